Background: an optimization exercise with open tools, aiming at small area. Do not read the settings as production practice. RTL that was checked went through simulation tests only; none was proved equivalent to the original. The runs stand in the order in which they began. Some may have run side by side, so a run need not build on the results above it, and the first need not be the original design. Some runs may be left out. An edit can pass the tests and still lose a function that they never use. Function not checked in runs 1 to 7, 16, 17, 24, 25, 28 and 29: the RTL went through the layout flow alone. Power is estimated from default activity; no workload was simulated.

--- design/flow/design.v ---
`timescale 1ns / 1ps
module pipelined_complex_mult (
    input clk,                    
    input rst,                    
    input signed [7:0] a,         
    input signed [7:0] b,         
    input signed [7:0] c,         
    input signed [7:0] d,         
    output reg signed [16:0] real_out,  
    output reg signed [16:0] imag_out   
);
reg signed [7:0] a_reg, b_reg, c_reg, d_reg;
reg signed [15:0] r1,r2,i1,i2; 
reg signed [16:0] re, im;  
always@(posedge clk, posedge rst)
begin
    if(rst) begin
        a_reg <= 0;
        b_reg <= 0;
        c_reg <= 0;
        d_reg <= 0;
    end
    else    begin
        a_reg <= a;
        b_reg <= b;
        c_reg <= c;
        d_reg <= d;
    end
end
always@(posedge clk, posedge rst)
begin
    if(rst) begin
        r1 <= 0;
        r2 <= 0;
        i1 <= 0;
        i2 <= 0;
    end
    else    begin
        r1 <= a_reg * c_reg;
        r2 <= b_reg * d_reg;
        i1 <= a_reg * d_reg;
        i2 <= b_reg * c_reg;
    end 
end
always@(posedge clk, posedge rst)
begin
    if(rst) begin
        re <= 0;
        im <= 0;
    end
    else    begin
        re <= r1 - r2;
        im <= i1 + i2;
    end 
end
always@(posedge clk, posedge rst)
begin
    if(rst) begin
        real_out <= 0;
        imag_out <= 0;
    end
    else    begin
        real_out <= re;
        imag_out <= im;
    end 
end
endmodule
--- design/flow/run.sh ---
#!/bin/bash
# synth_recipe.tcl (not shown) runs the flow's synth.tcl, then flattens the netlist and writes it again
# the make line also repeats each setting of config.mk as NAME=value (left out here)
make -C /OpenROAD-flow-scripts/flow DESIGN_CONFIG=/design/flow/config.mk WORK_HOME=/design/flow/orfs CLKGATE_MAP_FILE= SYNTH_SCRIPT=/design/flow/synth_recipe.tcl finish
--- design/flow/config.mk ---
export PLATFORM = sky130hd
export DESIGN_NAME = pipelined_complex_mult
export DESIGN_NICKNAME = pipelined_complex_mult
export VERILOG_FILES = /design/flow/design.v
export SDC_FILE = /design/flow/constraint.sdc
export NUM_CORES = 4
export LEC_CHECK = 0
export CAP_MARGIN = 20
export CORE_MARGIN = 2
export CORE_UTILIZATION = 40
export SLEW_MARGIN = 20
--- design/flow/constraint.sdc ---
create_clock -name core_clock -period 5.0 [get_ports {clk}]
set_input_delay 1.0000 -clock core_clock [delete_from_list [all_inputs] [get_ports {clk}]]
set_output_delay 1.0000 -clock core_clock [all_outputs]
set_load 0.01 [all_outputs]
==> flow_summary.ini, run 1 <==
[layout]
fillCellCount = 3727
nets = 2055
multiInputGateArea_mm2 = 0.0104
mostFrequentLayoutCells = inv_1, fa_1, and2_1
layout-drive-gt1-share_pct = 4.09
post-route-util_pct = 45.4
final_common_cell = inv_1
antenna_cells = 0
register_area_mm2 = 0.00411
synthToLayoutAreaGrowth_pct = 12.4

[global_routing]
use_met2_pct = 27.0
antenna_found_initial = 0
overflow = 0
busiest_layer = met2
grt_use_met1_pct = 25.3
grt_pass1_vias = 11365
track_usage_pct = 17.4
grt_max_degree = 91
use_met3_pct = 3.60
grt_pass1_wl_mm = 57.3

[critical_path]
crit_end = i2[15]
startpoint = c_reg[0]
r2r_slack_ps = 380
crit_required_ps = 5340
crit_fanout = 16
worstPathArrival_ps = 4950
cp-start-kind = flip-flop
end_kind = flip-flop
r2r_cells = 15
r2r_start = c_reg[0]
criticalPathCategory = reg2reg
r2r_end = i2[15]

[sta]
fin_crit_sh_pct = 92.4
whs_ps = 346
setup_tns_ps = 0
rsz0062_at_grt = no
finalHoldViolCount = 0
fmax_ghz = 0.217
setup_viol = 0
slew_viol_final = 0
fin_crit_ps = 4620
slew_headroom_pct = 52.0
clock_skew_ps = 13.0
worstMarginPinSlew_ps = 719

[power_and_ir_drop]
fin_total_pwr_mw = 10.4
internal_power_mw = 5.86
swShare_pct = 43.5
peakVddDrop_mv = 0.264
power_density_mw_per_mm2 = 577
p_seq_share_pct = 20.4
p_sw_mw = 4.51
leakage_nw = 8.78
clkPwrFrac_pct = 13.9
p_comb_share_pct = 65.7

[drt]
vias = 10636
via_per_inst = 4.86
drt_wl_total_mm = 32.6
drtIter0Drc = 630
detail-route-antenna-nets = 0
wl_per_cell_um = 14.9
drc = 0
first_pass_iters = 5

[clock_network]
numCtsBuffers = 17
clk_path_buf_depth = 2
insertion_delay_ps = 460
cts_tree = yes
cts_sinks = 164
clk_root_buffer_cell = clkbuf_16
post_cts_buffers = 0
clk_pin_slew_worst_paths_ps = 70
htreeDepth = 4

[place]
gp_congestion = 0.864
dpl.hpwl_mm = 25.7
io_buffers = 67

[synth]
avgSynthCellArea_um2 = 10.1
ys_warn_count = 1
syn_area_mm2 = 0.0160
yosysSeqAreaShare_pct = 25.7
synth.distinct_cells = 57
synth_edf_count = 0
syn_inst = 1586
ys_seq_elements = 164
synth_top_flop_cell = dfrtp_1
synthArstFlopShare_pct = 100

[flow_run]
maxCapViolCount = 0

[floorplanning]
start_util_pct = 40.4
die_area_mm2 = 0.0416
rows = 73
die_w_um = 204
io_pins = 68
die_h_um = 204
coreArea_mm2 = 0.0395

[worst_hold_path]
hp-class = reg2reg

[status]
status = finished clean
[cell type report]
type	instances	area share (%)
repair buffers	83	4.54
well taps	525	3.66
multi-input cells	1034	58.1
flip-flops and latches	164	22.9
clock inverters	14	1.09
clock buffers	18	2.44
inverters	351	7.35
[layer usage]
metal  wire (um)  vias to the layer above
met4         387                        0
met2       14400                      243
met1       16300                     5374
li1            -                     4994
met5           0                        -
met3        1560                       25
[power by group through the flow]
stage / Clock, mW / Sequential [mW] / Combinational (mW)
floorplan: 0 / 2.13 / 5.18
global placement: 0 / 2.14 / 6.69
detailed placement: 0 / 2.15 / 6.82
CTS: 1.49 / 2.13 / 6.87
global route: 1.53 / 2.17 / 7.80
finish: 1.44 / 2.12 / 6.81
[per-stage QoR]
stage / area (um^2) / setup WS [ps] / cells
after floorplan: 16000 / 649 / 1586
after global placement: 17300 / 399 / 2156
after detailed placement: 17300 / 321 / 2156
after CTS: 17900 / 286 / 2188
after global routing: 18000 / 109 / 2189
final: 18000 / 382 / 2189
[cells by family after synthesis]
logic type                 after synthesis  synth area share [%]
xor gates and xnor gates                83                  4.55
buffers and inverters                  388                  9.11
and+or+nand+nor                        409                  13.8
DFF                                    164                  25.7
AOI/OAI and AO/OA                      163                  6.89
adders and majority gates              370                  39.4
muxes                                    9                 0.610
[synthesized netlist by cell type, types with 2 or more instances]
cell | n | area [um^2]
or4_1 | 3 | 22.5
a31oi_1 | 5 | 31.3
and3_1 | 2 | 12.5
nor3_1 | 11 | 55.1
or3_1 | 2 | 12.5
a21o_1 | 23 | 173
o31ai_1 | 2 | 15.0
xor2_1 | 15 | 131
or3b_2 | 2 | 17.5
ha_1 | 148 | 1850
nor4_1 | 4 | 25.0
xnor2_1 | 68 | 596
inv_1 | 351 | 1320
nand2b_1 | 20 | 125
mux2i_1 | 3 | 30.0
fa_1 | 222 | 4440
nand2_1 | 83 | 312
o21a_1 | 10 | 75.1
and2_1 | 169 | 1060
o21bai_1 | 2 | 15.0
nand4_1 | 8 | 50.1
o21ai_0 | 29 | 145
a21boi_0 | 2 | 15.0
nor2_1 | 54 | 203
nor2b_1 | 30 | 188
o221ai_1 | 3 | 26.3
clkbuf_1 | 37 | 139
dfrtp_1 | 164 | 4100
nand3_1 | 14 | 70.1
or2_2 | 2 | 12.5
a31o_2 | 2 | 17.5
a32oi_1 | 2 | 17.5
a211o_1 | 3 | 26.3
o211ai_1 | 10 | 75.1
a311o_1 | 3 | 30.0
a21oi_1 | 46 | 230
a211oi_1 | 7 | 52.6
mux2_2 | 6 | 67.6
[repair_timing]
item,in CTS,in global routing
endpoints found under the setup margin,0,1
resized for setup,0,2
hold buffers,0,0
[worst min path at each step]
stage              endpoint  slack [ps]  startpoint  cells past startpoint
3_5_place_dp    imag_out[0]         330       im[0]                      0
4_1_cts        real_out[16]         350      re[16]                      0
3_3_place_gp    real_out[5]         330       re[5]                      0
5_1_grt        imag_out[16]         350      im[16]                      0
2_1_floorplan   imag_out[0]         330       im[0]                      0
6_report       imag_out[11]         350      im[11]                      0
[critical path: stages, from the launching register on]
cell and delay (ps):
dfrtp_1 610, and2_1 280, fa_1 490, inv_1 50, fa_1 490, inv_1 50
fa_1 520, inv_1 50, fa_1 470, inv_1 40, ha_1 320, a21o_1 170
a21oi_1 220, a21oi_1 160, o41ai_1 440, xnor2_1 130
==> run 2, diff against run 1 <==
==> design/flow/design.v (replaced) <==
`timescale 1ns / 1ps
module pipelined_complex_mult (
    input clk,
    input rst,
    input signed [7:0] a,
    input signed [7:0] b,
    input signed [7:0] c,
    input signed [7:0] d,
    output reg signed [16:0] real_out,
    output reg signed [16:0] imag_out
);
reg [7:0] a1, b1, c1, d1, a2, b2, c2, d2, a3, b3, c3, d3;
reg v1, v2, v3;
always @(posedge clk, posedge rst)
begin
    if (rst) begin
        v1 <= 1'b0; v2 <= 1'b0; v3 <= 1'b0;
    end else begin
        v1 <= 1'b1; v2 <= v1; v3 <= v2;
    end
end
always @(posedge clk)
begin
    a1 <= a; b1 <= b; c1 <= c; d1 <= d;
    a2 <= a1; b2 <= b1; c2 <= c1; d2 <= d1;
    a3 <= a2; b3 <= b2; c3 <= c2; d3 <= d2;
end
wire [7:0] ga = a3 & {8{v3}};
wire [7:0] gb = b3 & {8{v3}};
wire re_p1 = ~(ga[0] & c3[0]);
wire re_p2 = ~(ga[0] & c3[1]);
wire re_p3 = ~(ga[0] & c3[2]);
wire re_p4 = ~(ga[0] & c3[3]);
wire re_p5 = ~(ga[0] & c3[4]);
wire re_p6 = ~(ga[0] & c3[5]);
wire re_p7 = ~(ga[0] & c3[6]);
wire re_p8 = (ga[0] & c3[7]);
wire re_p9 = ~(ga[1] & c3[0]);
wire re_p10 = ~(ga[1] & c3[1]);
wire re_p11 = ~(ga[1] & c3[2]);
wire re_p12 = ~(ga[1] & c3[3]);
wire re_p13 = ~(ga[1] & c3[4]);
wire re_p14 = ~(ga[1] & c3[5]);
wire re_p15 = ~(ga[1] & c3[6]);
wire re_p16 = (ga[1] & c3[7]);
wire re_p17 = ~(ga[2] & c3[0]);
wire re_p18 = ~(ga[2] & c3[1]);
wire re_p19 = ~(ga[2] & c3[2]);
wire re_p20 = ~(ga[2] & c3[3]);
wire re_p21 = ~(ga[2] & c3[4]);
wire re_p22 = ~(ga[2] & c3[5]);
wire re_p23 = ~(ga[2] & c3[6]);
wire re_p24 = (ga[2] & c3[7]);
wire re_p25 = ~(ga[3] & c3[0]);
wire re_p26 = ~(ga[3] & c3[1]);
wire re_p27 = ~(ga[3] & c3[2]);
wire re_p28 = ~(ga[3] & c3[3]);
wire re_p29 = ~(ga[3] & c3[4]);
wire re_p30 = ~(ga[3] & c3[5]);
wire re_p31 = ~(ga[3] & c3[6]);
wire re_p32 = (ga[3] & c3[7]);
wire re_p33 = ~(ga[4] & c3[0]);
wire re_p34 = ~(ga[4] & c3[1]);
wire re_p35 = ~(ga[4] & c3[2]);
wire re_p36 = ~(ga[4] & c3[3]);
wire re_p37 = ~(ga[4] & c3[4]);
wire re_p38 = ~(ga[4] & c3[5]);
wire re_p39 = ~(ga[4] & c3[6]);
wire re_p40 = (ga[4] & c3[7]);
wire re_p41 = ~(ga[5] & c3[0]);
wire re_p42 = ~(ga[5] & c3[1]);
wire re_p43 = ~(ga[5] & c3[2]);
wire re_p44 = ~(ga[5] & c3[3]);
wire re_p45 = ~(ga[5] & c3[4]);
wire re_p46 = ~(ga[5] & c3[5]);
wire re_p47 = ~(ga[5] & c3[6]);
wire re_p48 = (ga[5] & c3[7]);
wire re_p49 = ~(ga[6] & c3[0]);
wire re_p50 = ~(ga[6] & c3[1]);
wire re_p51 = ~(ga[6] & c3[2]);
wire re_p52 = ~(ga[6] & c3[3]);
wire re_p53 = ~(ga[6] & c3[4]);
wire re_p54 = ~(ga[6] & c3[5]);
wire re_p55 = ~(ga[6] & c3[6]);
wire re_p56 = (ga[6] & c3[7]);
wire re_p57 = (ga[7] & c3[0]);
wire re_p58 = (ga[7] & c3[1]);
wire re_p59 = (ga[7] & c3[2]);
wire re_p60 = (ga[7] & c3[3]);
wire re_p61 = (ga[7] & c3[4]);
wire re_p62 = (ga[7] & c3[5]);
wire re_p63 = (ga[7] & c3[6]);
wire re_p64 = ~(ga[7] & c3[7]);
wire re_p65 = (gb[0] & d3[0]);
wire re_p66 = (gb[0] & d3[1]);
wire re_p67 = (gb[0] & d3[2]);
wire re_p68 = (gb[0] & d3[3]);
wire re_p69 = (gb[0] & d3[4]);
wire re_p70 = (gb[0] & d3[5]);
wire re_p71 = (gb[0] & d3[6]);
wire re_p72 = ~(gb[0] & d3[7]);
wire re_p73 = (gb[1] & d3[0]);
wire re_p74 = (gb[1] & d3[1]);
wire re_p75 = (gb[1] & d3[2]);
wire re_p76 = (gb[1] & d3[3]);
wire re_p77 = (gb[1] & d3[4]);
wire re_p78 = (gb[1] & d3[5]);
wire re_p79 = (gb[1] & d3[6]);
wire re_p80 = ~(gb[1] & d3[7]);
wire re_p81 = (gb[2] & d3[0]);
wire re_p82 = (gb[2] & d3[1]);
wire re_p83 = (gb[2] & d3[2]);
wire re_p84 = (gb[2] & d3[3]);
wire re_p85 = (gb[2] & d3[4]);
wire re_p86 = (gb[2] & d3[5]);
wire re_p87 = (gb[2] & d3[6]);
wire re_p88 = ~(gb[2] & d3[7]);
wire re_p89 = (gb[3] & d3[0]);
wire re_p90 = (gb[3] & d3[1]);
wire re_p91 = (gb[3] & d3[2]);
wire re_p92 = (gb[3] & d3[3]);
wire re_p93 = (gb[3] & d3[4]);
wire re_p94 = (gb[3] & d3[5]);
wire re_p95 = (gb[3] & d3[6]);
wire re_p96 = ~(gb[3] & d3[7]);
wire re_p97 = (gb[4] & d3[0]);
wire re_p98 = (gb[4] & d3[1]);
wire re_p99 = (gb[4] & d3[2]);
wire re_p100 = (gb[4] & d3[3]);
wire re_p101 = (gb[4] & d3[4]);
wire re_p102 = (gb[4] & d3[5]);
wire re_p103 = (gb[4] & d3[6]);
wire re_p104 = ~(gb[4] & d3[7]);
wire re_p105 = (gb[5] & d3[0]);
wire re_p106 = (gb[5] & d3[1]);
wire re_p107 = (gb[5] & d3[2]);
wire re_p108 = (gb[5] & d3[3]);
wire re_p109 = (gb[5] & d3[4]);
wire re_p110 = (gb[5] & d3[5]);
wire re_p111 = (gb[5] & d3[6]);
wire re_p112 = ~(gb[5] & d3[7]);
wire re_p113 = (gb[6] & d3[0]);
wire re_p114 = (gb[6] & d3[1]);
wire re_p115 = (gb[6] & d3[2]);
wire re_p116 = (gb[6] & d3[3]);
wire re_p117 = (gb[6] & d3[4]);
wire re_p118 = (gb[6] & d3[5]);
wire re_p119 = (gb[6] & d3[6]);
wire re_p120 = ~(gb[6] & d3[7]);
wire re_p121 = ~(gb[7] & d3[0]);
wire re_p122 = ~(gb[7] & d3[1]);
wire re_p123 = ~(gb[7] & d3[2]);
wire re_p124 = ~(gb[7] & d3[3]);
wire re_p125 = ~(gb[7] & d3[4]);
wire re_p126 = ~(gb[7] & d3[5]);
wire re_p127 = ~(gb[7] & d3[6]);
wire re_p128 = (gb[7] & d3[7]);
wire re_s129, re_c130;
cm_fa u_re_s129 (.x(re_p1), .y(re_p65), .z(1'b0), .s(re_s129), .c(re_c130));
wire re_s131, re_c132;
cm_fa u_re_s131 (.x(re_p2), .y(re_p9), .z(re_p66), .s(re_s131), .c(re_c132));
wire re_s133, re_c134;
cm_fa u_re_s133 (.x(re_p73), .y(1'b0), .z(re_c130), .s(re_s133), .c(re_c134));
wire re_s135, re_c136;
cm_fa u_re_s135 (.x(re_p3), .y(re_p10), .z(re_p17), .s(re_s135), .c(re_c136));
wire re_s137, re_c138;
cm_fa u_re_s137 (.x(re_p67), .y(re_p74), .z(re_p81), .s(re_s137), .c(re_c138));
wire re_s139, re_c140;
cm_fa u_re_s139 (.x(1'b0), .y(re_c132), .z(re_s135), .s(re_s139), .c(re_c140));
wire re_s141, re_c142;
cm_fa u_re_s141 (.x(re_s137), .y(re_c134), .z(re_s139), .s(re_s141), .c(re_c142));
wire re_s143, re_c144;
cm_fa u_re_s143 (.x(re_p4), .y(re_p11), .z(re_p18), .s(re_s143), .c(re_c144));
wire re_s145, re_c146;
cm_fa u_re_s145 (.x(re_p25), .y(re_p68), .z(re_p75), .s(re_s145), .c(re_c146));
wire re_s147, re_c148;
cm_fa u_re_s147 (.x(re_p82), .y(re_p89), .z(1'b0), .s(re_s147), .c(re_c148));
wire re_s149, re_c150;
cm_fa u_re_s149 (.x(re_c136), .y(re_c138), .z(re_s143), .s(re_s149), .c(re_c150));
wire re_s151, re_c152;
cm_fa u_re_s151 (.x(re_s145), .y(re_s147), .z(re_c140), .s(re_s151), .c(re_c152));
wire re_s153, re_c154;
cm_fa u_re_s153 (.x(re_s149), .y(re_c142), .z(re_s151), .s(re_s153), .c(re_c154));
wire re_s155, re_c156;
cm_fa u_re_s155 (.x(re_p5), .y(re_p12), .z(re_p19), .s(re_s155), .c(re_c156));
wire re_s157, re_c158;
cm_fa u_re_s157 (.x(re_p26), .y(re_p33), .z(re_p69), .s(re_s157), .c(re_c158));
wire re_s159, re_c160;
cm_fa u_re_s159 (.x(re_p76), .y(re_p83), .z(re_p90), .s(re_s159), .c(re_c160));
wire re_s161, re_c162;
cm_fa u_re_s161 (.x(re_p97), .y(1'b0), .z(re_c144), .s(re_s161), .c(re_c162));
wire re_s163, re_c164;
cm_fa u_re_s163 (.x(re_c146), .y(re_c148), .z(re_s155), .s(re_s163), .c(re_c164));
wire re_s165, re_c166;
cm_fa u_re_s165 (.x(re_s157), .y(re_s159), .z(re_c150), .s(re_s165), .c(re_c166));
wire re_s167, re_c168;
cm_fa u_re_s167 (.x(re_s161), .y(re_s163), .z(re_c152), .s(re_s167), .c(re_c168));
wire re_s169, re_c170;
cm_fa u_re_s169 (.x(re_s165), .y(re_c154), .z(re_s167), .s(re_s169), .c(re_c170));
wire re_s171, re_c172;
cm_fa u_re_s171 (.x(re_p6), .y(re_p13), .z(re_p20), .s(re_s171), .c(re_c172));
wire re_s173, re_c174;
cm_fa u_re_s173 (.x(re_p27), .y(re_p34), .z(re_p41), .s(re_s173), .c(re_c174));
wire re_s175, re_c176;
cm_fa u_re_s175 (.x(re_p70), .y(re_p77), .z(re_p84), .s(re_s175), .c(re_c176));
wire re_s177, re_c178;
cm_fa u_re_s177 (.x(re_p91), .y(re_p98), .z(re_p105), .s(re_s177), .c(re_c178));
wire re_s179, re_c180;
cm_fa u_re_s179 (.x(1'b0), .y(re_c156), .z(re_c158), .s(re_s179), .c(re_c180));
wire re_s181, re_c182;
cm_fa u_re_s181 (.x(re_c160), .y(re_s171), .z(re_s173), .s(re_s181), .c(re_c182));
wire re_s183, re_c184;
cm_fa u_re_s183 (.x(re_s175), .y(re_s177), .z(re_c162), .s(re_s183), .c(re_c184));
wire re_s185, re_c186;
cm_fa u_re_s185 (.x(re_c164), .y(re_s179), .z(re_s181), .s(re_s185), .c(re_c186));
wire re_s187, re_c188;
cm_fa u_re_s187 (.x(re_c166), .y(re_s183), .z(re_s185), .s(re_s187), .c(re_c188));
wire re_s189, re_c190;
cm_fa u_re_s189 (.x(re_c168), .y(re_s187), .z(re_c170), .s(re_s189), .c(re_c190));
wire re_s191, re_c192;
cm_fa u_re_s191 (.x(re_p7), .y(re_p14), .z(re_p21), .s(re_s191), .c(re_c192));
wire re_s193, re_c194;
cm_fa u_re_s193 (.x(re_p28), .y(re_p35), .z(re_p42), .s(re_s193), .c(re_c194));
wire re_s195, re_c196;
cm_fa u_re_s195 (.x(re_p49), .y(re_p71), .z(re_p78), .s(re_s195), .c(re_c196));
wire re_s197, re_c198;
cm_fa u_re_s197 (.x(re_p85), .y(re_p92), .z(re_p99), .s(re_s197), .c(re_c198));
wire re_s199, re_c200;
cm_fa u_re_s199 (.x(re_p106), .y(re_p113), .z(1'b0), .s(re_s199), .c(re_c200));
wire re_s201, re_c202;
cm_fa u_re_s201 (.x(re_c172), .y(re_c174), .z(re_c176), .s(re_s201), .c(re_c202));
wire re_s203, re_c204;
cm_fa u_re_s203 (.x(re_c178), .y(re_s191), .z(re_s193), .s(re_s203), .c(re_c204));
wire re_s205, re_c206;
cm_fa u_re_s205 (.x(re_s195), .y(re_s197), .z(re_s199), .s(re_s205), .c(re_c206));
wire re_s207, re_c208;
cm_fa u_re_s207 (.x(re_c180), .y(re_c182), .z(re_s201), .s(re_s207), .c(re_c208));
wire re_s209, re_c210;
cm_fa u_re_s209 (.x(re_s203), .y(re_s205), .z(re_c184), .s(re_s209), .c(re_c210));
wire re_s211, re_c212;
cm_fa u_re_s211 (.x(re_c186), .y(re_s207), .z(re_s209), .s(re_s211), .c(re_c212));
wire re_s213, re_c214;
cm_fa u_re_s213 (.x(re_c188), .y(re_s211), .z(re_c190), .s(re_s213), .c(re_c214));
wire re_s215, re_c216;
cm_fa u_re_s215 (.x(re_p8), .y(re_p15), .z(re_p22), .s(re_s215), .c(re_c216));
wire re_s217, re_c218;
cm_fa u_re_s217 (.x(re_p29), .y(re_p36), .z(re_p43), .s(re_s217), .c(re_c218));
wire re_s219, re_c220;
cm_fa u_re_s219 (.x(re_p50), .y(re_p57), .z(re_p72), .s(re_s219), .c(re_c220));
wire re_s221, re_c222;
cm_fa u_re_s221 (.x(re_p79), .y(re_p86), .z(re_p93), .s(re_s221), .c(re_c222));
wire re_s223, re_c224;
cm_fa u_re_s223 (.x(re_p100), .y(re_p107), .z(re_p114), .s(re_s223), .c(re_c224));
wire re_s225, re_c226;
cm_fa u_re_s225 (.x(re_p121), .y(1'b0), .z(re_c192), .s(re_s225), .c(re_c226));
wire re_s227, re_c228;
cm_fa u_re_s227 (.x(re_c194), .y(re_c196), .z(re_c198), .s(re_s227), .c(re_c228));
wire re_s229, re_c230;
cm_fa u_re_s229 (.x(re_c200), .y(re_s215), .z(re_s217), .s(re_s229), .c(re_c230));
wire re_s231, re_c232;
cm_fa u_re_s231 (.x(re_s219), .y(re_s221), .z(re_s223), .s(re_s231), .c(re_c232));
wire re_s233, re_c234;
cm_fa u_re_s233 (.x(re_c202), .y(re_c204), .z(re_c206), .s(re_s233), .c(re_c234));
wire re_s235, re_c236;
cm_fa u_re_s235 (.x(re_s225), .y(re_s227), .z(re_s229), .s(re_s235), .c(re_c236));
wire re_s237, re_c238;
cm_fa u_re_s237 (.x(re_s231), .y(re_c208), .z(re_s233), .s(re_s237), .c(re_c238));
wire re_s239, re_c240;
cm_fa u_re_s239 (.x(re_s235), .y(re_c210), .z(re_s237), .s(re_s239), .c(re_c240));
wire re_s241, re_c242;
cm_fa u_re_s241 (.x(re_c212), .y(re_s239), .z(re_c214), .s(re_s241), .c(re_c242));
wire re_s243, re_c244;
cm_fa u_re_s243 (.x(re_p16), .y(re_p23), .z(re_p30), .s(re_s243), .c(re_c244));
wire re_s245, re_c246;
cm_fa u_re_s245 (.x(re_p37), .y(re_p44), .z(re_p51), .s(re_s245), .c(re_c246));
wire re_s247, re_c248;
cm_fa u_re_s247 (.x(re_p58), .y(re_p80), .z(re_p87), .s(re_s247), .c(re_c248));
wire re_s249, re_c250;
cm_fa u_re_s249 (.x(re_p94), .y(re_p101), .z(re_p108), .s(re_s249), .c(re_c250));
wire re_s251, re_c252;
cm_fa u_re_s251 (.x(re_p115), .y(re_p122), .z(1'b0), .s(re_s251), .c(re_c252));
wire re_s253, re_c254;
cm_fa u_re_s253 (.x(re_c216), .y(re_c218), .z(re_c220), .s(re_s253), .c(re_c254));
wire re_s255, re_c256;
cm_fa u_re_s255 (.x(re_c222), .y(re_c224), .z(re_s243), .s(re_s255), .c(re_c256));
wire re_s257, re_c258;
cm_fa u_re_s257 (.x(re_s245), .y(re_s247), .z(re_s249), .s(re_s257), .c(re_c258));
wire re_s259, re_c260;
cm_fa u_re_s259 (.x(re_s251), .y(re_c226), .z(re_c228), .s(re_s259), .c(re_c260));
wire re_s261, re_c262;
cm_fa u_re_s261 (.x(re_c230), .y(re_c232), .z(re_s253), .s(re_s261), .c(re_c262));
wire re_s263, re_c264;
cm_fa u_re_s263 (.x(re_s255), .y(re_s257), .z(re_c234), .s(re_s263), .c(re_c264));
wire re_s265, re_c266;
cm_fa u_re_s265 (.x(re_s259), .y(re_c236), .z(re_s261), .s(re_s265), .c(re_c266));
wire re_s267, re_c268;
cm_fa u_re_s267 (.x(re_c238), .y(re_s263), .z(re_s265), .s(re_s267), .c(re_c268));
wire re_s269, re_c270;
cm_fa u_re_s269 (.x(re_c240), .y(re_s267), .z(re_c242), .s(re_s269), .c(re_c270));
wire re_s271, re_c272;
cm_fa u_re_s271 (.x(re_p24), .y(re_p31), .z(re_p38), .s(re_s271), .c(re_c272));
wire re_s273, re_c274;
cm_fa u_re_s273 (.x(re_p45), .y(re_p52), .z(re_p59), .s(re_s273), .c(re_c274));
wire re_s275, re_c276;
cm_fa u_re_s275 (.x(re_p88), .y(re_p95), .z(re_p102), .s(re_s275), .c(re_c276));
wire re_s277, re_c278;
cm_fa u_re_s277 (.x(re_p109), .y(re_p116), .z(re_p123), .s(re_s277), .c(re_c278));
wire re_s279, re_c280;
cm_fa u_re_s279 (.x(re_c244), .y(re_c246), .z(re_c248), .s(re_s279), .c(re_c280));
wire re_s281, re_c282;
cm_fa u_re_s281 (.x(re_c250), .y(re_c252), .z(re_s271), .s(re_s281), .c(re_c282));
wire re_s283, re_c284;
cm_fa u_re_s283 (.x(re_s273), .y(re_s275), .z(re_s277), .s(re_s283), .c(re_c284));
wire re_s285, re_c286;
cm_fa u_re_s285 (.x(re_c254), .y(re_c256), .z(re_c258), .s(re_s285), .c(re_c286));
wire re_s287, re_c288;
cm_fa u_re_s287 (.x(re_s279), .y(re_s281), .z(re_s283), .s(re_s287), .c(re_c288));
wire re_s289, re_c290;
cm_fa u_re_s289 (.x(re_c260), .y(re_c262), .z(re_s285), .s(re_s289), .c(re_c290));
wire re_s291, re_c292;
cm_fa u_re_s291 (.x(re_s287), .y(re_c264), .z(re_c266), .s(re_s291), .c(re_c292));
wire re_s293, re_c294;
cm_fa u_re_s293 (.x(re_s289), .y(re_c268), .z(re_s291), .s(re_s293), .c(re_c294));
wire re_s295, re_c296;
cm_fa u_re_s295 (.x(re_p32), .y(re_p39), .z(re_p46), .s(re_s295), .c(re_c296));
wire re_s297, re_c298;
cm_fa u_re_s297 (.x(re_p53), .y(re_p60), .z(re_p96), .s(re_s297), .c(re_c298));
wire re_s299, re_c300;
cm_fa u_re_s299 (.x(re_p103), .y(re_p110), .z(re_p117), .s(re_s299), .c(re_c300));
wire re_s301, re_c302;
cm_fa u_re_s301 (.x(re_p124), .y(re_c272), .z(re_c274), .s(re_s301), .c(re_c302));
wire re_s303, re_c304;
cm_fa u_re_s303 (.x(re_c276), .y(re_c278), .z(re_s295), .s(re_s303), .c(re_c304));
wire re_s305, re_c306;
cm_fa u_re_s305 (.x(re_s297), .y(re_s299), .z(re_c280), .s(re_s305), .c(re_c306));
wire re_s307, re_c308;
cm_fa u_re_s307 (.x(re_c282), .y(re_c284), .z(re_s301), .s(re_s307), .c(re_c308));
wire re_s309, re_c310;
cm_fa u_re_s309 (.x(re_s303), .y(re_c286), .z(re_s305), .s(re_s309), .c(re_c310));
wire re_s311, re_c312;
cm_fa u_re_s311 (.x(re_c288), .y(re_s307), .z(re_c290), .s(re_s311), .c(re_c312));
wire re_s313, re_c314;
cm_fa u_re_s313 (.x(re_s309), .y(re_c292), .z(re_s311), .s(re_s313), .c(re_c314));
wire re_s315, re_c316;
cm_fa u_re_s315 (.x(re_p40), .y(re_p47), .z(re_p54), .s(re_s315), .c(re_c316));
wire re_s317, re_c318;
cm_fa u_re_s317 (.x(re_p61), .y(re_p104), .z(re_p111), .s(re_s317), .c(re_c318));
wire re_s319, re_c320;
cm_fa u_re_s319 (.x(re_p118), .y(re_p125), .z(re_c296), .s(re_s319), .c(re_c320));
wire re_s321, re_c322;
cm_fa u_re_s321 (.x(re_c298), .y(re_c300), .z(re_s315), .s(re_s321), .c(re_c322));
wire re_s323, re_c324;
cm_fa u_re_s323 (.x(re_s317), .y(re_c302), .z(re_c304), .s(re_s323), .c(re_c324));
wire re_s325, re_c326;
cm_fa u_re_s325 (.x(re_s319), .y(re_s321), .z(re_c306), .s(re_s325), .c(re_c326));
wire re_s327, re_c328;
cm_fa u_re_s327 (.x(re_c308), .y(re_s323), .z(re_s325), .s(re_s327), .c(re_c328));
wire re_s329, re_c330;
cm_fa u_re_s329 (.x(re_c310), .y(re_s327), .z(re_c312), .s(re_s329), .c(re_c330));
wire re_s331, re_c332;
cm_fa u_re_s331 (.x(re_p48), .y(re_p55), .z(re_p62), .s(re_s331), .c(re_c332));
wire re_s333, re_c334;
cm_fa u_re_s333 (.x(re_p112), .y(re_p119), .z(re_p126), .s(re_s333), .c(re_c334));
wire re_s335, re_c336;
cm_fa u_re_s335 (.x(re_c316), .y(re_c318), .z(re_s331), .s(re_s335), .c(re_c336));
wire re_s337, re_c338;
cm_fa u_re_s337 (.x(re_s333), .y(re_c320), .z(re_c322), .s(re_s337), .c(re_c338));
wire re_s339, re_c340;
cm_fa u_re_s339 (.x(re_s335), .y(re_c324), .z(re_s337), .s(re_s339), .c(re_c340));
wire re_s341, re_c342;
cm_fa u_re_s341 (.x(re_c326), .y(re_s339), .z(re_c328), .s(re_s341), .c(re_c342));
wire re_s343, re_c344;
cm_fa u_re_s343 (.x(re_p56), .y(re_p63), .z(re_p120), .s(re_s343), .c(re_c344));
wire re_s345, re_c346;
cm_fa u_re_s345 (.x(re_p127), .y(re_c332), .z(re_c334), .s(re_s345), .c(re_c346));
wire re_s347, re_c348;
cm_fa u_re_s347 (.x(re_s343), .y(re_c336), .z(re_s345), .s(re_s347), .c(re_c348));
wire re_s349, re_c350;
cm_fa u_re_s349 (.x(re_c338), .y(re_s347), .z(re_c340), .s(re_s349), .c(re_c350));
wire re_s351, re_c352;
cm_fa u_re_s351 (.x(re_p64), .y(re_p128), .z(re_c344), .s(re_s351), .c(re_c352));
wire re_s353, re_c354;
cm_fa u_re_s353 (.x(re_c346), .y(re_s351), .z(re_c348), .s(re_s353), .c(re_c354));
wire [16:0] re_ra = {1'b0, re_c352, re_c350, re_c342, re_c330, re_c314, re_c294, re_c270, re_s269, re_s241, re_s213, re_s189, re_s169, re_s153, re_s141, re_s131, re_s129};
wire [16:0] re_rb = {1'b1, re_c354, re_s353, re_s349, re_s341, re_s329, re_s313, re_s293, 1'b1, 1'b1, 1'b1, 1'b1, 1'b1, 1'b1, 1'b1, re_s133, 1'b1};
wire [16:0] re_sum;
assign re_sum = ~(re_ra + re_rb + 17'd1);
wire im_p355 = ~(ga[0] & d3[0]);
wire im_p356 = ~(ga[0] & d3[1]);
wire im_p357 = ~(ga[0] & d3[2]);
wire im_p358 = ~(ga[0] & d3[3]);
wire im_p359 = ~(ga[0] & d3[4]);
wire im_p360 = ~(ga[0] & d3[5]);
wire im_p361 = ~(ga[0] & d3[6]);
wire im_p362 = (ga[0] & d3[7]);
wire im_p363 = ~(ga[1] & d3[0]);
wire im_p364 = ~(ga[1] & d3[1]);
wire im_p365 = ~(ga[1] & d3[2]);
wire im_p366 = ~(ga[1] & d3[3]);
wire im_p367 = ~(ga[1] & d3[4]);
wire im_p368 = ~(ga[1] & d3[5]);
wire im_p369 = ~(ga[1] & d3[6]);
wire im_p370 = (ga[1] & d3[7]);
wire im_p371 = ~(ga[2] & d3[0]);
wire im_p372 = ~(ga[2] & d3[1]);
wire im_p373 = ~(ga[2] & d3[2]);
wire im_p374 = ~(ga[2] & d3[3]);
wire im_p375 = ~(ga[2] & d3[4]);
wire im_p376 = ~(ga[2] & d3[5]);
wire im_p377 = ~(ga[2] & d3[6]);
wire im_p378 = (ga[2] & d3[7]);
wire im_p379 = ~(ga[3] & d3[0]);
wire im_p380 = ~(ga[3] & d3[1]);
wire im_p381 = ~(ga[3] & d3[2]);
wire im_p382 = ~(ga[3] & d3[3]);
wire im_p383 = ~(ga[3] & d3[4]);
wire im_p384 = ~(ga[3] & d3[5]);
wire im_p385 = ~(ga[3] & d3[6]);
wire im_p386 = (ga[3] & d3[7]);
wire im_p387 = ~(ga[4] & d3[0]);
wire im_p388 = ~(ga[4] & d3[1]);
wire im_p389 = ~(ga[4] & d3[2]);
wire im_p390 = ~(ga[4] & d3[3]);
wire im_p391 = ~(ga[4] & d3[4]);
wire im_p392 = ~(ga[4] & d3[5]);
wire im_p393 = ~(ga[4] & d3[6]);
wire im_p394 = (ga[4] & d3[7]);
wire im_p395 = ~(ga[5] & d3[0]);
wire im_p396 = ~(ga[5] & d3[1]);
wire im_p397 = ~(ga[5] & d3[2]);
wire im_p398 = ~(ga[5] & d3[3]);
wire im_p399 = ~(ga[5] & d3[4]);
wire im_p400 = ~(ga[5] & d3[5]);
wire im_p401 = ~(ga[5] & d3[6]);
wire im_p402 = (ga[5] & d3[7]);
wire im_p403 = ~(ga[6] & d3[0]);
wire im_p404 = ~(ga[6] & d3[1]);
wire im_p405 = ~(ga[6] & d3[2]);
wire im_p406 = ~(ga[6] & d3[3]);
wire im_p407 = ~(ga[6] & d3[4]);
wire im_p408 = ~(ga[6] & d3[5]);
wire im_p409 = ~(ga[6] & d3[6]);
wire im_p410 = (ga[6] & d3[7]);
wire im_p411 = (ga[7] & d3[0]);
wire im_p412 = (ga[7] & d3[1]);
wire im_p413 = (ga[7] & d3[2]);
wire im_p414 = (ga[7] & d3[3]);
wire im_p415 = (ga[7] & d3[4]);
wire im_p416 = (ga[7] & d3[5]);
wire im_p417 = (ga[7] & d3[6]);
wire im_p418 = ~(ga[7] & d3[7]);
wire im_p419 = ~(gb[0] & c3[0]);
wire im_p420 = ~(gb[0] & c3[1]);
wire im_p421 = ~(gb[0] & c3[2]);
wire im_p422 = ~(gb[0] & c3[3]);
wire im_p423 = ~(gb[0] & c3[4]);
wire im_p424 = ~(gb[0] & c3[5]);
wire im_p425 = ~(gb[0] & c3[6]);
wire im_p426 = (gb[0] & c3[7]);
wire im_p427 = ~(gb[1] & c3[0]);
wire im_p428 = ~(gb[1] & c3[1]);
wire im_p429 = ~(gb[1] & c3[2]);
wire im_p430 = ~(gb[1] & c3[3]);
wire im_p431 = ~(gb[1] & c3[4]);
wire im_p432 = ~(gb[1] & c3[5]);
wire im_p433 = ~(gb[1] & c3[6]);
wire im_p434 = (gb[1] & c3[7]);
wire im_p435 = ~(gb[2] & c3[0]);
wire im_p436 = ~(gb[2] & c3[1]);
wire im_p437 = ~(gb[2] & c3[2]);
wire im_p438 = ~(gb[2] & c3[3]);
wire im_p439 = ~(gb[2] & c3[4]);
wire im_p440 = ~(gb[2] & c3[5]);
wire im_p441 = ~(gb[2] & c3[6]);
wire im_p442 = (gb[2] & c3[7]);
wire im_p443 = ~(gb[3] & c3[0]);
wire im_p444 = ~(gb[3] & c3[1]);
wire im_p445 = ~(gb[3] & c3[2]);
wire im_p446 = ~(gb[3] & c3[3]);
wire im_p447 = ~(gb[3] & c3[4]);
wire im_p448 = ~(gb[3] & c3[5]);
wire im_p449 = ~(gb[3] & c3[6]);
wire im_p450 = (gb[3] & c3[7]);
wire im_p451 = ~(gb[4] & c3[0]);
wire im_p452 = ~(gb[4] & c3[1]);
wire im_p453 = ~(gb[4] & c3[2]);
wire im_p454 = ~(gb[4] & c3[3]);
wire im_p455 = ~(gb[4] & c3[4]);
wire im_p456 = ~(gb[4] & c3[5]);
wire im_p457 = ~(gb[4] & c3[6]);
wire im_p458 = (gb[4] & c3[7]);
wire im_p459 = ~(gb[5] & c3[0]);
wire im_p460 = ~(gb[5] & c3[1]);
wire im_p461 = ~(gb[5] & c3[2]);
wire im_p462 = ~(gb[5] & c3[3]);
wire im_p463 = ~(gb[5] & c3[4]);
wire im_p464 = ~(gb[5] & c3[5]);
wire im_p465 = ~(gb[5] & c3[6]);
wire im_p466 = (gb[5] & c3[7]);
wire im_p467 = ~(gb[6] & c3[0]);
wire im_p468 = ~(gb[6] & c3[1]);
wire im_p469 = ~(gb[6] & c3[2]);
wire im_p470 = ~(gb[6] & c3[3]);
wire im_p471 = ~(gb[6] & c3[4]);
wire im_p472 = ~(gb[6] & c3[5]);
wire im_p473 = ~(gb[6] & c3[6]);
wire im_p474 = (gb[6] & c3[7]);
wire im_p475 = (gb[7] & c3[0]);
wire im_p476 = (gb[7] & c3[1]);
wire im_p477 = (gb[7] & c3[2]);
wire im_p478 = (gb[7] & c3[3]);
wire im_p479 = (gb[7] & c3[4]);
wire im_p480 = (gb[7] & c3[5]);
wire im_p481 = (gb[7] & c3[6]);
wire im_p482 = ~(gb[7] & c3[7]);
wire im_s483, im_c484;
cm_fa u_im_s483 (.x(im_p356), .y(im_p363), .z(im_p420), .s(im_s483), .c(im_c484));
wire im_s485, im_c486;
cm_fa u_im_s485 (.x(im_p357), .y(im_p364), .z(im_p371), .s(im_s485), .c(im_c486));
wire im_s487, im_c488;
cm_fa u_im_s487 (.x(im_p421), .y(im_p428), .z(im_p435), .s(im_s487), .c(im_c488));
wire im_s489, im_c490;
cm_fa u_im_s489 (.x(im_c484), .y(im_s485), .z(im_s487), .s(im_s489), .c(im_c490));
wire im_s491, im_c492;
cm_fa u_im_s491 (.x(im_p358), .y(im_p365), .z(im_p372), .s(im_s491), .c(im_c492));
wire im_s493, im_c494;
cm_fa u_im_s493 (.x(im_p379), .y(im_p422), .z(im_p429), .s(im_s493), .c(im_c494));
wire im_s495, im_c496;
cm_fa u_im_s495 (.x(im_p436), .y(im_p443), .z(im_c486), .s(im_s495), .c(im_c496));
wire im_s497, im_c498;
cm_fa u_im_s497 (.x(im_c488), .y(im_s491), .z(im_s493), .s(im_s497), .c(im_c498));
wire im_s499, im_c500;
cm_fa u_im_s499 (.x(im_c490), .y(im_s495), .z(im_s497), .s(im_s499), .c(im_c500));
wire im_s501, im_c502;
cm_fa u_im_s501 (.x(im_p359), .y(im_p366), .z(im_p373), .s(im_s501), .c(im_c502));
wire im_s503, im_c504;
cm_fa u_im_s503 (.x(im_p380), .y(im_p387), .z(im_p423), .s(im_s503), .c(im_c504));
wire im_s505, im_c506;
cm_fa u_im_s505 (.x(im_p430), .y(im_p437), .z(im_p444), .s(im_s505), .c(im_c506));
wire im_s507, im_c508;
cm_fa u_im_s507 (.x(im_p451), .y(im_c492), .z(im_c494), .s(im_s507), .c(im_c508));
wire im_s509, im_c510;
cm_fa u_im_s509 (.x(im_s501), .y(im_s503), .z(im_s505), .s(im_s509), .c(im_c510));
wire im_s511, im_c512;
cm_fa u_im_s511 (.x(im_c496), .y(im_c498), .z(im_s507), .s(im_s511), .c(im_c512));
wire im_s513, im_c514;
cm_fa u_im_s513 (.x(im_s509), .y(im_c500), .z(im_s511), .s(im_s513), .c(im_c514));
wire im_s515, im_c516;
cm_fa u_im_s515 (.x(im_p360), .y(im_p367), .z(im_p374), .s(im_s515), .c(im_c516));
wire im_s517, im_c518;
cm_fa u_im_s517 (.x(im_p381), .y(im_p388), .z(im_p395), .s(im_s517), .c(im_c518));
wire im_s519, im_c520;
cm_fa u_im_s519 (.x(im_p424), .y(im_p431), .z(im_p438), .s(im_s519), .c(im_c520));
wire im_s521, im_c522;
cm_fa u_im_s521 (.x(im_p445), .y(im_p452), .z(im_p459), .s(im_s521), .c(im_c522));
wire im_s523, im_c524;
cm_fa u_im_s523 (.x(im_c502), .y(im_c504), .z(im_c506), .s(im_s523), .c(im_c524));
wire im_s525, im_c526;
cm_fa u_im_s525 (.x(im_s515), .y(im_s517), .z(im_s519), .s(im_s525), .c(im_c526));
wire im_s527, im_c528;
cm_fa u_im_s527 (.x(im_s521), .y(im_c508), .z(im_c510), .s(im_s527), .c(im_c528));
wire im_s529, im_c530;
cm_fa u_im_s529 (.x(im_s523), .y(im_s525), .z(im_c512), .s(im_s529), .c(im_c530));
wire im_s531, im_c532;
cm_fa u_im_s531 (.x(im_s527), .y(im_c514), .z(im_s529), .s(im_s531), .c(im_c532));
wire im_s533, im_c534;
cm_fa u_im_s533 (.x(im_p361), .y(im_p368), .z(im_p375), .s(im_s533), .c(im_c534));
wire im_s535, im_c536;
cm_fa u_im_s535 (.x(im_p382), .y(im_p389), .z(im_p396), .s(im_s535), .c(im_c536));
wire im_s537, im_c538;
cm_fa u_im_s537 (.x(im_p403), .y(im_p425), .z(im_p432), .s(im_s537), .c(im_c538));
wire im_s539, im_c540;
cm_fa u_im_s539 (.x(im_p439), .y(im_p446), .z(im_p453), .s(im_s539), .c(im_c540));
wire im_s541, im_c542;
cm_fa u_im_s541 (.x(im_p460), .y(im_p467), .z(im_c516), .s(im_s541), .c(im_c542));
wire im_s543, im_c544;
cm_fa u_im_s543 (.x(im_c518), .y(im_c520), .z(im_c522), .s(im_s543), .c(im_c544));
wire im_s545, im_c546;
cm_fa u_im_s545 (.x(im_s533), .y(im_s535), .z(im_s537), .s(im_s545), .c(im_c546));
wire im_s547, im_c548;
cm_fa u_im_s547 (.x(im_s539), .y(im_c524), .z(im_c526), .s(im_s547), .c(im_c548));
wire im_s549, im_c550;
cm_fa u_im_s549 (.x(im_s541), .y(im_s543), .z(im_s545), .s(im_s549), .c(im_c550));
wire im_s551, im_c552;
cm_fa u_im_s551 (.x(im_c528), .y(im_s547), .z(im_s549), .s(im_s551), .c(im_c552));
wire im_s553, im_c554;
cm_fa u_im_s553 (.x(im_c530), .y(im_s551), .z(im_c532), .s(im_s553), .c(im_c554));
wire im_s555, im_c556;
cm_fa u_im_s555 (.x(im_p362), .y(im_p369), .z(im_p376), .s(im_s555), .c(im_c556));
wire im_s557, im_c558;
cm_fa u_im_s557 (.x(im_p383), .y(im_p390), .z(im_p397), .s(im_s557), .c(im_c558));
wire im_s559, im_c560;
cm_fa u_im_s559 (.x(im_p404), .y(im_p411), .z(im_p426), .s(im_s559), .c(im_c560));
wire im_s561, im_c562;
cm_fa u_im_s561 (.x(im_p433), .y(im_p440), .z(im_p447), .s(im_s561), .c(im_c562));
wire im_s563, im_c564;
cm_fa u_im_s563 (.x(im_p454), .y(im_p461), .z(im_p468), .s(im_s563), .c(im_c564));
wire im_s565, im_c566;
cm_fa u_im_s565 (.x(im_p475), .y(im_c534), .z(im_c536), .s(im_s565), .c(im_c566));
wire im_s567, im_c568;
cm_fa u_im_s567 (.x(im_c538), .y(im_c540), .z(im_s555), .s(im_s567), .c(im_c568));
wire im_s569, im_c570;
cm_fa u_im_s569 (.x(im_s557), .y(im_s559), .z(im_s561), .s(im_s569), .c(im_c570));
wire im_s571, im_c572;
cm_fa u_im_s571 (.x(im_s563), .y(im_c542), .z(im_c544), .s(im_s571), .c(im_c572));
wire im_s573, im_c574;
cm_fa u_im_s573 (.x(im_c546), .y(im_s565), .z(im_s567), .s(im_s573), .c(im_c574));
wire im_s575, im_c576;
cm_fa u_im_s575 (.x(im_s569), .y(im_c548), .z(im_s571), .s(im_s575), .c(im_c576));
wire im_s577, im_c578;
cm_fa u_im_s577 (.x(im_c550), .y(im_s573), .z(im_s575), .s(im_s577), .c(im_c578));
wire im_s579, im_c580;
cm_fa u_im_s579 (.x(im_c552), .y(im_s577), .z(im_c554), .s(im_s579), .c(im_c580));
wire im_s581, im_c582;
cm_fa u_im_s581 (.x(im_p370), .y(im_p377), .z(im_p384), .s(im_s581), .c(im_c582));
wire im_s583, im_c584;
cm_fa u_im_s583 (.x(im_p391), .y(im_p398), .z(im_p405), .s(im_s583), .c(im_c584));
wire im_s585, im_c586;
cm_fa u_im_s585 (.x(im_p412), .y(im_p434), .z(im_p441), .s(im_s585), .c(im_c586));
wire im_s587, im_c588;
cm_fa u_im_s587 (.x(im_p448), .y(im_p455), .z(im_p462), .s(im_s587), .c(im_c588));
wire im_s589, im_c590;
cm_fa u_im_s589 (.x(im_p469), .y(im_p476), .z(im_c556), .s(im_s589), .c(im_c590));
wire im_s591, im_c592;
cm_fa u_im_s591 (.x(im_c558), .y(im_c560), .z(im_c562), .s(im_s591), .c(im_c592));
wire im_s593, im_c594;
cm_fa u_im_s593 (.x(im_c564), .y(im_s581), .z(im_s583), .s(im_s593), .c(im_c594));
wire im_s595, im_c596;
cm_fa u_im_s595 (.x(im_s585), .y(im_s587), .z(im_c566), .s(im_s595), .c(im_c596));
wire im_s597, im_c598;
cm_fa u_im_s597 (.x(im_c568), .y(im_c570), .z(im_s589), .s(im_s597), .c(im_c598));
wire im_s599, im_c600;
cm_fa u_im_s599 (.x(im_s591), .y(im_s593), .z(im_c572), .s(im_s599), .c(im_c600));
wire im_s601, im_c602;
cm_fa u_im_s601 (.x(im_s595), .y(im_c574), .z(im_s597), .s(im_s601), .c(im_c602));
wire im_s603, im_c604;
cm_fa u_im_s603 (.x(im_s599), .y(im_c576), .z(im_s601), .s(im_s603), .c(im_c604));
wire im_s605, im_c606;
cm_fa u_im_s605 (.x(im_c578), .y(im_s603), .z(im_c580), .s(im_s605), .c(im_c606));
wire im_s607, im_c608;
cm_fa u_im_s607 (.x(im_p378), .y(im_p385), .z(im_p392), .s(im_s607), .c(im_c608));
wire im_s609, im_c610;
cm_fa u_im_s609 (.x(im_p399), .y(im_p406), .z(im_p413), .s(im_s609), .c(im_c610));
wire im_s611, im_c612;
cm_fa u_im_s611 (.x(im_p442), .y(im_p449), .z(im_p456), .s(im_s611), .c(im_c612));
wire im_s613, im_c614;
cm_fa u_im_s613 (.x(im_p463), .y(im_p470), .z(im_p477), .s(im_s613), .c(im_c614));
wire im_s615, im_c616;
cm_fa u_im_s615 (.x(1'b0), .y(im_c582), .z(im_c584), .s(im_s615), .c(im_c616));
wire im_s617, im_c618;
cm_fa u_im_s617 (.x(im_c586), .y(im_c588), .z(im_s607), .s(im_s617), .c(im_c618));
wire im_s619, im_c620;
cm_fa u_im_s619 (.x(im_s609), .y(im_s611), .z(im_s613), .s(im_s619), .c(im_c620));
wire im_s621, im_c622;
cm_fa u_im_s621 (.x(im_c590), .y(im_c592), .z(im_c594), .s(im_s621), .c(im_c622));
wire im_s623, im_c624;
cm_fa u_im_s623 (.x(im_s615), .y(im_s617), .z(im_s619), .s(im_s623), .c(im_c624));
wire im_s625, im_c626;
cm_fa u_im_s625 (.x(im_c596), .y(im_c598), .z(im_s621), .s(im_s625), .c(im_c626));
wire im_s627, im_c628;
cm_fa u_im_s627 (.x(im_s623), .y(im_c600), .z(im_c602), .s(im_s627), .c(im_c628));
wire im_s629, im_c630;
cm_fa u_im_s629 (.x(im_s625), .y(im_c604), .z(im_s627), .s(im_s629), .c(im_c630));
wire im_s631, im_c632;
cm_fa u_im_s631 (.x(im_p386), .y(im_p393), .z(im_p400), .s(im_s631), .c(im_c632));
wire im_s633, im_c634;
cm_fa u_im_s633 (.x(im_p407), .y(im_p414), .z(im_p450), .s(im_s633), .c(im_c634));
wire im_s635, im_c636;
cm_fa u_im_s635 (.x(im_p457), .y(im_p464), .z(im_p471), .s(im_s635), .c(im_c636));
wire im_s637, im_c638;
cm_fa u_im_s637 (.x(im_p478), .y(im_c608), .z(im_c610), .s(im_s637), .c(im_c638));
wire im_s639, im_c640;
cm_fa u_im_s639 (.x(im_c612), .y(im_c614), .z(im_s631), .s(im_s639), .c(im_c640));
wire im_s641, im_c642;
cm_fa u_im_s641 (.x(im_s633), .y(im_s635), .z(im_c616), .s(im_s641), .c(im_c642));
wire im_s643, im_c644;
cm_fa u_im_s643 (.x(im_c618), .y(im_c620), .z(im_s637), .s(im_s643), .c(im_c644));
wire im_s645, im_c646;
cm_fa u_im_s645 (.x(im_s639), .y(im_c622), .z(im_s641), .s(im_s645), .c(im_c646));
wire im_s647, im_c648;
cm_fa u_im_s647 (.x(im_c624), .y(im_s643), .z(im_c626), .s(im_s647), .c(im_c648));
wire im_s649, im_c650;
cm_fa u_im_s649 (.x(im_s645), .y(im_c628), .z(im_s647), .s(im_s649), .c(im_c650));
wire im_s651, im_c652;
cm_fa u_im_s651 (.x(im_p394), .y(im_p401), .z(im_p408), .s(im_s651), .c(im_c652));
wire im_s653, im_c654;
cm_fa u_im_s653 (.x(im_p415), .y(im_p458), .z(im_p465), .s(im_s653), .c(im_c654));
wire im_s655, im_c656;
cm_fa u_im_s655 (.x(im_p472), .y(im_p479), .z(im_c632), .s(im_s655), .c(im_c656));
wire im_s657, im_c658;
cm_fa u_im_s657 (.x(im_c634), .y(im_c636), .z(im_s651), .s(im_s657), .c(im_c658));
wire im_s659, im_c660;
cm_fa u_im_s659 (.x(im_s653), .y(im_c638), .z(im_c640), .s(im_s659), .c(im_c660));
wire im_s661, im_c662;
cm_fa u_im_s661 (.x(im_s655), .y(im_s657), .z(im_c642), .s(im_s661), .c(im_c662));
wire im_s663, im_c664;
cm_fa u_im_s663 (.x(im_c644), .y(im_s659), .z(im_s661), .s(im_s663), .c(im_c664));
wire im_s665, im_c666;
cm_fa u_im_s665 (.x(im_c646), .y(im_s663), .z(im_c648), .s(im_s665), .c(im_c666));
wire im_s667, im_c668;
cm_fa u_im_s667 (.x(im_p402), .y(im_p409), .z(im_p416), .s(im_s667), .c(im_c668));
wire im_s669, im_c670;
cm_fa u_im_s669 (.x(im_p466), .y(im_p473), .z(im_p480), .s(im_s669), .c(im_c670));
wire im_s671, im_c672;
cm_fa u_im_s671 (.x(im_c652), .y(im_c654), .z(im_s667), .s(im_s671), .c(im_c672));
wire im_s673, im_c674;
cm_fa u_im_s673 (.x(im_s669), .y(im_c656), .z(im_c658), .s(im_s673), .c(im_c674));
wire im_s675, im_c676;
cm_fa u_im_s675 (.x(im_s671), .y(im_c660), .z(im_s673), .s(im_s675), .c(im_c676));
wire im_s677, im_c678;
cm_fa u_im_s677 (.x(im_c662), .y(im_s675), .z(im_c664), .s(im_s677), .c(im_c678));
wire im_s679, im_c680;
cm_fa u_im_s679 (.x(im_p410), .y(im_p417), .z(im_p474), .s(im_s679), .c(im_c680));
wire im_s681, im_c682;
cm_fa u_im_s681 (.x(im_p481), .y(im_c668), .z(im_c670), .s(im_s681), .c(im_c682));
wire im_s683, im_c684;
cm_fa u_im_s683 (.x(im_s679), .y(im_c672), .z(im_s681), .s(im_s683), .c(im_c684));
wire im_s685, im_c686;
cm_fa u_im_s685 (.x(im_c674), .y(im_s683), .z(im_c676), .s(im_s685), .c(im_c686));
wire im_s687, im_c688;
cm_fa u_im_s687 (.x(im_p418), .y(im_p482), .z(im_c680), .s(im_s687), .c(im_c688));
wire im_s689, im_c690;
cm_fa u_im_s689 (.x(im_c682), .y(im_s687), .z(im_c684), .s(im_s689), .c(im_c690));
wire [16:0] im_ra = {1'b0, im_c688, im_c686, im_c678, im_c666, im_c650, im_c630, im_c606, im_s605, im_s579, im_s553, im_s531, im_s513, im_s499, im_s489, im_p427, im_p355};
wire [16:0] im_rb = {1'b1, im_c690, im_s689, im_s685, im_s677, im_s665, im_s649, im_s629, 1'b1, 1'b1, 1'b1, 1'b1, 1'b1, 1'b1, 1'b1, im_s483, im_p419};
wire [16:0] im_sum;
assign im_sum = ~(im_ra + im_rb + 17'd1);
always @(posedge clk, posedge rst)
begin
    if (rst) begin
        real_out <= 17'd0;
        imag_out <= 17'd0;
    end else begin
        real_out <= re_sum;
        imag_out <= im_sum;
    end
end
endmodule
module cm_fa (input x, input y, input z, output s, output c);
assign s = x ^ y ^ z;
assign c = (x & y) | (x & z) | (y & z);
endmodule
--- a/design/flow/config.mk
+++ b/design/flow/config.mk
@@ -11 +11,2 @@
 export SLEW_MARGIN = 20
+export SYNTH_HIERARCHICAL = 1
==> flow_summary.ini, run 2 <==
[status]
status = complete, but fails checks
violations = setup timing

[synth]
synth.distinct_cells = 36
synth_edf_count = 0
syn_area_mm2 = 0.00967
syn_inst = 807
synth_top_cell_area_share_pct = 45.1
ys_seq_elements = 133
synth_area_leader_cell = fa_1
synth_top_flop_cell = dfxtp_1
synth_most_common_cell = fa_1
ys_warn_count = 7
synthArstFlopShare_pct = 27.8
yosys-top-cells-count = fa_1, nand2_1, dfxtp_1
yosysSeqAreaShare_pct = 29.4
avgSynthCellArea_um2 = 12.0
synth_area_leaders = fa_1, dfxtp_1, dfrtp_1, nand2_1, and3_1

[clock_network]
clk_path_buf_depth = 2
insertion_delay_ps = 430
holdBufCountCts = 0
numCtsBuffers = 17
clk_root_buffer_cell = clkbuf_16
htreeDepth = 4
cts_tree = yes
cts_sinks = 133
clk_pin_slew_worst_paths_ps = 70

[drt]
detail-route-antenna-nets = 0
drt_wl_total_mm = 23.8
wl_per_cell_um = 18.1
vias = 6732
first_pass_iters = 5
via_per_inst = 5.11
drtIter0Drc = 454
drc = 0

[layout]
final_common_cell = fa_1
nets = 1257
fillCellCount = 2063
antenna_cells = 0
largestRegisters = imag_out x17, real_out x17
layout-drive-gt1-share_pct = 23.5
mostFrequentLayoutCells = fa_1, nand2_1, buf_4
synthToLayoutAreaGrowth_pct = 30.7

[critical_path]
crit_chain = and2_4 > nand2_2 > fa_1 > fa_2 > fa_2 > fa_2 > fa_2 > fa_2 > fa_2 > fa_2 > fa_2 > nor3_4 > nand4_1 > a31oi_2 > buf_4 > xor2_1
startpoint = v3
path_delay_family = adder cells
cp_slowest_stage_delay_ps = 560
r2r_start = v3
r2r_end = real_out[12]
critical_path_buf_inv_count = 1
worstPathArrival_ps = 5800
criticalPathCategory = reg2reg
cp-start-kind = flip-flop
crit_required_ps = 5340
r2r_cells = 16
r2r_slack_ps = -460
end_kind = flip-flop
cp.depth = 16
slowest_stage = fa_1
crit_path_frequent_cell = fa_2
crit_end = real_out[12]
crit_fanout = 7

[global_routing]
use_met2_pct = 33.0
busiest_layer = met2
grt_max_degree = 38
overflow = 0
antenna_found_initial = 0
grt_use_met1_pct = 27.0
use_met3_pct = 3.20
grt_pass1_wl_mm = 39.3
grt_pass1_vias = 7377
track_usage_pct = 20.1

[place]
dpl.hpwl_mm = 18.2
io_buffers = 67
gp_congestion = 0.912
post-place-ws_ps = -537

[worst_hold_path]
whs_path_depth = 0
hp-class = reg2reg

[sta]
setup_viol = 15
slew_viol_final = 0
fin_crit_ps = 5460
finalHoldViolCount = 0
whs_ps = 319
fin_ws_ps = -456
worstMarginPinSlew_ps = 535
fin_crit_sh_pct = 109
rsz0062_at_grt = yes
fmax_ghz = 0.183
clock_skew_ps = 15.3
slew_headroom_pct = 64.4

[power_and_ir_drop]
leakage_nw = 5.21
peakVddDrop_mv = 0.611
fin_total_pwr_mw = 9.74
power_density_mw_per_mm2 = 770

[flow_run]
maxCapViolCount = 0

[floorplanning]
die_w_um = 159
rows = 56
start_util_pct = 41.0
coreArea_mm2 = 0.0236
die_h_um = 159
die_area_mm2 = 0.0254
io_pins = 68
[run 2: cell count changes after synthesis, moves of 26 or more]
cell,before,now
ha_1,148,19
a21oi_1,46,9
nand2_1,83,166
and3_1,2,95
and2_1,169,15
nor2_1,54,11
xnor2_1,68,15
dfrtp_1,164,37
inv_1,351,10
o21ai_0,29,3
nor2b_1,30,3
dfxtp_1,0,96
[run 2: how the worst min path moves through the flow]
stage          start  endpoint  slack (ps)
2_1_floorplan  a1[0]     a2[0]         310
3_3_place_gp   c1[2]     c2[2]         310
3_5_place_dp   a1[1]     a2[1]         310
4_1_cts        b1[5]     b2[5]         320
5_1_grt        b1[5]     b2[5]         320
6_report       b1[5]     b2[5]         320
[run 2: final cells by class]
cell class / count / area, um^2 / share of cell area [%]
clock buffers: 20 / 447 / 3.53
clock inverters: 12 / 144 / 1.14
inverters: 10 / 37.5 / 0.297
multi-input cells: 627 / 6960 / 55.0
flip-flops and latches: 133 / 2850 / 22.5
well taps: 319 / 399 / 3.16
repair buffers: 197 / 1810 / 14.3
[run 2: metrics by stage]
step	area [um^2]	util, %	setup TNS [ps]	instances
floorplan	9880	-	-1220	816
global placement	11700	49.6	-4580	1274
detailed placement	11700	49.6	-5930	1274
CTS	12600	53.4	-3780	1317
global route	12600	53.5	-6680	1318
finish	12600	53.5	-3870	1318
[run 2: worst reg2reg max path, stage by stage (launching register included)]
cell and delay [ps]:
dfrtp_2 460, and2_4 220, nand2_2 70, fa_1 560, fa_2 450, fa_2 370, fa_2 410, fa_2 390
fa_2 340, fa_2 340, fa_2 350, fa_2 450, nor3_4 180, nand4_1 170, a31oi_2 280, buf_4 150
xor2_1 140
[run 2: power breakdown]
part | switching (mW) | internal, mW | leakage, nW | total, mW
sequential | 0.0633 | 1.32 | 1.24 | 1.39
clock | 0.529 | 0.759 | 0.281 | 1.29
combinational | 3.30 | 3.76 | 3.69 | 7.06
[run 2: per-module statistics from Yosys (local to each module, per instance)]
| module | cells inside | area [um^2] | copies in the design |
|---|---|---|---|
| pipelined_complex_mult | 590 | 5330 | 1 |
| cm_fa | 1 | 20.0 | 217 |
[run 2: logic make-up after synthesis]
| kind of cell | count (synthesis) | share of synthesized area, % |
|---|---|---|
| other | 2 | 0.0776 |
| DFF | 133 | 29.4 |
| and+or+nand+nor | 319 | 16.0 |
| xor gates and xnor gates | 27 | 2.45 |
| adders and majority gates | 237 | 47.6 |
| AOI/OAI and AO/OA | 33 | 2.25 |
| buffers and inverters | 56 | 2.17 |
[run 2: metal layers]
layer	up-vias	wire length, um
li1	2935	-
met1	3473	9830
met2	273	11800
met3	49	1450
met4	2	646
met5	-	52
[run 2: repair_timing]
action,in CTS,in global routing
gates resized for setup,60,11
endpoints found under the setup margin,16,17
setup buffers,13,4
pin swaps,44,18
==> run 3, diff against run 2 <==
==> design/flow/design.v (replaced) <==
`timescale 1ns / 1ps
module pipelined_complex_mult (
    input clk,                    
    input rst,                    
    input signed [7:0] a,         
    input signed [7:0] b,         
    input signed [7:0] c,         
    input signed [7:0] d,         
    output signed [16:0] real_out,  
    output signed [16:0] imag_out   
);
reg [7:0] a1, b1, c1, d1, a2, b2, c2, d2, a3, b3, c3, d3, c4, d4;
reg [7:0] a4, b4;
reg v1, v2, v3;
always @(posedge clk, posedge rst)
begin
    if (rst) begin
        v1 <= 1'b0;
        v2 <= 1'b0;
        v3 <= 1'b0;
        a4 <= 8'd0;
        b4 <= 8'd0;
    end else begin
        v1 <= 1'b1;
        v2 <= v1;
        v3 <= v2;
        a4 <= a3 & {8{v3}};
        b4 <= b3 & {8{v3}};
    end
end
always @(posedge clk)
begin
    a1 <= a; b1 <= b; c1 <= c; d1 <= d;
    a2 <= a1; b2 <= b1; c2 <= c1; d2 <= d1;
    a3 <= a2; b3 <= b2; c3 <= c2; d3 <= d2;
    c4 <= c3; d4 <= d3;
end
wire re_p1 = ~(a4[0] & c4[0]);
wire re_p2 = ~(a4[0] & c4[1]);
wire re_p3 = ~(a4[0] & c4[2]);
wire re_p4 = ~(a4[0] & c4[3]);
wire re_p5 = ~(a4[0] & c4[4]);
wire re_p6 = ~(a4[0] & c4[5]);
wire re_p7 = ~(a4[0] & c4[6]);
wire re_p8 = (a4[0] & c4[7]);
wire re_p9 = ~(a4[1] & c4[0]);
wire re_p10 = ~(a4[1] & c4[1]);
wire re_p11 = ~(a4[1] & c4[2]);
wire re_p12 = ~(a4[1] & c4[3]);
wire re_p13 = ~(a4[1] & c4[4]);
wire re_p14 = ~(a4[1] & c4[5]);
wire re_p15 = ~(a4[1] & c4[6]);
wire re_p16 = (a4[1] & c4[7]);
wire re_p17 = ~(a4[2] & c4[0]);
wire re_p18 = ~(a4[2] & c4[1]);
wire re_p19 = ~(a4[2] & c4[2]);
wire re_p20 = ~(a4[2] & c4[3]);
wire re_p21 = ~(a4[2] & c4[4]);
wire re_p22 = ~(a4[2] & c4[5]);
wire re_p23 = ~(a4[2] & c4[6]);
wire re_p24 = (a4[2] & c4[7]);
wire re_p25 = ~(a4[3] & c4[0]);
wire re_p26 = ~(a4[3] & c4[1]);
wire re_p27 = ~(a4[3] & c4[2]);
wire re_p28 = ~(a4[3] & c4[3]);
wire re_p29 = ~(a4[3] & c4[4]);
wire re_p30 = ~(a4[3] & c4[5]);
wire re_p31 = ~(a4[3] & c4[6]);
wire re_p32 = (a4[3] & c4[7]);
wire re_p33 = ~(a4[4] & c4[0]);
wire re_p34 = ~(a4[4] & c4[1]);
wire re_p35 = ~(a4[4] & c4[2]);
wire re_p36 = ~(a4[4] & c4[3]);
wire re_p37 = ~(a4[4] & c4[4]);
wire re_p38 = ~(a4[4] & c4[5]);
wire re_p39 = ~(a4[4] & c4[6]);
wire re_p40 = (a4[4] & c4[7]);
wire re_p41 = ~(a4[5] & c4[0]);
wire re_p42 = ~(a4[5] & c4[1]);
wire re_p43 = ~(a4[5] & c4[2]);
wire re_p44 = ~(a4[5] & c4[3]);
wire re_p45 = ~(a4[5] & c4[4]);
wire re_p46 = ~(a4[5] & c4[5]);
wire re_p47 = ~(a4[5] & c4[6]);
wire re_p48 = (a4[5] & c4[7]);
wire re_p49 = ~(a4[6] & c4[0]);
wire re_p50 = ~(a4[6] & c4[1]);
wire re_p51 = ~(a4[6] & c4[2]);
wire re_p52 = ~(a4[6] & c4[3]);
wire re_p53 = ~(a4[6] & c4[4]);
wire re_p54 = ~(a4[6] & c4[5]);
wire re_p55 = ~(a4[6] & c4[6]);
wire re_p56 = (a4[6] & c4[7]);
wire re_p57 = (a4[7] & c4[0]);
wire re_p58 = (a4[7] & c4[1]);
wire re_p59 = (a4[7] & c4[2]);
wire re_p60 = (a4[7] & c4[3]);
wire re_p61 = (a4[7] & c4[4]);
wire re_p62 = (a4[7] & c4[5]);
wire re_p63 = (a4[7] & c4[6]);
wire re_p64 = ~(a4[7] & c4[7]);
wire re_p65 = (b4[0] & d4[0]);
wire re_p66 = (b4[0] & d4[1]);
wire re_p67 = (b4[0] & d4[2]);
wire re_p68 = (b4[0] & d4[3]);
wire re_p69 = (b4[0] & d4[4]);
wire re_p70 = (b4[0] & d4[5]);
wire re_p71 = (b4[0] & d4[6]);
wire re_p72 = ~(b4[0] & d4[7]);
wire re_p73 = (b4[1] & d4[0]);
wire re_p74 = (b4[1] & d4[1]);
wire re_p75 = (b4[1] & d4[2]);
wire re_p76 = (b4[1] & d4[3]);
wire re_p77 = (b4[1] & d4[4]);
wire re_p78 = (b4[1] & d4[5]);
wire re_p79 = (b4[1] & d4[6]);
wire re_p80 = ~(b4[1] & d4[7]);
wire re_p81 = (b4[2] & d4[0]);
wire re_p82 = (b4[2] & d4[1]);
wire re_p83 = (b4[2] & d4[2]);
wire re_p84 = (b4[2] & d4[3]);
wire re_p85 = (b4[2] & d4[4]);
wire re_p86 = (b4[2] & d4[5]);
wire re_p87 = (b4[2] & d4[6]);
wire re_p88 = ~(b4[2] & d4[7]);
wire re_p89 = (b4[3] & d4[0]);
wire re_p90 = (b4[3] & d4[1]);
wire re_p91 = (b4[3] & d4[2]);
wire re_p92 = (b4[3] & d4[3]);
wire re_p93 = (b4[3] & d4[4]);
wire re_p94 = (b4[3] & d4[5]);
wire re_p95 = (b4[3] & d4[6]);
wire re_p96 = ~(b4[3] & d4[7]);
wire re_p97 = (b4[4] & d4[0]);
wire re_p98 = (b4[4] & d4[1]);
wire re_p99 = (b4[4] & d4[2]);
wire re_p100 = (b4[4] & d4[3]);
wire re_p101 = (b4[4] & d4[4]);
wire re_p102 = (b4[4] & d4[5]);
wire re_p103 = (b4[4] & d4[6]);
wire re_p104 = ~(b4[4] & d4[7]);
wire re_p105 = (b4[5] & d4[0]);
wire re_p106 = (b4[5] & d4[1]);
wire re_p107 = (b4[5] & d4[2]);
wire re_p108 = (b4[5] & d4[3]);
wire re_p109 = (b4[5] & d4[4]);
wire re_p110 = (b4[5] & d4[5]);
wire re_p111 = (b4[5] & d4[6]);
wire re_p112 = ~(b4[5] & d4[7]);
wire re_p113 = (b4[6] & d4[0]);
wire re_p114 = (b4[6] & d4[1]);
wire re_p115 = (b4[6] & d4[2]);
wire re_p116 = (b4[6] & d4[3]);
wire re_p117 = (b4[6] & d4[4]);
wire re_p118 = (b4[6] & d4[5]);
wire re_p119 = (b4[6] & d4[6]);
wire re_p120 = ~(b4[6] & d4[7]);
wire re_p121 = ~(b4[7] & d4[0]);
wire re_p122 = ~(b4[7] & d4[1]);
wire re_p123 = ~(b4[7] & d4[2]);
wire re_p124 = ~(b4[7] & d4[3]);
wire re_p125 = ~(b4[7] & d4[4]);
wire re_p126 = ~(b4[7] & d4[5]);
wire re_p127 = ~(b4[7] & d4[6]);
wire re_p128 = (b4[7] & d4[7]);
wire re_s129, re_c130;
cm_ha u_re_s129 (.x(re_p7), .y(re_p14), .s(re_s129), .c(re_c130));
wire re_s131, re_c132;
cm_ha u_re_s131 (.x(re_p8), .y(re_p15), .s(re_s131), .c(re_c132));
wire re_s133, re_c134;
cm_fa u_re_s133 (.x(re_p22), .y(re_p29), .z(re_p36), .s(re_s133), .c(re_c134));
wire re_s135, re_c136;
cm_han u_re_s135 (.x(re_p43), .y(re_p50), .s(re_s135), .c(re_c136));
wire re_s137, re_c138;
cm_ha u_re_s137 (.x(re_p16), .y(re_p23), .s(re_s137), .c(re_c138));
wire re_s139, re_c140;
cm_fa u_re_s139 (.x(re_p30), .y(re_p37), .z(re_p44), .s(re_s139), .c(re_c140));
wire re_s141, re_c142;
cm_han u_re_s141 (.x(re_p51), .y(re_p58), .s(re_s141), .c(re_c142));
wire re_s143, re_c144;
cm_fa u_re_s143 (.x(re_p24), .y(re_p31), .z(re_p38), .s(re_s143), .c(re_c144));
wire re_s145, re_c146;
cm_ha u_re_s145 (.x(re_p5), .y(re_p12), .s(re_s145), .c(re_c146));
wire re_s147, re_c148;
cm_ha u_re_s147 (.x(re_p6), .y(re_p13), .s(re_s147), .c(re_c148));
wire re_s149, re_c150;
cm_fa u_re_s149 (.x(re_p20), .y(re_p27), .z(re_p34), .s(re_s149), .c(re_c150));
wire re_s151, re_c152;
cm_han u_re_s151 (.x(re_p41), .y(re_p70), .s(re_s151), .c(re_c152));
wire re_s153, re_c154;
cm_fa u_re_s153 (.x(re_p21), .y(re_p28), .z(re_p35), .s(re_s153), .c(re_c154));
wire re_s155, re_c156;
cm_fa u_re_s155 (.x(re_p42), .y(re_p49), .z(re_p71), .s(re_s155), .c(re_c156));
wire re_s157, re_c158;
cm_fa u_re_s157 (.x(re_p78), .y(re_p85), .z(re_p92), .s(re_s157), .c(re_c158));
wire re_s159, re_c160;
cm_han u_re_s159 (.x(re_p99), .y(re_p106), .s(re_s159), .c(re_c160));
wire re_s161, re_c162;
cm_fa u_re_s161 (.x(re_p57), .y(re_p72), .z(re_p79), .s(re_s161), .c(re_c162));
wire re_s163, re_c164;
cm_fa u_re_s163 (.x(re_p86), .y(re_p93), .z(re_p100), .s(re_s163), .c(re_c164));
wire re_s165, re_c166;
cm_fa u_re_s165 (.x(re_p107), .y(re_p114), .z(re_p121), .s(re_s165), .c(re_c166));
wire re_s167, re_c168;
cm_fa u_re_s167 (.x(re_c130), .y(re_s131), .z(re_s135), .s(re_s167), .c(re_c168));
wire re_s169, re_c170;
cm_fa u_re_s169 (.x(re_p80), .y(re_p87), .z(re_p94), .s(re_s169), .c(re_c170));
wire re_s171, re_c172;
cm_fa u_re_s171 (.x(re_p101), .y(re_p108), .z(re_p115), .s(re_s171), .c(re_c172));
wire re_s173, re_c174;
cm_fa u_re_s173 (.x(re_p122), .y(re_c132), .z(re_c136), .s(re_s173), .c(re_c174));
wire re_s175, re_c176;
cm_fa u_re_s175 (.x(re_s137), .y(re_s141), .z(re_c134), .s(re_s175), .c(re_c176));
wire re_s177, re_c178;
cm_fa u_re_s177 (.x(re_p45), .y(re_p52), .z(re_p59), .s(re_s177), .c(re_c178));
wire re_s179, re_c180;
cm_fa u_re_s179 (.x(re_p88), .y(re_p95), .z(re_p102), .s(re_s179), .c(re_c180));
wire re_s181, re_c182;
cm_fa u_re_s181 (.x(re_p109), .y(re_p116), .z(re_p123), .s(re_s181), .c(re_c182));
wire re_s183, re_c184;
cm_fa u_re_s183 (.x(re_c138), .y(re_c142), .z(re_c140), .s(re_s183), .c(re_c184));
wire re_s185, re_c186;
cm_fa u_re_s185 (.x(re_p32), .y(re_p39), .z(re_p46), .s(re_s185), .c(re_c186));
wire re_s187, re_c188;
cm_fa u_re_s187 (.x(re_p53), .y(re_p60), .z(re_p96), .s(re_s187), .c(re_c188));
wire re_s189, re_c190;
cm_fa u_re_s189 (.x(re_p103), .y(re_p110), .z(re_p117), .s(re_s189), .c(re_c190));
wire re_s191, re_c192;
cm_fa u_re_s191 (.x(re_p40), .y(re_p47), .z(re_p54), .s(re_s191), .c(re_c192));
wire re_s193 = ~re_p3;
wire re_s194, re_c195;
cm_ha u_re_s194 (.x(re_p4), .y(re_p11), .s(re_s194), .c(re_c195));
wire re_s196, re_c197;
cm_fa u_re_s196 (.x(re_p18), .y(re_p25), .z(re_p68), .s(re_s196), .c(re_c197));
wire re_s198, re_c199;
cm_fa u_re_s198 (.x(re_p19), .y(re_p26), .z(re_p33), .s(re_s198), .c(re_c199));
wire re_s200, re_c201;
cm_fa u_re_s200 (.x(re_p69), .y(re_p76), .z(re_p83), .s(re_s200), .c(re_c201));
wire re_s202, re_c203;
cm_han u_re_s202 (.x(re_p90), .y(re_p97), .s(re_s202), .c(re_c203));
wire re_s204, re_c205;
cm_fa u_re_s204 (.x(re_p77), .y(re_p84), .z(re_p91), .s(re_s204), .c(re_c205));
wire re_s206, re_c207;
cm_fa u_re_s206 (.x(re_p98), .y(re_p105), .z(re_c146), .s(re_s206), .c(re_c207));
wire re_s208, re_c209;
cm_fa u_re_s208 (.x(re_s147), .y(re_s151), .z(re_s149), .s(re_s208), .c(re_c209));
wire re_s210, re_c211;
cm_fa u_re_s210 (.x(re_p113), .y(re_c148), .z(re_c152), .s(re_s210), .c(re_c211));
wire re_s212, re_c213;
cm_fa u_re_s212 (.x(re_s159), .y(re_s129), .z(re_c150), .s(re_s212), .c(re_c213));
wire re_s214, re_c215;
cm_fa u_re_s214 (.x(re_s153), .y(re_s155), .z(re_s157), .s(re_s214), .c(re_c215));
wire re_s216, re_c217;
cm_fa u_re_s216 (.x(re_c160), .y(re_c154), .z(re_c156), .s(re_s216), .c(re_c217));
wire re_s218, re_c219;
cm_fa u_re_s218 (.x(re_c158), .y(re_s161), .z(re_s163), .s(re_s218), .c(re_c219));
wire re_s220, re_c221;
cm_fa u_re_s220 (.x(re_s165), .y(re_s133), .z(re_s167), .s(re_s220), .c(re_c221));
wire re_s222, re_c223;
cm_fa u_re_s222 (.x(re_c162), .y(re_c164), .z(re_c166), .s(re_s222), .c(re_c223));
wire re_s224, re_c225;
cm_fa u_re_s224 (.x(re_s169), .y(re_s171), .z(re_s139), .s(re_s224), .c(re_c225));
wire re_s226, re_c227;
cm_fa u_re_s226 (.x(re_c168), .y(re_s173), .z(re_s175), .s(re_s226), .c(re_c227));
wire re_s228, re_c229;
cm_fa u_re_s228 (.x(re_c170), .y(re_c172), .z(re_s177), .s(re_s228), .c(re_c229));
wire re_s230, re_c231;
cm_fa u_re_s230 (.x(re_s179), .y(re_s181), .z(re_s143), .s(re_s230), .c(re_c231));
wire re_s232, re_c233;
cm_fa u_re_s232 (.x(re_c174), .y(re_c176), .z(re_s183), .s(re_s232), .c(re_c233));
wire re_s234, re_c235;
cm_fa u_re_s234 (.x(re_p124), .y(re_c178), .z(re_c180), .s(re_s234), .c(re_c235));
wire re_s236, re_c237;
cm_fa u_re_s236 (.x(re_c182), .y(re_c144), .z(re_s185), .s(re_s236), .c(re_c237));
wire re_s238, re_c239;
cm_fa u_re_s238 (.x(re_s187), .y(re_s189), .z(re_c184), .s(re_s238), .c(re_c239));
wire re_s240, re_c241;
cm_fa u_re_s240 (.x(re_p61), .y(re_p104), .z(re_p111), .s(re_s240), .c(re_c241));
wire re_s242, re_c243;
cm_fa u_re_s242 (.x(re_p118), .y(re_p125), .z(re_c186), .s(re_s242), .c(re_c243));
wire re_s244, re_c245;
cm_fa u_re_s244 (.x(re_c188), .y(re_c190), .z(re_s191), .s(re_s244), .c(re_c245));
wire re_s246, re_c247;
cm_fa u_re_s246 (.x(re_p48), .y(re_p55), .z(re_p62), .s(re_s246), .c(re_c247));
wire re_s248, re_c249;
cm_fa u_re_s248 (.x(re_p112), .y(re_p119), .z(re_p126), .s(re_s248), .c(re_c249));
wire re_s250 = ~re_p2;
wire re_s251, re_c252;
cm_fa u_re_s251 (.x(re_p10), .y(re_p17), .z(re_p67), .s(re_s251), .c(re_c252));
wire re_s253, re_c254;
cm_han u_re_s253 (.x(re_p74), .y(re_p81), .s(re_s253), .c(re_c254));
wire re_s255, re_c256;
cm_fa u_re_s255 (.x(re_p3), .y(re_p75), .z(re_p82), .s(re_s255), .c(re_c256));
wire re_s257, re_c258;
cm_fa u_re_s257 (.x(re_p89), .y(re_s194), .z(re_s196), .s(re_s257), .c(re_c258));
wire re_s259, re_c260;
cm_fa u_re_s259 (.x(re_c195), .y(re_s202), .z(re_s145), .s(re_s259), .c(re_c260));
wire re_s261, re_c262;
cm_fa u_re_s261 (.x(re_c197), .y(re_s198), .z(re_s200), .s(re_s261), .c(re_c262));
wire re_s263, re_c264;
cm_fa u_re_s263 (.x(re_c203), .y(re_c199), .z(re_c201), .s(re_s263), .c(re_c264));
wire re_s265, re_c266;
cm_fa u_re_s265 (.x(re_s204), .y(re_s206), .z(re_s208), .s(re_s265), .c(re_c266));
wire re_s267, re_c268;
cm_fa u_re_s267 (.x(re_c205), .y(re_c207), .z(re_s210), .s(re_s267), .c(re_c268));
wire re_s269, re_c270;
cm_fa u_re_s269 (.x(re_c209), .y(re_s212), .z(re_s214), .s(re_s269), .c(re_c270));
wire re_s271, re_c272;
cm_fa u_re_s271 (.x(re_c211), .y(re_c213), .z(re_c215), .s(re_s271), .c(re_c272));
wire re_s273, re_c274;
cm_fa u_re_s273 (.x(re_s216), .y(re_s218), .z(re_s220), .s(re_s273), .c(re_c274));
wire re_s275, re_c276;
cm_fa u_re_s275 (.x(re_c217), .y(re_c219), .z(re_s222), .s(re_s275), .c(re_c276));
wire re_s277, re_c278;
cm_fa u_re_s277 (.x(re_s224), .y(re_c221), .z(re_s226), .s(re_s277), .c(re_c278));
wire re_s279, re_c280;
cm_fa u_re_s279 (.x(re_c223), .y(re_c225), .z(re_s228), .s(re_s279), .c(re_c280));
wire re_s281, re_c282;
cm_fa u_re_s281 (.x(re_s230), .y(re_c227), .z(re_s232), .s(re_s281), .c(re_c282));
wire re_s283, re_c284;
cm_fa u_re_s283 (.x(re_c229), .y(re_c231), .z(re_s234), .s(re_s283), .c(re_c284));
wire re_s285, re_c286;
cm_fa u_re_s285 (.x(re_s236), .y(re_c233), .z(re_s238), .s(re_s285), .c(re_c286));
wire re_s287, re_c288;
cm_fa u_re_s287 (.x(re_s240), .y(re_c235), .z(re_c237), .s(re_s287), .c(re_c288));
wire re_s289, re_c290;
cm_fa u_re_s289 (.x(re_s242), .y(re_s244), .z(re_c239), .s(re_s289), .c(re_c290));
wire re_s291, re_c292;
cm_fa u_re_s291 (.x(re_c241), .y(re_c192), .z(re_s246), .s(re_s291), .c(re_c292));
wire re_s293, re_c294;
cm_fa u_re_s293 (.x(re_s248), .y(re_c243), .z(re_c245), .s(re_s293), .c(re_c294));
wire re_s295, re_c296;
cm_fa u_re_s295 (.x(re_p56), .y(re_p63), .z(re_p120), .s(re_s295), .c(re_c296));
wire re_s297, re_c298;
cm_fa u_re_s297 (.x(re_p127), .y(re_c247), .z(re_c249), .s(re_s297), .c(re_c298));
wire re_s299, re_c300;
cm_han u_re_s299 (.x(re_p9), .y(re_p66), .s(re_s299), .c(re_c300));
wire re_s301, re_c302;
cm_fa u_re_s301 (.x(re_p2), .y(re_s193), .z(re_s253), .s(re_s301), .c(re_c302));
wire re_s303, re_c304;
cm_fa u_re_s303 (.x(re_c254), .y(re_c252), .z(re_s255), .s(re_s303), .c(re_c304));
wire re_s305, re_c306;
cm_fa u_re_s305 (.x(re_c256), .y(re_s259), .z(re_c258), .s(re_s305), .c(re_c306));
wire re_s307, re_c308;
cm_fa u_re_s307 (.x(re_c260), .y(re_c262), .z(re_s263), .s(re_s307), .c(re_c308));
wire re_s309, re_c310;
cm_fa u_re_s309 (.x(re_c264), .y(re_s267), .z(re_c266), .s(re_s309), .c(re_c310));
wire re_s311, re_c312;
cm_fa u_re_s311 (.x(re_c268), .y(re_c270), .z(re_s271), .s(re_s311), .c(re_c312));
wire re_s313, re_c314;
cm_fa u_re_s313 (.x(re_c272), .y(re_s275), .z(re_c274), .s(re_s313), .c(re_c314));
wire re_s315, re_c316;
cm_fa u_re_s315 (.x(re_c276), .y(re_s279), .z(re_c278), .s(re_s315), .c(re_c316));
wire re_s317, re_c318;
cm_fa u_re_s317 (.x(re_c280), .y(re_s283), .z(re_s285), .s(re_s317), .c(re_c318));
wire re_s319, re_c320;
cm_fa u_re_s319 (.x(re_c284), .y(re_s287), .z(re_c286), .s(re_s319), .c(re_c320));
wire re_s321, re_c322;
cm_fa u_re_s321 (.x(re_s291), .y(re_c288), .z(re_s293), .s(re_s321), .c(re_c322));
wire re_s323, re_c324;
cm_fa u_re_s323 (.x(re_s295), .y(re_c292), .z(re_s297), .s(re_s323), .c(re_c324));
wire re_s325, re_c326;
cm_fa u_re_s325 (.x(re_p64), .y(re_p128), .z(re_c296), .s(re_s325), .c(re_c326));
wire re_s327 = ~re_p1;
wire re_s328, re_c329;
cm_fa u_re_s328 (.x(re_p73), .y(re_s250), .z(re_s299), .s(re_s328), .c(re_c329));
wire re_s330, re_c331;
cm_fa u_re_s330 (.x(re_c300), .y(re_s251), .z(re_s301), .s(re_s330), .c(re_c331));
wire re_s332, re_c333;
cm_fa u_re_s332 (.x(re_c302), .y(re_s303), .z(re_s257), .s(re_s332), .c(re_c333));
wire re_s334, re_c335;
cm_fa u_re_s334 (.x(re_c304), .y(re_s261), .z(re_s305), .s(re_s334), .c(re_c335));
wire re_s336, re_c337;
cm_fa u_re_s336 (.x(re_c306), .y(re_s307), .z(re_s265), .s(re_s336), .c(re_c337));
wire re_s338, re_c339;
cm_fa u_re_s338 (.x(re_c308), .y(re_s269), .z(re_s309), .s(re_s338), .c(re_c339));
wire re_s340, re_c341;
cm_fa u_re_s340 (.x(re_c310), .y(re_s273), .z(re_s311), .s(re_s340), .c(re_c341));
wire re_s342, re_c343;
cm_fa u_re_s342 (.x(re_c312), .y(re_s277), .z(re_s313), .s(re_s342), .c(re_c343));
wire re_s344, re_c345;
cm_fa u_re_s344 (.x(re_s281), .y(re_c314), .z(re_s315), .s(re_s344), .c(re_c345));
wire re_s346, re_c347;
cm_fa u_re_s346 (.x(re_c282), .y(re_c316), .z(re_s317), .s(re_s346), .c(re_c347));
wire re_s348, re_c349;
cm_fa u_re_s348 (.x(re_s289), .y(re_c318), .z(re_s319), .s(re_s348), .c(re_c349));
wire re_s350, re_c351;
cm_fa u_re_s350 (.x(re_c290), .y(re_s321), .z(re_c320), .s(re_s350), .c(re_c351));
wire re_s352, re_c353;
cm_fa u_re_s352 (.x(re_c294), .y(re_s323), .z(re_c322), .s(re_s352), .c(re_c353));
wire re_s354, re_c355;
cm_fa u_re_s354 (.x(re_c298), .y(re_s325), .z(re_c324), .s(re_s354), .c(re_c355));
wire [16:0] re_ra = {1'b0, re_c355, re_c353, re_c351, re_c349, re_c347, re_c345, re_c343, re_c341, re_c339, re_c337, re_c335, re_c333, re_c331, re_c329, re_p1, re_s327};
wire [16:0] re_rb = {1'b1, re_c326, re_s354, re_s352, re_s350, re_s348, re_s346, re_s344, re_s342, re_s340, re_s338, re_s336, re_s334, re_s332, re_s330, re_s328, re_p65};
wire [16:0] re_sum;
assign re_sum = ~(re_ra + re_rb + 17'd1);
wire im_p356 = ~(a4[0] & d4[0]);
wire im_p357 = ~(a4[0] & d4[1]);
wire im_p358 = ~(a4[0] & d4[2]);
wire im_p359 = ~(a4[0] & d4[3]);
wire im_p360 = ~(a4[0] & d4[4]);
wire im_p361 = ~(a4[0] & d4[5]);
wire im_p362 = ~(a4[0] & d4[6]);
wire im_p363 = (a4[0] & d4[7]);
wire im_p364 = ~(a4[1] & d4[0]);
wire im_p365 = ~(a4[1] & d4[1]);
wire im_p366 = ~(a4[1] & d4[2]);
wire im_p367 = ~(a4[1] & d4[3]);
wire im_p368 = ~(a4[1] & d4[4]);
wire im_p369 = ~(a4[1] & d4[5]);
wire im_p370 = ~(a4[1] & d4[6]);
wire im_p371 = (a4[1] & d4[7]);
wire im_p372 = ~(a4[2] & d4[0]);
wire im_p373 = ~(a4[2] & d4[1]);
wire im_p374 = ~(a4[2] & d4[2]);
wire im_p375 = ~(a4[2] & d4[3]);
wire im_p376 = ~(a4[2] & d4[4]);
wire im_p377 = ~(a4[2] & d4[5]);
wire im_p378 = ~(a4[2] & d4[6]);
wire im_p379 = (a4[2] & d4[7]);
wire im_p380 = ~(a4[3] & d4[0]);
wire im_p381 = ~(a4[3] & d4[1]);
wire im_p382 = ~(a4[3] & d4[2]);
wire im_p383 = ~(a4[3] & d4[3]);
wire im_p384 = ~(a4[3] & d4[4]);
wire im_p385 = ~(a4[3] & d4[5]);
wire im_p386 = ~(a4[3] & d4[6]);
wire im_p387 = (a4[3] & d4[7]);
wire im_p388 = ~(a4[4] & d4[0]);
wire im_p389 = ~(a4[4] & d4[1]);
wire im_p390 = ~(a4[4] & d4[2]);
wire im_p391 = ~(a4[4] & d4[3]);
wire im_p392 = ~(a4[4] & d4[4]);
wire im_p393 = ~(a4[4] & d4[5]);
wire im_p394 = ~(a4[4] & d4[6]);
wire im_p395 = (a4[4] & d4[7]);
wire im_p396 = ~(a4[5] & d4[0]);
wire im_p397 = ~(a4[5] & d4[1]);
wire im_p398 = ~(a4[5] & d4[2]);
wire im_p399 = ~(a4[5] & d4[3]);
wire im_p400 = ~(a4[5] & d4[4]);
wire im_p401 = ~(a4[5] & d4[5]);
wire im_p402 = ~(a4[5] & d4[6]);
wire im_p403 = (a4[5] & d4[7]);
wire im_p404 = ~(a4[6] & d4[0]);
wire im_p405 = ~(a4[6] & d4[1]);
wire im_p406 = ~(a4[6] & d4[2]);
wire im_p407 = ~(a4[6] & d4[3]);
wire im_p408 = ~(a4[6] & d4[4]);
wire im_p409 = ~(a4[6] & d4[5]);
wire im_p410 = ~(a4[6] & d4[6]);
wire im_p411 = (a4[6] & d4[7]);
wire im_p412 = (a4[7] & d4[0]);
wire im_p413 = (a4[7] & d4[1]);
wire im_p414 = (a4[7] & d4[2]);
wire im_p415 = (a4[7] & d4[3]);
wire im_p416 = (a4[7] & d4[4]);
wire im_p417 = (a4[7] & d4[5]);
wire im_p418 = (a4[7] & d4[6]);
wire im_p419 = ~(a4[7] & d4[7]);
wire im_p420 = ~(b4[0] & c4[0]);
wire im_p421 = ~(b4[0] & c4[1]);
wire im_p422 = ~(b4[0] & c4[2]);
wire im_p423 = ~(b4[0] & c4[3]);
wire im_p424 = ~(b4[0] & c4[4]);
wire im_p425 = ~(b4[0] & c4[5]);
wire im_p426 = ~(b4[0] & c4[6]);
wire im_p427 = (b4[0] & c4[7]);
wire im_p428 = ~(b4[1] & c4[0]);
wire im_p429 = ~(b4[1] & c4[1]);
wire im_p430 = ~(b4[1] & c4[2]);
wire im_p431 = ~(b4[1] & c4[3]);
wire im_p432 = ~(b4[1] & c4[4]);
wire im_p433 = ~(b4[1] & c4[5]);
wire im_p434 = ~(b4[1] & c4[6]);
wire im_p435 = (b4[1] & c4[7]);
wire im_p436 = ~(b4[2] & c4[0]);
wire im_p437 = ~(b4[2] & c4[1]);
wire im_p438 = ~(b4[2] & c4[2]);
wire im_p439 = ~(b4[2] & c4[3]);
wire im_p440 = ~(b4[2] & c4[4]);
wire im_p441 = ~(b4[2] & c4[5]);
wire im_p442 = ~(b4[2] & c4[6]);
wire im_p443 = (b4[2] & c4[7]);
wire im_p444 = ~(b4[3] & c4[0]);
wire im_p445 = ~(b4[3] & c4[1]);
wire im_p446 = ~(b4[3] & c4[2]);
wire im_p447 = ~(b4[3] & c4[3]);
wire im_p448 = ~(b4[3] & c4[4]);
wire im_p449 = ~(b4[3] & c4[5]);
wire im_p450 = ~(b4[3] & c4[6]);
wire im_p451 = (b4[3] & c4[7]);
wire im_p452 = ~(b4[4] & c4[0]);
wire im_p453 = ~(b4[4] & c4[1]);
wire im_p454 = ~(b4[4] & c4[2]);
wire im_p455 = ~(b4[4] & c4[3]);
wire im_p456 = ~(b4[4] & c4[4]);
wire im_p457 = ~(b4[4] & c4[5]);
wire im_p458 = ~(b4[4] & c4[6]);
wire im_p459 = (b4[4] & c4[7]);
wire im_p460 = ~(b4[5] & c4[0]);
wire im_p461 = ~(b4[5] & c4[1]);
wire im_p462 = ~(b4[5] & c4[2]);
wire im_p463 = ~(b4[5] & c4[3]);
wire im_p464 = ~(b4[5] & c4[4]);
wire im_p465 = ~(b4[5] & c4[5]);
wire im_p466 = ~(b4[5] & c4[6]);
wire im_p467 = (b4[5] & c4[7]);
wire im_p468 = ~(b4[6] & c4[0]);
wire im_p469 = ~(b4[6] & c4[1]);
wire im_p470 = ~(b4[6] & c4[2]);
wire im_p471 = ~(b4[6] & c4[3]);
wire im_p472 = ~(b4[6] & c4[4]);
wire im_p473 = ~(b4[6] & c4[5]);
wire im_p474 = ~(b4[6] & c4[6]);
wire im_p475 = (b4[6] & c4[7]);
wire im_p476 = (b4[7] & c4[0]);
wire im_p477 = (b4[7] & c4[1]);
wire im_p478 = (b4[7] & c4[2]);
wire im_p479 = (b4[7] & c4[3]);
wire im_p480 = (b4[7] & c4[4]);
wire im_p481 = (b4[7] & c4[5]);
wire im_p482 = (b4[7] & c4[6]);
wire im_p483 = ~(b4[7] & c4[7]);
wire im_s484, im_c485;
cm_han u_im_s484 (.x(im_p362), .y(im_p369), .s(im_s484), .c(im_c485));
wire im_s486, im_c487;
cm_fa u_im_s486 (.x(im_p363), .y(im_p370), .z(im_p377), .s(im_s486), .c(im_c487));
wire im_s488, im_c489;
cm_fa u_im_s488 (.x(im_p384), .y(im_p391), .z(im_p398), .s(im_s488), .c(im_c489));
wire im_s490, im_c491;
cm_fa u_im_s490 (.x(im_p371), .y(im_p378), .z(im_p385), .s(im_s490), .c(im_c491));
wire im_s492, im_c493;
cm_han u_im_s492 (.x(im_p392), .y(im_p399), .s(im_s492), .c(im_c493));
wire im_s494, im_c495;
cm_ha u_im_s494 (.x(im_p379), .y(im_p386), .s(im_s494), .c(im_c495));
wire im_s496, im_c497;
cm_han u_im_s496 (.x(im_p360), .y(im_p367), .s(im_s496), .c(im_c497));
wire im_s498, im_c499;
cm_fa u_im_s498 (.x(im_p361), .y(im_p368), .z(im_p375), .s(im_s498), .c(im_c499));
wire im_s500, im_c501;
cm_fa u_im_s500 (.x(im_p382), .y(im_p389), .z(im_p396), .s(im_s500), .c(im_c501));
wire im_s502, im_c503;
cm_fa u_im_s502 (.x(im_p376), .y(im_p383), .z(im_p390), .s(im_s502), .c(im_c503));
wire im_s504, im_c505;
cm_fa u_im_s504 (.x(im_p397), .y(im_p404), .z(im_p426), .s(im_s504), .c(im_c505));
wire im_s506, im_c507;
cm_fa u_im_s506 (.x(im_p433), .y(im_p440), .z(im_p447), .s(im_s506), .c(im_c507));
wire im_s508, im_c509;
cm_fa u_im_s508 (.x(im_p405), .y(im_p412), .z(im_p427), .s(im_s508), .c(im_c509));
wire im_s510, im_c511;
cm_fa u_im_s510 (.x(im_p434), .y(im_p441), .z(im_p448), .s(im_s510), .c(im_c511));
wire im_s512, im_c513;
cm_fa u_im_s512 (.x(im_p455), .y(im_p462), .z(im_p469), .s(im_s512), .c(im_c513));
wire im_s514, im_c515;
cm_han u_im_s514 (.x(im_p476), .y(im_c485), .s(im_s514), .c(im_c515));
wire im_s516, im_c517;
cm_fa u_im_s516 (.x(im_p406), .y(im_p413), .z(im_p435), .s(im_s516), .c(im_c517));
wire im_s518, im_c519;
cm_fa u_im_s518 (.x(im_p442), .y(im_p449), .z(im_p456), .s(im_s518), .c(im_c519));
wire im_s520, im_c521;
cm_fa u_im_s520 (.x(im_p463), .y(im_p470), .z(im_p477), .s(im_s520), .c(im_c521));
wire im_s522, im_c523;
cm_fa u_im_s522 (.x(im_s492), .y(im_c487), .z(im_c489), .s(im_s522), .c(im_c523));
wire im_s524, im_c525;
cm_fa u_im_s524 (.x(im_p393), .y(im_p400), .z(im_p407), .s(im_s524), .c(im_c525));
wire im_s526, im_c527;
cm_fa u_im_s526 (.x(im_p414), .y(im_p443), .z(im_p450), .s(im_s526), .c(im_c527));
wire im_s528, im_c529;
cm_fa u_im_s528 (.x(im_p457), .y(im_p464), .z(im_p471), .s(im_s528), .c(im_c529));
wire im_s530, im_c531;
cm_fa u_im_s530 (.x(im_p478), .y(im_c493), .z(im_s494), .s(im_s530), .c(im_c531));
wire im_s532, im_c533;
cm_fa u_im_s532 (.x(im_p387), .y(im_p394), .z(im_p401), .s(im_s532), .c(im_c533));
wire im_s534, im_c535;
cm_fa u_im_s534 (.x(im_p408), .y(im_p415), .z(im_p451), .s(im_s534), .c(im_c535));
wire im_s536, im_c537;
cm_fa u_im_s536 (.x(im_p458), .y(im_p465), .z(im_p472), .s(im_s536), .c(im_c537));
wire im_s538, im_c539;
cm_fa u_im_s538 (.x(im_p395), .y(im_p402), .z(im_p409), .s(im_s538), .c(im_c539));
wire im_s540, im_c541;
cm_fa u_im_s540 (.x(im_p359), .y(im_p366), .z(im_p373), .s(im_s540), .c(im_c541));
wire im_s542, im_c543;
cm_fa u_im_s542 (.x(im_p374), .y(im_p381), .z(im_p388), .s(im_s542), .c(im_c543));
wire im_s544, im_c545;
cm_fa u_im_s544 (.x(im_p424), .y(im_p431), .z(im_p438), .s(im_s544), .c(im_c545));
wire im_s546, im_c547;
cm_fa u_im_s546 (.x(im_p425), .y(im_p432), .z(im_p439), .s(im_s546), .c(im_c547));
wire im_s548, im_c549;
cm_fa u_im_s548 (.x(im_p446), .y(im_p453), .z(im_p460), .s(im_s548), .c(im_c549));
wire im_s550, im_c551;
cm_han u_im_s550 (.x(im_c497), .y(im_s498), .s(im_s550), .c(im_c551));
wire im_s552, im_c553;
cm_fa u_im_s552 (.x(im_p454), .y(im_p461), .z(im_p468), .s(im_s552), .c(im_c553));
wire im_s554, im_c555;
cm_fa u_im_s554 (.x(im_s484), .y(im_c499), .z(im_c501), .s(im_s554), .c(im_c555));
wire im_s556, im_c557;
cm_fa u_im_s556 (.x(im_s502), .y(im_s504), .z(im_s506), .s(im_s556), .c(im_c557));
wire im_s558, im_c559;
cm_fa u_im_s558 (.x(im_c503), .y(im_c505), .z(im_c507), .s(im_s558), .c(im_c559));
wire im_s560, im_c561;
cm_fa u_im_s560 (.x(im_s508), .y(im_s510), .z(im_s512), .s(im_s560), .c(im_c561));
wire im_s562, im_c563;
cm_fa u_im_s562 (.x(im_s486), .y(im_s488), .z(im_s514), .s(im_s562), .c(im_c563));
wire im_s564, im_c565;
cm_fa u_im_s564 (.x(im_c509), .y(im_c511), .z(im_c513), .s(im_s564), .c(im_c565));
wire im_s566, im_c567;
cm_fa u_im_s566 (.x(im_s516), .y(im_s518), .z(im_s520), .s(im_s566), .c(im_c567));
wire im_s568, im_c569;
cm_fa u_im_s568 (.x(im_s490), .y(im_c515), .z(im_s522), .s(im_s568), .c(im_c569));
wire im_s570, im_c571;
cm_fa u_im_s570 (.x(im_c517), .y(im_c519), .z(im_c521), .s(im_s570), .c(im_c571));
wire im_s572, im_c573;
cm_fa u_im_s572 (.x(im_c491), .y(im_s524), .z(im_s526), .s(im_s572), .c(im_c573));
wire im_s574, im_c575;
cm_fa u_im_s574 (.x(im_s528), .y(im_c523), .z(im_s530), .s(im_s574), .c(im_c575));
wire im_s576, im_c577;
cm_fa u_im_s576 (.x(im_p479), .y(im_c495), .z(im_c525), .s(im_s576), .c(im_c577));
wire im_s578, im_c579;
cm_fa u_im_s578 (.x(im_c527), .y(im_c529), .z(im_s532), .s(im_s578), .c(im_c579));
wire im_s580, im_c581;
cm_fa u_im_s580 (.x(im_s534), .y(im_s536), .z(im_c531), .s(im_s580), .c(im_c581));
wire im_s582, im_c583;
cm_fa u_im_s582 (.x(im_p416), .y(im_p459), .z(im_p466), .s(im_s582), .c(im_c583));
wire im_s584, im_c585;
cm_fa u_im_s584 (.x(im_p473), .y(im_p480), .z(im_c533), .s(im_s584), .c(im_c585));
wire im_s586, im_c587;
cm_fa u_im_s586 (.x(im_c535), .y(im_c537), .z(im_s538), .s(im_s586), .c(im_c587));
wire im_s588, im_c589;
cm_fa u_im_s588 (.x(im_p403), .y(im_p410), .z(im_p417), .s(im_s588), .c(im_c589));
wire im_s590, im_c591;
cm_fa u_im_s590 (.x(im_p467), .y(im_p474), .z(im_p481), .s(im_s590), .c(im_c591));
wire im_s592, im_c593;
cm_fa u_im_s592 (.x(im_p358), .y(im_p365), .z(im_p372), .s(im_s592), .c(im_c593));
wire im_s594, im_c595;
cm_fa u_im_s594 (.x(im_p380), .y(im_p423), .z(im_p430), .s(im_s594), .c(im_c595));
wire im_s596, im_c597;
cm_han u_im_s596 (.x(im_p437), .y(im_p444), .s(im_s596), .c(im_c597));
wire im_s598, im_c599;
cm_fa u_im_s598 (.x(im_p445), .y(im_p452), .z(im_s496), .s(im_s598), .c(im_c599));
wire im_s600, im_c601;
cm_fa u_im_s600 (.x(im_c541), .y(im_s542), .z(im_s544), .s(im_s600), .c(im_c601));
wire im_s602, im_c603;
cm_fa u_im_s602 (.x(im_c543), .y(im_c545), .z(im_s546), .s(im_s602), .c(im_c603));
wire im_s604, im_c605;
cm_fa u_im_s604 (.x(im_s548), .y(im_s500), .z(im_s550), .s(im_s604), .c(im_c605));
wire im_s606, im_c607;
cm_fa u_im_s606 (.x(im_c547), .y(im_c549), .z(im_s552), .s(im_s606), .c(im_c607));
wire im_s608, im_c609;
cm_fa u_im_s608 (.x(im_c551), .y(im_s554), .z(im_s556), .s(im_s608), .c(im_c609));
wire im_s610, im_c611;
cm_fa u_im_s610 (.x(im_c553), .y(im_c555), .z(im_c557), .s(im_s610), .c(im_c611));
wire im_s612, im_c613;
cm_fa u_im_s612 (.x(im_s558), .y(im_s560), .z(im_s562), .s(im_s612), .c(im_c613));
wire im_s614, im_c615;
cm_fa u_im_s614 (.x(im_c559), .y(im_c561), .z(im_s564), .s(im_s614), .c(im_c615));
wire im_s616, im_c617;
cm_fa u_im_s616 (.x(im_s566), .y(im_c563), .z(im_s568), .s(im_s616), .c(im_c617));
wire im_s618, im_c619;
cm_fa u_im_s618 (.x(im_c565), .y(im_c567), .z(im_s570), .s(im_s618), .c(im_c619));
wire im_s620, im_c621;
cm_fa u_im_s620 (.x(im_s572), .y(im_c569), .z(im_s574), .s(im_s620), .c(im_c621));
wire im_s622, im_c623;
cm_fa u_im_s622 (.x(im_c571), .y(im_c573), .z(im_s576), .s(im_s622), .c(im_c623));
wire im_s624, im_c625;
cm_fa u_im_s624 (.x(im_s578), .y(im_c575), .z(im_s580), .s(im_s624), .c(im_c625));
wire im_s626, im_c627;
cm_fa u_im_s626 (.x(im_s582), .y(im_c577), .z(im_c579), .s(im_s626), .c(im_c627));
wire im_s628, im_c629;
cm_fa u_im_s628 (.x(im_s584), .y(im_s586), .z(im_c581), .s(im_s628), .c(im_c629));
wire im_s630, im_c631;
cm_fa u_im_s630 (.x(im_c583), .y(im_c539), .z(im_s588), .s(im_s630), .c(im_c631));
wire im_s632, im_c633;
cm_fa u_im_s632 (.x(im_s590), .y(im_c585), .z(im_c587), .s(im_s632), .c(im_c633));
wire im_s634, im_c635;
cm_fa u_im_s634 (.x(im_p411), .y(im_p418), .z(im_p475), .s(im_s634), .c(im_c635));
wire im_s636, im_c637;
cm_fa u_im_s636 (.x(im_p482), .y(im_c589), .z(im_c591), .s(im_s636), .c(im_c637));
wire im_s638, im_c639;
cm_han u_im_s638 (.x(im_p357), .y(im_p364), .s(im_s638), .c(im_c639));
wire im_s640, im_c641;
cm_fa u_im_s640 (.x(im_p422), .y(im_p429), .z(im_p436), .s(im_s640), .c(im_c641));
wire im_s642, im_c643;
cm_fa u_im_s642 (.x(im_s596), .y(im_c593), .z(im_s594), .s(im_s642), .c(im_c643));
wire im_s644, im_c645;
cm_fa u_im_s644 (.x(im_c597), .y(im_c595), .z(im_s598), .s(im_s644), .c(im_c645));
wire im_s646, im_c647;
cm_fa u_im_s646 (.x(im_c599), .y(im_c601), .z(im_s602), .s(im_s646), .c(im_c647));
wire im_s648, im_c649;
cm_fa u_im_s648 (.x(im_c603), .y(im_s606), .z(im_c605), .s(im_s648), .c(im_c649));
wire im_s650, im_c651;
cm_fa u_im_s650 (.x(im_c607), .y(im_c609), .z(im_s610), .s(im_s650), .c(im_c651));
wire im_s652, im_c653;
cm_fa u_im_s652 (.x(im_c611), .y(im_s614), .z(im_c613), .s(im_s652), .c(im_c653));
wire im_s654, im_c655;
cm_fa u_im_s654 (.x(im_c615), .y(im_s618), .z(im_c617), .s(im_s654), .c(im_c655));
wire im_s656, im_c657;
cm_fa u_im_s656 (.x(im_c619), .y(im_s622), .z(im_s624), .s(im_s656), .c(im_c657));
wire im_s658, im_c659;
cm_fa u_im_s658 (.x(im_c623), .y(im_s626), .z(im_c625), .s(im_s658), .c(im_c659));
wire im_s660, im_c661;
cm_fa u_im_s660 (.x(im_s630), .y(im_c627), .z(im_s632), .s(im_s660), .c(im_c661));
wire im_s662, im_c663;
cm_fa u_im_s662 (.x(im_s634), .y(im_c631), .z(im_s636), .s(im_s662), .c(im_c663));
wire im_s664, im_c665;
cm_fa u_im_s664 (.x(im_p419), .y(im_p483), .z(im_c635), .s(im_s664), .c(im_c665));
wire im_s666, im_c667;
cm_han u_im_s666 (.x(im_p421), .y(im_p428), .s(im_s666), .c(im_c667));
wire im_s668, im_c669;
cm_fa u_im_s668 (.x(im_c639), .y(im_s640), .z(im_s592), .s(im_s668), .c(im_c669));
wire im_s670, im_c671;
cm_fa u_im_s670 (.x(im_c641), .y(im_s540), .z(im_s642), .s(im_s670), .c(im_c671));
wire im_s672, im_c673;
cm_fa u_im_s672 (.x(im_c643), .y(im_s600), .z(im_s644), .s(im_s672), .c(im_c673));
wire im_s674, im_c675;
cm_fa u_im_s674 (.x(im_c645), .y(im_s604), .z(im_s646), .s(im_s674), .c(im_c675));
wire im_s676, im_c677;
cm_fa u_im_s676 (.x(im_c647), .y(im_s608), .z(im_s648), .s(im_s676), .c(im_c677));
wire im_s678, im_c679;
cm_fa u_im_s678 (.x(im_s612), .y(im_c649), .z(im_s650), .s(im_s678), .c(im_c679));
wire im_s680, im_c681;
cm_fa u_im_s680 (.x(im_c651), .y(im_s616), .z(im_s652), .s(im_s680), .c(im_c681));
wire im_s682, im_c683;
cm_fa u_im_s682 (.x(im_s620), .y(im_c653), .z(im_s654), .s(im_s682), .c(im_c683));
wire im_s684, im_c685;
cm_fa u_im_s684 (.x(im_c621), .y(im_c655), .z(im_s656), .s(im_s684), .c(im_c685));
wire im_s686, im_c687;
cm_fa u_im_s686 (.x(im_s628), .y(im_s658), .z(im_c657), .s(im_s686), .c(im_c687));
wire im_s688, im_c689;
cm_fa u_im_s688 (.x(im_c629), .y(im_s660), .z(im_c659), .s(im_s688), .c(im_c689));
wire im_s690, im_c691;
cm_fa u_im_s690 (.x(im_c633), .y(im_s662), .z(im_c661), .s(im_s690), .c(im_c691));
wire im_s692, im_c693;
cm_fa u_im_s692 (.x(im_c637), .y(im_s664), .z(im_c663), .s(im_s692), .c(im_c693));
wire [16:0] im_ra = {1'b0, im_c693, im_c691, im_c689, im_c687, im_c685, im_c683, im_c681, im_c679, im_c677, im_c675, im_c673, im_c671, im_c669, im_c667, im_s666, im_p356};
wire [16:0] im_rb = {1'b1, im_c665, im_s692, im_s690, im_s688, im_s686, im_s684, im_s682, im_s680, im_s678, im_s676, im_s674, im_s672, im_s670, im_s668, im_s638, im_p420};
wire [16:0] im_sum;
assign im_sum = ~(im_ra + im_rb + 17'd1);
assign real_out = re_sum;
assign imag_out = im_sum;
endmodule
module cm_fa (input x, input y, input z, output s, output c);
assign s = x ^ y ^ z;
assign c = (x & y) | (x & z) | (y & z);
endmodule
module cm_ha (input x, input y, output s, output c);
assign s = x ^ y;
assign c = x & y;
endmodule
module cm_han (input x, input y, output s, output c);
assign s = ~(x ^ y);
assign c = x | y;
endmodule
==> flow_summary.ini, run 3 <==
[synth]
ys_warn_count = 7
synth_area_leader_cell = fa_1
synth_area_leaders = fa_1, dfxtp_1, ha_1, and2_1, nand2_1
syn_inst = 906
synth_most_common_cell = fa_1
ys_seq_elements = 131
synth.distinct_cells = 47
synth_top_flop_cell = dfxtp_1
synth_edf_count = 0
yosys-top-cells-count = fa_1, nand2_1, dfxtp_1
synth_top_cell_area_share_pct = 39.3
avgSynthCellArea_um2 = 11.1
syn_area_mm2 = 0.0100
synthArstFlopShare_pct = 14.5
yosysSeqAreaShare_pct = 27.0

[status]
status = complete, but fails checks
violations = setup timing

[sta]
clock_skew_ps = 6.41
slew_headroom_pct = 52.9
slew_viol_final = 0
fin_ws_ps = -1300
fin_crit_sh_pct = 126
rsz0062_at_grt = yes
fmax_ghz = 0.159
worstMarginPinSlew_ps = 706
setup_viol = 25
finalHoldViolCount = 0
setup_tns_ps = -21260
fin_crit_ps = 6300

[flow_run]
maxCapViolCount = 0

[global_routing]
busiest_layer = met2
use_met2_pct = 33.6
grt_pass1_vias = 7828
track_usage_pct = 18.5
use_met3_pct = 2.19
overflow = 0
antenna_found_initial = 0
grt_use_met1_pct = 22.8
grt_pass1_wl_mm = 37.9
grt_max_degree = 20

[clock_network]
insertion_delay_ps = 410
clk_pin_slew_worst_paths_ps = 60
htreeDepth = 4
clk_root_buffer_cell = clkbuf_16
numCtsBuffers = 17
cts_tree = yes
clk_path_buf_depth = 2
cts_sinks = 131

[critical_path]
worstPathArrival_ps = 5300
criticalPathCategory = reg2out
cp-start-kind = flip-flop
crit_required_ps = 4000
r2r_end = b4[2]
r2r_start = v3
r2r_cells = 1
end_kind = output port
crit_fanout = 6
r2r_slack_ps = 4190

[place]
io_buffers = 67
gp_congestion = 0.855
dpl.hpwl_mm = 17.9

[layout]
layout-drive-gt1-share_pct = 34.7
mostFrequentLayoutCells = fa_1, nand2_1, buf_4
synthToLayoutAreaGrowth_pct = 38.4
post-route-util_pct = 55.9
final_common_cell = fa_1
nets = 1434
antenna_cells = 0

[drt]
via_per_inst = 4.70
detail-route-antenna-nets = 0
drtIter0Drc = 275
first_pass_iters = 4
drt_wl_total_mm = 22.8
wl_per_cell_um = 15.3
vias = 7001
drc = 0

[worst_hold_path]
whs_path_depth = 0
hp-start = d2[2]
hp-class = reg2reg
worst_hold_path.endpoint = d3[2]

[floorplanning]
rows = 58
die_area_mm2 = 0.0264
start_util_pct = 40.4
coreArea_mm2 = 0.0249
die_h_um = 162
die_w_um = 162
io_pins = 68

[power_and_ir_drop]
power_density_mw_per_mm2 = 838
peakVddDrop_mv = 0.727
fin_total_pwr_mw = 11.7
leakage_nw = 5.91
-- run 3: cell type report --
class	count	area (um^2)
Fill cell	2128	11000
Multi-Input combinational cell	666	7630
Sequential cell	131	2760
Timing Repair Buffer	257	2220
Clock buffer	18	450
Tap cell	330	413
Inverter	74	278
Clock inverter	14	158
-- run 3: report_power, final --
part	internal (mW)	switching, mW
registers	1.10	0.0416
logic	5.06	4.21
clock network	0.739	0.502
total	6.90	4.76
-- run 3: repair_timing --
| item | CTS | global route |
|---|---|---|
| endpoints found under the setup margin | 27 | 29 |
| gates resized for setup | 221 | 42 |
| pin swaps | 87 | 60 |
| setup buffers | 30 | 4 |
| hold buffers | 0 | 0 |
-- run 3: critical path, stage by stage, from the launching register on --
cell and delay, ps:
dfrtp_1 370, buf_12 120, buf_12 110, nand2_2 50, fa_2 340, fa_2 550
fa_1 450, fa_2 350, fa_1 450, fa_1 530, ha_4 210, a21o_1 150
a21o_1 180, a221o_1 380, a221o_1 340, a21o_1 160, buf_2 130
-- run 3: how the worst max path moves through the flow --
stage          slack [ps]  depth (start not counted)           end  startpoint
2_1_floorplan        -670                         16  real_out[16]       a4[7]
4_1_cts             -1370                         17  imag_out[14]       a4[3]
3_3_place_gp        -1320                         14  real_out[16]       d4[6]
6_report            -1300                         16  real_out[16]       a4[3]
3_5_place_dp        -1320                         15  imag_out[14]       d4[6]
5_1_grt             -1440                         16  real_out[16]       a4[2]
-- run 3: routing by layer --
metal  part of all wire, %  vias up
met1                    42     3536
met3                   2.8       34
met5                     0        -
met4                   2.2        0
met2                    53      123
li1                      -     3308
-- run 3: kinds of logic after synthesis --
| logic type | synth area share (%) |
|---|---|
| AND/OR/NAND/NOR | 15.3 |
| adder cells (fa/ha/maj) | 46.2 |
| flip-flops | 27.0 |
| buffers and inverters | 4.12 |
| AO/OA/AOI/OAI | 5.12 |
| XOR/XNOR | 2.18 |
| other | 0.0373 |
-- run 3: per-module statistics from Yosys, one instance, submodules excluded --
module                  flops+latches  cells inside  cell area, um^2  copies in the design
pipelined_complex_mult            131           629             5640                     1
cm_fa                               0             1             20.0                   195
cm_han                              0             5             27.5                    15
cm_ha                               0             1             12.5                     7
-- run 3: metrics by stage --
step | setup WS, ps | cells | hold WS [ps] | cell area [um^2]
after floorplan | -667 | 906 | 310 | 10400
after global placement | -1320 | 1425 | 311 | 12500
after detailed placement | -1320 | 1425 | 312 | 12500
after CTS | -1370 | 1487 | 320 | 13700
after global routing | -1440 | 1490 | 325 | 13900
final | -1300 | 1490 | 322 | 13900
==> run 4, diff against run 3 <==
--- a/design/flow/design.v
+++ b/design/flow/design.v
@@ -8,8 +8,8 @@
     input signed [7:0] d,         
-    output signed [16:0] real_out,  
-    output signed [16:0] imag_out   
+    output reg signed [16:0] real_out,  
+    output reg signed [16:0] imag_out   
 );
-reg [7:0] a1, b1, c1, d1, a2, b2, c2, d2, a3, b3, c3, d3, c4, d4;
-reg [7:0] a4, b4;
-reg v1, v2, v3;
+reg [7:0] a1, b1, c1, d1, a2, b2, c2, d2, c3, d3;
+reg [7:0] a3, b3;
+reg v1, v2;
 always @(posedge clk, posedge rst)
@@ -19,5 +19,4 @@
         v2 <= 1'b0;
-        v3 <= 1'b0;
-        a4 <= 8'd0;
-        b4 <= 8'd0;
+        a3 <= 8'd0;
+        b3 <= 8'd0;
     end else begin
@@ -25,5 +24,4 @@
         v2 <= v1;
-        v3 <= v2;
-        a4 <= a3 & {8{v3}};
-        b4 <= b3 & {8{v3}};
+        a3 <= a2 & {8{v2}};
+        b3 <= b2 & {8{v2}};
     end
@@ -34,133 +32,132 @@
     a2 <= a1; b2 <= b1; c2 <= c1; d2 <= d1;
-    a3 <= a2; b3 <= b2; c3 <= c2; d3 <= d2;
-    c4 <= c3; d4 <= d3;
+    c3 <= c2; d3 <= d2;
 end
-wire re_p1 = ~(a4[0] & c4[0]);
-wire re_p2 = ~(a4[0] & c4[1]);
-wire re_p3 = ~(a4[0] & c4[2]);
-wire re_p4 = ~(a4[0] & c4[3]);
-wire re_p5 = ~(a4[0] & c4[4]);
-wire re_p6 = ~(a4[0] & c4[5]);
-wire re_p7 = ~(a4[0] & c4[6]);
-wire re_p8 = (a4[0] & c4[7]);
-wire re_p9 = ~(a4[1] & c4[0]);
-wire re_p10 = ~(a4[1] & c4[1]);
-wire re_p11 = ~(a4[1] & c4[2]);
-wire re_p12 = ~(a4[1] & c4[3]);
-wire re_p13 = ~(a4[1] & c4[4]);
-wire re_p14 = ~(a4[1] & c4[5]);
-wire re_p15 = ~(a4[1] & c4[6]);
-wire re_p16 = (a4[1] & c4[7]);
-wire re_p17 = ~(a4[2] & c4[0]);
-wire re_p18 = ~(a4[2] & c4[1]);
-wire re_p19 = ~(a4[2] & c4[2]);
-wire re_p20 = ~(a4[2] & c4[3]);
-wire re_p21 = ~(a4[2] & c4[4]);
-wire re_p22 = ~(a4[2] & c4[5]);
-wire re_p23 = ~(a4[2] & c4[6]);
-wire re_p24 = (a4[2] & c4[7]);
-wire re_p25 = ~(a4[3] & c4[0]);
-wire re_p26 = ~(a4[3] & c4[1]);
-wire re_p27 = ~(a4[3] & c4[2]);
-wire re_p28 = ~(a4[3] & c4[3]);
-wire re_p29 = ~(a4[3] & c4[4]);
-wire re_p30 = ~(a4[3] & c4[5]);
-wire re_p31 = ~(a4[3] & c4[6]);
-wire re_p32 = (a4[3] & c4[7]);
-wire re_p33 = ~(a4[4] & c4[0]);
-wire re_p34 = ~(a4[4] & c4[1]);
-wire re_p35 = ~(a4[4] & c4[2]);
-wire re_p36 = ~(a4[4] & c4[3]);
-wire re_p37 = ~(a4[4] & c4[4]);
-wire re_p38 = ~(a4[4] & c4[5]);
-wire re_p39 = ~(a4[4] & c4[6]);
-wire re_p40 = (a4[4] & c4[7]);
-wire re_p41 = ~(a4[5] & c4[0]);
-wire re_p42 = ~(a4[5] & c4[1]);
-wire re_p43 = ~(a4[5] & c4[2]);
-wire re_p44 = ~(a4[5] & c4[3]);
-wire re_p45 = ~(a4[5] & c4[4]);
-wire re_p46 = ~(a4[5] & c4[5]);
-wire re_p47 = ~(a4[5] & c4[6]);
-wire re_p48 = (a4[5] & c4[7]);
-wire re_p49 = ~(a4[6] & c4[0]);
-wire re_p50 = ~(a4[6] & c4[1]);
-wire re_p51 = ~(a4[6] & c4[2]);
-wire re_p52 = ~(a4[6] & c4[3]);
-wire re_p53 = ~(a4[6] & c4[4]);
-wire re_p54 = ~(a4[6] & c4[5]);
-wire re_p55 = ~(a4[6] & c4[6]);
-wire re_p56 = (a4[6] & c4[7]);
-wire re_p57 = (a4[7] & c4[0]);
-wire re_p58 = (a4[7] & c4[1]);
-wire re_p59 = (a4[7] & c4[2]);
-wire re_p60 = (a4[7] & c4[3]);
-wire re_p61 = (a4[7] & c4[4]);
-wire re_p62 = (a4[7] & c4[5]);
-wire re_p63 = (a4[7] & c4[6]);
-wire re_p64 = ~(a4[7] & c4[7]);
-wire re_p65 = (b4[0] & d4[0]);
-wire re_p66 = (b4[0] & d4[1]);
-wire re_p67 = (b4[0] & d4[2]);
-wire re_p68 = (b4[0] & d4[3]);
-wire re_p69 = (b4[0] & d4[4]);
-wire re_p70 = (b4[0] & d4[5]);
-wire re_p71 = (b4[0] & d4[6]);
-wire re_p72 = ~(b4[0] & d4[7]);
-wire re_p73 = (b4[1] & d4[0]);
-wire re_p74 = (b4[1] & d4[1]);
-wire re_p75 = (b4[1] & d4[2]);
-wire re_p76 = (b4[1] & d4[3]);
-wire re_p77 = (b4[1] & d4[4]);
-wire re_p78 = (b4[1] & d4[5]);
-wire re_p79 = (b4[1] & d4[6]);
-wire re_p80 = ~(b4[1] & d4[7]);
-wire re_p81 = (b4[2] & d4[0]);
-wire re_p82 = (b4[2] & d4[1]);
-wire re_p83 = (b4[2] & d4[2]);
-wire re_p84 = (b4[2] & d4[3]);
-wire re_p85 = (b4[2] & d4[4]);
-wire re_p86 = (b4[2] & d4[5]);
-wire re_p87 = (b4[2] & d4[6]);
-wire re_p88 = ~(b4[2] & d4[7]);
-wire re_p89 = (b4[3] & d4[0]);
-wire re_p90 = (b4[3] & d4[1]);
-wire re_p91 = (b4[3] & d4[2]);
-wire re_p92 = (b4[3] & d4[3]);
-wire re_p93 = (b4[3] & d4[4]);
-wire re_p94 = (b4[3] & d4[5]);
-wire re_p95 = (b4[3] & d4[6]);
-wire re_p96 = ~(b4[3] & d4[7]);
-wire re_p97 = (b4[4] & d4[0]);
-wire re_p98 = (b4[4] & d4[1]);
-wire re_p99 = (b4[4] & d4[2]);
-wire re_p100 = (b4[4] & d4[3]);
-wire re_p101 = (b4[4] & d4[4]);
-wire re_p102 = (b4[4] & d4[5]);
-wire re_p103 = (b4[4] & d4[6]);
-wire re_p104 = ~(b4[4] & d4[7]);
-wire re_p105 = (b4[5] & d4[0]);
-wire re_p106 = (b4[5] & d4[1]);
-wire re_p107 = (b4[5] & d4[2]);
-wire re_p108 = (b4[5] & d4[3]);
-wire re_p109 = (b4[5] & d4[4]);
-wire re_p110 = (b4[5] & d4[5]);
-wire re_p111 = (b4[5] & d4[6]);
-wire re_p112 = ~(b4[5] & d4[7]);
-wire re_p113 = (b4[6] & d4[0]);
-wire re_p114 = (b4[6] & d4[1]);
-wire re_p115 = (b4[6] & d4[2]);
-wire re_p116 = (b4[6] & d4[3]);
-wire re_p117 = (b4[6] & d4[4]);
-wire re_p118 = (b4[6] & d4[5]);
-wire re_p119 = (b4[6] & d4[6]);
-wire re_p120 = ~(b4[6] & d4[7]);
-wire re_p121 = ~(b4[7] & d4[0]);
-wire re_p122 = ~(b4[7] & d4[1]);
-wire re_p123 = ~(b4[7] & d4[2]);
-wire re_p124 = ~(b4[7] & d4[3]);
-wire re_p125 = ~(b4[7] & d4[4]);
-wire re_p126 = ~(b4[7] & d4[5]);
-wire re_p127 = ~(b4[7] & d4[6]);
-wire re_p128 = (b4[7] & d4[7]);
+wire re_p1 = ~(a3[0] & c3[0]);
+wire re_p2 = ~(a3[0] & c3[1]);
+wire re_p3 = ~(a3[0] & c3[2]);
+wire re_p4 = ~(a3[0] & c3[3]);
+wire re_p5 = ~(a3[0] & c3[4]);
+wire re_p6 = ~(a3[0] & c3[5]);
+wire re_p7 = ~(a3[0] & c3[6]);
+wire re_p8 = (a3[0] & c3[7]);
+wire re_p9 = ~(a3[1] & c3[0]);
+wire re_p10 = ~(a3[1] & c3[1]);
+wire re_p11 = ~(a3[1] & c3[2]);
+wire re_p12 = ~(a3[1] & c3[3]);
+wire re_p13 = ~(a3[1] & c3[4]);
+wire re_p14 = ~(a3[1] & c3[5]);
+wire re_p15 = ~(a3[1] & c3[6]);
+wire re_p16 = (a3[1] & c3[7]);
+wire re_p17 = ~(a3[2] & c3[0]);
+wire re_p18 = ~(a3[2] & c3[1]);
+wire re_p19 = ~(a3[2] & c3[2]);
+wire re_p20 = ~(a3[2] & c3[3]);
+wire re_p21 = ~(a3[2] & c3[4]);
+wire re_p22 = ~(a3[2] & c3[5]);
+wire re_p23 = ~(a3[2] & c3[6]);
+wire re_p24 = (a3[2] & c3[7]);
+wire re_p25 = ~(a3[3] & c3[0]);
+wire re_p26 = ~(a3[3] & c3[1]);
+wire re_p27 = ~(a3[3] & c3[2]);
+wire re_p28 = ~(a3[3] & c3[3]);
+wire re_p29 = ~(a3[3] & c3[4]);
+wire re_p30 = ~(a3[3] & c3[5]);
+wire re_p31 = ~(a3[3] & c3[6]);
+wire re_p32 = (a3[3] & c3[7]);
+wire re_p33 = ~(a3[4] & c3[0]);
+wire re_p34 = ~(a3[4] & c3[1]);
+wire re_p35 = ~(a3[4] & c3[2]);
+wire re_p36 = ~(a3[4] & c3[3]);
+wire re_p37 = ~(a3[4] & c3[4]);
+wire re_p38 = ~(a3[4] & c3[5]);
+wire re_p39 = ~(a3[4] & c3[6]);
+wire re_p40 = (a3[4] & c3[7]);
+wire re_p41 = ~(a3[5] & c3[0]);
+wire re_p42 = ~(a3[5] & c3[1]);
+wire re_p43 = ~(a3[5] & c3[2]);
+wire re_p44 = ~(a3[5] & c3[3]);
+wire re_p45 = ~(a3[5] & c3[4]);
+wire re_p46 = ~(a3[5] & c3[5]);
+wire re_p47 = ~(a3[5] & c3[6]);
+wire re_p48 = (a3[5] & c3[7]);
+wire re_p49 = ~(a3[6] & c3[0]);
+wire re_p50 = ~(a3[6] & c3[1]);
+wire re_p51 = ~(a3[6] & c3[2]);
+wire re_p52 = ~(a3[6] & c3[3]);
+wire re_p53 = ~(a3[6] & c3[4]);
+wire re_p54 = ~(a3[6] & c3[5]);
+wire re_p55 = ~(a3[6] & c3[6]);
+wire re_p56 = (a3[6] & c3[7]);
+wire re_p57 = (a3[7] & c3[0]);
+wire re_p58 = (a3[7] & c3[1]);
+wire re_p59 = (a3[7] & c3[2]);
+wire re_p60 = (a3[7] & c3[3]);
+wire re_p61 = (a3[7] & c3[4]);
+wire re_p62 = (a3[7] & c3[5]);
+wire re_p63 = (a3[7] & c3[6]);
+wire re_p64 = ~(a3[7] & c3[7]);
+wire re_p65 = (b3[0] & d3[0]);
+wire re_p66 = (b3[0] & d3[1]);
+wire re_p67 = (b3[0] & d3[2]);
+wire re_p68 = (b3[0] & d3[3]);
+wire re_p69 = (b3[0] & d3[4]);
+wire re_p70 = (b3[0] & d3[5]);
+wire re_p71 = (b3[0] & d3[6]);
+wire re_p72 = ~(b3[0] & d3[7]);
+wire re_p73 = (b3[1] & d3[0]);
+wire re_p74 = (b3[1] & d3[1]);
+wire re_p75 = (b3[1] & d3[2]);
+wire re_p76 = (b3[1] & d3[3]);
+wire re_p77 = (b3[1] & d3[4]);
+wire re_p78 = (b3[1] & d3[5]);
+wire re_p79 = (b3[1] & d3[6]);
+wire re_p80 = ~(b3[1] & d3[7]);
+wire re_p81 = (b3[2] & d3[0]);
+wire re_p82 = (b3[2] & d3[1]);
+wire re_p83 = (b3[2] & d3[2]);
+wire re_p84 = (b3[2] & d3[3]);
+wire re_p85 = (b3[2] & d3[4]);
+wire re_p86 = (b3[2] & d3[5]);
+wire re_p87 = (b3[2] & d3[6]);
+wire re_p88 = ~(b3[2] & d3[7]);
+wire re_p89 = (b3[3] & d3[0]);
+wire re_p90 = (b3[3] & d3[1]);
+wire re_p91 = (b3[3] & d3[2]);
+wire re_p92 = (b3[3] & d3[3]);
+wire re_p93 = (b3[3] & d3[4]);
+wire re_p94 = (b3[3] & d3[5]);
+wire re_p95 = (b3[3] & d3[6]);
+wire re_p96 = ~(b3[3] & d3[7]);
+wire re_p97 = (b3[4] & d3[0]);
+wire re_p98 = (b3[4] & d3[1]);
+wire re_p99 = (b3[4] & d3[2]);
+wire re_p100 = (b3[4] & d3[3]);
+wire re_p101 = (b3[4] & d3[4]);
+wire re_p102 = (b3[4] & d3[5]);
+wire re_p103 = (b3[4] & d3[6]);
+wire re_p104 = ~(b3[4] & d3[7]);
+wire re_p105 = (b3[5] & d3[0]);
+wire re_p106 = (b3[5] & d3[1]);
+wire re_p107 = (b3[5] & d3[2]);
+wire re_p108 = (b3[5] & d3[3]);
+wire re_p109 = (b3[5] & d3[4]);
+wire re_p110 = (b3[5] & d3[5]);
+wire re_p111 = (b3[5] & d3[6]);
+wire re_p112 = ~(b3[5] & d3[7]);
+wire re_p113 = (b3[6] & d3[0]);
+wire re_p114 = (b3[6] & d3[1]);
+wire re_p115 = (b3[6] & d3[2]);
+wire re_p116 = (b3[6] & d3[3]);
+wire re_p117 = (b3[6] & d3[4]);
+wire re_p118 = (b3[6] & d3[5]);
+wire re_p119 = (b3[6] & d3[6]);
+wire re_p120 = ~(b3[6] & d3[7]);
+wire re_p121 = ~(b3[7] & d3[0]);
+wire re_p122 = ~(b3[7] & d3[1]);
+wire re_p123 = ~(b3[7] & d3[2]);
+wire re_p124 = ~(b3[7] & d3[3]);
+wire re_p125 = ~(b3[7] & d3[4]);
+wire re_p126 = ~(b3[7] & d3[5]);
+wire re_p127 = ~(b3[7] & d3[6]);
+wire re_p128 = (b3[7] & d3[7]);
 wire re_s129, re_c130;
@@ -396,130 +393,130 @@
 assign re_sum = ~(re_ra + re_rb + 17'd1);
-wire im_p356 = ~(a4[0] & d4[0]);
-wire im_p357 = ~(a4[0] & d4[1]);
-wire im_p358 = ~(a4[0] & d4[2]);
-wire im_p359 = ~(a4[0] & d4[3]);
-wire im_p360 = ~(a4[0] & d4[4]);
-wire im_p361 = ~(a4[0] & d4[5]);
-wire im_p362 = ~(a4[0] & d4[6]);
-wire im_p363 = (a4[0] & d4[7]);
-wire im_p364 = ~(a4[1] & d4[0]);
-wire im_p365 = ~(a4[1] & d4[1]);
-wire im_p366 = ~(a4[1] & d4[2]);
-wire im_p367 = ~(a4[1] & d4[3]);
-wire im_p368 = ~(a4[1] & d4[4]);
-wire im_p369 = ~(a4[1] & d4[5]);
-wire im_p370 = ~(a4[1] & d4[6]);
-wire im_p371 = (a4[1] & d4[7]);
-wire im_p372 = ~(a4[2] & d4[0]);
-wire im_p373 = ~(a4[2] & d4[1]);
-wire im_p374 = ~(a4[2] & d4[2]);
-wire im_p375 = ~(a4[2] & d4[3]);
-wire im_p376 = ~(a4[2] & d4[4]);
-wire im_p377 = ~(a4[2] & d4[5]);
-wire im_p378 = ~(a4[2] & d4[6]);
-wire im_p379 = (a4[2] & d4[7]);
-wire im_p380 = ~(a4[3] & d4[0]);
-wire im_p381 = ~(a4[3] & d4[1]);
-wire im_p382 = ~(a4[3] & d4[2]);
-wire im_p383 = ~(a4[3] & d4[3]);
-wire im_p384 = ~(a4[3] & d4[4]);
-wire im_p385 = ~(a4[3] & d4[5]);
-wire im_p386 = ~(a4[3] & d4[6]);
-wire im_p387 = (a4[3] & d4[7]);
-wire im_p388 = ~(a4[4] & d4[0]);
-wire im_p389 = ~(a4[4] & d4[1]);
-wire im_p390 = ~(a4[4] & d4[2]);
-wire im_p391 = ~(a4[4] & d4[3]);
-wire im_p392 = ~(a4[4] & d4[4]);
-wire im_p393 = ~(a4[4] & d4[5]);
-wire im_p394 = ~(a4[4] & d4[6]);
-wire im_p395 = (a4[4] & d4[7]);
-wire im_p396 = ~(a4[5] & d4[0]);
-wire im_p397 = ~(a4[5] & d4[1]);
-wire im_p398 = ~(a4[5] & d4[2]);
-wire im_p399 = ~(a4[5] & d4[3]);
-wire im_p400 = ~(a4[5] & d4[4]);
-wire im_p401 = ~(a4[5] & d4[5]);
-wire im_p402 = ~(a4[5] & d4[6]);
-wire im_p403 = (a4[5] & d4[7]);
-wire im_p404 = ~(a4[6] & d4[0]);
-wire im_p405 = ~(a4[6] & d4[1]);
-wire im_p406 = ~(a4[6] & d4[2]);
-wire im_p407 = ~(a4[6] & d4[3]);
-wire im_p408 = ~(a4[6] & d4[4]);
-wire im_p409 = ~(a4[6] & d4[5]);
-wire im_p410 = ~(a4[6] & d4[6]);
-wire im_p411 = (a4[6] & d4[7]);
-wire im_p412 = (a4[7] & d4[0]);
-wire im_p413 = (a4[7] & d4[1]);
-wire im_p414 = (a4[7] & d4[2]);
-wire im_p415 = (a4[7] & d4[3]);
-wire im_p416 = (a4[7] & d4[4]);
-wire im_p417 = (a4[7] & d4[5]);
-wire im_p418 = (a4[7] & d4[6]);
-wire im_p419 = ~(a4[7] & d4[7]);
-wire im_p420 = ~(b4[0] & c4[0]);
-wire im_p421 = ~(b4[0] & c4[1]);
-wire im_p422 = ~(b4[0] & c4[2]);
-wire im_p423 = ~(b4[0] & c4[3]);
-wire im_p424 = ~(b4[0] & c4[4]);
-wire im_p425 = ~(b4[0] & c4[5]);
-wire im_p426 = ~(b4[0] & c4[6]);
-wire im_p427 = (b4[0] & c4[7]);
-wire im_p428 = ~(b4[1] & c4[0]);
-wire im_p429 = ~(b4[1] & c4[1]);
-wire im_p430 = ~(b4[1] & c4[2]);
-wire im_p431 = ~(b4[1] & c4[3]);
-wire im_p432 = ~(b4[1] & c4[4]);
-wire im_p433 = ~(b4[1] & c4[5]);
-wire im_p434 = ~(b4[1] & c4[6]);
-wire im_p435 = (b4[1] & c4[7]);
-wire im_p436 = ~(b4[2] & c4[0]);
-wire im_p437 = ~(b4[2] & c4[1]);
-wire im_p438 = ~(b4[2] & c4[2]);
-wire im_p439 = ~(b4[2] & c4[3]);
-wire im_p440 = ~(b4[2] & c4[4]);
-wire im_p441 = ~(b4[2] & c4[5]);
-wire im_p442 = ~(b4[2] & c4[6]);
-wire im_p443 = (b4[2] & c4[7]);
-wire im_p444 = ~(b4[3] & c4[0]);
-wire im_p445 = ~(b4[3] & c4[1]);
-wire im_p446 = ~(b4[3] & c4[2]);
-wire im_p447 = ~(b4[3] & c4[3]);
-wire im_p448 = ~(b4[3] & c4[4]);
-wire im_p449 = ~(b4[3] & c4[5]);
-wire im_p450 = ~(b4[3] & c4[6]);
-wire im_p451 = (b4[3] & c4[7]);
-wire im_p452 = ~(b4[4] & c4[0]);
-wire im_p453 = ~(b4[4] & c4[1]);
-wire im_p454 = ~(b4[4] & c4[2]);
-wire im_p455 = ~(b4[4] & c4[3]);
-wire im_p456 = ~(b4[4] & c4[4]);
-wire im_p457 = ~(b4[4] & c4[5]);
-wire im_p458 = ~(b4[4] & c4[6]);
-wire im_p459 = (b4[4] & c4[7]);
-wire im_p460 = ~(b4[5] & c4[0]);
-wire im_p461 = ~(b4[5] & c4[1]);
-wire im_p462 = ~(b4[5] & c4[2]);
-wire im_p463 = ~(b4[5] & c4[3]);
-wire im_p464 = ~(b4[5] & c4[4]);
-wire im_p465 = ~(b4[5] & c4[5]);
-wire im_p466 = ~(b4[5] & c4[6]);
-wire im_p467 = (b4[5] & c4[7]);
-wire im_p468 = ~(b4[6] & c4[0]);
-wire im_p469 = ~(b4[6] & c4[1]);
-wire im_p470 = ~(b4[6] & c4[2]);
-wire im_p471 = ~(b4[6] & c4[3]);
-wire im_p472 = ~(b4[6] & c4[4]);
-wire im_p473 = ~(b4[6] & c4[5]);
-wire im_p474 = ~(b4[6] & c4[6]);
-wire im_p475 = (b4[6] & c4[7]);
-wire im_p476 = (b4[7] & c4[0]);
-wire im_p477 = (b4[7] & c4[1]);
-wire im_p478 = (b4[7] & c4[2]);
-wire im_p479 = (b4[7] & c4[3]);
-wire im_p480 = (b4[7] & c4[4]);
-wire im_p481 = (b4[7] & c4[5]);
-wire im_p482 = (b4[7] & c4[6]);
-wire im_p483 = ~(b4[7] & c4[7]);
+wire im_p356 = ~(a3[0] & d3[0]);
+wire im_p357 = ~(a3[0] & d3[1]);
+wire im_p358 = ~(a3[0] & d3[2]);
+wire im_p359 = ~(a3[0] & d3[3]);
+wire im_p360 = ~(a3[0] & d3[4]);
+wire im_p361 = ~(a3[0] & d3[5]);
+wire im_p362 = ~(a3[0] & d3[6]);
+wire im_p363 = (a3[0] & d3[7]);
+wire im_p364 = ~(a3[1] & d3[0]);
+wire im_p365 = ~(a3[1] & d3[1]);
+wire im_p366 = ~(a3[1] & d3[2]);
+wire im_p367 = ~(a3[1] & d3[3]);
+wire im_p368 = ~(a3[1] & d3[4]);
+wire im_p369 = ~(a3[1] & d3[5]);
+wire im_p370 = ~(a3[1] & d3[6]);
+wire im_p371 = (a3[1] & d3[7]);
+wire im_p372 = ~(a3[2] & d3[0]);
+wire im_p373 = ~(a3[2] & d3[1]);
+wire im_p374 = ~(a3[2] & d3[2]);
+wire im_p375 = ~(a3[2] & d3[3]);
+wire im_p376 = ~(a3[2] & d3[4]);
+wire im_p377 = ~(a3[2] & d3[5]);
+wire im_p378 = ~(a3[2] & d3[6]);
+wire im_p379 = (a3[2] & d3[7]);
+wire im_p380 = ~(a3[3] & d3[0]);
+wire im_p381 = ~(a3[3] & d3[1]);
+wire im_p382 = ~(a3[3] & d3[2]);
+wire im_p383 = ~(a3[3] & d3[3]);
+wire im_p384 = ~(a3[3] & d3[4]);
+wire im_p385 = ~(a3[3] & d3[5]);
+wire im_p386 = ~(a3[3] & d3[6]);
+wire im_p387 = (a3[3] & d3[7]);
+wire im_p388 = ~(a3[4] & d3[0]);
+wire im_p389 = ~(a3[4] & d3[1]);
+wire im_p390 = ~(a3[4] & d3[2]);
+wire im_p391 = ~(a3[4] & d3[3]);
+wire im_p392 = ~(a3[4] & d3[4]);
+wire im_p393 = ~(a3[4] & d3[5]);
+wire im_p394 = ~(a3[4] & d3[6]);
+wire im_p395 = (a3[4] & d3[7]);
+wire im_p396 = ~(a3[5] & d3[0]);
+wire im_p397 = ~(a3[5] & d3[1]);
+wire im_p398 = ~(a3[5] & d3[2]);
+wire im_p399 = ~(a3[5] & d3[3]);
+wire im_p400 = ~(a3[5] & d3[4]);
+wire im_p401 = ~(a3[5] & d3[5]);
+wire im_p402 = ~(a3[5] & d3[6]);
+wire im_p403 = (a3[5] & d3[7]);
+wire im_p404 = ~(a3[6] & d3[0]);
+wire im_p405 = ~(a3[6] & d3[1]);
+wire im_p406 = ~(a3[6] & d3[2]);
+wire im_p407 = ~(a3[6] & d3[3]);
+wire im_p408 = ~(a3[6] & d3[4]);
+wire im_p409 = ~(a3[6] & d3[5]);
+wire im_p410 = ~(a3[6] & d3[6]);
+wire im_p411 = (a3[6] & d3[7]);
+wire im_p412 = (a3[7] & d3[0]);
+wire im_p413 = (a3[7] & d3[1]);
+wire im_p414 = (a3[7] & d3[2]);
+wire im_p415 = (a3[7] & d3[3]);
+wire im_p416 = (a3[7] & d3[4]);
+wire im_p417 = (a3[7] & d3[5]);
+wire im_p418 = (a3[7] & d3[6]);
+wire im_p419 = ~(a3[7] & d3[7]);
+wire im_p420 = ~(b3[0] & c3[0]);
+wire im_p421 = ~(b3[0] & c3[1]);
+wire im_p422 = ~(b3[0] & c3[2]);
+wire im_p423 = ~(b3[0] & c3[3]);
+wire im_p424 = ~(b3[0] & c3[4]);
+wire im_p425 = ~(b3[0] & c3[5]);
+wire im_p426 = ~(b3[0] & c3[6]);
+wire im_p427 = (b3[0] & c3[7]);
+wire im_p428 = ~(b3[1] & c3[0]);
+wire im_p429 = ~(b3[1] & c3[1]);
+wire im_p430 = ~(b3[1] & c3[2]);
+wire im_p431 = ~(b3[1] & c3[3]);
+wire im_p432 = ~(b3[1] & c3[4]);
+wire im_p433 = ~(b3[1] & c3[5]);
+wire im_p434 = ~(b3[1] & c3[6]);
+wire im_p435 = (b3[1] & c3[7]);
+wire im_p436 = ~(b3[2] & c3[0]);
+wire im_p437 = ~(b3[2] & c3[1]);
+wire im_p438 = ~(b3[2] & c3[2]);
+wire im_p439 = ~(b3[2] & c3[3]);
+wire im_p440 = ~(b3[2] & c3[4]);
+wire im_p441 = ~(b3[2] & c3[5]);
+wire im_p442 = ~(b3[2] & c3[6]);
+wire im_p443 = (b3[2] & c3[7]);
+wire im_p444 = ~(b3[3] & c3[0]);
+wire im_p445 = ~(b3[3] & c3[1]);
+wire im_p446 = ~(b3[3] & c3[2]);
+wire im_p447 = ~(b3[3] & c3[3]);
+wire im_p448 = ~(b3[3] & c3[4]);
+wire im_p449 = ~(b3[3] & c3[5]);
+wire im_p450 = ~(b3[3] & c3[6]);
+wire im_p451 = (b3[3] & c3[7]);
+wire im_p452 = ~(b3[4] & c3[0]);
+wire im_p453 = ~(b3[4] & c3[1]);
+wire im_p454 = ~(b3[4] & c3[2]);
+wire im_p455 = ~(b3[4] & c3[3]);
+wire im_p456 = ~(b3[4] & c3[4]);
+wire im_p457 = ~(b3[4] & c3[5]);
+wire im_p458 = ~(b3[4] & c3[6]);
+wire im_p459 = (b3[4] & c3[7]);
+wire im_p460 = ~(b3[5] & c3[0]);
+wire im_p461 = ~(b3[5] & c3[1]);
+wire im_p462 = ~(b3[5] & c3[2]);
+wire im_p463 = ~(b3[5] & c3[3]);
+wire im_p464 = ~(b3[5] & c3[4]);
+wire im_p465 = ~(b3[5] & c3[5]);
+wire im_p466 = ~(b3[5] & c3[6]);
+wire im_p467 = (b3[5] & c3[7]);
+wire im_p468 = ~(b3[6] & c3[0]);
+wire im_p469 = ~(b3[6] & c3[1]);
+wire im_p470 = ~(b3[6] & c3[2]);
+wire im_p471 = ~(b3[6] & c3[3]);
+wire im_p472 = ~(b3[6] & c3[4]);
+wire im_p473 = ~(b3[6] & c3[5]);
+wire im_p474 = ~(b3[6] & c3[6]);
+wire im_p475 = (b3[6] & c3[7]);
+wire im_p476 = (b3[7] & c3[0]);
+wire im_p477 = (b3[7] & c3[1]);
+wire im_p478 = (b3[7] & c3[2]);
+wire im_p479 = (b3[7] & c3[3]);
+wire im_p480 = (b3[7] & c3[4]);
+wire im_p481 = (b3[7] & c3[5]);
+wire im_p482 = (b3[7] & c3[6]);
+wire im_p483 = ~(b3[7] & c3[7]);
 wire im_s484, im_c485;
@@ -738,4 +735,12 @@
 assign im_sum = ~(im_ra + im_rb + 17'd1);
-assign real_out = re_sum;
-assign imag_out = im_sum;
+always @(posedge clk, posedge rst)
+begin
+    if (rst) begin
+        real_out <= 17'd0;
+        imag_out <= 17'd0;
+    end else begin
+        real_out <= re_sum;
+        imag_out <= im_sum;
+    end
+end
 endmodule
==> flow_summary.ini, run 4 <==
[floorplanning]
io_pins = 68
die_w_um = 164
die_area_mm2 = 0.0269
start_util_pct = 40.6
coreArea_mm2 = 0.0252
rows = 58
die_h_um = 164

[synth]
ys_seq_elements = 132
yosys-top-cells-count = fa_1, nand2_1, and2_1
synthArstFlopShare_pct = 39.4
syn_area_mm2 = 0.0102
synth_edf_count = 0
ys_warn_count = 7
synth_top_flop_cell = dfxtp_1
yosysSeqAreaShare_pct = 28.4
synth.distinct_cells = 47
syn_inst = 907
synth_top_cell_area_share_pct = 38.5
synth_area_leaders = fa_1, dfxtp_1, dfrtp_1, ha_1, and2_1
synth_area_leader_cell = fa_1
avgSynthCellArea_um2 = 11.3
synth_most_common_cell = fa_1

[critical_path]
end_kind = flip-flop
crit_path_frequent_cell = fa_1
criticalPathCategory = reg2reg
cp_slowest_stage_delay_ps = 570
worstPathArrival_ps = 5190
crit_required_ps = 5310
crit_fanout = 4
path_delay_family = adder cells
slowest_stage = fa_1
r2r_slack_ps = 120
critical_path_buf_inv_count = 3
crit_chain = buf_4 > nand2_1 > inv_1 > ha_1 > inv_1 > fa_1 > fa_1 > fa_1 > fa_1 > fa_2 > ha_1 > a21o_1 > a21o_1 > a221o_1 > a221o_1 > a21o_1
cp-start-kind = flip-flop

[clock_network]
cts_tree = yes
numCtsBuffers = 17
clk_pin_slew_worst_paths_ps = 70
insertion_delay_ps = 420
clk_path_buf_depth = 2
htreeDepth = 4
clk_root_buffer_cell = clkbuf_16
cts_sinks = 132

[sta]
finalHoldViolCount = 0
setup_viol = 0
slew_viol_final = 0
worstMarginPinSlew_ps = 769
slew_headroom_pct = 48.7
fin_ws_ps = 120
fin_crit_sh_pct = 97.6
clock_skew_ps = 14.8
fmax_ghz = 0.205
fin_crit_ps = 4880

[layout]
post-route-util_pct = 50.2
largestRegisters = imag_out x17, real_out x17
stdcell_count = 1390
nets = 1334
layout-drive-gt1-share_pct = 16.3
mostFrequentLayoutCells = fa_1, nand2_1, and2_1
antenna_cells = 0
final_common_cell = fa_1
synthToLayoutAreaGrowth_pct = 23.6
design_area_mm2 = 0.0126

[worst_hold_path]
hp-class = reg2reg

[place]
gp_congestion = 0.892
io_buffers = 67
post_dp_cell_area_mm2 = 0.0119
dp_cells = 1355
post-place-ws_ps = -157
dpl.hpwl_mm = 17.7

[drt]
vias = 6692
first_pass_iters = 5
via_per_inst = 4.81
drc = 0
drtIter0Drc = 322
drt_wl_total_mm = 22.6
wl_per_cell_um = 16.3
detail-route-antenna-nets = 0

[global_routing]
track_usage_pct = 18.3
grt_pass1_vias = 7130
overflow = 0
antenna_found_initial = 0
grt_pass1_wl_mm = 37.3
grt_max_degree = 35

[status]
status = finished clean

[power_and_ir_drop]
leakage_nw = 5.30
p_sw_mw = 3.43
p_seq_share_pct = 16.3
swShare_pct = 40.5
peakVddDrop_mv = 0.437
clkPwrFrac_pct = 14.3
power_density_mw_per_mm2 = 669
internal_power_mw = 5.04
p_comb_share_pct = 69.4
fin_total_pwr_mw = 8.47

[flow_run]
maxCapViolCount = 0
## run 4: cell types whose count changed in the layout (fill, tap and decap cells not counted), sizes merged, moves of 2 or more
cell,change
buf,-127
dfrtp,+33
dfxtp,-32
clkdlybuf4s50,+29
inv,-6
clkbuf,+2
clkinv,+2
clkinvlp,+2
dlygate4sd2,-2
## run 4: layout make-up
class | instances | area (um^2)
fill | 2276 | 12500
multi-input combinational | 666 | 7070
sequential | 132 | 2920
timing repair buffer | 156 | 1420
clock buffer | 20 | 447
tap | 330 | 413
inverter | 74 | 278
clock inverter | 12 | 106
## run 4: cell families after synthesis
family / count (synthesis) / share of synthesized area (%)
flops: 132 / 28.4
other cells: 1 / 0.0366
compound gates: 69 / 5.03
fa+ha+maj: 253 / 45.4
xor+xnor: 25 / 2.14
simple gates: 318 / 15.0
buf+inv: 109 / 4.05
## run 4: worst register-to-register path, delay by kind of cell (launching register included)
kind | cells | cell delay [ps]
adder cells (fa/ha/maj) | 7 | 2900
AO/OA/AOI/OAI | 5 | 1210
flip-flops | 1 | 360
buffers and inverters | 3 | 250
AND/OR/NAND/NOR | 1 | 50
## run 4: what timing repair did
| action | 4_1_cts | 5_1_grt |
|---|---|---|
| resized for setup | 5 | 49 |
| hold buffers | 0 | 0 |
| buffers inserted | 0 | 3 |
| setup endpoints to repair | 4 | 11 |
| pin swaps | 2 | 24 |
## run 4: layer usage
metal	GRT usage, %	wire length (um)
met1	24.4	9890
met2	30.7	11400
met3	3.13	1010
met4	5.86	369
met5	0	0
## run 4: metrics by stage
stage	hold slack, ps	TNS [ps]
3_3_place_gp	311	-211
6_report	320	0
2_1_floorplan	310	-9.48
3_5_place_dp	312	-500
4_1_cts	316	-3.66
5_1_grt	325	-12.0
## run 4: power groups by stage
stage / clock, mW / combinational (mW) / sequential (mW)
floorplan: 0 / 3.65 / 1.45
global placement: 0 / 5.41 / 1.40
detailed placement: 0 / 5.47 / 1.40
CTS: 1.24 / 5.49 / 1.38
global route: 1.28 / 6.59 / 1.40
finish: 1.21 / 5.88 / 1.38
## run 4: worst paths after layout
check / from / to / depth (start not counted)
setup / recovery: c3[1] / real_out[16] / 16
hold / removal: d1[0] / d2[0] / 0
setup reg to reg: c3[1] / real_out[16] / 16
hold reg to reg: d1[0] / d2[0] / 0
max in group asynchronous: rst / b3[5] / 3
min in group asynchronous: rst / imag_out[1] / 2
## run 4: modules after synthesis, one instance, submodules excluded
module,copies in the design,flops+latches,cells inside
cm_han,15,0,5
pipelined_complex_mult,1,132,630
cm_ha,7,0,1
cm_fa,195,0,1
==> run 5: too many edits to list; what changed since run 4 <==
design/flow/design.v: 758 -> 964 lines; modules unchanged: 2
  pipelined_complex_mult: edited, 745 -> 940 lines, shown in part
  cm_xor: new, 3 lines
  cm_xnor: new, 3 lines
  cm_or: new, 3 lines
  cm_ao: new, 3 lines
  cm_and: new, 3 lines
  removed: cm_han
==> module pipelined_complex_mult, changes in run 5, first 27 of 916 lines <==
@@ -168,3 +168,4 @@
 wire re_s135, re_c136;
-cm_han u_re_s135 (.x(re_p43), .y(re_p50), .s(re_s135), .c(re_c136));
+cm_xnor u_re_s135 (.x(re_p43), .y(re_p50), .s(re_s135));
+cm_or u_re_c136 (.x(re_p43), .y(re_p50), .c(re_c136));
 wire re_s137, re_c138;
@@ -174,3 +175,4 @@
 wire re_s141, re_c142;
-cm_han u_re_s141 (.x(re_p51), .y(re_p58), .s(re_s141), .c(re_c142));
+cm_xnor u_re_s141 (.x(re_p51), .y(re_p58), .s(re_s141));
+cm_or u_re_c142 (.x(re_p51), .y(re_p58), .c(re_c142));
 wire re_s143, re_c144;
@@ -184,3 +186,4 @@
 wire re_s151, re_c152;
-cm_han u_re_s151 (.x(re_p41), .y(re_p70), .s(re_s151), .c(re_c152));
+cm_xnor u_re_s151 (.x(re_p41), .y(re_p70), .s(re_s151));
+cm_or u_re_c152 (.x(re_p41), .y(re_p70), .c(re_c152));
 wire re_s153, re_c154;
@@ -192,3 +195,4 @@
 wire re_s159, re_c160;
-cm_han u_re_s159 (.x(re_p99), .y(re_p106), .s(re_s159), .c(re_c160));
+cm_xnor u_re_s159 (.x(re_p99), .y(re_p106), .s(re_s159));
+cm_or u_re_c160 (.x(re_p99), .y(re_p106), .c(re_c160));
 wire re_s161, re_c162;
@@ -200,3 +204,3 @@
 wire re_s167, re_c168;
-cm_fa u_re_s167 (.x(re_c130), .y(re_s131), .z(re_s135), .s(re_s167), .c(re_c168));
==> module cm_xor as of run 5 <==
module cm_xor (input x, input y, output s);
assign s = x ^ y;
endmodule
==> module cm_xnor as of run 5 <==
module cm_xnor (input x, input y, output s);
assign s = ~(x ^ y);
endmodule
==> module cm_or as of run 5 <==
module cm_or (input x, input y, output c);
assign c = x | y;
endmodule
==> module cm_ao as of run 5 <==
module cm_ao (input a, input b, input c, output y);
assign y = c | (a & b);
endmodule
==> module cm_and as of run 5 <==
module cm_and (input a, input b, output y);
assign y = a & b;
endmodule
--- a/design/flow/config.mk
+++ b/design/flow/config.mk
@@ -10,2 +10,4 @@
 export CORE_UTILIZATION = 40
+export CTS_BUF_LIST = sky130_fd_sc_hd__clkbuf_8
+export GPL_TIMING_DRIVEN = 0
 export SLEW_MARGIN = 20
==> flow_summary.ini, run 5 <==
[status]
status = finished clean

[critical_path]
r2r_end = real_out[16]
cp-start-kind = flip-flop
r2r_start = b3[0]
crit_required_ps = 5340
crit_fanout = 7
worstPathArrival_ps = 5290
criticalPathCategory = reg2reg
r2r_slack_ps = 50
end_kind = flip-flop
r2r_cells = 14

[sta]
fmax_ghz = 0.202
setup_tns_ps = 0
worstMarginPinSlew_ps = 675
setup_viol = 0
finalHoldViolCount = 0
fin_crit_ps = 4950
rsz0062_at_grt = yes
slew_viol_final = 0
slew_headroom_pct = 55.0
fin_crit_sh_pct = 98.9
clock_skew_ps = 31.7

[floorplanning]
io_pins = 68
start_util_pct = 40.4
coreArea_mm2 = 0.0241
die_h_um = 160
rows = 57
die_w_um = 160
die_area_mm2 = 0.0256

[synth]
synthAdderAreaFrac_pct = 45.9
synth_top_cell_area_share_pct = 43.0
synth_compound_area_share_pct = 2.00
synth.distinct_cells = 13
yosysSeqAreaShare_pct = 29.8
synth_edf_count = 0
synthArstFlopShare_pct = 39.4
ys_seq_elements = 132
synth_area_leaders = fa_1, dfxtp_1, dfrtp_1, and2_1, nand2_1
synth_area_leader_cell = fa_1
synthMuxAreaShare_pct = 0
ys_warn_count = 7
synth_xor_area_share_pct = 2.97
avgSynthCellArea_um2 = 12.5
yosys-top-cells-count = fa_1, nand2_1, and2_1
synth_top_family_by_area = adder cells
syn_inst = 777
synth_most_common_cell = fa_1
yosys.area_share.simple_pct = 15.2
synth_top_flop_cell = dfxtp_1
syn_area_mm2 = 0.00974

[drt]
drtIter0Drc = 404
wl_per_cell_um = 17.3
first_pass_iters = 5
vias = 5856
detail-route-antenna-nets = 0
drt_wl_total_mm = 21.2
via_per_inst = 4.78
drc = 0

[global_routing]
antenna_found_initial = 0
grt_pass1_wl_mm = 34.6
grt_max_degree = 53
grt_pass1_vias = 6564
overflow = 0
track_usage_pct = 17.8

[layout]
antenna_cells = 0
stdcell_count = 1226
synthToLayoutAreaGrowth_pct = 19.5
fillCellCount = 2234
final_common_cell = fa_1
mostFrequentLayoutCells = fa_1, nand2_1, and2_1
layout-drive-gt1-share_pct = 15.4
largestRegisters = imag_out x17, real_out x17
nets = 1155

[worst_hold_path]
worst_hold_path.endpoint = c3[4]
hp-class = reg2reg
hp-start = c2[4]
whs_path_depth = 0

[power_and_ir_drop]
peakVddDrop_mv = 0.360
fin_total_pwr_mw = 6.12
leakage_nw = 4.57
power_density_mw_per_mm2 = 525

[clock_network]
clk_pin_slew_worst_paths_ps = 110
holdBufCountCts = 0
htreeDepth = 4
cts_tree = yes
clk_root_buffer_cell = clkbuf_8
numCtsBuffers = 17
cts_sinks = 132
clk_path_buf_depth = 2
insertion_delay_ps = 470

[place]
gp_congestion = 0.857
dpl.hpwl_mm = 15.4
io_buffers = 67
dp_cells = 1168

[flow_run]
maxCapViolCount = 0
-- run 5: report_power, final --
part           internal [mW]  leakage (nW)  switching [mW]
Combinational           2.05          3.06            1.68
Sequential              1.30          1.30          0.0716
Clock                  0.524         0.217           0.492
Total                   3.87          4.57            2.24
-- run 5: critical path, cell delays in order, from the launching register on --
cell and delay [ps]:
dfrtp_2 490, buf_6 160, and2_4 130, fa_1 450, fa_2 370, fa_1 500, fa_1 450, fa_2 410
fa_2 350, fa_2 350, fa_2 340, a21o_1 220, a21o_4 230, a21o_1 210, a21o_1 160
-- run 5: what timing repair did --
item                       in CTS  in global routing
gates resized for setup        45                 14
buffers inserted               20                  6
hold endpoints to repair        0                  0
pin swaps                      23                  8
setup endpoints to repair      15                 11
-- run 5: routing by layer --
layer	routed length (um)	part of all wire [%]	GRT usage, %
met4	306	1.4	4.79
met3	1260	6.0	3.56
met1	8640	41	23.3
met2	10900	52	30.4
met5	0	0	0
-- run 5: per-module statistics from Yosys (local to each module, per instance) --
module | cell area, um^2 | flops+latches | cells inside
cm_fa | 20.0 | 0 | 1
pipelined_complex_mult | 4610 | 132 | 459
cm_or | 6.26 | 0 | 1
cm_and | 6.26 | 0 | 1
cm_xnor | 8.76 | 0 | 1
cm_ao | 7.51 | 0 | 1
cm_ha | 12.5 | 0 | 1
-- run 5: cells by family after synthesis --
| group | Yosys count |
|---|---|
| adders and majority gates | 232 |
| DFF | 132 |
| xor gates and xnor gates | 33 |
| other | 1 |
| and+or+nand+nor | 302 |
| AOI/OAI and AO/OA | 26 |
| buffers and inverters | 51 |
-- run 5: worst max-delay path by stage --
stage / from / end / slack, ps / depth (start not counted)
detailed placement: b3[0] / imag_out[16] / -470 / 14
global placement: b3[0] / imag_out[16] / -450 / 14
CTS: b3[2] / real_out[16] / -10 / 15
floorplan: b3[2] / real_out[16] / -4 / 15
global route: b3[0] / real_out[16] / -80 / 14
finish: b3[0] / real_out[16] / 50 / 14
-- run 5: layout make-up --
type | instances | area, um^2 | share of cell area (%)
Buffer | 34 | 372 | 3.19
Clock buffer | 18 | 248 | 2.13
Clock inverter | 14 | 191 | 1.64
Inverter | 17 | 66.3 | 0.570
Multi-Input combinational cell | 594 | 6540 | 56.2
Sequential cell | 132 | 2960 | 25.4
Tap cell | 324 | 405 | 3.48
Timing Repair Buffer | 93 | 866 | 7.44
-- run 5: per-stage QoR --
stage / util (%) / hold slack, ps / cell area [um^2] / setup slack (ps)
floorplan: - / 310 / 9760 / -4.28
global placement: 44.9 / 312 / 10800 / -446
detailed placement: 45.0 / 312 / 10800 / -473
CTS: 47.9 / 300 / 11500 / -13.3
global route: 48.3 / 312 / 11600 / -84.1
finish: 48.3 / 293 / 11600 / 54.4
## Run 6: large edit since run 5, in outline
design/flow/design.v: 964 -> 1255 lines; modules unchanged: 7
  pipelined_complex_mult: edited, 940 -> 1222 lines, shown in part
  cm_ao22: new, 3 lines
  cm_bpp0: new, 3 lines
  cm_bpp0n: new, 3 lines
==> module pipelined_complex_mult as of run 6, first 53 of 1222 lines <==
module pipelined_complex_mult (
    input clk,                    
    input rst,                    
    input signed [7:0] a,         
    input signed [7:0] b,         
    input signed [7:0] c,         
    input signed [7:0] d,         
    output reg signed [16:0] real_out,  
    output reg signed [16:0] imag_out   
);
reg [7:0] a1, b1, c1, d1, a2, b2, c2, d2, c3, d3;
reg [7:0] a3, b3;
reg v1, v2;
always @(posedge clk, posedge rst)
begin
    if (rst) begin
        v1 <= 1'b0;
        v2 <= 1'b0;
        a3 <= 8'd0;
        b3 <= 8'd0;
    end else begin
        v1 <= 1'b1;
        v2 <= v1;
        a3 <= a2 & {8{v2}};
        b3 <= b2 & {8{v2}};
    end
end
always @(posedge clk)
begin
    a1 <= a; b1 <= b; c1 <= c; d1 <= d;
    a2 <= a1; b2 <= b1; c2 <= c1; d2 <= d1;
    c3 <= c2; d3 <= d2;
end
wire c3_one0 = c3[0] ^ 1'b0;
wire c3_two0 = (c3[1] ^ c3[0]) & ~c3_one0;
wire c3_one1 = c3[2] ^ c3[1];
wire c3_two1 = (c3[3] ^ c3[2]) & ~c3_one1;
wire c3_one2 = c3[4] ^ c3[3];
wire c3_two2 = (c3[5] ^ c3[4]) & ~c3_one2;
wire c3_one3 = c3[6] ^ c3[5];
wire c3_two3 = (c3[7] ^ c3[6]) & ~c3_one3;
wire d3_one0 = d3[0] ^ 1'b0;
wire d3_two0 = (d3[1] ^ d3[0]) & ~d3_one0;
wire d3_one1 = d3[2] ^ d3[1];
wire d3_two1 = (d3[3] ^ d3[2]) & ~d3_one1;
wire d3_one2 = d3[4] ^ d3[3];
wire d3_two2 = (d3[5] ^ d3[4]) & ~d3_one2;
wire d3_one3 = d3[6] ^ d3[5];
wire d3_two3 = (d3[7] ^ d3[6]) & ~d3_one3;
wire re_p1;
cm_bpp0n u_re_p1 (.x(a3[0]), .one(c3_one0), .n(c3[1]), .y(re_p1));
wire re_p2;
wire re_p2_t;
==> module cm_ao22 as of run 6 <==
module cm_ao22 (input a, input b, input c, input d, output y);
assign y = (a & b) | (c & d);
endmodule
==> module cm_bpp0 as of run 6 <==
module cm_bpp0 (input x, input one, input n, output y);
assign y = (x & one) ^ n;
endmodule
==> module cm_bpp0n as of run 6 <==
module cm_bpp0n (input x, input one, input n, output y);
assign y = ~((x & one) ^ n);
endmodule
==> flow_summary.ini, run 6 <==
[global_routing]
grt_max_degree = 53
track_usage_pct = 18.0
antenna_found_initial = 0
grt_pass1_vias = 6281
grt_pass1_wl_mm = 34.2
overflow = 0

[place]
dpl.hpwl_mm = 13.7
post-place-ws_ps = -723
gp_congestion = 0.790
dp_cells = 1180
io_buffers = 67

[sta]
slew_headroom_pct = 41.2
rsz0062_at_grt = no
fin_ws_ps = 257
clock_skew_ps = 18.9
setup_viol = 0
slew_viol_final = 0
setup_tns_ps = 0
fmax_ghz = 0.211
worstMarginPinSlew_ps = 882
fin_crit_ps = 4740
finalHoldViolCount = 0
fin_crit_sh_pct = 94.9

[power_and_ir_drop]
leakage_nw = 4.88
swShare_pct = 40.9
p_seq_share_pct = 18.1
clkPwrFrac_pct = 12.2
internal_power_mw = 4.77
peakVddDrop_mv = 0.559
p_sw_mw = 3.31
p_comb_share_pct = 69.7
power_density_mw_per_mm2 = 694

[synth]
syn_inst = 785
synth_edf_count = 0
avgSynthCellArea_um2 = 12.0
synth_top_flop_cell = dfxtp_1
syn_area_mm2 = 0.00941
synth_area_leader_cell = fa_1
synthArstFlopShare_pct = 39.4
yosys-top-cells-count = xnor2_1, a22o_1, fa_1
synth.distinct_cells = 18
synth_most_common_cell = xnor2_1
yosysSeqAreaShare_pct = 30.8
ys_warn_count = 7
synth_top_cell_area_share_pct = 20.8
synth_area_leaders = fa_1, dfxtp_1, dfrtp_1, xnor2_1, a22o_1
ys_seq_elements = 132

[clock_network]
clk_path_buf_depth = 2
cts_tree = yes
cts_sinks = 132
clk_root_buffer_cell = clkbuf_8
numCtsBuffers = 17
insertion_delay_ps = 460
htreeDepth = 4
clk_pin_slew_worst_paths_ps = 90

[critical_path]
worstPathArrival_ps = 5090
path_delay_family = adder cells
crit_required_ps = 5350
cp_slowest_stage_delay_ps = 930
cp-start-kind = flip-flop
critical_path_buf_inv_count = 0
r2r_cells = 12
criticalPathCategory = reg2reg
crit_fanout = 24
slowest_stage = dfrtp_1
crit_chain = a22o_1 > xor2_1 > fa_1 > fa_1 > fa_1 > fa_1 > ha_1 > a21o_1 > a21o_1 > a21o_1 > a21o_1 > a21o_1
end_kind = flip-flop
cp.depth = 12
crit_path_frequent_cell = a21o_1

[worst_hold_path]
hp-class = reg2reg
whs_path_depth = 0

[layout]
final_common_cell = xnor2_1
largestRegisters = imag_out x17, real_out x17
antenna_cells = 0
layout-drive-gt1-share_pct = 12.5
nets = 1090
mostFrequentLayoutCells = xnor2_1, a22o_1, fa_1
post-route-util_pct = 50.0
fillCellCount = 2166
synthToLayoutAreaGrowth_pct = 23.6
stdcell_count = 1252

[floorplanning]
io_pins = 68
die_area_mm2 = 0.0248
coreArea_mm2 = 0.0233
die_w_um = 157
rows = 56
die_h_um = 157
start_util_pct = 40.5

[drt]
vias = 6267
wl_per_cell_um = 17.6
drt_wl_total_mm = 22.1
detail-route-antenna-nets = 0
drtIter0Drc = 267
drc = 0
first_pass_iters = 5
via_per_inst = 5.01

[flow_run]
maxCapViolCount = 0

[status]
status = finished clean
-- run 6: logic make-up (layout without fill, tap and decap cells) --
kind of cell,count (synthesis),in the layout,share of synthesized area [%]
buffers and inverters,12,158,0.558
adders and majority gates,136,136,25.9
DFF,132,132,30.8
xor gates and xnor gates,202,202,18.8
AOI/OAI and AO/OA,200,200,17.6
and+or+nand+nor,102,102,6.30
other,1,3,0.0398
-- run 6: final cells by class --
class	count	area, um^2	share of cell area (%)
tap	319	399	3.43
sequential	132	2940	25.2
inverter	11	43.8	0.376
clock inverter	15	213	1.83
timing repair buffer	114	1160	10.0
multi-input combinational	643	6640	57.0
clock buffer	17	234	2.01
buffer	1	11.3	0.0968
-- run 6: repair_timing --
item	4_1_cts	5_1_grt
gates cloned	0	0
pin swaps	3	6
setup endpoints to repair	20	17
resized for setup	17	5
buffers inserted	7	33
hold buffers	0	0
-- run 6: modules after synthesis (local to each module, per instance) --
module,cells,flip-flops and latches,times used
cm_ao,1,0,66
cm_fa,1,0,98
cm_xor,1,0,40
pipelined_complex_mult,187,132,1
cm_and,1,0,34
cm_bpp0n,2,0,12
cm_ao22,1,0,128
cm_ha,1,0,38
cm_or,1,0,22
cm_bpp0,2,0,4
cm_xnor,1,0,140
-- run 6: power by group through the flow --
stage	Clock [mW]	Combinational, mW	Sequential [mW]
after floorplan	0	4.29	1.54
after CTS	1.03	5.64	1.48
after global placement	0	5.50	1.50
final	0.987	5.63	1.46
after global routing	1.06	6.35	1.49
after detailed placement	0	5.55	1.50
-- run 6: metrics by stage --
stage	power (mW)	hold WS (ps)	cell area, um^2
floorplan	5.83	310	9450
global placement	7.01	312	10500
detailed placement	7.05	312	10700
CTS	8.14	317	11300
global route	8.90	322	11600
finish	8.08	323	11600
-- run 6: worst paths after layout --
path                            start      endpoint  slack, ps
max in group asynchronous         rst  imag_out[11]       3540
worst min-delay path            d2[3]         d3[3]        320
worst max register to register  b3[7]  real_out[16]        260
worst max-delay path            b3[7]  real_out[16]        260
min in group asynchronous         rst         b3[1]       1000
worst min register to register  d2[3]         d3[3]        320
-- run 6: per-layer routing --
layer | track usage (%) | share of wire [%]
met5 | 0 | 0
met3 | 2.81 | 4.1
met2 | 30.5 | 50
met1 | 23.6 | 45
met4 | 5.71 | 1.7
-- run 6: worst register-to-register path, cell delays in order, from the launching register on --
cell and delay [ps]:
dfrtp_1 930, a22o_1 280, xor2_1 200, fa_1 470, fa_1 430, fa_1 600
fa_1 440, ha_1 350, a21o_1 220, a21o_1 220, a21o_1 180, a21o_1 170
a21o_1 150
## Run 7: large edit since run 6, in outline
design/flow/design.v: 1255 -> 1181 lines; modules unchanged: 10
  pipelined_complex_mult: edited, 1222 -> 1148 lines, shown in part
==> module pipelined_complex_mult, changes in run 7, first 36 of 1277 lines <==
@@ -467,746 +467,672 @@
 cm_fa u_re_s206 (.x(re_p79), .y(n177), .z(re_c176), .s(re_s206), .c(re_c207));
-wire re_hp208, re_hg209;
-cm_ha u_re_hp208 (.x(re_s178), .y(re_p41), .s(re_hp208), .c(re_hg209));
-wire re_hp210, re_hg211;
-cm_ha u_re_hp210 (.x(re_c179), .y(re_s180), .s(re_hp210), .c(re_hg211));
-wire re_hp212, re_hg213;
-cm_ha u_re_hp212 (.x(re_c181), .y(re_s182), .s(re_hp212), .c(re_hg213));
-wire re_hp214, re_hg215;
-cm_ha u_re_hp214 (.x(re_c183), .y(re_s184), .s(re_hp214), .c(re_hg215));
-wire re_hp216, re_hg217;
-cm_ha u_re_hp216 (.x(re_c185), .y(re_s186), .s(re_hp216), .c(re_hg217));
-wire re_hp218, re_hg219;
-cm_ha u_re_hp218 (.x(re_c187), .y(re_s188), .s(re_hp218), .c(re_hg219));
+wire re_s208, re_c209;
+cm_xnor u_re_s208 (.x(re_s178), .y(re_p41), .s(re_s208));
+cm_or u_re_c209 (.x(re_s178), .y(re_p41), .c(re_c209));
+wire n210 = ~re_s208;
+wire re_s211, re_c212;
+cm_fa u_re_s211 (.x(re_c179), .y(re_s180), .z(re_c209), .s(re_s211), .c(re_c212));
+wire n213 = ~re_s211;
+wire re_s214, re_c215;
+cm_fa u_re_s214 (.x(re_c181), .y(re_s182), .z(re_c212), .s(re_s214), .c(re_c215));
+wire n216 = ~re_s214;
+wire re_s217, re_c218;
+cm_fa u_re_s217 (.x(re_c183), .y(re_s184), .z(re_c215), .s(re_s217), .c(re_c218));
+wire n219 = ~re_s217;
 wire re_hp220, re_hg221;
-cm_ha u_re_hp220 (.x(re_c189), .y(re_s190), .s(re_hp220), .c(re_hg221));
+cm_ha u_re_hp220 (.x(re_c185), .y(re_s186), .s(re_hp220), .c(re_hg221));
 wire re_hp222, re_hg223;
-cm_ha u_re_hp222 (.x(re_c191), .y(re_s192), .s(re_hp222), .c(re_hg223));
+cm_ha u_re_hp222 (.x(re_c187), .y(re_s188), .s(re_hp222), .c(re_hg223));
 wire re_hp224, re_hg225;
-cm_ha u_re_hp224 (.x(re_c193), .y(re_s194), .s(re_hp224), .c(re_hg225));
+cm_ha u_re_hp224 (.x(re_c189), .y(re_s190), .s(re_hp224), .c(re_hg225));
==> flow_summary.ini, run 7 <==
[layout]
antenna_cells = 0
mostFrequentLayoutCells = xnor2_1, a22o_1, fa_1
nets = 1065
synthToLayoutAreaGrowth_pct = 25.1
stdcell_count = 1195
multiInputGateArea_mm2 = 0.00641
largestRegisters = imag_out x17, real_out x17
layout-drive-gt1-share_pct = 14.1
register_area_mm2 = 0.00294
final_common_cell = xnor2_1
fillCellCount = 2046

[synth]
synth_area_leaders = fa_1, dfxtp_1, dfrtp_1, xnor2_1, a22o_1
synth_area_leader_cell = fa_1
ys_warn_count = 7
ys_seq_elements = 132
yosys-top-cells-count = xnor2_1, a22o_1, fa_1
synthArstFlopShare_pct = 39.4
syn_inst = 753
synth_most_common_cell = xnor2_1
synth_top_flop_cell = dfxtp_1
avgSynthCellArea_um2 = 12.2
synth_edf_count = 0
synth.distinct_cells = 18
syn_area_mm2 = 0.00919
yosysSeqAreaShare_pct = 31.6
synth_top_cell_area_share_pct = 22.7

[global_routing]
grt_pass1_wl_mm = 34.0
use_met2_pct = 29.8
antenna_found_initial = 0
use_met3_pct = 3.44
grt_pass1_vias = 6336
track_usage_pct = 18.2
grt_use_met1_pct = 24.6
busiest_layer = met2
grt_max_degree = 34
overflow = 0

[sta]
setup_tns_ps = 0
setup_viol = 0
fin_crit_sh_pct = 96.1
worstMarginPinSlew_ps = 856
fmax_ghz = 0.208
slew_headroom_pct = 42.9
clock_skew_ps = 22.5
finalHoldViolCount = 0
fin_crit_ps = 4810
whs_ps = 324
slew_viol_final = 0

[drt]
drt_wl_total_mm = 21.5
vias = 6330
via_per_inst = 5.30
drtIter0Drc = 379
detail-route-antenna-nets = 0
wl_per_cell_um = 18.0
drc = 0
first_pass_iters = 5

[critical_path]
r2r_start = c3[3]
crit_chain = buf_12 > nand2b_1 > o22ai_4 > a22o_1 > xnor2_1 > fa_1 > fa_1 > fa_1 > fa_1 > ha_1 > a21o_1 > a21o_1 > a21o_1 > a21o_1 > xnor2_1
cp-start-kind = flip-flop
crit_required_ps = 5360
worstPathArrival_ps = 5170
r2r_slack_ps = 190
crit_fanout = 8
r2r_cells = 15
r2r_end = real_out[14]
cp_slowest_stage_delay_ps = 580
end_kind = flip-flop
startpoint = c3[3]
slowest_stage = fa_1
criticalPathCategory = reg2reg

[power_and_ir_drop]
leakage_nw = 4.74
peakVddDrop_mv = 0.366
power_density_mw_per_mm2 = 648

[flow_run]
maxCapViolCount = 0

[worst_hold_path]
hp-start = a1[1]
worst_hold_path.endpoint = a2[1]
hp-class = reg2reg
whs_path_depth = 0

[clock_network]
cts_tree = yes
htreeDepth = 4
cts_sinks = 132
insertion_delay_ps = 470
clk_pin_slew_worst_paths_ps = 90
clk_path_buf_depth = 2
numCtsBuffers = 17
clk_root_buffer_cell = clkbuf_8

[place]
dp_cells = 1112
io_buffers = 67
gp_congestion = 0.766
dpl.hpwl_mm = 13.4

[floorplanning]
start_util_pct = 40.7
coreArea_mm2 = 0.0226
die_area_mm2 = 0.0242
io_pins = 68
rows = 55
die_w_um = 156
die_h_um = 156

[status]
status = finished clean
run 7: cell count changes after synthesis, sizes merged, moves of 4 or more:
cell / delta
a21o: -22
and2: -14
ha: -8
inv: +8
fa: +6
xnor2: -4
run 7: final cells by class:
class,instances,share of cell area [%]
Multi-Input combinational cell,601,55.8
Sequential cell,132,25.6
Timing Repair Buffer,125,11.3
Tap cell,285,3.10
Clock buffer,17,2.04
Clock inverter,15,1.46
Inverter,19,0.642
Buffer,1,0.0980
run 7: what timing repair did:
action	CTS	global route
setup endpoints to repair	20	12
endpoints found under the hold margin	0	0
buffers inserted	5	46
pin swaps	1	7
gates resized for setup	21	7
hold buffers	0	0
run 7: critical path: cells and delay by family (launching register included):
family	cells	cell delay (ps)
AO/OA/AOI/OAI	6	1350
adder cells (fa/ha/maj)	5	2300
buffers and inverters	1	150
flip-flops	1	450
XOR/XNOR	2	360
AND/OR/NAND/NOR	1	100
run 7: cells by family after synthesis:
logic type               Yosys count  share of synthesized area, %
XOR/XNOR                         198                          18.9
flip-flops                       132                          31.6
other                              1                        0.0408
buffers and inverters             20                         0.899
AND/OR/NAND/NOR                   90                          5.64
adder cells (fa/ha/maj)          134                          26.7
AO/OA/AOI/OAI                    178                          16.2
run 7: stage by stage:
| step | worst slack, ps | power (mW) | cell area [um^2] | util (%) |
|---|---|---|---|---|
| 6_report | 193 | 7.45 | 11500 | 50.9 |
| 4_1_cts | 1.43 | 7.54 | 11000 | 48.7 |
| 3_5_place_dp | -828 | 6.52 | 10400 | 46.1 |
| 2_1_floorplan | 2.58 | 5.43 | 9220 | - |
| 5_1_grt | -6.63 | 8.21 | 11500 | 50.9 |
| 3_3_place_gp | -1140 | 6.46 | 10200 | 45.4 |
run 7: worst max-delay path by stage:
stage	endpoint	cells past startpoint
floorplan	imag_out[14]	14
global placement	real_out[14]	14
detailed placement	real_out[14]	14
CTS	real_out[14]	15
global route	real_out[14]	15
finish	real_out[14]	15
run 7: power breakdown:
group | total (mW) | internal (mW) | switching [mW]
logic | 5.03 | 2.68 | 2.35
registers | 1.46 | 1.35 | 0.115
clock network | 0.953 | 0.457 | 0.496
total | 7.45 | 4.49 | 2.96
run 7: per-module statistics from Yosys (local to each module, per instance), excerpt:
module	flip-flops and latches	area, um^2	times used
cm_ao22	0	8.76	128
cm_ha	0	12.5	30
cm_xor	0	8.76	40
cm_bpp0n	0	12.5	12
cm_xnor	0	8.76	136
cm_fa	0	20.0	104
pipelined_complex_mult	132	3260	1
cm_and	0	6.26	20
cm_bpp0	0	12.5	4
cm_or	0	6.26	24
run 7: layer usage:
layer | wire length (um) | vias to the layer above | share of wire [%]
met5 | 0 | - | 0
met4 | 381 | 0 | 1.8
met3 | 1130 | 26 | 5.2
met2 | 10500 | 192 | 49
met1 | 9420 | 3216 | 44
li1 | - | 2896 | -
## Run 8: large edit since run 7, in outline
design/flow/design.v: 1181 -> 1028 lines; modules unchanged: 7
  pipelined_complex_mult: edited, 1148 -> 1004 lines, shown in part
  removed: cm_ao22, cm_bpp0, cm_bpp0n
==> module pipelined_complex_mult as of run 8, first 64 of 1004 lines <==
module pipelined_complex_mult (
    input clk,                    
    input rst,                    
    input signed [7:0] a,         
    input signed [7:0] b,         
    input signed [7:0] c,         
    input signed [7:0] d,         
    output reg signed [16:0] real_out,  
    output reg signed [16:0] imag_out   
);
reg [7:0] a1, b1, c1, d1, a2, b2, c2, d2, c3, d3;
reg [7:0] a3, b3;
reg v1, v2;
always @(posedge clk, posedge rst)
begin
    if (rst) begin
        v1 <= 1'b0;
        v2 <= 1'b0;
        a3 <= 8'd0;
        b3 <= 8'd0;
    end else begin
        v1 <= 1'b1;
        v2 <= v1;
        a3 <= a2 & {8{v2}};
        b3 <= b2 & {8{v2}};
    end
end
always @(posedge clk)
begin
    a1 <= a; b1 <= b; c1 <= c; d1 <= d;
    a2 <= a1; b2 <= b1; c2 <= c1; d2 <= d1;
    c3 <= c2; d3 <= d2;
end
wire re_p1 = ~(a3[0] & c3[0]);
wire re_p2 = ~(a3[0] & c3[1]);
wire re_p3 = ~(a3[0] & c3[2]);
wire re_p4 = ~(a3[0] & c3[3]);
wire re_p5 = ~(a3[0] & c3[4]);
wire re_p6 = ~(a3[0] & c3[5]);
wire re_p7 = ~(a3[0] & c3[6]);
wire re_p8 = (a3[0] & c3[7]);
wire re_p9 = ~(a3[1] & c3[0]);
wire re_p10 = ~(a3[1] & c3[1]);
wire re_p11 = ~(a3[1] & c3[2]);
wire re_p12 = ~(a3[1] & c3[3]);
wire re_p13 = ~(a3[1] & c3[4]);
wire re_p14 = ~(a3[1] & c3[5]);
wire re_p15 = ~(a3[1] & c3[6]);
wire re_p16 = (a3[1] & c3[7]);
wire re_p17 = ~(a3[2] & c3[0]);
wire re_p18 = ~(a3[2] & c3[1]);
wire re_p19 = ~(a3[2] & c3[2]);
wire re_p20 = ~(a3[2] & c3[3]);
wire re_p21 = ~(a3[2] & c3[4]);
wire re_p22 = ~(a3[2] & c3[5]);
wire re_p23 = ~(a3[2] & c3[6]);
wire re_p24 = (a3[2] & c3[7]);
wire re_p25 = ~(a3[3] & c3[0]);
wire re_p26 = ~(a3[3] & c3[1]);
wire re_p27 = ~(a3[3] & c3[2]);
wire re_p28 = ~(a3[3] & c3[3]);
wire re_p29 = ~(a3[3] & c3[4]);
wire re_p30 = ~(a3[3] & c3[5]);
wire re_p31 = ~(a3[3] & c3[6]);
==> flow_summary.ini, run 8 <==
[global_routing]
grt_pass1_wl_mm = 34.8
track_usage_pct = 17.5
antenna_found_initial = 0
grt_pass1_vias = 6539
overflow = 0
grt_max_degree = 53

[critical_path]
worstPathArrival_ps = 5210
cp-start-kind = flip-flop
crit_fanout = 10
crit_required_ps = 5370
end_kind = flip-flop
criticalPathCategory = reg2reg

[synth]
ys_seq_elements = 132
syn_inst = 805
yosys-top-cells-count = fa_1, nand2_1, and2_1
syn_area_mm2 = 0.00992
avgSynthCellArea_um2 = 12.3
synth_most_common_cell = fa_1
synth_top_cell_area_share_pct = 40.6
ys_warn_count = 7
synthArstFlopShare_pct = 39.4
synth_area_leader_cell = fa_1
synth_area_leaders = fa_1, dfxtp_1, dfrtp_1, and2_1, nand2_1
yosysSeqAreaShare_pct = 29.3
synth.distinct_cells = 13
synth_edf_count = 0
synth_top_flop_cell = dfxtp_1

[clock_network]
cts_sinks = 132
clk_root_buffer_cell = clkbuf_8
numCtsBuffers = 17
clk_pin_slew_worst_paths_ps = 100
htreeDepth = 4
clk_path_buf_depth = 2
insertion_delay_ps = 460
cts_tree = yes

[flow_run]
maxCapViolCount = 0

[floorplanning]
die_h_um = 161
start_util_pct = 40.8
die_w_um = 161
rows = 57
io_pins = 68
die_area_mm2 = 0.0261
coreArea_mm2 = 0.0243

[worst_hold_path]
hp-class = reg2reg

[layout]
layout-drive-gt1-share_pct = 11.0
stdcell_count = 1234
largestRegisters = imag_out x17, real_out x17
antenna_cells = 0
synthToLayoutAreaGrowth_pct = 16.7
nets = 1163
design_area_mm2 = 0.0116
final_common_cell = fa_1
mostFrequentLayoutCells = fa_1, nand2_1, and2_1

[drt]
drtIter0Drc = 341
first_pass_iters = 5
vias = 5876
detail-route-antenna-nets = 0
via_per_inst = 4.76
wl_per_cell_um = 17.1
drc = 0
drt_wl_total_mm = 21.1

[sta]
slew_viol_final = 0
fmax_ghz = 0.207
whs_ps = 311
fin_crit_sh_pct = 96.8
fin_crit_ps = 4840
finalHoldViolCount = 0
rsz0062_at_grt = no
slew_headroom_pct = 54.0
worstMarginPinSlew_ps = 691
setup_viol = 0
clock_skew_ps = 22.6
setup_tns_ps = 0

[power_and_ir_drop]
fin_total_pwr_mw = 6.52
leakage_nw = 4.59
peakVddDrop_mv = 0.356
power_density_mw_per_mm2 = 564

[place]
dpl.hpwl_mm = 15.4
io_buffers = 67
dp_cells = 1196
post_dp_cell_area_mm2 = 0.0110
gp_congestion = 0.836

[status]
status = finished clean
-- run 8: cell count changes in the layout (fill, tap and decap cells not counted), sizes merged, moves of 58 or more --
cell   previous run  this run
a22o            128         0
nand2            22       164
fa              104       201
and2             36       131
xnor2           140        41
xor2             58         0
-- run 8: path summary, 6_finish.rpt --
check                      slack [ps]  start  cells past startpoint      endpoint
max                               160  a3[3]                     14  real_out[14]
min                               310  c2[2]                      0         c3[2]
max reg2reg                       160  a3[3]                     14  real_out[14]
min reg2reg                       310  c2[2]                      0         c3[2]
max in group asynchronous        3480    rst                      2         a3[5]
min in group asynchronous        1000    rst                      2   real_out[1]
-- run 8: what timing repair did --
| action | 4_1_cts | 5_1_grt |
|---|---|---|
| setup endpoints to repair | 11 | 9 |
| setup buffers | 3 | 3 |
| hold buffers | 0 | 0 |
| pin swaps | 1 | 3 |
| resized for setup | 17 | 23 |
| hold endpoints to repair | 0 | 0 |
-- run 8: cell type report --
class,instances,area (um^2)
plain buffers,34,364
flip-flops and latches,132,2940
clock inverters,15,160
well taps,324,405
multi-input cells,630,6720
repair buffers,73,716
clock buffers,17,234
fillers,2236,12800
inverters,9,36.3
-- run 8: per-layer routing --
layer | GRT usage, % | wire length, um | vias to the layer above
li1 | - | - | 2655
met1 | 23.7 | 9120 | 3050
met2 | 29.2 | 10600 | 148
met3 | 2.70 | 916 | 23
met4 | 5.48 | 375 | 0
met5 | 0 | 0 | -
-- run 8: through the flow --
step	worst slack [ps]	utilization (%)
after floorplan	310	-
after global placement	-122	45.2
after detailed placement	-176	45.2
after CTS	12.5	47.0
after global routing	9.44	47.6
final	162	47.6
-- run 8: cell families (layout without fill, tap and decap cells) --
family          Yosys count  after routing  synth area share (%)
compound gates           44             44                  3.33
xor+xnor                 41             41                  3.62
fa+ha+maj               232            232                  44.5
buf+inv                  43            148                  3.71
flops                   132            132                  29.3
other cells               1              1                0.0378
simple gates            312            312                  15.5
-- run 8: power breakdown --
part	switching, mW	total (mW)	internal [mW]
Clock	0.511	0.929	0.418
Sequential	0.0704	1.38	1.31
Combinational	1.93	4.22	2.29
-- run 8: worst max-delay path: stages, from the launching register on --
cell and delay (ps):
dfrtp_2 450, buf_6 170, nand2_1 90, fa_1 450, fa_1 530, fa_1 480, fa_2 390, fa_1 480
fa_1 570, ha_4 230, and2_1 150, and2_1 150, a21o_2 260, a21o_1 180, xnor2_1 160
-- run 8: per-module statistics from Yosys (local to each module, per instance) --
module	cell area (um^2)	times used	cells
cm_fa	20.0	201	1
cm_or	6.26	17	1
cm_ha	12.5	31	1
cm_xnor	8.76	41	1
cm_and	6.26	20	1
cm_ao	7.51	44	1
pipelined_complex_mult	4580	1	451
==> run 9, diff against run 8 <==
==> design/flow/flow/run.sh (new file) <==
#!/bin/bash
set -e
cd "$(dirname "$0")/.."
export BUFFER_PORTS_ARGS="-buffer_cell sky130_fd_sc_hd__buf_1"
export RECOVER_POWER=100
cp standard.sh run_standard_copy.log
bash standard.sh > run.log 2>&1
==> design/flow/standard.sh (new file) <==
#!/bin/bash
# synth_recipe.tcl (not shown) runs the flow's synth.tcl, then flattens the netlist and writes it again
# the make line also repeats each setting of config.mk as NAME=value (left out here)
make -C /OpenROAD-flow-scripts/flow DESIGN_CONFIG=/design/flow/config.mk WORK_HOME=/design/flow/orfs CLKGATE_MAP_FILE= SYNTH_SCRIPT=/design/flow/synth_recipe.tcl "${@:-finish}"
removed: design/flow/run.sh
==> flow_summary.ini, run 9 <==
[drt]
via_per_inst = 4.72
vias = 5816
drtIter0Drc = 390
detail-route-antenna-nets = 0
wl_per_cell_um = 16.8
drt_wl_total_mm = 20.7
drc = 0
first_pass_iters = 5

[synth]
synth_most_common_cell = fa_1
syn_inst = 805
synth_xor_area_share_pct = 3.62
yosys-top-cells-count = fa_1, nand2_1, and2_1
ys_warn_count = 7
syn_area_mm2 = 0.00992
synthArstFlopShare_pct = 39.4
synthMuxAreaShare_pct = 0
synth_top_flop_cell = dfxtp_1
synth_top_family_by_area = adder cells
yosys.area_share.simple_pct = 15.5
synth_area_leader_cell = fa_1
synth_top_cell_area_share_pct = 40.6
synth_area_leaders = fa_1, dfxtp_1, dfrtp_1, and2_1, nand2_1
yosysSeqAreaShare_pct = 29.3
ys_seq_elements = 132
avgSynthCellArea_um2 = 12.3
synth_edf_count = 0
synth.distinct_cells = 13
synthAdderAreaFrac_pct = 44.5
synth_compound_area_share_pct = 3.33

[global_routing]
antenna_found_initial = 0
grt_max_degree = 53
overflow = 0
track_usage_pct = 17.2
grt_pass1_wl_mm = 34.2
grt_pass1_vias = 6569

[status]
status = complete, but fails checks
violations = capacitance limit, slew limit

[sta]
setup_tns_ps = 0
fmax_ghz = 0.207
setup_viol = 0
fin_ws_ps = 175
fin_crit_ps = 4830
whs_ps = 303
worstMarginPinSlew_ps = 2370
slew_viol_final = 53
clock_skew_ps = 22.7
fin_crit_sh_pct = 96.5
slew_headroom_pct = -59.1
finalHoldViolCount = 0

[place]
gp_congestion = 0.830
io_buffers = 67
post-place-ws_ps = -154
dpl.hpwl_mm = 15.5

[critical_path]
cp_slowest_stage_delay_ps = 620
criticalPathCategory = reg2reg
crit_required_ps = 5350
crit_chain = buf_6 > nand2_1 > fa_1 > fa_1 > fa_1 > fa_1 > fa_1 > fa_1 > ha_4 > and2_1 > and2_1 > a21o_4 > a21o_1 > xnor2_1
cp-start-kind = flip-flop
crit_fanout = 10
slowest_stage = fa_1
critical_path_buf_inv_count = 1
end_kind = flip-flop
path_delay_family = adder cells
crit_path_frequent_cell = fa_1
worstPathArrival_ps = 5180

[clock_network]
holdBufCountCts = 0
cts_tree = yes
clk_pin_slew_worst_paths_ps = 110
clk_path_buf_depth = 2
clk_root_buffer_cell = clkbuf_8
htreeDepth = 4
insertion_delay_ps = 470
cts_sinks = 132
numCtsBuffers = 17

[power_and_ir_drop]
power_density_mw_per_mm2 = 566
fin_total_pwr_mw = 6.30
internal_power_mw = 3.81
peakVddDrop_mv = 0.413
p_seq_share_pct = 21.9
p_sw_mw = 2.48
clkPwrFrac_pct = 15.2
p_comb_share_pct = 62.9
swShare_pct = 39.4
leakage_nw = 4.39

[floorplanning]
start_util_pct = 40.8
rows = 57
die_area_mm2 = 0.0261
die_w_um = 161
coreArea_mm2 = 0.0243
die_h_um = 161
io_pins = 68

[layout]
mostFrequentLayoutCells = fa_1, nand2_1, and2_1
nets = 1162
largestRegisters = imag_out x17, real_out x17
layout-drive-gt1-share_pct = 10.8
synthToLayoutAreaGrowth_pct = 12.2
antenna_cells = 0
final_common_cell = fa_1
post-route-util_pct = 45.8

[worst_hold_path]
hp-class = reg2reg

[flow_run]
maxCapViolCount = 1
[run 9: what timing repair did]
item,CTS,global route
pin swaps,0,5
gates resized for setup,13,23
endpoints found under the setup margin,12,10
cloned,0,0
buffers inserted,3,2
[run 9: logic make-up after synthesis]
| family | Yosys count |
|---|---|
| flip-flops | 132 |
| AO/OA/AOI/OAI | 44 |
| AND/OR/NAND/NOR | 312 |
| other | 1 |
| buffers and inverters | 43 |
| XOR/XNOR | 41 |
| adder cells (fa/ha/maj) | 232 |
[run 9: Yosys stat by module, one instance, submodules excluded]
module	cell area (um^2)	flip-flops and latches	cells	copies in the design
cm_xnor	8.76	0	1	41
cm_ha	12.5	0	1	31
cm_ao	7.51	0	1	44
cm_fa	20.0	0	1	201
cm_and	6.26	0	1	20
pipelined_complex_mult	4580	132	451	1
cm_or	6.26	0	1	17
[run 9: power groups by stage]
stage	sequential, mW	clock, mW	combinational [mW]
2_1_floorplan	1.45	0	3.07
3_3_place_gp	1.41	0	3.78
3_5_place_dp	1.41	0	3.83
4_1_cts	1.38	1.00	3.86
5_1_grt	1.40	1.04	4.60
6_report	1.38	0.959	3.96
[run 9: metrics by stage]
stage,instances,instance area [um^2]
global placement,1196,10600
floorplan,805,9920
CTS,1231,11000
global route,1233,11100
finish,1233,11100
detailed placement,1196,10600
[run 9: area by class of cell]
class / count / area (um^2)
multi-input cells: 630 / 6710
clock buffers: 17 / 234
well taps: 324 / 405
inverters: 9 / 35.0
clock inverters: 15 / 175
flip-flops and latches: 132 / 2940
repair buffers: 72 / 289
fillers: 2292 / 13200
plain buffers: 34 / 345
[run 9: routing by layer]
layer	share of wire, %	vias up	track usage, %
met5	0.25	-	1.52
met4	1.1	2	4.87
met3	5.3	18	3.65
met2	50	153	28.7
met1	43	2990	22.7
li1	-	2653	-
[run 9: final timing paths]
path                       slack, ps      endpoint  cells after the start  start
min in group asynchronous       1130   imag_out[5]                      2    rst
hold reg to reg                  300         a2[7]                      0  a1[7]
max in group asynchronous       2630         a3[5]                      2    rst
setup / recovery                 170  real_out[15]                     14  a3[3]
hold / removal                   300         a2[7]                      0  a1[7]
setup reg to reg                 170  real_out[15]                     14  a3[3]
==> run 10, diff against run 9 <==
==> design/flow/flow/run.sh (replaced) <==
#!/bin/bash
# The standard layout (standard.sh) with one change: the buffers that
# buffer_ports puts on every input and output port are the smallest buffer,
# sky130_fd_sc_hd__buf_1, instead of the cell it picks by default.
# Each tool's full output is in the logs standard.sh writes under orfs/logs;
# this script's own output goes to run.log.
set -e
cd "$(dirname "$0")/.."
export BUFFER_PORTS_ARGS="-buffer_cell sky130_fd_sc_hd__buf_1"
bash standard.sh > run.log 2>&1
==> flow_summary.ini, run 10 <==
[status]
status = finished clean

[layout]
antenna_cells = 0
largestRegisters = imag_out x17, real_out x17
layout-drive-gt1-share_pct = 10.9
mostFrequentLayoutCells = fa_1, nand2_1, and2_1
final_common_cell = fa_1
synthToLayoutAreaGrowth_pct = 12.3
fillCellCount = 2289
design_area_mm2 = 0.0111
nets = 1162

[global_routing]
use_met2_pct = 28.7
grt_max_degree = 53
antenna_found_initial = 0
track_usage_pct = 17.2
grt_use_met1_pct = 22.7
overflow = 0
use_met3_pct = 3.65
busiest_layer = met2
grt_pass1_wl_mm = 34.2
grt_pass1_vias = 6569

[synth]
ys_warn_count = 7
synth_area_leader_cell = fa_1
ys_seq_elements = 132
yosys-top-cells-count = fa_1, nand2_1, and2_1
avgSynthCellArea_um2 = 12.3
synth_top_flop_cell = dfxtp_1
synth_top_cell_area_share_pct = 40.6
syn_inst = 805
synthArstFlopShare_pct = 39.4
synth_most_common_cell = fa_1
synth_area_leaders = fa_1, dfxtp_1, dfrtp_1, and2_1, nand2_1
synth.distinct_cells = 13
yosysSeqAreaShare_pct = 29.3
synth_edf_count = 0
syn_area_mm2 = 0.00992

[drt]
first_pass_iters = 4
drt_wl_total_mm = 20.7
drc = 0
drtIter0Drc = 352
via_per_inst = 4.70
detail-route-antenna-nets = 0
wl_per_cell_um = 16.8
vias = 5801

[worst_hold_path]
hp-start = a1[7]
hp-class = reg2reg

[sta]
worstMarginPinSlew_ps = 674
clock_skew_ps = 25.0
fin_crit_ps = 4830
fmax_ghz = 0.207
fin_crit_sh_pct = 96.6
whs_ps = 301
slew_viol_final = 0
finalHoldViolCount = 0
setup_viol = 0
slew_headroom_pct = 55.1

[floorplanning]
io_pins = 68
die_h_um = 161
rows = 57
die_area_mm2 = 0.0261
start_util_pct = 40.8
die_w_um = 161
coreArea_mm2 = 0.0243

[place]
io_buffers = 67
post_dp_cell_area_mm2 = 0.0106
gp_congestion = 0.830
dpl.hpwl_mm = 15.5

[critical_path]
r2r_start = a3[3]
crit_fanout = 10
cp-start-kind = flip-flop
worstPathArrival_ps = 5190
criticalPathCategory = reg2reg
startpoint = a3[3]
end_kind = flip-flop
crit_required_ps = 5360

[power_and_ir_drop]
power_density_mw_per_mm2 = 566
leakage_nw = 4.41
peakVddDrop_mv = 0.413

[clock_network]
clk_pin_slew_worst_paths_ps = 110
clk_root_buffer_cell = clkbuf_8
insertion_delay_ps = 480
cts_sinks = 132
htreeDepth = 4
numCtsBuffers = 17
clk_path_buf_depth = 2
cts_tree = yes

[flow_run]
maxCapViolCount = 0
run 10: cell counts after synthesis:
Identical to the previous run, type by type.
run 10: per-module statistics from Yosys (local to each module, per instance):
module                  copies in the design  area, um^2  cells inside
cm_or                                     17        6.26             1
cm_fa                                    201        20.0             1
cm_ao                                     44        7.51             1
pipelined_complex_mult                     1        4580           451
cm_ha                                     31        12.5             1
cm_xnor                                   41        8.76             1
cm_and                                    20        6.26             1
run 10: where the power goes:
part,switching [mW],internal (mW),total (mW)
Sequential,0.0701,1.31,1.38
Combinational,1.88,2.08,3.96
Clock,0.534,0.427,0.961
Total,2.49,3.81,6.30
run 10: what timing repair did:
| action | 4_1_cts | 5_1_grt |
|---|---|---|
| gates cloned | 0 | 0 |
| buffers inserted | 3 | 2 |
| endpoints found under the setup margin | 12 | 10 |
| pin swaps | 0 | 5 |
| resized for setup | 13 | 23 |
| hold buffers | 0 | 0 |
run 10: layout make-up:
class                   instances  area, um^2  area share [%]
flip-flops and latches        132        2940            26.4
inverters                       9        36.3           0.326
clock inverters                15         175            1.57
well taps                     324         405            3.64
repair buffers                 72         289            2.60
multi-input cells             630        6710            60.3
clock buffers                  17         234            2.10
plain buffers                  34         349            3.14
run 10: critical path: stages (launching register included):
cell     delay, ps
dfrtp_2        450
buf_6          170
nand2_1         80
fa_1           440
fa_1           530
fa_1           460
fa_1           440
fa_1           440
fa_1           620
ha_4           230
and2_1         160
and2_1         160
a21o_4         240
a21o_1         160
xnor2_1        120
run 10: final timing paths:
check,depth (start not counted),to,slack (ps)
max,14,real_out[15],170
min,0,a2[7],300
max reg2reg,14,real_out[15],170
min reg2reg,0,a2[7],300
max in group asynchronous,2,a3[5],3880
min in group asynchronous,2,imag_out[5],600
run 10: through the flow:
step                TNS [ps]  util (%)  cells  setup slack, ps  total power, mW
finish                     0      45.8   1233              171             6.30
global route           -5.97      45.8   1233            -5.97             7.04
CTS                        0      45.3   1231             15.5             6.24
detailed placement     -1090      43.5   1196             -154             5.24
global placement        -820      43.5   1196             -120             5.18
floorplan                  0         -    805              310             4.53
run 10: cells by family after synthesis:
logic type      synth area share (%)
compound gates                  3.33
xor+xnor                        3.62
fa+ha+maj                       44.5
buf+inv                         3.71
flops                           29.3
other cells                   0.0378
simple gates                    15.5
run 10: metal layers:
layer,vias to the layer above,wire length (um)
li1,2652,-
met1,2987,8640
met2,144,10600
met3,16,1220
met4,2,246
met5,-,51
==> run 11, diff against run 10 <==
==> design/flow/flow/run.sh (replaced) <==
#!/bin/bash
# The standard layout (standard.sh) with these changes:
#  - buffer_ports puts the smallest buffer, sky130_fd_sc_hd__buf_1, on every
#    input and output port instead of the cell it picks by default;
#  - clock tree synthesis arguments as set below (CTS_ARGS), if any.
# Each tool's full output is in the logs standard.sh writes under orfs/logs;
# this script's own output goes to run.log.
set -e
cd "$(dirname "$0")/.."
export BUFFER_PORTS_ARGS="-buffer_cell sky130_fd_sc_hd__buf_1"
export CTS_ARGS="-sink_clustering_enable -repair_clock_nets -dont_use_dummy_load -buf_list sky130_fd_sc_hd__clkbuf_8"
bash standard.sh > run.log 2>&1
==> design/flow/flow/ff.json (new file) <==
{"SYNTH_HIERARCHICAL": 1, "GPL_TIMING_DRIVEN": 0, "CTS_BUF_LIST": ["sky130_fd_sc_hd__clkbuf_8"]}
--- a/design/flow/config.mk
+++ b/design/flow/config.mk
@@ -10,5 +10,2 @@
 export CORE_UTILIZATION = 40
-export CTS_BUF_LIST = sky130_fd_sc_hd__clkbuf_8
-export GPL_TIMING_DRIVEN = 0
 export SLEW_MARGIN = 20
-export SYNTH_HIERARCHICAL = 1
==> flow_summary.ini, run 11 <==
[status]
status = finished clean

[layout]
mostFrequentLayoutCells = fa_1, inv_1, and2_1
multiInputGateArea_mm2 = 0.00682
synthToLayoutAreaGrowth_pct = 14.1
final_common_cell = fa_1
largestRegisters = imag_out x17, real_out x17
stdcell_count = 1423
antenna_cells = 0
post-route-util_pct = 46.2
register_area_mm2 = 0.00292
layout-drive-gt1-share_pct = 11.5
nets = 1380
fillCellCount = 2512

[sta]
clock_skew_ps = 39.1
fin_crit_ps = 4890
finalHoldViolCount = 0
whs_ps = 303
slew_viol_final = 0
slew_headroom_pct = 54.0
rsz0062_at_grt = yes
fin_ws_ps = 111
worstMarginPinSlew_ps = 690
fin_crit_sh_pct = 97.8
setup_viol = 0
fmax_ghz = 0.205
setup_tns_ps = 0

[floorplanning]
coreArea_mm2 = 0.0259
start_util_pct = 40.5
die_h_um = 166
rows = 59
io_pins = 68
die_area_mm2 = 0.0276
die_w_um = 166

[drt]
drc = 0
drt_wl_total_mm = 21.3
vias = 6544
via_per_inst = 4.60
wl_per_cell_um = 15.0
detail-route-antenna-nets = 0
drtIter0Drc = 256
first_pass_iters = 4

[power_and_ir_drop]
internal_power_mw = 3.78
peakVddDrop_mv = 0.464
power_density_mw_per_mm2 = 542
p_seq_share_pct = 21.2
clkPwrFrac_pct = 10.4
swShare_pct = 41.8
p_comb_share_pct = 68.4
leakage_nw = 5.64
p_sw_mw = 2.71

[clock_network]
cts_tree = yes
clk_root_buffer_cell = clkbuf_8
insertion_delay_ps = 450
cts_sinks = 132
clk_path_buf_depth = 2
numCtsBuffers = 17
htreeDepth = 4
clk_pin_slew_worst_paths_ps = 90

[synth]
yosys-top-cells-count = fa_1, inv_1, and2_1
synth_edf_count = 0
ys_seq_elements = 132
synth_area_leaders = fa_1, dfxtp_1, dfrtp_1, and2_1, inv_1
ys_warn_count = 1
synthAdderAreaFrac_pct = 45.4
synth_top_family_by_area = adder cells
synth_area_leader_cell = fa_1
syn_area_mm2 = 0.0105
yosys.area_share.simple_pct = 14.6
synth_most_common_cell = fa_1
syn_inst = 969
synth_xor_area_share_pct = 1.25
synthArstFlopShare_pct = 39.4
yosysSeqAreaShare_pct = 27.7
synth_top_flop_cell = dfxtp_1
synthMuxAreaShare_pct = 0
synth_top_cell_area_share_pct = 39.7
synth.distinct_cells = 34
synth_compound_area_share_pct = 2.80
avgSynthCellArea_um2 = 10.8

[global_routing]
grt_max_degree = 53
grt_pass1_wl_mm = 36.9
overflow = 0
antenna_found_initial = 0
track_usage_pct = 16.9
grt_pass1_vias = 7366

[place]
gp_congestion = 0.848
dp_cells = 1399
io_buffers = 67
dpl.hpwl_mm = 16.8
post-place-ws_ps = -114

[critical_path]
end_kind = flip-flop
criticalPathCategory = reg2reg
cp-start-kind = flip-flop
crit_fanout = 6
worstPathArrival_ps = 5220
crit_required_ps = 5330

[worst_hold_path]
hp-class = reg2reg

[flow_run]
maxCapViolCount = 0
## run 11: cell count changes after synthesis, moves of 9 or more
cell / change
nor2_1: +9
xor2_1: +10
buf_4: -13
ha_1: +17
or2_1: -17
nand2_1: -43
xnor2_1: -36
a21o_1: -36
buf_6: -21
clkbuf_1: +35
and2_1: +22
inv_1: +188
## run 11: cell type report
| class | instances | area share (%) |
|---|---|---|
| Tap cell | 335 | 3.50 |
| Clock buffer | 17 | 1.95 |
| Inverter | 197 | 6.18 |
| Sequential cell | 132 | 24.4 |
| Multi-Input combinational cell | 605 | 57.0 |
| Timing Repair Buffer | 137 | 7.04 |
## run 11: worst paths after layout
check / slack [ps] / start / depth (start not counted) / to
max in group asynchronous: 3770 / rst / 3 / a3[3]
worst min-delay path: 300 / d1[4] / 0 / d2[4]
worst max-delay path: 110 / a3[2] / 16 / imag_out[13]
min in group asynchronous: 710 / rst / 3 / imag_out[11]
worst max register to register: 110 / a3[2] / 16 / imag_out[13]
worst min register to register: 300 / d1[4] / 0 / d2[4]
## run 11: cells by family after synthesis
logic type | count (synthesis)
adders and majority gates | 256
AOI/OAI and AO/OA | 37
buffers and inverters | 232
and+or+nand+nor | 296
other | 1
DFF | 132
xor gates and xnor gates | 15
## run 11: timing repair
item | 4_1_cts | 5_1_grt
buffers inserted | 2 | 5
hold buffers | 0 | 0
pin swaps | 0 | 12
setup endpoints to repair | 6 | 12
resized for setup | 4 | 28
## run 11: per-stage QoR
step | area (um^2) | total power, mW
floorplan | 10500 | 4.40
global placement | 11600 | 5.55
detailed placement | 11600 | 5.62
CTS | 11800 | 6.36
global route | 12000 | 7.28
finish | 12000 | 6.48
## run 11: critical path: stages (launching register included)
cell	delay, ps
dfrtp_1	410
buf_4	140
buf_4	150
and2_1	170
fa_1	480
ha_1	340
fa_1	470
fa_1	540
inv_1	50
fa_1	470
ha_1	350
o21a_1	200
o31ai_2	80
a21oi_2	140
buf_4	160
and3_1	150
or4_1	490
## run 11: per-layer routing
metal | global-route usage (%) | vias to the layer above | part of all wire [%] | routed length, um
met5 | 0 | - | 0 | 0
met4 | 4.05 | 0 | 1.6 | 344
met3 | 2.91 | 23 | 4.3 | 907
met2 | 29.6 | 129 | 51 | 10900
met1 | 22.0 | 3347 | 43 | 9130
li1 | - | 3045 | - | -
## run 11: power by group through the flow
stage	Clock [mW]	Combinational (mW)	Sequential, mW
5_1_grt	0.744	5.14	1.39
3_5_place_dp	0	4.22	1.40
6_report	0.674	4.44	1.37
2_1_floorplan	0	2.95	1.45
3_3_place_gp	0	4.15	1.40
4_1_cts	0.706	4.27	1.38
==> run 12, diff against run 11 <==
--- a/design/flow/flow/run.sh
+++ b/design/flow/flow/run.sh
@@ -10,3 +10,3 @@
 export BUFFER_PORTS_ARGS="-buffer_cell sky130_fd_sc_hd__buf_1"
-export CTS_ARGS="-sink_clustering_enable -repair_clock_nets -dont_use_dummy_load -buf_list sky130_fd_sc_hd__clkbuf_8"
+export CTS_ARGS="-sink_clustering_enable -repair_clock_nets -dont_use_dummy_load -buf_list sky130_fd_sc_hd__clkbuf_8 -sink_clustering_size 30 -sink_clustering_max_diameter 150"
 bash standard.sh > run.log 2>&1
==> flow_summary.ini, run 12 <==
[status]
status = finished clean

[layout]
post-route-util_pct = 46.2
nets = 1380
design_area_mm2 = 0.0120
antenna_cells = 0
stdcell_count = 1423
layout-drive-gt1-share_pct = 11.5
largestRegisters = imag_out x17, real_out x17
mostFrequentLayoutCells = fa_1, inv_1, and2_1
synthToLayoutAreaGrowth_pct = 14.1
final_common_cell = fa_1

[drt]
drc = 0
drtIter0Drc = 256
via_per_inst = 4.60
wl_per_cell_um = 15.0
vias = 6544
drt_wl_total_mm = 21.3
first_pass_iters = 4
detail-route-antenna-nets = 0

[synth]
yosys.area_share.simple_pct = 14.6
synth_area_leader_cell = fa_1
synth.distinct_cells = 34
synthMuxAreaShare_pct = 0
yosysSeqAreaShare_pct = 27.7
syn_inst = 969
avgSynthCellArea_um2 = 10.8
synth_compound_area_share_pct = 2.80
yosys-top-cells-count = fa_1, inv_1, and2_1
synth_top_cell_area_share_pct = 39.7
synth_most_common_cell = fa_1
synthAdderAreaFrac_pct = 45.4
ys_warn_count = 1
ys_seq_elements = 132
syn_area_mm2 = 0.0105
synth_area_leaders = fa_1, dfxtp_1, dfrtp_1, and2_1, inv_1
synth_top_family_by_area = adder cells
synth_edf_count = 0
synth_xor_area_share_pct = 1.25
synth_top_flop_cell = dfxtp_1
synthArstFlopShare_pct = 39.4

[critical_path]
crit_fanout = 6
criticalPathCategory = reg2reg
crit_required_ps = 5330
worstPathArrival_ps = 5220
cp-start-kind = flip-flop
end_kind = flip-flop

[power_and_ir_drop]
power_density_mw_per_mm2 = 542
fin_total_pwr_mw = 6.48
leakage_nw = 5.64
peakVddDrop_mv = 0.464

[clock_network]
insertion_delay_ps = 450
clk_path_buf_depth = 2
clk_pin_slew_worst_paths_ps = 90
clk_root_buffer_cell = clkbuf_8
numCtsBuffers = 17
cts_tree = yes
cts_sinks = 132
htreeDepth = 4

[worst_hold_path]
hp-class = reg2reg

[place]
post_dp_cell_area_mm2 = 0.0116
io_buffers = 67
gp_congestion = 0.848
dp_cells = 1399
post-place-ws_ps = -114
dpl.hpwl_mm = 16.8

[floorplanning]
coreArea_mm2 = 0.0259
die_area_mm2 = 0.0276
die_w_um = 166
io_pins = 68
start_util_pct = 40.5
rows = 59
die_h_um = 166

[sta]
finalHoldViolCount = 0
clock_skew_ps = 39.1
fmax_ghz = 0.205
slew_viol_final = 0
fin_crit_sh_pct = 97.8
setup_viol = 0
worstMarginPinSlew_ps = 690
rsz0062_at_grt = yes
fin_ws_ps = 111
setup_tns_ps = 0
whs_ps = 303
fin_crit_ps = 4890
slew_headroom_pct = 54.0

[global_routing]
grt_max_degree = 53
overflow = 0
antenna_found_initial = 0
track_usage_pct = 16.9
grt_pass1_vias = 7366
grt_pass1_wl_mm = 36.9

[flow_run]
maxCapViolCount = 0
run 12: cell counts in the layout (fill, tap and decap cells not counted):
Identical to the previous run, type by type.
run 12: kinds of logic (layout without fill, tap and decap cells):
| family | Yosys count | count (layout) |
|---|---|---|
| flip-flops | 132 | 132 |
| AO/OA/AOI/OAI | 37 | 37 |
| adder cells (fa/ha/maj) | 256 | 256 |
| AND/OR/NAND/NOR | 296 | 296 |
| buffers and inverters | 232 | 351 |
| XOR/XNOR | 15 | 15 |
| other | 1 | 1 |
run 12: report_power, final:
part	switching (mW)	internal (mW)	leakage (nW)	total, mW
Sequential	0.0662	1.31	1.30	1.37
Combinational	2.27	2.17	4.22	4.44
Clock	0.375	0.299	0.122	0.674
Total	2.71	3.78	5.64	6.48
run 12: area by class of cell:
class,instances,area [um^2]
inverters,197,739
repair buffers,137,843
fillers,2512,13900
flip-flops and latches,132,2920
multi-input cells,605,6820
clock buffers,17,234
well taps,335,419
run 12: layer usage:
metal  GRT usage (%)  vias to the layer above  wire length [um]
met4            4.05                        0               344
li1                -                     3045                 -
met2            29.6                      129             10900
met3            2.91                       23               907
met1            22.0                     3347              9130
met5               0                        -                 0
run 12: worst paths after layout:
path	from	to	slack [ps]	depth (start not counted)
worst max-delay path	a3[2]	imag_out[13]	110	16
worst min-delay path	d1[4]	d2[4]	300	0
worst max register to register	a3[2]	imag_out[13]	110	16
worst min register to register	d1[4]	d2[4]	300	0
max in group asynchronous	rst	a3[3]	3770	3
min in group asynchronous	rst	imag_out[11]	710	3
run 12: critical path: stages (launching register included):
cell     delay [ps]
dfrtp_1         410
buf_4           140
buf_4           150
and2_1          170
fa_1            480
ha_1            340
fa_1            470
fa_1            540
inv_1            50
fa_1            470
ha_1            350
o21a_1          200
o31ai_2          80
a21oi_2         140
buf_4           160
and3_1          150
or4_1           490
run 12: what timing repair did:
action                     in CTS  in global routing
hold buffers                    0                  0
setup endpoints to repair       6                 12
buffers inserted                2                  5
gates cloned                    0                  0
resized for setup               4                 28
pin swaps                       0                 12
==> run 13, diff against run 12 <==
--- a/design/flow/flow/run.sh
+++ b/design/flow/flow/run.sh
@@ -10,3 +10,3 @@
 export BUFFER_PORTS_ARGS="-buffer_cell sky130_fd_sc_hd__buf_1"
-export CTS_ARGS="-sink_clustering_enable -repair_clock_nets -dont_use_dummy_load -buf_list sky130_fd_sc_hd__clkbuf_8 -sink_clustering_size 30 -sink_clustering_max_diameter 150"
+export CTS_ARGS="-sink_clustering_enable -repair_clock_nets -dont_use_dummy_load -buf_list sky130_fd_sc_hd__clkbuf_8"
 bash standard.sh > run.log 2>&1
--- a/design/flow/config.mk
+++ b/design/flow/config.mk
@@ -10,2 +10,5 @@
 export CORE_UTILIZATION = 40
+export CTS_BUF_LIST = sky130_fd_sc_hd__clkbuf_8
+export GPL_TIMING_DRIVEN = 0
 export SLEW_MARGIN = 20
+export SYNTH_HIERARCHICAL = 1
removed: design/flow/flow/ff.json
==> flow_summary.ini, run 13 <==
[critical_path]
end_kind = flip-flop
crit_chain = buf_6 > nand2_1 > fa_1 > fa_1 > fa_1 > fa_1 > fa_1 > fa_1 > ha_1 > and2_1 > and2_1 > a21o_4 > a21o_1 > xnor2_1
crit_path_frequent_cell = fa_1
crit_fanout = 10
cp-start-kind = flip-flop
worstPathArrival_ps = 5190
cp_slowest_stage_delay_ps = 540
critical_path_buf_inv_count = 1
r2r_cells = 14
cp.depth = 14
crit_required_ps = 5340
criticalPathCategory = reg2reg
path_delay_family = adder cells
slowest_stage = fa_1

[clock_network]
cts_tree = yes
htreeDepth = 4
holdBufCountCts = 0
numCtsBuffers = 17
clk_root_buffer_cell = clkbuf_8
insertion_delay_ps = 470
clk_pin_slew_worst_paths_ps = 90
clk_path_buf_depth = 2
cts_sinks = 132

[layout]
final_common_cell = fa_1
post-route-util_pct = 45.1
largestRegisters = imag_out x17, real_out x17
mostFrequentLayoutCells = fa_1, nand2_1, and2_1
fillCellCount = 2297
synthToLayoutAreaGrowth_pct = 10.5
design_area_mm2 = 0.0110
nets = 1164
layout-drive-gt1-share_pct = 9.49
antenna_cells = 0

[floorplanning]
coreArea_mm2 = 0.0243
die_w_um = 161
rows = 57
die_h_um = 161
die_area_mm2 = 0.0261
io_pins = 68
start_util_pct = 40.8

[synth]
synth_most_common_cell = fa_1
avgSynthCellArea_um2 = 12.3
ys_seq_elements = 132
synth_edf_count = 0
synth_top_cell_area_share_pct = 40.6
synthArstFlopShare_pct = 39.4
synth_area_leaders = fa_1, dfxtp_1, dfrtp_1, and2_1, nand2_1
synth_top_flop_cell = dfxtp_1
synth_area_leader_cell = fa_1
synth.distinct_cells = 13
syn_inst = 805
yosys-top-cells-count = fa_1, nand2_1, and2_1
syn_area_mm2 = 0.00992
ys_warn_count = 7
yosysSeqAreaShare_pct = 29.3

[drt]
detail-route-antenna-nets = 0
wl_per_cell_um = 16.8
vias = 5805
via_per_inst = 4.76
first_pass_iters = 5
drc = 0
drt_wl_total_mm = 20.5
drtIter0Drc = 372

[global_routing]
grt_pass1_vias = 6499
grt_max_degree = 53
grt_pass1_wl_mm = 33.9
antenna_found_initial = 0
overflow = 0
track_usage_pct = 17.1

[sta]
setup_viol = 0
fmax_ghz = 0.206
fin_crit_sh_pct = 97.0
worstMarginPinSlew_ps = 681
finalHoldViolCount = 0
whs_ps = 298
setup_tns_ps = 0
clock_skew_ps = 34.0
slew_viol_final = 0
fin_crit_ps = 4850
slew_headroom_pct = 54.6

[flow_run]
maxCapViolCount = 0

[place]
post_dp_cell_area_mm2 = 0.0106
io_buffers = 67
gp_congestion = 0.830
dpl.hpwl_mm = 15.5

[status]
status = finished clean

[power_and_ir_drop]
fin_total_pwr_mw = 5.96
peakVddDrop_mv = 0.414
power_density_mw_per_mm2 = 544
leakage_nw = 4.33

[worst_hold_path]
hp-class = reg2reg
whs_path_depth = 0
-- run 13: cells by family (layout without fill, tap and decap cells) --
group / Yosys count / after routing / share of synthesized area, %
flip-flops: 132 / 132 / 29.3
XOR/XNOR: 41 / 41 / 3.62
other: 1 / 1 / 0.0378
AO/OA/AOI/OAI: 44 / 44 / 3.33
adder cells (fa/ha/maj): 232 / 232 / 44.5
buffers and inverters: 43 / 134 / 3.71
AND/OR/NAND/NOR: 312 / 312 / 15.5
-- run 13: final timing paths --
| check | startpoint | endpoint | slack [ps] |
|---|---|---|---|
| max in group asynchronous | rst | a3[2] | 3850 |
| setup reg to reg | a3[3] | real_out[15] | 150 |
| setup / recovery | a3[3] | real_out[15] | 150 |
| min in group asynchronous | rst | imag_out[5] | 640 |
| hold / removal | b1[1] | b2[1] | 300 |
| hold reg to reg | b1[1] | b2[1] | 300 |
-- run 13: per-module statistics from Yosys (local to each module, per instance) --
module	cells	area, um^2
cm_ao	1	7.51
cm_xnor	1	8.76
pipelined_complex_mult	451	4580
cm_ha	1	12.5
cm_and	1	6.26
cm_or	1	6.26
cm_fa	1	20.0
-- run 13: metal layers --
layer  vias to the layer above  GRT usage, %  wire length [um]
met2                       160          28.4             10300
met3                        21          3.85              1080
li1                       2637             -                 -
met4                         0          4.71               282
met5                         -             0                 0
met1                      2987          22.6              8810
-- run 13: power breakdown --
part           leakage, nW  switching, mW  internal (mW)  total, mW
clock network        0.122          0.371          0.299      0.670
registers             1.30         0.0694           1.31       1.38
logic                 2.91           1.87           2.04       3.91
-- run 13: area by class of cell --
| cell class | count | area, um^2 | share of cell area (%) |
|---|---|---|---|
| sequential | 132 | 2940 | 26.8 |
| tap | 324 | 405 | 3.70 |
| buffer | 34 | 353 | 3.22 |
| timing repair buffer | 74 | 304 | 2.77 |
| inverter | 9 | 36.3 | 0.331 |
| multi-input combinational | 630 | 6700 | 61.1 |
| clock buffer | 17 | 234 | 2.13 |
-- run 13: timing repair --
action / in CTS / in global routing
endpoints found under the setup margin: 10 / 12
resized for setup: 10 / 26
pin swaps: 0 / 4
buffers inserted: 3 / 4
-- run 13: per-stage QoR --
step                setup WS, ps  std cells
floorplan                    310        805
global placement            -120       1196
detailed placement          -154       1196
CTS                         1.89       1216
global route               -8.87       1220
finish                       151       1220
==> run 14, diff against run 13 <==
--- a/design/flow/flow/run.sh
+++ b/design/flow/flow/run.sh
@@ -11,2 +11,3 @@
 export CTS_ARGS="-sink_clustering_enable -repair_clock_nets -dont_use_dummy_load -buf_list sky130_fd_sc_hd__clkbuf_8"
+export REMOVE_ABC_BUFFERS=1
 bash standard.sh > run.log 2>&1
==> flow_summary.ini, run 14 <==
[place]
dpl.hpwl_mm = 13.5
io_buffers = 67
dp_cells = 1162
gp_congestion = 0.776

[drt]
via_per_inst = 4.82
wl_per_cell_um = 16.7
detail-route-antenna-nets = 0
first_pass_iters = 7
drtIter0Drc = 345
vias = 5803
drt_wl_total_mm = 20.2
drc = 0

[clock_network]
cts_sinks = 132
insertion_delay_ps = 470
clk_path_buf_depth = 2
clk_root_buffer_cell = clkbuf_8
holdBufCountCts = 0
cts_tree = yes
clk_pin_slew_worst_paths_ps = 90
numCtsBuffers = 17
htreeDepth = 4

[sta]
fin_crit_ps = 4850
worstMarginPinSlew_ps = 684
fmax_ghz = 0.206
setup_viol = 0
slew_headroom_pct = 54.4
clock_skew_ps = 36.1
slew_viol_final = 0
finalHoldViolCount = 0
fin_crit_sh_pct = 97.0

[power_and_ir_drop]
power_density_mw_per_mm2 = 549
leakage_nw = 4.22
peakVddDrop_mv = 0.352

[layout]
largestRegisters = imag_out x17, real_out x17
final_common_cell = fa_1
antenna_cells = 0
synthToLayoutAreaGrowth_pct = 8.81
mostFrequentLayoutCells = fa_1, nand2_1, and2_1
layout-drive-gt1-share_pct = 8.97
stdcell_count = 1205
nets = 1149
post-route-util_pct = 44.4

[critical_path]
crit_chain = and2_1 > fa_1 > fa_1 > fa_1 > fa_1 > fa_1 > fa_1 > ha_4 > and2_1 > and2_1 > a21o_2 > a21o_1 > xnor2_1
startpoint = a3[0]
r2r_end = imag_out[15]
cp_slowest_stage_delay_ps = 630
crit_path_frequent_cell = fa_1
path_delay_family = adder cells
critical_path_buf_inv_count = 0
slowest_stage = fa_1
cp-start-kind = flip-flop
r2r_start = a3[0]
crit_fanout = 6
crit_required_ps = 5340
r2r_slack_ps = 150
criticalPathCategory = reg2reg
r2r_cells = 13
worstPathArrival_ps = 5190
end_kind = flip-flop

[synth]
synthMuxAreaShare_pct = 0
synth.distinct_cells = 13
synth_most_common_cell = fa_1
ys_warn_count = 7
avgSynthCellArea_um2 = 12.3
synthArstFlopShare_pct = 39.4
syn_inst = 805
synthAdderAreaFrac_pct = 44.5
ys_seq_elements = 132
yosys-top-cells-count = fa_1, nand2_1, and2_1
synth_top_family_by_area = adder cells
synth_top_flop_cell = dfxtp_1
yosys.area_share.simple_pct = 15.5
synth_edf_count = 0
synth_area_leader_cell = fa_1
synth_top_cell_area_share_pct = 40.6
synth_compound_area_share_pct = 3.33
synth_xor_area_share_pct = 3.62
syn_area_mm2 = 0.00992
yosysSeqAreaShare_pct = 29.3
synth_area_leaders = fa_1, dfxtp_1, dfrtp_1, and2_1, nand2_1

[global_routing]
track_usage_pct = 16.8
grt_pass1_wl_mm = 33.5
antenna_found_initial = 0
overflow = 0
grt_pass1_vias = 6472
grt_max_degree = 53

[worst_hold_path]
worst_hold_path.endpoint = d3[7]
hp-start = d2[7]
hp-class = reg2reg
whs_path_depth = 0

[floorplanning]
coreArea_mm2 = 0.0243
die_w_um = 161
die_h_um = 161
rows = 57
die_area_mm2 = 0.0261
io_pins = 68
start_util_pct = 40.8

[flow_run]
maxCapViolCount = 0

[status]
status = finished clean
## run 14: kinds of logic after synthesis
group                    count (synthesis)
XOR/XNOR                                41
other                                    1
AO/OA/AOI/OAI                           44
adder cells (fa/ha/maj)                232
flip-flops                             132
AND/OR/NAND/NOR                        312
buffers and inverters                   43
## run 14: worst max path at each step
stage / end / slack, ps / depth (start not counted)
floorplan: imag_out[14] / 260 / 13
global placement: real_out[14] / -280 / 13
detailed placement: real_out[12] / -330 / 13
CTS: imag_out[15] / 5 / 13
global route: imag_out[15] / -6 / 13
finish: imag_out[15] / 150 / 13
## run 14: what timing repair did
item | 4_1_cts | 5_1_grt
buffers inserted | 2 | 24
gates resized for setup | 26 | 27
setup endpoints to repair | 12 | 10
## run 14: layer usage
| metal | routed length, um | up-vias | track usage [%] | part of all wire, % |
|---|---|---|---|---|
| met4 | 316 | 0 | 5.48 | 1.6 |
| li1 | - | 2608 | - | - |
| met1 | 8430 | 3002 | 21.4 | 42 |
| met3 | 975 | 27 | 3.70 | 4.8 |
| met5 | 0 | - | 0 | 0 |
| met2 | 10500 | 166 | 28.6 | 52 |
## run 14: worst register-to-register path: stages, from the launching register on
cell and delay (ps):
dfrtp_4 490, and2_1 170, fa_1 400, fa_1 610
fa_1 460, fa_1 430, fa_1 440, fa_1 630
ha_4 230, and2_1 160, and2_1 150, a21o_2 270
a21o_1 190, xnor2_1 120
## run 14: final cells by class
type	count	area [um^2]
fill	2255	13500
tap	324	405
clock buffer	17	234
timing repair buffer	93	454
inverter	9	36.3
multi-input combinational	630	6670
sequential	132	2990
## run 14: report_power, final
group / switching [mW] / internal (mW) / leakage (nW) / total [mW]
clock network: 0.375 / 0.299 / 0.122 / 0.674
registers: 0.102 / 1.31 / 1.29 / 1.41
logic: 1.85 / 2.00 / 2.81 / 3.84
total: 2.32 / 3.61 / 4.22 / 5.93
## run 14: stage by stage
stage	TNS, ps	power, mW	cell area (um^2)	setup WS [ps]	hold slack (ps)
2_1_floorplan	0	4.50	9580	257	310
3_3_place_gp	-2710	5.16	10200	-285	310
3_5_place_dp	-3130	5.20	10200	-331	312
4_1_cts	0	5.93	10500	5.40	316
5_1_grt	-5.67	6.60	10800	-5.67	320
6_report	0	5.93	10800	149	316
## run 14: modules after synthesis, one instance, submodules excluded
| module | flip-flops and latches | cells inside | area (um^2) | copies in the design |
|---|---|---|---|---|
| pipelined_complex_mult | 132 | 451 | 4580 | 1 |
| cm_fa | 0 | 1 | 20.0 | 201 |
| cm_ha | 0 | 1 | 12.5 | 31 |
| cm_xnor | 0 | 1 | 8.76 | 41 |
| cm_ao | 0 | 1 | 7.51 | 44 |
| cm_and | 0 | 1 | 6.26 | 20 |
| cm_or | 0 | 1 | 6.26 | 17 |
--- run 15: outline of the changes from run 14 ---
design/flow/design.v: 1028 -> 1153 lines; modules unchanged: 7
  pipelined_complex_mult: edited, 1004 -> 1120 lines, not shown
  cm_ao22: new, 3 lines
  cm_bpp0: new, 3 lines
  cm_bpp0n: new, 3 lines
==> module cm_ao22 as of run 15 <==
module cm_ao22 (input a, input b, input c, input d, output y);
assign y = (a & b) | (c & d);
endmodule
==> module cm_bpp0 as of run 15 <==
module cm_bpp0 (input x, input one, input n, output y);
assign y = (x & one) ^ n;
endmodule
==> module cm_bpp0n as of run 15 <==
module cm_bpp0n (input x, input one, input n, output y);
assign y = ~((x & one) ^ n);
endmodule
==> design/flow/flow/run.sh (replaced) <==
#!/bin/bash
# The standard layout (standard.sh) with one change: the buffers that
# buffer_ports puts on every input and output port are the smallest buffer,
# sky130_fd_sc_hd__buf_1, instead of the cell it picks by default.
# Each tool's full output is in the logs standard.sh writes under orfs/logs;
# this script's own output goes to run.log.
set -e
cd "$(dirname "$0")/.."
export BUFFER_PORTS_ARGS="-buffer_cell sky130_fd_sc_hd__buf_1"
bash standard.sh > run.log 2>&1
==> flow_summary.ini, run 15 <==
[status]
status = finished clean

[synth]
ys_seq_elements = 140
synth_compound_area_share_pct = 15.3
synthArstFlopShare_pct = 37.1
yosysSeqAreaShare_pct = 33.1
synth_edf_count = 0
ys_warn_count = 7
yosys-top-cells-count = xnor2_1, a22o_1, fa_1
syn_area_mm2 = 0.00925
yosys.area_share.simple_pct = 5.27
synth.distinct_cells = 18
synth_most_common_cell = xnor2_1
synth_top_cell_area_share_pct = 23.4
synthAdderAreaFrac_pct = 26.9
syn_inst = 745
synth_area_leaders = fa_1, dfxtp_1, dfrtp_1, xnor2_1, a22o_1
synth_top_flop_cell = dfxtp_1
synth_area_leader_cell = fa_1
avgSynthCellArea_um2 = 12.4
synth_xor_area_share_pct = 18.4
synthMuxAreaShare_pct = 0
synth_top_family_by_area = adder cells

[global_routing]
grt_use_met1_pct = 23.5
grt_pass1_vias = 6107
use_met2_pct = 29.8
overflow = 0
use_met3_pct = 3.08
grt_max_degree = 53
busiest_layer = met2
grt_pass1_wl_mm = 33.5
antenna_found_initial = 0
track_usage_pct = 17.9

[layout]
mostFrequentLayoutCells = xnor2_1, a22o_1, fa_1
layout-drive-gt1-share_pct = 10.5
synthToLayoutAreaGrowth_pct = 13.2
multiInputGateArea_mm2 = 0.00612
design_area_mm2 = 0.0105
stdcell_count = 1141
antenna_cells = 0
largestRegisters = imag_out x17, real_out x17
final_common_cell = xnor2_1
register_area_mm2 = 0.00311
post-route-util_pct = 46.3
nets = 1011
fillCellCount = 2121

[floorplanning]
io_pins = 68
die_h_um = 156
coreArea_mm2 = 0.0226
rows = 55
die_area_mm2 = 0.0244
start_util_pct = 40.9
die_w_um = 156

[drt]
first_pass_iters = 5
drt_wl_total_mm = 20.7
drc = 0
vias = 5844
drtIter0Drc = 251
detail-route-antenna-nets = 0
wl_per_cell_um = 18.1
via_per_inst = 5.12

[power_and_ir_drop]
fin_total_pwr_mw = 7.22
peakVddDrop_mv = 0.582
power_density_mw_per_mm2 = 690
leakage_nw = 4.24

[place]
dpl.hpwl_mm = 13.1
io_buffers = 67
post_dp_cell_area_mm2 = 0.00987
gp_congestion = 0.799
post-place-ws_ps = -500
dp_cells = 1097

[sta]
slew_viol_final = 0
clock_skew_ps = 13.1
finalHoldViolCount = 0
fin_crit_sh_pct = 96.3
slew_headroom_pct = 40.5
worstMarginPinSlew_ps = 891
rsz0062_at_grt = no
setup_viol = 0
fmax_ghz = 0.208
fin_ws_ps = 184
fin_crit_ps = 4820

[critical_path]
worstPathArrival_ps = 5160
end_kind = flip-flop
criticalPathCategory = reg2reg
r2r_slack_ps = 180
cp-start-kind = flip-flop
crit_fanout = 7
crit_required_ps = 5340

[clock_network]
insertion_delay_ps = 450
clk_pin_slew_worst_paths_ps = 90
numCtsBuffers = 17
holdBufCountCts = 0
clk_root_buffer_cell = clkbuf_8
clk_path_buf_depth = 2
cts_tree = yes
cts_sinks = 140
htreeDepth = 4

[flow_run]
maxCapViolCount = 0

[worst_hold_path]
hp-class = reg2reg
## run 15: changes by cell type after synthesis, sizes merged, moves of 6 or more
cell / before / now
fa: 201 / 108
inv: 9 / 23
o22ai: 0 / 6
nand2: 164 / 22
a22o: 0 / 128
xnor2: 41 / 136
nand2b: 0 / 6
and2: 131 / 30
or2: 17 / 24
a21o: 44 / 34
dfxtp: 80 / 88
buf: 34 / 1
xor2: 0 / 58
## run 15: path summary, 6_finish.rpt
check                      depth (start not counted)            to   from
max                                               14  imag_out[14]  a3[1]
min                                                0         d2[7]  d1[7]
max reg2reg                                       14  imag_out[14]  a3[1]
min reg2reg                                        0         d2[7]  d1[7]
max in group asynchronous                          2         a3[0]    rst
min in group asynchronous                          2   real_out[4]    rst
## run 15: layer usage
metal | vias up | wire length (um)
li1 | 2758 | -
met1 | 2927 | 9360
met2 | 141 | 10100
met3 | 18 | 899
met4 | 0 | 348
met5 | - | 0
## run 15: layout make-up
class,instances,area share [%]
well taps,285,3.41
multi-input cells,581,58.5
clock buffers,18,2.37
clock inverters,14,1.79
flip-flops and latches,140,29.7
inverters,23,0.848
repair buffers,79,3.26
plain buffers,1,0.108
## run 15: cell families after synthesis
kind of cell	after synthesis
xor gates and xnor gates	194
other	1
DFF	140
adders and majority gates	134
buffers and inverters	24
AOI/OAI and AO/OA	168
and+or+nand+nor	84
## run 15: Yosys stat by module (local to each module, per instance), a selection
module / flops+latches / area [um^2]
cm_xnor: 0 / 8.76
cm_bpp0: 0 / 12.5
cm_ha: 0 / 12.5
cm_ao: 0 / 7.51
cm_fa: 0 / 20.0
cm_ao22: 0 / 8.76
cm_bpp0n: 0 / 12.5
cm_xor: 0 / 8.76
## run 15: worst max-delay path, cell delays in order (launching register included)
cell     delay (ps)
dfrtp_4         540
buf_4           170
a22o_1          220
xnor2_2         140
fa_1            540
fa_1            450
fa_1            460
fa_1            430
fa_2            390
fa_2            380
a21o_1          200
a21o_1          240
a21o_1          240
a21o_1          180
xnor2_1         120
## run 15: metrics by stage
step / setup TNS [ps] / hold slack, ps
detailed placement: -4760 / 312
global route: 0 / 336
finish: 0 / 328
global placement: -4480 / 312
CTS: 0 / 332
floorplan: 0 / 310
## run 15: power by group
group          total (mW)  internal (mW)  leakage [nW]  switching [mW]
sequential           1.60           1.42          1.36           0.181
clock                1.00          0.488         0.223           0.517
combinational        4.62           2.37          2.66            2.24
## run 15: timing repair
action | 4_1_cts | 5_1_grt
setup buffers | 2 | 10
gates resized for setup | 14 | 20
gates cloned | 0 | 0
setup endpoints to repair | 17 | 6
hold endpoints to repair | 0 | 0
pin swaps | 0 | 2
## Run 16: large edit since run 15, in outline
design/flow/design.v: 1153 -> 1125 lines; modules unchanged: 10
  pipelined_complex_mult: edited, 1120 -> 1092 lines, shown in part
==> module pipelined_complex_mult, changes in run 16, first 28 of 978 lines <==
@@ -494,96 +494,106 @@
 wire n225 = ~re_s223;
-wire re_hp226, re_hg227;
-cm_ha u_re_hp226 (.x(re_c189), .y(re_s190), .s(re_hp226), .c(re_hg227));
-wire re_hp228, re_hg229;
-cm_ha u_re_hp228 (.x(re_c191), .y(re_s192), .s(re_hp228), .c(re_hg229));
-wire re_hp230, re_hg231;
-cm_ha u_re_hp230 (.x(re_c193), .y(re_s194), .s(re_hp230), .c(re_hg231));
+wire re_s226, re_c227;
+cm_fa u_re_s226 (.x(re_c189), .y(re_s190), .z(re_c224), .s(re_s226), .c(re_c227));
+wire n228 = ~re_s226;
+wire re_s229, re_c230;
+cm_fa u_re_s229 (.x(re_c191), .y(re_s192), .z(re_c227), .s(re_s229), .c(re_c230));
+wire n231 = ~re_s229;
 wire re_hp232, re_hg233;
-cm_ha u_re_hp232 (.x(re_c195), .y(re_s196), .s(re_hp232), .c(re_hg233));
+cm_ha u_re_hp232 (.x(re_c193), .y(re_s194), .s(re_hp232), .c(re_hg233));
 wire re_hp234, re_hg235;
-cm_ha u_re_hp234 (.x(re_c197), .y(re_s198), .s(re_hp234), .c(re_hg235));
+cm_ha u_re_hp234 (.x(re_c195), .y(re_s196), .s(re_hp234), .c(re_hg235));
 wire re_hp236, re_hg237;
-cm_ha u_re_hp236 (.x(re_c199), .y(re_s200), .s(re_hp236), .c(re_hg237));
+cm_ha u_re_hp236 (.x(re_c197), .y(re_s198), .s(re_hp236), .c(re_hg237));
 wire re_hp238, re_hg239;
-cm_ha u_re_hp238 (.x(re_c201), .y(re_s202), .s(re_hp238), .c(re_hg239));
+cm_ha u_re_hp238 (.x(re_c199), .y(re_s200), .s(re_hp238), .c(re_hg239));
 wire re_hp240, re_hg241;
-cm_ha u_re_hp240 (.x(re_c203), .y(re_s204), .s(re_hp240), .c(re_hg241));
==> design/flow/flow/run.sh (replaced) <==
#!/bin/bash
# The standard layout (standard.sh) with these changes:
#  - buffer_ports puts the smallest buffer, sky130_fd_sc_hd__buf_1, on every
#    input and output port instead of the cell it picks by default;
#  - clock tree synthesis arguments as set below (CTS_ARGS), if any.
# Each tool's full output is in the logs standard.sh writes under orfs/logs;
# this script's own output goes to run.log.
set -e
cd "$(dirname "$0")/.."
export BUFFER_PORTS_ARGS="-buffer_cell sky130_fd_sc_hd__buf_1"
export CTS_ARGS="-sink_clustering_enable -repair_clock_nets -dont_use_dummy_load -buf_list sky130_fd_sc_hd__clkbuf_8"
export REMOVE_ABC_BUFFERS=1
bash standard.sh > run.log 2>&1
==> flow_summary.ini, run 16 <==
[sta]
rsz0062_at_grt = yes
finalHoldViolCount = 0
worstMarginPinSlew_ps = 891
fin_ws_ps = -5.05
clock_skew_ps = 31.2
whs_ps = 303
slew_viol_final = 0
fin_crit_ps = 5010
slew_headroom_pct = 40.6
fmax_ghz = 0.200
setup_viol = 1
fin_crit_sh_pct = 100

[layout]
mostFrequentLayoutCells = a22o_1, xnor2_1, fa_1
final_common_cell = a22o_1
layout-drive-gt1-share_pct = 12.9
design_area_mm2 = 0.0104
largestRegisters = imag_out x17, real_out x17
antenna_cells = 0
stdcell_count = 1122
register_area_mm2 = 0.00312
synthToLayoutAreaGrowth_pct = 13.3
multiInputGateArea_mm2 = 0.00614
fillCellCount = 2139
nets = 1007

[critical_path]
critical_path_buf_inv_count = 0
cp_slowest_stage_delay_ps = 550
startpoint = a3[2]
crit_path_frequent_cell = fa_2
crit_chain = a22o_1 > xnor2_2 > fa_1 > fa_1 > fa_2 > fa_2 > fa_2 > fa_2 > fa_2 > fa_2 > a21o_1 > a21o_4 > a21o_1 > a21o_1
r2r_end = imag_out[16]
crit_required_ps = 5340
criticalPathCategory = reg2reg
cp-start-kind = flip-flop
cp.depth = 14
end_kind = flip-flop
worstPathArrival_ps = 5340
crit_end = imag_out[16]
crit_fanout = 6
r2r_cells = 14
r2r_start = a3[2]
path_delay_family = adder cells
slowest_stage = dfrtp_4
r2r_slack_ps = -5

[power_and_ir_drop]
peakVddDrop_mv = 0.441
leakage_nw = 4.16
power_density_mw_per_mm2 = 645
fin_total_pwr_mw = 6.71

[global_routing]
grt_pass1_vias = 6102
grt_pass1_wl_mm = 31.6
track_usage_pct = 17.0
grt_max_degree = 53
antenna_found_initial = 0
overflow = 0

[clock_network]
clk_path_buf_depth = 2
insertion_delay_ps = 440
cts_sinks = 140
numCtsBuffers = 17
cts_tree = yes
htreeDepth = 4
clk_pin_slew_worst_paths_ps = 80
clk_root_buffer_cell = clkbuf_8

[place]
gp_congestion = 0.768
io_buffers = 67
post-place-ws_ps = -1120
dpl.hpwl_mm = 12.7
dp_cells = 1084
post_dp_cell_area_mm2 = 0.00978

[synth]
syn_area_mm2 = 0.00918
synth_compound_area_share_pct = 14.8
synth_top_flop_cell = dfxtp_1
synth_edf_count = 0
ys_seq_elements = 140
synthAdderAreaFrac_pct = 27.4
yosys.area_share.simple_pct = 5.04
synthMuxAreaShare_pct = 0
synth.distinct_cells = 18
yosysSeqAreaShare_pct = 33.4
synth_xor_area_share_pct = 18.1
synthArstFlopShare_pct = 37.1
yosys-top-cells-count = xnor2_1, a22o_1, fa_1
synth_most_common_cell = xnor2_1
avgSynthCellArea_um2 = 12.5
syn_inst = 733
synth_top_family_by_area = adder cells
synth_top_cell_area_share_pct = 24.4
ys_warn_count = 7
synth_area_leaders = fa_1, dfxtp_1, dfrtp_1, xnor2_1, a22o_1
synth_area_leader_cell = fa_1

[drt]
vias = 5907
wl_met3_um = 924
detail-route-antenna-nets = 0
wl_met1_mm = 8.72
routed-wl-met2_mm = 9.61
drc = 0
highest_layer = met4
wl_per_cell_um = 17.4
drt_wl_total_mm = 19.6
via_per_inst = 5.26
drtIter0Drc = 469
first_pass_iters = 5

[flow_run]
maxCapViolCount = 0

[floorplanning]
io_pins = 68
start_util_pct = 40.7
coreArea_mm2 = 0.0226
die_h_um = 155
die_area_mm2 = 0.0242
rows = 55
die_w_um = 155

[worst_hold_path]
hp-class = reg2reg
hp-start = d1[4]

[status]
violations = setup timing
status = complete, but fails checks
==> run 16: changes by cell type in the layout (fill, tap and decap cells not counted), moves of 4 or more <==
cell	change
xnor2_1	-13
fa_2	+11
xnor2_2	+9
a21o_1	-8
fa_1	-7
inv_8	-6
and2_1	-4
ha_1	-4
inv_1	+4
inv_6	-4
==> run 16: report_power, final <==
part           total (mW)  switching [mW]  internal, mW  leakage, nW
registers            1.59           0.176          1.42         1.36
logic                4.45            2.07          2.38         2.68
clock network       0.666           0.367         0.300        0.122
total                6.71            2.61          4.09         4.16
==> run 16: modules after synthesis (local to each module, per instance) <==
module / cells inside / flops+latches / copies in the design
pipelined_complex_mult: 211 / 140 / 1
cm_fa: 1 / 0 / 112
cm_bpp0: 2 / 0 / 4
cm_bpp0n: 2 / 0 / 12
cm_ha: 1 / 0 / 22
cm_ao22: 1 / 0 / 128
cm_xnor: 1 / 0 / 128
cm_xor: 1 / 0 / 40
cm_ao: 1 / 0 / 26
cm_and: 1 / 0 / 10
cm_or: 1 / 0 / 24
==> run 16: through the flow <==
step,setup TNS [ps],utilization [%]
CTS,-185,45.7
finish,-5.05,46.1
floorplan,-7180,-
global route,-1150,46.1
detailed placement,-16820,43.3
global placement,-16410,43.3
==> run 16: worst min-delay path by stage <==
stage	endpoint	slack (ps)	depth (start not counted)
finish	d2[4]	300	0
global route	d2[4]	310	0
CTS	d2[4]	300	0
detailed placement	b2[4]	310	0
global placement	c2[6]	310	0
floorplan	a2[0]	310	0
==> run 16: logic make-up (layout without fill, tap and decap cells) <==
logic type / count (synthesis) / count (layout)
adder cells (fa/ha/maj): 134 / 134
AND/OR/NAND/NOR: 80 / 80
buffers and inverters: 28 / 132
XOR/XNOR: 190 / 190
flip-flops: 140 / 140
AO/OA/AOI/OAI: 160 / 160
other: 1 / 1
==> run 16: what timing repair did <==
action / in CTS / in global routing
gates cloned: 0 / 0
hold buffers: 0 / 0
setup buffers: 17 / 4
resized for setup: 55 / 11
pin swaps: 37 / 25
setup endpoints to repair: 20 / 11
==> run 16: layer usage <==
metal  up-vias  GRT usage (%)
met2       176           29.0
met1      3011           22.5
met5         -              0
li1       2700              -
met4         0           4.76
met3        20           2.87
==> run 16: layout make-up <==
class / count / area share (%)
multi-input combinational: 565 / 59.0
sequential: 140 / 30.0
timing repair buffer: 88 / 4.27
tap: 285 / 3.43
clock buffer: 17 / 2.25
inverter: 27 / 0.998
## Run 17: large edit since run 16, in outline
design/flow/design.v: 1125 -> 1097 lines; modules unchanged: 10
  pipelined_complex_mult: edited, 1092 -> 1064 lines, shown in part
==> module pipelined_complex_mult, changes in run 17, first 36 of 924 lines <==
@@ -500,76 +500,86 @@
 wire n231 = ~re_s229;
-wire re_hp232, re_hg233;
-cm_ha u_re_hp232 (.x(re_c193), .y(re_s194), .s(re_hp232), .c(re_hg233));
-wire re_hp234, re_hg235;
-cm_ha u_re_hp234 (.x(re_c195), .y(re_s196), .s(re_hp234), .c(re_hg235));
-wire re_hp236, re_hg237;
-cm_ha u_re_hp236 (.x(re_c197), .y(re_s198), .s(re_hp236), .c(re_hg237));
+wire re_s232, re_c233;
+cm_fa u_re_s232 (.x(re_c193), .y(re_s194), .z(re_c230), .s(re_s232), .c(re_c233));
+wire n234 = ~re_s232;
+wire re_s235, re_c236;
+cm_fa u_re_s235 (.x(re_c195), .y(re_s196), .z(re_c233), .s(re_s235), .c(re_c236));
+wire n237 = ~re_s235;
 wire re_hp238, re_hg239;
-cm_ha u_re_hp238 (.x(re_c199), .y(re_s200), .s(re_hp238), .c(re_hg239));
+cm_ha u_re_hp238 (.x(re_c197), .y(re_s198), .s(re_hp238), .c(re_hg239));
 wire re_hp240, re_hg241;
-cm_ha u_re_hp240 (.x(re_c201), .y(re_s202), .s(re_hp240), .c(re_hg241));
+cm_ha u_re_hp240 (.x(re_c199), .y(re_s200), .s(re_hp240), .c(re_hg241));
 wire re_hp242, re_hg243;
-cm_ha u_re_hp242 (.x(re_c203), .y(re_s204), .s(re_hp242), .c(re_hg243));
+cm_ha u_re_hp242 (.x(re_c201), .y(re_s202), .s(re_hp242), .c(re_hg243));
 wire re_hp244, re_hg245;
-cm_ha u_re_hp244 (.x(re_c205), .y(re_s206), .s(re_hp244), .c(re_hg245));
+cm_ha u_re_hp244 (.x(re_c203), .y(re_s204), .s(re_hp244), .c(re_hg245));
 wire re_hp246, re_hg247;
-cm_ha u_re_hp246 (.x(re_c207), .y(re_p39), .s(re_hp246), .c(re_hg247));
-wire re_g248;
-cm_ao u_re_g248 (.a(re_hp232), .b(re_c230), .c(re_hg233), .y(re_g248));
-wire re_g249;
-cm_ao u_re_g249 (.a(re_hp236), .b(re_hg235), .c(re_hg237), .y(re_g249));
-wire re_pp250;
-cm_and u_re_pp250 (.a(re_hp236), .b(re_hp234), .y(re_pp250));
+cm_ha u_re_hp246 (.x(re_c205), .y(re_s206), .s(re_hp246), .c(re_hg247));
+wire re_hp248, re_hg249;
==> flow_summary.ini, run 17 <==
[critical_path]
slowest_stage = dfrtp_4
cp_slowest_stage_delay_ps = 560
cp.depth = 16
crit_chain = a22o_1 > xnor2_2 > fa_1 > fa_1 > fa_2 > fa_2 > fa_2 > fa_2 > fa_2 > fa_2 > fa_2 > fa_2 > a21o_1 > a21o_1 > a21o_1 > xnor2_2
r2r_cells = 16
startpoint = a3[2]
cp-start-kind = flip-flop
worstPathArrival_ps = 5990
r2r_start = a3[2]
crit_fanout = 6
end_kind = flip-flop
crit_required_ps = 5340
crit_path_frequent_cell = fa_2
criticalPathCategory = reg2reg
path_delay_family = adder cells
critical_path_buf_inv_count = 0

[sta]
rsz0062_at_grt = yes
slew_viol_final = 0
clock_skew_ps = 37.0
finalHoldViolCount = 0
fin_crit_ps = 5650
fmax_ghz = 0.177
whs_ps = 306
fin_crit_sh_pct = 113
setup_viol = 16
worstMarginPinSlew_ps = 879
slew_headroom_pct = 41.4
fin_ws_ps = -654

[floorplanning]
coreArea_mm2 = 0.0225
die_w_um = 155
die_h_um = 155
die_area_mm2 = 0.0240
rows = 55
io_pins = 68
start_util_pct = 40.5

[synth]
synth_edf_count = 0
synth.distinct_cells = 18
synth_top_cell_area_share_pct = 25.5
ys_warn_count = 7
syn_area_mm2 = 0.00910
synth_top_flop_cell = dfxtp_1
syn_inst = 721
synth_area_leader_cell = fa_1
ys_seq_elements = 140
avgSynthCellArea_um2 = 12.6
yosys-top-cells-count = a22o_1, xnor2_1, fa_1
yosysSeqAreaShare_pct = 33.6
synthArstFlopShare_pct = 37.1
synth_area_leaders = fa_1, dfxtp_1, dfrtp_1, a22o_1, xnor2_1

[power_and_ir_drop]
power_density_mw_per_mm2 = 657
p_comb_share_pct = 66.6
leakage_nw = 4.13
internal_power_mw = 4.19
clkPwrFrac_pct = 10.1
p_seq_share_pct = 23.3
swShare_pct = 38.5
peakVddDrop_mv = 0.543
fin_total_pwr_mw = 6.82
p_sw_mw = 2.62

[place]
dpl.hpwl_mm = 12.3
io_buffers = 67
post-place-ws_ps = -1930
gp_congestion = 0.771
post_dp_cell_area_mm2 = 0.00971

[drt]
highest_layer = met4
drt_wl_total_mm = 19.6
drtIter0Drc = 380
wl_per_cell_um = 17.5
wl_met3_um = 976
vias = 5803
routed-wl-met2_mm = 9.72
wl_met1_mm = 8.53
first_pass_iters = 5
via_per_inst = 5.19
drc = 0
detail-route-antenna-nets = 0

[clock_network]
cts_tree = yes
htreeDepth = 4
clk_path_buf_depth = 2
insertion_delay_ps = 460
numCtsBuffers = 17
clk_root_buffer_cell = clkbuf_8
clk_pin_slew_worst_paths_ps = 100
cts_sinks = 140

[global_routing]
grt_max_degree = 53
antenna_found_initial = 0
overflow = 0
grt_pass1_vias = 5909
track_usage_pct = 17.3
grt_pass1_wl_mm = 31.8

[worst_hold_path]
hp-start = a1[4]
hp-class = reg2reg
whs_path_depth = 0

[layout]
final_common_cell = a22o_1
largestRegisters = imag_out x17, real_out x17
mostFrequentLayoutCells = a22o_1, xnor2_1, fa_1
nets = 1002
layout-drive-gt1-share_pct = 14.3
design_area_mm2 = 0.0104
synthToLayoutAreaGrowth_pct = 14.0
fillCellCount = 2096

[flow_run]
maxCapViolCount = 0

[status]
violations = setup timing
status = complete, but fails checks
## run 17: cell types whose count changed after synthesis, sizes merged
cell   before  now
a21o       26   18
and2       26   22
fa        112  116
ha         22   18
inv        27   31
xnor2     132  128
## run 17: stage by stage
step | util [%] | TNS, ps | cells
finish | 46.1 | -6970 | 1118
global route | 46.1 | -9480 | 1117
CTS | 45.6 | -6540 | 1107
detailed placement | 43.1 | -28690 | 1072
global placement | 43.1 | -27770 | 1072
floorplan | - | -18620 | 720
## run 17: per-module statistics from Yosys (local to each module, per instance), a selection
module | area, um^2 | copies in the design | flip-flops and latches
cm_and | 6.26 | 6 | 0
cm_ha | 12.5 | 18 | 0
cm_fa | 20.0 | 116 | 0
cm_bpp0n | 12.5 | 12 | 0
cm_bpp0 | 12.5 | 4 | 0
pipelined_complex_mult | 3470 | 1 | 140
cm_xor | 8.76 | 40 | 0
cm_ao | 7.51 | 18 | 0
cm_ao22 | 8.76 | 128 | 0
cm_or | 6.26 | 24 | 0
## run 17: layout make-up
cell class	instances	area, um^2	area share (%)
antenna	1	2.50	0.0241
clock buffer	17	234	2.26
inverter	31	119	1.15
multi-input combinational	549	6050	58.3
sequential	140	3120	30.1
tap	285	357	3.44
timing repair buffer	95	492	4.74
## run 17: power by group through the flow
stage	Sequential [mW]	Clock (mW)	Combinational, mW
after floorplan	1.63	0	2.82
after global placement	1.62	0	3.59
after detailed placement	1.62	0	3.59
after CTS	1.59	0.728	4.28
after global routing	1.61	0.773	5.15
final	1.59	0.690	4.54
## run 17: metal layers
metal	global-route usage, %	vias up
li1	-	2660
met1	22.5	2969
met2	29.0	151
met3	3.84	23
met4	5.03	0
met5	0	-
## run 17: worst paths after layout
| path | slack, ps | to |
|---|---|---|
| max | -650 | imag_out[14] |
| min | 310 | a2[4] |
| max reg2reg | -650 | imag_out[14] |
| min reg2reg | 310 | a2[4] |
| max in group asynchronous | 3850 | b3[1] |
| min in group asynchronous | 640 | a3[2] |
## run 17: logic make-up (layout without fill, tap and decap cells)
kind of cell / Yosys count / in the layout / synth area share (%)
fa+ha+maj: 134 / 134 / 28.0
xor+xnor: 186 / 186 / 17.9
flops: 140 / 140 / 33.6
other cells: 1 / 2 / 0.0412
buf+inv: 32 / 143 / 1.40
simple gates: 76 / 76 / 4.81
compound gates: 152 / 152 / 14.2
## run 17: what timing repair did
| action | in CTS | in global routing |
|---|---|---|
| pin swaps | 36 | 10 |
| endpoints found under the setup margin | 20 | 16 |
| resized for setup | 65 | 9 |
| buffers inserted | 18 | 11 |
| endpoints found under the hold margin | 0 | 0 |
| hold buffers | 0 | 0 |
==> run 18, diff against run 17 <==
==> design/flow/design.v: back to that of run 15 <==
==> flow_summary.ini, run 18 <==
[synth]
synth.distinct_cells = 18
synth_xor_area_share_pct = 18.4
yosysSeqAreaShare_pct = 33.1
synth_top_cell_area_share_pct = 23.4
synth_compound_area_share_pct = 15.3
syn_inst = 745
ys_seq_elements = 140
synthAdderAreaFrac_pct = 26.9
yosys-top-cells-count = xnor2_1, a22o_1, fa_1
synth_top_family_by_area = adder cells
synthMuxAreaShare_pct = 0
synth_area_leader_cell = fa_1
synthArstFlopShare_pct = 37.1
ys_warn_count = 7
syn_area_mm2 = 0.00925
synth_edf_count = 0
yosys.area_share.simple_pct = 5.27
avgSynthCellArea_um2 = 12.4
synth_most_common_cell = xnor2_1
synth_area_leaders = fa_1, dfxtp_1, dfrtp_1, xnor2_1, a22o_1
synth_top_flop_cell = dfxtp_1

[global_routing]
grt_max_degree = 53
track_usage_pct = 17.3
antenna_found_initial = 0
grt_pass1_vias = 5924
overflow = 0
grt_pass1_wl_mm = 32.3

[layout]
largestRegisters = imag_out x17, real_out x17
final_common_cell = xnor2_1
antenna_cells = 0
fillCellCount = 2117
post-route-util_pct = 45.4
synthToLayoutAreaGrowth_pct = 11.1
mostFrequentLayoutCells = xnor2_1, a22o_1, fa_1
stdcell_count = 1126
layout-drive-gt1-share_pct = 9.16
nets = 1011

[drt]
vias = 5780
drc = 0
first_pass_iters = 6
detail-route-antenna-nets = 0
wl_per_cell_um = 17.8
wl_met3_um = 889
highest_layer = met4
drtIter0Drc = 283
drt_wl_total_mm = 20.1
routed-wl-met2_mm = 9.89
wl_met1_mm = 8.90
via_per_inst = 5.13

[clock_network]
numCtsBuffers = 17
clk_pin_slew_worst_paths_ps = 70
insertion_delay_ps = 450
cts_sinks = 140
htreeDepth = 4
cts_tree = yes
clk_root_buffer_cell = clkbuf_8
holdBufCountCts = 0
clk_path_buf_depth = 2

[critical_path]
r2r_cells = 12
r2r_end = real_out[14]
crit_fanout = 16
crit_chain = a22o_1 > xor2_1 > fa_1 > fa_1 > fa_1 > fa_2 > fa_1 > a21o_1 > a21o_2 > a21o_4 > a21o_1 > xnor2_1
critical_path_buf_inv_count = 0
crit_required_ps = 5310
r2r_start = b3[4]
worstPathArrival_ps = 5110
path_delay_family = adder cells
r2r_slack_ps = 190
cp_slowest_stage_delay_ps = 830
cp-start-kind = flip-flop
criticalPathCategory = reg2reg
end_kind = flip-flop
crit_path_frequent_cell = fa_1
slowest_stage = dfrtp_1

[status]
status = finished clean

[sta]
fin_crit_sh_pct = 96.1
rsz0062_at_grt = no
setup_tns_ps = 0
slew_headroom_pct = 41.1
fin_crit_ps = 4810
slew_viol_final = 0
worstMarginPinSlew_ps = 883
finalHoldViolCount = 0
fmax_ghz = 0.208
setup_viol = 0
clock_skew_ps = 38.5
whs_ps = 310

[floorplanning]
start_util_pct = 40.9
coreArea_mm2 = 0.0226
rows = 55
io_pins = 68
die_area_mm2 = 0.0244
die_h_um = 156
die_w_um = 156

[worst_hold_path]
whs_path_depth = 0
hp-class = reg2reg
hp-start = b1[6]
worst_hold_path.endpoint = b2[6]

[place]
gp_congestion = 0.805
io_buffers = 67
dp_cells = 1096
dpl.hpwl_mm = 13.0

[power_and_ir_drop]
power_density_mw_per_mm2 = 673
peakVddDrop_mv = 0.532
leakage_nw = 4.14

[flow_run]
maxCapViolCount = 0
-- run 18: cell types whose count changed after synthesis --
cell and change:
inv_1 -8, xnor2_1 +8, and2_1 +8, fa_1 -8, a21o_1 +16, ha_1 +8
-- run 18: repair_timing --
action | 4_1_cts | 5_1_grt
setup endpoints to repair | 17 | 7
gates resized for setup | 16 | 22
pin swaps | 0 | 1
buffers inserted | 3 | 10
-- run 18: where the power goes --
group / internal, mW / switching [mW] / leakage, nW
combinational: 2.40 / 2.25 / 2.66
clock: 0.300 / 0.369 / 0.122
sequential: 1.42 / 0.177 / 1.36
total: 4.12 / 2.79 / 4.14
-- run 18: Yosys stat by module (local to each module, per instance), excerpt --
module / flops+latches / copies in the design
pipelined_complex_mult: 140 / 1
cm_and: 0 / 14
cm_bpp0n: 0 / 12
cm_ao22: 0 / 128
cm_xor: 0 / 40
cm_xnor: 0 / 132
cm_ha: 0 / 26
-- run 18: how the worst max path moves through the flow --
stage,startpoint,cells after the start,endpoint,slack [ps]
floorplan,c3_neg[0],13,imag_out[15],100
global placement,c3_neg[0],13,real_out[14],-460
detailed placement,c3_neg[0],13,real_out[15],-520
CTS,a3[1],13,real_out[15],10
global route,a3[2],13,real_out[15],3
finish,b3[4],12,real_out[14],190
-- run 18: layer usage --
layer	track usage, %	up-vias
met4	5.94	0
li1	-	2737
met5	0	-
met3	2.89	21
met1	22.5	2871
met2	29.1	151
-- run 18: cell families (layout without fill, tap and decap cells) --
family,count (synthesis),after routing
compound gates,168,168
simple gates,84,84
other cells,1,1
flops,140,140
xor+xnor,194,194
fa+ha+maj,134,134
buf+inv,24,120
-- run 18: final cells by class --
cell class / count / area (um^2) / area share [%]
clock buffers: 17 / 234 / 2.28
inverters: 23 / 88.8 / 0.864
multi-input cells: 581 / 6130 / 59.7
flip-flops and latches: 140 / 3120 / 30.3
well taps: 285 / 357 / 3.47
repair buffers: 80 / 349 / 3.40
-- run 18: metrics by stage --
stage	cell area [um^2]	power, mW	setup WS, ps
5_1_grt	10300	7.68	3.16
6_report	10300	6.91	193
3_5_place_dp	9860	6.14	-515
3_3_place_gp	9850	6.11	-463
4_1_cts	10100	6.88	9.81
2_1_floorplan	9240	5.20	101
==> run 19, diff against run 18 <==
--- a/design/flow/config.mk
+++ b/design/flow/config.mk
@@ -9,5 +9,6 @@
 export CORE_MARGIN = 2
-export CORE_UTILIZATION = 40
+export CORE_UTILIZATION = 65
 export CTS_BUF_LIST = sky130_fd_sc_hd__clkbuf_8
 export GPL_TIMING_DRIVEN = 0
+export PLACE_DENSITY = 0.75
 export SLEW_MARGIN = 20
==> flow_summary.ini, run 19 <==
[global_routing]
overflow = 0
use_met2_pct = 47.7
grt_use_met1_pct = 36.1
grt_pass1_wl_mm = 31.7
use_met3_pct = 5.03
busiest_layer = met2
antenna_found_initial = 0
track_usage_pct = 28.0
grt_pass1_vias = 6194
grt_max_degree = 31

[sta]
fmax_ghz = 0.207
fin_crit_sh_pct = 96.5
setup_tns_ps = 0
clock_skew_ps = 21.9
setup_viol = 0
fin_crit_ps = 4830
finalHoldViolCount = 0
slew_headroom_pct = 40.1
slew_viol_final = 0
worstMarginPinSlew_ps = 898

[drt]
drtIter0Drc = 360
drc = 0
drt_wl_total_mm = 20.1
via_per_inst = 5.95
first_pass_iters = 5
wl_per_cell_um = 19.6
detail-route-antenna-nets = 0
vias = 6093

[critical_path]
crit_required_ps = 5350
worstPathArrival_ps = 5180
crit_fanout = 6
criticalPathCategory = reg2reg
cp-start-kind = flip-flop
end_kind = flip-flop

[synth]
yosysSeqAreaShare_pct = 33.1
avgSynthCellArea_um2 = 12.4
synth_top_flop_cell = dfxtp_1
synth_edf_count = 0
synth_area_leaders = fa_1, dfxtp_1, dfrtp_1, xnor2_1, a22o_1
synth.distinct_cells = 18
synth_most_common_cell = xnor2_1
syn_inst = 745
synth_area_leader_cell = fa_1
syn_area_mm2 = 0.00925
yosys-top-cells-count = xnor2_1, a22o_1, fa_1
synth_top_cell_area_share_pct = 23.4
ys_seq_elements = 140
synthArstFlopShare_pct = 37.1
ys_warn_count = 7

[status]
status = finished clean

[layout]
fillCellCount = 999
antenna_cells = 0
post-route-util_pct = 73.2
register_area_mm2 = 0.00311
final_common_cell = xnor2_1
multiInputGateArea_mm2 = 0.00612
mostFrequentLayoutCells = xnor2_1, a22o_1, fa_1
design_area_mm2 = 0.0102
layout-drive-gt1-share_pct = 8.89
largestRegisters = imag_out x17, real_out x17
nets = 1014
synthToLayoutAreaGrowth_pct = 9.79

[place]
dpl.hpwl_mm = 13.3
post_dp_cell_area_mm2 = 0.00974
io_buffers = 67
gp_congestion = 0.829

[worst_hold_path]
hp-class = reg2reg

[clock_network]
clk_pin_slew_worst_paths_ps = 70
numCtsBuffers = 17
cts_tree = yes
clk_path_buf_depth = 2
insertion_delay_ps = 440
clk_root_buffer_cell = clkbuf_8
htreeDepth = 4
cts_sinks = 140

[flow_run]
maxCapViolCount = 0

[floorplanning]
die_area_mm2 = 0.0152
die_w_um = 123
io_pins = 68
start_util_pct = 66.7
coreArea_mm2 = 0.0139
die_h_um = 123
rows = 43

[power_and_ir_drop]
peakVddDrop_mv = 0.621
fin_total_pwr_mw = 6.86
power_density_mw_per_mm2 = 675
leakage_nw = 4.17
[run 19: worst max-delay path, stage by stage (launching register included)]
cell     delay [ps]
dfrtp_4         520
a22o_1          280
xnor2_2         150
fa_1            540
fa_1            450
fa_1            460
fa_1            420
fa_1            440
fa_2            400
a21o_1          220
a21o_2          260
a21o_1          240
a21o_1          190
xnor2_1         160
[run 19: metal layers]
metal | routed length, um | vias to the layer above
met5 | 0 | -
met4 | 272 | 0
met3 | 1110 | 25
met2 | 10200 | 214
met1 | 8460 | 3107
li1 | - | 2747
[run 19: repair_timing]
item | in CTS | in global routing
endpoints found under the hold margin | 0 | 0
gates resized for setup | 13 | 18
hold buffers | 0 | 0
buffers inserted | 0 | 15
pin swaps | 0 | 0
endpoints found under the setup margin | 16 | 5
[run 19: modules after synthesis, one instance, submodules excluded, excerpt]
module | area, um^2 | copies in the design
cm_xnor | 8.76 | 132
cm_ha | 12.5 | 26
cm_xor | 8.76 | 40
cm_fa | 20.0 | 108
cm_and | 6.26 | 14
cm_ao | 7.51 | 34
cm_bpp0n | 12.5 | 12
cm_or | 6.26 | 24
cm_ao22 | 8.76 | 128
cm_bpp0 | 12.5 | 4
[run 19: area by class of cell]
cell class / count / share of cell area (%)
clock buffers: 17 / 2.30
inverters: 23 / 0.850
multi-input cells: 581 / 60.2
flip-flops and latches: 140 / 30.6
well taps: 180 / 2.22
repair buffers: 83 / 3.78
[run 19: kinds of logic (layout without fill, tap and decap cells)]
| group | count (synthesis) | after routing | share of synthesized area [%] |
|---|---|---|---|
| AOI/OAI and AO/OA | 168 | 168 | 15.3 |
| xor gates and xnor gates | 194 | 194 | 18.4 |
| adders and majority gates | 134 | 134 | 26.9 |
| buffers and inverters | 24 | 123 | 1.05 |
| DFF | 140 | 140 | 33.1 |
| other | 1 | 1 | 0.0405 |
| and+or+nand+nor | 84 | 84 | 5.27 |
[run 19: metrics by stage]
step | setup WS, ps | hold slack [ps] | std cells
floorplan | 101 | 310 | 744
global placement | -397 | 310 | 991
detailed placement | -455 | 312 | 992
CTS | 44.4 | 316 | 1009
global route | -21.5 | 315 | 1024
finish | 174 | 314 | 1024
[run 19: worst paths after layout]
check / depth (start not counted) / from / to / slack [ps]
max in group asynchronous: 3 / rst / imag_out[6] / 3870
worst max-delay path: 13 / a3[2] / real_out[15] / 170
worst min-delay path: 0 / d1[4] / d2[4] / 310
worst max register to register: 13 / a3[2] / real_out[15] / 170
min in group asynchronous: 2 / rst / v2 / 550
worst min register to register: 0 / d1[4] / d2[4] / 310
[run 19: report_power, final]
part	total [mW]	leakage, nW	switching [mW]	internal, mW
clock	0.648	0.122	0.349	0.298
sequential	1.60	1.36	0.180	1.42
combinational	4.61	2.68	2.30	2.31
==> run 20, diff against run 19 <==
--- a/design/flow/design.v
+++ b/design/flow/design.v
@@ -342,3 +342,3 @@
 wire re_s83, re_c84;
-cm_fa u_re_s83 (.x(re_p30), .y(re_p70), .z(re_p5), .s(re_s83), .c(re_c84));
+cm_fa u_re_s83 (.x(re_p5), .y(re_p30), .z(re_p70), .s(re_s83), .c(re_c84));
 wire re_s85, re_c86;
@@ -347,3 +347,3 @@
 wire re_s87, re_c88;
-cm_fa u_re_s87 (.x(re_s81), .y(re_p7), .z(re_p15), .s(re_s87), .c(re_c88));
+cm_fa u_re_s87 (.x(re_p7), .y(re_p15), .z(re_s81), .s(re_s87), .c(re_c88));
 wire re_s89, re_c90;
@@ -351,3 +351,3 @@
 wire re_s91, re_c92;
-cm_fa u_re_s91 (.x(re_c82), .y(re_p8), .z(re_p16), .s(re_s91), .c(re_c92));
+cm_fa u_re_s91 (.x(re_p8), .y(re_p16), .z(re_c82), .s(re_s91), .c(re_c92));
 wire re_s93, re_c94;
@@ -374,3 +374,3 @@
 wire re_s111, re_c112;
-cm_fa u_re_s111 (.x(re_p20), .y(re_p60), .z(re_p3), .s(re_s111), .c(re_c112));
+cm_fa u_re_s111 (.x(re_p3), .y(re_p20), .z(re_p60), .s(re_s111), .c(re_c112));
 wire re_s113, re_c114;
@@ -386,3 +386,3 @@
 wire re_s121, re_c122;
-cm_fa u_re_s121 (.x(re_p62), .y(re_s85), .z(re_c84), .s(re_s121), .c(re_c122));
+cm_fa u_re_s121 (.x(re_c84), .y(re_s85), .z(re_p62), .s(re_s121), .c(re_c122));
 wire re_s123, re_c124;
@@ -390,19 +390,19 @@
 wire re_s125, re_c126;
-cm_fa u_re_s125 (.x(re_c86), .y(re_s87), .z(re_s89), .s(re_s125), .c(re_c126));
+cm_fa u_re_s125 (.x(re_s87), .y(re_s89), .z(re_c86), .s(re_s125), .c(re_c126));
 wire re_s127, re_c128;
-cm_fa u_re_s127 (.x(re_p72), .y(re_s95), .z(re_c88), .s(re_s127), .c(re_c128));
+cm_fa u_re_s127 (.x(re_c88), .y(re_s95), .z(re_p72), .s(re_s127), .c(re_c128));
 wire re_s129, re_c130;
-cm_fa u_re_s129 (.x(re_c90), .y(re_s91), .z(re_s93), .s(re_s129), .c(re_c130));
+cm_fa u_re_s129 (.x(re_s91), .y(re_s93), .z(re_c90), .s(re_s129), .c(re_c130));
 wire re_s131, re_c132;
-cm_fa u_re_s131 (.x(re_s101), .y(re_c96), .z(re_c92), .s(re_s131), .c(re_c132));
+cm_fa u_re_s131 (.x(re_c92), .y(re_c96), .z(re_s101), .s(re_s131), .c(re_c132));
 wire re_s133, re_c134;
-cm_fa u_re_s133 (.x(re_c94), .y(re_s97), .z(re_s99), .s(re_s133), .c(re_c134));
+cm_fa u_re_s133 (.x(re_s97), .y(re_s99), .z(re_c94), .s(re_s133), .c(re_c134));
 wire re_s135, re_c136;
-cm_fa u_re_s135 (.x(re_p74), .y(re_c102), .z(re_s103), .s(re_s135), .c(re_c136));
+cm_fa u_re_s135 (.x(re_s103), .y(re_c102), .z(re_p74), .s(re_s135), .c(re_c136));
 wire re_s137, re_c138;
-cm_fa u_re_s137 (.x(re_c98), .y(re_c100), .z(re_s105), .s(re_s137), .c(re_c138));
+cm_fa u_re_s137 (.x(re_s105), .y(re_c98), .z(re_c100), .s(re_s137), .c(re_c138));
 wire re_s139, re_c140;
-cm_fa u_re_s139 (.x(re_p67), .y(re_p75), .z(re_s109), .s(re_s139), .c(re_c140));
+cm_fa u_re_s139 (.x(re_s109), .y(re_p67), .z(re_p75), .s(re_s139), .c(re_c140));
 wire re_s141, re_c142;
-cm_fa u_re_s141 (.x(re_c104), .y(re_s107), .z(re_c106), .s(re_s141), .c(re_c142));
+cm_fa u_re_s141 (.x(re_c106), .y(re_s107), .z(re_c104), .s(re_s141), .c(re_c142));
 wire re_s143, re_c144;
@@ -410,3 +410,3 @@
 wire re_s145, re_c146;
-cm_fa u_re_s145 (.x(re_p76), .y(re_c108), .z(re_c110), .s(re_s145), .c(re_c146));
+cm_fa u_re_s145 (.x(re_c108), .y(re_c110), .z(re_p76), .s(re_s145), .c(re_c146));
 wire re_s147, re_c148;
@@ -423,23 +423,23 @@
 wire re_s155, re_c156;
-cm_fa u_re_s155 (.x(re_p44), .y(re_p52), .z(re_s113), .s(re_s155), .c(re_c156));
+cm_fa u_re_s155 (.x(re_s113), .y(re_p44), .z(re_p52), .s(re_s155), .c(re_c156));
 wire re_s157, re_c158;
-cm_fa u_re_s157 (.x(re_s117), .y(re_c114), .z(re_s115), .s(re_s157), .c(re_c158));
+cm_fa u_re_s157 (.x(re_s115), .y(re_c114), .z(re_s117), .s(re_s157), .c(re_c158));
 wire re_s159, re_c160;
-cm_fa u_re_s159 (.x(re_c118), .y(re_c116), .z(re_s119), .s(re_s159), .c(re_c160));
+cm_fa u_re_s159 (.x(re_s119), .y(re_c116), .z(re_c118), .s(re_s159), .c(re_c160));
 wire re_s161, re_c162;
-cm_fa u_re_s161 (.x(re_c120), .y(re_s123), .z(re_c122), .s(re_s161), .c(re_c162));
+cm_fa u_re_s161 (.x(re_c122), .y(re_s123), .z(re_c120), .s(re_s161), .c(re_c162));
 wire re_s163, re_c164;
-cm_fa u_re_s163 (.x(re_c124), .y(re_c126), .z(re_s127), .s(re_s163), .c(re_c164));
+cm_fa u_re_s163 (.x(re_c126), .y(re_s127), .z(re_c124), .s(re_s163), .c(re_c164));
 wire re_s165, re_c166;
-cm_fa u_re_s165 (.x(re_c128), .y(re_c130), .z(re_s131), .s(re_s165), .c(re_c166));
+cm_fa u_re_s165 (.x(re_c130), .y(re_s131), .z(re_c128), .s(re_s165), .c(re_c166));
 wire re_s167, re_c168;
-cm_fa u_re_s167 (.x(re_c132), .y(re_s135), .z(re_c134), .s(re_s167), .c(re_c168));
+cm_fa u_re_s167 (.x(re_c134), .y(re_c132), .z(re_s135), .s(re_s167), .c(re_c168));
 wire re_s169, re_c170;
-cm_fa u_re_s169 (.x(re_c136), .y(re_s139), .z(re_c138), .s(re_s169), .c(re_c170));
+cm_fa u_re_s169 (.x(re_c138), .y(re_s139), .z(re_c136), .s(re_s169), .c(re_c170));
 wire re_s171, re_c172;
-cm_fa u_re_s171 (.x(re_s143), .y(re_c140), .z(re_s145), .s(re_s171), .c(re_c172));
+cm_fa u_re_s171 (.x(re_s145), .y(re_c140), .z(re_s143), .s(re_s171), .c(re_c172));
 wire re_s173, re_c174;
-cm_fa u_re_s173 (.x(re_s149), .y(re_s147), .z(re_c144), .s(re_s173), .c(re_c174));
+cm_fa u_re_s173 (.x(re_c144), .y(re_s147), .z(re_s149), .s(re_s173), .c(re_c174));
 wire re_s175, re_c176;
-cm_fa u_re_s175 (.x(re_p38), .y(re_p78), .z(re_c148), .s(re_s175), .c(re_c176));
+cm_fa u_re_s175 (.x(re_c148), .y(re_p38), .z(re_p78), .s(re_s175), .c(re_c176));
 wire n177 = ~re_p39;
@@ -449,29 +449,29 @@
 wire re_s180, re_c181;
-cm_fa u_re_s180 (.x(re_c152), .y(re_p2), .z(re_p42), .s(re_s180), .c(re_c181));
+cm_fa u_re_s180 (.x(re_p2), .y(re_p42), .z(re_c152), .s(re_s180), .c(re_c181));
 wire re_s182, re_c183;
-cm_fa u_re_s182 (.x(re_p51), .y(re_s153), .z(re_s111), .s(re_s182), .c(re_c183));
+cm_fa u_re_s182 (.x(re_s111), .y(re_s153), .z(re_p51), .s(re_s182), .c(re_c183));
 wire re_s184, re_c185;
-cm_fa u_re_s184 (.x(re_c154), .y(re_c112), .z(re_s155), .s(re_s184), .c(re_c185));
+cm_fa u_re_s184 (.x(re_s155), .y(re_c112), .z(re_c154), .s(re_s184), .c(re_c185));
 wire re_s186, re_c187;
-cm_fa u_re_s186 (.x(re_s83), .y(re_c156), .z(re_s157), .s(re_s186), .c(re_c187));
+cm_fa u_re_s186 (.x(re_s157), .y(re_c156), .z(re_s83), .s(re_s186), .c(re_c187));
 wire re_s188, re_c189;
-cm_fa u_re_s188 (.x(re_c158), .y(re_s121), .z(re_s159), .s(re_s188), .c(re_c189));
+cm_fa u_re_s188 (.x(re_s159), .y(re_c158), .z(re_s121), .s(re_s188), .c(re_c189));
 wire re_s190, re_c191;
-cm_fa u_re_s190 (.x(re_c160), .y(re_s125), .z(re_s161), .s(re_s190), .c(re_c191));
+cm_fa u_re_s190 (.x(re_s161), .y(re_s125), .z(re_c160), .s(re_s190), .c(re_c191));
 wire re_s192, re_c193;
-cm_fa u_re_s192 (.x(re_s129), .y(re_c162), .z(re_s163), .s(re_s192), .c(re_c193));
+cm_fa u_re_s192 (.x(re_s163), .y(re_c162), .z(re_s129), .s(re_s192), .c(re_c193));
 wire re_s194, re_c195;
-cm_fa u_re_s194 (.x(re_s133), .y(re_c164), .z(re_s165), .s(re_s194), .c(re_c195));
+cm_fa u_re_s194 (.x(re_s165), .y(re_c164), .z(re_s133), .s(re_s194), .c(re_c195));
 wire re_s196, re_c197;
-cm_fa u_re_s196 (.x(re_s137), .y(re_c166), .z(re_s167), .s(re_s196), .c(re_c197));
+cm_fa u_re_s196 (.x(re_s167), .y(re_c166), .z(re_s137), .s(re_s196), .c(re_c197));
 wire re_s198, re_c199;
-cm_fa u_re_s198 (.x(re_s141), .y(re_c168), .z(re_s169), .s(re_s198), .c(re_c199));
+cm_fa u_re_s198 (.x(re_s169), .y(re_c168), .z(re_s141), .s(re_s198), .c(re_c199));
 wire re_s200, re_c201;
-cm_fa u_re_s200 (.x(re_c142), .y(re_s171), .z(re_c170), .s(re_s200), .c(re_c201));
+cm_fa u_re_s200 (.x(re_c170), .y(re_s171), .z(re_c142), .s(re_s200), .c(re_c201));
 wire re_s202, re_c203;
-cm_fa u_re_s202 (.x(re_c146), .y(re_s173), .z(re_c172), .s(re_s202), .c(re_c203));
+cm_fa u_re_s202 (.x(re_c172), .y(re_s173), .z(re_c146), .s(re_s202), .c(re_c203));
 wire re_s204, re_c205;
-cm_fa u_re_s204 (.x(re_c150), .y(re_s175), .z(re_c174), .s(re_s204), .c(re_c205));
+cm_fa u_re_s204 (.x(re_c174), .y(re_s175), .z(re_c150), .s(re_s204), .c(re_c205));
 wire re_s206, re_c207;
-cm_fa u_re_s206 (.x(re_p79), .y(n177), .z(re_c176), .s(re_s206), .c(re_c207));
+cm_fa u_re_s206 (.x(re_c176), .y(n177), .z(re_p79), .s(re_s206), .c(re_c207));
 wire re_s208, re_c209;
@@ -481,15 +481,15 @@
 wire re_s211, re_c212;
-cm_fa u_re_s211 (.x(re_c179), .y(re_s180), .z(re_c209), .s(re_s211), .c(re_c212));
+cm_fa u_re_s211 (.x(re_s180), .y(re_c209), .z(re_c179), .s(re_s211), .c(re_c212));
 wire n213 = ~re_s211;
 wire re_s214, re_c215;
-cm_fa u_re_s214 (.x(re_c181), .y(re_s182), .z(re_c212), .s(re_s214), .c(re_c215));
+cm_fa u_re_s214 (.x(re_s182), .y(re_c212), .z(re_c181), .s(re_s214), .c(re_c215));
 wire n216 = ~re_s214;
 wire re_s217, re_c218;
-cm_fa u_re_s217 (.x(re_c183), .y(re_s184), .z(re_c215), .s(re_s217), .c(re_c218));
+cm_fa u_re_s217 (.x(re_c215), .y(re_s184), .z(re_c183), .s(re_s217), .c(re_c218));
 wire n219 = ~re_s217;
 wire re_s220, re_c221;
-cm_fa u_re_s220 (.x(re_c185), .y(re_s186), .z(re_c218), .s(re_s220), .c(re_c221));
+cm_fa u_re_s220 (.x(re_c218), .y(re_s186), .z(re_c185), .s(re_s220), .c(re_c221));
 wire n222 = ~re_s220;
 wire re_s223, re_c224;
-cm_fa u_re_s223 (.x(re_c187), .y(re_s188), .z(re_c221), .s(re_s223), .c(re_c224));
+cm_fa u_re_s223 (.x(re_c221), .y(re_s188), .z(re_c187), .s(re_s223), .c(re_c224));
 wire n225 = ~re_s223;
@@ -868,3 +868,3 @@
 wire im_s362, im_c363;
-cm_fa u_im_s362 (.x(im_p309), .y(im_p349), .z(im_p284), .s(im_s362), .c(im_c363));
+cm_fa u_im_s362 (.x(im_p284), .y(im_p309), .z(im_p349), .s(im_s362), .c(im_c363));
 wire im_s364, im_c365;
@@ -873,3 +873,3 @@
 wire im_s366, im_c367;
-cm_fa u_im_s366 (.x(im_s360), .y(im_p286), .z(im_p294), .s(im_s366), .c(im_c367));
+cm_fa u_im_s366 (.x(im_p286), .y(im_p294), .z(im_s360), .s(im_s366), .c(im_c367));
 wire im_s368, im_c369;
@@ -877,3 +877,3 @@
 wire im_s370, im_c371;
-cm_fa u_im_s370 (.x(im_c361), .y(im_p287), .z(im_p295), .s(im_s370), .c(im_c371));
+cm_fa u_im_s370 (.x(im_p287), .y(im_p295), .z(im_c361), .s(im_s370), .c(im_c371));
 wire im_s372, im_c373;
@@ -900,3 +900,3 @@
 wire im_s390, im_c391;
-cm_fa u_im_s390 (.x(im_p299), .y(im_p339), .z(im_p282), .s(im_s390), .c(im_c391));
+cm_fa u_im_s390 (.x(im_p282), .y(im_p299), .z(im_p339), .s(im_s390), .c(im_c391));
 wire im_s392, im_c393;
@@ -912,3 +912,3 @@
 wire im_s400, im_c401;
-cm_fa u_im_s400 (.x(im_p341), .y(im_s364), .z(im_c363), .s(im_s400), .c(im_c401));
+cm_fa u_im_s400 (.x(im_c363), .y(im_s364), .z(im_p341), .s(im_s400), .c(im_c401));
 wire im_s402, im_c403;
@@ -916,19 +916,19 @@
 wire im_s404, im_c405;
-cm_fa u_im_s404 (.x(im_c365), .y(im_s366), .z(im_s368), .s(im_s404), .c(im_c405));
+cm_fa u_im_s404 (.x(im_s366), .y(im_s368), .z(im_c365), .s(im_s404), .c(im_c405));
 wire im_s406, im_c407;
-cm_fa u_im_s406 (.x(im_p351), .y(im_s374), .z(im_c367), .s(im_s406), .c(im_c407));
+cm_fa u_im_s406 (.x(im_c367), .y(im_s374), .z(im_p351), .s(im_s406), .c(im_c407));
 wire im_s408, im_c409;
-cm_fa u_im_s408 (.x(im_c369), .y(im_s370), .z(im_s372), .s(im_s408), .c(im_c409));
+cm_fa u_im_s408 (.x(im_s370), .y(im_s372), .z(im_c369), .s(im_s408), .c(im_c409));
 wire im_s410, im_c411;
-cm_fa u_im_s410 (.x(im_s380), .y(im_c375), .z(im_c371), .s(im_s410), .c(im_c411));
+cm_fa u_im_s410 (.x(im_c371), .y(im_c375), .z(im_s380), .s(im_s410), .c(im_c411));
 wire im_s412, im_c413;
-cm_fa u_im_s412 (.x(im_c373), .y(im_s376), .z(im_s378), .s(im_s412), .c(im_c413));
+cm_fa u_im_s412 (.x(im_s376), .y(im_s378), .z(im_c373), .s(im_s412), .c(im_c413));
 wire im_s414, im_c415;
-cm_fa u_im_s414 (.x(im_p353), .y(im_c381), .z(im_s382), .s(im_s414), .c(im_c415));
+cm_fa u_im_s414 (.x(im_s382), .y(im_c381), .z(im_p353), .s(im_s414), .c(im_c415));
 wire im_s416, im_c417;
-cm_fa u_im_s416 (.x(im_c377), .y(im_c379), .z(im_s384), .s(im_s416), .c(im_c417));
+cm_fa u_im_s416 (.x(im_s384), .y(im_c377), .z(im_c379), .s(im_s416), .c(im_c417));
 wire im_s418, im_c419;
-cm_fa u_im_s418 (.x(im_p346), .y(im_p354), .z(im_s388), .s(im_s418), .c(im_c419));
+cm_fa u_im_s418 (.x(im_s388), .y(im_p346), .z(im_p354), .s(im_s418), .c(im_c419));
 wire im_s420, im_c421;
-cm_fa u_im_s420 (.x(im_c383), .y(im_s386), .z(im_c385), .s(im_s420), .c(im_c421));
+cm_fa u_im_s420 (.x(im_c385), .y(im_s386), .z(im_c383), .s(im_s420), .c(im_c421));
 wire im_s422, im_c423;
@@ -936,3 +936,3 @@
 wire im_s424, im_c425;
-cm_fa u_im_s424 (.x(im_p355), .y(im_c387), .z(im_c389), .s(im_s424), .c(im_c425));
+cm_fa u_im_s424 (.x(im_c387), .y(im_c389), .z(im_p355), .s(im_s424), .c(im_c425));
 wire im_s426, im_c427;
@@ -949,23 +949,23 @@
 wire im_s434, im_c435;
-cm_fa u_im_s434 (.x(im_p323), .y(im_p331), .z(im_s392), .s(im_s434), .c(im_c435));
+cm_fa u_im_s434 (.x(im_s392), .y(im_p323), .z(im_p331), .s(im_s434), .c(im_c435));
 wire im_s436, im_c437;
-cm_fa u_im_s436 (.x(im_s396), .y(im_c393), .z(im_s394), .s(im_s436), .c(im_c437));
+cm_fa u_im_s436 (.x(im_s394), .y(im_c393), .z(im_s396), .s(im_s436), .c(im_c437));
 wire im_s438, im_c439;
-cm_fa u_im_s438 (.x(im_c397), .y(im_c395), .z(im_s398), .s(im_s438), .c(im_c439));
+cm_fa u_im_s438 (.x(im_s398), .y(im_c395), .z(im_c397), .s(im_s438), .c(im_c439));
 wire im_s440, im_c441;
-cm_fa u_im_s440 (.x(im_c399), .y(im_s402), .z(im_c401), .s(im_s440), .c(im_c441));
+cm_fa u_im_s440 (.x(im_c401), .y(im_s402), .z(im_c399), .s(im_s440), .c(im_c441));
 wire im_s442, im_c443;
-cm_fa u_im_s442 (.x(im_c403), .y(im_c405), .z(im_s406), .s(im_s442), .c(im_c443));
+cm_fa u_im_s442 (.x(im_c405), .y(im_s406), .z(im_c403), .s(im_s442), .c(im_c443));
 wire im_s444, im_c445;
-cm_fa u_im_s444 (.x(im_c407), .y(im_c409), .z(im_s410), .s(im_s444), .c(im_c445));
+cm_fa u_im_s444 (.x(im_c409), .y(im_s410), .z(im_c407), .s(im_s444), .c(im_c445));
 wire im_s446, im_c447;
-cm_fa u_im_s446 (.x(im_c411), .y(im_s414), .z(im_c413), .s(im_s446), .c(im_c447));
+cm_fa u_im_s446 (.x(im_c413), .y(im_c411), .z(im_s414), .s(im_s446), .c(im_c447));
 wire im_s448, im_c449;
-cm_fa u_im_s448 (.x(im_c415), .y(im_s418), .z(im_c417), .s(im_s448), .c(im_c449));
+cm_fa u_im_s448 (.x(im_c417), .y(im_s418), .z(im_c415), .s(im_s448), .c(im_c449));
 wire im_s450, im_c451;
-cm_fa u_im_s450 (.x(im_s422), .y(im_c419), .z(im_s424), .s(im_s450), .c(im_c451));
+cm_fa u_im_s450 (.x(im_s424), .y(im_c419), .z(im_s422), .s(im_s450), .c(im_c451));
 wire im_s452, im_c453;
-cm_fa u_im_s452 (.x(im_s428), .y(im_s426), .z(im_c423), .s(im_s452), .c(im_c453));
+cm_fa u_im_s452 (.x(im_c423), .y(im_s426), .z(im_s428), .s(im_s452), .c(im_c453));
 wire im_s454, im_c455;
-cm_fa u_im_s454 (.x(im_p317), .y(im_p357), .z(im_c427), .s(im_s454), .c(im_c455));
+cm_fa u_im_s454 (.x(im_c427), .y(im_p317), .z(im_p357), .s(im_s454), .c(im_c455));
 wire n456 = ~im_p318;
@@ -975,29 +975,29 @@
 wire im_s459, im_c460;
-cm_fa u_im_s459 (.x(im_c431), .y(im_p281), .z(im_p321), .s(im_s459), .c(im_c460));
+cm_fa u_im_s459 (.x(im_p281), .y(im_p321), .z(im_c431), .s(im_s459), .c(im_c460));
 wire im_s461, im_c462;
-cm_fa u_im_s461 (.x(im_p330), .y(im_s432), .z(im_s390), .s(im_s461), .c(im_c462));
+cm_fa u_im_s461 (.x(im_s390), .y(im_s432), .z(im_p330), .s(im_s461), .c(im_c462));
 wire im_s463, im_c464;
-cm_fa u_im_s463 (.x(im_c433), .y(im_c391), .z(im_s434), .s(im_s463), .c(im_c464));
+cm_fa u_im_s463 (.x(im_s434), .y(im_c391), .z(im_c433), .s(im_s463), .c(im_c464));
 wire im_s465, im_c466;
-cm_fa u_im_s465 (.x(im_s362), .y(im_c435), .z(im_s436), .s(im_s465), .c(im_c466));
+cm_fa u_im_s465 (.x(im_s436), .y(im_c435), .z(im_s362), .s(im_s465), .c(im_c466));
 wire im_s467, im_c468;
-cm_fa u_im_s467 (.x(im_c437), .y(im_s400), .z(im_s438), .s(im_s467), .c(im_c468));
+cm_fa u_im_s467 (.x(im_s438), .y(im_c437), .z(im_s400), .s(im_s467), .c(im_c468));
 wire im_s469, im_c470;
-cm_fa u_im_s469 (.x(im_c439), .y(im_s404), .z(im_s440), .s(im_s469), .c(im_c470));
+cm_fa u_im_s469 (.x(im_s440), .y(im_s404), .z(im_c439), .s(im_s469), .c(im_c470));
 wire im_s471, im_c472;
-cm_fa u_im_s471 (.x(im_s408), .y(im_c441), .z(im_s442), .s(im_s471), .c(im_c472));
+cm_fa u_im_s471 (.x(im_s442), .y(im_c441), .z(im_s408), .s(im_s471), .c(im_c472));
 wire im_s473, im_c474;
-cm_fa u_im_s473 (.x(im_s412), .y(im_c443), .z(im_s444), .s(im_s473), .c(im_c474));
+cm_fa u_im_s473 (.x(im_s444), .y(im_c443), .z(im_s412), .s(im_s473), .c(im_c474));
 wire im_s475, im_c476;
-cm_fa u_im_s475 (.x(im_s416), .y(im_c445), .z(im_s446), .s(im_s475), .c(im_c476));
+cm_fa u_im_s475 (.x(im_s446), .y(im_c445), .z(im_s416), .s(im_s475), .c(im_c476));
 wire im_s477, im_c478;
-cm_fa u_im_s477 (.x(im_s420), .y(im_c447), .z(im_s448), .s(im_s477), .c(im_c478));
+cm_fa u_im_s477 (.x(im_s448), .y(im_c447), .z(im_s420), .s(im_s477), .c(im_c478));
 wire im_s479, im_c480;
-cm_fa u_im_s479 (.x(im_c421), .y(im_s450), .z(im_c449), .s(im_s479), .c(im_c480));
+cm_fa u_im_s479 (.x(im_c449), .y(im_s450), .z(im_c421), .s(im_s479), .c(im_c480));
 wire im_s481, im_c482;
-cm_fa u_im_s481 (.x(im_c425), .y(im_s452), .z(im_c451), .s(im_s481), .c(im_c482));
+cm_fa u_im_s481 (.x(im_c451), .y(im_s452), .z(im_c425), .s(im_s481), .c(im_c482));
 wire im_s483, im_c484;
-cm_fa u_im_s483 (.x(im_c429), .y(im_s454), .z(im_c453), .s(im_s483), .c(im_c484));
+cm_fa u_im_s483 (.x(im_c453), .y(im_s454), .z(im_c429), .s(im_s483), .c(im_c484));
 wire im_s485, im_c486;
-cm_fa u_im_s485 (.x(im_p358), .y(n456), .z(im_c455), .s(im_s485), .c(im_c486));
+cm_fa u_im_s485 (.x(im_c455), .y(n456), .z(im_p358), .s(im_s485), .c(im_c486));
 wire im_s487, im_c488;
@@ -1007,15 +1007,15 @@
 wire im_s490, im_c491;
-cm_fa u_im_s490 (.x(im_c458), .y(im_s459), .z(im_c488), .s(im_s490), .c(im_c491));
+cm_fa u_im_s490 (.x(im_s459), .y(im_c488), .z(im_c458), .s(im_s490), .c(im_c491));
 wire n492 = ~im_s490;
 wire im_s493, im_c494;
-cm_fa u_im_s493 (.x(im_c460), .y(im_s461), .z(im_c491), .s(im_s493), .c(im_c494));
+cm_fa u_im_s493 (.x(im_s461), .y(im_c491), .z(im_c460), .s(im_s493), .c(im_c494));
 wire n495 = ~im_s493;
 wire im_s496, im_c497;
-cm_fa u_im_s496 (.x(im_c462), .y(im_s463), .z(im_c494), .s(im_s496), .c(im_c497));
+cm_fa u_im_s496 (.x(im_c494), .y(im_s463), .z(im_c462), .s(im_s496), .c(im_c497));
 wire n498 = ~im_s496;
 wire im_s499, im_c500;
-cm_fa u_im_s499 (.x(im_c464), .y(im_s465), .z(im_c497), .s(im_s499), .c(im_c500));
+cm_fa u_im_s499 (.x(im_c497), .y(im_s465), .z(im_c464), .s(im_s499), .c(im_c500));
 wire n501 = ~im_s499;
 wire im_s502, im_c503;
-cm_fa u_im_s502 (.x(im_c466), .y(im_s467), .z(im_c500), .s(im_s502), .c(im_c503));
+cm_fa u_im_s502 (.x(im_c500), .y(im_s467), .z(im_c466), .s(im_s502), .c(im_c503));
 wire n504 = ~im_s502;
--- a/design/flow/config.mk
+++ b/design/flow/config.mk
@@ -9,6 +9,5 @@
 export CORE_MARGIN = 2
-export CORE_UTILIZATION = 65
+export CORE_UTILIZATION = 40
 export CTS_BUF_LIST = sky130_fd_sc_hd__clkbuf_8
 export GPL_TIMING_DRIVEN = 0
-export PLACE_DENSITY = 0.75
 export SLEW_MARGIN = 20
==> flow_summary.ini, run 20 <==
[status]
status = finished clean

[critical_path]
criticalPathCategory = reg2reg
crit_chain = a22o_1 > xor2_1 > fa_1 > fa_1 > fa_1 > fa_1 > fa_1 > a21o_1 > a21o_1 > a21o_1 > a21o_1 > xnor2_1
end_kind = flip-flop
r2r_cells = 12
cp-start-kind = flip-flop
slowest_stage = dfrtp_1
r2r_end = real_out[14]
critical_path_buf_inv_count = 0
worstPathArrival_ps = 5140
startpoint = b3[4]
path_delay_family = adder cells
crit_path_frequent_cell = fa_1
r2r_start = b3[4]
r2r_slack_ps = 180
cp_slowest_stage_delay_ps = 820
crit_required_ps = 5320
crit_fanout = 16

[clock_network]
clk_path_buf_depth = 2
clk_root_buffer_cell = clkbuf_8
holdBufCountCts = 0
cts_tree = yes
clk_pin_slew_worst_paths_ps = 80
insertion_delay_ps = 460
numCtsBuffers = 17
cts_sinks = 140
htreeDepth = 4

[layout]
final_common_cell = xnor2_1
multiInputGateArea_mm2 = 0.00609
register_area_mm2 = 0.00309
stdcell_count = 1115
layout-drive-gt1-share_pct = 6.39
design_area_mm2 = 0.0101
antenna_cells = 0
mostFrequentLayoutCells = xnor2_1, a22o_1, fa_1
synthToLayoutAreaGrowth_pct = 9.48
fillCellCount = 2124
nets = 1000
largestRegisters = imag_out x17, real_out x17

[power_and_ir_drop]
leakage_nw = 4.08
power_density_mw_per_mm2 = 663
peakVddDrop_mv = 0.544

[global_routing]
antenna_found_initial = 0
track_usage_pct = 17.5
overflow = 0
grt_pass1_wl_mm = 32.7
grt_pass1_vias = 6030
grt_max_degree = 53

[drt]
vias = 5710
via_per_inst = 5.12
drc = 0
drt_wl_total_mm = 19.9
detail-route-antenna-nets = 0
wl_per_cell_um = 17.9
drtIter0Drc = 251
first_pass_iters = 4

[floorplanning]
rows = 55
coreArea_mm2 = 0.0226
start_util_pct = 40.9
io_pins = 68
die_w_um = 156
die_h_um = 156
die_area_mm2 = 0.0244

[sta]
fmax_ghz = 0.207
finalHoldViolCount = 0
slew_viol_final = 0
fin_crit_sh_pct = 96.5
slew_headroom_pct = 42.8
rsz0062_at_grt = no
setup_viol = 0
clock_skew_ps = 42.3
worstMarginPinSlew_ps = 858
fin_crit_ps = 4820

[worst_hold_path]
whs_path_depth = 0
hp-class = reg2reg
worst_hold_path.endpoint = a2[5]
hp-start = a1[5]

[synth]
synth.distinct_cells = 18
synth_area_leader_cell = fa_1
yosysSeqAreaShare_pct = 33.1
syn_area_mm2 = 0.00925
ys_warn_count = 7
avgSynthCellArea_um2 = 12.4
synth_top_cell_area_share_pct = 23.4
synth_edf_count = 0
synth_area_leaders = fa_1, dfxtp_1, dfrtp_1, xnor2_1, a22o_1
synth_top_flop_cell = dfxtp_1
ys_seq_elements = 140
syn_inst = 745
synth_most_common_cell = xnor2_1
yosys-top-cells-count = xnor2_1, a22o_1, fa_1
synthArstFlopShare_pct = 37.1

[flow_run]
maxCapViolCount = 0

[place]
io_buffers = 67
post_dp_cell_area_mm2 = 0.00986
dpl.hpwl_mm = 13.0
dp_cells = 1096
gp_congestion = 0.815
run 20: cell types whose count changed in the layout (fill, tap and decap cells not counted), sizes merged:
| cell | before | now |
|---|---|---|
| buf | 83 | 69 |
run 20: worst reg2reg max path, stage by stage, from the launching register on:
cell     delay (ps)
dfrtp_1         820
a22o_1          280
xor2_1          220
fa_1            490
fa_1            520
fa_1            450
fa_1            450
fa_1            410
a21o_1          230
a21o_1          260
a21o_1          270
a21o_1          190
xnor2_1         120
run 20: logic make-up (layout without fill, tap and decap cells):
logic type	Yosys count	in the layout	synth area share, %
DFF	140	140	33.1
and+or+nand+nor	84	84	5.27
xor gates and xnor gates	194	194	18.4
AOI/OAI and AO/OA	168	168	15.3
other	1	1	0.0405
buffers and inverters	24	109	1.05
adders and majority gates	134	134	26.9
run 20: timing repair:
action / CTS / global route
setup buffers: 0 / 2
setup endpoints to repair: 15 / 6
gates resized for setup: 4 / 13
run 20: worst max path at each step:
stage	to	slack [ps]	cells past startpoint
3_3_place_gp	real_out[14]	-420	13
2_1_floorplan	imag_out[15]	230	13
6_report	real_out[14]	180	12
4_1_cts	real_out[14]	5	13
5_1_grt	real_out[14]	5	12
3_5_place_dp	real_out[14]	-440	13
run 20: power breakdown:
part           leakage, nW  switching (mW)  total [mW]  internal, mW
clock network        0.122           0.365       0.664         0.299
registers             1.36           0.184        1.60          1.42
logic                 2.60            2.19        4.45          2.26
total                 4.08            2.74        6.72          3.98
run 20: metrics by stage:
stage / setup slack (ps) / hold slack [ps] / util (%) / power, mW / TNS [ps]
after global routing: 5.13 / 319 / 44.7 / 7.41 / 0
after CTS: 4.77 / 307 / 44.6 / 6.84 / 0
final: 176 / 308 / 44.7 / 6.72 / 0
after detailed placement: -437 / 312 / 43.5 / 6.10 / -3500
after global placement: -415 / 311 / 43.5 / 6.07 / -3150
after floorplan: 228 / 310 / - / 5.17 / 0
run 20: per-layer routing:
layer  track usage (%)  wire length (um)  part of all wire (%)  vias up
li1                  -                 -                     -     2720
met1              22.9              8750                    44     2821
met2              28.8              9730                    49      145
met3              3.08              1030                   5.1       24
met4              7.03               426                   2.1        0
met5                 0                 0                     0        -
run 20: Yosys stat by module (local to each module, per instance):
module,times used,flops+latches
cm_and,14,0
cm_ao,34,0
cm_ao22,128,0
cm_bpp0,4,0
cm_bpp0n,12,0
cm_fa,108,0
cm_ha,26,0
cm_or,24,0
cm_xnor,132,0
cm_xor,40,0
pipelined_complex_mult,1,140
run 20: cell type report:
| class | count | share of cell area [%] |
|---|---|---|
| clock buffers | 17 | 2.31 |
| inverters | 23 | 0.877 |
| multi-input cells | 581 | 60.1 |
| flip-flops and latches | 140 | 30.5 |
| well taps | 285 | 3.52 |
| repair buffers | 69 | 2.63 |
==> run 21, diff against run 20 <==
--- a/design/flow/flow/run.sh
+++ b/design/flow/flow/run.sh
@@ -10,3 +10,3 @@
 export BUFFER_PORTS_ARGS="-buffer_cell sky130_fd_sc_hd__buf_1"
-export CTS_ARGS="-sink_clustering_enable -repair_clock_nets -dont_use_dummy_load -buf_list sky130_fd_sc_hd__clkbuf_8"
+export CTS_ARGS="-sink_clustering_enable -repair_clock_nets -dont_use_dummy_load -buf_list sky130_fd_sc_hd__clkbuf_8 -sink_clustering_size 16 -sink_clustering_max_diameter 120"
 export REMOVE_ABC_BUFFERS=1
==> flow_summary.ini, run 21 <==
[drt]
drc = 0
routed-wl-met2_mm = 9.73
wl_per_cell_um = 17.9
first_pass_iters = 4
wl_met3_mm = 1.03
via_per_inst = 5.12
highest_layer = met4
drt_wl_total_mm = 19.9
detail-route-antenna-nets = 0
drtIter0Drc = 251
vias = 5710
wl_met1_mm = 8.75

[layout]
largestRegisters = imag_out x17, real_out x17
design_area_mm2 = 0.0101
final_common_cell = xnor2_1
nets = 1000
stdcell_count = 1115
synthToLayoutAreaGrowth_pct = 9.48
layout-drive-gt1-share_pct = 6.39
mostFrequentLayoutCells = xnor2_1, a22o_1, fa_1
antenna_cells = 0

[worst_hold_path]
hp-start = a1[5]
hp-class = reg2reg

[synth]
synth_compound_area_share_pct = 15.3
ys_seq_elements = 140
synthAdderAreaFrac_pct = 26.9
syn_area_mm2 = 0.00925
synth_edf_count = 0
ys_warn_count = 7
synth_top_family_by_area = adder cells
synth_area_leader_cell = fa_1
synth_area_leaders = fa_1, dfxtp_1, dfrtp_1, xnor2_1, a22o_1
syn_inst = 745
avgSynthCellArea_um2 = 12.4
synth_most_common_cell = xnor2_1
yosys-top-cells-count = xnor2_1, a22o_1, fa_1
synthMuxAreaShare_pct = 0
synth_top_flop_cell = dfxtp_1
yosys.area_share.simple_pct = 5.27
synthArstFlopShare_pct = 37.1
synth.distinct_cells = 18
yosysSeqAreaShare_pct = 33.1
synth_xor_area_share_pct = 18.4
synth_top_cell_area_share_pct = 23.4

[critical_path]
r2r_start = b3[4]
slowest_stage = dfrtp_1
crit_required_ps = 5320
r2r_slack_ps = 180
criticalPathCategory = reg2reg
end_kind = flip-flop
crit_path_frequent_cell = fa_1
crit_end = real_out[14]
r2r_end = real_out[14]
r2r_cells = 12
cp-start-kind = flip-flop
worstPathArrival_ps = 5140
crit_chain = a22o_1 > xor2_1 > fa_1 > fa_1 > fa_1 > fa_1 > fa_1 > a21o_1 > a21o_1 > a21o_1 > a21o_1 > xnor2_1
startpoint = b3[4]
crit_fanout = 16
cp_slowest_stage_delay_ps = 820

[clock_network]
clk_path_buf_depth = 2
clk_root_buffer_cell = clkbuf_8
clk_pin_slew_worst_paths_ps = 80
htreeDepth = 4
cts_sinks = 140
numCtsBuffers = 17
insertion_delay_ps = 460
cts_tree = yes
holdBufCountCts = 0

[power_and_ir_drop]
swShare_pct = 40.8
power_density_mw_per_mm2 = 663
p_sw_mw = 2.74
internal_power_mw = 3.98
peakVddDrop_mv = 0.544
leakage_nw = 4.08
p_seq_share_pct = 23.8
p_comb_share_pct = 66.3
clkPwrFrac_pct = 9.9

[sta]
fmax_ghz = 0.207
rsz0062_at_grt = no
clock_skew_ps = 42.3
slew_viol_final = 0
fin_crit_sh_pct = 96.5
setup_viol = 0
fin_crit_ps = 4820
whs_ps = 308
finalHoldViolCount = 0
worstMarginPinSlew_ps = 858
slew_headroom_pct = 42.8
fin_ws_ps = 176

[place]
dpl.hpwl_mm = 13.0
post-place-ws_ps = -437
post_dp_cell_area_mm2 = 0.00986
gp_congestion = 0.815
dp_cells = 1096
io_buffers = 67

[global_routing]
track_usage_pct = 17.5
antenna_found_initial = 0
grt_max_degree = 53
grt_pass1_wl_mm = 32.7
grt_pass1_vias = 6030
overflow = 0

[floorplanning]
die_area_mm2 = 0.0244
die_h_um = 156
io_pins = 68
die_w_um = 156
rows = 55
start_util_pct = 40.9
coreArea_mm2 = 0.0226

[status]
status = finished clean

[flow_run]
maxCapViolCount = 0
==> run 21: cell families after synthesis <==
logic type | after synthesis
AOI/OAI and AO/OA | 168
xor gates and xnor gates | 194
adders and majority gates | 134
buffers and inverters | 24
DFF | 140
other | 1
and+or+nand+nor | 84
==> run 21: metal layers <==
metal	vias to the layer above	global-route usage, %
met1	2821	22.9
li1	2720	-
met4	0	7.03
met5	-	0
met3	24	3.08
met2	145	28.8
==> run 21: area by class of cell <==
cell class	count	area, um^2
fill	2124	12500
tap	285	357
inverter	23	88.8
multi-input combinational	581	6090
sequential	140	3090
clock buffer	17	234
timing repair buffer	69	267
==> run 21: how the worst min path moves through the flow <==
stage	end	cells past startpoint
6_report	a2[5]	0
5_1_grt	a2[5]	0
4_1_cts	b2[5]	0
3_5_place_dp	a2[6]	0
3_3_place_gp	c2[5]	0
2_1_floorplan	a2[0]	0
==> run 21: what timing repair did <==
| item | 4_1_cts | 5_1_grt |
|---|---|---|
| gates cloned | 0 | 0 |
| resized for setup | 4 | 13 |
| endpoints found under the setup margin | 15 | 6 |
| buffers inserted | 0 | 2 |
==> run 21: modules after synthesis, one instance, submodules excluded <==
module                  times used  cells
cm_and                          14      1
cm_ao                           34      1
cm_ao22                        128      1
cm_bpp0                          4      2
cm_bpp0n                        12      2
cm_fa                          108      1
cm_ha                           26      1
cm_or                           24      1
cm_xnor                        132      1
cm_xor                          40      1
pipelined_complex_mult           1    207
==> run 21: power groups by stage <==
stage / clock [mW] / sequential, mW / combinational [mW]
2_1_floorplan: 0 / 1.64 / 3.53
3_3_place_gp: 0 / 1.63 / 4.44
3_5_place_dp: 0 / 1.62 / 4.47
4_1_cts: 0.700 / 1.60 / 4.53
5_1_grt: 0.745 / 1.63 / 5.04
6_report: 0.664 / 1.60 / 4.45
==> run 21: per-stage QoR <==
| stage | power (mW) | util, % | setup TNS, ps |
|---|---|---|---|
| finish | 6.72 | 44.7 | 0 |
| global route | 7.41 | 44.7 | 0 |
| CTS | 6.84 | 44.6 | 0 |
| detailed placement | 6.10 | 43.5 | -3500 |
| global placement | 6.07 | 43.5 | -3150 |
| floorplan | 5.17 | - | 0 |
==> run 21: critical path, delay by kind of cell, from the launching register on <==
family	cells	cell delay [ps]
flops	1	820
xor+xnor	2	340
fa+ha+maj	5	2320
compound gates	5	1220
==> run 22, diff against run 21 <==
--- a/design/flow/flow/run.sh
+++ b/design/flow/flow/run.sh
@@ -10,3 +10,3 @@
 export BUFFER_PORTS_ARGS="-buffer_cell sky130_fd_sc_hd__buf_1"
-export CTS_ARGS="-sink_clustering_enable -repair_clock_nets -dont_use_dummy_load -buf_list sky130_fd_sc_hd__clkbuf_8 -sink_clustering_size 16 -sink_clustering_max_diameter 120"
+export CTS_ARGS="-sink_clustering_enable -repair_clock_nets -dont_use_dummy_load -buf_list sky130_fd_sc_hd__clkbuf_8 -sink_clustering_size 24 -sink_clustering_max_diameter 120"
 export REMOVE_ABC_BUFFERS=1
==> flow_summary.ini, run 22 <==
[status]
status = finished clean

[clock_network]
numCtsBuffers = 17
clk_root_buffer_cell = clkbuf_8
cts_sinks = 140
holdBufCountCts = 0
cts_tree = yes
clk_pin_slew_worst_paths_ps = 80
clk_path_buf_depth = 2
htreeDepth = 4
insertion_delay_ps = 460

[floorplanning]
rows = 55
start_util_pct = 40.9
die_area_mm2 = 0.0244
die_h_um = 156
coreArea_mm2 = 0.0226
die_w_um = 156
io_pins = 68

[synth]
synth_top_flop_cell = dfxtp_1
syn_inst = 745
ys_warn_count = 7
synth_most_common_cell = xnor2_1
yosysSeqAreaShare_pct = 33.1
ys_seq_elements = 140
yosys-top-cells-count = xnor2_1, a22o_1, fa_1
avgSynthCellArea_um2 = 12.4
synthArstFlopShare_pct = 37.1
synth_top_cell_area_share_pct = 23.4
synth.distinct_cells = 18
synth_area_leaders = fa_1, dfxtp_1, dfrtp_1, xnor2_1, a22o_1
synth_edf_count = 0
synth_area_leader_cell = fa_1
syn_area_mm2 = 0.00925

[layout]
post-route-util_pct = 44.7
design_area_mm2 = 0.0101
synthToLayoutAreaGrowth_pct = 9.48
nets = 1000
final_common_cell = xnor2_1
mostFrequentLayoutCells = xnor2_1, a22o_1, fa_1
largestRegisters = imag_out x17, real_out x17
stdcell_count = 1115
layout-drive-gt1-share_pct = 6.39
fillCellCount = 2124
antenna_cells = 0

[critical_path]
cp-start-kind = flip-flop
crit_path_frequent_cell = fa_1
cp_slowest_stage_delay_ps = 820
r2r_slack_ps = 180
crit_fanout = 16
crit_chain = a22o_1 > xor2_1 > fa_1 > fa_1 > fa_1 > fa_1 > fa_1 > a21o_1 > a21o_1 > a21o_1 > a21o_1 > xnor2_1
end_kind = flip-flop
slowest_stage = dfrtp_1
crit_required_ps = 5320
r2r_end = real_out[14]
worstPathArrival_ps = 5140
r2r_start = b3[4]
r2r_cells = 12
criticalPathCategory = reg2reg

[sta]
clock_skew_ps = 42.3
fin_crit_sh_pct = 96.5
slew_viol_final = 0
fin_ws_ps = 176
worstMarginPinSlew_ps = 858
whs_ps = 308
setup_tns_ps = 0
fmax_ghz = 0.207
rsz0062_at_grt = no
setup_viol = 0
finalHoldViolCount = 0
slew_headroom_pct = 42.8
fin_crit_ps = 4820

[drt]
via_per_inst = 5.12
drtIter0Drc = 251
first_pass_iters = 4
vias = 5710
wl_per_cell_um = 17.9
detail-route-antenna-nets = 0
drt_wl_total_mm = 19.9
drc = 0

[worst_hold_path]
hp-class = reg2reg
whs_path_depth = 0
hp-start = a1[5]
worst_hold_path.endpoint = a2[5]

[global_routing]
antenna_found_initial = 0
grt_max_degree = 53
grt_pass1_wl_mm = 32.7
grt_pass1_vias = 6030
track_usage_pct = 17.5
overflow = 0

[power_and_ir_drop]
peakVddDrop_mv = 0.544
leakage_nw = 4.08
fin_total_pwr_mw = 6.72
power_density_mw_per_mm2 = 663

[place]
io_buffers = 67
post-place-ws_ps = -437
dp_cells = 1096
post_dp_cell_area_mm2 = 0.00986
gp_congestion = 0.815
dpl.hpwl_mm = 13.0

[flow_run]
maxCapViolCount = 0
-- run 22: metal layers --
layer	share of wire [%]	global-route usage (%)	vias up
li1	-	-	2720
met1	44	22.9	2821
met2	49	28.8	145
met3	5.1	3.08	24
met4	2.1	7.03	0
met5	0	0	-
-- run 22: timing repair --
item,in CTS,in global routing
setup buffers,0,2
gates resized for setup,4,13
endpoints found under the setup margin,15,6
cloned,0,0
-- run 22: how the worst max path moves through the flow --
stage	start	end
global route	c3_neg[1]	real_out[14]
detailed placement	c3_neg[0]	real_out[14]
global placement	c3_neg[0]	real_out[14]
CTS	b3[1]	real_out[14]
floorplan	c3_neg[0]	imag_out[15]
finish	b3[4]	real_out[14]
-- run 22: cell type report --
type / instances / area, um^2 / share of cell area (%)
clock buffer: 17 / 234 / 2.31
inverter: 23 / 88.8 / 0.877
multi-input combinational: 581 / 6090 / 60.1
sequential: 140 / 3090 / 30.5
tap: 285 / 357 / 3.52
timing repair buffer: 69 / 267 / 2.63
-- run 22: kinds of logic after synthesis --
logic type | count (synthesis) | synth area share (%)
fa+ha+maj | 134 | 26.9
simple gates | 84 | 5.27
other cells | 1 | 0.0405
xor+xnor | 194 | 18.4
compound gates | 168 | 15.3
flops | 140 | 33.1
buf+inv | 24 | 1.05
-- run 22: critical path, delay by kind of cell (launching register included) --
kind	cells	cell delay [ps]
adders and majority gates	5	2320
AOI/OAI and AO/OA	5	1220
xor gates and xnor gates	2	340
DFF	1	820
-- run 22: modules after synthesis, one instance, submodules excluded, excerpt --
module	area, um^2	cells inside
pipelined_complex_mult	3440	207
cm_fa	20.0	1
cm_bpp0n	12.5	2
cm_ha	12.5	1
cm_xnor	8.76	1
cm_ao22	8.76	1
cm_ao	7.51	1
-- run 22: power breakdown --
part / leakage [nW] / internal, mW / total (mW) / switching, mW
clock: 0.122 / 0.299 / 0.664 / 0.365
sequential: 1.36 / 1.42 / 1.60 / 0.184
combinational: 2.60 / 2.26 / 4.45 / 2.19
total: 4.08 / 3.98 / 6.72 / 2.74
==> run 23, diff against run 22 <==
==> design/flow/flow/run.sh (replaced) <==
#!/bin/bash
# The standard layout (standard.sh), with these ORFS settings changed:
#  - BUFFER_PORTS_ARGS: buffer_ports puts the smallest buffer,
#    sky130_fd_sc_hd__buf_1, on every input and output port instead of the
#    cell it picks by default (every port still gets its buffer);
#  - CTS_ARGS: the standard clock tree synthesis arguments plus
#    -dont_use_dummy_load (no dummy clock loads for balancing);
#  - REMOVE_ABC_BUFFERS: the floorplan step removes the buffers that ABC put
#    into the synthesized netlist and leaves buffering to the resizer.
# Each tool's full output is in the logs standard.sh writes under orfs/logs;
# this script's own output goes to run.log.
set -e
cd "$(dirname "$0")/.."
export BUFFER_PORTS_ARGS="-buffer_cell sky130_fd_sc_hd__buf_1"
export CTS_ARGS="-sink_clustering_enable -repair_clock_nets -dont_use_dummy_load -buf_list sky130_fd_sc_hd__clkbuf_8"
export REMOVE_ABC_BUFFERS=1
bash standard.sh > run.log 2>&1
==> flow_summary.ini, run 23 <==
[status]
status = finished clean

[power_and_ir_drop]
clkPwrFrac_pct = 9.9
leakage_nw = 4.08
internal_power_mw = 3.98
p_comb_share_pct = 66.3
peakVddDrop_mv = 0.544
power_density_mw_per_mm2 = 663
p_seq_share_pct = 23.8
p_sw_mw = 2.74
swShare_pct = 40.8

[floorplanning]
io_pins = 68
start_util_pct = 40.9
coreArea_mm2 = 0.0226
rows = 55
die_area_mm2 = 0.0244
die_h_um = 156
die_w_um = 156

[flow_run]
maxCapViolCount = 0

[drt]
drtIter0Drc = 251
wl_per_cell_um = 17.9
drt_wl_total_mm = 19.9
first_pass_iters = 4
detail-route-antenna-nets = 0
vias = 5710
via_per_inst = 5.12
drc = 0

[synth]
syn_area_mm2 = 0.00925
syn_inst = 745
ys_seq_elements = 140
yosysSeqAreaShare_pct = 33.1
avgSynthCellArea_um2 = 12.4
ys_warn_count = 7
yosys-top-cells-count = xnor2_1, a22o_1, fa_1
synthArstFlopShare_pct = 37.1
synth.distinct_cells = 18
synth_edf_count = 0
synth_top_flop_cell = dfxtp_1
synth_area_leader_cell = fa_1
synth_top_cell_area_share_pct = 23.4
synth_most_common_cell = xnor2_1
synth_area_leaders = fa_1, dfxtp_1, dfrtp_1, xnor2_1, a22o_1

[clock_network]
holdBufCountCts = 0
cts_sinks = 140
insertion_delay_ps = 460
cts_tree = yes
clk_path_buf_depth = 2
clk_root_buffer_cell = clkbuf_8
clk_pin_slew_worst_paths_ps = 80
htreeDepth = 4
numCtsBuffers = 17

[critical_path]
cp-start-kind = flip-flop
crit_chain = a22o_1 > xor2_1 > fa_1 > fa_1 > fa_1 > fa_1 > fa_1 > a21o_1 > a21o_1 > a21o_1 > a21o_1 > xnor2_1
criticalPathCategory = reg2reg
crit_fanout = 16
r2r_cells = 12
slowest_stage = dfrtp_1
end_kind = flip-flop
worstPathArrival_ps = 5140
cp_slowest_stage_delay_ps = 820
crit_required_ps = 5320
crit_path_frequent_cell = fa_1

[layout]
multiInputGateArea_mm2 = 0.00609
final_common_cell = xnor2_1
mostFrequentLayoutCells = xnor2_1, a22o_1, fa_1
design_area_mm2 = 0.0101
layout-drive-gt1-share_pct = 6.39
largestRegisters = imag_out x17, real_out x17
nets = 1000
antenna_cells = 0
fillCellCount = 2124
register_area_mm2 = 0.00309
synthToLayoutAreaGrowth_pct = 9.48

[sta]
setup_viol = 0
fin_crit_sh_pct = 96.5
rsz0062_at_grt = no
fin_crit_ps = 4820
whs_ps = 308
clock_skew_ps = 42.3
setup_tns_ps = 0
worstMarginPinSlew_ps = 858
finalHoldViolCount = 0
slew_viol_final = 0
slew_headroom_pct = 42.8
fmax_ghz = 0.207

[place]
io_buffers = 67
dpl.hpwl_mm = 13.0
post_dp_cell_area_mm2 = 0.00986
gp_congestion = 0.815

[global_routing]
grt_pass1_wl_mm = 32.7
overflow = 0
track_usage_pct = 17.5
antenna_found_initial = 0
grt_max_degree = 53
grt_pass1_vias = 6030

[worst_hold_path]
whs_path_depth = 0
hp-class = reg2reg
[run 23: cell counts after synthesis]
No cell type changed its count.
[run 23: Yosys stat by module, one instance, submodules excluded, a selection]
module / times used / cell area, um^2 / flip-flops and latches / cells
cm_ao: 34 / 7.51 / 0 / 1
cm_or: 24 / 6.26 / 0 / 1
cm_ha: 26 / 12.5 / 0 / 1
cm_ao22: 128 / 8.76 / 0 / 1
pipelined_complex_mult: 1 / 3440 / 140 / 207
cm_xnor: 132 / 8.76 / 0 / 1
cm_and: 14 / 6.26 / 0 / 1
cm_bpp0n: 12 / 12.5 / 0 / 2
cm_xor: 40 / 8.76 / 0 / 1
cm_bpp0: 4 / 12.5 / 0 / 2
[run 23: per-stage QoR]
| stage | power [mW] | instances | setup slack, ps | utilization [%] |
|---|---|---|---|---|
| final | 6.72 | 1115 | 176 | 44.7 |
| after global routing | 7.41 | 1115 | 5.13 | 44.7 |
| after CTS | 6.84 | 1113 | 4.77 | 44.6 |
| after detailed placement | 6.10 | 1096 | -437 | 43.5 |
| after global placement | 6.07 | 1096 | -415 | 43.5 |
| after floorplan | 5.17 | 744 | 228 | - |
[run 23: worst paths after layout]
check	from	to	slack [ps]
max	b3[4]	real_out[14]	180
min	a1[5]	a2[5]	310
max reg2reg	b3[4]	real_out[14]	180
min reg2reg	a1[5]	a2[5]	310
max in group asynchronous	rst	b3[1]	3870
min in group asynchronous	rst	v1	630
[run 23: cell type report]
class	instances	share of cell area, %
clock buffer	17	2.31
inverter	23	0.877
multi-input combinational	581	60.1
sequential	140	30.5
tap	285	3.52
timing repair buffer	69	2.63
[run 23: logic make-up after synthesis]
logic type / count (synthesis) / synth area share [%]
AND/OR/NAND/NOR: 84 / 5.27
flip-flops: 140 / 33.1
AO/OA/AOI/OAI: 168 / 15.3
other: 1 / 0.0405
buffers and inverters: 24 / 1.05
adder cells (fa/ha/maj): 134 / 26.9
XOR/XNOR: 194 / 18.4
[run 23: routing by layer]
metal | wire length (um) | global-route usage (%)
met2 | 9730 | 28.8
met5 | 0 | 0
met1 | 8750 | 22.9
met3 | 1030 | 3.08
met4 | 426 | 7.03
[run 23: power groups by stage]
stage / sequential, mW / clock (mW) / combinational, mW
finish: 1.60 / 0.664 / 4.45
global route: 1.63 / 0.745 / 5.04
detailed placement: 1.62 / 0 / 4.47
global placement: 1.63 / 0 / 4.44
CTS: 1.60 / 0.700 / 4.53
floorplan: 1.64 / 0 / 3.53
[run 23: critical path: cells and delay by family, from the launching register on]
kind                       cells  cell delay, ps
DFF                            1             820
AOI/OAI and AO/OA              5            1220
adders and majority gates      5            2320
xor gates and xnor gates       2             340
[run 23: what timing repair did]
item / in CTS / in global routing
cloned: 0 / 0
setup buffers: 0 / 2
gates resized for setup: 4 / 13
setup endpoints to repair: 15 / 6
==> run 24: too many edits to list; what changed since run 23 <==
design/flow/design.v: 1153 -> 1139 lines; modules unchanged: 10
  pipelined_complex_mult: edited, 1120 -> 1106 lines, shown in part
==> module pipelined_complex_mult, changes in run 24, first 38 of 1023 lines <==
@@ -494,96 +494,101 @@
 wire n225 = ~re_s223;
-wire re_hp226, re_hg227;
-cm_ha u_re_hp226 (.x(re_c189), .y(re_s190), .s(re_hp226), .c(re_hg227));
-wire re_hp228, re_hg229;
-cm_ha u_re_hp228 (.x(re_c191), .y(re_s192), .s(re_hp228), .c(re_hg229));
-wire re_hp230, re_hg231;
-cm_ha u_re_hp230 (.x(re_c193), .y(re_s194), .s(re_hp230), .c(re_hg231));
-wire re_hp232, re_hg233;
-cm_ha u_re_hp232 (.x(re_c195), .y(re_s196), .s(re_hp232), .c(re_hg233));
-wire re_hp234, re_hg235;
-cm_ha u_re_hp234 (.x(re_c197), .y(re_s198), .s(re_hp234), .c(re_hg235));
-wire re_hp236, re_hg237;
-cm_ha u_re_hp236 (.x(re_c199), .y(re_s200), .s(re_hp236), .c(re_hg237));
-wire re_hp238, re_hg239;
-cm_ha u_re_hp238 (.x(re_c201), .y(re_s202), .s(re_hp238), .c(re_hg239));
-wire re_hp240, re_hg241;
-cm_ha u_re_hp240 (.x(re_c203), .y(re_s204), .s(re_hp240), .c(re_hg241));
-wire re_hp242, re_hg243;
-cm_ha u_re_hp242 (.x(re_c205), .y(re_s206), .s(re_hp242), .c(re_hg243));
-wire re_hp244, re_hg245;
-cm_ha u_re_hp244 (.x(re_c207), .y(re_p39), .s(re_hp244), .c(re_hg245));
-wire re_g246;
-cm_ao u_re_g246 (.a(re_hp226), .b(re_c224), .c(re_hg227), .y(re_g246));
+wire re_s226, re_c227;
+cm_fa u_re_s226 (.x(re_c224), .y(re_s190), .z(re_c189), .s(re_s226), .c(re_c227));
+wire n228 = ~re_s226;
+wire re_hp229, re_hg230;
+cm_ha u_re_hp229 (.x(re_c191), .y(re_s192), .s(re_hp229), .c(re_hg230));
+wire re_hp231, re_hg232;
+cm_ha u_re_hp231 (.x(re_c193), .y(re_s194), .s(re_hp231), .c(re_hg232));
+wire re_hp233, re_hg234;
+cm_ha u_re_hp233 (.x(re_c195), .y(re_s196), .s(re_hp233), .c(re_hg234));
+wire re_hp235, re_hg236;
+cm_ha u_re_hp235 (.x(re_c197), .y(re_s198), .s(re_hp235), .c(re_hg236));
+wire re_hp237, re_hg238;
+cm_ha u_re_hp237 (.x(re_c199), .y(re_s200), .s(re_hp237), .c(re_hg238));
+wire re_hp239, re_hg240;
==> flow_summary.ini, run 24 <==
[status]
status = finished clean

[synth]
ys_seq_elements = 140
avgSynthCellArea_um2 = 12.5
synth_xor_area_share_pct = 18.2
synth_most_common_cell = xnor2_1
synth_area_leaders = fa_1, dfxtp_1, dfrtp_1, xnor2_1, a22o_1
synth_edf_count = 0
syn_inst = 739
synth_compound_area_share_pct = 15.0
yosys-top-cells-count = xnor2_1, a22o_1, fa_1
ys_warn_count = 7
yosysSeqAreaShare_pct = 33.2
synth_top_family_by_area = adder cells
synthMuxAreaShare_pct = 0
synth.distinct_cells = 18
synthArstFlopShare_pct = 37.1
synth_top_flop_cell = dfxtp_1
synthAdderAreaFrac_pct = 27.2
syn_area_mm2 = 0.00922
yosys.area_share.simple_pct = 5.16
synth_area_leader_cell = fa_1
synth_top_cell_area_share_pct = 23.9

[clock_network]
cts_sinks = 140
clk_root_buffer_cell = clkbuf_8
clk_path_buf_depth = 2
cts_tree = yes
insertion_delay_ps = 450
numCtsBuffers = 17
htreeDepth = 4
holdBufCountCts = 0
clk_pin_slew_worst_paths_ps = 100

[sta]
fin_ws_ps = 183
worstMarginPinSlew_ps = 896
whs_ps = 295
setup_tns_ps = 0
fmax_ghz = 0.208
finalHoldViolCount = 0
slew_viol_final = 0
slew_headroom_pct = 40.3
fin_crit_ps = 4820
fin_crit_sh_pct = 96.3
setup_viol = 0
clock_skew_ps = 32.1

[drt]
drt_wl_total_mm = 20.5
drc = 0
via_per_inst = 5.22
wl_per_cell_um = 18.3
detail-route-antenna-nets = 0
vias = 5846
drtIter0Drc = 280
first_pass_iters = 5

[floorplanning]
die_area_mm2 = 0.0243
die_w_um = 156
io_pins = 68
die_h_um = 156
start_util_pct = 40.7
rows = 55
coreArea_mm2 = 0.0226

[power_and_ir_drop]
leakage_nw = 4.12
power_density_mw_per_mm2 = 663
peakVddDrop_mv = 0.429
fin_total_pwr_mw = 6.81

[global_routing]
grt_pass1_vias = 6129
overflow = 0
antenna_found_initial = 0
grt_max_degree = 53
track_usage_pct = 17.8
grt_pass1_wl_mm = 33.3

[place]
dpl.hpwl_mm = 13.1
io_buffers = 67
gp_congestion = 0.796
post-place-ws_ps = -692

[critical_path]
cp-start-kind = flip-flop
worstPathArrival_ps = 5130
crit_fanout = 16
r2r_slack_ps = 180
criticalPathCategory = reg2reg
crit_required_ps = 5310
end_kind = flip-flop

[worst_hold_path]
hp-class = reg2reg

[layout]
fillCellCount = 2113
layout-drive-gt1-share_pct = 10.4
largestRegisters = imag_out x17, real_out x17
multiInputGateArea_mm2 = 0.00611
nets = 1005
synthToLayoutAreaGrowth_pct = 11.5
final_common_cell = xnor2_1
antenna_cells = 0
register_area_mm2 = 0.00312
mostFrequentLayoutCells = xnor2_1, a22o_1, fa_1

[flow_run]
maxCapViolCount = 0
run 24: metrics by stage:
stage	instance area [um^2]	cells	util (%)
floorplan	9200	738	-
global placement	9810	1090	43.3
detailed placement	9820	1090	43.4
CTS	10200	1117	45.0
global route	10300	1120	45.4
finish	10300	1120	45.4
run 24: area by class of cell:
cell class / instances / share of cell area, %
flip-flops and latches: 140 / 30.4
repair buffers: 80 / 3.40
well taps: 285 / 3.47
inverters: 25 / 0.938
multi-input cells: 573 / 59.5
clock buffers: 17 / 2.28
run 24: worst max-delay path, cell delays in order, from the launching register on:
cell and delay, ps:
dfrtp_2 550, a22o_1 260, xnor2_1 180, fa_1 470
fa_2 390, fa_1 440, fa_2 350, fa_2 340
fa_1 380, fa_2 370, a21o_1 230, a21o_1 200
a21o_1 230, a21o_1 180, xnor2_1 120
run 24: worst paths after layout:
kind	start	endpoint	depth (start not counted)
worst max-delay path	a3[0]	real_out[15]	14
worst min-delay path	b1[3]	b2[3]	0
worst max register to register	a3[0]	real_out[15]	14
worst min register to register	b1[3]	b2[3]	0
max in group asynchronous	rst	a3[2]	2
min in group asynchronous	rst	v2	2
run 24: report_power, final:
part | internal [mW] | switching [mW] | total [mW] | leakage, nW
combinational | 2.33 | 2.21 | 4.55 | 2.64
sequential | 1.42 | 0.178 | 1.60 | 1.36
clock | 0.299 | 0.371 | 0.671 | 0.122
total | 4.05 | 2.76 | 6.81 | 4.12
run 24: timing repair:
| action | CTS | global route |
|---|---|---|
| pin swaps | 2 | 8 |
| buffers inserted | 10 | 3 |
| setup endpoints to repair | 18 | 13 |
| resized for setup | 33 | 15 |
run 24: kinds of logic (layout without fill, tap and decap cells):
logic type,after synthesis,after routing
XOR/XNOR,192,192
AO/OA/AOI/OAI,164,164
flip-flops,140,140
adder cells (fa/ha/maj),134,134
AND/OR/NAND/NOR,82,82
buffers and inverters,26,122
other,1,1
run 24: per-module statistics from Yosys, one instance, submodules excluded:
module                  flip-flops and latches  times used
cm_and                                       0          12
cm_or                                        0          24
cm_bpp0                                      0           4
cm_xor                                       0          40
cm_xnor                                      0         130
cm_ha                                        0          24
pipelined_complex_mult                     140           1
cm_ao22                                      0         128
cm_bpp0n                                     0          12
cm_fa                                        0         110
cm_ao                                        0          30
run 24: metal layers:
metal | up-vias | track usage [%] | share of wire, %
met4 | 0 | 6.25 | 1.4
met1 | 2955 | 23.5 | 45
met5 | - | 0 | 0
met3 | 20 | 3.53 | 5.7
li1 | 2707 | - | -
met2 | 164 | 29.3 | 48
--- run 25: outline of the changes from run 24 ---
design/flow/design.v: 1139 -> 1147 lines; modules unchanged: 10
  pipelined_complex_mult: edited, 1106 -> 1114 lines, shown in part
==> module pipelined_complex_mult, changes in run 25, first 38 of 977 lines <==
@@ -494,89 +494,94 @@
 wire n225 = ~re_s223;
-wire re_s226, re_c227;
-cm_fa u_re_s226 (.x(re_c224), .y(re_s190), .z(re_c189), .s(re_s226), .c(re_c227));
-wire n228 = ~re_s226;
-wire re_hp229, re_hg230;
-cm_ha u_re_hp229 (.x(re_c191), .y(re_s192), .s(re_hp229), .c(re_hg230));
-wire re_hp231, re_hg232;
-cm_ha u_re_hp231 (.x(re_c193), .y(re_s194), .s(re_hp231), .c(re_hg232));
-wire re_hp233, re_hg234;
-cm_ha u_re_hp233 (.x(re_c195), .y(re_s196), .s(re_hp233), .c(re_hg234));
-wire re_hp235, re_hg236;
-cm_ha u_re_hp235 (.x(re_c197), .y(re_s198), .s(re_hp235), .c(re_hg236));
-wire re_hp237, re_hg238;
-cm_ha u_re_hp237 (.x(re_c199), .y(re_s200), .s(re_hp237), .c(re_hg238));
-wire re_hp239, re_hg240;
-cm_ha u_re_hp239 (.x(re_c201), .y(re_s202), .s(re_hp239), .c(re_hg240));
-wire re_hp241, re_hg242;
-cm_ha u_re_hp241 (.x(re_c203), .y(re_s204), .s(re_hp241), .c(re_hg242));
-wire re_hp243, re_hg244;
-cm_ha u_re_hp243 (.x(re_c205), .y(re_s206), .s(re_hp243), .c(re_hg244));
-wire re_hp245, re_hg246;
-cm_ha u_re_hp245 (.x(re_c207), .y(re_p39), .s(re_hp245), .c(re_hg246));
-wire re_g247;
-cm_ao u_re_g247 (.a(re_hp229), .b(re_c227), .c(re_hg230), .y(re_g247));
+wire re_hp226, re_hg227;
+cm_ha u_re_hp226 (.x(re_c189), .y(re_s190), .s(re_hp226), .c(re_hg227));
+wire re_hp228, re_hg229;
+cm_ha u_re_hp228 (.x(re_c191), .y(re_s192), .s(re_hp228), .c(re_hg229));
+wire re_hp230, re_hg231;
+cm_ha u_re_hp230 (.x(re_c193), .y(re_s194), .s(re_hp230), .c(re_hg231));
+wire re_hp232, re_hg233;
+cm_ha u_re_hp232 (.x(re_c195), .y(re_s196), .s(re_hp232), .c(re_hg233));
+wire re_hp234, re_hg235;
+cm_ha u_re_hp234 (.x(re_c197), .y(re_s198), .s(re_hp234), .c(re_hg235));
+wire re_hp236, re_hg237;
+cm_ha u_re_hp236 (.x(re_c199), .y(re_s200), .s(re_hp236), .c(re_hg237));
+wire re_hp238, re_hg239;
==> flow_summary.ini, run 25 <==
[synth]
yosysSeqAreaShare_pct = 33.0
synth_most_common_cell = xnor2_1
synth.distinct_cells = 19
synth_area_leader_cell = fa_1
syn_inst = 742
yosys-top-cells-count = xnor2_1, a22o_1, fa_1
ys_warn_count = 7
syn_area_mm2 = 0.00921
synth_area_leaders = fa_1, dfxtp_1, dfrtp_1, xnor2_1, a22o_1
ys_seq_elements = 139
synth_top_cell_area_share_pct = 23.5
synth_edf_count = 0
synth_top_flop_cell = dfxtp_1
synthArstFlopShare_pct = 36.7
avgSynthCellArea_um2 = 12.4

[clock_network]
numCtsBuffers = 17
post_cts_buffers = 0
clk_pin_slew_worst_paths_ps = 70
cts_tree = yes
clk_path_buf_depth = 2
cts_sinks = 139
clk_root_buffer_cell = clkbuf_8
insertion_delay_ps = 440
holdBufCountCts = 0
htreeDepth = 4

[global_routing]
grt_pass1_vias = 5790
grt_max_degree = 52
track_usage_pct = 16.1
grt_pass1_wl_mm = 30.4
antenna_found_initial = 0
overflow = 0

[critical_path]
crit_required_ps = 5320
cp-start-kind = flip-flop
end_kind = flip-flop
crit_fanout = 16
criticalPathCategory = reg2reg
worstPathArrival_ps = 5090

[drt]
drc = 0
via_per_inst = 5.17
drtIter0Drc = 315
drt_wl_total_mm = 18.5
first_pass_iters = 7
wl_per_cell_um = 16.7
detail-route-antenna-nets = 0
vias = 5728

[layout]
largestRegisters = imag_out x17, real_out x16
max_flop_register = imag_out
layout-drive-gt1-share_pct = 5.46
antenna_cells = 0
nets = 993
final_common_cell = xnor2_1
largest_reg_flops = 17
synthToLayoutAreaGrowth_pct = 9.17
mostFrequentLayoutCells = xnor2_1, a22o_1, fa_1

[floorplanning]
die_area_mm2 = 0.0243
coreArea_mm2 = 0.0226
rows = 55
die_w_um = 156
io_pins = 68
start_util_pct = 40.7
die_h_um = 156

[power_and_ir_drop]
p_seq_share_pct = 24.5
leakage_nw = 4.04
p_comb_share_pct = 65.5
power_density_mw_per_mm2 = 645
fin_total_pwr_mw = 6.48
swShare_pct = 39.6
p_sw_mw = 2.56
internal_power_mw = 3.92
peakVddDrop_mv = 0.362
clkPwrFrac_pct = 10.1

[sta]
fin_crit_sh_pct = 95.3
slew_headroom_pct = 26.4
worstMarginPinSlew_ps = 1100
setup_tns_ps = 0
finalHoldViolCount = 0
slew_viol_final = 0
setup_viol = 0
whs_ps = 301
clock_skew_ps = 39.8
fmax_ghz = 0.210
fin_crit_ps = 4760
rsz0062_at_grt = no

[place]
dpl.hpwl_mm = 12.6
gp_congestion = 0.776
io_buffers = 67

[status]
status = finished clean

[flow_run]
maxCapViolCount = 0

[worst_hold_path]
hp-class = reg2reg
==> run 25: final timing paths <==
kind                       startpoint            to  slack [ps]  cells past startpoint
max in group asynchronous         rst         a3[2]        3870                      2
min reg2reg                     b1[1]         b2[1]         300                      0
max reg2reg                     a3[1]  imag_out[14]         240                     13
max                             a3[1]  imag_out[14]         240                     13
min                             b1[1]         b2[1]         300                      0
min in group asynchronous         rst  imag_out[16]         650                      2
==> run 25: what timing repair did <==
| item | in CTS | in global routing |
|---|---|---|
| endpoints found under the setup margin | 10 | 4 |
| pin swaps | 0 | 0 |
| gates resized for setup | 2 | 8 |
==> run 25: cell type report <==
type / instances / area [um^2]
fillers: 2093 / 12600
flip-flops and latches: 139 / 3060
clock buffers: 17 / 234
well taps: 285 / 357
inverters: 23 / 88.8
repair buffers: 67 / 251
multi-input cells: 578 / 6070
==> run 25: kinds of logic (layout without fill, tap and decap cells) <==
| logic type | after synthesis | in the layout | share of synthesized area [%] |
|---|---|---|---|
| and+or+nand+nor | 83 | 83 | 5.23 |
| other | 1 | 1 | 0.0407 |
| DFF | 139 | 139 | 33.0 |
| AOI/OAI and AO/OA | 166 | 166 | 15.2 |
| buffers and inverters | 25 | 107 | 1.14 |
| xor gates and xnor gates | 195 | 195 | 18.5 |
| adders and majority gates | 133 | 133 | 26.9 |
==> run 25: per-layer routing <==
| layer | up-vias | wire, um | global-route usage (%) |
|---|---|---|---|
| met5 | - | 0 | 0 |
| met4 | 0 | 261 | 4.46 |
| met3 | 15 | 927 | 2.78 |
| met2 | 167 | 9070 | 26.8 |
| met1 | 2855 | 8250 | 21.9 |
| li1 | 2691 | - | - |
==> run 25: Yosys stat by module, one instance, submodules excluded <==
module	cells	cell area (um^2)	times used	flip-flops and latches
cm_bpp0n	2	12.5	12	0
cm_ha	1	12.5	25	0
cm_fa	1	20.0	108	0
cm_or	1	6.26	24	0
cm_ao22	1	8.76	128	0
cm_bpp0	2	12.5	4	0
cm_xor	1	8.76	41	0
pipelined_complex_mult	207	3430	1	139
cm_xnor	1	8.76	132	0
cm_and	1	6.26	13	0
cm_ao	1	7.51	32	0
==> run 25: critical path, cell delays in order, from the launching register on <==
cell	delay, ps
dfrtp_1	790
a22o_1	270
xnor2_1	140
fa_1	450
fa_1	410
fa_1	440
fa_1	390
fa_1	390
fa_1	410
a21o_1	210
a21o_1	240
a21o_1	240
a21o_1	180
xnor2_1	110
==> run 25: metrics by stage <==
stage / setup WS, ps / instances / area [um^2] / util, %
after floorplan: 228 / 740 / 9190 / -
after global placement: -232 / 1092 / 9800 / 43.3
after detailed placement: -227 / 1092 / 9810 / 43.3
after CTS: 15.9 / 1109 / 10000 / 44.4
after global routing: 5.46 / 1109 / 10100 / 44.4
final: 237 / 1109 / 10100 / 44.4
==> run 25: power by group through the flow <==
| stage | registers, mW | logic [mW] | clock network (mW) |
|---|---|---|---|
| floorplan | 1.63 | 3.51 | 0 |
| global route | 1.61 | 4.91 | 0.728 |
| finish | 1.59 | 4.24 | 0.652 |
| CTS | 1.58 | 4.36 | 0.685 |
| detailed placement | 1.61 | 4.33 | 0 |
| global placement | 1.61 | 4.27 | 0 |
## Run 26: large edit since run 25, in outline
design/flow/design.v: 1147 -> 1113 lines; modules unchanged: 10
  pipelined_complex_mult: edited, 1114 -> 1080 lines, not shown
==> flow_summary.ini, run 26 <==
[drt]
drc = 0
drt_wl_total_mm = 18.5
via_per_inst = 5.26
detail-route-antenna-nets = 0
drtIter0Drc = 322
wl_per_cell_um = 17.1
first_pass_iters = 5
vias = 5705

[place]
dp_cells = 1067
post-place-ws_ps = 110
io_buffers = 67
dpl.hpwl_mm = 12.3
gp_congestion = 0.761
post_dp_cell_area_mm2 = 0.00961

[layout]
design_area_mm2 = 0.00985
post-route-util_pct = 44.7
mostFrequentLayoutCells = a22o_1, xnor2_1, fa_1
fillCellCount = 2114
nets = 973
largest_reg_flops = 17
multiInputGateArea_mm2 = 0.00591
register_area_mm2 = 0.00304
synthToLayoutAreaGrowth_pct = 9.02
largestRegisters = imag_out x17, real_out x16
layout-drive-gt1-share_pct = 4.73
final_common_cell = a22o_1
max_flop_register = imag_out
antenna_cells = 0
stdcell_count = 1084

[power_and_ir_drop]
swShare_pct = 39.5
p_sw_mw = 2.50
internal_power_mw = 3.84
leakage_nw = 3.97
p_seq_share_pct = 24.9
power_density_mw_per_mm2 = 643
peakVddDrop_mv = 0.531
p_comb_share_pct = 64.7
clkPwrFrac_pct = 10.5

[sta]
setup_tns_ps = 0
fin_crit_ps = 4800
worstMarginPinSlew_ps = 1090
rsz0062_at_grt = no
finalHoldViolCount = 0
fmax_ghz = 0.208
slew_headroom_pct = 27.5
setup_viol = 0
fin_ws_ps = 201
fin_crit_sh_pct = 96.0
clock_skew_ps = 33.6
slew_viol_final = 0

[synth]
syn_inst = 724
synth_most_common_cell = a22o_1
avgSynthCellArea_um2 = 12.5
synth_edf_count = 0
synth_top_flop_cell = dfxtp_1
synth_top_cell_area_share_pct = 23.9
synth_area_leaders = fa_1, dfxtp_1, dfrtp_1, a22o_1, xnor2_1
synth_area_leader_cell = fa_1
yosys-top-cells-count = a22o_1, xnor2_1, fa_1
synthArstFlopShare_pct = 36.7
syn_area_mm2 = 0.00903
ys_seq_elements = 139
synth.distinct_cells = 20
yosysSeqAreaShare_pct = 33.6
ys_warn_count = 7

[floorplanning]
start_util_pct = 41.0
die_h_um = 154
coreArea_mm2 = 0.0220
die_area_mm2 = 0.0238
die_w_um = 154
rows = 54
io_pins = 68

[status]
status = finished clean

[critical_path]
crit_chain = a22o_1 > xnor2_1 > fa_1 > fa_1 > fa_1 > fa_1 > fa_1 > fa_1 > a21o_1 > a21o_1 > a21o_1 > a21o_1 > xnor2_1
r2r_start = a3[2]
cp_slowest_stage_delay_ps = 820
r2r_slack_ps = 200
r2r_cells = 13
slowest_stage = dfrtp_1
r2r_end = imag_out[15]
crit_path_frequent_cell = fa_1
path_delay_family = adder cells
criticalPathCategory = reg2reg
crit_required_ps = 5370
cp-start-kind = flip-flop
crit_fanout = 16
worstPathArrival_ps = 5170
critical_path_buf_inv_count = 0
end_kind = flip-flop

[clock_network]
cts_sinks = 139
numCtsBuffers = 17
clk_root_buffer_cell = clkbuf_8
post_cts_buffers = 0
cts_tree = yes
clk_pin_slew_worst_paths_ps = 90
clk_path_buf_depth = 2
insertion_delay_ps = 450
htreeDepth = 4
holdBufCountCts = 0

[global_routing]
overflow = 0
track_usage_pct = 16.4
grt_max_degree = 52
grt_pass1_vias = 5766
antenna_found_initial = 0
grt_pass1_wl_mm = 30.4

[worst_hold_path]
hp-start = c1[1]
whs_path_depth = 0
worst_hold_path.endpoint = c2[1]
hp-class = reg2reg

[flow_run]
maxCapViolCount = 0
-- run 26: final cells by class --
class,count,share of cell area (%)
clock buffers,17,2.38
inverters,15,0.597
multi-input cells,566,60.0
flip-flops and latches,139,30.9
well taps,280,3.56
repair buffers,67,2.55
-- run 26: modules after synthesis (local to each module, per instance) --
module / copies in the design / cell area (um^2)
cm_and: 13 / 6.26
pipelined_complex_mult: 1 / 3540
cm_ao22: 128 / 8.76
cm_ao: 32 / 7.51
cm_fa: 108 / 20.0
cm_or: 18 / 6.26
cm_xor: 41 / 8.76
cm_xnor: 126 / 8.76
cm_ha: 25 / 12.5
-- run 26: through the flow --
step	power, mW	hold slack, ps
after global placement	5.72	310
final	6.34	312
after floorplan	5.00	310
after global routing	7.07	318
after detailed placement	5.77	312
after CTS	6.47	317
-- run 26: power groups by stage --
stage	combinational [mW]	clock, mW	sequential, mW
after floorplan	3.39	0	1.61
after global placement	4.12	0	1.59
after detailed placement	4.17	0	1.60
after CTS	4.20	0.704	1.57
after global routing	4.72	0.747	1.60
final	4.10	0.664	1.58
-- run 26: cells by family (layout without fill, tap and decap cells) --
logic type	Yosys count	after routing	share of synthesized area, %
other	1	1	0.0415
AOI/OAI and AO/OA	166	166	15.5
DFF	139	139	33.6
and+or+nand+nor	93	93	5.72
buffers and inverters	19	99	0.942
adders and majority gates	133	133	27.4
xor gates and xnor gates	173	173	16.8
-- run 26: per-layer routing --
layer | wire length, um | GRT usage [%] | up-vias | share of wire, %
met5 | 0 | 0 | - | 0
met4 | 313 | 4.98 | 0 | 1.7
met3 | 791 | 2.89 | 15 | 4.3
met2 | 9120 | 27.6 | 153 | 49
met1 | 8310 | 21.9 | 2894 | 45
li1 | - | - | 2643 | -
-- run 26: worst max-delay path by stage --
stage	start	to	slack (ps)	depth (start not counted)
floorplan	d3_neg[0]	imag_out[15]	580	12
global placement	d3_neg[0]	imag_out[15]	120	12
detailed placement	d3_neg[0]	imag_out[15]	110	12
CTS	d3_neg[0]	imag_out[15]	120	12
global route	c3_neg[0]	real_out[15]	7	12
finish	a3[2]	imag_out[15]	200	13
-- run 26: timing repair --
item	in CTS	in global routing
setup endpoints to repair	0	2
resized for setup	0	2
hold endpoints to repair	0	0
==> run 27, diff against run 26 <==
--- a/design/flow/flow/run.sh
+++ b/design/flow/flow/run.sh
@@ -14,3 +14,3 @@
 export BUFFER_PORTS_ARGS="-buffer_cell sky130_fd_sc_hd__buf_1"
-export CTS_ARGS="-sink_clustering_enable -repair_clock_nets -dont_use_dummy_load -buf_list sky130_fd_sc_hd__clkbuf_8"
+export CTS_ARGS="-sink_clustering_enable -repair_clock_nets -dont_use_dummy_load -buf_list sky130_fd_sc_hd__clkbuf_8 -sink_clustering_levels 1"
 export REMOVE_ABC_BUFFERS=1
==> flow_summary.ini, run 27 <==
[sta]
fin_crit_sh_pct = 96.0
slew_headroom_pct = 27.5
fin_crit_ps = 4800
worstMarginPinSlew_ps = 1090
fin_ws_ps = 201
clock_skew_ps = 33.6
rsz0062_at_grt = no
setup_viol = 0
setup_tns_ps = 0
finalHoldViolCount = 0
slew_viol_final = 0
fmax_ghz = 0.208

[critical_path]
criticalPathCategory = reg2reg
cp_slowest_stage_delay_ps = 820
end_kind = flip-flop
crit_fanout = 16
r2r_start = a3[2]
crit_required_ps = 5370
crit_chain = a22o_1 > xnor2_1 > fa_1 > fa_1 > fa_1 > fa_1 > fa_1 > fa_1 > a21o_1 > a21o_1 > a21o_1 > a21o_1 > xnor2_1
slowest_stage = dfrtp_1
crit_path_frequent_cell = fa_1
r2r_slack_ps = 200
r2r_end = imag_out[15]
worstPathArrival_ps = 5170
cp-start-kind = flip-flop
r2r_cells = 13

[worst_hold_path]
hp-class = reg2reg
worst_hold_path.endpoint = c2[1]
whs_path_depth = 0
hp-start = c1[1]

[clock_network]
holdBufCountCts = 0
clk_path_buf_depth = 2
cts_sinks = 139
htreeDepth = 4
clk_pin_slew_worst_paths_ps = 90
post_cts_buffers = 0
insertion_delay_ps = 450
clk_root_buffer_cell = clkbuf_8
numCtsBuffers = 17
cts_tree = yes

[synth]
synth_top_flop_cell = dfxtp_1
syn_area_mm2 = 0.00903
synth_top_cell_area_share_pct = 23.9
synth.distinct_cells = 20
synthArstFlopShare_pct = 36.7
ys_seq_elements = 139
synth_area_leader_cell = fa_1
synth_edf_count = 0
synth_most_common_cell = a22o_1
avgSynthCellArea_um2 = 12.5
syn_inst = 724
yosysSeqAreaShare_pct = 33.6
synth_area_leaders = fa_1, dfxtp_1, dfrtp_1, a22o_1, xnor2_1
yosys-top-cells-count = a22o_1, xnor2_1, fa_1
ys_warn_count = 7

[place]
dpl.hpwl_mm = 12.3
post-place-ws_ps = 110
gp_congestion = 0.761
io_buffers = 67

[layout]
fillCellCount = 2114
layout-drive-gt1-share_pct = 4.73
final_common_cell = a22o_1
nets = 973
largestRegisters = imag_out x17, real_out x16
synthToLayoutAreaGrowth_pct = 9.02
mostFrequentLayoutCells = a22o_1, xnor2_1, fa_1
post-route-util_pct = 44.7
antenna_cells = 0
max_flop_register = imag_out
largest_reg_flops = 17

[drt]
drtIter0Drc = 322
detail-route-antenna-nets = 0
drt_wl_total_mm = 18.5
first_pass_iters = 5
vias = 5705
drc = 0
via_per_inst = 5.26
wl_per_cell_um = 17.1

[global_routing]
grt_pass1_vias = 5766
grt_pass1_wl_mm = 30.4
track_usage_pct = 16.4
overflow = 0
grt_max_degree = 52
antenna_found_initial = 0

[power_and_ir_drop]
power_density_mw_per_mm2 = 643
peakVddDrop_mv = 0.531
leakage_nw = 3.97

[floorplanning]
io_pins = 68
die_w_um = 154
start_util_pct = 41.0
rows = 54
die_h_um = 154
die_area_mm2 = 0.0238
coreArea_mm2 = 0.0220

[status]
status = finished clean

[flow_run]
maxCapViolCount = 0
==> run 27: cell counts after synthesis <==
No cell type changed its count.
==> run 27: worst max path at each step <==
stage / startpoint / cells past startpoint / end / slack, ps
after global placement: d3_neg[0] / 12 / imag_out[15] / 120
after detailed placement: d3_neg[0] / 12 / imag_out[15] / 110
after floorplan: d3_neg[0] / 12 / imag_out[15] / 580
after CTS: d3_neg[0] / 12 / imag_out[15] / 120
after global routing: c3_neg[0] / 12 / real_out[15] / 7
final: a3[2] / 13 / imag_out[15] / 200
==> run 27: timing repair <==
action | CTS | global route
gates resized for setup | 0 | 2
hold endpoints to repair | 0 | 0
endpoints found under the setup margin | 0 | 2
==> run 27: kinds of logic (layout without fill, tap and decap cells) <==
logic type,count (synthesis),count (layout),share of synthesized area (%)
AOI/OAI and AO/OA,166,166,15.5
xor gates and xnor gates,173,173,16.8
adders and majority gates,133,133,27.4
buffers and inverters,19,99,0.942
DFF,139,139,33.6
other,1,1,0.0415
and+or+nand+nor,93,93,5.72
==> run 27: modules after synthesis (local to each module, per instance) <==
module / flip-flops and latches / cells inside
cm_fa: 0 / 1
cm_and: 0 / 1
cm_xor: 0 / 1
cm_or: 0 / 1
cm_ao: 0 / 1
cm_ha: 0 / 1
cm_ao22: 0 / 1
cm_xnor: 0 / 1
pipelined_complex_mult: 139 / 233
==> run 27: worst max-delay path: cells and delay by family, from the launching register on <==
| family | cells | cell delay, ps |
|---|---|---|
| fa+ha+maj | 6 | 2460 |
| compound gates | 5 | 1140 |
| flops | 1 | 820 |
| xor+xnor | 2 | 300 |
==> run 27: final cells by class <==
| type | count | area, um^2 | area share [%] |
|---|---|---|---|
| clock buffers | 17 | 234 | 2.38 |
| inverters | 15 | 58.8 | 0.597 |
| multi-input cells | 566 | 5910 | 60.0 |
| flip-flops and latches | 139 | 3040 | 30.9 |
| well taps | 280 | 350 | 3.56 |
| repair buffers | 67 | 251 | 2.55 |
==> run 27: report_power, final <==
group / switching [mW] / internal, mW / total (mW)
clock network: 0.365 / 0.299 / 0.664
logic: 1.95 / 2.14 / 4.10
registers: 0.181 / 1.39 / 1.58
total: 2.50 / 3.84 / 6.34
==> run 27: through the flow <==
step / instances / hold slack (ps) / instance area [um^2] / total power, mW
4_1_cts: 1084 / 317 / 9840 / 6.47
5_1_grt: 1084 / 318 / 9850 / 7.07
6_report: 1084 / 312 / 9850 / 6.34
2_1_floorplan: 720 / 310 / 9000 / 5.00
3_5_place_dp: 1067 / 312 / 9610 / 5.77
3_3_place_gp: 1067 / 310 / 9610 / 5.72
==> run 27: metal layers <==
metal / GRT usage (%) / up-vias / part of all wire, %
li1: - / 2643 / -
met1: 21.9 / 2894 / 45
met2: 27.6 / 153 / 49
met3: 2.89 / 15 / 4.3
met4: 4.98 / 0 / 1.7
met5: 0 / - / 0
==> run 28: too many edits to list; what changed since run 27 <==
design/flow/design.v: 1113 -> 1102 lines; modules unchanged: 10
  pipelined_complex_mult: edited, 1080 -> 1066 lines, not shown
  cm_oai22: new, 3 lines
==> module cm_oai22 as of run 28 <==
module cm_oai22 (input a, input b, input c, input d, output y);
assign y = ~((a | b) & (c | d));
endmodule
--- a/design/flow/flow/run.sh
+++ b/design/flow/flow/run.sh
@@ -14,3 +14,3 @@
 export BUFFER_PORTS_ARGS="-buffer_cell sky130_fd_sc_hd__buf_1"
-export CTS_ARGS="-sink_clustering_enable -repair_clock_nets -dont_use_dummy_load -buf_list sky130_fd_sc_hd__clkbuf_8 -sink_clustering_levels 1"
+export CTS_ARGS="-sink_clustering_enable -repair_clock_nets -dont_use_dummy_load -buf_list sky130_fd_sc_hd__clkbuf_8"
 export REMOVE_ABC_BUFFERS=1
==> flow_summary.ini, run 28 <==
[critical_path]
worstPathArrival_ps = 5110
end_kind = flip-flop
crit_required_ps = 5300
cp-start-kind = flip-flop
startpoint = a3n[2]
criticalPathCategory = reg2reg
r2r_start = a3n[2]
crit_fanout = 5

[synth]
syn_area_mm2 = 0.00868
avgSynthCellArea_um2 = 12.1
yosysSeqAreaShare_pct = 35.2
synth_most_common_cell = xnor2_1
yosys-top-cells-count = xnor2_1, o22ai_1, fa_1
synth_top_flop_cell = dfxtp_1
synth_top_cell_area_share_pct = 25.4
synth_area_leader_cell = fa_1
synth_area_leaders = fa_1, dfxtp_1, xnor2_1, dfrtp_1, o22ai_1
syn_inst = 719
synthArstFlopShare_pct = 36.7
synth.distinct_cells = 21
ys_warn_count = 7
synth_edf_count = 0
ys_seq_elements = 139

[sta]
whs_ps = 317
setup_viol = 0
fin_crit_sh_pct = 96.1
finalHoldViolCount = 0
fin_crit_ps = 4810
slew_headroom_pct = 29.6
rsz0062_at_grt = no
slew_viol_final = 0
worstMarginPinSlew_ps = 1050
fmax_ghz = 0.208
clock_skew_ps = 27.6

[layout]
max_flop_register = imag_out
design_area_mm2 = 0.00959
largestRegisters = imag_out x17, real_out x16
mostFrequentLayoutCells = xnor2_1, o22ai_1, fa_1
antenna_cells = 0
final_common_cell = xnor2_1
largest_reg_flops = 17
synthToLayoutAreaGrowth_pct = 10.5
nets = 974
layout-drive-gt1-share_pct = 7.45
fillCellCount = 2022

[power_and_ir_drop]
power_density_mw_per_mm2 = 662
fin_total_pwr_mw = 6.35
leakage_nw = 3.64
clkPwrFrac_pct = 10.4
p_seq_share_pct = 24.7
p_comb_share_pct = 64.8
swShare_pct = 39.2
p_sw_mw = 2.49
internal_power_mw = 3.86
peakVddDrop_mv = 0.488

[drt]
drt_wl_total_mm = 18.2
detail-route-antenna-nets = 0
vias = 5690
first_pass_iters = 4
drtIter0Drc = 303
via_per_inst = 5.27
drc = 0
wl_per_cell_um = 16.9

[floorplanning]
coreArea_mm2 = 0.0212
rows = 53
io_pins = 68
start_util_pct = 41.0
die_h_um = 151
die_w_um = 151
die_area_mm2 = 0.0229

[global_routing]
track_usage_pct = 16.8
overflow = 0
grt_max_degree = 52
grt_pass1_wl_mm = 29.2
antenna_found_initial = 0
grt_pass1_vias = 5749

[clock_network]
clk_pin_slew_worst_paths_ps = 60
cts_sinks = 139
cts_tree = yes
htreeDepth = 4
clk_path_buf_depth = 2
clk_root_buffer_cell = clkbuf_8
numCtsBuffers = 17
insertion_delay_ps = 430
holdBufCountCts = 0

[place]
dpl.hpwl_mm = 12.2
post_dp_cell_area_mm2 = 0.00926
gp_congestion = 0.776
io_buffers = 67

[worst_hold_path]
hp-start = a1[0]
hp-class = reg2reg

[flow_run]
maxCapViolCount = 0

[status]
status = finished clean
==> run 28: cell types whose count changed after synthesis, sizes merged, moves of 16 or more <==
cell	previous run	this run
dfrtp	51	35
or2	18	34
a22o	128	0
and2	29	11
o22ai	6	128
dfstp	0	16
==> run 28: cell families (layout without fill, tap and decap cells) <==
group                    count (synthesis)  in the layout  synth area share (%)
AO/OA/AOI/OAI                          162            162                  12.0
XOR/XNOR                               171            171                  17.3
adder cells (fa/ha/maj)                133            133                  28.7
buffers and inverters                   22            108                  1.05
flip-flops                             139            139                  35.2
other                                    1              1                0.0432
AND/OR/NAND/NOR                         91             91                  5.72
==> run 28: layer usage <==
| metal | routed length (um) | track usage [%] | vias up |
|---|---|---|---|
| met5 | 0 | 0 | - |
| met4 | 218 | 5.28 | 0 |
| met3 | 877 | 2.89 | 16 |
| met2 | 9030 | 28.3 | 163 |
| met1 | 8100 | 22.0 | 2861 |
| li1 | - | - | 2650 |
==> run 28: power groups by stage <==
stage / clock network [mW] / logic (mW) / registers [mW]
2_1_floorplan: 0 / 3.21 / 1.61
3_3_place_gp: 0 / 3.96 / 1.59
3_5_place_dp: 0 / 4.02 / 1.60
4_1_cts: 0.691 / 4.04 / 1.57
5_1_grt: 0.741 / 4.72 / 1.60
6_report: 0.663 / 4.12 / 1.57
==> run 28: path summary, 6_finish.rpt <==
kind,cells after the start,endpoint,slack [ps]
hold / removal,0,a2[0],320
setup / recovery,14,real_out[15],190
max in group asynchronous,2,real_out[11],3890
min in group asynchronous,2,imag_out[4],660
hold reg to reg,0,a2[0],320
setup reg to reg,14,real_out[15],190
==> run 28: critical path, cell delays in order (launching register included) <==
cell,delay [ps]
dfstp_4,670
o22ai_1,100
xnor2_1,230
fa_1,470
fa_1,460
fa_1,390
fa_2,350
fa_1,380
fa_2,350
fa_2,350
a21o_1,220
a21o_4,230
a21o_1,180
a21o_1,180
xnor2_2,130
==> run 28: final cells by class <==
| class | instances | area [um^2] | share of cell area, % |
|---|---|---|---|
| Sequential cell | 139 | 3080 | 32.1 |
| Multi-Input combinational cell | 558 | 5570 | 58.1 |
| Timing Repair Buffer | 72 | 289 | 3.01 |
| Tap cell | 275 | 344 | 3.59 |
| Clock buffer | 17 | 234 | 2.44 |
| Inverter | 19 | 73.8 | 0.770 |
==> run 28: what timing repair did <==
item / in CTS / in global routing
buffers inserted: 4 / 1
endpoints found under the setup margin: 9 / 5
gates resized for setup: 10 / 11
gates cloned: 0 / 0
pin swaps: 0 / 7
==> run 28: Yosys stat by module (local to each module, per instance) <==
module                  cells  flip-flops and latches  times used
cm_fa                       1                       0         110
cm_and                      1                       0          11
cm_ao                       1                       0          28
cm_ha                       1                       0          23
cm_xnor                     1                       0         124
cm_oai22                    1                       0         128
cm_or                       1                       0          18
pipelined_complex_mult    236                     139           1
cm_xor                      1                       0          41
==> run 28: metrics by stage <==
| step | util (%) | TNS [ps] | std cells | setup WS, ps |
|---|---|---|---|---|
| finish | 45.3 | 0 | 1080 | 194 |
| global route | 45.3 | 0 | 1080 | 17.2 |
| CTS | 45.1 | 0 | 1079 | 34.2 |
| detailed placement | 43.8 | -976 | 1058 | -276 |
| global placement | 43.7 | -721 | 1058 | -232 |
| floorplan | - | 0 | 716 | 218 |
==> run 29: too many edits to list; what changed since run 28 <==
design/flow/design.v: 1102 -> 1092 lines; modules unchanged: 11
  pipelined_complex_mult: edited, 1066 -> 1056 lines, shown in part
==> module pipelined_complex_mult, changes in run 29, first 38 of 940 lines <==
@@ -480,80 +480,81 @@
 wire n222 = ~re_s220;
-wire re_hp223, re_hg224;
-cm_ha u_re_hp223 (.x(re_c185), .y(re_s186), .s(re_hp223), .c(re_hg224));
-wire re_hp225, re_hg226;
-cm_ha u_re_hp225 (.x(re_c187), .y(re_s188), .s(re_hp225), .c(re_hg226));
-wire re_hp227, re_hg228;
-cm_ha u_re_hp227 (.x(re_c189), .y(re_s190), .s(re_hp227), .c(re_hg228));
-wire re_hp229, re_hg230;
-cm_ha u_re_hp229 (.x(re_c191), .y(re_s192), .s(re_hp229), .c(re_hg230));
-wire re_hp231, re_hg232;
-cm_ha u_re_hp231 (.x(re_c193), .y(re_s194), .s(re_hp231), .c(re_hg232));
-wire re_hp233, re_hg234;
-cm_ha u_re_hp233 (.x(re_c195), .y(re_s196), .s(re_hp233), .c(re_hg234));
-wire re_hp235, re_hg236;
-cm_ha u_re_hp235 (.x(re_c197), .y(re_s198), .s(re_hp235), .c(re_hg236));
-wire re_hp237, re_hg238;
-cm_ha u_re_hp237 (.x(re_c199), .y(re_s200), .s(re_hp237), .c(re_hg238));
-wire re_x239;
-cm_xor u_re_x239 (.x(re_p40), .y(re_c201), .s(re_x239));
-wire re_g240;
-cm_ao u_re_g240 (.a(re_hp223), .b(re_c221), .c(re_hg224), .y(re_g240));
+wire re_s223, re_c224;
+cm_fa u_re_s223 (.x(re_c221), .y(re_s186), .z(re_c185), .s(re_s223), .c(re_c224));
+wire n225 = ~re_s223;
+wire re_hp226, re_hg227;
+cm_ha u_re_hp226 (.x(re_c187), .y(re_s188), .s(re_hp226), .c(re_hg227));
+wire re_hp228, re_hg229;
+cm_ha u_re_hp228 (.x(re_c189), .y(re_s190), .s(re_hp228), .c(re_hg229));
+wire re_hp230, re_hg231;
+cm_ha u_re_hp230 (.x(re_c191), .y(re_s192), .s(re_hp230), .c(re_hg231));
+wire re_hp232, re_hg233;
+cm_ha u_re_hp232 (.x(re_c193), .y(re_s194), .s(re_hp232), .c(re_hg233));
+wire re_hp234, re_hg235;
+cm_ha u_re_hp234 (.x(re_c195), .y(re_s196), .s(re_hp234), .c(re_hg235));
+wire re_hp236, re_hg237;
+cm_ha u_re_hp236 (.x(re_c197), .y(re_s198), .s(re_hp236), .c(re_hg237));
+wire re_hp238, re_hg239;
==> flow_summary.ini, run 29 <==
[status]
status = finished clean

[floorplanning]
rows = 53
die_area_mm2 = 0.0228
coreArea_mm2 = 0.0212
io_pins = 68
die_w_um = 151
start_util_pct = 40.9
die_h_um = 151

[clock_network]
clk_pin_slew_worst_paths_ps = 80
cts_sinks = 139
holdBufCountCts = 0
insertion_delay_ps = 450
numCtsBuffers = 17
clk_root_buffer_cell = clkbuf_8
cts_tree = yes
htreeDepth = 4
clk_path_buf_depth = 2

[critical_path]
r2r_slack_ps = 110
crit_required_ps = 5350
criticalPathCategory = reg2reg
r2r_start = a3n[2]
startpoint = a3n[2]
r2r_cells = 14
cp-start-kind = flip-flop
end_kind = flip-flop
worstPathArrival_ps = 5230
crit_fanout = 5

[synth]
ys_seq_elements = 139
synthArstFlopShare_pct = 36.7
synth.distinct_cells = 21
syn_area_mm2 = 0.00865
ys_warn_count = 7
synth_top_cell_area_share_pct = 25.9
synth_edf_count = 0
syn_inst = 715
synth_area_leaders = fa_1, dfxtp_1, xnor2_1, dfrtp_1, o22ai_1
yosysSeqAreaShare_pct = 35.3
synth_area_leader_cell = fa_1
yosys-top-cells-count = o22ai_1, xnor2_1, fa_1
avgSynthCellArea_um2 = 12.1
synth_top_flop_cell = dfxtp_1

[power_and_ir_drop]
p_seq_share_pct = 25.2
p_comb_share_pct = 64.3
clkPwrFrac_pct = 10.5
p_sw_mw = 2.41
internal_power_mw = 3.83
power_density_mw_per_mm2 = 647
peakVddDrop_mv = 0.481
swShare_pct = 38.6
leakage_nw = 3.66

[layout]
fillCellCount = 2043
nets = 977
largestRegisters = imag_out x17, real_out x16
max_flop_register = imag_out
stdcell_count = 1083
synthToLayoutAreaGrowth_pct = 11.4
antenna_cells = 0
mostFrequentLayoutCells = xnor2_1, o22ai_1, fa_1
post-route-util_pct = 45.6
layout-drive-gt1-share_pct = 9.28
largest_reg_flops = 17

[drt]
drc = 0
drtIter0Drc = 418
drt_wl_total_mm = 18.5
via_per_inst = 5.27
vias = 5702
detail-route-antenna-nets = 0
first_pass_iters = 4
wl_per_cell_um = 17.0

[global_routing]
grt_max_degree = 28
overflow = 0
antenna_found_initial = 0
track_usage_pct = 17.2
grt_pass1_wl_mm = 29.9
grt_pass1_vias = 5850

[worst_hold_path]
hp-start = a1[6]
hp-class = reg2reg
whs_path_depth = 0

[sta]
clock_skew_ps = 42.2
fin_crit_ps = 4890
finalHoldViolCount = 0
fin_crit_sh_pct = 97.7
setup_tns_ps = 0
worstMarginPinSlew_ps = 1120
slew_viol_final = 0
fmax_ghz = 0.205
slew_headroom_pct = 25.4
setup_viol = 0
rsz0062_at_grt = yes

[flow_run]
maxCapViolCount = 0

[place]
gp_congestion = 0.759
dpl.hpwl_mm = 12.2
dp_cells = 1055
io_buffers = 67
-- run 29: through the flow --
| stage | hold WS [ps] | power (mW) | instance area [um^2] | setup slack [ps] |
|---|---|---|---|---|
| floorplan | 310 | 4.65 | 8630 | -18.2 |
| global placement | 310 | 5.32 | 9230 | -471 |
| detailed placement | 312 | 5.39 | 9250 | -511 |
| CTS | 298 | 6.23 | 9590 | 1.74 |
| global route | 303 | 6.90 | 9640 | -15.5 |
| finish | 298 | 6.24 | 9640 | 114 |
-- run 29: repair_timing --
item | 4_1_cts | 5_1_grt
endpoints found under the setup margin | 15 | 11
pin swaps | 5 | 12
resized for setup | 21 | 9
buffers inserted | 8 | 3
-- run 29: final timing paths --
kind / end
worst max-delay path: imag_out[16]
worst min-delay path: a2[6]
worst max register to register: imag_out[16]
worst min register to register: a2[6]
max in group asynchronous: b3n[0]
min in group asynchronous: imag_out[15]
-- run 29: final cells by class --
type                    instances  area (um^2)  area share (%)
multi-input cells             552         5550            57.5
clock buffers                  17          234            2.43
repair buffers                 79          354            3.67
inverters                      21         78.8           0.817
flip-flops and latches        139         3080            32.0
well taps                     275          344            3.57
-- run 29: power groups by stage --
stage	Combinational, mW	Sequential, mW	Clock, mW
final	4.01	1.57	0.654
after global routing	4.57	1.60	0.727
after CTS	3.97	1.57	0.688
after detailed placement	3.79	1.60	0
after global placement	3.73	1.59	0
after floorplan	3.04	1.61	0
-- run 29: cell families (layout without fill, tap and decap cells) --
| logic type | count (synthesis) | count (layout) | synth area share, % |
|---|---|---|---|
| xor gates and xnor gates | 169 | 169 | 17.1 |
| AOI/OAI and AO/OA | 159 | 159 | 11.8 |
| DFF | 139 | 139 | 35.3 |
| adders and majority gates | 133 | 133 | 28.9 |
| and+or+nand+nor | 90 | 90 | 5.67 |
| buffers and inverters | 24 | 117 | 1.14 |
| other | 1 | 1 | 0.0433 |
-- run 29: routing by layer --
layer | part of all wire [%] | up-vias | global-route usage (%)
li1 | - | 2647 | -
met1 | 43 | 2870 | 22.1
met2 | 51 | 169 | 29.8
met3 | 4.5 | 16 | 2.98
met4 | 1.5 | 0 | 5.37
met5 | 0 | - | 0
-- run 29: critical path, cell delays in order, from the launching register on --
cell and delay (ps):
dfstp_4 670, o22ai_4 80, xnor2_2 160, fa_1 540, fa_1 430, fa_2 350
fa_2 340, fa_2 340, fa_2 350, fa_2 350, fa_2 370, a21o_1 220
a21o_1 220, a21o_1 220, a21o_1 150
-- run 29: Yosys stat by module (local to each module, per instance), a selection --
module                  copies in the design  cells
pipelined_complex_mult                     1    238
cm_ha                                     21      1
cm_xor                                    41      1
cm_and                                    10      1
cm_or                                     18      1
cm_fa                                    112      1
cm_oai22                                 128      1
## Run 30: large edit since run 29, in outline
design/flow/design.v: 1092 -> 1116 lines; modules unchanged: 11
  pipelined_complex_mult: edited, 1056 -> 1080 lines, shown in part
==> module pipelined_complex_mult, changes in run 30, first 36 of 940 lines <==
@@ -477,54 +477,56 @@
 wire n219 = ~re_s217;
-wire re_s220, re_c221;
-cm_fa u_re_s220 (.x(re_c218), .y(re_s184), .z(re_c183), .s(re_s220), .c(re_c221));
-wire n222 = ~re_s220;
-wire re_s223, re_c224;
-cm_fa u_re_s223 (.x(re_c221), .y(re_s186), .z(re_c185), .s(re_s223), .c(re_c224));
-wire n225 = ~re_s223;
+wire re_hp220, re_hg221;
+cm_ha u_re_hp220 (.x(re_c183), .y(re_s184), .s(re_hp220), .c(re_hg221));
+wire re_hp222, re_hg223;
+cm_ha u_re_hp222 (.x(re_c185), .y(re_s186), .s(re_hp222), .c(re_hg223));
+wire re_hp224, re_hg225;
+cm_ha u_re_hp224 (.x(re_c187), .y(re_s188), .s(re_hp224), .c(re_hg225));
 wire re_hp226, re_hg227;
-cm_ha u_re_hp226 (.x(re_c187), .y(re_s188), .s(re_hp226), .c(re_hg227));
+cm_ha u_re_hp226 (.x(re_c189), .y(re_s190), .s(re_hp226), .c(re_hg227));
 wire re_hp228, re_hg229;
-cm_ha u_re_hp228 (.x(re_c189), .y(re_s190), .s(re_hp228), .c(re_hg229));
+cm_ha u_re_hp228 (.x(re_c191), .y(re_s192), .s(re_hp228), .c(re_hg229));
 wire re_hp230, re_hg231;
-cm_ha u_re_hp230 (.x(re_c191), .y(re_s192), .s(re_hp230), .c(re_hg231));
+cm_ha u_re_hp230 (.x(re_c193), .y(re_s194), .s(re_hp230), .c(re_hg231));
 wire re_hp232, re_hg233;
-cm_ha u_re_hp232 (.x(re_c193), .y(re_s194), .s(re_hp232), .c(re_hg233));
+cm_ha u_re_hp232 (.x(re_c195), .y(re_s196), .s(re_hp232), .c(re_hg233));
 wire re_hp234, re_hg235;
-cm_ha u_re_hp234 (.x(re_c195), .y(re_s196), .s(re_hp234), .c(re_hg235));
+cm_ha u_re_hp234 (.x(re_c197), .y(re_s198), .s(re_hp234), .c(re_hg235));
 wire re_hp236, re_hg237;
-cm_ha u_re_hp236 (.x(re_c197), .y(re_s198), .s(re_hp236), .c(re_hg237));
-wire re_hp238, re_hg239;
-cm_ha u_re_hp238 (.x(re_c199), .y(re_s200), .s(re_hp238), .c(re_hg239));
-wire re_x240;
-cm_xor u_re_x240 (.x(re_p40), .y(re_c201), .s(re_x240));
-wire re_g241;
==> flow_summary.ini, run 30 <==
[critical_path]
path_delay_family = adder cells
crit_chain = o22ai_1 > xnor2_1 > fa_1 > fa_1 > fa_1 > fa_1 > fa_1 > fa_1 > a21o_1 > a21o_1 > a21o_1 > a21o_1 > xnor2_1
criticalPathCategory = reg2reg
crit_fanout = 16
cp-start-kind = flip-flop
crit_path_frequent_cell = fa_1
slowest_stage = dfstp_2
worstPathArrival_ps = 5070
crit_required_ps = 5360
critical_path_buf_inv_count = 0
cp_slowest_stage_delay_ps = 760
end_kind = flip-flop

[power_and_ir_drop]
clkPwrFrac_pct = 10.4
p_seq_share_pct = 25.1
power_density_mw_per_mm2 = 657
p_sw_mw = 2.47
p_comb_share_pct = 64.5
internal_power_mw = 3.82
leakage_nw = 3.66
peakVddDrop_mv = 0.464
swShare_pct = 39.2

[layout]
nets = 976
synthToLayoutAreaGrowth_pct = 9.68
max_flop_register = imag_out
antenna_cells = 0
layout-drive-gt1-share_pct = 5.33
largest_reg_flops = 17
mostFrequentLayoutCells = xnor2_1, o22ai_1, fa_1
largestRegisters = imag_out x17, real_out x16
final_common_cell = xnor2_1
stdcell_count = 1087

[clock_network]
clk_root_buffer_cell = clkbuf_8
post_cts_buffers = 0
htreeDepth = 4
numCtsBuffers = 17
clk_pin_slew_worst_paths_ps = 90
ctsResizeCount = 0
cts_sinks = 139
holdBufCountCts = 0
cts_tree = yes
insertion_delay_ps = 450
clk_path_buf_depth = 2

[drt]
first_pass_iters = 6
drt_wl_total_mm = 18.2
via_per_inst = 5.31
drc = 0
drtIter0Drc = 351
wl_per_cell_um = 16.7
vias = 5767
detail-route-antenna-nets = 0

[synth]
synth_most_common_cell = xnor2_1
syn_area_mm2 = 0.00872
yosys-top-cells-count = xnor2_1, o22ai_1, fa_1
yosysSeqAreaShare_pct = 35.1
synthArstFlopShare_pct = 36.7
synth_top_flop_cell = dfxtp_1
synth_area_leader_cell = fa_1
synth_area_leaders = fa_1, dfxtp_1, xnor2_1, dfrtp_1, o22ai_1
synth_edf_count = 0
synth_top_cell_area_share_pct = 24.8
ys_seq_elements = 139
ys_warn_count = 7
syn_inst = 725
avgSynthCellArea_um2 = 12.0
synth.distinct_cells = 21

[status]
status = finished clean

[floorplanning]
coreArea_mm2 = 0.0216
start_util_pct = 40.3
die_area_mm2 = 0.0230
die_h_um = 152
die_w_um = 152
rows = 54
io_pins = 68

[worst_hold_path]
hp-class = reg2reg

[global_routing]
grt_pass1_wl_mm = 30.0
grt_pass1_vias = 5917
track_usage_pct = 17.0
grt_max_degree = 30
overflow = 0
antenna_found_initial = 0

[sta]
slew_viol_final = 0
fin_crit_sh_pct = 94.2
setup_viol = 0
fin_crit_ps = 4710
finalHoldViolCount = 0
worstMarginPinSlew_ps = 1120
slew_headroom_pct = 25.1
clock_skew_ps = 43.9
fmax_ghz = 0.212
rsz0062_at_grt = no
setup_tns_ps = 0

[place]
dpl.hpwl_mm = 12.2
gp_congestion = 0.759
io_buffers = 67
dp_cells = 1070

[flow_run]
maxCapViolCount = 0
run 30: path summary, 6_finish.rpt:
path                            startpoint            to  slack, ps  depth (start not counted)
worst max-delay path                a3n[2]  real_out[15]        290                         13
worst min-delay path                 d1[7]         d2[7]        300                          0
worst max register to register      a3n[2]  real_out[15]        290                         13
worst min register to register       d1[7]         d2[7]        300                          0
max in group asynchronous              rst        b3n[2]       3800                          3
min in group asynchronous              rst  imag_out[16]        560                          2
run 30: through the flow:
step | hold slack, ps | instance area, um^2 | utilization (%) | worst slack [ps] | total power, mW
3_5_place_dp | 312 | 9320 | 43.1 | 116 | 5.73
6_report | 296 | 9560 | 44.2 | 288 | 6.28
4_1_cts | 297 | 9550 | 44.2 | 122 | 6.43
2_1_floorplan | 310 | 8700 | - | 585 | 4.99
3_3_place_gp | 311 | 9300 | 43.0 | 142 | 5.69
5_1_grt | 295 | 9560 | 44.2 | 32.2 | 7.04
run 30: per-module statistics from Yosys (local to each module, per instance):
module                  area (um^2)  copies in the design
pipelined_complex_mult         3540                     1
cm_fa                          20.0                   108
cm_ha                          12.5                    25
cm_xnor                        8.76                   126
cm_xor                         8.76                    41
cm_ao                          7.51                    32
cm_and                         6.26                    13
cm_oai22                       6.26                   128
cm_or                          6.26                    18
run 30: cell type report:
cell class              instances  area (um^2)
flip-flops and latches        139         3070
well taps                     280          350
repair buffers                 68          272
inverters                      17         63.8
multi-input cells             566         5570
clock buffers                  17          234
fillers                      2045        12100
run 30: power groups by stage:
| stage | Sequential (mW) | Combinational (mW) | Clock [mW] |
|---|---|---|---|
| global route | 1.61 | 4.70 | 0.729 |
| CTS | 1.58 | 4.17 | 0.689 |
| floorplan | 1.61 | 3.37 | 0 |
| finish | 1.58 | 4.05 | 0.656 |
| global placement | 1.60 | 4.10 | 0 |
| detailed placement | 1.60 | 4.13 | 0 |
run 30: kinds of logic (layout without fill, tap and decap cells):
logic type               after synthesis  after routing  synth area share, %
XOR/XNOR                             173            173                 17.4
AO/OA/AOI/OAI                        166            166                 12.3
flip-flops                           139            139                 35.1
adder cells (fa/ha/maj)              133            133                 28.4
AND/OR/NAND/NOR                       93             93                 5.84
buffers and inverters                 20            102                0.962
other                                  1              1               0.0430
run 30: routing by layer:
layer	wire [um]	up-vias	part of all wire (%)	track usage [%]
met5	0	-	0	0
met4	346	0	1.9	6.44
met3	920	27	5.1	3.14
met2	9000	182	50	28.4
met1	7900	2894	43	22.1
li1	-	2664	-	-
==> run 31, diff against run 30 <==
--- a/design/flow/flow/run.sh
+++ b/design/flow/flow/run.sh
@@ -14,3 +14,3 @@
 export BUFFER_PORTS_ARGS="-buffer_cell sky130_fd_sc_hd__buf_1"
-export CTS_ARGS="-sink_clustering_enable -repair_clock_nets -dont_use_dummy_load -buf_list sky130_fd_sc_hd__clkbuf_8"
+export CTS_ARGS="-repair_clock_nets -dont_use_dummy_load -buf_list sky130_fd_sc_hd__clkbuf_8"
 export REMOVE_ABC_BUFFERS=1
==> flow_summary.ini, run 31 <==
[synth]
ys_warn_count = 7
yosysSeqAreaShare_pct = 35.1
synth_top_flop_cell = dfxtp_1
avgSynthCellArea_um2 = 12.0
synth_edf_count = 0
synthArstFlopShare_pct = 36.7
synth.distinct_cells = 21
syn_area_mm2 = 0.00872
synth_top_cell_area_share_pct = 24.8
yosys-top-cells-count = xnor2_1, o22ai_1, fa_1
ys_seq_elements = 139
synth_most_common_cell = xnor2_1
synth_area_leader_cell = fa_1
synth_area_leaders = fa_1, dfxtp_1, xnor2_1, dfrtp_1, o22ai_1
syn_inst = 725

[sta]
slew_viol_final = 0
finalHoldViolCount = 0
setup_viol = 0
slew_headroom_pct = 25.1
clock_skew_ps = 43.9
fin_ws_ps = 288
fmax_ghz = 0.212
worstMarginPinSlew_ps = 1120
rsz0062_at_grt = no
fin_crit_ps = 4710
fin_crit_sh_pct = 94.2
setup_tns_ps = 0

[place]
post-place-ws_ps = 116
io_buffers = 67
dpl.hpwl_mm = 12.2
gp_congestion = 0.759

[floorplanning]
die_area_mm2 = 0.0230
io_pins = 68
coreArea_mm2 = 0.0216
start_util_pct = 40.3
die_w_um = 152
rows = 54
die_h_um = 152

[critical_path]
crit_chain = o22ai_1 > xnor2_1 > fa_1 > fa_1 > fa_1 > fa_1 > fa_1 > fa_1 > a21o_1 > a21o_1 > a21o_1 > a21o_1 > xnor2_1
r2r_slack_ps = 290
end_kind = flip-flop
cp-start-kind = flip-flop
r2r_cells = 13
critical_path_buf_inv_count = 0
criticalPathCategory = reg2reg
cp_slowest_stage_delay_ps = 760
slowest_stage = dfstp_2
r2r_end = real_out[15]
worstPathArrival_ps = 5070
crit_required_ps = 5360
path_delay_family = adder cells
r2r_start = a3n[2]
crit_fanout = 16
crit_path_frequent_cell = fa_1

[clock_network]
insertion_delay_ps = 450
htreeDepth = 4
clk_pin_slew_worst_paths_ps = 90
cts_sinks = 139
clk_root_buffer_cell = clkbuf_8
cts_tree = yes
clk_path_buf_depth = 2
post_cts_buffers = 0
numCtsBuffers = 17

[drt]
wl_per_cell_um = 16.7
drc = 0
via_per_inst = 5.31
first_pass_iters = 6
drt_wl_total_mm = 18.2
routed-wl-met2_mm = 9.00
detail-route-antenna-nets = 0
vias = 5767
wl_met1_mm = 7.90
wl_met3_um = 920
drtIter0Drc = 351
highest_layer = met4

[layout]
largestRegisters = imag_out x17, real_out x16
fillCellCount = 2045
synthToLayoutAreaGrowth_pct = 9.68
layout-drive-gt1-share_pct = 5.33
antenna_cells = 0
mostFrequentLayoutCells = xnor2_1, o22ai_1, fa_1
max_flop_register = imag_out
nets = 976
final_common_cell = xnor2_1
largest_reg_flops = 17

[power_and_ir_drop]
peakVddDrop_mv = 0.464
power_density_mw_per_mm2 = 657
leakage_nw = 3.66

[status]
status = finished clean

[global_routing]
grt_max_degree = 30
antenna_found_initial = 0
overflow = 0
grt_pass1_wl_mm = 30.0
grt_pass1_vias = 5917
track_usage_pct = 17.0

[worst_hold_path]
hp-start = d1[7]
worst_hold_path.endpoint = d2[7]
hp-class = reg2reg
whs_path_depth = 0

[flow_run]
maxCapViolCount = 0
==> run 31: cell counts in the layout (fill, tap and decap cells not counted) <==
Identical to the previous run, type by type.
==> run 31: metrics by stage <==
| step | power [mW] | area (um^2) | hold slack [ps] | util, % | std cells |
|---|---|---|---|---|---|
| after floorplan | 4.99 | 8700 | 310 | - | 722 |
| after global placement | 5.69 | 9300 | 311 | 43.0 | 1069 |
| after detailed placement | 5.73 | 9320 | 312 | 43.1 | 1070 |
| after CTS | 6.43 | 9550 | 297 | 44.2 | 1087 |
| after global routing | 7.04 | 9560 | 295 | 44.2 | 1087 |
| final | 6.28 | 9560 | 296 | 44.2 | 1087 |
==> run 31: power by group <==
part	switching (mW)	internal [mW]
sequential	0.175	1.40
combinational	1.93	2.12
clock	0.357	0.299
==> run 31: repair_timing <==
item                                    CTS  global route
gates resized for setup                   0             5
endpoints found under the setup margin    0             4
hold buffers                              0             0
==> run 31: kinds of logic after synthesis <==
| kind of cell | synth area share [%] |
|---|---|
| buffers and inverters | 0.962 |
| DFF | 35.1 |
| AOI/OAI and AO/OA | 12.3 |
| xor gates and xnor gates | 17.4 |
| adders and majority gates | 28.4 |
| other | 0.0430 |
| and+or+nand+nor | 5.84 |
==> run 31: final cells by class <==
class | instances | area [um^2] | area share, %
Clock buffer | 17 | 234 | 2.45
Inverter | 17 | 63.8 | 0.668
Multi-Input combinational cell | 566 | 5570 | 58.3
Sequential cell | 139 | 3070 | 32.1
Tap cell | 280 | 350 | 3.66
Timing Repair Buffer | 68 | 272 | 2.84
==> run 31: worst max-delay path by stage <==
stage	from	to	slack, ps	cells after the start
finish	a3n[2]	real_out[15]	290	13
global route	c3_twon[0]	real_out[15]	30	13
CTS	d3_neg[0]	imag_out[14]	120	12
detailed placement	d3_neg[0]	imag_out[15]	120	12
global placement	d3_neg[0]	imag_out[15]	140	12
floorplan	d3_neg[0]	imag_out[15]	580	12
==> run 31: per-module statistics from Yosys, one instance, submodules excluded <==
module	cells inside	flip-flops and latches	cell area, um^2	copies in the design
pipelined_complex_mult	234	139	3540	1
cm_fa	1	0	20.0	108
cm_ha	1	0	12.5	25
cm_xnor	1	0	8.76	126
cm_xor	1	0	8.76	41
cm_ao	1	0	7.51	32
cm_and	1	0	6.26	13
cm_oai22	1	0	6.26	128
cm_or	1	0	6.26	18
==> run 31: metal layers <==
layer / global-route usage, % / vias up
met3: 3.14 / 27
met2: 28.4 / 182
met5: 0 / -
li1: - / 2664
met4: 6.44 / 0
met1: 22.1 / 2894
==> run 32, diff against run 31 <==
--- a/design/flow/flow/run.sh
+++ b/design/flow/flow/run.sh
@@ -14,3 +14,3 @@
 export BUFFER_PORTS_ARGS="-buffer_cell sky130_fd_sc_hd__buf_1"
-export CTS_ARGS="-repair_clock_nets -dont_use_dummy_load -buf_list sky130_fd_sc_hd__clkbuf_8"
+export CTS_ARGS="-sink_clustering_enable -repair_clock_nets -dont_use_dummy_load -buf_list sky130_fd_sc_hd__clkbuf_8 -distance_between_buffers 200 -branching_point_buffers_distance 200"
 export REMOVE_ABC_BUFFERS=1
==> flow_summary.ini, run 32 <==
[global_routing]
track_usage_pct = 17.2
grt_pass1_wl_mm = 30.0
antenna_found_initial = 0
grt_pass1_vias = 5890
grt_max_degree = 30
overflow = 0

[layout]
max_flop_register = imag_out
mostFrequentLayoutCells = xnor2_1, o22ai_1, fa_1
stdcell_count = 1087
largestRegisters = imag_out x17, real_out x16
synthToLayoutAreaGrowth_pct = 9.68
fillCellCount = 2052
antenna_cells = 0
nets = 976
layout-drive-gt1-share_pct = 5.33
largest_reg_flops = 17
final_common_cell = xnor2_1

[drt]
drt_wl_total_mm = 18.1
drc = 0
via_per_inst = 5.32
wl_per_cell_um = 16.6
first_pass_iters = 5
drtIter0Drc = 418
detail-route-antenna-nets = 0
vias = 5779

[synth]
ys_seq_elements = 139
synth_area_leaders = fa_1, dfxtp_1, xnor2_1, dfrtp_1, o22ai_1
avgSynthCellArea_um2 = 12.0
syn_area_mm2 = 0.00872
syn_inst = 725
synth_top_cell_area_share_pct = 24.8
synth_top_flop_cell = dfxtp_1
synth_area_leader_cell = fa_1
yosys-top-cells-count = xnor2_1, o22ai_1, fa_1
ys_warn_count = 7
synthArstFlopShare_pct = 36.7
synth_most_common_cell = xnor2_1
synth.distinct_cells = 21
synth_edf_count = 0
yosysSeqAreaShare_pct = 35.1

[floorplanning]
die_w_um = 152
coreArea_mm2 = 0.0216
die_area_mm2 = 0.0230
rows = 54
start_util_pct = 40.3
die_h_um = 152
io_pins = 68

[clock_network]
ctsResizeCount = 0
clk_pin_slew_worst_paths_ps = 90
htreeDepth = 4
insertion_delay_ps = 470
post_cts_buffers = 0
clk_root_buffer_cell = clkbuf_8
cts_sinks = 139
holdBufCountCts = 0
numCtsBuffers = 17
clk_path_buf_depth = 2
cts_tree = yes

[sta]
fin_crit_sh_pct = 93.9
fmax_ghz = 0.213
fin_crit_ps = 4700
finalHoldViolCount = 0
setup_viol = 0
slew_viol_final = 0
setup_tns_ps = 0
slew_headroom_pct = 24.5
clock_skew_ps = 41.9
rsz0062_at_grt = no
worstMarginPinSlew_ps = 1130

[place]
dp_cells = 1070
io_buffers = 67
gp_congestion = 0.759
dpl.hpwl_mm = 12.2

[status]
status = finished clean

[critical_path]
crit_path_frequent_cell = fa_1
cp-start-kind = flip-flop
criticalPathCategory = reg2reg
r2r_slack_ps = 300
end_kind = flip-flop
slowest_stage = dfstp_2
crit_chain = o22ai_1 > xnor2_1 > fa_1 > fa_1 > fa_1 > fa_1 > fa_1 > fa_1 > a21o_1 > a21o_1 > a21o_1 > a21o_1 > xnor2_1
worstPathArrival_ps = 5080
crit_fanout = 16
crit_required_ps = 5380
cp_slowest_stage_delay_ps = 760

[flow_run]
maxCapViolCount = 0

[power_and_ir_drop]
fin_total_pwr_mw = 6.28
leakage_nw = 3.66
peakVddDrop_mv = 0.481
power_density_mw_per_mm2 = 657

[worst_hold_path]
hp-class = reg2reg
==> run 32: cell counts in the layout (fill, tap and decap cells not counted) <==
No cell type changed its count.
==> run 32: final cells by class <==
| type | instances | area (um^2) | share of cell area (%) |
|---|---|---|---|
| multi-input cells | 566 | 5570 | 58.3 |
| flip-flops and latches | 139 | 3070 | 32.1 |
| clock buffers | 17 | 234 | 2.45 |
| inverters | 17 | 63.8 | 0.668 |
| repair buffers | 68 | 272 | 2.84 |
| well taps | 280 | 350 | 3.66 |
==> run 32: stage by stage <==
stage                     utilization, %  cell area (um^2)  setup WS (ps)  hold WS (ps)
final                               44.2              9560            304           299
after global routing                44.2              9560           41.8           292
after CTS                           44.2              9550            124           296
after detailed placement            43.1              9320            116           312
after global placement              43.0              9300            142           311
after floorplan                        -              8700            585           310
==> run 32: path summary, 6_finish.rpt <==
| kind | startpoint | end | cells past startpoint |
|---|---|---|---|
| setup / recovery | a3n[2] | real_out[15] | 13 |
| hold / removal | d1[7] | d2[7] | 0 |
| setup reg to reg | a3n[2] | real_out[15] | 13 |
| hold reg to reg | d1[7] | d2[7] | 0 |
| max in group asynchronous | rst | b3n[2] | 3 |
| min in group asynchronous | rst | imag_out[16] | 2 |
==> run 32: cells by family after synthesis <==
| kind of cell | share of synthesized area, % |
|---|---|
| compound gates | 12.3 |
| xor+xnor | 17.4 |
| fa+ha+maj | 28.4 |
| buf+inv | 0.962 |
| flops | 35.1 |
| other cells | 0.0430 |
| simple gates | 5.84 |
==> run 32: per-layer routing <==
layer | routed length [um] | track usage (%)
met3 | 941 | 3.62
met5 | 0 | 0
met4 | 389 | 7.50
met2 | 8810 | 28.2
met1 | 7920 | 21.9
==> run 32: critical path, delay by kind of cell, from the launching register on <==
kind | cells | cell delay [ps]
adders and majority gates | 6 | 2490
AOI/OAI and AO/OA | 5 | 960
DFF | 1 | 760
xor gates and xnor gates | 2 | 380
==> run 32: power breakdown <==
part           switching (mW)  total [mW]  internal, mW
clock                   0.361       0.659         0.298
sequential              0.175        1.58          1.40
combinational            1.93        4.04          2.12
==> run 32: per-module statistics from Yosys, one instance, submodules excluded <==
module	flip-flops and latches	cell area [um^2]	cells inside
pipelined_complex_mult	139	3540	234
cm_oai22	0	6.26	1
cm_and	0	6.26	1
cm_fa	0	20.0	1
cm_ao	0	7.51	1
cm_or	0	6.26	1
cm_xnor	0	8.76	1
cm_xor	0	8.76	1
cm_ha	0	12.5	1
==> run 33, diff against run 32 <==
--- a/design/flow/flow/run.sh
+++ b/design/flow/flow/run.sh
@@ -14,3 +14,3 @@
 export BUFFER_PORTS_ARGS="-buffer_cell sky130_fd_sc_hd__buf_1"
-export CTS_ARGS="-sink_clustering_enable -repair_clock_nets -dont_use_dummy_load -buf_list sky130_fd_sc_hd__clkbuf_8 -distance_between_buffers 200 -branching_point_buffers_distance 200"
+export CTS_ARGS="-sink_clustering_enable -repair_clock_nets -dont_use_dummy_load -buf_list sky130_fd_sc_hd__clkbuf_8 -sink_buffer_max_cap_derate 1.0 -sink_clustering_size 30 -sink_clustering_max_diameter 200"
 export REMOVE_ABC_BUFFERS=1
==> flow_summary.ini, run 33 <==
[status]
status = finished clean

[critical_path]
crit_chain = o22ai_1 > xnor2_1 > fa_1 > fa_1 > fa_1 > fa_1 > fa_1 > fa_1 > a21o_1 > a21o_1 > a21o_1 > a21o_1 > xnor2_1
crit_fanout = 16
crit_path_frequent_cell = fa_1
crit_required_ps = 5360
cp-start-kind = flip-flop
critical_path_buf_inv_count = 0
slowest_stage = dfstp_2
end_kind = flip-flop
criticalPathCategory = reg2reg
cp_slowest_stage_delay_ps = 760
worstPathArrival_ps = 5070
path_delay_family = adder cells

[power_and_ir_drop]
clkPwrFrac_pct = 10.4
leakage_nw = 3.66
swShare_pct = 39.2
power_density_mw_per_mm2 = 657
internal_power_mw = 3.82
p_seq_share_pct = 25.1
p_sw_mw = 2.47
fin_total_pwr_mw = 6.28
peakVddDrop_mv = 0.464
p_comb_share_pct = 64.5

[clock_network]
insertion_delay_ps = 450
cts_tree = yes
holdBufCountCts = 0
clk_pin_slew_worst_paths_ps = 90
clk_root_buffer_cell = clkbuf_8
clk_path_buf_depth = 2
htreeDepth = 4
cts_sinks = 139
numCtsBuffers = 17

[synth]
ys_seq_elements = 139
yosysSeqAreaShare_pct = 35.1
synthArstFlopShare_pct = 36.7
syn_inst = 725
avgSynthCellArea_um2 = 12.0
ys_warn_count = 7
synth_area_leader_cell = fa_1
synth_top_cell_area_share_pct = 24.8
synth_most_common_cell = xnor2_1
synth_area_leaders = fa_1, dfxtp_1, xnor2_1, dfrtp_1, o22ai_1
synth.distinct_cells = 21
yosys-top-cells-count = xnor2_1, o22ai_1, fa_1
synth_top_flop_cell = dfxtp_1
syn_area_mm2 = 0.00872
synth_edf_count = 0

[layout]
synthToLayoutAreaGrowth_pct = 9.68
mostFrequentLayoutCells = xnor2_1, o22ai_1, fa_1
nets = 976
antenna_cells = 0
largestRegisters = imag_out x17, real_out x16
layout-drive-gt1-share_pct = 5.33
largest_reg_flops = 17
max_flop_register = imag_out
post-route-util_pct = 44.2
final_common_cell = xnor2_1

[sta]
finalHoldViolCount = 0
fin_ws_ps = 288
fmax_ghz = 0.212
rsz0062_at_grt = no
setup_viol = 0
worstMarginPinSlew_ps = 1120
slew_headroom_pct = 25.1
setup_tns_ps = 0
fin_crit_ps = 4710
fin_crit_sh_pct = 94.2
slew_viol_final = 0
clock_skew_ps = 43.9

[floorplanning]
die_h_um = 152
die_w_um = 152
io_pins = 68
coreArea_mm2 = 0.0216
rows = 54
die_area_mm2 = 0.0230
start_util_pct = 40.3

[place]
post-place-ws_ps = 116
gp_congestion = 0.759
dpl.hpwl_mm = 12.2
io_buffers = 67

[global_routing]
grt_pass1_wl_mm = 30.0
grt_pass1_vias = 5917
overflow = 0
antenna_found_initial = 0
grt_max_degree = 30
track_usage_pct = 17.0

[drt]
drc = 0
wl_per_cell_um = 16.7
drtIter0Drc = 351
via_per_inst = 5.31
vias = 5767
first_pass_iters = 6
detail-route-antenna-nets = 0
drt_wl_total_mm = 18.2

[worst_hold_path]
hp-class = reg2reg

[flow_run]
maxCapViolCount = 0
-- run 33: cell counts after synthesis --
No cell type changed its count.
-- run 33: Yosys stat by module (local to each module, per instance), excerpt --
module	times used	flops+latches	cells	cell area (um^2)
cm_xor	41	0	1	8.76
cm_xnor	126	0	1	8.76
cm_and	13	0	1	6.26
cm_or	18	0	1	6.26
pipelined_complex_mult	1	139	234	3540
cm_fa	108	0	1	20.0
cm_ha	25	0	1	12.5
-- run 33: metrics by stage --
stage | instances | hold slack, ps | area, um^2
after floorplan | 722 | 310 | 8700
after global placement | 1069 | 311 | 9300
after detailed placement | 1070 | 312 | 9320
after CTS | 1087 | 297 | 9550
after global routing | 1087 | 295 | 9560
final | 1087 | 296 | 9560
-- run 33: kinds of logic (layout without fill, tap and decap cells) --
logic type      after synthesis  after routing  share of synthesized area (%)
fa+ha+maj                   133            133                           28.4
flops                       139            139                           35.1
compound gates              166            166                           12.3
simple gates                 93             93                           5.84
buf+inv                      20            102                          0.962
xor+xnor                    173            173                           17.4
other cells                   1              1                         0.0430
-- run 33: power by group through the flow --
stage	Sequential (mW)	Clock (mW)	Combinational, mW
2_1_floorplan	1.61	0	3.37
3_3_place_gp	1.60	0	4.10
3_5_place_dp	1.60	0	4.13
4_1_cts	1.58	0.689	4.17
5_1_grt	1.61	0.729	4.70
6_report	1.58	0.656	4.05
-- run 33: what timing repair did --
action                                 4_1_cts  5_1_grt
buffers inserted                             0        0
endpoints found under the hold margin        0        0
setup endpoints to repair                    0        4
gates resized for setup                      0        5
-- run 33: worst register-to-register path: stages (launching register included) --
cell	delay [ps]
dfstp_2	760
o22ai_1	150
xnor2_1	220
fa_1	460
fa_1	460
fa_1	390
fa_1	390
fa_1	380
fa_1	420
a21o_1	220
a21o_1	240
a21o_1	210
a21o_1	170
xnor2_1	160
-- run 33: per-layer routing --
| metal | share of wire [%] | GRT usage (%) |
|---|---|---|
| met5 | 0 | 0 |
| met4 | 1.9 | 6.44 |
| met3 | 5.1 | 3.14 |
| met2 | 50 | 28.4 |
| met1 | 43 | 22.1 |
-- run 33: final cells by class --
class	count	area (um^2)
fill	2045	12100
multi-input combinational	566	5570
sequential	139	3070
tap	280	350
timing repair buffer	68	272
clock buffer	17	234
inverter	17	63.8
-- run 33: path summary, 6_finish.rpt --
path / start / to / slack [ps] / cells past startpoint
max in group asynchronous: rst / b3n[2] / 3800 / 3
worst min register to register: d1[7] / d2[7] / 300 / 0
worst min-delay path: d1[7] / d2[7] / 300 / 0
worst max register to register: a3n[2] / real_out[15] / 290 / 13
worst max-delay path: a3n[2] / real_out[15] / 290 / 13
min in group asynchronous: rst / imag_out[16] / 560 / 2
==> run 34, diff against run 33 <==
--- a/design/flow/flow/run.sh
+++ b/design/flow/flow/run.sh
@@ -14,3 +14,3 @@
 export BUFFER_PORTS_ARGS="-buffer_cell sky130_fd_sc_hd__buf_1"
-export CTS_ARGS="-sink_clustering_enable -repair_clock_nets -dont_use_dummy_load -buf_list sky130_fd_sc_hd__clkbuf_8 -sink_buffer_max_cap_derate 1.0 -sink_clustering_size 30 -sink_clustering_max_diameter 200"
+export CTS_ARGS="-sink_clustering_enable -repair_clock_nets -dont_use_dummy_load -buf_list \"sky130_fd_sc_hd__clkbuf_4 sky130_fd_sc_hd__clkbuf_8\""
 export REMOVE_ABC_BUFFERS=1
==> flow_summary.ini, run 34 <==
[status]
status = finished clean

[drt]
drt_wl_total_mm = 18.2
highest_layer = met4
wl_met1_mm = 7.90
routed-wl-met2_mm = 9.00
first_pass_iters = 6
wl_per_cell_um = 16.7
wl_met3_um = 920
via_per_inst = 5.31
vias = 5767
drtIter0Drc = 351
drc = 0
detail-route-antenna-nets = 0

[synth]
avgSynthCellArea_um2 = 12.0
synth_area_leaders = fa_1, dfxtp_1, xnor2_1, dfrtp_1, o22ai_1
synth_top_cell_area_share_pct = 24.8
synth.distinct_cells = 21
synth_edf_count = 0
syn_area_mm2 = 0.00872
syn_inst = 725
synth_most_common_cell = xnor2_1
yosysSeqAreaShare_pct = 35.1
yosys-top-cells-count = xnor2_1, o22ai_1, fa_1
ys_warn_count = 7
ys_seq_elements = 139
synthArstFlopShare_pct = 36.7
synth_area_leader_cell = fa_1
synth_top_flop_cell = dfxtp_1

[floorplanning]
coreArea_mm2 = 0.0216
die_h_um = 152
io_pins = 68
die_area_mm2 = 0.0230
die_w_um = 152
rows = 54
start_util_pct = 40.3

[layout]
largestRegisters = imag_out x17, real_out x16
max_flop_register = imag_out
largest_reg_flops = 17
design_area_mm2 = 0.00956
stdcell_count = 1087
nets = 976
mostFrequentLayoutCells = xnor2_1, o22ai_1, fa_1
antenna_cells = 0
final_common_cell = xnor2_1
layout-drive-gt1-share_pct = 5.33
synthToLayoutAreaGrowth_pct = 9.68

[sta]
setup_tns_ps = 0
clock_skew_ps = 43.9
finalHoldViolCount = 0
fin_crit_sh_pct = 94.2
worstMarginPinSlew_ps = 1120
rsz0062_at_grt = no
slew_viol_final = 0
fin_crit_ps = 4710
slew_headroom_pct = 25.1
setup_viol = 0
fmax_ghz = 0.212
whs_ps = 296

[global_routing]
antenna_found_initial = 0
track_usage_pct = 17.0
overflow = 0
grt_pass1_vias = 5917
grt_pass1_wl_mm = 30.0
grt_max_degree = 30

[critical_path]
r2r_cells = 13
crit_required_ps = 5360
crit_fanout = 16
end_kind = flip-flop
worstPathArrival_ps = 5070
r2r_end = real_out[15]
startpoint = a3n[2]
criticalPathCategory = reg2reg
r2r_slack_ps = 290
r2r_start = a3n[2]
crit_chain = o22ai_1 > xnor2_1 > fa_1 > fa_1 > fa_1 > fa_1 > fa_1 > fa_1 > a21o_1 > a21o_1 > a21o_1 > a21o_1 > xnor2_1
cp_slowest_stage_delay_ps = 760
cp-start-kind = flip-flop
crit_path_frequent_cell = fa_1
slowest_stage = dfstp_2

[worst_hold_path]
hp-start = d1[7]
hp-class = reg2reg
worst_hold_path.endpoint = d2[7]
whs_path_depth = 0

[clock_network]
htreeDepth = 4
clk_path_buf_depth = 2
cts_sinks = 139
clk_root_buffer_cell = clkbuf_8
cts_tree = yes
insertion_delay_ps = 450
clk_pin_slew_worst_paths_ps = 90
numCtsBuffers = 17

[place]
gp_congestion = 0.759
io_buffers = 67
dp_cells = 1070
post_dp_cell_area_mm2 = 0.00932
dpl.hpwl_mm = 12.2

[power_and_ir_drop]
power_density_mw_per_mm2 = 657
leakage_nw = 3.66
peakVddDrop_mv = 0.464
fin_total_pwr_mw = 6.28

[flow_run]
maxCapViolCount = 0
[run 34: modules after synthesis, one instance, submodules excluded, excerpt]
module	area (um^2)	times used
cm_oai22	6.26	128
pipelined_complex_mult	3540	1
cm_xnor	8.76	126
cm_ha	12.5	25
cm_or	6.26	18
cm_and	6.26	13
cm_xor	8.76	41
[run 34: metrics by stage]
| stage | util [%] | setup slack, ps |
|---|---|---|
| 6_report | 44.2 | 288 |
| 3_5_place_dp | 43.1 | 116 |
| 3_3_place_gp | 43.0 | 142 |
| 4_1_cts | 44.2 | 122 |
| 2_1_floorplan | - | 585 |
| 5_1_grt | 44.2 | 32.2 |
[run 34: kinds of logic (layout without fill, tap and decap cells)]
logic type,after synthesis,count (layout),synth area share (%)
xor gates and xnor gates,173,173,17.4
AOI/OAI and AO/OA,166,166,12.3
DFF,139,139,35.1
adders and majority gates,133,133,28.4
and+or+nand+nor,93,93,5.84
buffers and inverters,20,102,0.962
other,1,1,0.0430
[run 34: worst max-delay path, delay by kind of cell, from the launching register on]
kind / cells / cell delay, ps
xor gates and xnor gates: 2 / 380
DFF: 1 / 760
AOI/OAI and AO/OA: 5 / 980
adders and majority gates: 6 / 2500
[run 34: report_power, final]
group          switching (mW)  internal (mW)  total (mW)  leakage [nW]
clock network           0.357          0.299       0.656         0.122
registers               0.175           1.40        1.58          1.32
logic                    1.93           2.12        4.05          2.22
total                    2.47           3.82        6.28          3.66
[run 34: cell type report]
type | instances | area (um^2)
Sequential cell | 139 | 3070
Multi-Input combinational cell | 566 | 5570
Timing Repair Buffer | 68 | 272
Tap cell | 280 | 350
Inverter | 17 | 63.8
Fill cell | 2045 | 12100
Clock buffer | 17 | 234
[run 34: worst max path at each step]
stage | end | cells after the start | slack, ps
4_1_cts | imag_out[14] | 12 | 120
3_3_place_gp | imag_out[15] | 12 | 140
2_1_floorplan | imag_out[15] | 12 | 580
5_1_grt | real_out[15] | 13 | 30
6_report | real_out[15] | 13 | 290
3_5_place_dp | imag_out[15] | 12 | 120
[run 34: what timing repair did]
action                                  CTS  global route
endpoints found under the setup margin    0             4
buffers inserted                          0             0
hold buffers                              0             0
resized for setup                         0             5
[run 34: layer usage]
| layer | vias to the layer above | track usage, % |
|---|---|---|
| met5 | - | 0 |
| met4 | 0 | 6.44 |
| met3 | 27 | 3.14 |
| met2 | 182 | 28.4 |
| met1 | 2894 | 22.1 |
| li1 | 2664 | - |
==> run 35, diff against run 34 <==
--- a/design/flow/design.v
+++ b/design/flow/design.v
@@ -35,24 +35,24 @@
     c3_twon[0] <= ~((c2[1] ^ c2[0]) & ~(c2[0] ^ 1'b0));
-    c3_neg[0] <= c2[1];
+    c3_neg[0] <= c2[1] & v2;
     c3_onen[1] <= ~(c2[2] ^ c2[1]);
     c3_twon[1] <= ~((c2[3] ^ c2[2]) & ~(c2[2] ^ c2[1]));
-    c3_neg[1] <= c2[3];
+    c3_neg[1] <= c2[3] & v2;
     c3_onen[2] <= ~(c2[4] ^ c2[3]);
     c3_twon[2] <= ~((c2[5] ^ c2[4]) & ~(c2[4] ^ c2[3]));
-    c3_neg[2] <= c2[5];
+    c3_neg[2] <= c2[5] & v2;
     c3_onen[3] <= ~(c2[6] ^ c2[5]);
     c3_twon[3] <= ~((c2[7] ^ c2[6]) & ~(c2[6] ^ c2[5]));
-    c3_neg[3] <= c2[7];
+    c3_neg[3] <= c2[7] & v2;
     d3_onen[0] <= ~(d2[0] ^ 1'b0);
     d3_twon[0] <= ~((d2[1] ^ d2[0]) & ~(d2[0] ^ 1'b0));
-    d3_neg[0] <= d2[1];
+    d3_neg[0] <= d2[1] & v2;
     d3_onen[1] <= ~(d2[2] ^ d2[1]);
     d3_twon[1] <= ~((d2[3] ^ d2[2]) & ~(d2[2] ^ d2[1]));
-    d3_neg[1] <= d2[3];
+    d3_neg[1] <= d2[3] & v2;
     d3_onen[2] <= ~(d2[4] ^ d2[3]);
     d3_twon[2] <= ~((d2[5] ^ d2[4]) & ~(d2[4] ^ d2[3]));
-    d3_neg[2] <= d2[5];
+    d3_neg[2] <= d2[5] & v2;
     d3_onen[3] <= ~(d2[6] ^ d2[5]);
     d3_twon[3] <= ~((d2[7] ^ d2[6]) & ~(d2[6] ^ d2[5]));
-    d3_neg[3] <= d2[7];
+    d3_neg[3] <= d2[7] & v2;
 end
--- a/design/flow/flow/run.sh
+++ b/design/flow/flow/run.sh
@@ -14,3 +14,3 @@
 export BUFFER_PORTS_ARGS="-buffer_cell sky130_fd_sc_hd__buf_1"
-export CTS_ARGS="-sink_clustering_enable -repair_clock_nets -dont_use_dummy_load -buf_list \"sky130_fd_sc_hd__clkbuf_4 sky130_fd_sc_hd__clkbuf_8\""
+export CTS_ARGS="-sink_clustering_enable -repair_clock_nets -dont_use_dummy_load -buf_list sky130_fd_sc_hd__clkbuf_8"
 export REMOVE_ABC_BUFFERS=1
==> flow_summary.ini, run 35 <==
[clock_network]
cts_sinks = 139
post_cts_buffers = 0
clk_pin_slew_worst_paths_ps = 70
cts_tree = yes
holdBufCountCts = 0
insertion_delay_ps = 450
htreeDepth = 4
clk_root_buffer_cell = clkbuf_8
numCtsBuffers = 17
ctsResizeCount = 0
clk_path_buf_depth = 2

[synth]
synth_most_common_cell = xnor2_1
synth_top_cell_area_share_pct = 24.7
synth.distinct_cells = 23
avgSynthCellArea_um2 = 12.0
syn_area_mm2 = 0.00877
synthArstFlopShare_pct = 36.7
synth_top_flop_cell = dfxtp_1
synth_area_leader_cell = fa_1
synth_area_leaders = fa_1, dfxtp_1, xnor2_1, dfrtp_1, o22ai_1
yosys-top-cells-count = xnor2_1, o22ai_1, fa_1
synth_edf_count = 0
syn_inst = 733
ys_seq_elements = 139
ys_warn_count = 7
yosysSeqAreaShare_pct = 34.9

[sta]
fin_ws_ps = 173
rsz0062_at_grt = no
slew_viol_final = 0
finalHoldViolCount = 0
fin_crit_ps = 4830
whs_ps = 316
clock_skew_ps = 34.3
fin_crit_sh_pct = 96.5
setup_viol = 0
fmax_ghz = 0.207
setup_tns_ps = 0
worstMarginPinSlew_ps = 1120
slew_headroom_pct = 25.3

[drt]
drtIter0Drc = 372
wl_per_cell_um = 16.8
via_per_inst = 5.25
detail-route-antenna-nets = 0
first_pass_iters = 5
drc = 0
drt_wl_total_mm = 18.4
vias = 5751

[layout]
stdcell_count = 1096
max_flop_register = imag_out
largest_reg_flops = 17
synthToLayoutAreaGrowth_pct = 9.90
design_area_mm2 = 0.00964
mostFrequentLayoutCells = xnor2_1, o22ai_1, fa_1
antenna_cells = 0
largestRegisters = imag_out x17, real_out x16
post-route-util_pct = 44.4
layout-drive-gt1-share_pct = 6.37
nets = 985
final_common_cell = xnor2_1

[place]
gp_congestion = 0.775
dp_cells = 1078
dpl.hpwl_mm = 12.4
post-place-ws_ps = 82.3
io_buffers = 67
post_dp_cell_area_mm2 = 0.00937

[floorplanning]
coreArea_mm2 = 0.0217
die_area_mm2 = 0.0231
die_w_um = 152
io_pins = 68
start_util_pct = 40.4
die_h_um = 152
rows = 54

[global_routing]
grt_max_degree = 28
track_usage_pct = 16.4
antenna_found_initial = 0
grt_pass1_wl_mm = 30.1
overflow = 0
grt_pass1_vias = 5899

[critical_path]
r2r_start = d3_twon[0]
r2r_slack_ps = 170
cp-start-kind = flip-flop
crit_required_ps = 5330
cp_slowest_stage_delay_ps = 790
end_kind = flip-flop
critical_path_buf_inv_count = 0
slowest_stage = dfxtp_1
crit_path_frequent_cell = fa_1
r2r_end = imag_out[14]
path_delay_family = adder cells
crit_chain = o22ai_1 > xnor2_1 > fa_1 > fa_1 > fa_1 > fa_1 > fa_1 > fa_1 > a21o_1 > a21o_1 > a21o_1 > a21o_1 > xnor2_1
worstPathArrival_ps = 5150
crit_fanout = 16
r2r_cells = 13
criticalPathCategory = reg2reg

[worst_hold_path]
whs_path_depth = 0
hp-class = reg2reg
hp-start = c1[7]
worst_hold_path.endpoint = c2[7]

[power_and_ir_drop]
leakage_nw = 3.65
fin_total_pwr_mw = 6.23
power_density_mw_per_mm2 = 646
peakVddDrop_mv = 0.385

[flow_run]
maxCapViolCount = 0

[status]
status = finished clean
run 35: worst max path at each step:
| stage | start | endpoint | cells past startpoint |
|---|---|---|---|
| 2_1_floorplan | d3_neg[0] | imag_out[15] | 12 |
| 3_3_place_gp | d3_neg[0] | imag_out[15] | 12 |
| 3_5_place_dp | d3_neg[0] | imag_out[14] | 12 |
| 4_1_cts | d3_neg[0] | imag_out[14] | 12 |
| 5_1_grt | d3_twon[0] | imag_out[14] | 13 |
| 6_report | d3_twon[0] | imag_out[14] | 13 |
run 35: cell families (layout without fill, tap and decap cells):
kind of cell               Yosys count  in the layout  synth area share [%]
and+or+nand+nor                    101            101                  6.41
xor gates and xnor gates           173            173                  17.3
AOI/OAI and AO/OA                  166            166                  12.2
adders and majority gates          133            133                  28.2
DFF                                139            139                  34.9
buffers and inverters               20            103                 0.956
other                                1              1                0.0428
run 35: cell type report:
type | instances | area (um^2)
inverter | 17 | 63.8
multi-input combinational | 574 | 5630
tap | 280 | 350
timing repair buffer | 69 | 299
fill | 2091 | 12100
clock buffer | 17 | 234
sequential | 139 | 3060
run 35: report_power, final:
part	switching [mW]	internal [mW]	leakage, nW
sequential	0.176	1.40	1.32
clock	0.358	0.299	0.122
combinational	1.92	2.08	2.21
run 35: metal layers:
metal | part of all wire [%] | GRT usage (%) | vias up
li1 | - | - | 2690
met1 | 44 | 21.0 | 2847
met2 | 49 | 27.5 | 187
met3 | 5.5 | 3.62 | 27
met4 | 1.7 | 6.01 | 0
met5 | 0 | 0 | -
run 35: modules after synthesis, one instance, submodules excluded:
| module | copies in the design | cells inside |
|---|---|---|
| cm_and | 13 | 1 |
| cm_ao | 32 | 1 |
| cm_fa | 108 | 1 |
| cm_ha | 25 | 1 |
| cm_oai22 | 128 | 1 |
| cm_or | 18 | 1 |
| cm_xnor | 126 | 1 |
| cm_xor | 41 | 1 |
| pipelined_complex_mult | 1 | 242 |
==> run 36, diff against run 35 <==
--- a/design/flow/flow/run.sh
+++ b/design/flow/flow/run.sh
@@ -14,3 +14,3 @@
 export BUFFER_PORTS_ARGS="-buffer_cell sky130_fd_sc_hd__buf_1"
-export CTS_ARGS="-sink_clustering_enable -repair_clock_nets -dont_use_dummy_load -buf_list sky130_fd_sc_hd__clkbuf_8"
+export CTS_ARGS="-sink_clustering_enable -repair_clock_nets -dont_use_dummy_load -buf_list sky130_fd_sc_hd__clkbuf_8 -sink_clustering_size 20 -sink_clustering_max_diameter 60 -sink_clustering_levels 1 -balance_levels -num_static_layers 1"
 export REMOVE_ABC_BUFFERS=1
==> flow_summary.ini, run 36 <==
[status]
status = finished clean

[sta]
worstMarginPinSlew_ps = 1090
rsz0062_at_grt = no
fmax_ghz = 0.208
slew_viol_final = 0
setup_viol = 0
setup_tns_ps = 0
fin_crit_ps = 4810
finalHoldViolCount = 0
slew_headroom_pct = 27.4
fin_ws_ps = 185
clock_skew_ps = 33.3
whs_ps = 315
fin_crit_sh_pct = 96.3

[floorplanning]
start_util_pct = 40.4
coreArea_mm2 = 0.0217
io_pins = 68
die_h_um = 152
rows = 54
die_area_mm2 = 0.0231
die_w_um = 152

[drt]
via_per_inst = 5.25
drtIter0Drc = 367
vias = 5753
drc = 0
detail-route-antenna-nets = 0
wl_per_cell_um = 16.8
drt_wl_total_mm = 18.5
first_pass_iters = 7

[worst_hold_path]
hp-class = reg2reg
worst_hold_path.endpoint = c2[7]
hp-start = c1[7]
whs_path_depth = 0

[critical_path]
crit_chain = o22ai_1 > xnor2_1 > fa_1 > fa_1 > fa_1 > fa_1 > fa_1 > fa_1 > a21o_1 > a21o_1 > a21o_1 > a21o_1 > xnor2_1
crit_required_ps = 5330
crit_path_frequent_cell = fa_1
criticalPathCategory = reg2reg
crit_fanout = 16
r2r_start = d3_twon[0]
r2r_slack_ps = 190
cp_slowest_stage_delay_ps = 780
slowest_stage = dfxtp_1
worstPathArrival_ps = 5140
cp-start-kind = flip-flop
r2r_cells = 13
end_kind = flip-flop
r2r_end = imag_out[14]

[layout]
layout-drive-gt1-share_pct = 6.37
max_flop_register = imag_out
register_area_mm2 = 0.00306
antenna_cells = 0
mostFrequentLayoutCells = xnor2_1, o22ai_1, fa_1
synthToLayoutAreaGrowth_pct = 9.90
largestRegisters = imag_out x17, real_out x16
multiInputGateArea_mm2 = 0.00563
nets = 985
largest_reg_flops = 17
final_common_cell = xnor2_1
fillCellCount = 2095

[clock_network]
clk_path_buf_depth = 2
numCtsBuffers = 17
htreeDepth = 4
post_cts_buffers = 0
cts_sinks = 139
clk_root_buffer_cell = clkbuf_8
insertion_delay_ps = 450
clk_pin_slew_worst_paths_ps = 70
cts_tree = yes

[flow_run]
maxCapViolCount = 0

[synth]
synth_area_leaders = fa_1, dfxtp_1, xnor2_1, dfrtp_1, o22ai_1
syn_inst = 733
syn_area_mm2 = 0.00877
synth_area_leader_cell = fa_1
synth_top_cell_area_share_pct = 24.7
synth.distinct_cells = 23
synth_edf_count = 0
avgSynthCellArea_um2 = 12.0
synth_most_common_cell = xnor2_1
ys_seq_elements = 139
yosys-top-cells-count = xnor2_1, o22ai_1, fa_1
synth_top_flop_cell = dfxtp_1
ys_warn_count = 7
synthArstFlopShare_pct = 36.7
yosysSeqAreaShare_pct = 34.9

[power_and_ir_drop]
peakVddDrop_mv = 0.385
power_density_mw_per_mm2 = 647
leakage_nw = 3.65

[place]
post-place-ws_ps = 82.3
io_buffers = 67
gp_congestion = 0.775
dpl.hpwl_mm = 12.4

[global_routing]
grt_pass1_wl_mm = 30.2
grt_pass1_vias = 5891
antenna_found_initial = 0
overflow = 0
grt_max_degree = 28
track_usage_pct = 16.5
==> run 36: final cells by class <==
| class | instances | area share (%) |
|---|---|---|
| Tap cell | 280 | 3.64 |
| Clock buffer | 17 | 2.43 |
| Sequential cell | 139 | 31.8 |
| Multi-Input combinational cell | 574 | 58.4 |
| Timing Repair Buffer | 69 | 3.10 |
| Inverter | 17 | 0.662 |
==> run 36: worst max-delay path, delay by kind of cell, from the launching register on <==
family          cells  cell delay, ps
compound gates      5            1090
flops               1             780
fa+ha+maj           6            2500
xor+xnor            2             360
==> run 36: through the flow <==
step                total power, mW  util (%)  cell area (um^2)  cells
finish                         6.24      44.4              9640   1096
global route                   6.91      44.4              9640   1096
CTS                            6.36      44.3              9600   1095
detailed placement             5.65      43.2              9370   1078
global placement               5.58      43.1              9350   1077
floorplan                      4.88         -              8750    730
==> run 36: how the worst max path moves through the flow <==
| stage | from | endpoint | slack (ps) | depth (start not counted) |
|---|---|---|---|---|
| floorplan | d3_neg[0] | imag_out[15] | 580 | 12 |
| global placement | d3_neg[0] | imag_out[15] | 140 | 12 |
| detailed placement | d3_neg[0] | imag_out[14] | 80 | 12 |
| CTS | d3_neg[0] | imag_out[14] | 90 | 12 |
| global route | d3_twon[0] | imag_out[14] | 2 | 13 |
| finish | d3_twon[0] | imag_out[14] | 190 | 13 |
==> run 36: what timing repair did <==
action / 4_1_cts / 5_1_grt
resized for setup: 0 / 3
hold buffers: 0 / 0
endpoints found under the hold margin: 0 / 0
setup endpoints to repair: 0 / 4
==> run 36: per-module statistics from Yosys (local to each module, per instance) <==
module | cells inside | times used | flops+latches
pipelined_complex_mult | 242 | 1 | 139
cm_fa | 1 | 108 | 0
cm_ha | 1 | 25 | 0
cm_xnor | 1 | 126 | 0
cm_xor | 1 | 41 | 0
cm_ao | 1 | 32 | 0
cm_and | 1 | 13 | 0
cm_oai22 | 1 | 128 | 0
cm_or | 1 | 18 | 0
==> run 36: per-layer routing <==
| metal | global-route usage, % | part of all wire (%) | routed length (um) | up-vias |
|---|---|---|---|---|
| li1 | - | - | - | 2687 |
| met1 | 21.2 | 44 | 8180 | 2869 |
| met2 | 27.8 | 49 | 9080 | 173 |
| met3 | 3.54 | 5.2 | 962 | 24 |
| met4 | 5.56 | 1.3 | 245 | 0 |
| met5 | 0 | 0 | 0 | - |
==> run 36: cells by family after synthesis <==
family	Yosys count	share of synthesized area, %
AO/OA/AOI/OAI	166	12.2
XOR/XNOR	173	17.3
adder cells (fa/ha/maj)	133	28.2
buffers and inverters	20	0.956
flip-flops	139	34.9
other	1	0.0428
AND/OR/NAND/NOR	101	6.41
==> run 36: report_power, final <==
part / switching [mW] / internal, mW
sequential: 0.175 / 1.40
clock: 0.363 / 0.299
combinational: 1.92 / 2.08
total: 2.46 / 3.77

port drivers added, routing unchanged:
No port has a modelled driver above. Below, the same layouts with a new extraction and two added sets of constraints. Step 1 sets driving cells, clkbuf_16 on the clock port and buf_2 on the other inputs (assumed; they add their load-dependent delay and slew). Step 2, shift: input delay + t, output delay - t, t = (earliest + latest rising clock arrival at the registers) / 2. This alone moves slack from input paths to output paths. Three values: no drivers, after step 1, after step 2; two values: the first two.
| run | t (ns) | setup slack, ns | worst hold slack (ns) | worst setup path after step 2 | latest minus earliest clock arrival (ns) |
|---|---|---|---|---|---|
| run 1 | 0.499 | 0.382 / 0.382 / 0.382 | 0.346 / 0.346 / 0.346 | register to register | 0.015 / 0.015 |
| run 2 | 0.474 | -0.456 / -0.456 / -0.456 | 0.319 / 0.319 / 0.319 | register to register | 0.016 / 0.016 |
| run 3 | 0.451 | -1.298 / -1.341 / -0.890 | 0.322 / 0.322 / 0.322 | register to output | 0.011 / 0.011 |
| run 4 | 0.465 | 0.120 / 0.120 / 0.120 | 0.320 / 0.320 / 0.320 | register to register | 0.015 / 0.015 |
| run 5 | 0.499 | 0.054 / 0.054 / 0.054 | 0.293 / 0.293 / 0.293 | register to register | 0.032 / 0.033 |
| run 6 | 0.491 | 0.257 / 0.257 / 0.257 | 0.323 / 0.323 / 0.323 | register to register | 0.020 / 0.020 |
| run 7 | 0.498 | 0.193 / 0.193 / 0.193 | 0.324 / 0.324 / 0.324 | register to register | 0.023 / 0.023 |
| run 8 | 0.495 | 0.162 / 0.162 / 0.162 | 0.311 / 0.311 / 0.311 | register to register | 0.024 / 0.024 |
| run 9 | 0.504 | 0.175 / 0.175 / 0.175 | 0.303 / 0.303 / 0.303 | register to register | 0.023 / 0.023 |
| run 10 | 0.512 | 0.171 / 0.171 / 0.171 | 0.301 / 0.301 / 0.301 | register to register | 0.025 / 0.025 |
| run 11 | 0.476 | 0.111 / 0.111 / 0.111 | 0.303 / 0.303 / 0.303 | register to register | 0.041 / 0.041 |
| run 12 | 0.476 | 0.111 / 0.111 / 0.111 | 0.303 / 0.303 / 0.303 | register to register | 0.041 / 0.041 |
| run 13 | 0.491 | 0.151 / 0.151 / 0.151 | 0.298 / 0.298 / 0.298 | register to register | 0.041 / 0.040 |
| run 14 | 0.493 | 0.149 / 0.149 / 0.149 | 0.316 / 0.316 / 0.316 | register to register | 0.036 / 0.036 |
| run 15 | 0.487 | 0.184 / 0.184 / 0.184 | 0.328 / 0.328 / 0.328 | register to register | 0.013 / 0.013 |
| run 16 | 0.467 | -0.005 / -0.005 / -0.005 | 0.303 / 0.303 / 0.303 | register to register | 0.035 / 0.035 |
| run 17 | 0.480 | -0.654 / -0.654 / -0.654 | 0.306 / 0.306 / 0.306 | register to register | 0.038 / 0.038 |
| run 18 | 0.476 | 0.193 / 0.193 / 0.193 | 0.310 / 0.310 / 0.310 | register to register | 0.040 / 0.040 |
| run 19 | 0.472 | 0.174 / 0.174 / 0.174 | 0.314 / 0.314 / 0.314 | register to register | 0.034 / 0.034 |
| run 20 | 0.480 | 0.176 / 0.176 / 0.176 | 0.308 / 0.308 / 0.308 | register to register | 0.043 / 0.044 |
| run 21 | 0.480 | 0.176 / 0.176 / 0.176 | 0.308 / 0.308 / 0.308 | register to register | 0.043 / 0.044 |
| run 22 | 0.480 | 0.176 / 0.176 / 0.176 | 0.308 / 0.308 / 0.308 | register to register | 0.043 / 0.044 |
| run 23 | 0.480 | 0.176 / 0.176 / 0.176 | 0.308 / 0.308 / 0.308 | register to register | 0.043 / 0.044 |
| run 24 | 0.471 | 0.183 / 0.183 / 0.183 | 0.295 / 0.295 / 0.295 | register to register | 0.042 / 0.042 |
| run 25 | 0.463 | 0.237 / 0.237 / 0.237 | 0.301 / 0.301 / 0.301 | register to register | 0.040 / 0.040 |
| run 26 | 0.470 | 0.201 / 0.201 / 0.201 | 0.312 / 0.312 / 0.312 | register to register | 0.034 / 0.034 |
| run 27 | 0.470 | 0.201 / 0.201 / 0.201 | 0.312 / 0.312 / 0.312 | register to register | 0.034 / 0.034 |
| run 28 | 0.462 | 0.194 / 0.194 / 0.194 | 0.317 / 0.317 / 0.317 | register to register | 0.029 / 0.029 |
| run 29 | 0.469 | 0.114 / 0.114 / 0.114 | 0.298 / 0.298 / 0.298 | register to register | 0.042 / 0.043 |
| run 30 | 0.466 | 0.288 / 0.288 / 0.288 | 0.296 / 0.296 / 0.296 | register to register | 0.045 / 0.045 |
| run 31 | 0.466 | 0.288 / 0.288 / 0.288 | 0.296 / 0.296 / 0.296 | register to register | 0.045 / 0.045 |
| run 32 | 0.490 | 0.304 / 0.304 / 0.304 | 0.299 / 0.299 / 0.299 | register to register | 0.042 / 0.042 |
| run 33 | 0.466 | 0.288 / 0.288 / 0.288 | 0.296 / 0.296 / 0.296 | register to register | 0.045 / 0.045 |
| run 34 | 0.466 | 0.288 / 0.288 / 0.288 | 0.296 / 0.296 / 0.296 | register to register | 0.045 / 0.045 |
| run 35 | 0.464 | 0.173 / 0.173 / 0.173 | 0.316 / 0.316 / 0.316 | register to register | 0.044 / 0.044 |
| run 36 | 0.467 | 0.185 / 0.185 / 0.185 | 0.315 / 0.315 / 0.315 | register to register | 0.042 / 0.041 |
